Background: an optimization exercise with open tools, aiming at small area and a short achievable clock period. Do not read the settings as production practice. Where RTL was checked, it was by simulation tests only, not by an equivalence proof against the original. Runs are listed by start time; runs that overlapped did not see each other's results, and the first one shown may already differ from the original design. Not every run is shown, and edits may drop behaviour that the tests do not exercise. Only the layout flow was run in runs 3 to 10, 12, 26, 29, 31 to 34, 36, 40 and 43; the RTL was not checked for function there. No activity file was given, so power comes from the tool's default toggle rates.

File: flow/config.mk
export PLATFORM = sky130hd
export DESIGN_NAME = arm_exe
export DESIGN_NICKNAME = arm_exe
export VERILOG_FILES = /design/flow/design.v
export SDC_FILE = /design/flow/constraint.sdc
export NUM_CORES = 4
export LEC_CHECK = 0
export CAP_MARGIN = 20
export CORE_MARGIN = 2
export CORE_UTILIZATION = 40
export PLACE_DENSITY = 0.6
export SLEW_MARGIN = 20
File: flow/constraint.sdc
create_clock -name core_clock -period 10.0 [get_ports {clk}]
set_input_delay 2.0000 -clock core_clock [delete_from_list [all_inputs] [get_ports {clk}]]
set_output_delay 2.0000 -clock core_clock [all_outputs]
set_load 0.01 [all_outputs]
File: flow/design.v
module Val2gen (
    input         m,
    input         I,
    input  [31:0] Val_RM,
    input  [11:0] imm,
    input  [11:0] shift_operand,
    output reg [31:0] Val2
);
wire [4:0]  rot_amt  = {imm[11:8], 1'b0};
wire [63:0] rot_imm  = {24'b0, imm[7:0], 24'b0, imm[7:0]} >> rot_amt;
wire [4:0]  sh_amt   = shift_operand[11:7];
wire [63:0] rot_rm   = {Val_RM, Val_RM} >> sh_amt;
always @(*) begin
    if (m)
        Val2 = {20'b0, imm};
    else if (I)
        Val2 = rot_imm[31:0];
    else begin
        case (shift_operand[6:5])
            2'b00: Val2 = Val_RM << sh_amt;
            2'b01: Val2 = Val_RM >> sh_amt;
            2'b10: Val2 = $signed(Val_RM) >>> sh_amt;
            default: Val2 = rot_rm[31:0];
        endcase
    end
end
endmodule
module ALU (input [3:0] ALU_Comnd,
            input [31:0] Val1,Val2,
            input C,
            output reg [31:0] ALU_out,
            output [3:0] SR);
reg V1, C1;
wire N1, Z1;
assign SR = {Z1, C1, N1, V1};
assign N1 = ALU_out[31];
assign Z1 = |ALU_out ? 1'b0:1'b1;
parameter [3:0] MOV=4'b0001,MVN=4'b1001,ADD=4'b0010,ADC=4'b0011,         SUB=4'b0100,AND=4'b0110,SBC=4'b0101,
                ORR=4'b0111,EOR=4'b1000,CMP=4'b0100,TST=4'b0110,LDR=4'b0010,STR=4'b0010;
always @(ALU_Comnd,Val1,Val2,C) begin
    C1 = 1'b0; V1 = 1'b0;
    case (ALU_Comnd)
    MOV:  ALU_out = Val2;
    MVN:  ALU_out = ~Val2;
    ADD:  begin {C1, ALU_out} = Val1+Val2;
                    V1 = (Val1[31] ~^ Val2[31]) & (ALU_out[31] ^ Val1[31]);
    end
    ADC:  begin {C1, ALU_out} = Val1+Val2+C; V1 = (Val1[31] ~^ Val2[31]) & (ALU_out[31] ^ Val1[31]);end
    SUB:  begin {C1, ALU_out} = Val1-Val2; V1 = (Val1[31] ^ Val2[31]) & (ALU_out[31] ^ Val1[31]);end
    SBC:  begin {C1, ALU_out} = Val1-Val2-(!C); V1 = (Val1[31] ^ Val2[31]) & (ALU_out[31] ^ Val1[31]);end
    AND:  ALU_out = Val1&Val2;
    ORR:  ALU_out = Val1|Val2;
    EOR:  ALU_out = Val1^Val2;
    CMP:  begin {C1, ALU_out} = Val1-Val2; V1 = (Val1[31] ^ Val2[31]) &     (ALU_out[31] ^ Val1[31]);end
    TST:  ALU_out = Val1&Val2;
    LDR:  ALU_out = Val1+Val2;
    STR:  ALU_out = Val1+Val2;
        default: ALU_out=32'b0;
    endcase 
end
endmodule
module EXE_stage(
                input [31:0] PC,
                input MEM_R_EN,
                input MEM_W_EN,
                input [3:0] EXE_CMD,
                input S, 
                input I,
                input [31:0] Val_RN,
                input [31:0] Val_RM,
                input [11:0] imm,
                input [11:0] shift_operand,
                input signed [23:0] signed_immed_24,
                input [3:0] status,
                output wire [31:0] BranchAddr,
                output [3:0] status_out,
                output wire [31:0] ALU_out
                );
wire [31:0] Val2;
            Val2gen val2gen_instance (
                                      .m(MEM_R_EN|MEM_W_EN),
                                      .I(I),
                                      .Val_RM(Val_RM),
                                      .imm(imm),
                                      .shift_operand(shift_operand),
                                      .Val2(Val2)
                                     );
assign BranchAddr = PC + {signed_immed_24[23], signed_immed_24[23],
                          signed_immed_24[23], signed_immed_24[23],
                          signed_immed_24[23], signed_immed_24[23],
                          signed_immed_24, 2'b00};
            ALU alu_instance(
                             .ALU_Comnd(EXE_CMD),
                             .Val1(Val_RN), 
                             .Val2(Val2),
                             .C(status[2]),
                             .ALU_out(ALU_out),
                             .SR(status_out)
                            );
endmodule
module arm_exe (
    input             clk,
    input             rst,
    input      [31:0] PC,
    input             MEM_R_EN,
    input             MEM_W_EN,
    input      [3:0]  EXE_CMD,
    input             I,
    input      [31:0] Val_RN,
    input      [31:0] Val_RM,
    input      [11:0] imm,
    input      [11:0] shift_operand,
    input      [23:0] signed_immed_24,
    input      [3:0]  status,
    output reg [31:0] BranchAddr,
    output reg [3:0]  status_out,
    output reg [31:0] ALU_out
);
wire [31:0] branch_w, alu_w;
wire [3:0]  status_w;
EXE_stage exe (
    .PC(PC), .MEM_R_EN(MEM_R_EN), .MEM_W_EN(MEM_W_EN), .EXE_CMD(EXE_CMD),
    .S(1'b0), .I(I), .Val_RN(Val_RN), .Val_RM(Val_RM), .imm(imm),
    .shift_operand(shift_operand), .signed_immed_24(signed_immed_24),
    .status(status), .BranchAddr(branch_w), .status_out(status_w),
    .ALU_out(alu_w)
);
always @(posedge clk or posedge rst) begin
    if (rst) begin
        BranchAddr <= 32'b0;
        status_out <= 4'b0;
        ALU_out    <= 32'b0;
    end else begin
        BranchAddr <= branch_w;
        status_out <= status_w;
        ALU_out    <= alu_w;
    end
end
endmodule
File: flow/run.sh
#!/bin/bash
# synth_recipe.tcl (not shown) runs the flow's synth.tcl, then flattens the netlist and writes it again
# the make line also repeats each setting of config.mk as NAME=value (left out here)
make -C /OpenROAD-flow-scripts/flow DESIGN_CONFIG=/design/flow/config.mk WORK_HOME=/design/flow/orfs CLKGATE_MAP_FILE= SYNTH_SCRIPT=/design/flow/synth_recipe.tcl finish
==> results of run 1 <==
routing by layer:
metal	track usage, %	vias to the layer above	part of all wire [%]
met2	60.0	1338	45
met4	18.0	6	5.5
li1	-	9863	-
met5	0	-	0.045
met3	4.93	251	8.9
met1	49.5	10800	41
layout make-up:
| type | instances | area share [%] |
|---|---|---|
| sequential | 67 | 7.47 |
| clock buffer | 9 | 1.00 |
| clock inverter | 5 | 0.357 |
| multi-input combinational | 2086 | 68.9 |
| inverter | 125 | 2.09 |
| timing repair buffer | 425 | 16.8 |
| tap | 600 | 3.34 |
cells in the mapped netlist, types with 10 or more instances:
master / instances / share of area (%)
nand2b_1: 42 / 1.4
nor3_1: 75 / 2.0
a31oi_1: 34 / 1.1
xnor2_1: 84 / 4.0
a211o_1: 11 / 0.52
inv_1: 121 / 2.4
o311ai_0: 11 / 0.52
mux2i_1: 96 / 5.2
or3_1: 21 / 0.71
o221ai_1: 25 / 1.2
nand2_1: 208 / 4.2
buf_1: 18 / 0.36
nor4_1: 23 / 0.77
a32oi_1: 10 / 0.47
or4_1: 12 / 0.49
or2_2: 19 / 0.64
o21a_1: 20 / 0.81
ha_1: 131 / 8.8
nand4_1: 29 / 0.98
mux2_2: 39 / 2.4
o21ai_0: 135 / 3.6
nor4b_1: 10 / 0.47
a221o_1: 10 / 0.54
a21oi_1: 142 / 3.8
nor2b_1: 31 / 1.0
a221oi_1: 23 / 1.1
nor2_1: 203 / 4.1
o211ai_1: 52 / 2.1
o31ai_1: 25 / 1.0
mux4_2: 53 / 6.4
buf_2: 46 / 1.2
o21bai_1: 11 / 0.44
clkbuf_1: 114 / 2.3
a211oi_1: 47 / 1.9
and2_1: 28 / 0.94
and3_1: 32 / 1.1
xor2_1: 29 / 1.4
o22ai_1: 27 / 0.91
nand3_1: 77 / 2.1
dfrtp_1: 67 / 9.0
a311oi_1: 12 / 0.57
a22oi_1: 31 / 1.3
buf_4: 10 / 0.40
a21o_1: 33 / 1.3
cells in the final DEF, fill, tap and decap left out, types with 27 or more instances in the layout:
master | synthesis | final
xnor2_1 | 84 | 84
ha_1 | 131 | 131
o211ai_1 | 52 | 52
nand2_1 | 208 | 208
a22oi_1 | 31 | 31
mux2_2 | 39 | 39
nand4_1 | 29 | 29
clkdlybuf4s50_1 | 0 | 211
dfrtp_1 | 67 | 67
a211oi_1 | 47 | 47
a21oi_1 | 142 | 142
nor2b_1 | 31 | 31
nand3_1 | 77 | 77
mux4_2 | 53 | 53
and3_1 | 32 | 32
a21o_1 | 33 | 33
and2_1 | 28 | 28
nand2b_1 | 42 | 42
a31oi_1 | 34 | 34
nor2_1 | 203 | 203
xor2_1 | 29 | 29
o22ai_1 | 27 | 27
mux2i_1 | 96 | 96
inv_1 | 121 | 120
o21ai_0 | 135 | 135
buf_4 | 10 | 206
nor3_1 | 75 | 75
worst min-delay path by stage:
stage | startpoint | endpoint | slack (ns) | cells after the start
finish | PC[0] | BranchAddr[0] | 2.09 | 1
floorplan | PC[0] | BranchAddr[0] | 2.03 | 0
global placement | PC[0] | BranchAddr[0] | 2.45 | 1
global route | PC[1] | BranchAddr[1] | 2.09 | 1
detailed placement | PC[0] | BranchAddr[0] | 2.45 | 1
CTS | PC[0] | BranchAddr[0] | 2.08 | 1
through the flow:
step | total power, W | instance area [µm²] | instances | setup WS (ns) | hold slack (ns)
after global placement | 0.00175 | 22100 | 3303 | 0.363 | 2.45
after floorplan | 0.00119 | 18600 | 2480 | 1.78 | 2.03
after CTS | 0.00213 | 22400 | 3317 | 0.644 | 2.08
after global routing | 0.00227 | 22400 | 3317 | 0.194 | 2.09
after detailed placement | 0.00177 | 22100 | 3303 | 0.348 | 2.45
final | 0.00216 | 22400 | 3317 | 0.385 | 2.09
sequential cells by signal (all words and copies together), names as in the netlist:
register    flops
BranchAddr     32
ALU_out        31
status_out      4
power by group through the flow:
stage                     Sequential [W]  Clock (W)  Combinational [W]
final                           0.000330   0.000354            0.00148
after global routing            0.000334   0.000367            0.00157
after CTS                       0.000330   0.000360            0.00144
after detailed placement        0.000335          0            0.00143
after global placement          0.000335          0            0.00142
after floorplan                 0.000359          0           0.000833
logic make-up after synthesis:
logic type | Yosys count
AO/OA/AOI/OAI | 769
XOR/XNOR | 114
adder cells (fa/ha/maj) | 134
buffers and inverters | 327
flip-flops | 67
multiplexers | 197
AND/OR/NAND/NOR | 872
==> impl_metrics.csv, run 1 <==
group,metric,value,unit
finish,area_delta_synth_final,20.9,%
drt,vias,22300,
clocking,cts_htree_levels,3,
logic_synthesis,synth-simple-area-share,24.4,%
worst_setup_path,startpoint,"Val_RM[13]",
job,max_cap_viol_count,0,
logic_synthesis,synth_area,18600,µm²
finish,multiInputGateArea,15500,µm²
place,hpwl,73500,µm
global_routing,grt_usage,37.4,%
floorplanning,dieArea,48200,µm²
worst_setup_path,critical_path_class,"in -> reg",
place,gp_congestion,1.08,
clocking,clockBufferDepth,2,
logic_synthesis,synth_top_family_by_area,"compound AO/OA/AOI/OAI gates",
worst_setup_path,cp.depth,25,
logic_synthesis,syn_avg_cell_area,7.49,µm²
global_routing,grt_overflow,0,
clocking,cts_hold_buf,0,
global_routing,grt_pass1_vias,21100,
clocking,clockRootBuffer,"clkbuf_16",
finish,finalNetCount,3005,
worst_setup_path,cpMaxStageDelayCell,"clkdlybuf4s50_1",
drt,drt-total-wl,91900,µm
logic_synthesis,synth_xor_xnor_area_share,5.42,%
logic_synthesis,synth_mux_area_share,15.1,%
logic_synthesis,syn-instance-count,2480,
logic_synthesis,synth_warnings,3,
sta,timing.fmax,104,MHz
drt,ant_nets,0,
finish,final_util,49.3,%
finish,ff_latch_area,1680,µm²
logic_synthesis,ys_ff_latch,67,
power_and_ir_drop,p_per_area,96.3,nW/µm²
drt,vias_per_cell,6.71,
clocking,cts.sinks,67,
drt,drtIter0Drc,2585,
floorplanning,core_area,45600,µm²
sta,finalHoldViolCount,0,
floorplanning,rows,78,
power_and_ir_drop,ir_drop,0.0000751,V
sta,period_share,96.1,%
logic_synthesis,synth_edf_count,0,
logic_synthesis,synth_fa_ha_area_share,9.15,%
worst_setup_path,critPathBufInv,5,
worst_setup_path,max_stage_delay,0.82,ns
clocking,cts_resized,0,
worst_setup_path,crit_path_start_kind,"input port",
sta,rsz0062_at_grt,"no",
run_status,status,"timing/DRC/antenna clean",
power_and_ir_drop,power_frac_clock,16.4,%
sta,post-route-min-period,9.61,ns
sta,worstMarginPinSlew,1.17,ns
place,port_buffers,216,
floorplanning,start_util,40.8,%
clocking,cts_made_buffers,9,
sta,setup_viol,0,
power_and_ir_drop,p_sw_share,47.3,%
worst_setup_path,critPathCapture,"status_out[3]",
floorplanning,die_w,219,µm
logic_synthesis,synthDistinctLibCells,119,
drt,drc,0,
global_routing,grt_antenna_before_repair,3,
worst_setup_path,cp-end-kind,"flip-flop",
logic_synthesis,synth_ff_type,"dfrtp_1",
power_and_ir_drop,p_switching,0.00102,W
clocking,cts_tree,"built",
sta,setup_tns,0,ns
worst_setup_path,crit_path_frequent_cell,"mux2i_1",
finish,layout-drive-gt1-share,14.5,%
worst_setup_path,worstPathArrival,9.87,ns
clocking,path_clk_slew,0.06,ns
global_routing,grt_pass1_wl,135000,µm
floorplanning,die_h,219,µm
sta,timing.slew.headroom,21.5,%
floorplanning,io_pins,225,
power_and_ir_drop,total_leakage_power,9.19,nW
sta,slew_violations,0,
power_and_ir_drop,sequentialPowerShare,15.2,%
logic_synthesis,synth_async_sr_flop_share,100,%
worst_setup_path,required,10.26,ns
power_and_ir_drop,combPwrFrac,68.4,%
clocking,post-cts-setup-buffers,0,
logic_synthesis,synth-seq-area-share,9.03,%
power_and_ir_drop,power.internal,0.00114,W
finish,fillCellCount,4543,
drt,dr.pass1.iters,6,
finish,antenna_cells,0,
logic_synthesis,synth_compound_area_share,29.0,%
global_routing,grt_max_degree,68,
worst_setup_path,crit_family,"compound AO/OA/AOI/OAI gates",
hold_path,min_path_type,"in -> reg",
logic_synthesis,synth_fp_nets,2771,
drt,avgRoutedWirePerCell,27.7,µm
worst_setup_path,path_max_fanout,13,
==> run 2: changes to the inputs <==
==> flow/design.v (replaced) <==
module Val2gen (
    input         m,
    input         I,
    input  [31:0] Val_RM,
    input  [11:0] imm,
    input  [11:0] shift_operand,
    output [31:0] Val2
);
wire [4:0] n   = shift_operand[11:7];
wire [1:0] st  = shift_operand[6:5];
wire       sh  = ~(m | I);
wire       lsl = sh & (st == 2'b00);
wire       rsh = sh & (st[1] ^ st[0]);       
wire       asr = sh & (st == 2'b10);
wire [4:0] nn  = {n[4] ^ (|n[3:0]), n[3] ^ (|n[2:0]), n[2] ^ (|n[1:0]),
                  n[1] ^ n[0], n[0]};
wire [4:0] amt = m ? 5'd0 : I ? {imm[11:8], 1'b0} : lsl ? nn : n;
wire [31:0] d  = m ? {20'b0, imm} : I ? {24'b0, imm[7:0]} : Val_RM;
wire [31:0] r1 = amt[0] ? {d[0],      d[31:1]}   : d;
wire [31:0] r2 = amt[1] ? {r1[1:0],   r1[31:2]}  : r1;
wire [31:0] r3 = amt[2] ? {r2[3:0],   r2[31:4]}  : r2;
wire [31:0] r4 = amt[3] ? {r3[7:0],   r3[31:8]}  : r3;
wire [31:0] r5 = amt[4] ? {r4[15:0],  r4[31:16]} : r4;
wire [31:0] lo;
wire        fill = asr & Val_RM[31];
genvar i;
generate
    for (i = 0; i < 32; i = i + 1) begin : g_mask
        assign lo[i] = n > i;
        wire drop = (lsl & lo[i]) | (rsh & lo[31-i]);
        assign Val2[i] = drop ? fill : r5[i];
    end
endgenerate
endmodule
module ALU (input [3:0] ALU_Comnd,
            input [31:0] Val1, Val2,
            input C,
            output [31:0] ALU_out,
            output [3:0] SR);
wire [3:0] cmd = ALU_Comnd;
wire add   = cmd == 4'b0010;
wire adc   = cmd == 4'b0011;
wire sub   = cmd == 4'b0100;
wire sbc   = cmd == 4'b0101;
wire arith = add | adc | sub | sbc;
wire neg   = sub | sbc;
wire pos   = add | adc;
wire cin   = ((adc | sbc) & C) | sub;
reg [3:0] t;
always @(*) begin
    case (cmd)
    4'b0001: t = 4'b1010;            
    4'b1001: t = 4'b0101;            
    4'b0010, 4'b0011,
    4'b1000: t = 4'b0110;            
    4'b0100, 4'b0101: t = 4'b1001;   
    4'b0110: t = 4'b1000;            
    4'b0111: t = 4'b1110;            
    default: t = 4'b0000;
    endcase
end
wire [31:0] A = Val1, B = Val2;
wire [31:0] X, g, k;
genvar i;
generate
    for (i = 0; i < 32; i = i + 1) begin : g_bit
        assign X[i] = t[{A[i], B[i]}];
        assign g[i] = A[i] & ((B[i] & pos) | (~B[i] & neg));
        assign k[i] = (A[i] & arith) | (B[i] & pos) | (~B[i] & neg);
    end
endgenerate
wire [32:0] c;       
prefix_carry #(.N(32)) pc (.g(g), .k(k), .cin(cin), .c(c));
assign ALU_out = X ^ c[31:0];
wire [31:0] zb = ~(X ^ {k[30:0], cin});
wire Z1 = &zb;
wire N1 = ALU_out[31];
wire C1 = c[32] ^ neg;
wire V1 = arith & ~(A[31] ^ B[31] ^ neg) & (A[31] ^ c[31]);
assign SR = {Z1, C1, N1, V1};
endmodule
module prefix_carry #(parameter N = 32) (
    input  [N-1:0] g, k,
    input          cin,
    output [N:0]   c
);
localparam L = 5;   
wire [N*(L+1)-1:0] G, K;
genvar l, i;
generate
    for (i = 0; i < N; i = i + 1) begin : g_l0
        if (i == 0) begin : g_c
            assign G[0] = g[0] | (k[0] & cin);
            assign K[0] = 1'b0;
        end else begin : g_n
            assign G[i] = g[i];
            assign K[i] = k[i];
        end
    end
    for (l = 1; l <= L; l = l + 1) begin : g_lv
        for (i = 0; i < N; i = i + 1) begin : g_b
            if (i >= (1 << (l-1))) begin : g_op
                assign G[l*N+i] = G[(l-1)*N+i] | (K[(l-1)*N+i] & G[(l-1)*N+i-(1<<(l-1))]);
                assign K[l*N+i] = K[(l-1)*N+i] & K[(l-1)*N+i-(1<<(l-1))];
            end else begin : g_pass
                assign G[l*N+i] = G[(l-1)*N+i];
                assign K[l*N+i] = K[(l-1)*N+i];
            end
        end
    end
endgenerate
assign c = {G[L*N +: N], cin};
endmodule
module EXE_stage(
                input [31:0] PC,
                input MEM_R_EN,
                input MEM_W_EN,
                input [3:0] EXE_CMD,
                input S,
                input I,
                input [31:0] Val_RN,
                input [31:0] Val_RM,
                input [11:0] imm,
                input [11:0] shift_operand,
                input signed [23:0] signed_immed_24,
                input [3:0] status,
                output wire [31:0] BranchAddr,
                output [3:0] status_out,
                output wire [31:0] ALU_out
                );
wire [31:0] Val2;
            Val2gen val2gen_instance (
                                      .m(MEM_R_EN|MEM_W_EN),
                                      .I(I),
                                      .Val_RM(Val_RM),
                                      .imm(imm),
                                      .shift_operand(shift_operand),
                                      .Val2(Val2)
                                     );
assign BranchAddr[1:0]  = PC[1:0];
assign BranchAddr[31:2] = PC[31:2] + {{6{signed_immed_24[23]}}, signed_immed_24};
            ALU alu_instance(
                             .ALU_Comnd(EXE_CMD),
                             .Val1(Val_RN),
                             .Val2(Val2),
                             .C(status[2]),
                             .ALU_out(ALU_out),
                             .SR(status_out)
                            );
endmodule
module arm_exe (
    input             clk,
    input             rst,
    input      [31:0] PC,
    input             MEM_R_EN,
    input             MEM_W_EN,
    input      [3:0]  EXE_CMD,
    input             I,
    input      [31:0] Val_RN,
    input      [31:0] Val_RM,
    input      [11:0] imm,
    input      [11:0] shift_operand,
    input      [23:0] signed_immed_24,
    input      [3:0]  status,
    output reg [31:0] BranchAddr,
    output reg [3:0]  status_out,
    output reg [31:0] ALU_out
);
wire [31:0] branch_w, alu_w;
wire [3:0]  status_w;
EXE_stage exe (
    .PC(PC), .MEM_R_EN(MEM_R_EN), .MEM_W_EN(MEM_W_EN), .EXE_CMD(EXE_CMD),
    .S(1'b0), .I(I), .Val_RN(Val_RN), .Val_RM(Val_RM), .imm(imm),
    .shift_operand(shift_operand), .signed_immed_24(signed_immed_24),
    .status(status), .BranchAddr(branch_w), .status_out(status_w),
    .ALU_out(alu_w)
);
always @(posedge clk or posedge rst) begin
    if (rst) begin
        BranchAddr <= 32'b0;
        status_out <= 4'b0;
        ALU_out    <= 32'b0;
    end else begin
        BranchAddr <= branch_w;
        status_out <= status_w;
        ALU_out    <= alu_w;
    end
end
endmodule
==> run 2 against run 1 <==
  * Core utilization decreased by 1.0 points
  * Cell area decreased by 30%
  * Synthesized area decreased by 30%
  * Sequential power increased by 1%
  * Setup slack improved by 1.5 ns
  * Non-clock buffer count decreased by 178
  * Via count decreased by 34%
  * Clock power decreased by 8.5%
  * First-iteration DRC count decreased by 36%
  * Critical path depth decreased by 4
==> impl_metrics.csv, run 2 <==
group,metric,value,unit
worst_setup_path,worstPathArrival,8.31,ns
drt,dr.pass1.iters,6,
floorplanning,dieArea,34100,µm²
worst_setup_path,crit_family,"compound AO/OA/AOI/OAI gates",
drt,avgRoutedWirePerCell,21.4,µm
place,pre_cts_ws,1.73,ns
sta,worstMarginPinSlew,1.25,ns
global_routing,grt_pass1_vias,13400,
worst_setup_path,required,10.24,ns
floorplanning,die_w,185,µm
finish,multiInputGateArea,10500,µm²
sta,period_share,80.7,%
drt,drtIter0Drc,1661,
floorplanning,io_pins,225,
logic_synthesis,yosys.area.top_type,"dfrtp_1",
logic_synthesis,ys_ff_latch,67,
floorplanning,start_util,40.4,%
finish,fillCellCount,3269,
sta,setup_viol,0,
worst_setup_path,path_max_fanout,21,
worst_setup_path,critPathBufInv,4,
global_routing,grt_usage,28.9,%
logic_synthesis,synth_area,13100,µm²
logic_synthesis,synth_async_sr_flop_share,100,%
worst_setup_path,critical_path_class,"in -> reg",
power_and_ir_drop,p_per_area,102,nW/µm²
sta,slew_violations,0,
sta,finalHoldViolCount,0,
logic_synthesis,syn-instance-count,1789,
clocking,cts_resized,0,
finish,regMostFlops,"BranchAddr",
logic_synthesis,synth_edf_count,0,
finish,largest_reg_flops,32,
logic_synthesis,synth_warnings,2,
finish,layout-drive-gt1-share,8.03,%
clocking,cts.sinks,67,
clocking,post-cts-setup-buffers,0,
drt,drt-total-wl,50400,µm
place,port_buffers,216,
drt,vias_per_cell,6.22,
logic_synthesis,synth_common_cells,"nor2_1 (185), nand2_1 (141), o21ai_0 (122)",
run_status,status,"timing/DRC/antenna clean",
power_and_ir_drop,ir_drop,0.0000866,V
hold_path,min_path_type,"in -> reg",
clocking,cts_htree_levels,3,
clocking,path_clk_slew,0.06,ns
finish,top_regs,"BranchAddr (32), ALU_out (31), status_out (4)",
drt,drc,0,
sta,rsz0062_at_grt,"no",
global_routing,grt_antenna_before_repair,1,
sta,timing.slew.headroom,16.6,%
clocking,clockRootBuffer,"clkbuf_16",
floorplanning,core_area,32400,µm²
finish,area_delta_synth_final,19.4,%
clocking,cts_tree,"built",
place,hpwl,38300,µm
job,max_cap_viol_count,0,
worst_setup_path,cp_cell_sequence,"clkdlybuf4s50_1, buf_4, inv_1, ha_1, ha_1, mux2i_4, a211o_1, buf_4, a21oi_1, a22oi_1, nand3_1, a31oi_2, nor2_1, o31a_1, o22a_1, o21ai_0, nand3_1, o22a_1, nor4_1, nand4_1, nor4_1",
finish,most-common-layout-cells,"clkdlybuf4s50_1 (214), nor2_1 (181), nand2_1 (141), o21ai_0 (122), a21oi_1 (113)",
drt,vias,14700,
worst_setup_path,cpMaxStageDelayCell,"a211o_1",
sta,timing.final.ws_setup,1.93,ns
finish,final_common_cell,"clkdlybuf4s50_1",
logic_synthesis,synthTopCellsByArea,"dfrtp_1 (13%), mux2i_1 (6.4%), nor2_1 (5.3%), xnor2_1 (5.0%), o21ai_0 (4.7%)",
logic_synthesis,synth.most_common_cell,"nor2_1",
global_routing,grt_pass1_wl,77100,µm
power_and_ir_drop,total_leakage_power,5.93,nW
logic_synthesis,yosysTopAreaCellShare,12.8,%
global_routing,grt_overflow,0,
logic_synthesis,syn_avg_cell_area,7.31,µm²
logic_synthesis,synth_ff_type,"dfrtp_1",
logic_synthesis,synth_fp_nets,1983,
floorplanning,rows,66,
clocking,cts_hold_buf,0,
drt,ant_nets,0,
sta,post-route-min-period,8.07,ns
worst_setup_path,crit_path_start_kind,"input port",
logic_synthesis,synth-seq-area-share,12.8,%
sta,timing.fmax,124,MHz
worst_setup_path,max_stage_delay,0.64,ns
clocking,clockBufferDepth,2,
global_routing,grt_max_degree,68,
sta,setup_tns,0,ns
worst_setup_path,cp-end-kind,"flip-flop",
floorplanning,die_h,185,µm
clocking,cts_made_buffers,9,
place,gp_congestion,0.994,
finish,ff_latch_area,1680,µm²
finish,finalNetCount,2107,
logic_synthesis,synthDistinctLibCells,113,
[run 2: changes by cell type in the layout (fill, tap and decap cells not counted), moves of 19 or more]
cell | previous run | this run
buf_4 | 206 | 31
ha_1 | 131 | 36
nand2_1 | 208 | 141
inv_1 | 120 | 55
mux4_2 | 53 | 1
maj3_1 | 0 | 39
a21oi_1 | 142 | 113
nand2b_1 | 42 | 15
mux2_2 | 39 | 13
o211ai_1 | 52 | 26
nor2_1 | 203 | 181
nand4_1 | 29 | 10
o221ai_1 | 25 | 6
[run 2: cells by family after synthesis]
family	Yosys count	synth area share [%]
muxes	108	9.08
and+or+nand+nor	615	22.9
DFF	67	12.8
AOI/OAI and AO/OA	617	33.7
buffers and inverters	191	7.27
xor gates and xnor gates	115	7.71
adders and majority gates	76	6.59
[run 2: per-layer routing]
metal	up-vias	global-route usage [%]	part of all wire (%)
met5	-	0	0
met4	0	9.84	3.4
met3	101	4.78	10
met2	809	46.0	44
met1	6834	39.3	43
li1	6945	-	-
[run 2: path summary, 6_finish.rpt]
kind	end	start	depth (start not counted)	slack (ns)
min in group asynchronous	BranchAddr[9]	rst	3	2.25
min	BranchAddr[1]	PC[1]	1	2.10
max	status_out[3]	shift_operand[8]	21	1.93
max in group asynchronous	ALU_out[23]	rst	3	7.21
[run 2: layout make-up]
class	instances	area share [%]
Tap cell	442	3.54
Antenna cell	1	0.0160
Sequential cell	67	10.7
Timing Repair Buffer	247	15.3
Clock inverter	6	0.465
Multi-Input combinational cell	1531	67.1
Clock buffer	10	1.53
Inverter	57	1.37
[run 2: report_power, final]
group / internal [W] / total (W) / switching [W]
logic: 0.000406 / 0.000939 / 0.000533
clock network: 0.000202 / 0.000324 / 0.000122
registers: 0.000322 / 0.000334 / 0.0000128
[run 2: per-stage QoR]
step	power [W]	std cells	area, µm²	util [%]	hold slack, ns
floorplan	0.000929	1789	13100	-	2.03
global placement	0.00125	2344	15300	47.2	2.45
detailed placement	0.00126	2344	15300	47.2	2.45
CTS	0.00159	2360	15600	48.2	2.08
global route	0.00170	2361	15600	48.2	2.08
finish	0.00160	2361	15600	48.2	2.10
==> run 3: changes to the inputs <==
--- a/flow/design.v
+++ b/flow/design.v
@@ -10,27 +10,35 @@
 wire [1:0] st  = shift_operand[6:5];
 wire       sh  = ~(m | I);
 wire       lsl = sh & (st == 2'b00);
-wire       rsh = sh & (st[1] ^ st[0]);       
+wire       ror = sh & (st == 2'b11);
 wire       asr = sh & (st == 2'b10);
-wire [4:0] nn  = {n[4] ^ (|n[3:0]), n[3] ^ (|n[2:0]), n[2] ^ (|n[1:0]),
-                  n[1] ^ n[0], n[0]};
-wire [4:0] amt = m ? 5'd0 : I ? {imm[11:8], 1'b0} : lsl ? nn : n;
-wire [31:0] d  = m ? {20'b0, imm} : I ? {24'b0, imm[7:0]} : Val_RM;
-wire [31:0] r1 = amt[0] ? {d[0],      d[31:1]}   : d;
-wire [31:0] r2 = amt[1] ? {r1[1:0],   r1[31:2]}  : r1;
-wire [31:0] r3 = amt[2] ? {r2[3:0],   r2[31:4]}  : r2;
-wire [31:0] r4 = amt[3] ? {r3[7:0],   r3[31:8]}  : r3;
-wire [31:0] r5 = amt[4] ? {r4[15:0],  r4[31:16]} : r4;
+wire       rm_lo = sh & ~lsl;           
+wire [31:0] imx = {24'b0, imm[7:0]};
+wire [30:0] hi;
 wire [31:0] lo;
-wire        fill = asr & Val_RM[31];
 genvar i;
 generate
-    for (i = 0; i < 32; i = i + 1) begin : g_mask
-        assign lo[i] = n > i;
-        wire drop = (lsl & lo[i]) | (rsh & lo[31-i]);
-        assign Val2[i] = drop ? fill : r5[i];
+    for (i = 0; i < 31; i = i + 1) begin : g_hi
+        assign hi[i] = (ror & Val_RM[i]) | (asr & Val_RM[31]) | (lsl & Val_RM[i+1]) | (I & imx[i]);
+    end
+    for (i = 0; i < 32; i = i + 1) begin : g_lo
+        if (i < 8)
+            assign lo[i] = (rm_lo & Val_RM[i]) | (~sh & imm[i]);
+        else if (i < 12)
+            assign lo[i] = (rm_lo & Val_RM[i]) | (m & imm[i]);
+        else if (i < 31)
+            assign lo[i] = rm_lo & Val_RM[i];
+        else
+            assign lo[i] = (rm_lo & Val_RM[31]) | (lsl & Val_RM[0]);
     end
 endgenerate
+wire [4:0] k = m ? 5'd0 : I ? {imm[11:8], 1'b0} : lsl ? ~n : n;
+wire [62:0] s0 = {hi, lo};
+wire [46:0] s4 = k[4] ? s0[62:16] : s0[46:0];
+wire [38:0] s3 = k[3] ? s4[46:8]  : s4[38:0];
+wire [34:0] s2 = k[2] ? s3[38:4]  : s3[34:0];
+wire [32:0] s1 = k[1] ? s2[34:2]  : s2[32:0];
+assign Val2    = k[0] ? s1[32:1]  : s1[31:0];
 endmodule
 module ALU (input [3:0] ALU_Comnd,
             input [31:0] Val1, Val2,
@@ -70,7 +78,7 @@
     end
 endgenerate
 wire [32:0] c;       
-prefix_carry #(.N(32)) pc (.g(g), .k(k), .cin(cin), .c(c));
+prefix_carry #(.N(32), .TYPE(1)) pc (.g(g), .k(k), .cin(cin), .c(c));
 assign ALU_out = X ^ c[31:0];
 wire [31:0] zb = ~(X ^ {k[30:0], cin});
 wire Z1 = &zb;
@@ -79,14 +87,15 @@
 wire V1 = arith & ~(A[31] ^ B[31] ^ neg) & (A[31] ^ c[31]);
 assign SR = {Z1, C1, N1, V1};
 endmodule
-module prefix_carry #(parameter N = 32) (
+module prefix_carry #(parameter N = 32, parameter TYPE = 1) (
     input  [N-1:0] g, k,
     input          cin,
     output [N:0]   c
 );
-localparam L = 5;   
-wire [N*(L+1)-1:0] G, K;
-genvar l, i;
+localparam L = 5;    
+localparam S = 2*L;
+wire [N*(S+1)-1:0] G, K;
+genvar s, i;
 generate
     for (i = 0; i < N; i = i + 1) begin : g_l0
         if (i == 0) begin : g_c
@@ -97,19 +106,27 @@
             assign K[i] = k[i];
         end
     end
-    for (l = 1; l <= L; l = l + 1) begin : g_lv
+    for (s = 1; s <= S; s = s + 1) begin : g_st
         for (i = 0; i < N; i = i + 1) begin : g_b
-            if (i >= (1 << (l-1))) begin : g_op
-                assign G[l*N+i] = G[(l-1)*N+i] | (K[(l-1)*N+i] & G[(l-1)*N+i-(1<<(l-1))]);
-                assign K[l*N+i] = K[(l-1)*N+i] & K[(l-1)*N+i-(1<<(l-1))];
+            localparam integer J =
+                (TYPE == 0) ? ((s <= L && i >= (1 << (s-1))) ? i - (1 << (s-1)) : -1) :
+                (TYPE == 1) ? ((s <= L && ((i >> (s-1)) & 1)) ? ((i >> (s-1)) << (s-1)) - 1 : -1) :
+                (TYPE == 2) ? ((s <= L) ? ((((i + 1) % (1 << s)) == 0) ? i - (1 << (s-1)) : -1)
+                                        : ((s < S && ((i + 1) % (1 << (S-s))) == (1 << (S-s-1)) && i >= (1 << (S-s)))
+                                              ? i - (1 << (S-s-1)) : -1)) :
+                      ((s <= L) ? (((i % 2) == 1 && i >= (1 << (s-1))) ? i - (1 << (s-1)) : -1)
+                            : ((s == L+1 && (i % 2) == 0 && i > 0) ? i - 1 : -1));
+            if (J >= 0) begin : g_op
+                assign G[s*N+i] = G[(s-1)*N+i] | (K[(s-1)*N+i] & G[(s-1)*N+J]);
+                assign K[s*N+i] = K[(s-1)*N+i] & K[(s-1)*N+J];
             end else begin : g_pass
-                assign G[l*N+i] = G[(l-1)*N+i];
-                assign K[l*N+i] = K[(l-1)*N+i];
+                assign G[s*N+i] = G[(s-1)*N+i];
+                assign K[s*N+i] = K[(s-1)*N+i];
             end
         end
     end
 endgenerate
-assign c = {G[L*N +: N], cin};
+assign c = {G[S*N +: N], cin};
 endmodule
 module EXE_stage(
                 input [31:0] PC,
==> flow/flow/run.sh (new file) <==
#!/bin/bash
# Own layout flow: the standard ORFS flow (standard.sh) with two changes:
#  - synthesis maps with the ABC script in flow/abc.script (an area-oriented
#    mapping; OpenROAD's repair steps buffer and size the netlist later),
#  - the port buffers that global placement inserts are buf_1 cells.
# Everything else (synthesis script, floorplan, power grid, tap cells,
# placement, CTS, routing) is the standard flow. Each tool's output goes
# to the ORFS logs under orfs/logs; make's own output to flow_make.log.
set -euo pipefail
W=$(pwd)
rm -rf "$W/own_scripts"
cp -r "$FLOW_HOME/scripts" "$W/own_scripts"
cp "$W/flow/abc.script" "$W/own_scripts/abc_area.script"
export SCRIPTS_DIR="$W/own_scripts"
export BUFFER_PORTS_ARGS="-buffer_cell sky130_fd_sc_hd__buf_1"
bash "$W/standard.sh" > "$W/flow_make.log" 2>&1
==> flow/flow/abc.script (new file) <==
strash
&get -n
&fraig -x
&put
scorr
dc2
dretime
strash
&get -n
&dch -f
&nf
&put
==> flow/standard.sh (new file) <==
#!/bin/bash
# synth_recipe.tcl (not shown) runs the flow's synth.tcl, then flattens the netlist and writes it again
# the make line also repeats each setting of config.mk as NAME=value (left out here)
make -C /OpenROAD-flow-scripts/flow DESIGN_CONFIG=/design/flow/config.mk WORK_HOME=/design/flow/orfs CLKGATE_MAP_FILE= SYNTH_SCRIPT=/design/flow/synth_recipe.tcl "${@:-finish}"
--- a/flow/config.mk
+++ b/flow/config.mk
@@ -5,6 +5,7 @@
 export SDC_FILE = /design/flow/constraint.sdc
 export NUM_CORES = 4
 export LEC_CHECK = 0
+export ABC_AREA = 1
 export CAP_MARGIN = 20
 export CORE_MARGIN = 2
 export CORE_UTILIZATION = 40
removed: flow/run.sh
==> run 3 against run 2 <==
  * Still clean on timing, DRC and antenna
  * Total power is 24% lower
  * First-iteration DRC count shrank 65%
  * Sequential power is essentially flat
  * Sequential share of layout area increased by 5.5 points
  * Clock-buffer cell count grew 1
  * Critical path type unchanged
  * Largest cell class unchanged
  * Largest power group unchanged
  * Highest routed layer unchanged
==> impl_metrics.csv, run 3 <==
group,metric,value,unit
hold_path,min_path_type,"in -> reg",
drt,drt-met1-wl,11000,µm
finish,layout-drive-gt1-share,15.0,%
worst_setup_path,max_stage_delay,0.56,ns
finish,most-common-layout-cells,"buf_1 (216), buf_4 (121), mux2i_1 (92), o21ai_0 (88), nand2_1 (87)",
place,post_dp_cell_area,9870,µm²
logic_synthesis,synth_fp_nets,1091,
worst_setup_path,startpoint,"shift_operand[5]",
finish,regMostFlops,"BranchAddr",
drt,wl_met2,13200,µm
worst_setup_path,critical_path_class,"in -> reg",
global_routing,grt_max_degree,68,
logic_synthesis,syn-instance-count,904,
logic_synthesis,yosysTopAreaCellShare,21.5,%
clocking,cts_tree,"built",
drt,vias_per_cell,5.73,
worst_setup_path,crit_path_frequent_cell,"a22o_1",
finish,finalNetCount,1441,
run_status,status,"timing/DRC/antenna clean",
sta,worstMarginPinSlew,0.984,ns
sta,rsz0062_at_grt,"no",
sta,setup_viol,0,
place,gp_congestion,0.949,
logic_synthesis,synth_warnings,2,
clocking,cts_htree_levels,3,
finish,antenna_cells,0,
finish,ff_latch_area,1680,µm²
sta,slew_violations,0,
global_routing,grt_pass1_vias,8271,
place,hpwl,21900,µm
floorplanning,die_w,144,µm
sta,timing.fmax,104,MHz
floorplanning,rows,51,
finish,stdcell_area,10300,µm²
clocking,cts_made_buffers,9,
global_routing,grt_antenna_before_repair,0,
place,port_buffers,216,
sta,post-route-min-period,9.61,ns
logic_synthesis,synth-seq-area-share,21.5,%
sta,finalHoldViolCount,0,
clocking,cts.sinks,67,
power_and_ir_drop,total_leakage_power,4.37,nW
drt,avgRoutedWirePerCell,18.0,µm
logic_synthesis,synth_area,7790,µm²
worst_setup_path,critPathBufInv,8,
power_and_ir_drop,ir_drop,0.0000973,V
floorplanning,dieArea,20600,µm²
floorplanning,start_util,40.4,%
global_routing,grt_overflow,0,
drt,vias,8730,
worst_setup_path,required,10.26,ns
logic_synthesis,synth_ff_type,"dfrtp_1",
logic_synthesis,synth_async_sr_flop_share,100,%
clocking,path_clk_slew,0.05,ns
worst_setup_path,worstPathArrival,9.87,ns
power_and_ir_drop,p_per_area,118,nW/µm²
finish,largest_reg_flops,32,
clocking,clockBufferDepth,2,
logic_synthesis,synth.most_common_cell,"o21ai_0",
logic_synthesis,synthTopCellsByArea,"dfrtp_1 (22%), mux2i_1 (12%), mux4_2 (9.3%), o21ai_0 (6.0%), xor2_1 (5.7%)",
drt,drtIter0Drc,584,
floorplanning,core_area,19300,µm²
drt,drc,0,
global_routing,grt_pass1_wl,42500,µm
drt,dr.pass1.iters,8,
finish,multiInputGateArea,6140,µm²
logic_synthesis,ys_ff_latch,67,
worst_setup_path,critPathCapture,"status_out[0]",
logic_synthesis,yosys.area.top_type,"dfrtp_1",
worst_setup_path,cp-end-kind,"flip-flop",
floorplanning,io_pins,225,
floorplanning,die_h,144,µm
finish,top_regs,"BranchAddr (32), ALU_out (31), status_out (4)",
drt,ant_nets,0,
logic_synthesis,synth_common_cells,"o21ai_0 (94), mux2i_1 (92), nand2_1 (88)",
logic_synthesis,synthDistinctLibCells,54,
global_routing,grt_usage,26.0,%
worst_setup_path,crit_path_start_kind,"input port",
worst_setup_path,path_max_fanout,8,
drt,dr.max_layer_used,"met4",
clocking,clockRootBuffer,"clkbuf_16",
worst_setup_path,cp.depth,38,
finish,fillCellCount,1869,
logic_synthesis,synth_edf_count,0,
drt,drt-total-wl,27400,µm
finish,area_delta_synth_final,32.2,%
finish,final_common_cell,"buf_1",
worst_setup_path,cpMaxStageDelayCell,"o311ai_0",
power_and_ir_drop,p_total,0.00121,W
sta,period_share,96.1,%
worst_setup_path,crit_family,"compound AO/OA/AOI/OAI gates",
logic_synthesis,syn_avg_cell_area,8.61,µm²
sta,timing.slew.headroom,34.2,%
drt,route.met3.wl,2000,µm
job,max_cap_viol_count,0,
run 3: through the flow:
stage	worst slack (ns)	TNS [ns]	utilization (%)	instances	hold WS, ns
4_1_cts	0.0913	0	52.8	1517	1.77
5_1_grt	0.00556	0	53.4	1524	1.78
3_5_place_dp	-0.142	-0.142	51.2	1501	2.10
3_3_place_gp	-0.0329	-0.0329	51.2	1501	2.11
6_report	0.390	0	53.4	1524	1.78
2_1_floorplan	0.0392	0	-	904	2.03
run 3: how the worst min path moves through the flow:
| stage | from | endpoint | cells after the start |
|---|---|---|---|
| 4_1_cts | PC[1] | BranchAddr[1] | 1 |
| 3_5_place_dp | PC[1] | BranchAddr[1] | 1 |
| 6_report | PC[1] | BranchAddr[1] | 1 |
| 3_3_place_gp | PC[1] | BranchAddr[1] | 1 |
| 2_1_floorplan | PC[0] | BranchAddr[0] | 0 |
| 5_1_grt | PC[0] | BranchAddr[0] | 1 |
run 3: power breakdown:
part	leakage, nW	total [W]	internal [W]	switching, W
clock network	0.150	0.000325	0.000217	0.000108
registers	0.821	0.000335	0.000322	0.0000130
logic	3.40	0.000550	0.000232	0.000318
run 3: cell type report:
class | count | share of cell area (%)
clock buffer | 11 | 2.26
clock inverter | 5 | 0.753
inverter | 24 | 0.875
multi-input combinational | 813 | 59.6
sequential | 67 | 16.3
tap | 265 | 3.22
timing repair buffer | 339 | 17.0
run 3: cells by family (layout without fill, tap and decap cells):
group                      count (synthesis)  after routing  synth area share (%)
adders and majority gates                 30             30                  4.92
DFF                                       67             67                  21.5
AOI/OAI and AO/OA                        301            301                  25.2
xor gates and xnor gates                  94             94                  10.6
muxes                                    130            130                  21.9
buffers and inverters                     25            379                  1.25
and+or+nand+nor                          257            258                  14.6
run 3: metal layers:
metal	vias up	global-route usage, %
li1	4218	-
met1	4006	31.3
met2	433	45.9
met3	73	3.63
met4	0	11.8
met5	-	0
run 3: what timing repair did:
item	4_1_cts	5_1_grt
setup endpoints to repair	0	3
hold buffers	0	0
resized for setup	0	18
setup buffers	0	6
==> run 4: changes to the inputs <==
==> flow/flow/abc.script (replaced) <==
strash
&get -n
&dch
&nf
&put
==> run 4 against run 3 <==
  * Critical path depth decreased by 19
  * Critical path type unchanged
  * Highest routed layer unchanged
  * Sequential cell count stayed put
  * Clock power about the same
  * Die area grew 7.0%
  * Clock-buffer cell count is 1 lower
  * Total power fell by 6.0%
  * Critical endpoint unchanged
  * Largest power group unchanged
  * Sequential power is essentially flat
==> impl_metrics.csv, run 4 <==
group,metric,value,unit
logic_synthesis,synth_ff_type,"dfrtp_1",
global_routing,grt_max_degree,68,
clocking,cts_htree_levels,3,
floorplanning,dieArea,22000,µm²
logic_synthesis,synth_async_sr_flop_share,100,%
sta,worstMarginPinSlew,1.30,ns
logic_synthesis,synth-seq-area-share,20.1,%
power_and_ir_drop,ir_drop,0.0000689,V
clocking,cts_resized,0,
worst_setup_path,cp-end-kind,"flip-flop",
worst_setup_path,cp.depth,19,
worst_setup_path,critPathBufInv,3,
hold_path,min_path_type,"in -> reg",
power_and_ir_drop,total_leakage_power,3.82,nW
sta,timing.slew.headroom,11.0,%
clocking,cts_made_buffers,9,
sta,setup_viol,0,
drt,drtIter0Drc,658,
drt,drt-total-wl,27600,µm
place,gp_congestion,0.958,
worst_setup_path,worstPathArrival,8.65,ns
floorplanning,core_area,20400,µm²
worst_setup_path,max_stage_delay,0.65,ns
worst_setup_path,cp_cell_sequence,"buf_1, or3_1, o31ai_1, o21a_1, buf_4, mux2i_1, o22ai_1, a211oi_1, a21oi_1, o21ai_0, a221oi_1, o32ai_1, a31oi_1, o211ai_1, a221oi_1, buf_4, or3_1, nand3_1, nor4bb_1",
logic_synthesis,synth_warnings,2,
drt,avgRoutedWirePerCell,19.0,µm
finish,finalNetCount,1362,
worst_setup_path,crit_family,"compound AO/OA/AOI/OAI gates",
global_routing,grt_pass1_wl,43300,µm
hold_path,min_path_cells,1,
floorplanning,die_w,148,µm
finish,antenna_cells,0,
worst_setup_path,crit_path_start_kind,"input port",
clocking,clockBufferDepth,2,
clocking,path_clk_slew,0.06,ns
drt,dr.pass1.iters,5,
finish,stdcell_area,10000,µm²
floorplanning,start_util,41.0,%
drt,vias,8659,
finish,area_delta_synth_final,20.0,%
finish,regMostFlops,"BranchAddr",
floorplanning,rows,52,
logic_synthesis,synthTopCellsByArea,"dfrtp_1 (20%), mux2i_1 (16%), mux4_2 (8.6%), xor2_1 (5.8%), o21ai_0 (4.5%)",
drt,drc,0,
logic_synthesis,syn_avg_cell_area,9.03,µm²
logic_synthesis,synth.most_common_cell,"mux2i_1",
logic_synthesis,ys_ff_latch,67,
worst_setup_path,cpMaxStageDelayCell,"or3_1",
global_routing,grt_antenna_before_repair,0,
clocking,cts.sinks,67,
clocking,post-cts-setup-buffers,0,
finish,layout-drive-gt1-share,6.78,%
sta,setup_tns,0,ns
logic_synthesis,synth_fp_nets,1111,
clocking,cts_tree,"built",
logic_synthesis,synth_common_cells,"mux2i_1 (136), nand2_1 (80), o21ai_0 (75)",
floorplanning,die_h,148,µm
finish,final_common_cell,"buf_1",
job,max_cap_viol_count,0,
clocking,clockRootBuffer,"clkbuf_16",
global_routing,grt_overflow,0,
drt,vias_per_cell,5.97,
place,port_buffers,216,
drt,ant_nets,0,
finish,top_regs,"BranchAddr (32), ALU_out (31), status_out (4)",
place,post_dp_cell_area,9700,µm²
power_and_ir_drop,p_per_area,114,nW/µm²
logic_synthesis,synth_edf_count,0,
sta,finalHoldViolCount,0,
worst_setup_path,required,10.24,ns
sta,post-route-min-period,8.41,ns
logic_synthesis,synthDistinctLibCells,60,
logic_synthesis,syn-instance-count,924,
logic_synthesis,synth_area,8350,µm²
sta,timing.fmax,119,MHz
finish,most-common-layout-cells,"buf_1 (216), mux2i_1 (136), nand2_1 (80), o21ai_0 (72), dfrtp_1 (67)",
logic_synthesis,yosysTopAreaCellShare,20.1,%
worst_setup_path,startpoint,"I",
global_routing,grt_pass1_vias,8183,
sta,period_share,84.1,%
global_routing,grt_usage,24.6,%
sta,slew_violations,0,
worst_setup_path,critPathCapture,"status_out[0]",
logic_synthesis,yosys.area.top_type,"dfrtp_1",
floorplanning,io_pins,225,
worst_setup_path,path_max_fanout,21,
place,hpwl,21400,µm
finish,largest_reg_flops,32,
run_status,status,"timing/DRC/antenna clean",
worst_setup_path,critical_path_class,"in -> reg",
sta,rsz0062_at_grt,"no",
sta,hold_ws,1.78,ns
clocking,cts_hold_buf,0,
==> run 4: area by class of cell <==
type / instances / area [µm²]
clock inverters: 6 / 63.8
well taps: 270 / 338
clock buffers: 10 / 239
multi-input cells: 837 / 6630
flip-flops and latches: 67 / 1680
inverters: 19 / 71.3
fillers: 2071 / 10300
repair buffers: 241 / 998
==> run 4: power breakdown <==
part | total (W) | internal (W) | leakage, nW | switching, W
sequential | 0.000335 | 0.000320 | 0.822 | 0.0000146
combinational | 0.000481 | 0.000190 | 2.85 | 0.000292
clock | 0.000322 | 0.000200 | 0.145 | 0.000122
total | 0.00114 | 0.000709 | 3.82 | 0.000429
==> run 4: cell families (layout without fill, tap and decap cells) <==
| family | after synthesis | in the layout | synth area share [%] |
|---|---|---|---|
| AOI/OAI and AO/OA | 310 | 310 | 25.2 |
| and+or+nand+nor | 221 | 221 | 12.5 |
| muxes | 181 | 181 | 26.7 |
| xor gates and xnor gates | 95 | 95 | 9.97 |
| DFF | 67 | 67 | 20.1 |
| adders and majority gates | 30 | 30 | 4.59 |
| buffers and inverters | 20 | 276 | 0.944 |
==> run 4: worst min-delay path by stage <==
stage                     startpoint            end
after global placement         PC[0]  BranchAddr[0]
after global routing           PC[0]  BranchAddr[0]
after floorplan                PC[0]  BranchAddr[0]
final                          PC[1]  BranchAddr[1]
after CTS                      PC[0]  BranchAddr[0]
after detailed placement       PC[0]  BranchAddr[0]
==> run 4: through the flow <==
| stage | utilization [%] | worst slack, ns | cells | total power [W] |
|---|---|---|---|---|
| 2_1_floorplan | - | 0.332 | 924 | 0.000658 |
| 5_1_grt | 49.2 | 1.02 | 1450 | 0.00121 |
| 3_5_place_dp | 47.6 | 1.37 | 1434 | 0.000818 |
| 6_report | 49.2 | 1.59 | 1450 | 0.00114 |
| 4_1_cts | 49.1 | 1.73 | 1450 | 0.00115 |
| 3_3_place_gp | 47.6 | 1.41 | 1434 | 0.000816 |
==> run 4: routing by layer <==
| layer | routed length, µm | GRT usage [%] |
|---|---|---|
| met1 | 12500 | 33.6 |
| met2 | 12600 | 39.7 |
| met3 | 1760 | 3.47 |
| met4 | 816 | 8.76 |
| met5 | 0 | 0 |
==> run 5: changes to the inputs <==
==> flow/flow/abc.script (replaced) <==
strash
&get -n
&dch -f
&nf
&put
buffer -c
upsize -c
dnsize -c
==> run 5 against run 4 <==
  * Via count shrank 1.2%
  * Die area grew 7.2%
  * Routed wire length shrank 4.0%
  * Cell area grew 1.8%
  * Synthesized cell count grew 7.5%
  * Largest cell class unchanged
  * Largest power group unchanged
==> impl_metrics.csv, run 5 <==
group,metric,value,unit
run_status,status,"timing/DRC/antenna clean",
worst_setup_path,path_max_fanout,41,
logic_synthesis,synth_async_sr_flop_share,100,%
clocking,path_clk_slew,0.05,ns
drt,ant_nets,0,
place,gp_congestion,0.889,
finish,antenna_cells,0,
global_routing,grt_overflow,0,
global_routing,grt_antenna_before_repair,0,
power_and_ir_drop,p_total,0.00118,W
clocking,cts_hold_buf,0,
finish,final_common_cell,"buf_1",
logic_synthesis,yosysTopAreaCellShare,18.7,%
logic_synthesis,synth_xor_xnor_area_share,9.17,%
logic_synthesis,synth_fp_nets,1180,
global_routing,grt_util_met1,30.6,%
hold_path,min_path_type,"in -> reg",
finish,largest_reg_flops,32,
clocking,clockBufferDepth,2,
worst_setup_path,required,10.24,ns
finish,stdcell_area,10200,µm²
power_and_ir_drop,p_per_area,115,nW/µm²
logic_synthesis,syn_avg_cell_area,9.03,µm²
place,dp.cells,1435,
logic_synthesis,synth_common_cells,"mux2i_1 (143), nand2_1 (93), a21oi_1 (68)",
global_routing,use_met3,2.65,%
floorplanning,die_h,154,µm
sta,hold_ws,1.77,ns
finish,regMostFlops,"BranchAddr",
sta,setup_tns,0,ns
drt,drc,0,
finish,most-common-layout-cells,"buf_1 (216), mux2i_1 (143), nand2_1 (93), a21oi_1 (68), dfrtp_1 (67)",
floorplanning,dieArea,23600,µm²
floorplanning,rows,54,
worst_setup_path,critical_path_class,"in -> reg",
global_routing,grt_pass1_vias,8163,
logic_synthesis,synth-simple-area-share,13.5,%
drt,dr.pass1.iters,5,
logic_synthesis,synthDistinctLibCells,86,
floorplanning,start_util,40.9,%
clocking,cts_made_buffers,9,
logic_synthesis,synth_fa_ha_area_share,4.27,%
sta,timing.fmax,136,MHz
place,port_buffers,216,
drt,drt-total-wl,26500,µm
sta,timing.slew.headroom,28.6,%
logic_synthesis,ys_ff_latch,67,
sta,slew_violations,0,
place,hpwl,20700,µm
logic_synthesis,synth-seq-area-share,18.7,%
clocking,cts.sinks,67,
drt,avgRoutedWirePerCell,18.3,µm
job,max_cap_viol_count,0,
finish,area_delta_synth_final,13.8,%
clocking,cts_tree,"built",
logic_synthesis,synth_mux_area_share,27.5,%
logic_synthesis,synth_edf_count,0,
logic_synthesis,syn-instance-count,993,
finish,fin_cells,1452,
finish,layout-drive-gt1-share,10.2,%
global_routing,grt_pass1_wl,42400,µm
power_and_ir_drop,ir_drop,0.0000711,V
sta,rsz0062_at_grt,"no",
sta,post-route-min-period,7.36,ns
drt,drtIter0Drc,594,
clocking,cts_resized,0,
logic_synthesis,synth.most_common_cell,"mux2i_1",
worst_setup_path,crit_path_start_kind,"input port",
sta,period_share,73.6,%
drt,vias,8552,
global_routing,grt_usage,21.8,%
floorplanning,core_area,21900,µm²
logic_synthesis,synth_top_family_by_area,"multiplexers",
sta,worstMarginPinSlew,1.07,ns
logic_synthesis,synth_area,8960,µm²
logic_synthesis,synthTopCellsByArea,"dfrtp_1 (19%), mux2i_1 (16%), mux4_2 (8.0%), xnor2_1 (5.7%), ha_1 (4.0%)",
sta,setup_viol,0,
logic_synthesis,synth_warnings,2,
finish,fillCellCount,2178,
clocking,post-cts-setup-buffers,0,
logic_synthesis,synth_ff_type,"dfrtp_1",
clocking,clockRootBuffer,"clkbuf_16",
finish,top_regs,"BranchAddr (32), ALU_out (31), status_out (4)",
global_routing,use_met2,36.1,%
drt,vias_per_cell,5.89,
global_routing,grt_busiest_layer,"met2",
worst_setup_path,worstPathArrival,7.59,ns
finish,finalNetCount,1354,
logic_synthesis,yosys.area.top_type,"dfrtp_1",
global_routing,grt_max_degree,68,
floorplanning,io_pins,225,
power_and_ir_drop,total_leakage_power,3.96,nW
sta,finalHoldViolCount,0,
floorplanning,die_w,154,µm
logic_synthesis,synth_compound_area_share,21.8,%
place,post_dp_cell_area,9850,µm²
worst_setup_path,cp-end-kind,"flip-flop",
clocking,cts_htree_levels,3,
-- run 5: worst max-delay path, stage by stage --
cell and delay, ns:
buf_1 0.16, nor3_4 0.67, a21o_1 0.18, o31a_2 0.85, mux2i_1 0.53, a221oi_1 0.17, a21oi_1 0.21, mux2i_1 0.13
mux2i_1 0.40, mux2i_1 0.33, o21ai_0 0.22, or4_1 0.48, o211a_4 0.28, o221ai_4 0.37, nand2_2 0.19, a22oi_1 0.25
xnor2_1 0.16
-- run 5: per-layer routing --
metal,wire length [µm],vias up,part of all wire [%]
met5,0,-,0
met4,444,0,1.7
met3,1850,30,7.0
met2,12300,364,46
met1,11900,4002,45
li1,-,4156,-
-- run 5: kinds of logic after synthesis --
family	Yosys count
AOI/OAI and AO/OA	281
xor gates and xnor gates	93
adders and majority gates	30
buffers and inverters	84
DFF	67
muxes	200
and+or+nand+nor	238
-- run 5: worst paths after layout --
check                         start        endpoint  depth (start not counted)
min in group asynchronous       rst  BranchAddr[15]                          3
worst min-delay path          PC[1]   BranchAddr[1]                          1
max in group asynchronous       rst     ALU_out[30]                          3
worst max-delay path       MEM_W_EN     ALU_out[26]                         17
-- run 5: metrics by stage --
stage	utilization (%)	setup slack, ns
6_report	46.6	2.64
5_1_grt	46.6	2.30
4_1_cts	46.5	2.42
3_5_place_dp	45.0	2.07
3_3_place_gp	45.0	2.09
2_1_floorplan	-	3.99
-- run 5: cell type report --
class	count	area [µm²]	share of cell area, %
multi-input cells	842	6840	67.1
clock inverters	6	87.6	0.859
repair buffers	233	946	9.28
well taps	280	350	3.44
inverters	14	52.6	0.515
clock buffers	10	239	2.34
flip-flops and latches	67	1680	16.4
-- run 5: power breakdown --
group	switching (W)	internal, W
clock	0.000118	0.000225
combinational	0.000294	0.000204
sequential	0.0000142	0.000321
==> run 6: changes to the inputs <==
--- a/flow/config.mk
+++ b/flow/config.mk
@@ -10,4 +10,5 @@
 export CORE_MARGIN = 2
 export CORE_UTILIZATION = 40
 export PLACE_DENSITY = 0.6
+export SETUP_SLACK_MARGIN = 4.5
 export SLEW_MARGIN = 20
==> run 6 against run 5 <==
  * Synthesized cell count is the same
  * Setup slack gained 1.3 ns
  * Via count grew 14%
  * Total power grew 14%
  * Routed wire length grew 22%
  * Fmax grew 21%
  * Sequential cell count is the same
  * Critical path depth grew 3
  * Largest cell class unchanged
  * Largest power group unchanged
==> impl_metrics.csv, run 6 <==
group,metric,value,unit
run_status,status,"timing/DRC/antenna clean",
power_and_ir_drop,ir_drop,0.0000936,V
worst_setup_path,crit_path_start_kind,"input port",
logic_synthesis,synth_edf_count,0,
place,hpwl,21000,µm
finish,area_delta_synth_final,42.4,%
clocking,clockBufferDepth,2,
logic_synthesis,synth_async_sr_flop_share,100,%
finish,final_util,58.3,%
floorplanning,io_pins,225,
clocking,cts_made_buffers,9,
global_routing,grt_usage,24.5,%
finish,regMostFlops,"BranchAddr",
logic_synthesis,synthDistinctLibCells,86,
sta,period_share,61.0,%
logic_synthesis,ys_ff_latch,67,
finish,finalNetCount,1488,
worst_setup_path,required,10.26,ns
finish,stdcell_area,12800,µm²
floorplanning,dieArea,23600,µm²
logic_synthesis,synth.most_common_cell,"mux2i_1",
worst_setup_path,max_stage_delay,0.50,ns
global_routing,grt_max_degree,68,
logic_synthesis,synth_warnings,2,
sta,finalHoldViolCount,0,
logic_synthesis,syn-instance-count,993,
sta,setup_tns,0,ns
worst_setup_path,worstPathArrival,6.36,ns
finish,fillCellCount,1891,
finish,antenna_cells,0,
job,max_cap_viol_count,0,
finish,most-common-layout-cells,"buf_1 (211), buf_4 (111), nand2_1 (85), mux2i_1 (73), dfrtp_1 (67)",
worst_setup_path,cp-end-kind,"flip-flop",
hold_path,min_path_type,"in -> reg",
worst_setup_path,critPathBufInv,5,
worst_setup_path,path_max_fanout,7,
place,port_buffers,216,
floorplanning,start_util,40.9,%
sta,timing.fmax,164,MHz
clocking,path_clk_slew,0.06,ns
drt,dr.pass1.iters,5,
worst_setup_path,cp_cell_sequence,"buf_12, or3_4, buf_4, nor3_4, o311ai_2, buf_6, buf_4, o22a_1, mux2i_2, mux2i_4, mux2i_4, mux2i_2, nor2_1, or4_1, o211a_4, o221ai_4, buf_12, nand3_4, a31oi_4, xnor2_2",
sta,timing.slew.headroom,42.0,%
finish,layout-drive-gt1-share,32.2,%
global_routing,grt_overflow,0,
sta,post-route-min-period,6.10,ns
place,gp_congestion,0.918,
sta,slew_violations,0,
clocking,cts_tree,"built",
logic_synthesis,synth-seq-area-share,18.7,%
drt,vias,9726,
power_and_ir_drop,p_total,0.00134,W
power_and_ir_drop,p_per_area,105,nW/µm²
drt,avgRoutedWirePerCell,20.4,µm
worst_setup_path,cpMaxStageDelayCell,"or4_1",
logic_synthesis,synth_area,8960,µm²
logic_synthesis,synth_ff_type,"dfrtp_1",
floorplanning,rows,54,
global_routing,grt_pass1_wl,47700,µm
logic_synthesis,yosysTopAreaCellShare,18.7,%
place,post_dp_cell_area,9910,µm²
drt,vias_per_cell,6.13,
sta,rsz0062_at_grt,"yes",
finish,final_common_cell,"buf_1",
clocking,cts_htree_levels,3,
logic_synthesis,synth_common_cells,"mux2i_1 (143), nand2_1 (93), a21oi_1 (68)",
drt,drtIter0Drc,676,
sta,worstMarginPinSlew,0.870,ns
sta,setup_viol,0,
drt,drt-total-wl,32300,µm
floorplanning,die_h,154,µm
sta,hold_ws,1.78,ns
clocking,cts.sinks,67,
finish,largest_reg_flops,32,
clocking,cts_hold_buf,0,
floorplanning,core_area,21900,µm²
floorplanning,die_w,154,µm
logic_synthesis,yosys.area.top_type,"dfrtp_1",
logic_synthesis,syn_avg_cell_area,9.03,µm²
worst_setup_path,critical_path_class,"in -> reg",
finish,top_regs,"BranchAddr (32), ALU_out (31), status_out (4)",
power_and_ir_drop,total_leakage_power,4.89,nW
drt,ant_nets,0,
logic_synthesis,synthTopCellsByArea,"dfrtp_1 (19%), mux2i_1 (16%), mux4_2 (8.0%), xnor2_1 (5.7%), ha_1 (4.0%)",
drt,drc,0,
logic_synthesis,synth_fp_nets,1180,
worst_setup_path,crit_family,"simple AND/OR/NAND/NOR gates",
global_routing,grt_antenna_before_repair,0,
global_routing,grt_pass1_vias,9252,
clocking,clockRootBuffer,"clkbuf_16",
[run 6: cell counts after synthesis]
Identical to the previous run, type by type.
[run 6: path summary, 6_finish.rpt]
kind / slack (ns) / from / cells after the start / endpoint
worst max-delay path: 3.90 / MEM_R_EN / 20 / ALU_out[22]
worst min-delay path: 1.78 / PC[0] / 1 / BranchAddr[0]
max in group asynchronous: 7.51 / rst / 3 / BranchAddr[2]
min in group asynchronous: 1.87 / rst / 3 / BranchAddr[14]
[run 6: power breakdown]
part / switching [W] / total, W / internal [W]
logic: 0.000363 / 0.000655 / 0.000292
clock network: 0.000127 / 0.000348 / 0.000221
registers: 0.0000136 / 0.000335 / 0.000321
[run 6: kinds of logic (layout without fill, tap and decap cells)]
logic type | count (synthesis) | count (layout) | share of synthesized area (%)
flip-flops | 67 | 67 | 18.7
adder cells (fa/ha/maj) | 30 | 30 | 4.27
XOR/XNOR | 93 | 93 | 9.17
buffers and inverters | 84 | 389 | 5.10
AND/OR/NAND/NOR | 238 | 242 | 13.5
AO/OA/AOI/OAI | 281 | 285 | 21.8
multiplexers | 200 | 200 | 27.5
[run 6: cell type report]
cell class	instances	area (µm²)	share of cell area [%]
flip-flops and latches	67	1680	13.1
clock buffers	9	225	1.76
repair buffers	359	2210	17.3
inverters	14	55.1	0.431
multi-input cells	850	8150	63.8
clock inverters	7	98.8	0.774
well taps	280	350	2.74
[run 6: through the flow]
stage                     instances  setup WS [ns]
after floorplan                 993           4.15
after global placement         1436           2.07
after detailed placement       1436           2.02
after CTS                      1537           3.96
after global routing           1586           3.76
final                          1586           3.90
[run 6: repair_timing]
action                     CTS  global route
hold endpoints to repair     0             0
setup buffers               75            44
gates cloned                10             5
gates resized for setup    129           163
setup endpoints to repair   35            32
pin swaps                   38            38
[run 6: metal layers]
layer / global-route usage [%] / vias to the layer above / wire (µm)
met5: 0 / - / 0
met4: 9.96 / 0 / 1600
met3: 3.78 / 143 / 2600
met2: 42.1 / 573 / 15200
met1: 30.9 / 4567 / 12900
li1: - / 4443 / -
==> run 7: changes to the inputs <==
--- a/flow/config.mk
+++ b/flow/config.mk
@@ -10,5 +10,5 @@
 export CORE_MARGIN = 2
 export CORE_UTILIZATION = 40
 export PLACE_DENSITY = 0.6
-export SETUP_SLACK_MARGIN = 4.5
+export SETUP_SLACK_MARGIN = 3
 export SLEW_MARGIN = 20
==> run 7 against run 6 <==
  * Sequential share of layout area rose by 3.0 points
  * Worst hold slack lost 0.0057 ns
  * Non-clock buffer count is 121 lower
  * Clock-buffer cell count rose by 1
  * First-iteration DRC count shrank 2.4%
  * Via count fell by 9.8%
  * Sequential power barely moved
  * Total power is 11% lower
  * Combinational power shrank 22%
  * Fmax fell by 9.3%
  * Global-route usage down 2.3 points
  * Critical path depth shrank 3
  * Critical path type unchanged
  * Largest power group unchanged
  * Highest routed layer unchanged
==> impl_metrics.csv, run 7 <==
group,metric,value,unit
finish,antenna_cells,0,
place,port_buffers,216,
logic_synthesis,synth_async_sr_flop_share,100,%
sta,setup_tns,0,ns
sta,setup_viol,0,
global_routing,grt_pass1_vias,8228,
logic_synthesis,syn_avg_cell_area,9.03,µm²
drt,vias_per_cell,6.00,
logic_synthesis,syn-instance-count,993,
clocking,path_clk_slew,0.05,ns
clocking,cts_made_buffers,9,
floorplanning,io_pins,225,
clocking,clockBufferDepth,2,
floorplanning,dieArea,23600,µm²
sta,post-route-min-period,6.73,ns
run_status,status,"timing/DRC/antenna clean",
floorplanning,rows,54,
floorplanning,die_w,154,µm
worst_setup_path,startpoint,"I",
drt,drc,0,
power_and_ir_drop,ir_drop,0.0000711,V
finish,stdcell_area,10400,µm²
global_routing,grt_max_degree,68,
logic_synthesis,synth_fp_nets,1180,
finish,fillCellCount,2164,
sta,finalHoldViolCount,0,
logic_synthesis,synth.most_common_cell,"mux2i_1",
hold_path,worstHoldStart,"PC[1]",
clocking,cts_htree_levels,3,
drt,avgRoutedWirePerCell,19.0,µm
drt,ant_nets,0,
logic_synthesis,synth_warnings,2,
place,hpwl,20700,µm
sta,rsz0062_at_grt,"no",
logic_synthesis,synth_common_cells,"mux2i_1 (143), nand2_1 (93), a21oi_1 (68)",
floorplanning,start_util,40.9,%
finish,layout-drive-gt1-share,12.4,%
finish,final_common_cell,"buf_1",
finish,area_delta_synth_final,15.7,%
sta,worstMarginPinSlew,1.06,ns
job,max_cap_viol_count,0,
finish,regMostFlops,"BranchAddr",
logic_synthesis,yosysTopAreaCellShare,18.7,%
worst_setup_path,crit_path_start_kind,"input port",
clocking,cts_tree,"built",
global_routing,grt_pass1_wl,43000,µm
clocking,cts.sinks,67,
worst_setup_path,critical_path_class,"in -> reg",
logic_synthesis,synthTopCellsByArea,"dfrtp_1 (19%), mux2i_1 (16%), mux4_2 (8.0%), xnor2_1 (5.7%), ha_1 (4.0%)",
clocking,clockRootBuffer,"clkbuf_16",
drt,drtIter0Drc,660,
hold_path,min_path_type,"in -> reg",
logic_synthesis,synth_area,8960,µm²
finish,top_regs,"BranchAddr (32), ALU_out (31), status_out (4)",
sta,period_share,67.3,%
finish,most-common-layout-cells,"buf_1 (214), mux2i_1 (137), nand2_1 (93), a21oi_1 (68), dfrtp_1 (67)",
floorplanning,die_h,154,µm
global_routing,grt_antenna_before_repair,0,
place,gp_congestion,0.889,
logic_synthesis,synth-seq-area-share,18.7,%
drt,dr.pass1.iters,6,
logic_synthesis,synth_ff_type,"dfrtp_1",
worst_setup_path,path_max_fanout,25,
logic_synthesis,ys_ff_latch,67,
logic_synthesis,synthDistinctLibCells,86,
power_and_ir_drop,total_leakage_power,4.02,nW
worst_setup_path,cp-end-kind,"flip-flop",
sta,slew_violations,0,
global_routing,grt_usage,22.2,%
sta,timing.slew.headroom,29.1,%
drt,vias,8771,
drt,drt-total-wl,27800,µm
logic_synthesis,synth_edf_count,0,
global_routing,grt_overflow,0,
place,post_dp_cell_area,9850,µm²
sta,timing.fmax,149,MHz
finish,largest_reg_flops,32,
worst_setup_path,required,10.24,ns
floorplanning,core_area,21900,µm²
worst_setup_path,worstPathArrival,6.97,ns
finish,finalNetCount,1364,
power_and_ir_drop,p_per_area,115,nW/µm²
logic_synthesis,yosys.area.top_type,"dfrtp_1",
[run 7: cell counts after synthesis]
Identical to the previous run, type by type.
[run 7: worst paths after layout]
path,to,slack [ns],depth (start not counted)
worst max-delay path,ALU_out[26],3.27,17
worst min-delay path,BranchAddr[1],1.77,1
max in group asynchronous,ALU_out[30],7.57,3
min in group asynchronous,BranchAddr[15],1.91,3
[run 7: worst max-delay path, cell delays in order]
cell      delay, ns
clkbuf_4       0.28
or3_4          0.52
nor3_4         0.31
o31a_2         0.41
mux2_2         0.41
mux2i_1        0.32
mux2i_1        0.19
mux2_2         0.30
mux2i_1        0.28
mux2i_1        0.28
a21o_1         0.22
nand3b_1       0.16
or2_2          0.34
o221ai_4       0.35
nand2_2        0.19
a22oi_1        0.24
xnor2_1        0.16
[run 7: area by class of cell]
cell class | count | area, µm² | area share [%]
multi-input combinational | 847 | 6980 | 67.3
timing repair buffer | 238 | 987 | 9.52
inverter | 14 | 52.6 | 0.507
sequential | 67 | 1680 | 16.2
clock inverter | 6 | 87.6 | 0.844
tap | 280 | 350 | 3.38
clock buffer | 10 | 239 | 2.30
[run 7: cells by family after synthesis]
family	share of synthesized area (%)
flip-flops	18.7
XOR/XNOR	9.17
adder cells (fa/ha/maj)	4.27
AO/OA/AOI/OAI	21.8
multiplexers	27.5
buffers and inverters	5.10
AND/OR/NAND/NOR	13.5
[run 7: layer usage]
metal,GRT usage [%],vias up,part of all wire [%]
met5,0,-,0
met4,5.64,0,2.1
met3,2.71,51,7.3
met2,36.6,429,47
met1,31.0,4093,44
li1,-,4198,-
[run 7: metrics by stage]
step                hold slack, ns  utilization, %  setup slack (ns)  total power, W  instances
floorplan                     2.03               -              3.99        0.000694        993
global route                  1.76            47.4              3.01         0.00126       1462
global placement              2.11            45.0              2.09        0.000833       1435
detailed placement            2.10            45.0              2.07        0.000836       1435
CTS                           1.76            46.8              3.01         0.00119       1454
finish                        1.77            47.4              3.27         0.00119       1462
[run 7: what timing repair did]
action	CTS	global route
setup buffers	2	4
setup endpoints to repair	27	24
pin swaps	2	4
cloned	1	4
gates resized for setup	10	17
hold buffers	0	0
[run 7: power by group]
group / internal (W) / switching, W / leakage [nW]
combinational: 0.000208 / 0.000302 / 3.04
sequential: 0.000321 / 0.0000143 / 0.821
clock: 0.000225 / 0.000118 / 0.163
total: 0.000754 / 0.000434 / 4.02
==> run 8: changes to the inputs <==
--- a/flow/config.mk
+++ b/flow/config.mk
@@ -9,6 +9,7 @@
 export CAP_MARGIN = 20
 export CORE_MARGIN = 2
 export CORE_UTILIZATION = 40
+export CTS_BUF_LIST = sky130_fd_sc_hd__clkbuf_4 sky130_fd_sc_hd__clkbuf_8
 export PLACE_DENSITY = 0.6
 export SETUP_SLACK_MARGIN = 3
 export SLEW_MARGIN = 20
==> run 8 against run 7 <==
  * Critical path type unchanged
  * Combinational power is 0.8% lower
  * Cell area down 1.4%
  * Via count shrank 0.93%
  * Setup slack better by 0.053 ns
  * Global-route usage shrank 0.066 points
  * Fmax increased by 0.80%
  * Die area stayed put
  * Synthesized cell count unchanged
  * Sequential cell count stayed put
  * Clock power is 25% lower
==> impl_metrics.csv, run 8 <==
group,metric,value,unit
clocking,cts_made_buffers,9,
logic_synthesis,yosysTopAreaCellShare,18.7,%
worst_setup_path,cp-end-kind,"flip-flop",
power_and_ir_drop,ir_drop,0.0000566,V
worst_setup_path,crit_path_start_kind,"input port",
power_and_ir_drop,p_per_area,107,nW/µm²
floorplanning,die_h,154,µm
clocking,clockRootBuffer,"clkbuf_8",
power_and_ir_drop,combPwrFrac,46.1,%
place,gp_congestion,0.889,
clocking,cts_tree,"built",
place,hpwl,20700,µm
sta,timing.fmax,150,MHz
finish,regMostFlops,"BranchAddr",
drt,vias,8689,
floorplanning,dieArea,23600,µm²
sta,finalHoldViolCount,0,
finish,finalNetCount,1362,
job,max_cap_viol_count,0,
clocking,cts.sinks,67,
power_and_ir_drop,sequentialPowerShare,30.5,%
logic_synthesis,synth_area,8960,µm²
drt,ant_nets,0,
logic_synthesis,synth_common_cells,"mux2i_1 (143), nand2_1 (93), a21oi_1 (68)",
logic_synthesis,synth.most_common_cell,"mux2i_1",
drt,avgRoutedWirePerCell,18.6,µm
finish,top_regs,"BranchAddr (32), ALU_out (31), status_out (4)",
finish,area_delta_synth_final,14.2,%
power_and_ir_drop,p_total,0.00110,W
logic_synthesis,synth_edf_count,0,
logic_synthesis,synth_warnings,2,
logic_synthesis,yosys.area.top_type,"dfrtp_1",
floorplanning,die_w,154,µm
global_routing,grt_pass1_vias,8204,
global_routing,grt_max_degree,68,
sta,worstMarginPinSlew,1.06,ns
logic_synthesis,synth_async_sr_flop_share,100,%
floorplanning,core_area,21900,µm²
power_and_ir_drop,total_leakage_power,3.96,nW
place,post_dp_cell_area,9850,µm²
logic_synthesis,synth_fp_nets,1180,
clocking,clockBufferDepth,2,
finish,antenna_cells,0,
sta,setup_tns,0,ns
sta,slew_violations,0,
logic_synthesis,synthDistinctLibCells,86,
finish,fillCellCount,2184,
drt,drtIter0Drc,576,
global_routing,grt_antenna_before_repair,0,
logic_synthesis,syn-instance-count,993,
drt,drc,0,
sta,post-route-min-period,6.68,ns
run_status,status,"timing/DRC/antenna clean",
finish,stdcell_area,10200,µm²
logic_synthesis,syn_avg_cell_area,9.03,µm²
power_and_ir_drop,power_frac_clock,23.4,%
logic_synthesis,synth-seq-area-share,18.7,%
worst_setup_path,required,10.25,ns
global_routing,grt_pass1_wl,42900,µm
worst_setup_path,worstPathArrival,6.93,ns
power_and_ir_drop,p_sw_share,38.5,%
global_routing,grt_overflow,0,
sta,rsz0062_at_grt,"no",
power_and_ir_drop,power.internal,0.000675,W
finish,largest_reg_flops,32,
worst_setup_path,critical_path_class,"in -> reg",
finish,final_common_cell,"buf_1",
floorplanning,io_pins,225,
sta,period_share,66.8,%
floorplanning,rows,54,
finish,final_util,46.7,%
logic_synthesis,synth_ff_type,"dfrtp_1",
drt,drt-total-wl,27100,µm
floorplanning,start_util,40.9,%
sta,setup_viol,0,
drt,vias_per_cell,5.95,
global_routing,grt_usage,22.1,%
clocking,path_clk_slew,0.07,ns
finish,most-common-layout-cells,"buf_1 (214), mux2i_1 (138), nand2_1 (93), a21oi_1 (68), dfrtp_1 (67)",
clocking,cts_hold_buf,0,
place,port_buffers,216,
power_and_ir_drop,p_switching,0.000422,W
finish,layout-drive-gt1-share,12.0,%
logic_synthesis,synthTopCellsByArea,"dfrtp_1 (19%), mux2i_1 (16%), mux4_2 (8.0%), xnor2_1 (5.7%), ha_1 (4.0%)",
drt,dr.pass1.iters,6,
worst_setup_path,path_max_fanout,23,
sta,timing.slew.headroom,29.3,%
hold_path,min_path_type,"in -> reg",
clocking,cts_htree_levels,3,
logic_synthesis,ys_ff_latch,67,
[run 8: cell counts after synthesis]
No cell type changed its count.
[run 8: cells by family (layout without fill, tap and decap cells)]
family | count (synthesis) | after routing | share of synthesized area [%]
xor+xnor | 93 | 93 | 9.17
mux | 200 | 200 | 27.5
simple gates | 238 | 239 | 13.5
flops | 67 | 67 | 18.7
compound gates | 281 | 283 | 21.8
buf+inv | 84 | 268 | 5.10
fa+ha+maj | 30 | 30 | 4.27
[run 8: final timing paths]
path | start | endpoint | cells past startpoint
min in group asynchronous | rst | ALU_out[29] | 3
max in group asynchronous | rst | ALU_out[7] | 3
worst min-delay path | PC[1] | BranchAddr[1] | 1
worst max-delay path | I | ALU_out[26] | 17
[run 8: cell type report]
cell class	instances	area, µm²	area share (%)
multi-input cells	845	6950	67.9
flip-flops and latches	67	1680	16.4
repair buffers	238	981	9.59
well taps	280	350	3.42
clock buffers	10	138	1.35
clock inverters	6	87.6	0.856
inverters	14	52.6	0.514
[run 8: timing repair]
action                     in CTS  in global routing
gates cloned                    1                  2
resized for setup               9                 13
setup buffers                   2                  4
pin swaps                       2                  3
setup endpoints to repair      25                 24
[run 8: per-layer routing]
metal	up-vias	global-route usage, %	wire length [µm]
met5	-	0	0
met4	0	5.90	543
met3	45	2.79	2020
met2	402	36.2	12500
met1	4058	31.0	12000
li1	4184	-	-
[run 8: critical path, stage by stage]
cell      delay [ns]
clkbuf_4        0.26
or3_4           0.51
nor3_1          0.33
o311a_4         0.41
buf_4           0.28
mux2i_1         0.12
mux2i_1         0.26
mux2i_1         0.17
mux2i_2         0.31
mux2i_1         0.32
o21ai_0         0.22
or4_1           0.48
o211a_4         0.28
o221ai_4        0.37
nand2_2         0.19
a22oi_1         0.24
xnor2_1         0.16
[run 8: power by group through the flow]
stage,Sequential (W),Clock [W],Combinational [W]
after floorplan,0.000367,0,0.000326
after global placement,0.000340,0,0.000492
after detailed placement,0.000341,0,0.000495
after CTS,0.000336,0.000266,0.000500
after global routing,0.000339,0.000276,0.000555
final,0.000335,0.000257,0.000506
[run 8: metrics by stage]
stage | hold WS (ns) | instances | setup WS [ns]
after floorplan | 2.03 | 993 | 3.99
after global routing | 1.74 | 1460 | 3.00
after CTS | 1.73 | 1454 | 3.03
after detailed placement | 2.10 | 1435 | 2.07
final | 1.76 | 1460 | 3.32
after global placement | 2.11 | 1435 | 2.09
==> run 9: changes to the inputs <==
--- a/flow/config.mk
+++ b/flow/config.mk
@@ -9,7 +9,7 @@
 export CAP_MARGIN = 20
 export CORE_MARGIN = 2
 export CORE_UTILIZATION = 40
-export CTS_BUF_LIST = sky130_fd_sc_hd__clkbuf_4 sky130_fd_sc_hd__clkbuf_8
+export GPL_TIMING_DRIVEN = 0
 export PLACE_DENSITY = 0.6
-export SETUP_SLACK_MARGIN = 3
+export SETUP_SLACK_MARGIN = 2
 export SLEW_MARGIN = 20
==> run 9 against run 8 <==
  * Setup slack got worse by 0.056 ns
  * Synthesized area unchanged
  * Fmax decreased by 0.82%
  * First-iteration DRC count is 15% higher
  * Still clean
  * Routed wire length rose by 5.1%
==> impl_metrics.csv, run 9 <==
group,metric,value,unit
run_status,status,"timing/DRC/antenna clean",
finish,ff_latch_area,1680,µm²
sta,worstMarginPinSlew,0.866,ns
global_routing,grt_overflow,0,
logic_synthesis,yosys.area.top_type,"dfrtp_1",
logic_synthesis,synth_area,8960,µm²
logic_synthesis,synthTopCellsByArea,"dfrtp_1 (19%), mux2i_1 (16%), mux4_2 (8.0%), xnor2_1 (5.7%), ha_1 (4.0%)",
logic_synthesis,synth_edf_count,0,
logic_synthesis,synth_xor_xnor_area_share,9.17,%
global_routing,grt_util_met1,31.0,%
finish,largest_reg_flops,32,
clocking,clockBufferDepth,2,
place,pre_cts_ws,3.02,ns
drt,drc,0,
logic_synthesis,synth.most_common_cell,"mux2i_1",
drt,avgRoutedWirePerCell,18.9,µm
drt,drt-total-wl,28500,µm
sta,setup_viol,0,
global_routing,grt_antenna_before_repair,0,
finish,multiInputGateArea,6830,µm²
logic_synthesis,synth_async_sr_flop_share,100,%
logic_synthesis,synth_warnings,2,
clocking,clockRootBuffer,"clkbuf_16",
global_routing,grt_usage,23.2,%
drt,drtIter0Drc,664,
logic_synthesis,synth-seq-area-share,18.7,%
sta,timing.fmax,148,MHz
global_routing,grt_pass1_vias,8475,
worst_setup_path,max_stage_delay,0.45,ns
clocking,path_clk_slew,0.06,ns
floorplanning,die_h,154,µm
clocking,cts_htree_levels,3,
worst_setup_path,critical_path_class,"in -> reg",
worst_setup_path,path_max_fanout,10,
drt,ant_nets,0,
power_and_ir_drop,p_per_area,109,nW/µm²
place,gp_congestion,0.914,
clocking,cts_resized,0,
sta,timing.slew.headroom,42.0,%
logic_synthesis,synth_ff_type,"dfrtp_1",
global_routing,use_met2,39.6,%
logic_synthesis,ys_ff_latch,67,
floorplanning,rows,54,
place,port_buffers,215,
power_and_ir_drop,total_leakage_power,4.09,nW
logic_synthesis,syn_avg_cell_area,9.03,µm²
worst_setup_path,crit_path_start_kind,"input port",
finish,finalNetCount,1407,
worst_setup_path,cp_cell_sequence,"buf_1, or3_4, buf_6, nor2_8, xor2_2, o211ai_1, buf_2, buf_2, mux2i_1, mux2i_1, mux2i_1, mux2i_1, o21ai_0, o2bb2a_1, o31a_1, o21ai_2, a21oi_1, nand3_1, nor4bb_1",
finish,top_regs,"BranchAddr (32), ALU_out (31), status_out (4)",
hold_path,min_path_type,"in -> async",
logic_synthesis,synthDistinctLibCells,86,
clocking,cts_made_buffers,9,
sta,post-route-min-period,6.74,ns
clocking,cts.sinks,67,
finish,layout-drive-gt1-share,11.4,%
sta,period_share,67.4,%
global_routing,grt_pass1_wl,44800,µm
logic_synthesis,synth_common_cells,"mux2i_1 (143), nand2_1 (93), a21oi_1 (68)",
logic_synthesis,synth_fa_ha_area_share,4.27,%
logic_synthesis,synth-simple-area-share,13.5,%
floorplanning,core_area,21900,µm²
sta,setup_tns,0,ns
finish,area_delta_synth_final,16.3,%
clocking,post-cts-setup-buffers,0,
worst_setup_path,required,10.23,ns
floorplanning,die_w,154,µm
drt,dr.pass1.iters,5,
drt,vias_per_cell,5.89,
place,hpwl,23500,µm
logic_synthesis,yosysTopAreaCellShare,18.7,%
worst_setup_path,crit_path_frequent_cell,"mux2i_1",
clocking,cts_hold_buf,0,
sta,timing.final.ws_setup,3.26,ns
global_routing,use_met3,2.93,%
worst_setup_path,cp-end-kind,"flip-flop",
finish,fillCellCount,2239,
finish,regMostFlops,"BranchAddr",
global_routing,grt_busiest_layer,"met2",
finish,final_common_cell,"buf_1",
logic_synthesis,synth_fp_nets,1180,
logic_synthesis,synth_top_family_by_area,"multiplexers",
logic_synthesis,syn-instance-count,993,
global_routing,grt_max_degree,40,
finish,most-common-layout-cells,"buf_1 (220), mux2i_1 (143), nand2_1 (93), a21oi_1 (68), dfrtp_1 (67)",
sta,slew_violations,0,
job,max_cap_viol_count,0,
sta,finalHoldViolCount,0,
drt,vias,8869,
logic_synthesis,synth_compound_area_share,21.8,%
clocking,cts_tree,"built",
logic_synthesis,synth_mux_area_share,27.5,%
floorplanning,start_util,40.9,%
worst_setup_path,cpMaxStageDelayCell,"or3_4",
power_and_ir_drop,ir_drop,0.0000620,V
worst_setup_path,worstPathArrival,6.96,ns
sta,rsz0062_at_grt,"no",
floorplanning,io_pins,225,
floorplanning,dieArea,23600,µm²
finish,antenna_cells,0,
==> run 9: final timing paths <==
path / from / endpoint / slack [ns] / depth (start not counted)
max: MEM_W_EN / status_out[0] / 3.26 / 19
min in group core_clock: PC[1] / BranchAddr[1] / 1.78 / 1
max in group asynchronous: rst / status_out[1] / 7.82 / 3
min: rst / BranchAddr[16] / 1.66 / 2
==> run 9: critical path, delay by kind of cell <==
kind / cells / cell delay, ns
AO/OA/AOI/OAI: 6 / 1.68
multiplexers: 4 / 1.16
buffers and inverters: 4 / 1.00
AND/OR/NAND/NOR: 4 / 0.99
XOR/XNOR: 1 / 0.10
==> run 9: cell type report <==
type                            count  area share, %
Tap cell                          280           3.36
Clock inverter                      4          0.252
Inverter                           14          0.528
Multi-Input combinational cell    842           65.6
Sequential cell                    67           16.1
Timing Repair Buffer              216           7.94
Clock buffer                       12           2.37
Buffer                             70           3.88
==> run 9: kinds of logic (layout without fill, tap and decap cells) <==
kind of cell / Yosys count / in the layout
and+or+nand+nor: 238 / 238
adders and majority gates: 30 / 30
muxes: 200 / 200
AOI/OAI and AO/OA: 281 / 281
xor gates and xnor gates: 93 / 93
DFF: 67 / 67
buffers and inverters: 84 / 316
==> run 9: per-layer routing <==
| metal | wire, µm | vias up |
|---|---|---|
| met2 | 13500 | 415 |
| met3 | 1910 | 45 |
| met4 | 631 | 0 |
| met1 | 12400 | 4153 |
| li1 | - | 4256 |
| met5 | 0 | - |
==> run 9: metrics by stage <==
stage                     utilization [%]  instances  instance area, µm²  hold WS, ns  total power [W]
after global placement               46.2       1488               10100         2.11         0.000845
final                                47.6       1505               10400         1.66          0.00113
after global routing                 47.6       1505               10400         1.67          0.00121
after detailed placement             46.3       1489               10100         2.01         0.000849
after floorplan                         -        993                8960         2.03         0.000694
after CTS                            47.6       1505               10400         1.66          0.00114
==> run 9: power breakdown <==
group	leakage [nW]	switching, W	internal, W
Clock	0.133	0.000112	0.000174
Sequential	0.821	0.0000130	0.000321
Combinational	3.13	0.000303	0.000210
Total	4.09	0.000428	0.000706
==> run 10: changes to the inputs <==
==> flow/flow/abc.script (replaced) <==
strash
&get -n
&dch
&nf
&put
--- a/flow/config.mk
+++ b/flow/config.mk
@@ -9,7 +9,7 @@
 export CAP_MARGIN = 20
 export CORE_MARGIN = 2
 export CORE_UTILIZATION = 40
-export GPL_TIMING_DRIVEN = 0
+export CTS_BUF_LIST = sky130_fd_sc_hd__clkbuf_4 sky130_fd_sc_hd__clkbuf_8
 export PLACE_DENSITY = 0.6
-export SETUP_SLACK_MARGIN = 2
+export SETUP_SLACK_MARGIN = 3
 export SLEW_MARGIN = 20
==> run 10 against run 9 <==
  * Global-route usage increased by 1.4 points
  * Non-clock buffer count decreased by 31
  * Core utilization increased by 2.6 points
  * Clock-buffer cell count decreased by 3
  * Combinational power decreased by 3.9%
  * Synthesized cell count decreased by 6.9%
  * Critical endpoint is now ALU_out[29]
  * Critical path depth decreased by 1
  * Sequential power about the same
  * Setup slack got worse by 0.064 ns
  * Total power decreased by 4.5%
  * Final cell count decreased by 2.7%
==> impl_metrics.csv, run 10 <==
group,metric,value,unit
finish,top_regs,"BranchAddr (32), ALU_out (31), status_out (4)",
place,port_buffers,216,
sta,timing.slew.headroom,44.5,%
finish,ff_latch_area,1680,µm²
place,gp_congestion,0.966,
drt,drc,0,
logic_synthesis,syn_avg_cell_area,9.03,µm²
logic_synthesis,synth_fa_ha_area_share,4.59,%
clocking,path_clk_slew,0.08,ns
finish,layout-drive-gt1-share,10.1,%
logic_synthesis,synth.most_common_cell,"mux2i_1",
clocking,clockRootBuffer,"clkbuf_8",
logic_synthesis,synthDistinctLibCells,60,
logic_synthesis,syn-instance-count,924,
clocking,cts_htree_levels,3,
finish,most-common-layout-cells,"buf_1 (216), mux2i_1 (132), nand2_1 (79), dfrtp_1 (67), o21ai_0 (62)",
sta,setup_viol,0,
logic_synthesis,synth_ff_type,"dfrtp_1",
power_and_ir_drop,p_total,0.00108,W
drt,drtIter0Drc,606,
worst_setup_path,path_max_fanout,20,
sta,period_share,68.0,%
logic_synthesis,synth_top_family_by_area,"multiplexers",
clocking,cts.sinks,67,
clocking,clockBufferDepth,2,
drt,ant_nets,0,
job,max_cap_viol_count,0,
worst_setup_path,crit_path_start_kind,"input port",
power_and_ir_drop,ir_drop,0.0000563,V
worst_setup_path,cpMaxStageDelayCell,"or3_4",
logic_synthesis,synth-simple-area-share,12.5,%
place,post_dp_cell_area,9790,µm²
worst_setup_path,critical_path_class,"in -> reg",
finish,regMostFlops,"BranchAddr",
global_routing,grt_max_degree,68,
finish,finalNetCount,1377,
clocking,cts_tree,"built",
drt,drt-total-wl,27900,µm
drt,vias,8841,
power_and_ir_drop,total_leakage_power,3.88,nW
logic_synthesis,synth_edf_count,0,
finish,area_delta_synth_final,22.5,%
finish,stdcell_area,10200,µm²
logic_synthesis,synth_xor_xnor_area_share,9.97,%
logic_synthesis,ys_ff_latch,67,
sta,worstMarginPinSlew,0.833,ns
logic_synthesis,synth-seq-area-share,20.1,%
sta,timing.fmax,147,MHz
power_and_ir_drop,p_per_area,106,nW/µm²
finish,final_util,50.2,%
logic_synthesis,synth_common_cells,"mux2i_1 (136), nand2_1 (80), o21ai_0 (75)",
floorplanning,start_util,41.0,%
worst_setup_path,crit_path_frequent_cell,"a211oi_1",
logic_synthesis,yosys.area.top_type,"dfrtp_1",
logic_synthesis,synth_mux_area_share,26.7,%
sta,setup_tns,0,ns
global_routing,grt_overflow,0,
global_routing,grt_pass1_vias,8406,
worst_setup_path,cp_cell_sequence,"buf_2, or3_4, o31ai_2, o21a_4, mux2i_1, o22ai_1, a211oi_1, a211oi_1, or3_1, a31oi_2, o32ai_2, a31oi_2, o211ai_1, buf_4, a221oi_4, nor2_1, a211oi_1, xor2_1",
finish,antenna_cells,0,
floorplanning,rows,52,
logic_synthesis,synthTopCellsByArea,"dfrtp_1 (20%), mux2i_1 (16%), mux4_2 (8.6%), xor2_1 (5.8%), o21ai_0 (4.5%)",
logic_synthesis,synth_fp_nets,1111,
hold_path,min_path_type,"in -> reg",
run_status,status,"timing/DRC/antenna clean",
global_routing,grt_antenna_before_repair,0,
logic_synthesis,yosysTopAreaCellShare,20.1,%
clocking,cts_hold_buf,0,
floorplanning,dieArea,22000,µm²
logic_synthesis,synth_area,8350,µm²
drt,vias_per_cell,6.03,
sta,rsz0062_at_grt,"yes",
floorplanning,die_h,148,µm
finish,final_common_cell,"buf_1",
logic_synthesis,synth_warnings,2,
place,hpwl,21600,µm
drt,dr.pass1.iters,5,
drt,avgRoutedWirePerCell,19.1,µm
worst_setup_path,worstPathArrival,7.08,ns
worst_setup_path,required,10.28,ns
finish,fillCellCount,2053,
worst_setup_path,max_stage_delay,0.48,ns
sta,post-route-min-period,6.80,ns
clocking,cts_made_buffers,9,
place,dp.cells,1434,
global_routing,grt_usage,24.7,%
floorplanning,io_pins,225,
finish,largest_reg_flops,32,
global_routing,grt_pass1_wl,43500,µm
sta,finalHoldViolCount,0,
sta,slew_violations,0,
logic_synthesis,synth_compound_area_share,25.2,%
floorplanning,core_area,20400,µm²
floorplanning,die_w,148,µm
finish,multiInputGateArea,6810,µm²
finish,fin_cells,1465,
logic_synthesis,synth_async_sr_flop_share,100,%
worst_setup_path,cp-end-kind,"flip-flop",
[run 10: cell count changes after synthesis, moves of 11 or more]
| cell | before | now |
|---|---|---|
| xor2_1 | 34 | 55 |
| mux2_2 | 18 | 0 |
| o221ai_1 | 0 | 12 |
| inv_1 | 14 | 0 |
| nand2_1 | 93 | 80 |
| buf_2 | 17 | 0 |
| clkbuf_1 | 26 | 0 |
| xnor2_1 | 58 | 40 |
| clkinv_1 | 0 | 19 |
| o21ai_0 | 50 | 75 |
| buf_4 | 12 | 1 |
| and2_0 | 0 | 12 |
[run 10: cells by family after synthesis]
group	Yosys count
AO/OA/AOI/OAI	310
XOR/XNOR	95
adder cells (fa/ha/maj)	30
buffers and inverters	20
flip-flops	67
multiplexers	181
AND/OR/NAND/NOR	221
[run 10: cell type report]
cell class,count,share of cell area [%]
multi-input combinational,838,66.6
sequential,67,16.4
timing repair buffer,255,10.8
tap,270,3.30
clock buffer,9,1.21
clock inverter,7,0.979
inverter,19,0.697
[run 10: power breakdown]
group,leakage [nW],internal [W],switching (W)
Sequential,0.822,0.000320,0.0000144
Clock,0.114,0.000142,0.000114
Combinational,2.95,0.000197,0.000297
Total,3.88,0.000658,0.000425
[run 10: path summary, 6_finish.rpt]
kind / slack [ns] / endpoint / cells past startpoint / startpoint
worst min-delay path: 1.73 / BranchAddr[1] / 1 / PC[1]
max in group asynchronous: 7.60 / ALU_out[30] / 3 / rst
min in group asynchronous: 1.87 / BranchAddr[10] / 3 / rst
worst max-delay path: 3.20 / ALU_out[29] / 18 / I
[run 10: repair_timing]
item,CTS,global route
pin swaps,5,4
endpoints found under the hold margin,0,0
setup buffers,7,7
setup endpoints to repair,27,22
gates resized for setup,20,16
cloned,1,0
[run 10: per-layer routing]
| metal | GRT usage, % | share of wire, % | up-vias | wire length, µm |
|---|---|---|---|---|
| met2 | 41.6 | 47 | 366 | 13100 |
| met4 | 6.62 | 2.2 | 0 | 624 |
| met3 | 3.50 | 6.4 | 46 | 1800 |
| li1 | - | - | 4212 | - |
| met5 | 0 | 0 | - | 0 |
| met1 | 33.3 | 44 | 4217 | 12400 |
[run 10: stage by stage]
stage          hold slack, ns  worst slack, ns
2_1_floorplan            2.03             2.69
3_3_place_gp             2.11             1.83
3_5_place_dp             2.10             1.73
4_1_cts                  1.72             3.00
5_1_grt                  1.72             2.92
6_report                 1.73             3.20
[run 10: critical path, delay by kind of cell]
| kind | cells | cell delay [ns] |
|---|---|---|
| buffers and inverters | 2 | 0.42 |
| AND/OR/NAND/NOR | 3 | 1.07 |
| AO/OA/AOI/OAI | 11 | 2.95 |
| XOR/XNOR | 1 | 0.21 |
| multiplexers | 1 | 0.43 |
==> run 11: changes to the inputs <==
--- a/flow/design.v
+++ b/flow/design.v
@@ -8,31 +8,34 @@
 );
 wire [4:0] n   = shift_operand[11:7];
 wire [1:0] st  = shift_operand[6:5];
-wire       sh  = ~(m | I);
-wire       lsl = sh & (st == 2'b00);
-wire       ror = sh & (st == 2'b11);
-wire       asr = sh & (st == 2'b10);
-wire       rm_lo = sh & ~lsl;           
-wire [31:0] imx = {24'b0, imm[7:0]};
+wire       t_lsl = (st == 2'b00);
+wire       t_ror = (st == 2'b11);
+wire       t_asr = (st == 2'b10);
+wire       nm    = ~m;
+wire       sh    = nm & ~I;
 wire [30:0] hi;
 wire [31:0] lo;
 genvar i;
 generate
     for (i = 0; i < 31; i = i + 1) begin : g_hi
-        assign hi[i] = (ror & Val_RM[i]) | (asr & Val_RM[31]) | (lsl & Val_RM[i+1]) | (I & imx[i]);
+        wire rs = (t_ror & Val_RM[i]) | (t_asr & Val_RM[31]) | (t_lsl & Val_RM[i+1]);
+        if (i < 8)
+            assign hi[i] = I ? imm[i] : rs;
+        else
+            assign hi[i] = ~I & rs;
     end
     for (i = 0; i < 32; i = i + 1) begin : g_lo
         if (i < 8)
-            assign lo[i] = (rm_lo & Val_RM[i]) | (~sh & imm[i]);
+            assign lo[i] = sh ? (~t_lsl & Val_RM[i]) : imm[i];
         else if (i < 12)
-            assign lo[i] = (rm_lo & Val_RM[i]) | (m & imm[i]);
+            assign lo[i] = sh ? (~t_lsl & Val_RM[i]) : (m & imm[i]);
         else if (i < 31)
-            assign lo[i] = rm_lo & Val_RM[i];
+            assign lo[i] = sh & ~t_lsl & Val_RM[i];
         else
-            assign lo[i] = (rm_lo & Val_RM[31]) | (lsl & Val_RM[0]);
+            assign lo[i] = sh & (t_lsl ? Val_RM[0] : Val_RM[31]);
     end
 endgenerate
-wire [4:0] k = m ? 5'd0 : I ? {imm[11:8], 1'b0} : lsl ? ~n : n;
+wire [4:0] k = {5{nm}} & (I ? {imm[11:8], 1'b0} : (n ^ {5{t_lsl}}));
 wire [62:0] s0 = {hi, lo};
 wire [46:0] s4 = k[4] ? s0[62:16] : s0[46:0];
 wire [38:0] s3 = k[3] ? s4[46:8]  : s4[38:0];
==> flow/flow/abc.script (replaced) <==
strash
&get -n
&dch -f
&nf
&put
buffer -c
upsize -c
dnsize -c
==> run 11 against run 10 <==
  * Critical endpoint is now status_out[2]
  * Clock-buffer cell count rose by 3
  * Clock power fell by 8.2%
  * Routed wire length rose by 2.5%
  * Final cell count rose by 5.9%
  * Total power rose by 3.8%
  * Combinational power rose by 11%
  * Sequential share of layout area fell by 0.61 points
  * Largest cell class unchanged
  * Still clean on timing, DRC and antenna
==> impl_metrics.csv, run 11 <==
group,metric,value,unit
run_status,status,"timing/DRC/antenna clean",
finish,final_common_cell,"buf_1",
power_and_ir_drop,p_total,0.00112,W
power_and_ir_drop,power_frac_clock,20.9,%
global_routing,grt_usage,22.4,%
finish,largest_reg_flops,32,
floorplanning,core_area,22800,µm²
worst_setup_path,path_max_fanout,41,
drt,vias_per_cell,5.87,
logic_synthesis,synth_compound_area_share,20.9,%
logic_synthesis,synth_common_cells,"mux2i_1 (142), nand2_1 (83), dfrtp_1 (67)",
drt,drtIter0Drc,665,
power_and_ir_drop,p_per_area,106,nW/µm²
logic_synthesis,synth_xor_xnor_area_share,8.83,%
logic_synthesis,synth_area,9320,µm²
finish,area_delta_synth_final,13.9,%
sta,finalHoldViolCount,0,
drt,drc,0,
power_and_ir_drop,sequentialPowerShare,30.2,%
logic_synthesis,synthDistinctLibCells,81,
worst_setup_path,critical_path_class,"in -> reg",
floorplanning,start_util,40.9,%
floorplanning,die_w,157,µm
finish,most-common-layout-cells,"buf_1 (213), mux2i_1 (137), nand2_1 (82), dfrtp_1 (67), a21oi_1 (65)",
drt,ant_nets,0,
clocking,cts_htree_levels,3,
sta,setup_viol,0,
floorplanning,dieArea,24500,µm²
logic_synthesis,syn-instance-count,1070,
global_routing,grt_pass1_wl,44200,µm
power_and_ir_drop,combPwrFrac,48.9,%
sta,period_share,68.2,%
sta,worstMarginPinSlew,0.938,ns
logic_synthesis,synth_async_sr_flop_share,100,%
clocking,clockBufferDepth,2,
logic_synthesis,synth-seq-area-share,18.0,%
sta,post-route-min-period,6.82,ns
floorplanning,io_pins,225,
power_and_ir_drop,ir_drop,0.0000501,V
logic_synthesis,yosysTopAreaCellShare,18.0,%
finish,regMostFlops,"BranchAddr",
worst_setup_path,cp-end-kind,"flip-flop",
sta,timing.fmax,147,MHz
finish,fin_cells,1551,
global_routing,grt_overflow,0,
finish,fillCellCount,2279,
power_and_ir_drop,p_switching,0.000448,W
logic_synthesis,synth_warnings,2,
job,max_cap_viol_count,0,
place,dp.cells,1530,
drt,dr.pass1.iters,5,
global_routing,grt_antenna_before_repair,1,
clocking,cts_tree,"built",
worst_setup_path,cp_cell_sequence,"clkbuf_2, buf_6, o21a_1, o311a_4, buf_4, a31oi_1, a221oi_1, a21oi_1, mux2i_1, mux2i_2, mux2i_1, o21ai_0, or4_1, o211a_2, o221a_4, or4_1, a21oi_1, xnor2_1",
logic_synthesis,synth_top_family_by_area,"multiplexers",
logic_synthesis,synth_ff_type,"dfrtp_1",
floorplanning,rows,55,
worst_setup_path,crit_path_start_kind,"input port",
worst_setup_path,max_stage_delay,0.58,ns
drt,avgRoutedWirePerCell,18.4,µm
sta,timing.slew.headroom,37.3,%
finish,top_regs,"BranchAddr (32), ALU_out (31), status_out (4)",
sta,setup_tns,0,ns
place,gp_congestion,0.907,
worst_setup_path,required,10.27,ns
clocking,cts_made_buffers,9,
worst_setup_path,cpMaxStageDelayCell,"or4_1",
logic_synthesis,synth_fa_ha_area_share,4.11,%
global_routing,grt_pass1_vias,8364,
global_routing,grt_max_degree,68,
logic_synthesis,synthTopCellsByArea,"dfrtp_1 (18%), mux2i_1 (15%), mux4_2 (7.2%), xnor2_1 (5.5%), ha_1 (3.9%)",
logic_synthesis,synth_edf_count,0,
logic_synthesis,yosys.area.top_type,"dfrtp_1",
sta,rsz0062_at_grt,"no",
drt,vias,9099,
logic_synthesis,synth_fp_nets,1257,
sta,slew_violations,0,
hold_path,min_path_type,"in -> reg",
power_and_ir_drop,total_leakage_power,4.21,nW
drt,drt-total-wl,28600,µm
logic_synthesis,ys_ff_latch,67,
clocking,cts.sinks,67,
floorplanning,die_h,157,µm
logic_synthesis,syn_avg_cell_area,8.71,µm²
place,hpwl,22100,µm
power_and_ir_drop,p_sw_share,39.9,%
logic_synthesis,synth_mux_area_share,26.8,%
finish,layout-drive-gt1-share,12.1,%
power_and_ir_drop,power.internal,0.000676,W
finish,finalNetCount,1420,
logic_synthesis,synth-simple-area-share,16.5,%
clocking,path_clk_slew,0.08,ns
worst_setup_path,worstPathArrival,7.10,ns
place,port_buffers,216,
logic_synthesis,synth.most_common_cell,"mux2i_1",
finish,antenna_cells,0,
clocking,clockRootBuffer,"clkbuf_8",
run 11: power groups by stage:
stage	Clock [W]	Sequential [W]	Combinational, W
3_3_place_gp	0	0.000345	0.000533
3_5_place_dp	0	0.000345	0.000538
2_1_floorplan	0	0.000372	0.000355
4_1_cts	0.000242	0.000340	0.000543
6_report	0.000235	0.000339	0.000550
5_1_grt	0.000250	0.000344	0.000603
run 11: worst max-delay path, delay by kind of cell:
family / cells / cell delay (ns)
buffers and inverters: 3 / 0.77
XOR/XNOR: 1 / 0.15
multiplexers: 3 / 0.70
AND/OR/NAND/NOR: 2 / 1.09
AO/OA/AOI/OAI: 9 / 2.36
run 11: worst paths after layout:
check	start	endpoint	slack, ns	depth (start not counted)
max	shift_operand[5]	status_out[2]	3.18	18
min	PC[1]	BranchAddr[1]	1.75	1
min in group asynchronous	rst	BranchAddr[3]	1.86	3
max in group asynchronous	rst	BranchAddr[27]	7.54	3
run 11: what timing repair did:
item                       4_1_cts  5_1_grt
setup endpoints to repair       23       16
gates cloned                     2        0
pin swaps                        2        0
buffers inserted                 0        3
hold buffers                     0        0
gates resized for setup         10       13
hold endpoints to repair         0        0
run 11: logic make-up after synthesis:
kind of cell / after synthesis
xor gates and xnor gates: 94
and+or+nand+nor: 294
DFF: 67
muxes: 202
AOI/OAI and AO/OA: 283
adders and majority gates: 30
buffers and inverters: 100
run 11: stage by stage:
step	cell area, µm²	util (%)	setup slack (ns)	hold WS (ns)
floorplan	9320	-	3.75	2.03
global placement	10300	45.1	2.05	2.11
global route	10600	46.6	2.99	1.75
detailed placement	10300	45.1	1.94	2.12
finish	10600	46.6	3.18	1.75
CTS	10500	46.3	3.00	1.75
run 11: layer usage:
metal  wire, µm  track usage [%]  up-vias
li1           -                -     4386
met1      12700             30.6     4261
met2      13200             37.2      410
met3       2110             2.94       40
met4        560             6.42        2
met5         13                0        -
run 11: cell type report:
class | instances | area, µm² | area share (%)
Clock buffer | 12 | 153 | 1.44
Timing Repair Buffer | 236 | 977 | 9.20
Inverter | 14 | 52.6 | 0.495
Tap cell | 313 | 392 | 3.69
Clock inverter | 4 | 50.0 | 0.471
Multi-Input combinational cell | 905 | 7320 | 68.9
Sequential cell | 67 | 1680 | 15.8
==> run 12: changes to the inputs <==
--- a/flow/design.v
+++ b/flow/design.v
@@ -8,34 +8,31 @@
 );
 wire [4:0] n   = shift_operand[11:7];
 wire [1:0] st  = shift_operand[6:5];
-wire       t_lsl = (st == 2'b00);
-wire       t_ror = (st == 2'b11);
-wire       t_asr = (st == 2'b10);
-wire       nm    = ~m;
-wire       sh    = nm & ~I;
+wire       sh  = ~(m | I);
+wire       lsl = sh & (st == 2'b00);
+wire       ror = sh & (st == 2'b11);
+wire       asr = sh & (st == 2'b10);
+wire       rm_lo = sh & ~lsl;           
+wire [31:0] imx = {24'b0, imm[7:0]};
 wire [30:0] hi;
 wire [31:0] lo;
 genvar i;
 generate
     for (i = 0; i < 31; i = i + 1) begin : g_hi
-        wire rs = (t_ror & Val_RM[i]) | (t_asr & Val_RM[31]) | (t_lsl & Val_RM[i+1]);
-        if (i < 8)
-            assign hi[i] = I ? imm[i] : rs;
-        else
-            assign hi[i] = ~I & rs;
+        assign hi[i] = (ror & Val_RM[i]) | (asr & Val_RM[31]) | (lsl & Val_RM[i+1]) | (I & imx[i]);
     end
     for (i = 0; i < 32; i = i + 1) begin : g_lo
         if (i < 8)
-            assign lo[i] = sh ? (~t_lsl & Val_RM[i]) : imm[i];
+            assign lo[i] = (rm_lo & Val_RM[i]) | (~sh & imm[i]);
         else if (i < 12)
-            assign lo[i] = sh ? (~t_lsl & Val_RM[i]) : (m & imm[i]);
+            assign lo[i] = (rm_lo & Val_RM[i]) | (m & imm[i]);
         else if (i < 31)
-            assign lo[i] = sh & ~t_lsl & Val_RM[i];
+            assign lo[i] = rm_lo & Val_RM[i];
         else
-            assign lo[i] = sh & (t_lsl ? Val_RM[0] : Val_RM[31]);
+            assign lo[i] = (rm_lo & Val_RM[31]) | (lsl & Val_RM[0]);
     end
 endgenerate
-wire [4:0] k = {5{nm}} & (I ? {imm[11:8], 1'b0} : (n ^ {5{t_lsl}}));
+wire [4:0] k = m ? 5'd0 : I ? {imm[11:8], 1'b0} : lsl ? ~n : n;
 wire [62:0] s0 = {hi, lo};
 wire [46:0] s4 = k[4] ? s0[62:16] : s0[46:0];
 wire [38:0] s3 = k[3] ? s4[46:8]  : s4[38:0];
==> flow/flow/abc.script (replaced) <==
strash
dch
map -D 3000
buffer -c
upsize -c
dnsize -c
==> run 12 against run 11 <==
  * Sequential power about the same
  * Sequential cell count unchanged
  * Clock power increased by 12%
  * Clock-buffer cell count decreased by 3
  * First-iteration DRC count increased by 34%
  * Combinational power decreased by 3%
  * Fmax increased by 3.2%
  * Critical path depth increased by 8
  * Synthesized cell count increased by 27%
  * Routed wire length increased by 6.9%
  * Setup slack improved by 0.21 ns
  * Cell area decreased by 5.3%
  * Largest power group unchanged
  * Highest routed layer is now met4
==> impl_metrics.csv, run 12 <==
group,metric,value,unit
floorplanning,die_w,153,µm
sta,worstMarginPinSlew,1.05,ns
drt,drc,0,
worst_setup_path,max_stage_delay,0.40,ns
logic_synthesis,synth_fp_nets,1551,
clocking,clockRootBuffer,"clkbuf_8",
worst_setup_path,crit_path_frequent_cell,"o21ai_1",
drt,avgRoutedWirePerCell,16.7,µm
sta,rsz0062_at_grt,"no",
place,gp_congestion,0.936,
worst_setup_path,path_max_fanout,40,
sta,post-route-min-period,6.61,ns
global_routing,grt_pass1_vias,9145,
finish,final_common_cell,"nand2_1",
global_routing,grt_usage,25.1,%
global_routing,grt_max_degree,68,
finish,layout-drive-gt1-share,8.21,%
drt,drtIter0Drc,893,
finish,regMostFlops,"BranchAddr",
clocking,cts_tree,"built",
logic_synthesis,syn-instance-count,1364,
place,port_buffers,216,
logic_synthesis,syn_avg_cell_area,6.51,µm²
worst_setup_path,worstPathArrival,6.85,ns
sta,period_share,66.1,%
sta,timing.final.ws_setup,3.39,ns
worst_setup_path,cp-end-kind,"flip-flop",
logic_synthesis,synthTopCellsByArea,"dfrtp_1 (19%), nand2_1 (13%), a21oi_1 (7.0%), o21ai_0 (6.2%), xor2_1 (5.8%)",
finish,fillCellCount,2415,
finish,most-common-layout-cells,"nand2_1 (315), buf_1 (216), a21oi_1 (125), o21ai_0 (109), inv_1 (105)",
floorplanning,io_pins,225,
sta,finalHoldViolCount,0,
floorplanning,die_h,153,µm
floorplanning,rows,54,
sta,timing.fmax,151,MHz
floorplanning,dieArea,23400,µm²
clocking,clockBufferDepth,2,
worst_setup_path,crit_path_start_kind,"input port",
floorplanning,start_util,40.7,%
worst_setup_path,required,10.24,ns
worst_setup_path,cpMaxStageDelayCell,"nor2_4",
place,pre_cts_ws,2.79,ns
power_and_ir_drop,total_leakage_power,4.23,nW
sta,slew_violations,0,
power_and_ir_drop,p_per_area,113,nW/µm²
floorplanning,core_area,21800,µm²
worst_setup_path,critical_path_class,"in -> reg",
clocking,cts_htree_levels,3,
drt,vias_per_cell,5.55,
drt,dr.pass1.iters,7,
logic_synthesis,synth_warnings,2,
drt,vias,10100,
logic_synthesis,yosys.area.top_type,"dfrtp_1",
clocking,post-cts-setup-buffers,0,
logic_synthesis,synth_edf_count,0,
sta,setup_viol,0,
logic_synthesis,synthDistinctLibCells,69,
logic_synthesis,synth_ff_type,"dfrtp_1",
logic_synthesis,synth.most_common_cell,"nand2_1",
job,max_cap_viol_count,0,
logic_synthesis,yosysTopAreaCellShare,18.9,%
logic_synthesis,ys_ff_latch,67,
sta,setup_tns,0,ns
clocking,cts_hold_buf,0,
clocking,cts_made_buffers,9,
global_routing,grt_overflow,0,
power_and_ir_drop,ir_drop,0.0000708,V
drt,drt-total-wl,30600,µm
drt,ant_nets,0,
logic_synthesis,synth-seq-area-share,18.9,%
finish,area_delta_synth_final,13.3,%
logic_synthesis,synth_common_cells,"nand2_1 (315), a21oi_1 (125), o21ai_0 (110)",
global_routing,grt_antenna_before_repair,1,
place,hpwl,23200,µm
hold_path,min_path_type,"in -> reg",
logic_synthesis,synth_area,8880,µm²
clocking,cts.sinks,67,
sta,timing.slew.headroom,29.9,%
finish,finalNetCount,1728,
finish,largest_reg_flops,32,
logic_synthesis,synth_async_sr_flop_share,100,%
global_routing,grt_pass1_wl,47700,µm
run_status,status,"timing/DRC/antenna clean",
finish,top_regs,"BranchAddr (32), ALU_out (31), status_out (4)",
clocking,path_clk_slew,0.09,ns
## run 12: routing by layer
| metal | part of all wire [%] | vias up | GRT usage (%) |
|---|---|---|---|
| met2 | 45 | 407 | 41.5 |
| met1 | 45 | 4617 | 34.4 |
| met4 | 2.2 | 0 | 6.35 |
| met3 | 7.3 | 44 | 3.83 |
| met5 | 0 | - | 0 |
| li1 | - | 5080 | - |
## run 12: per-stage QoR
step	cell area, µm²	total power (W)	util (%)	instances	hold WS, ns
2_1_floorplan	8880	0.000703	-	1364	2.03
3_3_place_gp	9790	0.000863	44.9	1808	2.11
3_5_place_dp	9790	0.000868	44.9	1808	2.12
4_1_cts	10000	0.00114	45.8	1824	1.72
5_1_grt	10100	0.00122	46.1	1826	1.72
6_report	10100	0.00113	46.1	1828	1.73
## run 12: cell families after synthesis
| kind of cell | share of synthesized area, % |
|---|---|
| xor+xnor | 7.98 |
| compound gates | 33.9 |
| flops | 18.9 |
| buf+inv | 9.58 |
| simple gates | 22.7 |
| mux | 2.59 |
| fa+ha+maj | 4.44 |
## run 12: repair_timing
action / CTS / global route
gates resized for setup: 0 / 9
hold endpoints to repair: 0 / 0
setup endpoints to repair: 0 / 25
## run 12: area by class of cell
cell class | instances | area, µm² | area share, %
Antenna cell | 2 | 5.00 | 0.0497
Clock buffer | 9 | 124 | 1.23
Clock inverter | 7 | 82.6 | 0.821
Inverter | 128 | 487 | 4.84
Multi-Input combinational cell | 1105 | 6420 | 63.8
Sequential cell | 67 | 1680 | 16.7
Tap cell | 280 | 350 | 3.48
Timing Repair Buffer | 229 | 908 | 9.03
Timing Repair inverter | 1 | 5.00 | 0.0497
## run 12: path summary, 6_finish.rpt
check,from,to,slack [ns],cells after the start
worst min-delay path,PC[1],BranchAddr[1],1.73,1
min in group asynchronous,rst,BranchAddr[2],1.82,3
worst max-delay path,I,ALU_out[22],3.39,26
max in group asynchronous,rst,BranchAddr[20],7.57,3
## run 12: critical path: cells and delay by family
| kind | cells | cell delay [ns] |
|---|---|---|
| AO/OA/AOI/OAI | 11 | 2.25 |
| AND/OR/NAND/NOR | 9 | 1.47 |
| buffers and inverters | 4 | 0.77 |
| XOR/XNOR | 2 | 0.29 |
## run 12: where the power goes
group	total, W	switching, W	internal, W	leakage (nW)
sequential	0.000336	0.0000133	0.000323	0.807
clock	0.000263	0.000143	0.000120	0.0988
combinational	0.000534	0.000358	0.000176	3.32
==> run 13: changes to the inputs <==
--- a/flow/design.v
+++ b/flow/design.v
@@ -8,31 +8,34 @@
 );
 wire [4:0] n   = shift_operand[11:7];
 wire [1:0] st  = shift_operand[6:5];
-wire       sh  = ~(m | I);
-wire       lsl = sh & (st == 2'b00);
-wire       ror = sh & (st == 2'b11);
-wire       asr = sh & (st == 2'b10);
-wire       rm_lo = sh & ~lsl;           
-wire [31:0] imx = {24'b0, imm[7:0]};
+wire       t_lsl = (st == 2'b00);
+wire       t_ror = (st == 2'b11);
+wire       t_asr = (st == 2'b10);
+wire       nm    = ~m;
+wire       sh    = nm & ~I;
 wire [30:0] hi;
 wire [31:0] lo;
 genvar i;
 generate
     for (i = 0; i < 31; i = i + 1) begin : g_hi
-        assign hi[i] = (ror & Val_RM[i]) | (asr & Val_RM[31]) | (lsl & Val_RM[i+1]) | (I & imx[i]);
+        wire rs = (t_ror & Val_RM[i]) | (t_asr & Val_RM[31]) | (t_lsl & Val_RM[i+1]);
+        if (i < 8)
+            assign hi[i] = I ? imm[i] : rs;
+        else
+            assign hi[i] = ~I & rs;
     end
     for (i = 0; i < 32; i = i + 1) begin : g_lo
         if (i < 8)
-            assign lo[i] = (rm_lo & Val_RM[i]) | (~sh & imm[i]);
+            assign lo[i] = sh ? (~t_lsl & Val_RM[i]) : imm[i];
         else if (i < 12)
-            assign lo[i] = (rm_lo & Val_RM[i]) | (m & imm[i]);
+            assign lo[i] = sh ? (~t_lsl & Val_RM[i]) : (m & imm[i]);
         else if (i < 31)
-            assign lo[i] = rm_lo & Val_RM[i];
+            assign lo[i] = sh & ~t_lsl & Val_RM[i];
         else
-            assign lo[i] = (rm_lo & Val_RM[31]) | (lsl & Val_RM[0]);
+            assign lo[i] = sh & (t_lsl ? Val_RM[0] : Val_RM[31]);
     end
 endgenerate
-wire [4:0] k = m ? 5'd0 : I ? {imm[11:8], 1'b0} : lsl ? ~n : n;
+wire [4:0] k = {5{nm}} & (I ? {imm[11:8], 1'b0} : (n ^ {5{t_lsl}}));
 wire [62:0] s0 = {hi, lo};
 wire [46:0] s4 = k[4] ? s0[62:16] : s0[46:0];
 wire [38:0] s3 = k[3] ? s4[46:8]  : s4[38:0];
==> flow/flow/abc.script (replaced) <==
strash
dch
map -D 4000
buffer -c
upsize -c
dnsize -c
==> run 13 against run 12 <==
  * Via count rose by 1.3%
  * Synthesized cell count increased by 7.2%
  * Highest routed layer unchanged
  * Synthesized area about the same
  * Largest cell class unchanged
  * Sequential cell count unchanged
  * Largest power group unchanged
  * Critical path type unchanged
  * Clock power decreased by 3%
  * Die area about the same
==> impl_metrics.csv, run 13 <==
group,metric,value,unit
run_status,status,"timing/DRC/antenna clean",
drt,vias_per_cell,5.35,
sta,worstMarginPinSlew,1.04,ns
drt,drt-total-wl,29600,µm
power_and_ir_drop,sequentialPowerShare,28.8,%
place,pre_cts_ws,2.77,ns
floorplanning,core_area,21800,µm²
worst_setup_path,crit_path_start_kind,"input port",
worst_setup_path,required,10.27,ns
sta,setup_viol,0,
sta,period_share,64.5,%
logic_synthesis,synth_common_cells,"nand2_1 (350), nor2_1 (142), a21oi_1 (140), o21ai_0 (140), inv_1 (108)",
logic_synthesis,synth_async_sr_flop_share,100,%
clocking,post-cts-setup-buffers,0,
sta,timing.fmax,155,MHz
floorplanning,rows,54,
finish,regMostFlops,"BranchAddr",
worst_setup_path,critPathBufInv,4,
worst_setup_path,cp.depth,19,
clocking,cts_hold_buf,0,
power_and_ir_drop,power_frac_clock,21.4,%
power_and_ir_drop,power.internal,0.000663,W
power_and_ir_drop,p_sw_share,44.1,%
sta,post-route-min-period,6.45,ns
power_and_ir_drop,combPwrFrac,49.8,%
finish,area_delta_synth_final,12.9,%
hold_path,min_path_type,"in -> reg",
global_routing,grt_pass1_vias,9423,
logic_synthesis,synth_edf_count,0,
floorplanning,io_pins,225,
logic_synthesis,synth_compound_area_share,31.1,%
sta,finalHoldViolCount,0,
sta,rsz0062_at_grt,"no",
drt,avgRoutedWirePerCell,15.4,µm
worst_setup_path,cp_cell_sequence,"buf_1, inv_1, nor2_2, inv_1, o21ai_0, o21ai_1, nor2_1, a21oi_1, o21ai_1, inv_1, o211ai_1, o21ai_0, o21ai_0, o21ai_0, a21oi_1, xnor2_1, nor4_1, nand3_1, nor3_1",
logic_synthesis,synth_top_family_by_area,"compound AO/OA/AOI/OAI gates",
logic_synthesis,synth-seq-area-share,18.9,%
sta,setup_tns,0,ns
clocking,cts_made_buffers,9,
finish,finalNetCount,1821,
worst_setup_path,max_stage_delay,0.81,ns
place,port_buffers,216,
logic_synthesis,synth_fp_nets,1649,
finish,most-common-layout-cells,"nand2_1 (350), buf_1 (216), o21ai_0 (140), nor2_1 (140), a21oi_1 (139)",
place,hpwl,23000,µm
floorplanning,die_w,153,µm
logic_synthesis,ys_ff_latch,67,
logic_synthesis,synth_mux_area_share,0.113,%
worst_setup_path,worstPathArrival,6.72,ns
logic_synthesis,yosysTopAreaCellShare,18.9,%
clocking,cts_resized,0,
logic_synthesis,synth_area,8890,µm²
sta,timing.final.ws_setup,3.55,ns
floorplanning,die_h,153,µm
clocking,cts.sinks,67,
place,gp_congestion,0.930,
logic_synthesis,synth_warnings,2,
power_and_ir_drop,p_total,0.00119,W
logic_synthesis,synth_xor_xnor_area_share,9.26,%
drt,dr.pass1.iters,5,
finish,largest_reg_flops,32,
hold_path,min_path_cells,1,
clocking,cts_tree,"built",
power_and_ir_drop,p_switching,0.000523,W
finish,top_regs,"BranchAddr (32), ALU_out (31), status_out (4)",
global_routing,grt_max_degree,68,
clocking,clockRootBuffer,"clkbuf_8",
worst_setup_path,crit_path_frequent_cell,"o21ai_0",
logic_synthesis,synth_ff_type,"dfrtp_1",
drt,vias,10300,
worst_setup_path,path_max_fanout,18,
global_routing,grt_pass1_wl,47500,µm
logic_synthesis,syn_avg_cell_area,6.08,µm²
power_and_ir_drop,total_leakage_power,4.45,nW
worst_setup_path,cpMaxStageDelayCell,"o21ai_0",
worst_setup_path,critical_path_class,"in -> reg",
floorplanning,dieArea,23400,µm²
logic_synthesis,synth.most_common_cell,"nand2_1",
clocking,cts_htree_levels,3,
job,max_cap_viol_count,0,
logic_synthesis,synth_fa_ha_area_share,4.42,%
logic_synthesis,synthDistinctLibCells,58,
drt,drtIter0Drc,776,
logic_synthesis,synthTopCellsByArea,"dfrtp_1 (19%), nand2_1 (15%), a21oi_1 (7.9%), o21ai_0 (7.9%), nor2_1 (6.0%)",
finish,final_common_cell,"nand2_1",
floorplanning,start_util,40.8,%
logic_synthesis,yosys.area.top_type,"dfrtp_1",
logic_synthesis,synth-simple-area-share,26.0,%
clocking,path_clk_slew,0.09,ns
logic_synthesis,syn-instance-count,1462,
sta,slew_violations,0,
worst_setup_path,crit_family,"compound AO/OA/AOI/OAI gates",
global_routing,grt_antenna_before_repair,2,
sta,timing.slew.headroom,29.7,%
drt,ant_nets,0,
global_routing,grt_usage,24.7,%
worst_setup_path,cp-end-kind,"flip-flop",
global_routing,grt_overflow,0,
drt,drc,0,
finish,layout-drive-gt1-share,6.65,%
power_and_ir_drop,ir_drop,0.0000743,V
clocking,clockBufferDepth,2,
power_and_ir_drop,p_per_area,118,nW/µm²
-- run 13: metal layers --
metal	wire, µm	up-vias	GRT usage (%)
met5	0	-	0
met4	902	0	8.07
met3	1580	49	2.75
met2	14100	330	43.0
met1	13000	4642	31.9
li1	-	5256	-
-- run 13: stage by stage --
step	utilization, %	hold WS (ns)	instance area (µm²)	instances
2_1_floorplan	-	2.03	8890	1462
3_3_place_gp	44.9	2.10	9790	1902
3_5_place_dp	44.9	2.10	9790	1902
4_1_cts	45.8	1.73	10000	1917
5_1_grt	46.0	1.74	10000	1919
6_report	46.0	1.74	10000	1920
-- run 13: worst paths after layout --
| path | startpoint | endpoint | slack, ns |
|---|---|---|---|
| worst min-delay path | PC[0] | BranchAddr[0] | 1.74 |
| min in group asynchronous | rst | BranchAddr[14] | 1.88 |
| max in group asynchronous | rst | ALU_out[5] | 7.55 |
| worst max-delay path | shift_operand[5] | status_out[3] | 3.55 |
-- run 13: logic make-up (layout without fill, tap and decap cells) --
group | Yosys count | in the layout
other cells | 0 | 2
mux | 1 | 1
fa+ha+maj | 31 | 31
compound gates | 488 | 488
buf+inv | 210 | 385
xor+xnor | 94 | 94
simple gates | 571 | 572
flops | 67 | 67
-- run 13: power by group through the flow --
stage	clock network [W]	logic [W]	registers [W]
after floorplan	0	0.000380	0.000379
after global placement	0	0.000578	0.000347
after detailed placement	0	0.000584	0.000348
after CTS	0.000261	0.000587	0.000342
after global routing	0.000273	0.000661	0.000347
final	0.000254	0.000590	0.000342
-- run 13: final cells by class --
cell class                      count  area (µm²)
Inverter                          140         538
Clock buffer                        9         124
Multi-Input combinational cell   1186        6340
Tap cell                          280         350
Fill cell                        2408       11800
Sequential cell                    67        1680
Clock inverter                      6        90.1
Antenna cell                        2        5.00
Timing Repair Buffer              230         916
==> run 14: changes to the inputs <==
==> flow/flow/abc.script (replaced) <==
strash
dch
map -D 3000
buffer -c
upsize -c
dnsize -c
==> run 14 against run 13 <==
  * Sequential power hardly changed
  * Sequential share of layout area is 0.11 points lower
  * Clock-buffer cell count stayed put
  * Final cell count is 0.63% lower
  * Fmax is 0.91% lower
  * Critical endpoint is now ALU_out[25]
  * Core utilization hardly changed
  * Non-clock buffer count is 1 higher
  * Still clean
  * Critical path type unchanged
==> impl_metrics.csv, run 14 <==
group,metric,value,unit
floorplanning,core_area,22000,µm²
floorplanning,start_util,41.0,%
global_routing,grt_pass1_wl,46200,µm
clocking,clockBufferDepth,2,
sta,worstMarginPinSlew,0.987,ns
clocking,cts_htree_levels,3,
finish,stdcell_area,10100,µm²
place,hpwl,22400,µm
finish,final_common_cell,"nand2_1",
logic_synthesis,synth_ff_type,"dfrtp_1",
floorplanning,die_h,154,µm
logic_synthesis,synth.most_common_cell,"nand2_1",
global_routing,grt_max_degree,68,
finish,antenna_cells,0,
global_routing,grt_overflow,0,
finish,layout-drive-gt1-share,6.27,%
drt,vias_per_cell,5.39,
hold_path,min_path_type,"in -> reg",
power_and_ir_drop,p_sw_share,44.9,%
logic_synthesis,synth_warnings,2,
drt,drt-total-wl,29200,µm
logic_synthesis,syn-instance-count,1447,
logic_synthesis,synth_edf_count,0,
hold_path,worstHoldStart,"PC[0]",
logic_synthesis,synthDistinctLibCells,60,
worst_setup_path,crit_path_frequent_cell,"nand2_1",
worst_setup_path,path_max_fanout,56,
logic_synthesis,synth_common_cells,"nand2_1 (331), o21ai_0 (143), a21oi_1 (130)",
logic_synthesis,synth_compound_area_share,31.7,%
floorplanning,rows,54,
place,pre_cts_ws,2.61,ns
power_and_ir_drop,combPwrFrac,49.9,%
sta,finalHoldViolCount,0,
finish,finalNetCount,1810,
drt,ant_nets,0,
finish,top_regs,"BranchAddr (32), ALU_out (31), status_out (4)",
logic_synthesis,synth-seq-area-share,18.6,%
logic_synthesis,yosys.area.top_type,"dfrtp_1",
worst_setup_path,crit_path_start_kind,"input port",
place,gp_congestion,0.944,
hold_path,min_to,"BranchAddr[0]",
finish,largest_reg_flops,32,
clocking,post-cts-setup-buffers,0,
logic_synthesis,ys_ff_latch,67,
clocking,clockRootBuffer,"clkbuf_8",
floorplanning,die_w,154,µm
worst_setup_path,max_stage_delay,0.45,ns
sta,timing.fmax,154,MHz
logic_synthesis,synth_async_sr_flop_share,100,%
run_status,status,"timing/DRC/antenna clean",
power_and_ir_drop,ir_drop,0.0000454,V
power_and_ir_drop,power_frac_clock,21.0,%
logic_synthesis,synth_top_family_by_area,"compound AO/OA/AOI/OAI gates",
sta,post-route-min-period,6.51,ns
logic_synthesis,synth_area,9000,µm²
place,post_dp_cell_area,9890,µm²
sta,slew_violations,0,
global_routing,grt_usage,23.9,%
drt,avgRoutedWirePerCell,15.3,µm
logic_synthesis,synthTopCellsByArea,"dfrtp_1 (19%), nand2_1 (14%), o21ai_0 (7.9%), a21oi_1 (7.2%), o21ai_1 (6.1%)",
logic_synthesis,syn_avg_cell_area,6.22,µm²
clocking,cts_tree,"built",
power_and_ir_drop,p_switching,0.000525,W
hold_path,min_path_cells,1,
logic_synthesis,synth_fa_ha_area_share,4.36,%
power_and_ir_drop,sequentialPowerShare,29.1,%
global_routing,grt_pass1_vias,9382,
drt,drtIter0Drc,736,
worst_setup_path,worstPathArrival,6.80,ns
floorplanning,io_pins,225,
worst_setup_path,required,10.29,ns
worst_setup_path,cpMaxStageDelayCell,"inv_2",
logic_synthesis,synth_mux_area_share,0.959,%
job,max_cap_viol_count,0,
place,port_buffers,216,
clocking,cts_made_buffers,9,
sta,timing.slew.headroom,34.1,%
logic_synthesis,synth_fp_nets,1634,
sta,rsz0062_at_grt,"no",
sta,setup_tns,0,ns
sta,timing.final.ws_setup,3.49,ns
power_and_ir_drop,total_leakage_power,4.50,nW
power_and_ir_drop,p_per_area,116,nW/µm²
drt,vias,10300,
worst_setup_path,critical_path_class,"in -> reg",
drt,dr.pass1.iters,6,
finish,area_delta_synth_final,12.2,%
sta,period_share,65.1,%
logic_synthesis,yosysTopAreaCellShare,18.6,%
finish,fillCellCount,2407,
logic_synthesis,synth-simple-area-share,25.0,%
clocking,path_clk_slew,0.09,ns
sta,setup_viol,0,
power_and_ir_drop,p_total,0.00117,W
logic_synthesis,synth_xor_xnor_area_share,9.05,%
finish,regMostFlops,"BranchAddr",
finish,final_util,46.0,%
finish,most-common-layout-cells,"nand2_1 (331), buf_1 (215), o21ai_0 (143), a21oi_1 (129), nor2_1 (124)",
drt,drc,0,
worst_setup_path,cp-end-kind,"flip-flop",
clocking,cts.sinks,67,
power_and_ir_drop,power.internal,0.000643,W
global_routing,grt_antenna_before_repair,0,
floorplanning,dieArea,23700,µm²
-- run 14: timing repair --
action                                  in CTS  in global routing
resized for setup                            0                  3
hold buffers                                 0                  0
endpoints found under the setup margin       0                 25
-- run 14: area by class of cell --
| cell class | count | area, µm² | share of cell area [%] |
|---|---|---|---|
| clock inverter | 7 | 82.6 | 0.817 |
| sequential | 67 | 1680 | 16.6 |
| timing repair buffer | 231 | 925 | 9.15 |
| clock buffer | 9 | 124 | 1.23 |
| tap | 280 | 350 | 3.47 |
| multi-input combinational | 1175 | 6420 | 63.6 |
| inverter | 139 | 524 | 5.19 |
-- run 14: cells by family after synthesis --
family	Yosys count
AND/OR/NAND/NOR	544
AO/OA/AOI/OAI	499
buffers and inverters	206
XOR/XNOR	93
flip-flops	67
adder cells (fa/ha/maj)	31
multiplexers	7
-- run 14: metrics by stage --
| step | std cells | hold WS, ns |
|---|---|---|
| floorplan | 1447 | 2.03 |
| global placement | 1891 | 2.10 |
| detailed placement | 1891 | 2.11 |
| CTS | 1907 | 1.71 |
| global route | 1908 | 1.70 |
| finish | 1908 | 1.73 |
-- run 14: worst max-delay path: cells and delay by family --
kind                   cells  cell delay, ns
AO/OA/AOI/OAI              8            1.41
XOR/XNOR                   1            0.20
buffers and inverters      5            1.42
AND/OR/NAND/NOR           15            1.72
-- run 14: layer usage --
layer	global-route usage [%]	vias to the layer above	routed length [µm]
met3	3.52	55	1720
met2	40.8	366	13500
met1	30.8	4629	13300
met4	8.10	0	712
li1	-	5235	-
met5	0	-	0
-- run 14: worst max path at each step --
stage | start | endpoint | slack (ns) | depth (start not counted)
after global routing | I | ALU_out[25] | 3.03 | 28
after floorplan | MEM_W_EN | status_out[0] | 4.69 | 27
after global placement | I | ALU_out[25] | 2.67 | 27
after detailed placement | I | ALU_out[25] | 2.61 | 28
after CTS | I | ALU_out[25] | 3.03 | 27
final | I | ALU_out[25] | 3.49 | 29
-- run 14: power groups by stage --
stage	Combinational, W	Sequential (W)	Clock [W]
2_1_floorplan	0.000382	0.000378	0
3_3_place_gp	0.000573	0.000346	0
3_5_place_dp	0.000578	0.000346	0
4_1_cts	0.000581	0.000341	0.000255
5_1_grt	0.000653	0.000347	0.000270
6_report	0.000583	0.000340	0.000246
==> run 15: changes to the inputs <==
==> flow/flow/abc.script (replaced) <==
strash
dch
map -D 4000
buffer -c
upsize -c
dnsize -c
--- a/flow/config.mk
+++ b/flow/config.mk
@@ -11,5 +11,5 @@
 export CORE_UTILIZATION = 40
 export CTS_BUF_LIST = sky130_fd_sc_hd__clkbuf_4 sky130_fd_sc_hd__clkbuf_8
 export PLACE_DENSITY = 0.6
-export SETUP_SLACK_MARGIN = 3
+export SETUP_SLACK_MARGIN = 3.6
 export SLEW_MARGIN = 20
==> run 15 against run 14 <==
  * Largest power group unchanged
  * Clock power grew 3%
  * Setup slack better by 0.45 ns
  * Critical path depth up 4
  * Cell area rose by 2.4%
  * Combinational power increased by 4.5%
  * Core utilization is 1.4 points higher
  * Sequential share of layout area shrank 0.40 points
  * Worst hold slack improved by 0.011 ns
  * Die area down 1.2%
  * Still clean
==> impl_metrics.csv, run 15 <==
group,metric,value,unit
logic_synthesis,synth-seq-area-share,18.9,%
clocking,cts_made_buffers,9,
sta,rsz0062_at_grt,"no",
finish,finalNetCount,1838,
sta,timing.fmax,165,MHz
logic_synthesis,synth_ff_type,"dfrtp_1",
sta,worstMarginPinSlew,0.942,ns
drt,vias,10500,
power_and_ir_drop,p_total,0.00120,W
drt,dr.pass1.iters,7,
floorplanning,rows,54,
clocking,cts_tree,"built",
hold_path,min_path_cells,1,
logic_synthesis,synth_warnings,2,
floorplanning,dieArea,23400,µm²
drt,route.met3.wl,2050,µm
place,post_dp_cell_area,9790,µm²
finish,most-common-layout-cells,"nand2_1 (349), buf_1 (214), a21oi_1 (138), o21ai_0 (137), nor2_1 (137)",
sta,hold_ws,1.74,ns
clocking,clockRootBuffer,"clkbuf_8",
worst_setup_path,cpMaxStageDelayCell,"nor2_4",
logic_synthesis,synth_fp_nets,1649,
drt,ant_nets,0,
sta,slew_violations,0,
finish,largest_reg_flops,32,
logic_synthesis,synth_async_sr_flop_share,100,%
sta,period_share,60.6,%
logic_synthesis,synthDistinctLibCells,58,
clocking,cts.sinks,67,
finish,stdcell_area,10400,µm²
global_routing,grt_max_degree,68,
clocking,path_clk_slew,0.09,ns
finish,final_util,47.4,%
logic_synthesis,syn-instance-count,1462,
sta,setup_viol,0,
logic_synthesis,synth_area,8890,µm²
clocking,clockBufferDepth,2,
power_and_ir_drop,ir_drop,0.0000739,V
worst_setup_path,required,10.29,ns
global_routing,grt_pass1_wl,47800,µm
floorplanning,die_w,153,µm
finish,regMostFlops,"BranchAddr",
hold_path,min_to,"BranchAddr[0]",
hold_path,min_path_type,"in -> reg",
floorplanning,die_h,153,µm
logic_synthesis,synth.most_common_cell,"nand2_1",
finish,layout-drive-gt1-share,8.58,%
place,gp_congestion,0.930,
sta,finalHoldViolCount,0,
drt,avgRoutedWirePerCell,15.8,µm
logic_synthesis,yosys.area.top_type,"dfrtp_1",
logic_synthesis,synthTopCellsByArea,"dfrtp_1 (19%), nand2_1 (15%), a21oi_1 (7.9%), o21ai_0 (7.9%), nor2_1 (6.0%)",
power_and_ir_drop,total_leakage_power,4.60,nW
run_status,status,"timing/DRC/antenna clean",
drt,drc,0,
floorplanning,core_area,21800,µm²
place,hpwl,23000,µm
worst_setup_path,worstPathArrival,6.35,ns
drt,wl_met2,14200,µm
sta,post-route-min-period,6.06,ns
drt,vias_per_cell,5.41,
clocking,cts_htree_levels,3,
floorplanning,start_util,40.8,%
floorplanning,io_pins,225,
worst_setup_path,crit_path_start_kind,"input port",
logic_synthesis,yosysTopAreaCellShare,18.9,%
finish,top_regs,"BranchAddr (32), ALU_out (31), status_out (4)",
logic_synthesis,synth_edf_count,0,
finish,final_common_cell,"nand2_1",
global_routing,grt_overflow,0,
drt,dr.max_layer_used,"met4",
sta,setup_tns,0,ns
global_routing,grt_usage,24.9,%
finish,fillCellCount,2384,
drt,drtIter0Drc,898,
logic_synthesis,synth_common_cells,"nand2_1 (350), nor2_1 (142), a21oi_1 (140), o21ai_0 (140), inv_1 (108)",
hold_path,worstHoldStart,"PC[0]",
worst_setup_path,cp-end-kind,"flip-flop",
power_and_ir_drop,p_per_area,116,nW/µm²
logic_synthesis,syn_avg_cell_area,6.08,µm²
job,max_cap_viol_count,0,
drt,drt-met1-wl,13100,µm
worst_setup_path,critical_path_class,"in -> reg",
global_routing,grt_pass1_vias,9458,
global_routing,grt_antenna_before_repair,2,
worst_setup_path,max_stage_delay,0.24,ns
drt,drt-total-wl,30500,µm
logic_synthesis,ys_ff_latch,67,
sta,timing.slew.headroom,36.5,%
place,port_buffers,216,
finish,area_delta_synth_final,16.4,%
worst_setup_path,path_max_fanout,47,
==> run 15: cell types whose count changed in the layout (fill, tap and decap cells not counted), sizes merged, moves of 5 or more <==
cell / change
o21ai: -26
nand2: +20
nor2: +19
a21oi: +16
a31oi: +12
buf: +11
mux2i: -6
a211oi: -5
or2: -5
==> run 15: metrics by stage <==
stage,setup slack (ns),std cells
4_1_cts,3.62,1920
3_5_place_dp,2.77,1902
2_1_floorplan,4.63,1462
5_1_grt,3.56,1936
3_3_place_gp,2.78,1902
6_report,3.94,1937
==> run 15: worst max path at each step <==
| stage | depth (start not counted) | start | to | slack, ns |
|---|---|---|---|---|
| after CTS | 31 | shift_operand[5] | status_out[2] | 3.62 |
| final | 33 | shift_operand[6] | status_out[2] | 3.94 |
| after global routing | 33 | shift_operand[6] | status_out[2] | 3.56 |
| after global placement | 33 | shift_operand[6] | ALU_out[25] | 2.78 |
| after floorplan | 23 | shift_operand[6] | status_out[2] | 4.63 |
| after detailed placement | 34 | shift_operand[6] | status_out[2] | 2.77 |
==> run 15: logic make-up after synthesis <==
family,Yosys count,synth area share (%)
buf+inv,210,10.3
fa+ha+maj,31,4.42
flops,67,18.9
simple gates,571,26.0
mux,1,0.113
xor+xnor,94,9.26
compound gates,488,31.1
==> run 15: layout make-up <==
cell class	count	area, µm²	area share (%)
diodes	2	5.00	0.0483
clock buffers	9	124	1.20
clock inverters	6	90.1	0.870
inverters	140	572	5.52
multi-input cells	1189	6450	62.3
flip-flops and latches	67	1680	16.2
well taps	280	350	3.38
repair buffers	244	1090	10.5
==> run 15: repair_timing <==
action,CTS,global route
hold buffers,0,0
gates resized for setup,6,44
pin swaps,1,9
setup endpoints to repair,23,24
gates cloned,1,4
buffers inserted,2,11
==> run 15: metal layers <==
layer	global-route usage (%)	up-vias
met2	42.8	408
met5	0	-
met4	8.60	0
met3	2.95	66
met1	32.2	4693
li1	-	5303
==> run 15: power breakdown <==
| part | internal [W] | switching [W] | leakage [nW] |
|---|---|---|---|
| sequential | 0.000327 | 0.0000153 | 0.803 |
| clock | 0.000140 | 0.000114 | 0.106 |
| combinational | 0.000205 | 0.000403 | 3.69 |
| total | 0.000672 | 0.000533 | 4.60 |
==> run 15: worst max-delay path: cells and delay by family <==
family | cells | cell delay, ns
AOI/OAI and AO/OA | 15 | 2.14
and+or+nand+nor | 9 | 1.05
buffers and inverters | 7 | 0.87
xor gates and xnor gates | 2 | 0.26
==> run 16: changes to the inputs <==
--- a/flow/config.mk
+++ b/flow/config.mk
@@ -11,5 +11,5 @@
 export CORE_UTILIZATION = 40
 export CTS_BUF_LIST = sky130_fd_sc_hd__clkbuf_4 sky130_fd_sc_hd__clkbuf_8
 export PLACE_DENSITY = 0.6
-export SETUP_SLACK_MARGIN = 3.6
+export SETUP_SLACK_MARGIN = 4.2
 export SLEW_MARGIN = 20
==> run 16 against run 15 <==
  * Still clean on timing, DRC and antenna
  * First-iteration DRC count up 17%
  * Sequential cell count unchanged
  * Critical path depth down 4
  * Clock power about the same
  * Clock-buffer cell count unchanged
  * Sequential power about the same
  * Critical path type unchanged
  * Largest power group unchanged
==> impl_metrics.csv, run 16 <==
group,metric,value,unit
power_and_ir_drop,p_switching,0.000569,W
sta,setup_tns,0,ns
power_and_ir_drop,p_total,0.00128,W
global_routing,grt_usage,26.0,%
logic_synthesis,synthTopCellsByArea,"dfrtp_1 (19%), nand2_1 (15%), a21oi_1 (7.9%), o21ai_0 (7.9%), nor2_1 (6.0%)",
drt,dr.max_layer_used,"met4",
finish,stdcell_area,11600,µm²
finish,most-common-layout-cells,"nand2_1 (335), buf_1 (214), o21ai_0 (124), nor2_1 (123), a21oi_1 (121)",
power_and_ir_drop,total_leakage_power,5.08,nW
global_routing,grt_max_degree,68,
clocking,path_clk_slew,0.09,ns
clocking,cts_made_buffers,9,
finish,regMostFlops,"BranchAddr",
clocking,clockRootBuffer,"clkbuf_8",
logic_synthesis,synth_ff_type,"dfrtp_1",
floorplanning,core_area,21800,µm²
power_and_ir_drop,p_sw_share,44.5,%
place,gp_congestion,0.930,
clocking,cts_htree_levels,3,
place,post_dp_cell_area,9790,µm²
floorplanning,start_util,40.8,%
sta,finalHoldViolCount,0,
finish,ff_latch_area,1680,µm²
sta,rsz0062_at_grt,"yes",
hold_path,worstHoldStart,"PC[0]",
power_and_ir_drop,power_frac_clock,20.1,%
finish,largest_reg_flops,32,
sta,setup_viol,0,
finish,multiInputGateArea,7000,µm²
clocking,cts.sinks,67,
drt,drc,0,
drt,wl_met2,15600,µm
power_and_ir_drop,sequentialPowerShare,26.8,%
drt,dr.pass1.iters,6,
drt,vias_per_cell,5.51,
power_and_ir_drop,combPwrFrac,53.2,%
place,port_buffers,216,
finish,final_common_cell,"nand2_1",
sta,slew_violations,0,
logic_synthesis,synth.most_common_cell,"nand2_1",
worst_setup_path,crit_path_frequent_cell,"nand2_1",
logic_synthesis,synthDistinctLibCells,58,
logic_synthesis,synth_compound_area_share,31.1,%
logic_synthesis,synth_top_family_by_area,"compound AO/OA/AOI/OAI gates",
logic_synthesis,synth_common_cells,"nand2_1 (350), nor2_1 (142), a21oi_1 (140), o21ai_0 (140), inv_1 (108)",
logic_synthesis,synth-simple-area-share,26.0,%
drt,drtIter0Drc,1048,
global_routing,grt_pass1_wl,49800,µm
logic_synthesis,synth_edf_count,0,
logic_synthesis,synth_fa_ha_area_share,4.42,%
finish,finalNetCount,1919,
logic_synthesis,syn_avg_cell_area,6.08,µm²
logic_synthesis,synth_warnings,2,
sta,worstMarginPinSlew,0.940,ns
drt,drt-total-wl,33100,µm
hold_path,min_path_cells,1,
logic_synthesis,yosysTopAreaCellShare,18.9,%
hold_path,min_path_type,"in -> reg",
logic_synthesis,synth_async_sr_flop_share,100,%
sta,timing.fmax,173,MHz
global_routing,grt_overflow,0,
drt,avgRoutedWirePerCell,16.4,µm
power_and_ir_drop,p_per_area,110,nW/µm²
power_and_ir_drop,ir_drop,0.0000752,V
worst_setup_path,required,10.29,ns
finish,top_regs,"BranchAddr (32), ALU_out (31), status_out (4)",
clocking,cts_hold_buf,0,
sta,post-route-min-period,5.80,ns
floorplanning,die_w,153,µm
drt,ant_nets,0,
logic_synthesis,synth_mux_area_share,0.113,%
global_routing,grt_pass1_vias,9804,
logic_synthesis,syn-instance-count,1462,
logic_synthesis,synth_area,8890,µm²
clocking,cts_tree,"built",
worst_setup_path,cpMaxStageDelayCell,"o22ai_1",
logic_synthesis,yosys.area.top_type,"dfrtp_1",
drt,vias,11100,
sta,timing.slew.headroom,36.9,%
worst_setup_path,crit_path_start_kind,"input port",
power_and_ir_drop,power.internal,0.000709,W
hold_path,min_to,"BranchAddr[0]",
global_routing,grt_antenna_before_repair,2,
worst_setup_path,max_stage_delay,0.29,ns
finish,area_delta_synth_final,30.3,%
place,hpwl,23000,µm
floorplanning,io_pins,225,
job,max_cap_viol_count,0,
logic_synthesis,ys_ff_latch,67,
logic_synthesis,synth_xor_xnor_area_share,9.26,%
worst_setup_path,cp-end-kind,"flip-flop",
finish,fillCellCount,2244,
sta,period_share,58.0,%
run_status,status,"timing/DRC/antenna clean",
floorplanning,rows,54,
finish,layout-drive-gt1-share,18.4,%
drt,route.met3.wl,2780,µm
clocking,clockBufferDepth,2,
worst_setup_path,worstPathArrival,6.08,ns
worst_setup_path,path_max_fanout,16,
logic_synthesis,synth_fp_nets,1649,
worst_setup_path,critical_path_class,"in -> reg",
floorplanning,die_h,153,µm
drt,drt-met1-wl,13400,µm
floorplanning,dieArea,23400,µm²
logic_synthesis,synth-seq-area-share,18.9,%
[run 16: cell counts after synthesis]
Identical to the previous run, type by type.
[run 16: per-layer routing]
metal  track usage (%)  up-vias
li1                  -     5475
met1              33.4     4988
met2              44.3      542
met3              3.49      105
met4              10.4        0
met5                 0        -
[run 16: logic make-up after synthesis]
| family | Yosys count |
|---|---|
| adders and majority gates | 31 |
| AOI/OAI and AO/OA | 488 |
| and+or+nand+nor | 571 |
| buffers and inverters | 210 |
| DFF | 67 |
| xor gates and xnor gates | 94 |
| muxes | 1 |
[run 16: area by class of cell]
cell class              count  area share, %
multi-input cells        1194           60.4
inverters                 140           5.34
flip-flops and latches     67           14.5
diodes                      2         0.0432
clock buffers               9           1.07
repair buffers            317           14.7
well taps                 280           3.02
repair inverters            3          0.216
clock inverters             6          0.777
[run 16: stage by stage]
stage	worst slack [ns]	instances	util, %	hold WS (ns)
2_1_floorplan	4.63	1462	-	2.03
3_3_place_gp	2.78	1902	44.9	2.10
3_5_place_dp	2.77	1902	44.9	2.10
4_1_cts	4.20	1947	48.2	1.73
5_1_grt	3.96	2017	53.1	1.74
6_report	4.20	2018	53.1	1.74
[run 16: what timing repair did]
action / CTS / global route
pin swaps: 14 / 35
endpoints found under the hold margin: 0 / 0
setup buffers: 23 / 63
cloned: 7 / 6
setup endpoints to repair: 31 / 26
resized for setup: 54 / 147
[run 16: worst max path at each step]
| stage | from | to | slack, ns | depth (start not counted) |
|---|---|---|---|---|
| 2_1_floorplan | shift_operand[6] | status_out[2] | 4.63 | 23 |
| 3_3_place_gp | shift_operand[6] | ALU_out[25] | 2.78 | 33 |
| 3_5_place_dp | shift_operand[6] | status_out[2] | 2.77 | 34 |
| 4_1_cts | shift_operand[5] | status_out[2] | 4.20 | 34 |
| 5_1_grt | MEM_W_EN | status_out[2] | 3.96 | 36 |
| 6_report | shift_operand[6] | status_out[2] | 4.20 | 29 |
[run 16: power by group through the flow]
stage / clock (W) / sequential, W / combinational (W)
3_5_place_dp: 0 / 0.000348 / 0.000584
6_report: 0.000256 / 0.000342 / 0.000680
3_3_place_gp: 0 / 0.000347 / 0.000578
5_1_grt: 0.000273 / 0.000347 / 0.000747
2_1_floorplan: 0 / 0.000379 / 0.000380
4_1_cts: 0.000261 / 0.000342 / 0.000616
[run 16: worst max-delay path: cells and delay by family]
kind                      cells  cell delay (ns)
xor gates and xnor gates      1             0.16
and+or+nand+nor              12             1.35
buffers and inverters         6             0.71
AOI/OAI and AO/OA            10             1.84
==> run 17: changes to the inputs <==
--- a/flow/design.v
+++ b/flow/design.v
@@ -157,8 +157,20 @@
                                       .shift_operand(shift_operand),
                                       .Val2(Val2)
                                      );
-assign BranchAddr[1:0]  = PC[1:0];
-assign BranchAddr[31:2] = PC[31:2] + {{6{signed_immed_24[23]}}, signed_immed_24};
+wire [24:0] ba_lo = {1'b0, PC[25:2]} + {1'b0, signed_immed_24};
+wire        ba_c  = ba_lo[24];
+wire        ba_s  = signed_immed_24[23];
+wire [5:0]  ba_h  = PC[31:26];
+wire [5:0]  ba_hi;
+genvar j;
+generate
+    for (j = 0; j < 6; j = j + 1) begin : g_hi
+        wire ones  = (j == 0) ? 1'b1 : &ba_h[(j == 0 ? 0 : j-1):0];
+        wire zeros = (j == 0) ? 1'b1 : ~|ba_h[(j == 0 ? 0 : j-1):0];
+        assign ba_hi[j] = ba_h[j] ^ ((ba_c & ~ba_s & ones) | (~ba_c & ba_s & zeros));
+    end
+endgenerate
+assign BranchAddr = {ba_hi, ba_lo[23:0], PC[1:0]};
             ALU alu_instance(
                              .ALU_Comnd(EXE_CMD),
                              .Val1(Val_RN),
--- a/flow/config.mk
+++ b/flow/config.mk
@@ -11,5 +11,5 @@
 export CORE_UTILIZATION = 40
 export CTS_BUF_LIST = sky130_fd_sc_hd__clkbuf_4 sky130_fd_sc_hd__clkbuf_8
 export PLACE_DENSITY = 0.6
-export SETUP_SLACK_MARGIN = 4.2
+export SETUP_SLACK_MARGIN = 3.6
 export SLEW_MARGIN = 20
==> run 17 against run 16 <==
  * Non-clock buffer count is 86 lower
  * Largest power group unchanged
  * Highest routed layer unchanged
  * Clock-buffer cell count is 1 higher
  * Synthesized cell count is 2.5% lower
  * Still clean on timing, DRC and antenna
==> impl_metrics.csv, run 17 <==
group,metric,value,unit
place,dp.cells,1867,
finish,regMostFlops,"BranchAddr",
sta,period_share,61.6,%
floorplanning,rows,54,
floorplanning,die_h,153,µm
logic_synthesis,ys_ff_latch,67,
worst_setup_path,cpMaxStageDelayCell,"o21ai_2",
sta,rsz0062_at_grt,"yes",
floorplanning,core_area,21800,µm²
drt,drt-total-wl,30400,µm
logic_synthesis,synth_async_sr_flop_share,100,%
floorplanning,dieArea,23400,µm²
global_routing,grt_max_degree,56,
run_status,status,"timing/DRC/antenna clean",
floorplanning,io_pins,225,
finish,top_regs,"BranchAddr (32), ALU_out (31), status_out (4)",
global_routing,grt_usage,24.8,%
drt,vias_per_cell,5.48,
worst_setup_path,path_max_fanout,16,
place,hpwl,23000,µm
power_and_ir_drop,ir_drop,0.0000559,V
clocking,cts.sinks,67,
sta,timing.slew.headroom,27.8,%
job,max_cap_viol_count,0,
worst_setup_path,required,10.23,ns
clocking,cts_tree,"built",
global_routing,grt_pass1_vias,9256,
drt,avgRoutedWirePerCell,16.0,µm
logic_synthesis,yosysTopAreaCellShare,18.8,%
global_routing,grt_antenna_before_repair,0,
global_routing,grt_pass1_wl,47600,µm
sta,timing.fmax,162,MHz
worst_setup_path,max_stage_delay,0.27,ns
place,port_buffers,216,
power_and_ir_drop,p_per_area,121,nW/µm²
drt,vias,10400,
finish,stdcell_area,10300,µm²
logic_synthesis,synth_warnings,2,
logic_synthesis,syn_avg_cell_area,6.24,µm²
logic_synthesis,synth-seq-area-share,18.8,%
clocking,cts_hold_buf,0,
clocking,cts_htree_levels,3,
clocking,clockRootBuffer,"clkbuf_8",
finish,final_common_cell,"nand2_1",
finish,fillCellCount,2362,
sta,post-route-min-period,6.16,ns
floorplanning,die_w,153,µm
finish,antenna_cells,0,
logic_synthesis,synth_ff_type,"dfrtp_1",
worst_setup_path,critical_path_class,"in -> reg",
logic_synthesis,synthTopCellsByArea,"dfrtp_1 (19%), nand2_1 (14%), o21ai_0 (7.5%), a21oi_1 (7.1%), xor2_1 (5.9%)",
sta,setup_viol,0,
sta,slew_violations,0,
place,gp_congestion,0.946,
finish,area_delta_synth_final,15.4,%
logic_synthesis,syn-instance-count,1426,
logic_synthesis,synth_common_cells,"nand2_1 (332), o21ai_0 (133), a21oi_1 (126)",
logic_synthesis,synth.most_common_cell,"nand2_1",
worst_setup_path,startpoint,"shift_operand[5]",
worst_setup_path,crit_path_frequent_cell,"o21ai_1",
drt,dr.pass1.iters,6,
drt,drtIter0Drc,1016,
finish,layout-drive-gt1-share,9.37,%
logic_synthesis,synth_edf_count,0,
drt,drc,0,
sta,finalHoldViolCount,0,
clocking,path_clk_slew,0.08,ns
finish,finalNetCount,1791,
power_and_ir_drop,total_leakage_power,4.58,nW
logic_synthesis,synth_area,8890,µm²
clocking,cts_made_buffers,9,
global_routing,grt_overflow,0,
worst_setup_path,critPathCapture,"ALU_out[28]",
worst_setup_path,cp-end-kind,"flip-flop",
finish,most-common-layout-cells,"nand2_1 (330), buf_1 (214), o21ai_0 (130), a21oi_1 (124), nor2_1 (120)",
clocking,clockBufferDepth,2,
drt,ant_nets,0,
hold_path,min_path_type,"in -> async",
logic_synthesis,yosys.area.top_type,"dfrtp_1",
worst_setup_path,crit_path_start_kind,"input port",
sta,worstMarginPinSlew,1.07,ns
finish,fin_cells,1892,
sta,setup_tns,0,ns
logic_synthesis,synthDistinctLibCells,66,
floorplanning,start_util,40.8,%
logic_synthesis,synth_fp_nets,1610,
finish,largest_reg_flops,32,
worst_setup_path,worstPathArrival,6.39,ns
place,post_dp_cell_area,9760,µm²
run 17: power by group:
group          internal, W  switching, W  total [W]  leakage [nW]
sequential        0.000324     0.0000148   0.000339         0.801
combinational     0.000200      0.000411   0.000611          3.65
clock             0.000173      0.000115   0.000288         0.126
run 17: final cells by class:
class,instances,area (µm²),share of cell area (%)
Clock buffer,10,138,1.34
Tap cell,280,350,3.41
Timing Repair Buffer,231,983,9.58
Multi-Input combinational cell,1145,6390,62.3
Clock inverter,6,113,1.10
Timing Repair inverter,2,12.5,0.122
Inverter,151,599,5.84
Sequential cell,67,1680,16.3
run 17: worst min path at each step:
stage	from	to	slack, ns	cells after the start
after floorplan	PC[0]	BranchAddr[0]	2.03	0
after global placement	rst	BranchAddr[1]	1.94	2
after detailed placement	rst	BranchAddr[1]	1.94	2
after CTS	rst	BranchAddr[1]	1.54	2
after global routing	rst	BranchAddr[1]	1.55	2
final	rst	BranchAddr[1]	1.55	2
run 17: timing repair:
action                                 CTS  global route
gates resized for setup                 16            32
pin swaps                                1             7
cloned                                   2             5
setup buffers                            0             2
setup endpoints to repair               31            23
endpoints found under the hold margin    0             0
run 17: cell families after synthesis:
kind of cell	Yosys count	share of synthesized area, %
AND/OR/NAND/NOR	522	24.0
AO/OA/AOI/OAI	501	33.3
buffers and inverters	218	10.8
XOR/XNOR	88	8.83
flip-flops	67	18.8
adder cells (fa/ha/maj)	28	4.01
multiplexers	2	0.239
run 17: critical path, delay by kind of cell:
family / cells / cell delay (ns)
xor gates and xnor gates: 2 / 0.26
buffers and inverters: 6 / 0.74
AOI/OAI and AO/OA: 11 / 1.92
and+or+nand+nor: 12 / 1.42
run 17: layer usage:
metal	routed length [µm]	global-route usage, %	share of wire [%]
met5	0	0	0
met4	852	7.50	2.8
met3	2180	3.37	7.2
met2	13800	40.8	46
met1	13500	34.0	44
run 17: per-stage QoR:
stage / hold slack (ns) / setup WS (ns) / total power [W] / util (%)
after floorplan: 2.03 / 4.61 / 0.000757 / -
after global placement: 1.94 / 2.05 / 0.000927 / 44.7
after detailed placement: 1.94 / 2.07 / 0.000933 / 44.7
after CTS: 1.54 / 3.61 / 0.00123 / 46.2
after global routing: 1.55 / 3.59 / 0.00133 / 47.0
final: 1.55 / 3.84 / 0.00124 / 47.0
==> run 18: changes to the inputs <==
--- a/flow/flow/run.sh
+++ b/flow/flow/run.sh
@@ -2,6 +2,7 @@
 # Own layout flow: the standard ORFS flow (standard.sh) with two changes:
 #  - synthesis maps with the ABC script in flow/abc.script (an area-oriented
 #    mapping; OpenROAD's repair steps buffer and size the netlist later),
+#  - no full/half-adder cell extraction before ABC,
 #  - the port buffers that global placement inserts are buf_1 cells.
 # Everything else (synthesis script, floorplan, power grid, tap cells,
 # placement, CTS, routing) is the standard flow. Each tool's output goes
@@ -13,4 +14,6 @@
 cp "$W/flow/abc.script" "$W/own_scripts/abc_area.script"
 export SCRIPTS_DIR="$W/own_scripts"
 export BUFFER_PORTS_ARGS="-buffer_cell sky130_fd_sc_hd__buf_1"
+# no full/half-adder cell extraction: ABC maps the adders itself
+export ADDER_MAP_FILE=
 bash "$W/standard.sh" > "$W/flow_make.log" 2>&1
==> run 18 against run 17 <==
  * Still clean
  * Sequential share of layout area decreased by 0.22 points
  * Core utilization increased by 0.80 points
  * Worst hold slack improved by 0.19 ns
  * Die area decreased by 0.56%
  * Final cell count increased by 4.3%
  * Combinational power decreased by 1%
  * Clock power decreased by 7%
  * Global-route usage decreased by 0.080 points
  * Critical path type unchanged
  * Critical endpoint is now ALU_out[23]
  * Highest routed layer unchanged
==> impl_metrics.csv, run 18 <==
group,metric,value,unit
run_status,status,"timing/DRC/antenna clean",
floorplanning,start_util,40.6,%
drt,vias_per_cell,5.44,
clocking,cts_htree_levels,3,
logic_synthesis,synth_edf_count,0,
logic_synthesis,synth_fa_ha_area_share,0,%
clocking,cts_hold_buf,0,
sta,post-route-min-period,6.09,ns
worst_setup_path,required,10.28,ns
finish,finalNetCount,1844,
hold_path,min_path_type,"in -> reg",
sta,slew_violations,0,
global_routing,grt_overflow,0,
clocking,cts_tree,"built",
finish,fillCellCount,2420,
worst_setup_path,startpoint,"shift_operand[6]",
global_routing,grt_pass1_wl,47600,µm
finish,most-common-layout-cells,"nand2_1 (339), buf_1 (214), inv_1 (160), nor2_1 (157), o21ai_0 (126)",
worst_setup_path,max_stage_delay,0.43,ns
drt,dr.pass1.iters,5,
finish,largest_reg_flops,32,
drt,ant_nets,0,
clocking,clockBufferDepth,2,
logic_synthesis,syn-instance-count,1484,
finish,layout-drive-gt1-share,9.63,%
worst_setup_path,worstPathArrival,6.37,ns
clocking,clockRootBuffer,"clkbuf_8",
logic_synthesis,synth_compound_area_share,33.6,%
logic_synthesis,ys_ff_latch,67,
worst_setup_path,critical_path_class,"in -> reg",
power_and_ir_drop,sequentialPowerShare,27.7,%
finish,final_common_cell,"nand2_1",
sta,timing.final.ws_setup,3.91,ns
finish,area_delta_synth_final,17.7,%
global_routing,grt_pass1_vias,9497,
logic_synthesis,yosys.area.top_type,"dfrtp_1",
place,gp_congestion,0.936,
sta,setup_viol,0,
logic_synthesis,synth-seq-area-share,19.0,%
clocking,path_clk_slew,0.08,ns
clocking,cts.sinks,67,
power_and_ir_drop,p_sw_share,45.2,%
finish,stdcell_area,10400,µm²
power_and_ir_drop,combPwrFrac,50.0,%
sta,timing.slew.headroom,31.6,%
sta,period_share,60.9,%
power_and_ir_drop,p_switching,0.000544,W
global_routing,grt_antenna_before_repair,2,
finish,regMostFlops,"BranchAddr",
logic_synthesis,synth_top_family_by_area,"compound AO/OA/AOI/OAI gates",
place,post_dp_cell_area,9760,µm²
logic_synthesis,synthDistinctLibCells,59,
sta,rsz0062_at_grt,"no",
logic_synthesis,yosysTopAreaCellShare,19.0,%
clocking,cts_made_buffers,9,
sta,worstMarginPinSlew,1.02,ns
power_and_ir_drop,power_frac_clock,22.3,%
drt,drt-total-wl,31000,µm
drt,drc,0,
place,pre_cts_ws,2.70,ns
logic_synthesis,synth_async_sr_flop_share,100,%
power_and_ir_drop,total_leakage_power,4.73,nW
sta,setup_tns,0,ns
power_and_ir_drop,p_per_area,116,nW/µm²
drt,vias,10700,
power_and_ir_drop,power.internal,0.000660,W
floorplanning,core_area,21800,µm²
place,port_buffers,216,
floorplanning,die_w,153,µm
logic_synthesis,synth_ff_type,"dfrtp_1",
floorplanning,die_h,153,µm
logic_synthesis,synth_area,8840,µm²
place,hpwl,23300,µm
worst_setup_path,path_max_fanout,8,
logic_synthesis,synth_xor_xnor_area_share,8.70,%
sta,timing.fmax,164,MHz
job,max_cap_viol_count,0,
worst_setup_path,cp-end-kind,"flip-flop",
finish,final_util,47.8,%
global_routing,grt_max_degree,68,
hold_path,worstHoldStart,"PC[1]",
logic_synthesis,synth.most_common_cell,"nand2_1",
drt,drtIter0Drc,977,
logic_synthesis,synth-simple-area-share,26.5,%
logic_synthesis,synth_mux_area_share,0.368,%
power_and_ir_drop,ir_drop,0.0000494,V
logic_synthesis,synth_common_cells,"nand2_1 (339), inv_1 (165), nor2_1 (162)",
worst_setup_path,crit_family,"compound AO/OA/AOI/OAI gates",
worst_setup_path,critPathBufInv,6,
worst_setup_path,cpMaxStageDelayCell,"o21ai_1",
sta,finalHoldViolCount,0,
floorplanning,dieArea,23300,µm²
finish,top_regs,"BranchAddr (32), ALU_out (31), status_out (4)",
logic_synthesis,synth_fp_nets,1641,
logic_synthesis,synthTopCellsByArea,"dfrtp_1 (19%), nand2_1 (14%), o21ai_0 (7.6%), inv_1 (7.0%), nor2_1 (6.9%)",
logic_synthesis,synth_warnings,2,
drt,avgRoutedWirePerCell,15.7,µm
global_routing,grt_usage,24.7,%
worst_setup_path,crit_path_start_kind,"input port",
floorplanning,rows,54,
logic_synthesis,syn_avg_cell_area,5.96,µm²
worst_setup_path,crit_path_frequent_cell,"o21ai_1",
floorplanning,io_pins,225,
run 18: changes by cell type after synthesis, sizes merged, moves of 6 or more:
cell / before / now
a22oi: 22 / 29
and2: 0 / 7
buf: 53 / 40
clkbuf: 14 / 28
ha: 26 / 0
inv: 147 / 181
nand2: 337 / 343
nor2: 129 / 170
o21ai: 268 / 261
o221ai: 3 / 13
o22ai: 7 / 13
xor2: 61 / 55
run 18: power groups by stage:
stage               logic [W]  clock network, W  registers [W]
floorplan            0.000371                 0       0.000368
global route         0.000668          0.000286       0.000340
detailed placement   0.000573                 0       0.000340
global placement     0.000567                 0       0.000339
finish               0.000602          0.000269       0.000334
CTS                  0.000578          0.000276       0.000335
run 18: metrics by stage:
stage | total power (W) | std cells | hold WS (ns)
global placement | 0.000906 | 1923 | 2.11
global route | 0.00129 | 1973 | 1.74
detailed placement | 0.000913 | 1923 | 2.11
finish | 0.00120 | 1974 | 1.74
CTS | 0.00119 | 1944 | 1.74
floorplan | 0.000739 | 1484 | 2.03
run 18: path summary, 6_finish.rpt:
path	cells after the start	slack (ns)	endpoint
setup / recovery	26	3.91	ALU_out[23]
hold / removal	1	1.74	BranchAddr[1]
max in group asynchronous	3	7.60	ALU_out[29]
min in group asynchronous	3	1.86	BranchAddr[11]
run 18: kinds of logic (layout without fill, tap and decap cells):
kind of cell / after synthesis / in the layout
buffers and inverters: 252 / 455
flip-flops: 67 / 67
XOR/XNOR: 87 / 87
other: 0 / 2
multiplexers: 2 / 2
AO/OA/AOI/OAI: 503 / 503
AND/OR/NAND/NOR: 573 / 578
run 18: layer usage:
layer / wire, µm / track usage, % / up-vias
li1: - / - / 5370
met1: 13800 / 32.9 / 4843
met2: 14300 / 42.4 / 469
met3: 2130 / 3.41 / 56
met4: 760 / 6.13 / 0
met5: 0 / 0 / -
run 18: timing repair:
action,4_1_cts,5_1_grt
buffers inserted,3,22
pin swaps,1,8
resized for setup,10,41
gates cloned,2,6
hold endpoints to repair,0,0
endpoints found under the setup margin,23,24
run 18: area by class of cell:
cell class,count,area [µm²],area share (%)
multi-input combinational,1170,6310,60.6
sequential,67,1680,16.1
timing repair buffer,252,1110,10.6
inverter,184,719,6.91
tap,280,350,3.37
clock buffer,9,124,1.19
clock inverter,7,98.8,0.950
timing repair inverter,3,20.0,0.192
antenna,2,5.00,0.0481
==> run 19: changes to the inputs <==
==> flow/flow/run.sh (replaced) <==
#!/bin/bash
# Own layout flow: the standard ORFS flow (standard.sh) with two changes:
#  - synthesis maps with the ABC script in flow/abc.script (an area-oriented
#    mapping; OpenROAD's repair steps buffer and size the netlist later),
#  - the port buffers that global placement inserts are buf_1 cells.
# Everything else (synthesis script, floorplan, power grid, tap cells,
# placement, CTS, routing) is the standard flow. Each tool's output goes
# to the ORFS logs under orfs/logs; make's own output to flow_make.log.
set -euo pipefail
W=$(pwd)
rm -rf "$W/own_scripts"
cp -r "$FLOW_HOME/scripts" "$W/own_scripts"
cp "$W/flow/abc.script" "$W/own_scripts/abc_area.script"
export SCRIPTS_DIR="$W/own_scripts"
export BUFFER_PORTS_ARGS="-buffer_cell sky130_fd_sc_hd__buf_1"
bash "$W/standard.sh" > "$W/flow_make.log" 2>&1
--- a/flow/config.mk
+++ b/flow/config.mk
@@ -8,8 +8,8 @@
 export ABC_AREA = 1
 export CAP_MARGIN = 20
 export CORE_MARGIN = 2
-export CORE_UTILIZATION = 40
+export CORE_UTILIZATION = 60
 export CTS_BUF_LIST = sky130_fd_sc_hd__clkbuf_4 sky130_fd_sc_hd__clkbuf_8
-export PLACE_DENSITY = 0.6
+export PLACE_DENSITY = 0.8
 export SETUP_SLACK_MARGIN = 3.6
 export SLEW_MARGIN = 20
==> run 19 against run 18 <==
  * Synthesized area up 0.58%
  * Total power down 4.5%
  * Worst hold slack worse by 0.0025 ns
  * Sequential power is 1% higher
  * Sequential share of layout area up 0.43 points
  * Sequential cell count is the same
  * Global-route usage is 10 points higher
  * Die area decreased by 32%
  * First-iteration DRC count increased by 38%
  * Largest cell class unchanged
  * Largest power group unchanged
  * Highest routed layer unchanged
==> impl_metrics.csv, run 19 <==
group,metric,value,unit
floorplanning,die_w,126,µm
sta,timing.slew.headroom,24.0,%
finish,area_delta_synth_final,14.0,%
floorplanning,dieArea,15800,µm²
floorplanning,die_h,126,µm
clocking,cts_tree,"built",
clocking,cts.sinks,67,
clocking,clockRootBuffer,"clkbuf_8",
power_and_ir_drop,ir_drop,0.0000553,V
finish,top_regs,"BranchAddr (32), ALU_out (31), status_out (4)",
logic_synthesis,synthDistinctLibCells,66,
sta,rsz0062_at_grt,"yes",
drt,drtIter0Drc,1350,
run_status,status,"timing/DRC/antenna clean",
logic_synthesis,synthTopCellsByArea,"dfrtp_1 (19%), nand2_1 (14%), o21ai_0 (7.5%), a21oi_1 (7.1%), xor2_1 (5.9%)",
place,gp_congestion,0.972,
logic_synthesis,synth_common_cells,"nand2_1 (332), o21ai_0 (133), a21oi_1 (126)",
finish,finalNetCount,1802,
hold_path,worstHoldStart,"PC[1]",
finish,regMostFlops,"BranchAddr",
logic_synthesis,yosys.area.top_type,"dfrtp_1",
logic_synthesis,synth_ff_type,"dfrtp_1",
drt,ant_nets,0,
place,port_buffers,216,
worst_setup_path,critical_path_class,"in -> reg",
hold_path,min_path_type,"in -> reg",
floorplanning,rows,44,
logic_synthesis,syn_avg_cell_area,6.24,µm²
drt,drc,0,
worst_setup_path,required,10.30,ns
power_and_ir_drop,total_leakage_power,4.59,nW
finish,antenna_cells,0,
clocking,cts_hold_buf,0,
sta,setup_tns,0,ns
global_routing,grt_usage,34.7,%
worst_setup_path,critPathBufInv,4,
logic_synthesis,synth_edf_count,0,
logic_synthesis,synth-seq-area-share,18.8,%
worst_setup_path,worstPathArrival,6.45,ns
finish,layout-drive-gt1-share,9.86,%
clocking,cts_made_buffers,9,
clocking,clockBufferDepth,2,
drt,avgRoutedWirePerCell,15.9,µm
floorplanning,start_util,61.2,%
floorplanning,core_area,14500,µm²
finish,final_common_cell,"nand2_1",
logic_synthesis,synth.most_common_cell,"nand2_1",
global_routing,grt_overflow,0,
sta,timing.fmax,163,MHz
logic_synthesis,yosysTopAreaCellShare,18.8,%
sta,period_share,61.5,%
worst_setup_path,path_max_fanout,39,
clocking,path_clk_slew,0.08,ns
drt,dr.pass1.iters,7,
logic_synthesis,synth_fp_nets,1610,
worst_setup_path,max_stage_delay,0.37,ns
sta,finalHoldViolCount,0,
drt,vias,10700,
hold_path,min_to,"BranchAddr[1]",
job,max_cap_viol_count,0,
global_routing,grt_pass1_wl,44900,µm
worst_setup_path,crit_path_frequent_cell,"o21ai_2",
sta,worstMarginPinSlew,1.13,ns
drt,vias_per_cell,5.92,
sta,hold_ws,1.73,ns
finish,most-common-layout-cells,"nand2_1 (331), buf_1 (215), o21ai_0 (131), a21oi_1 (125), nor2_1 (120)",
logic_synthesis,synth_area,8890,µm²
worst_setup_path,crit_family,"compound AO/OA/AOI/OAI gates",
logic_synthesis,synth_warnings,2,
clocking,cts_htree_levels,3,
power_and_ir_drop,p_per_area,114,nW/µm²
global_routing,grt_antenna_before_repair,0,
global_routing,grt_max_degree,68,
worst_setup_path,cpMaxStageDelayCell,"a221oi_1",
power_and_ir_drop,p_total,0.00115,W
floorplanning,io_pins,225,
global_routing,grt_pass1_vias,9446,
logic_synthesis,ys_ff_latch,67,
sta,slew_violations,0,
worst_setup_path,cp-end-kind,"flip-flop",
hold_path,min_path_cells,1,
place,hpwl,21000,µm
drt,drt-total-wl,28700,µm
sta,setup_viol,0,
finish,largest_reg_flops,32,
worst_setup_path,crit_path_start_kind,"input port",
logic_synthesis,syn-instance-count,1426,
sta,post-route-min-period,6.15,ns
logic_synthesis,synth_async_sr_flop_share,100,%
-- run 19: cell families (layout without fill, tap and decap cells) --
logic type	after synthesis	in the layout	share of synthesized area, %
AO/OA/AOI/OAI	501	501	33.3
XOR/XNOR	88	88	8.83
adder cells (fa/ha/maj)	28	28	4.01
buffers and inverters	218	410	10.8
flip-flops	67	67	18.8
multiplexers	2	2	0.239
AND/OR/NAND/NOR	522	527	24.0
-- run 19: final cells by class --
type / instances / area, µm²
clock buffer: 9 / 124
clock inverter: 7 / 45.0
sequential: 67 / 1680
timing repair inverter: 1 / 7.51
multi-input combinational: 1146 / 6400
inverter: 151 / 599
fill: 1359 / 4400
tap: 184 / 230
timing repair buffer: 242 / 1050
-- run 19: what timing repair did --
| action | 4_1_cts | 5_1_grt |
|---|---|---|
| cloned | 1 | 5 |
| buffers inserted | 4 | 11 |
| endpoints found under the setup margin | 29 | 28 |
| gates resized for setup | 5 | 33 |
| pin swaps | 1 | 7 |
-- run 19: how the worst max path moves through the flow --
stage	from	end	slack (ns)	depth (start not counted)
final	shift_operand[5]	status_out[2]	3.85	27
after global routing	shift_operand[5]	status_out[2]	3.55	28
after CTS	shift_operand[5]	status_out[2]	3.60	30
after detailed placement	shift_operand[5]	status_out[2]	2.38	30
after global placement	shift_operand[5]	status_out[0]	2.49	31
after floorplan	PC[2]	BranchAddr[30]	4.61	31
-- run 19: metrics by stage --
step | utilization, % | instances | cell area (µm²) | setup WS, ns
after global routing | 69.7 | 1807 | 10100 | 3.55
after global placement | 66.3 | 1770 | 9640 | 2.49
after CTS | 67.9 | 1791 | 9870 | 3.60
after detailed placement | 66.3 | 1770 | 9640 | 2.38
final | 69.7 | 1807 | 10100 | 3.85
after floorplan | - | 1426 | 8890 | 4.61
-- run 19: metal layers --
layer | vias up | share of wire (%) | GRT usage (%) | wire (µm)
li1 | 5200 | - | - | -
met1 | 4721 | 41 | 47.4 | 11800
met2 | 656 | 44 | 56.7 | 12700
met3 | 115 | 10 | 3.99 | 2990
met4 | 0 | 4.1 | 13.3 | 1190
met5 | - | 0 | 0 | 0
-- run 19: report_power, final --
| part | switching (W) | internal (W) | total [W] |
|---|---|---|---|
| Clock | 0.000116 | 0.0000888 | 0.000204 |
| Sequential | 0.0000151 | 0.000324 | 0.000339 |
| Combinational | 0.000405 | 0.000202 | 0.000607 |
| Total | 0.000536 | 0.000615 | 0.00115 |
==> run 20: changes to the inputs <==
==> flow/flow/abc.script (replaced) <==
strash
dch
map -D 3000
buffer -c
upsize -c
dnsize -c
--- a/flow/config.mk
+++ b/flow/config.mk
@@ -8,8 +8,8 @@
 export ABC_AREA = 1
 export CAP_MARGIN = 20
 export CORE_MARGIN = 2
-export CORE_UTILIZATION = 60
+export CORE_UTILIZATION = 40
 export CTS_BUF_LIST = sky130_fd_sc_hd__clkbuf_4 sky130_fd_sc_hd__clkbuf_8
-export PLACE_DENSITY = 0.8
+export PLACE_DENSITY = 0.6
 export SETUP_SLACK_MARGIN = 3.6
 export SLEW_MARGIN = 20
==> run 20 against run 19 <==
  * Clock-buffer cell count is the same
  * Sequential cell count is the same
  * First-iteration DRC count shrank 30%
  * Setup slack gained 0.075 ns
  * Synthesized cell count grew 0.56%
  * Critical path depth shrank 6
  * Sequential share of layout area shrank 0.32 points
  * Cell area grew 2.0%
  * Sequential power is essentially flat
  * Total power grew 4.2%
  * Critical path type unchanged
  * Critical endpoint is now status_out[3]
  * Largest cell class unchanged
==> impl_metrics.csv, run 20 <==
group,metric,value,unit
run_status,status,"timing/DRC/antenna clean",
sta,setup_tns,0,ns
global_routing,grt_max_degree,68,
drt,drc,0,
logic_synthesis,syn-instance-count,1434,
floorplanning,core_area,22400,µm²
global_routing,grt_pass1_wl,49100,µm
worst_setup_path,required,10.28,ns
worst_setup_path,worstPathArrival,6.35,ns
sta,timing.final.ws_setup,3.92,ns
floorplanning,io_pins,225,
worst_setup_path,crit_path_start_kind,"input port",
worst_setup_path,cpMaxStageDelayCell,"a2111oi_0",
logic_synthesis,syn_avg_cell_area,6.33,µm²
drt,vias,10500,
drt,ant_nets,0,
worst_setup_path,path_max_fanout,27,
logic_synthesis,ys_ff_latch,67,
floorplanning,start_util,40.5,%
clocking,clockRootBuffer,"clkbuf_8",
finish,layout-drive-gt1-share,9.17,%
power_and_ir_drop,power.internal,0.000647,W
logic_synthesis,synthDistinctLibCells,65,
worst_setup_path,cp-end-kind,"flip-flop",
floorplanning,rows,55,
place,gp_congestion,0.968,
drt,drtIter0Drc,949,
power_and_ir_drop,combPwrFrac,51.3,%
logic_synthesis,yosys.area.top_type,"dfrtp_1",
place,pre_cts_ws,2.28,ns
drt,dr.pass1.iters,6,
sta,setup_viol,0,
finish,area_delta_synth_final,13.8,%
power_and_ir_drop,p_sw_share,46.1,%
sta,rsz0062_at_grt,"no",
worst_setup_path,max_stage_delay,0.70,ns
worst_setup_path,critical_path_class,"in -> reg",
clocking,cts_hold_buf,0,
worst_setup_path,cp_cell_sequence,"clkbuf_4, inv_6, nor2_1, nor2_4, a21boi_4, nand2_1, o21ai_1, nand2_1, nand2_1, nand2_1, o21ai_1, nand2_1, o21ai_1, inv_2, o21ai_2, nor2_1, o31ai_1, o21ai_0, a2111oi_0, nand4_1, nor2_1",
sta,period_share,60.8,%
job,max_cap_viol_count,0,
logic_synthesis,yosysTopAreaCellShare,18.5,%
global_routing,grt_antenna_before_repair,0,
global_routing,grt_overflow,0,
finish,finalNetCount,1804,
finish,largest_reg_flops,32,
logic_synthesis,synthTopCellsByArea,"dfrtp_1 (18%), nand2_1 (14%), o21ai_1 (7.1%), a21oi_1 (6.6%), o21ai_0 (6.1%)",
sta,slew_violations,0,
clocking,cts_made_buffers,9,
finish,antenna_cells,0,
sta,timing.slew.headroom,33.6,%
sta,timing.fmax,165,MHz
clocking,cts_tree,"built",
power_and_ir_drop,sequentialPowerShare,28.4,%
logic_synthesis,synth_area,9080,µm²
floorplanning,dieArea,23900,µm²
sta,worstMarginPinSlew,0.996,ns
logic_synthesis,synth_edf_count,0,
clocking,clockBufferDepth,2,
floorplanning,die_w,155,µm
drt,vias_per_cell,5.50,
hold_path,min_path_type,"in -> reg",
power_and_ir_drop,ir_drop,0.0000583,V
finish,most-common-layout-cells,"nand2_1 (344), buf_1 (213), o21ai_1 (130), a21oi_1 (119), inv_1 (110)",
floorplanning,die_h,155,µm
place,hpwl,23900,µm
drt,avgRoutedWirePerCell,16.5,µm
global_routing,grt_usage,25.4,%
finish,regMostFlops,"BranchAddr",
sta,finalHoldViolCount,0,
finish,top_regs,"BranchAddr (32), ALU_out (31), status_out (4)",
clocking,cts_htree_levels,3,
clocking,cts.sinks,67,
clocking,path_clk_slew,0.08,ns
global_routing,grt_pass1_vias,9585,
logic_synthesis,synth_ff_type,"dfrtp_1",
worst_setup_path,crit_path_frequent_cell,"nand2_1",
power_and_ir_drop,power_frac_clock,20.3,%
logic_synthesis,synth-seq-area-share,18.5,%
drt,drt-total-wl,31500,µm
logic_synthesis,synth_fp_nets,1618,
sta,post-route-min-period,6.08,ns
power_and_ir_drop,total_leakage_power,4.59,nW
logic_synthesis,synth_async_sr_flop_share,100,%
power_and_ir_drop,p_per_area,116,nW/µm²
logic_synthesis,synth_warnings,2,
logic_synthesis,synth.most_common_cell,"nand2_1",
finish,final_common_cell,"nand2_1",
place,port_buffers,216,
power_and_ir_drop,p_switching,0.000553,W
logic_synthesis,synth_common_cells,"nand2_1 (346), o21ai_1 (128), a21oi_1 (119)",
==> run 20: worst paths after layout <==
kind | startpoint | cells after the start | endpoint
max in group asynchronous | rst | 3 | BranchAddr[20]
worst max-delay path | I | 21 | status_out[3]
worst min-delay path | PC[1] | 1 | BranchAddr[1]
min in group asynchronous | rst | 3 | BranchAddr[1]
==> run 20: power by group through the flow <==
stage	registers, W	logic, W	clock network (W)
after floorplan	0.000373	0.000390	0
after global placement	0.000345	0.000593	0
after detailed placement	0.000347	0.000600	0
after CTS	0.000341	0.000604	0.000252
after global routing	0.000346	0.000684	0.000262
final	0.000341	0.000615	0.000244
==> run 20: timing repair <==
action / CTS / global route
gates resized for setup: 5 / 20
endpoints found under the setup margin: 27 / 24
pin swaps: 1 / 3
cloned: 2 / 2
buffers inserted: 0 / 8
==> run 20: logic make-up after synthesis <==
group | share of synthesized area (%)
buf+inv | 10.3
xor+xnor | 7.54
compound gates | 33.5
fa+ha+maj | 3.93
mux | 1.01
simple gates | 25.3
flops | 18.5
==> run 20: final cells by class <==
cell class / count / area, µm²
multi-input cells: 1167 / 6570
repair buffers: 240 / 1000
well taps: 285 / 357
flip-flops and latches: 67 / 1680
inverters: 135 / 519
clock inverters: 7 / 82.6
fillers: 2446 / 12100
clock buffers: 9 / 124
==> run 20: metal layers <==
metal | share of wire (%) | global-route usage, % | vias to the layer above
li1 | - | - | 5234
met1 | 43 | 32.5 | 4699
met2 | 46 | 43.1 | 486
met3 | 7.2 | 3.78 | 80
met4 | 3.5 | 9.88 | 0
met5 | 0 | 0 | -
==> run 20: metrics by stage <==
step           utilization, %  total power, W  cells  hold WS, ns  cell area (µm²)
6_report                 46.1         0.00120   1910         1.74            10300
5_1_grt                  46.1         0.00129   1910         1.73            10300
4_1_cts                  45.4         0.00120   1900         1.72            10200
3_5_place_dp             44.4        0.000947   1882         2.10             9950
3_3_place_gp             44.4        0.000939   1882         2.10             9950
2_1_floorplan               -        0.000763   1434         2.03             9080
==> run 20: critical path: cells and delay by family <==
kind / cells / cell delay [ns]
AO/OA/AOI/OAI: 8 / 2.60
AND/OR/NAND/NOR: 10 / 1.18
buffers and inverters: 3 / 0.55
==> run 21: changes to the inputs <==
==> flow/flow/abc.script (replaced) <==
strash
dch
map -D 4000
buffer -c
upsize -c
dnsize -c
--- a/flow/config.mk
+++ b/flow/config.mk
@@ -9,7 +9,8 @@
 export CAP_MARGIN = 20
 export CORE_MARGIN = 2
 export CORE_UTILIZATION = 40
-export CTS_BUF_LIST = sky130_fd_sc_hd__clkbuf_4 sky130_fd_sc_hd__clkbuf_8
+export CTS_BUF_LIST = sky130_fd_sc_hd__clkbuf_4
+export CTS_CLUSTER_SIZE = 25
 export PLACE_DENSITY = 0.6
 export SETUP_SLACK_MARGIN = 3.6
 export SLEW_MARGIN = 20
==> run 21 against run 20 <==
  * Sequential power about the same
  * Synthesized area down 2.0%
  * Combinational power down 1%
  * Global-route usage down 0.71 points
  * Synthesized cell count down 0.56%
  * Core utilization up 0.34 points
  * Largest power group unchanged
==> impl_metrics.csv, run 21 <==
group,metric,value,unit
logic_synthesis,syn-instance-count,1426,
clocking,path_clk_slew,0.12,ns
job,max_cap_viol_count,0,
global_routing,grt_max_degree,56,
drt,drtIter0Drc,1067,
logic_synthesis,synth_area,8890,µm²
floorplanning,io_pins,225,
finish,final_common_cell,"nand2_1",
finish,regMostFlops,"BranchAddr",
finish,most-common-layout-cells,"nand2_1 (331), buf_1 (214), o21ai_0 (130), a21oi_1 (124), nor2_1 (120)",
clocking,cts_htree_levels,3,
floorplanning,die_w,153,µm
worst_setup_path,startpoint,"shift_operand[5]",
finish,final_util,46.4,%
sta,timing.slew.headroom,31.8,%
run_status,status,"timing/DRC/antenna clean",
hold_path,min_path_type,"in -> async",
floorplanning,core_area,21800,µm²
drt,dr.pass1.iters,5,
logic_synthesis,synth_warnings,2,
drt,vias,10300,
drt,drc,0,
logic_synthesis,synthDistinctLibCells,66,
sta,post-route-min-period,6.14,ns
logic_synthesis,synth-seq-area-share,18.8,%
sta,finalHoldViolCount,0,
drt,avgRoutedWirePerCell,15.9,µm
logic_synthesis,yosys.area.top_type,"dfrtp_1",
drt,ant_nets,0,
logic_synthesis,synth.most_common_cell,"nand2_1",
global_routing,grt_pass1_vias,9223,
logic_synthesis,synth_ff_type,"dfrtp_1",
sta,setup_viol,0,
worst_setup_path,max_stage_delay,0.28,ns
clocking,cts_hold_buf,0,
logic_synthesis,synth_common_cells,"nand2_1 (332), o21ai_0 (133), a21oi_1 (126)",
global_routing,grt_usage,24.7,%
global_routing,grt_antenna_before_repair,1,
global_routing,grt_overflow,0,
worst_setup_path,crit_path_frequent_cell,"o21ai_1",
worst_setup_path,cp-end-kind,"flip-flop",
floorplanning,dieArea,23400,µm²
place,gp_congestion,0.946,
sta,period_share,61.4,%
worst_setup_path,path_max_fanout,30,
logic_synthesis,synth_async_sr_flop_share,100,%
worst_setup_path,required,10.32,ns
finish,largest_reg_flops,32,
place,pre_cts_ws,2.07,ns
clocking,cts_made_buffers,9,
worst_setup_path,cpMaxStageDelayCell,"o21ai_2",
place,port_buffers,216,
logic_synthesis,synthTopCellsByArea,"dfrtp_1 (19%), nand2_1 (14%), o21ai_0 (7.5%), a21oi_1 (7.1%), xor2_1 (5.9%)",
clocking,clockBufferDepth,2,
worst_setup_path,cp.depth,31,
finish,fin_cells,1892,
power_and_ir_drop,total_leakage_power,4.52,nW
logic_synthesis,synth_fp_nets,1610,
finish,area_delta_synth_final,13.8,%
place,dp.cells,1867,
worst_setup_path,crit_family,"compound AO/OA/AOI/OAI gates",
finish,layout-drive-gt1-share,9.13,%
clocking,clockRootBuffer,"clkbuf_4",
sta,slew_violations,0,
sta,setup_tns,0,ns
sta,rsz0062_at_grt,"no",
floorplanning,die_h,153,µm
logic_synthesis,yosysTopAreaCellShare,18.8,%
power_and_ir_drop,ir_drop,0.0000499,V
floorplanning,start_util,40.8,%
finish,finalNetCount,1789,
power_and_ir_drop,p_per_area,117,nW/µm²
sta,timing.fmax,163,MHz
logic_synthesis,syn_avg_cell_area,6.24,µm²
worst_setup_path,critical_path_class,"in -> reg",
global_routing,grt_pass1_wl,47300,µm
logic_synthesis,synth_edf_count,0,
worst_setup_path,critPathBufInv,6,
clocking,cts.sinks,67,
worst_setup_path,critPathCapture,"ALU_out[28]",
finish,top_regs,"BranchAddr (32), ALU_out (31), status_out (4)",
place,hpwl,23000,µm
worst_setup_path,worstPathArrival,6.46,ns
logic_synthesis,ys_ff_latch,67,
drt,vias_per_cell,5.44,
drt,drt-total-wl,30100,µm
sta,worstMarginPinSlew,1.02,ns
clocking,cts_tree,"built",
sta,timing.final.ws_setup,3.86,ns
worst_setup_path,crit_path_start_kind,"input port",
floorplanning,rows,54,
[run 21: final cells by class]
| class | instances | area, µm² |
|---|---|---|
| antenna | 2 | 5.00 |
| clock buffer | 9 | 67.6 |
| clock inverter | 7 | 116 |
| fill | 2401 | 11700 |
| inverter | 151 | 589 |
| multi-input combinational | 1143 | 6350 |
| sequential | 67 | 1680 |
| tap | 280 | 350 |
| timing repair buffer | 231 | 961 |
| timing repair inverter | 2 | 12.5 |
[run 21: worst min-delay path by stage]
| stage | slack, ns | endpoint |
|---|---|---|
| 2_1_floorplan | 2.03 | BranchAddr[0] |
| 3_3_place_gp | 1.94 | BranchAddr[1] |
| 3_5_place_dp | 1.94 | BranchAddr[1] |
| 4_1_cts | 1.44 | BranchAddr[1] |
| 5_1_grt | 1.45 | BranchAddr[3] |
| 6_report | 1.45 | BranchAddr[1] |
[run 21: cell families (layout without fill, tap and decap cells)]
| family | Yosys count | in the layout | synth area share, % |
|---|---|---|---|
| flops | 67 | 67 | 18.8 |
| buf+inv | 218 | 400 | 10.8 |
| other cells | 0 | 2 | 0 |
| xor+xnor | 88 | 88 | 8.83 |
| fa+ha+maj | 28 | 28 | 4.01 |
| compound gates | 501 | 501 | 33.3 |
| simple gates | 522 | 524 | 24.0 |
| mux | 2 | 2 | 0.239 |
[run 21: routing by layer]
layer	global-route usage (%)	vias to the layer above	routed length, µm
met4	7.94	0	830
li1	-	5170	-
met3	3.01	56	2010
met1	33.6	4656	13500
met5	0	-	0
met2	40.8	409	13800
[run 21: power breakdown]
group          total (W)  switching, W  leakage, nW  internal (W)
logic           0.000606      0.000408         3.63      0.000198
registers       0.000338     0.0000149        0.801      0.000323
clock network   0.000236      0.000110       0.0975      0.000126
total            0.00118      0.000533         4.52      0.000648
[run 21: timing repair]
action,4_1_cts,5_1_grt
setup endpoints to repair,31,24
gates resized for setup,12,25
gates cloned,1,3
pin swaps,0,3
endpoints found under the hold margin,0,0
setup buffers,0,3
[run 21: per-stage QoR]
step / cell area (µm²) / power [W] / hold WS, ns
6_report: 10100 / 0.00118 / 1.45
5_1_grt: 10100 / 0.00127 / 1.45
4_1_cts: 9990 / 0.00118 / 1.44
3_5_place_dp: 9760 / 0.000933 / 1.94
3_3_place_gp: 9760 / 0.000927 / 1.94
2_1_floorplan: 8890 / 0.000757 / 2.03
==> run 22: changes to the inputs <==
--- a/flow/config.mk
+++ b/flow/config.mk
@@ -9,8 +9,7 @@
 export CAP_MARGIN = 20
 export CORE_MARGIN = 2
 export CORE_UTILIZATION = 40
-export CTS_BUF_LIST = sky130_fd_sc_hd__clkbuf_4
-export CTS_CLUSTER_SIZE = 25
+export CTS_BUF_LIST = sky130_fd_sc_hd__clkbuf_4 sky130_fd_sc_hd__clkbuf_8
 export PLACE_DENSITY = 0.6
-export SETUP_SLACK_MARGIN = 3.6
+export SETUP_SLACK_MARGIN = 3.9
 export SLEW_MARGIN = 20
==> run 22 against run 21 <==
  * Still clean on timing, DRC and antenna
  * Cell area up 6.0%
  * Global-route usage up 0.41 points
  * Sequential share of layout area down 0.93 points
  * Setup slack better by 0.23 ns
  * Sequential cell count unchanged
  * Combinational power up 5.8%
  * Critical endpoint is now ALU_out[30]
  * Largest power group unchanged
==> impl_metrics.csv, run 22 <==
group,metric,value,unit
logic_synthesis,synth_warnings,2,
clocking,cts.sinks,67,
finish,finalNetCount,1816,
drt,dr.pass1.iters,6,
clocking,clockBufferDepth,2,
worst_setup_path,crit_path_frequent_cell,"o21ai_1",
clocking,cts_tree,"built",
floorplanning,die_w,153,µm
run_status,status,"timing/DRC/antenna clean",
floorplanning,core_area,21800,µm²
logic_synthesis,synth_async_sr_flop_share,100,%
logic_synthesis,synth_ff_type,"dfrtp_1",
sta,timing.fmax,169,MHz
clocking,clockRootBuffer,"clkbuf_8",
logic_synthesis,syn-instance-count,1426,
logic_synthesis,synth_area,8890,µm²
place,port_buffers,216,
clocking,cts_htree_levels,3,
global_routing,grt_usage,25.1,%
logic_synthesis,synth-seq-area-share,18.8,%
logic_synthesis,synthTopCellsByArea,"dfrtp_1 (19%), nand2_1 (14%), o21ai_0 (7.5%), a21oi_1 (7.1%), xor2_1 (5.9%)",
sta,period_share,59.1,%
finish,top_regs,"BranchAddr (32), ALU_out (31), status_out (4)",
power_and_ir_drop,total_leakage_power,4.77,nW
logic_synthesis,ys_ff_latch,67,
logic_synthesis,synth_fp_nets,1610,
finish,regMostFlops,"BranchAddr",
drt,vias_per_cell,5.48,
floorplanning,dieArea,23400,µm²
finish,antenna_cells,0,
drt,avgRoutedWirePerCell,16.3,µm
sta,worstMarginPinSlew,1.05,ns
logic_synthesis,yosys.area.top_type,"dfrtp_1",
clocking,cts_made_buffers,9,
floorplanning,start_util,40.8,%
finish,largest_reg_flops,32,
sta,post-route-min-period,5.91,ns
floorplanning,rows,54,
floorplanning,die_h,153,µm
job,max_cap_viol_count,0,
power_and_ir_drop,p_total,0.00127,W
drt,drt-total-wl,31300,µm
sta,timing.final.ws_setup,4.09,ns
finish,area_delta_synth_final,20.6,%
worst_setup_path,cpMaxStageDelayCell,"o21ai_4",
power_and_ir_drop,p_per_area,118,nW/µm²
sta,rsz0062_at_grt,"no",
worst_setup_path,crit_path_start_kind,"input port",
drt,ant_nets,0,
logic_synthesis,synth.most_common_cell,"nand2_1",
global_routing,grt_max_degree,56,
drt,drc,0,
worst_setup_path,critical_path_class,"in -> reg",
power_and_ir_drop,ir_drop,0.0000558,V
sta,finalHoldViolCount,0,
global_routing,grt_pass1_vias,9315,
place,pre_cts_ws,2.07,ns
logic_synthesis,yosysTopAreaCellShare,18.8,%
floorplanning,io_pins,225,
sta,setup_tns,0,ns
place,hpwl,23000,µm
worst_setup_path,cp-end-kind,"flip-flop",
worst_setup_path,worstPathArrival,6.16,ns
worst_setup_path,max_stage_delay,0.26,ns
place,gp_congestion,0.946,
worst_setup_path,path_max_fanout,15,
finish,final_common_cell,"nand2_1",
worst_setup_path,required,10.24,ns
drt,drtIter0Drc,1000,
finish,final_util,49.2,%
finish,layout-drive-gt1-share,12.5,%
logic_synthesis,synthDistinctLibCells,66,
hold_path,min_path_type,"in -> async",
sta,timing.slew.headroom,29.6,%
clocking,path_clk_slew,0.08,ns
logic_synthesis,syn_avg_cell_area,6.24,µm²
finish,most-common-layout-cells,"nand2_1 (330), buf_1 (214), o21ai_0 (122), a21oi_1 (120), nor2_1 (118)",
global_routing,grt_overflow,0,
global_routing,grt_antenna_before_repair,0,
logic_synthesis,synth_common_cells,"nand2_1 (332), o21ai_0 (133), a21oi_1 (126)",
drt,vias,10500,
sta,slew_violations,0,
logic_synthesis,synth_edf_count,0,
global_routing,grt_pass1_wl,48000,µm
sta,setup_viol,0,
[run 22: cell counts after synthesis]
No cell type changed its count.
[run 22: worst paths after layout]
kind                                   from       endpoint
setup / recovery           shift_operand[5]    ALU_out[30]
hold / removal                          rst  BranchAddr[1]
max in group asynchronous               rst     ALU_out[3]
min in group core_clock               PC[1]  BranchAddr[1]
[run 22: through the flow]
| step | instance area [µm²] | instances | hold slack (ns) |
|---|---|---|---|
| after floorplan | 8890 | 1426 | 2.03 |
| after global placement | 9760 | 1867 | 1.94 |
| after detailed placement | 9760 | 1867 | 1.94 |
| after CTS | 10200 | 1891 | 1.54 |
| after global routing | 10700 | 1917 | 1.55 |
| final | 10700 | 1917 | 1.55 |
[run 22: cell type report]
| type | count | area (µm²) |
|---|---|---|
| fillers | 2306 | 11100 |
| multi-input cells | 1146 | 6620 |
| flip-flops and latches | 67 | 1680 |
| repair buffers | 254 | 1200 |
| inverters | 151 | 613 |
| well taps | 280 | 350 |
| clock buffers | 10 | 138 |
| clock inverters | 6 | 113 |
| repair inverters | 3 | 20.0 |
[run 22: cell families (layout without fill, tap and decap cells)]
kind of cell,after synthesis,count (layout),synth area share (%)
buffers and inverters,218,424,10.8
and+or+nand+nor,522,527,24.0
muxes,2,2,0.239
xor gates and xnor gates,88,88,8.83
AOI/OAI and AO/OA,501,501,33.3
DFF,67,67,18.8
adders and majority gates,28,28,4.01
[run 22: timing repair]
| item | 4_1_cts | 5_1_grt |
|---|---|---|
| pin swaps | 2 | 20 |
| hold endpoints to repair | 0 | 0 |
| cloned | 4 | 6 |
| gates resized for setup | 30 | 73 |
| setup buffers | 4 | 20 |
| endpoints found under the setup margin | 35 | 24 |
| hold buffers | 0 | 0 |
[run 22: routing by layer]
metal,track usage [%],wire [µm],vias to the layer above
met3,3.35,2280,58
met1,34.1,13800,4771
li1,-,-,5236
met5,0,0,-
met4,7.28,841,0
met2,41.6,14400,438
[run 22: critical path: cells and delay by family]
| family | cells | cell delay [ns] |
|---|---|---|
| buf+inv | 7 | 0.90 |
| xor+xnor | 2 | 0.32 |
| compound gates | 11 | 1.76 |
| simple gates | 11 | 1.15 |
[run 22: where the power goes]
part | switching (W) | internal, W | leakage [nW]
Sequential | 0.0000148 | 0.000324 | 0.801
Clock | 0.000116 | 0.000173 | 0.126
Combinational | 0.000425 | 0.000216 | 3.85
Total | 0.000556 | 0.000712 | 4.77
==> run 23: changes to the inputs <==
==> flow/flow/run.sh (replaced) <==
#!/bin/bash
# Own layout flow: the standard ORFS flow (standard.sh) with these changes:
#  - synthesis maps with the ABC script in flow/abc.script (an area-oriented
#    mapping; OpenROAD's repair steps buffer and size the netlist later),
#  - the port buffers that global placement inserts are buf_1 cells,
#  - clock tree synthesis uses small buffers and no dummy loads.
# Everything else (synthesis script, floorplan, power grid, tap cells,
# placement, CTS, routing) is the standard flow. Each tool's output goes
# to the ORFS logs under orfs/logs; make's own output to flow_make.log.
set -euo pipefail
W=$(pwd)
rm -rf "$W/own_scripts"
cp -r "$FLOW_HOME/scripts" "$W/own_scripts"
cp "$W/flow/abc.script" "$W/own_scripts/abc_area.script"
export SCRIPTS_DIR="$W/own_scripts"
export BUFFER_PORTS_ARGS="-buffer_cell sky130_fd_sc_hd__buf_1"
# clock tree of clkbuf_4 cells, at most 10 flip-flops per leaf buffer, and
# no dummy loads
export CTS_ARGS="-sink_clustering_enable -repair_clock_nets -sink_clustering_size 10 -buf_list sky130_fd_sc_hd__clkbuf_4 -dont_use_dummy_load"
bash "$W/standard.sh" > "$W/flow_make.log" 2>&1
--- a/flow/config.mk
+++ b/flow/config.mk
@@ -9,7 +9,6 @@
 export CAP_MARGIN = 20
 export CORE_MARGIN = 2
 export CORE_UTILIZATION = 40
-export CTS_BUF_LIST = sky130_fd_sc_hd__clkbuf_4 sky130_fd_sc_hd__clkbuf_8
 export PLACE_DENSITY = 0.6
-export SETUP_SLACK_MARGIN = 3.9
+export SETUP_SLACK_MARGIN = 3.6
 export SLEW_MARGIN = 20
==> run 23 against run 22 <==
  * Global-route usage shrank 0.32 points
  * Critical path depth fell by 1
  * Setup slack worse by 0.19 ns
  * Non-clock buffer count decreased by 24
  * Fmax down 3.1%
  * Combinational power down 5.5%
  * Synthesized area did not move
  * Critical endpoint is now ALU_out[25]
==> impl_metrics.csv, run 23 <==
group,metric,value,unit
run_status,status,"timing/DRC/antenna clean",
logic_synthesis,synth_async_sr_flop_share,100,%
clocking,clockRootBuffer,"clkbuf_4",
logic_synthesis,synth-seq-area-share,18.8,%
drt,ant_nets,0,
job,max_cap_viol_count,0,
drt,drt-total-wl,30000,µm
logic_synthesis,yosysTopAreaCellShare,18.8,%
global_routing,grt_antenna_before_repair,1,
logic_synthesis,synth_area,8890,µm²
logic_synthesis,synth_common_cells,"nand2_1 (332), o21ai_0 (133), a21oi_1 (126)",
global_routing,grt_usage,24.8,%
sta,hold_ws,1.46,ns
worst_setup_path,crit_path_start_kind,"input port",
logic_synthesis,synth.most_common_cell,"nand2_1",
clocking,path_clk_slew,0.11,ns
worst_setup_path,critical_path_class,"in -> reg",
power_and_ir_drop,total_leakage_power,4.46,nW
power_and_ir_drop,p_per_area,108,nW/µm²
drt,drc,0,
logic_synthesis,synthDistinctLibCells,66,
logic_synthesis,syn-instance-count,1426,
floorplanning,die_w,153,µm
sta,finalHoldViolCount,0,
drt,drtIter0Drc,1026,
floorplanning,core_area,21800,µm²
sta,rsz0062_at_grt,"yes",
worst_setup_path,cp-end-kind,"flip-flop",
finish,final_common_cell,"nand2_1",
finish,largest_reg_flops,32,
drt,vias_per_cell,5.46,
worst_setup_path,required,10.30,ns
sta,timing.final.ws_setup,3.90,ns
clocking,cts_tree,"built",
drt,avgRoutedWirePerCell,15.9,µm
hold_path,min_path_type,"in -> async",
sta,timing.slew.headroom,29.8,%
global_routing,grt_pass1_wl,47400,µm
sta,timing.fmax,164,MHz
global_routing,grt_max_degree,56,
place,gp_congestion,0.946,
drt,dr.pass1.iters,5,
finish,layout-drive-gt1-share,8.61,%
floorplanning,rows,54,
worst_setup_path,path_max_fanout,30,
global_routing,grt_pass1_vias,9214,
floorplanning,io_pins,225,
finish,finalNetCount,1788,
worst_setup_path,startpoint,"shift_operand[5]",
global_routing,grt_overflow,0,
logic_synthesis,synth_ff_type,"dfrtp_1",
sta,slew_violations,0,
worst_setup_path,cpMaxStageDelayCell,"o21ai_2",
drt,vias,10300,
sta,period_share,61.0,%
sta,worstMarginPinSlew,1.04,ns
finish,final_util,45.8,%
clocking,cts_htree_levels,3,
finish,area_delta_synth_final,12.4,%
power_and_ir_drop,ir_drop,0.0000371,V
finish,top_regs,"BranchAddr (32), ALU_out (31), status_out (4)",
logic_synthesis,yosys.area.top_type,"dfrtp_1",
worst_setup_path,critPathCapture,"ALU_out[25]",
logic_synthesis,ys_ff_latch,67,
logic_synthesis,synth_fp_nets,1610,
floorplanning,start_util,40.8,%
place,pre_cts_ws,2.07,ns
sta,setup_tns,0,ns
clocking,cts_made_buffers,9,
clocking,clockBufferDepth,2,
logic_synthesis,synth_edf_count,0,
place,port_buffers,216,
logic_synthesis,syn_avg_cell_area,6.24,µm²
floorplanning,die_h,153,µm
worst_setup_path,max_stage_delay,0.27,ns
sta,post-route-min-period,6.10,ns
logic_synthesis,synth_warnings,2,
clocking,cts.sinks,67,
logic_synthesis,synthTopCellsByArea,"dfrtp_1 (19%), nand2_1 (14%), o21ai_0 (7.5%), a21oi_1 (7.1%), xor2_1 (5.9%)",
finish,regMostFlops,"BranchAddr",
floorplanning,dieArea,23400,µm²
finish,most-common-layout-cells,"nand2_1 (331), buf_1 (214), o21ai_0 (130), a21oi_1 (124), nor2_1 (120)",
worst_setup_path,worstPathArrival,6.41,ns
place,hpwl,23000,µm
sta,setup_viol,0,
worst_setup_path,crit_path_frequent_cell,"o21ai_1",
[run 23: cell count changes in the layout (fill, tap and decap cells not counted), sizes merged]
cell / before / now
buf: 252 / 228
bufinv: 3 / 0
clkbuf: 12 / 11
clkinv: 6 / 3
clkinvlp: 5 / 4
diode: 0 / 2
nand2: 340 / 338
nor2: 131 / 130
[run 23: how the worst min path moves through the flow]
stage	from	endpoint	slack (ns)	cells after the start
4_1_cts	rst	BranchAddr[1]	1.45	2
5_1_grt	rst	BranchAddr[1]	1.46	2
3_3_place_gp	rst	BranchAddr[1]	1.94	2
6_report	rst	BranchAddr[1]	1.46	2
2_1_floorplan	PC[0]	BranchAddr[0]	2.03	0
3_5_place_dp	rst	BranchAddr[1]	1.94	2
[run 23: cell type report]
| cell class | count | area (µm²) |
|---|---|---|
| repair buffers | 230 | 953 |
| repair inverters | 2 | 12.5 |
| multi-input cells | 1143 | 6350 |
| diodes | 2 | 5.00 |
| inverters | 151 | 589 |
| flip-flops and latches | 67 | 1680 |
| clock buffers | 9 | 67.6 |
| well taps | 280 | 350 |
| fillers | 2409 | 11800 |
[run 23: per-layer routing]
metal	up-vias	wire, µm	global-route usage, %
met5	-	0	0
met4	0	827	8.25
met3	52	2010	3.15
met2	405	13700	40.6
met1	4668	13400	33.7
li1	5169	-	-
[run 23: kinds of logic (layout without fill, tap and decap cells)]
logic type	count (synthesis)	after routing	synth area share (%)
AOI/OAI and AO/OA	501	501	33.3
xor gates and xnor gates	88	88	8.83
adders and majority gates	28	28	4.01
buffers and inverters	218	392	10.8
DFF	67	67	18.8
muxes	2	2	0.239
other	0	2	0
and+or+nand+nor	522	524	24.0
[run 23: timing repair]
action,in CTS,in global routing
resized for setup,13,24
hold buffers,0,0
buffers inserted,0,2
endpoints found under the setup margin,31,24
pin swaps,1,2
gates cloned,2,2
[run 23: power by group]
group	switching, W	total (W)	internal, W
Combinational	0.000408	0.000606	0.000198
Clock	0.0000923	0.000134	0.0000418
Sequential	0.0000148	0.000338	0.000324
Total	0.000515	0.00108	0.000563
[run 23: metrics by stage]
| stage | cells | cell area [µm²] | total power [W] |
|---|---|---|---|
| after floorplan | 1426 | 8890 | 0.000757 |
| after global placement | 1867 | 9760 | 0.000927 |
| after detailed placement | 1867 | 9760 | 0.000933 |
| after CTS | 1878 | 9880 | 0.00107 |
| after global routing | 1884 | 10000 | 0.00117 |
| final | 1884 | 10000 | 0.00108 |
[run 23: critical path: cells and delay by family]
kind,cells,cell delay [ns]
AND/OR/NAND/NOR,12,1.43
XOR/XNOR,2,0.34
AO/OA/AOI/OAI,11,1.85
buffers and inverters,5,0.77
==> run 24: changes to the inputs <==
==> flow/flow/run.sh (replaced) <==
#!/bin/bash
# Own layout flow: the standard ORFS flow (standard.sh) with two changes:
#  - synthesis maps with the ABC script in flow/abc.script (an area-oriented
#    mapping; OpenROAD's repair steps buffer and size the netlist later),
#  - the port buffers that global placement inserts are buf_1 cells.
# Everything else (synthesis script, floorplan, power grid, tap cells,
# placement, CTS, routing) is the standard flow. Each tool's output goes
# to the ORFS logs under orfs/logs; make's own output to flow_make.log.
set -euo pipefail
W=$(pwd)
rm -rf "$W/own_scripts"
cp -r "$FLOW_HOME/scripts" "$W/own_scripts"
cp "$W/flow/abc.script" "$W/own_scripts/abc_area.script"
export SCRIPTS_DIR="$W/own_scripts"
export BUFFER_PORTS_ARGS="-buffer_cell sky130_fd_sc_hd__buf_1"
bash "$W/standard.sh" > "$W/flow_make.log" 2>&1
==> flow/flow/abc.script (replaced) <==
strash
dch
map -D 4000
--- a/flow/config.mk
+++ b/flow/config.mk
@@ -9,6 +9,7 @@
 export CAP_MARGIN = 20
 export CORE_MARGIN = 2
 export CORE_UTILIZATION = 40
+export CTS_BUF_LIST = sky130_fd_sc_hd__clkbuf_4 sky130_fd_sc_hd__clkbuf_8
 export PLACE_DENSITY = 0.6
 export SETUP_SLACK_MARGIN = 3.6
 export SLEW_MARGIN = 20
==> run 24 against run 23 <==
  * Core utilization up 6.4 points
  * Non-clock buffer count up 25
  * Largest cell class unchanged
  * Critical path type unchanged
  * Via count up 1.6%
  * First-iteration DRC count down 12%
  * Final cell count up 1.2%
  * Routed wire length up 1.5%
  * Clock power up 78%
  * Highest routed layer unchanged
==> impl_metrics.csv, run 24 <==
group,metric,value,unit
logic_synthesis,yosysTopAreaCellShare,20.4,%
power_and_ir_drop,sequentialPowerShare,28.1,%
worst_setup_path,critical_path_class,"in -> reg",
power_and_ir_drop,ir_drop,0.0000523,V
global_routing,grt_antenna_before_repair,0,
finish,largest_reg_flops,32,
hold_path,min_path_type,"in -> reg",
global_routing,grt_pass1_wl,47200,µm
worst_setup_path,crit_path_frequent_cell,"nand2_1",
sta,timing.final.ws_setup,3.90,ns
worst_setup_path,max_stage_delay,0.51,ns
job,max_cap_viol_count,0,
drt,drc,0,
place,port_buffers,216,
finish,regMostFlops,"BranchAddr",
sta,timing.slew.headroom,27.3,%
finish,fillCellCount,2191,
drt,dr.pass1.iters,6,
power_and_ir_drop,p_sw_share,45.8,%
run_status,status,"timing/DRC/antenna clean",
logic_synthesis,synth_ff_type,"dfrtp_1",
place,pre_cts_ws,2.31,ns
global_routing,grt_pass1_vias,9418,
worst_setup_path,cp-end-kind,"flip-flop",
clocking,clockBufferDepth,2,
clocking,cts.sinks,67,
power_and_ir_drop,p_total,0.00120,W
drt,avgRoutedWirePerCell,16.0,µm
worst_setup_path,worstPathArrival,6.39,ns
floorplanning,core_area,20200,µm²
logic_synthesis,synth_edf_count,0,
clocking,cts_made_buffers,9,
power_and_ir_drop,p_switching,0.000549,W
finish,multiInputGateArea,6500,µm²
logic_synthesis,synth.most_common_cell,"nand2_1",
floorplanning,die_h,147,µm
finish,stdcell_area,10500,µm²
power_and_ir_drop,power.internal,0.000651,W
sta,rsz0062_at_grt,"yes",
logic_synthesis,synth_warnings,2,
drt,vias,10500,
floorplanning,start_util,40.7,%
clocking,cts_htree_levels,3,
global_routing,grt_overflow,0,
sta,timing.fmax,164,MHz
worst_setup_path,critPathBufInv,5,
global_routing,grt_usage,27.0,%
power_and_ir_drop,combPwrFrac,52.1,%
floorplanning,dieArea,21700,µm²
worst_setup_path,crit_path_start_kind,"input port",
finish,layout-drive-gt1-share,10.7,%
clocking,clockRootBuffer,"clkbuf_8",
finish,finalNetCount,1815,
place,hpwl,22100,µm
finish,final_common_cell,"nand2_1",
logic_synthesis,synthTopCellsByArea,"dfrtp_1 (20%), o21ai_0 (16%), nand2_1 (15%), a21oi_1 (7.8%), clkinv_1 (6.9%)",
logic_synthesis,yosys.area.top_type,"dfrtp_1",
drt,drt-met1-wl,13200,µm
logic_synthesis,ys_ff_latch,67,
finish,ff_latch_area,1680,µm²
sta,period_share,61.0,%
power_and_ir_drop,p_per_area,114,nW/µm²
drt,dr.max_layer_used,"met4",
logic_synthesis,synthDistinctLibCells,37,
sta,worstMarginPinSlew,1.08,ns
drt,drt-total-wl,30400,µm
drt,vias_per_cell,5.48,
place,post_dp_cell_area,9610,µm²
logic_synthesis,synth_fp_nets,1544,
floorplanning,io_pins,225,
sta,setup_viol,0,
drt,wl_met2,14100,µm
worst_setup_path,cpMaxStageDelayCell,"o21ai_4",
worst_setup_path,startpoint,"shift_operand[6]",
logic_synthesis,synth-seq-area-share,20.4,%
finish,most-common-layout-cells,"nand2_1 (333), buf_1 (214), o21ai_0 (177), clkinv_1 (133), a21oi_1 (120)",
place,gp_congestion,0.928,
logic_synthesis,synth_area,8200,µm²
logic_synthesis,syn_avg_cell_area,6.03,µm²
worst_setup_path,crit_family,"compound AO/OA/AOI/OAI gates",
finish,top_regs,"BranchAddr (32), ALU_out (31), status_out (4)",
finish,area_delta_synth_final,28.4,%
power_and_ir_drop,power_frac_clock,19.8,%
logic_synthesis,syn-instance-count,1360,
drt,ant_nets,0,
drt,route.met3.wl,2400,µm
hold_path,worstHoldStart,"PC[0]",
floorplanning,die_w,147,µm
sta,setup_tns,0,ns
worst_setup_path,required,10.29,ns
sta,finalHoldViolCount,0,
floorplanning,rows,52,
clocking,path_clk_slew,0.09,ns
worst_setup_path,path_max_fanout,34,
logic_synthesis,synth_common_cells,"nand2_1 (337), o21ai_0 (268), clkinv_1 (151)",
global_routing,grt_max_degree,68,
power_and_ir_drop,total_leakage_power,4.25,nW
clocking,cts_tree,"built",
logic_synthesis,synth_async_sr_flop_share,100,%
sta,post-route-min-period,6.10,ns
sta,slew_violations,0,
drt,drtIter0Drc,908,
run 24: changes by cell type in the layout (fill, tap and decap cells not counted), sizes merged, moves of 2 or more:
cell,change
buf,+26
clkinvlp,-2
o21ai,+2
clkinv,+142
inv,-136
run 24: what timing repair did:
| item | in CTS | in global routing |
|---|---|---|
| setup buffers | 13 | 16 |
| gates resized for setup | 58 | 100 |
| cloned | 4 | 2 |
| endpoints found under the hold margin | 0 | 0 |
| hold buffers | 0 | 0 |
| setup endpoints to repair | 25 | 24 |
| pin swaps | 8 | 11 |
run 24: kinds of logic (layout without fill, tap and decap cells):
family	after synthesis	count (layout)	synth area share, %
AOI/OAI and AO/OA	501	503	33.5
DFF	67	67	20.4
xor gates and xnor gates	88	88	9.40
buffers and inverters	152	422	7.00
and+or+nand+nor	522	526	25.0
adders and majority gates	28	28	4.33
other	0	1	0
muxes	2	2	0.259
run 24: final timing paths:
kind | endpoint | slack (ns) | depth (start not counted)
worst max-delay path | status_out[0] | 3.90 | 27
worst min-delay path | BranchAddr[0] | 1.73 | 1
max in group asynchronous | ALU_out[7] | 7.58 | 3
min in group asynchronous | ALU_out[28] | 1.85 | 3
run 24: final cells by class:
class,instances,share of cell area [%]
multi-input cells,1147,61.8
flip-flops and latches,67,15.9
repair buffers,255,11.3
inverters,151,5.93
well taps,270,3.21
clock buffers,9,1.18
clock inverters,7,0.713
diodes,1,0.0238
run 24: power by group through the flow:
stage | Clock [W] | Sequential (W) | Combinational, W
2_1_floorplan | 0 | 0.000374 | 0.000353
6_report | 0.000238 | 0.000337 | 0.000625
4_1_cts | 0.000246 | 0.000338 | 0.000589
3_3_place_gp | 0 | 0.000342 | 0.000564
3_5_place_dp | 0 | 0.000343 | 0.000568
5_1_grt | 0.000256 | 0.000343 | 0.000694
run 24: per-stage QoR:
stage               cells  util [%]  hold slack, ns
floorplan            1360         -            2.03
global placement     1855      47.6            2.11
detailed placement   1855      47.6            2.10
CTS                  1888      50.1            1.71
global route         1906      52.2            1.71
finish               1907      52.2            1.73
run 24: layer usage:
layer / vias up / track usage, %
met5: - / 0
met4: 0 / 7.88
met2: 452 / 44.8
met1: 4720 / 36.1
li1: 5233 / -
met3: 53 / 4.75
==> run 25: changes to the inputs <==
==> flow/flow/run.sh (replaced) <==
#!/bin/bash
# Own layout flow: the standard ORFS flow (standard.sh) with these changes:
#  - synthesis maps with the ABC script in flow/abc.script (an area-oriented
#    mapping; OpenROAD's repair steps buffer and size the netlist later),
#  - the port buffers that global placement inserts are buf_1 cells,
#  - clock tree synthesis uses small buffers and no dummy loads.
# Everything else (synthesis script, floorplan, power grid, tap cells,
# placement, CTS, routing) is the standard flow. Each tool's output goes
# to the ORFS logs under orfs/logs; make's own output to flow_make.log.
set -euo pipefail
W=$(pwd)
rm -rf "$W/own_scripts"
cp -r "$FLOW_HOME/scripts" "$W/own_scripts"
cp "$W/flow/abc.script" "$W/own_scripts/abc_area.script"
export SCRIPTS_DIR="$W/own_scripts"
export BUFFER_PORTS_ARGS="-buffer_cell sky130_fd_sc_hd__buf_1"
# clock tree of clkbuf_4 and clkbuf_8 cells, and
# no dummy loads
export CTS_ARGS="-sink_clustering_enable -repair_clock_nets -buf_list \"sky130_fd_sc_hd__clkbuf_4 sky130_fd_sc_hd__clkbuf_8\" -dont_use_dummy_load"
bash "$W/standard.sh" > "$W/flow_make.log" 2>&1
==> flow/flow/abc.script (replaced) <==
strash
dch
map -D 4000
buffer -c
upsize -c
dnsize -c
--- a/flow/config.mk
+++ b/flow/config.mk
@@ -9,7 +9,6 @@
 export CAP_MARGIN = 20
 export CORE_MARGIN = 2
 export CORE_UTILIZATION = 40
-export CTS_BUF_LIST = sky130_fd_sc_hd__clkbuf_4 sky130_fd_sc_hd__clkbuf_8
 export PLACE_DENSITY = 0.6
 export SETUP_SLACK_MARGIN = 3.6
 export SLEW_MARGIN = 20
==> run 25 against run 24 <==
  * Sequential share of layout area grew 0.58 points
  * Total power shrank 5.8%
  * Non-clock buffer count shrank 24
  * Worst hold slack lost 0.18 ns
  * Global-route usage shrank 2.3 points
  * First-iteration DRC count grew 3.9%
  * Die area grew 8.2%
  * Sequential cell count is the same
  * Largest power group unchanged
==> impl_metrics.csv, run 25 <==
group,metric,value,unit
finish,antenna_cells,0,
power_and_ir_drop,ir_drop,0.0000486,V
logic_synthesis,synth_area,8890,µm²
logic_synthesis,synth_fp_nets,1610,
global_routing,grt_overflow,0,
worst_setup_path,crit_path_start_kind,"input port",
power_and_ir_drop,p_total,0.00113,W
logic_synthesis,synth_compound_area_share,33.3,%
sta,slew_violations,0,
sta,timing.slew.headroom,30.1,%
logic_synthesis,synth_xor_xnor_area_share,8.83,%
worst_setup_path,cp.depth,28,
worst_setup_path,critPathBufInv,5,
clocking,clockBufferDepth,2,
global_routing,use_met2,40.4,%
logic_synthesis,synth-seq-area-share,18.8,%
sta,finalHoldViolCount,0,
floorplanning,core_area,21800,µm²
sta,rsz0062_at_grt,"no",
finish,largest_reg_flops,32,
logic_synthesis,synthDistinctLibCells,66,
place,gp_congestion,0.946,
finish,final_util,46.6,%
power_and_ir_drop,p_per_area,111,nW/µm²
logic_synthesis,synth_ff_type,"dfrtp_1",
drt,vias,10300,
global_routing,grt_usage,24.8,%
logic_synthesis,synthTopCellsByArea,"dfrtp_1 (19%), nand2_1 (14%), o21ai_0 (7.5%), a21oi_1 (7.1%), xor2_1 (5.9%)",
logic_synthesis,synth_edf_count,0,
worst_setup_path,path_max_fanout,39,
clocking,cts_made_buffers,9,
logic_synthesis,syn_avg_cell_area,6.24,µm²
sta,worstMarginPinSlew,1.04,ns
worst_setup_path,worstPathArrival,6.46,ns
clocking,cts_tree,"built",
sta,setup_viol,0,
finish,final_common_cell,"nand2_1",
sta,setup_tns,0,ns
logic_synthesis,yosysTopAreaCellShare,18.8,%
worst_setup_path,startpoint,"shift_operand[5]",
logic_synthesis,synth_async_sr_flop_share,100,%
finish,regMostFlops,"BranchAddr",
worst_setup_path,required,10.29,ns
worst_setup_path,cp-end-kind,"flip-flop",
worst_setup_path,critical_path_class,"in -> reg",
floorplanning,start_util,40.8,%
place,port_buffers,216,
floorplanning,die_h,153,µm
floorplanning,dieArea,23400,µm²
clocking,cts_htree_levels,3,
finish,layout-drive-gt1-share,9.28,%
finish,top_regs,"BranchAddr (32), ALU_out (31), status_out (4)",
place,hpwl,23000,µm
global_routing,grt_util_met1,33.9,%
worst_setup_path,max_stage_delay,0.31,ns
sta,hold_ws,1.55,ns
finish,finalNetCount,1791,
place,pre_cts_ws,2.07,ns
floorplanning,io_pins,225,
logic_synthesis,synth_fa_ha_area_share,4.01,%
global_routing,grt_max_degree,56,
logic_synthesis,synth_top_family_by_area,"compound AO/OA/AOI/OAI gates",
sta,timing.fmax,162,MHz
logic_synthesis,ys_ff_latch,67,
drt,drt-total-wl,30300,µm
clocking,clockRootBuffer,"clkbuf_8",
global_routing,grt_busiest_layer,"met2",
drt,drc,0,
clocking,cts.sinks,67,
logic_synthesis,syn-instance-count,1426,
floorplanning,rows,54,
global_routing,use_met3,3.52,%
sta,timing.final.ws_setup,3.82,ns
finish,area_delta_synth_final,14.3,%
hold_path,min_path_type,"in -> async",
global_routing,grt_antenna_before_repair,0,
floorplanning,die_w,153,µm
logic_synthesis,synth-simple-area-share,24.0,%
drt,ant_nets,0,
logic_synthesis,synth.most_common_cell,"nand2_1",
sta,period_share,61.8,%
drt,vias_per_cell,5.47,
global_routing,grt_pass1_vias,9234,
worst_setup_path,cpMaxStageDelayCell,"a221oi_2",
logic_synthesis,synth_mux_area_share,0.239,%
drt,dr.pass1.iters,5,
drt,avgRoutedWirePerCell,16.1,µm
global_routing,grt_pass1_wl,47500,µm
sta,post-route-min-period,6.18,ns
clocking,path_clk_slew,0.08,ns
finish,most-common-layout-cells,"nand2_1 (330), buf_1 (214), o21ai_0 (129), a21oi_1 (124), nor2_1 (120)",
logic_synthesis,synth_common_cells,"nand2_1 (332), o21ai_0 (133), a21oi_1 (126)",
logic_synthesis,yosys.area.top_type,"dfrtp_1",
run_status,status,"timing/DRC/antenna clean",
job,max_cap_viol_count,0,
worst_setup_path,crit_family,"compound AO/OA/AOI/OAI gates",
power_and_ir_drop,total_leakage_power,4.52,nW
drt,drtIter0Drc,943,
logic_synthesis,synth_warnings,2,
==> run 25: changes by cell type in the layout (fill, tap and decap cells not counted), moves of 4 or more <==
cell / delta
inv_1: +116
clkinv_4: -4
o21ai_1: +51
or2_1: +5
or2_2: -6
clkinv_2: -7
clkinv_1: -130
buf_4: -19
inv_2: +22
o21ai_0: -48
a21oi_1: +4
nand2_2: +4
==> run 25: power breakdown <==
group | internal (W) | switching (W) | leakage, nW
Sequential | 0.000324 | 0.0000148 | 0.801
Combinational | 0.000201 | 0.000412 | 3.66
Clock | 0.0000802 | 0.0000977 | 0.0647
Total | 0.000605 | 0.000525 | 4.52
==> run 25: worst max-delay path by stage <==
stage                      to  slack (ns)
2_1_floorplan  BranchAddr[30]        4.61
3_3_place_gp    status_out[0]        2.05
3_5_place_dp    status_out[2]        2.07
4_1_cts         status_out[2]        3.61
5_1_grt           ALU_out[25]        3.57
6_report          ALU_out[26]        3.82
==> run 25: per-layer routing <==
layer,up-vias,share of wire (%)
li1,5161,-
met1,4665,45
met2,431,46
met3,56,6.7
met4,0,2.7
met5,-,0
==> run 25: through the flow <==
step,instance area (µm²),cells
5_1_grt,10200,1885
3_3_place_gp,9760,1867
2_1_floorplan,8890,1426
4_1_cts,9950,1878
3_5_place_dp,9760,1867
6_report,10200,1885
==> run 25: cell type report <==
class | count | area [µm²]
clock buffers | 9 | 124
fillers | 2384 | 11700
inverters | 151 | 599
multi-input cells | 1145 | 6430
flip-flops and latches | 67 | 1680
well taps | 280 | 350
repair buffers | 231 | 966
repair inverters | 2 | 12.5
==> run 25: cells by family after synthesis <==
kind of cell,Yosys count
XOR/XNOR,88
AND/OR/NAND/NOR,522
adder cells (fa/ha/maj),28
AO/OA/AOI/OAI,501
multiplexers,2
flip-flops,67
buffers and inverters,218
==> run 25: timing repair <==
action | in CTS | in global routing
pin swaps | 1 | 9
gates resized for setup | 16 | 39
endpoints found under the setup margin | 31 | 23
endpoints found under the hold margin | 0 | 0
hold buffers | 0 | 0
gates cloned | 2 | 4
setup buffers | 0 | 3
==> run 26: changes to the inputs <==
--- a/flow/design.v
+++ b/flow/design.v
@@ -81,7 +81,7 @@
     end
 endgenerate
 wire [32:0] c;       
-prefix_carry #(.N(32), .TYPE(1)) pc (.g(g), .k(k), .cin(cin), .c(c));
+prefix_carry #(.N(32), .TYPE(2)) pc (.g(g), .k(k), .cin(cin), .c(c));
 assign ALU_out = X ^ c[31:0];
 wire [31:0] zb = ~(X ^ {k[30:0], cin});
 wire Z1 = &zb;
==> flow/flow/run.sh (replaced) <==
#!/bin/bash
# Own layout flow: the standard ORFS flow (standard.sh) with two changes:
#  - synthesis maps with the ABC script in flow/abc.script (an area-oriented
#    mapping; OpenROAD's repair steps buffer and size the netlist later),
#  - the port buffers that global placement inserts are buf_1 cells.
# Everything else (synthesis script, floorplan, power grid, tap cells,
# placement, CTS, routing) is the standard flow. Each tool's output goes
# to the ORFS logs under orfs/logs; make's own output to flow_make.log.
set -euo pipefail
W=$(pwd)
rm -rf "$W/own_scripts"
cp -r "$FLOW_HOME/scripts" "$W/own_scripts"
cp "$W/flow/abc.script" "$W/own_scripts/abc_area.script"
export SCRIPTS_DIR="$W/own_scripts"
export BUFFER_PORTS_ARGS="-buffer_cell sky130_fd_sc_hd__buf_1"
bash "$W/standard.sh" > "$W/flow_make.log" 2>&1
--- a/flow/config.mk
+++ b/flow/config.mk
@@ -9,6 +9,7 @@
 export CAP_MARGIN = 20
 export CORE_MARGIN = 2
 export CORE_UTILIZATION = 40
+export CTS_BUF_LIST = sky130_fd_sc_hd__clkbuf_4 sky130_fd_sc_hd__clkbuf_8
 export PLACE_DENSITY = 0.6
 export SETUP_SLACK_MARGIN = 3.6
 export SLEW_MARGIN = 20
==> run 26 against run 25 <==
  * First-iteration DRC count shrank 17%
  * Sequential cell count is the same
  * Worst hold slack gained 0.11 ns
  * Setup slack got worse by 0.28 ns
  * Routed wire length decreased by 3.5%
  * Synthesized cell count decreased by 1.2%
  * Global-route usage about the same
  * Sequential power is essentially flat
  * Fmax decreased by 4.3%
  * Sequential share of layout area decreased by 1.2 points
  * Combinational power increased by 3%
  * Largest power group unchanged
==> impl_metrics.csv, run 26 <==
group,metric,value,unit
place,pre_cts_ws,1.70,ns
worst_setup_path,crit_path_start_kind,"input port",
clocking,cts_tree,"built",
sta,slew_violations,0,
logic_synthesis,synth_fp_nets,1593,
power_and_ir_drop,power_frac_clock,21.9,%
logic_synthesis,synth-seq-area-share,19.4,%
global_routing,grt_pass1_vias,9171,
clocking,path_clk_slew,0.11,ns
logic_synthesis,synth_area,8650,µm²
sta,rsz0062_at_grt,"yes",
logic_synthesis,yosys.area.top_type,"dfrtp_1",
power_and_ir_drop,ir_drop,0.0000657,V
sta,setup_viol,0,
drt,vias,10200,
sta,timing.final.ws_setup,3.54,ns
job,max_cap_viol_count,0,
power_and_ir_drop,p_switching,0.000540,W
finish,fillCellCount,2219,
sta,period_share,64.6,%
floorplanning,start_util,40.9,%
global_routing,grt_max_degree,43,
sta,timing.slew.headroom,31.0,%
finish,layout-drive-gt1-share,13.9,%
global_routing,grt_usage,24.8,%
floorplanning,dieArea,22800,µm²
floorplanning,core_area,21200,µm²
clocking,cts.sinks,67,
hold_path,min_path_type,"in -> async",
place,post_dp_cell_area,9650,µm²
sta,hold_ws,1.67,ns
place,hpwl,21300,µm
logic_synthesis,synth_async_sr_flop_share,100,%
floorplanning,io_pins,225,
global_routing,grt_antenna_before_repair,0,
clocking,cts_made_buffers,9,
clocking,clockRootBuffer,"clkbuf_8",
power_and_ir_drop,power.internal,0.000708,W
sta,post-route-min-period,6.46,ns
drt,drt-total-wl,29300,µm
global_routing,use_met3,3.67,%
finish,most-common-layout-cells,"nand2_1 (349), buf_1 (213), inv_1 (139), o21ai_0 (139), a21oi_1 (130)",
worst_setup_path,cpMaxStageDelayCell,"a221oi_4",
worst_setup_path,path_max_fanout,7,
drt,wl_met2,13500,µm
finish,regMostFlops,"BranchAddr",
drt,dr.max_layer_used,"met4",
drt,drt-met1-wl,12900,µm
worst_setup_path,crit_path_frequent_cell,"o21ai_2",
logic_synthesis,syn_avg_cell_area,6.14,µm²
finish,finalNetCount,1832,
power_and_ir_drop,sequentialPowerShare,27.5,%
finish,largest_reg_flops,32,
logic_synthesis,synth.most_common_cell,"nand2_1",
power_and_ir_drop,p_per_area,114,nW/µm²
drt,route.met3.wl,1960,µm
logic_synthesis,syn-instance-count,1409,
place,port_buffers,216,
floorplanning,rows,53,
clocking,clockBufferDepth,2,
logic_synthesis,synth_warnings,2,
logic_synthesis,synth_edf_count,0,
finish,fin_cells,1928,
power_and_ir_drop,total_leakage_power,4.77,nW
finish,final_common_cell,"nand2_1",
finish,top_regs,"BranchAddr (32), ALU_out (31), status_out (4)",
sta,setup_tns,0,ns
finish,stdcell_area,11000,µm²
run_status,status,"timing/DRC/antenna clean",
drt,drc,0,
global_routing,grt_util_met1,32.4,%
worst_setup_path,cp-end-kind,"flip-flop",
worst_setup_path,critical_path_class,"in -> reg",
place,gp_congestion,0.951,
power_and_ir_drop,combPwrFrac,50.6,%
floorplanning,die_h,151,µm
sta,timing.fmax,155,MHz
logic_synthesis,synthDistinctLibCells,55,
clocking,cts_htree_levels,3,
logic_synthesis,synthTopCellsByArea,"dfrtp_1 (19%), nand2_1 (15%), o21ai_0 (9.5%), a21oi_1 (7.6%), inv_1 (6.4%)",
drt,dr.pass1.iters,7,
power_and_ir_drop,p_sw_share,43.3,%
finish,antenna_cells,0,
logic_synthesis,ys_ff_latch,67,
worst_setup_path,required,10.25,ns
clocking,cts_hold_buf,0,
worst_setup_path,worstPathArrival,6.71,ns
global_routing,grt_busiest_layer,"met2",
logic_synthesis,synth_common_cells,"nand2_1 (355), o21ai_0 (164), inv_1 (147)",
global_routing,grt_overflow,0,
drt,avgRoutedWirePerCell,15.2,µm
drt,drtIter0Drc,782,
drt,vias_per_cell,5.30,
sta,finalHoldViolCount,0,
drt,ant_nets,0,
logic_synthesis,yosysTopAreaCellShare,19.4,%
logic_synthesis,synth_ff_type,"dfrtp_1",
global_routing,use_met2,42.2,%
floorplanning,die_w,151,µm
worst_setup_path,max_stage_delay,0.31,ns
place,dp.cells,1847,
sta,worstMarginPinSlew,1.03,ns
global_routing,grt_pass1_wl,45400,µm
finish,area_delta_synth_final,26.8,%
## run 26: cell count changes in the layout (fill, tap and decap cells not counted), moves of 7 or more
cell      before  now
o21ai_2       32   50
o211ai_1      14    7
buf_4         12   58
a31oi_1       19    5
nand2_1      330  349
o21ai_1      103   72
buf_6          0   10
a211oi_1       8    0
inv_1        116  139
nor2_1       120   79
inv_2         27   10
o21ai_0      129  139
## run 26: worst max-delay path by stage
stage	slack, ns	from	depth (start not counted)	endpoint
final	3.54	MEM_W_EN	38	status_out[0]
after global routing	3.22	MEM_W_EN	38	status_out[0]
after CTS	3.49	MEM_R_EN	36	status_out[0]
after detailed placement	1.70	I	31	status_out[2]
after global placement	1.76	I	31	status_out[2]
after floorplan	3.81	MEM_W_EN	33	status_out[2]
## run 26: kinds of logic after synthesis
logic type / after synthesis / synth area share [%]
buf+inv: 226 / 10.7
flops: 67 / 19.4
fa+ha+maj: 27 / 3.99
simple gates: 509 / 23.9
compound gates: 480 / 31.8
xor+xnor: 97 / 9.91
mux: 3 / 0.347
## run 26: critical path: cells and delay by family
| family | cells | cell delay (ns) |
|---|---|---|
| AOI/OAI and AO/OA | 14 | 1.80 |
| buffers and inverters | 8 | 1.13 |
| and+or+nand+nor | 16 | 1.78 |
## run 26: stage by stage
step	total power [W]	utilization [%]
after global routing	0.00135	51.8
final	0.00125	51.8
after global placement	0.000908	45.6
after floorplan	0.000750	-
after CTS	0.00123	49.7
after detailed placement	0.000915	45.6
## run 26: layout make-up
| cell class | instances | area [µm²] | area share, % |
|---|---|---|---|
| Multi-Input combinational cell | 1118 | 6490 | 59.2 |
| Sequential cell | 67 | 1680 | 15.3 |
| Timing Repair Buffer | 291 | 1580 | 14.4 |
| Inverter | 158 | 631 | 5.75 |
| Tap cell | 275 | 344 | 3.14 |
| Clock buffer | 10 | 138 | 1.26 |
| Clock inverter | 6 | 95.1 | 0.867 |
| Timing Repair inverter | 3 | 17.5 | 0.160 |
## run 26: what timing repair did
action / CTS / global route
endpoints found under the setup margin: 27 / 13
gates resized for setup: 80 / 74
setup buffers: 37 / 19
pin swaps: 26 / 33
hold endpoints to repair: 0 / 0
gates cloned: 6 / 3
## run 26: power groups by stage
| stage | logic [W] | clock network, W | registers [W] |
|---|---|---|---|
| floorplan | 0.000373 | 0 | 0.000377 |
| global placement | 0.000561 | 0 | 0.000346 |
| detailed placement | 0.000567 | 0 | 0.000349 |
| CTS | 0.000602 | 0.000284 | 0.000343 |
| global route | 0.000709 | 0.000294 | 0.000349 |
| finish | 0.000632 | 0.000273 | 0.000342 |
==> run 27: changes to the inputs <==
--- a/flow/design.v
+++ b/flow/design.v
@@ -81,7 +81,7 @@
     end
 endgenerate
 wire [32:0] c;       
-prefix_carry #(.N(32), .TYPE(2)) pc (.g(g), .k(k), .cin(cin), .c(c));
+prefix_carry #(.N(32), .TYPE(1)) pc (.g(g), .k(k), .cin(cin), .c(c));
 assign ALU_out = X ^ c[31:0];
 wire [31:0] zb = ~(X ^ {k[30:0], cin});
 wire Z1 = &zb;
==> flow/flow/run.sh (replaced) <==
#!/bin/bash
# Own layout flow: the standard ORFS flow (standard.sh) with these changes:
#  - synthesis maps with the ABC script in flow/abc.script (an area-oriented
#    mapping; OpenROAD's repair steps buffer and size the netlist later),
#  - the port buffers that global placement inserts are buf_1 cells,
#  - clock tree synthesis uses small buffers and no dummy loads.
# Everything else (synthesis script, floorplan, power grid, tap cells,
# placement, CTS, routing) is the standard flow. Each tool's output goes
# to the ORFS logs under orfs/logs; make's own output to flow_make.log.
set -euo pipefail
W=$(pwd)
rm -rf "$W/own_scripts"
cp -r "$FLOW_HOME/scripts" "$W/own_scripts"
cp "$W/flow/abc.script" "$W/own_scripts/abc_area.script"
export SCRIPTS_DIR="$W/own_scripts"
export BUFFER_PORTS_ARGS="-buffer_cell sky130_fd_sc_hd__buf_1"
# clock tree of clkbuf_4 and clkbuf_8 cells, and
# no dummy loads
export CTS_ARGS="-sink_clustering_enable -repair_clock_nets -buf_list \"sky130_fd_sc_hd__clkbuf_4 sky130_fd_sc_hd__clkbuf_8\" -dont_use_dummy_load"
bash "$W/standard.sh" > "$W/flow_make.log" 2>&1
==> flow/flow/abc.script (replaced) <==
strash
dch
map -D 3500
buffer -c
upsize -c
dnsize -c
--- a/flow/config.mk
+++ b/flow/config.mk
@@ -9,7 +9,6 @@
 export CAP_MARGIN = 20
 export CORE_MARGIN = 2
 export CORE_UTILIZATION = 40
-export CTS_BUF_LIST = sky130_fd_sc_hd__clkbuf_4 sky130_fd_sc_hd__clkbuf_8
 export PLACE_DENSITY = 0.6
 export SETUP_SLACK_MARGIN = 3.6
 export SLEW_MARGIN = 20
==> run 27 against run 26 <==
  * Total power is 9.5% lower
  * Via count is 0.60% higher
  * First-iteration DRC count is 26% higher
  * Highest routed layer unchanged
  * Critical path depth is 11 lower
  * Largest cell class unchanged
  * Cell area is 7.9% lower
  * Clock-buffer cell count is 1 lower
  * Synthesized cell count is 1.3% higher
  * Global-route usage is 0.79 points higher
  * Die area is 2.7% higher
  * Non-clock buffer count is 53 lower
  * Final cell count is 1.8% lower
  * Critical endpoint unchanged
==> impl_metrics.csv, run 27 <==
group,metric,value,unit
power_and_ir_drop,sequentialPowerShare,29.9,%
power_and_ir_drop,total_leakage_power,4.52,nW
global_routing,grt_pass1_wl,49000,µm
worst_setup_path,path_max_fanout,36,
floorplanning,io_pins,225,
global_routing,use_met3,4.68,%
worst_setup_path,crit_path_start_kind,"input port",
sta,period_share,60.5,%
global_routing,grt_busiest_layer,"met2",
finish,multiInputGateArea,6320,µm²
clocking,clockBufferDepth,2,
logic_synthesis,synth_async_sr_flop_share,100,%
finish,ff_latch_area,1680,µm²
floorplanning,die_w,153,µm
finish,largest_reg_flops,32,
sta,setup_viol,0,
worst_setup_path,cp.depth,27,
clocking,cts_htree_levels,3,
floorplanning,die_h,153,µm
sta,slew_violations,0,
drt,ant_nets,0,
sta,post-route-min-period,6.05,ns
logic_synthesis,synth-seq-area-share,18.9,%
place,post_dp_cell_area,9780,µm²
clocking,cts.sinks,67,
finish,fillCellCount,2431,
drt,vias,10300,
sta,hold_ws,1.76,ns
global_routing,use_met2,41.5,%
floorplanning,dieArea,23400,µm²
worst_setup_path,crit_family,"simple AND/OR/NAND/NOR gates",
global_routing,grt_util_met1,34.1,%
power_and_ir_drop,ir_drop,0.0000609,V
global_routing,grt_pass1_vias,9682,
drt,dr.pass1.iters,6,
worst_setup_path,max_stage_delay,0.28,ns
clocking,cts_hold_buf,0,
power_and_ir_drop,p_switching,0.000523,W
logic_synthesis,yosys.area.top_type,"dfrtp_1",
worst_setup_path,critPathBufInv,5,
worst_setup_path,required,10.24,ns
global_routing,grt_max_degree,68,
worst_setup_path,cp-end-kind,"flip-flop",
global_routing,grt_usage,25.6,%
clocking,cts_tree,"built",
sta,finalHoldViolCount,0,
logic_synthesis,synth.most_common_cell,"nand2_1",
logic_synthesis,synthDistinctLibCells,61,
global_routing,grt_overflow,0,
sta,setup_tns,0,ns
floorplanning,rows,54,
clocking,clockRootBuffer,"clkbuf_8",
drt,drtIter0Drc,987,
logic_synthesis,synth_fp_nets,1612,
floorplanning,core_area,21800,µm²
floorplanning,start_util,40.7,%
sta,worstMarginPinSlew,0.923,ns
drt,vias_per_cell,5.43,
hold_path,min_path_type,"in -> reg",
clocking,cts_made_buffers,9,
finish,layout-drive-gt1-share,9.12,%
logic_synthesis,synthTopCellsByArea,"dfrtp_1 (19%), nand2_1 (14%), a21oi_1 (7.0%), o21ai_0 (6.9%), o21ai_1 (6.7%)",
sta,timing.slew.headroom,38.1,%
finish,stdcell_area,10100,µm²
drt,avgRoutedWirePerCell,16.2,µm
place,hpwl,23500,µm
sta,timing.fmax,165,MHz
worst_setup_path,critical_path_class,"in -> reg",
place,pre_cts_ws,2.18,ns
sta,timing.final.ws_setup,3.95,ns
power_and_ir_drop,p_sw_share,46.4,%
run_status,status,"timing/DRC/antenna clean",
clocking,path_clk_slew,0.07,ns
drt,drt-total-wl,30700,µm
global_routing,grt_antenna_before_repair,0,
finish,area_delta_synth_final,13.5,%
worst_setup_path,cpMaxStageDelayCell,"nor2_8",
sta,rsz0062_at_grt,"no",
logic_synthesis,synth_edf_count,0,
logic_synthesis,ys_ff_latch,67,
finish,most-common-layout-cells,"nand2_1 (336), buf_1 (213), a21oi_1 (123), o21ai_0 (122), o21ai_1 (119)",
place,gp_congestion,0.971,
logic_synthesis,synth_area,8890,µm²
power_and_ir_drop,p_per_area,112,nW/µm²
finish,finalNetCount,1798,
hold_path,min_path_cells,1,
power_and_ir_drop,power_frac_clock,16.0,%
logic_synthesis,yosysTopAreaCellShare,18.9,%
power_and_ir_drop,power.internal,0.000605,W
logic_synthesis,synth_ff_type,"dfrtp_1",
logic_synthesis,syn-instance-count,1428,
logic_synthesis,synth_warnings,2,
finish,regMostFlops,"BranchAddr",
finish,top_regs,"BranchAddr (32), ALU_out (31), status_out (4)",
logic_synthesis,syn_avg_cell_area,6.23,µm²
drt,drc,0,
finish,final_common_cell,"nand2_1",
place,port_buffers,216,
job,max_cap_viol_count,0,
power_and_ir_drop,combPwrFrac,54.1,%
worst_setup_path,worstPathArrival,6.29,ns
logic_synthesis,synth_common_cells,"nand2_1 (336), a21oi_1 (125), o21ai_0 (123)",
[run 27: cell type report]
cell class / instances / area share [%]
timing repair inverter: 2 / 0.124
clock buffer: 9 / 1.23
inverter: 151 / 5.94
sequential: 67 / 16.6
tap: 280 / 3.47
timing repair buffer: 238 / 9.96
antenna: 1 / 0.0248
multi-input combinational: 1145 / 62.6
[run 27: power by group through the flow]
stage / clock network (W) / registers [W] / logic (W)
after CTS: 0.000188 / 0.000338 / 0.000601
after global placement: 0 / 0.000342 / 0.000590
final: 0.000181 / 0.000337 / 0.000610
after global routing: 0.000199 / 0.000343 / 0.000682
after floorplan: 0 / 0.000373 / 0.000386
after detailed placement: 0 / 0.000343 / 0.000594
[run 27: what timing repair did]
action / 4_1_cts / 5_1_grt
resized for setup: 12 / 19
gates cloned: 3 / 2
buffers inserted: 4 / 4
endpoints found under the setup margin: 30 / 24
pin swaps: 1 / 2
[run 27: metal layers]
| metal | part of all wire (%) | wire length, µm | vias to the layer above |
|---|---|---|---|
| met1 | 44 | 13500 | 4622 |
| met2 | 45 | 14000 | 440 |
| met5 | 0 | 0 | - |
| met4 | 3.0 | 917 | 0 |
| met3 | 7.8 | 2390 | 67 |
| li1 | - | - | 5159 |
[run 27: worst paths after layout]
kind                       slack, ns             end             start
min in group asynchronous       1.85  BranchAddr[25]               rst
setup / recovery                3.95   status_out[0]  shift_operand[5]
hold / removal                  1.76   BranchAddr[1]             PC[1]
max in group asynchronous       7.58      ALU_out[8]               rst
[run 27: logic make-up (layout without fill, tap and decap cells)]
kind of cell	Yosys count	after routing	synth area share (%)
xor gates and xnor gates	88	88	8.88
other	0	1	0
buffers and inverters	219	400	10.8
muxes	1	1	0.127
DFF	67	67	18.9
and+or+nand+nor	522	524	24.2
adders and majority gates	28	28	4.01
AOI/OAI and AO/OA	503	504	33.1
[run 27: per-stage QoR]
stage	power, W	std cells	utilization (%)
detailed placement	0.000937	1870	44.8
global route	0.00122	1892	46.3
global placement	0.000932	1870	44.8
finish	0.00113	1893	46.3
CTS	0.00113	1886	45.7
floorplan	0.000759	1428	-
==> run 28: changes to the inputs <==
==> flow/flow/abc.script (replaced) <==
strash
dch
map -D 4000
buffer -c
upsize -c
dnsize -c
--- a/flow/config.mk
+++ b/flow/config.mk
@@ -9,6 +9,7 @@
 export CAP_MARGIN = 20
 export CORE_MARGIN = 2
 export CORE_UTILIZATION = 40
+export GPL_TIMING_DRIVEN = 0
 export PLACE_DENSITY = 0.6
 export SETUP_SLACK_MARGIN = 3.6
 export SLEW_MARGIN = 20
==> run 28 against run 27 <==
  * Core utilization grew 0.69 points
  * Clock-buffer cell count is the same
  * Final cell count grew 2.0%
  * First-iteration DRC count grew 1.4%
  * Synthesized area is essentially flat
  * Critical path type unchanged
  * Critical endpoint is now ALU_out[25]
  * Largest cell class unchanged
==> impl_metrics.csv, run 28 <==
group,metric,value,unit
run_status,status,"timing/DRC/antenna clean",
global_routing,grt_overflow,0,
worst_setup_path,worstPathArrival,6.31,ns
worst_setup_path,max_stage_delay,0.29,ns
floorplanning,core_area,21800,µm²
worst_setup_path,critical_path_class,"in -> reg",
global_routing,grt_pass1_wl,52400,µm
hold_path,min_path_type,"in -> async",
logic_synthesis,yosysTopAreaCellShare,18.8,%
sta,setup_viol,0,
logic_synthesis,ys_ff_latch,67,
logic_synthesis,synth_warnings,2,
finish,area_delta_synth_final,15.2,%
clocking,clockBufferDepth,2,
logic_synthesis,synth_common_cells,"nand2_1 (332), o21ai_0 (133), a21oi_1 (126)",
sta,period_share,60.4,%
drt,drtIter0Drc,1001,
sta,finalHoldViolCount,0,
global_routing,grt_pass1_vias,9828,
drt,vias,10600,
finish,final_common_cell,"nand2_1",
logic_synthesis,syn-instance-count,1426,
floorplanning,die_w,153,µm
sta,setup_tns,0,ns
drt,ant_nets,0,
logic_synthesis,synth_edf_count,0,
global_routing,grt_usage,28.0,%
sta,slew_violations,0,
finish,regMostFlops,"BranchAddr",
power_and_ir_drop,ir_drop,0.0000470,V
finish,layout-drive-gt1-share,9.99,%
sta,rsz0062_at_grt,"yes",
finish,top_regs,"BranchAddr (32), ALU_out (31), status_out (4)",
drt,avgRoutedWirePerCell,17.4,µm
floorplanning,rows,54,
floorplanning,start_util,40.8,%
drt,dr.pass1.iters,5,
logic_synthesis,syn_avg_cell_area,6.24,µm²
sta,timing.fmax,165,MHz
finish,final_util,46.9,%
clocking,cts_tree,"built",
finish,antenna_cells,0,
clocking,clockRootBuffer,"clkbuf_8",
floorplanning,die_h,153,µm
logic_synthesis,synthTopCellsByArea,"dfrtp_1 (19%), nand2_1 (14%), o21ai_0 (7.5%), a21oi_1 (7.1%), xor2_1 (5.9%)",
clocking,cts.sinks,67,
clocking,cts_htree_levels,3,
power_and_ir_drop,p_per_area,113,nW/µm²
floorplanning,dieArea,23400,µm²
worst_setup_path,path_max_fanout,10,
logic_synthesis,yosys.area.top_type,"dfrtp_1",
place,gp_congestion,0.977,
finish,finalNetCount,1837,
logic_synthesis,synth_fp_nets,1610,
worst_setup_path,required,10.27,ns
global_routing,grt_max_degree,42,
logic_synthesis,synth-seq-area-share,18.8,%
floorplanning,io_pins,225,
power_and_ir_drop,total_leakage_power,4.66,nW
clocking,cts_made_buffers,9,
finish,largest_reg_flops,32,
worst_setup_path,cp-end-kind,"flip-flop",
sta,worstMarginPinSlew,0.976,ns
drt,drt-total-wl,33700,µm
logic_synthesis,synth.most_common_cell,"nand2_1",
logic_synthesis,synth_area,8890,µm²
drt,drc,0,
sta,post-route-min-period,6.04,ns
logic_synthesis,synthDistinctLibCells,66,
clocking,path_clk_slew,0.08,ns
global_routing,grt_antenna_before_repair,0,
place,hpwl,27600,µm
job,max_cap_viol_count,0,
place,port_buffers,215,
sta,timing.slew.headroom,34.4,%
logic_synthesis,synth_async_sr_flop_share,100,%
worst_setup_path,cpMaxStageDelayCell,"buf_2",
finish,most-common-layout-cells,"nand2_1 (332), buf_1 (219), o21ai_0 (131), a21oi_1 (126), nor2_1 (122)",
drt,vias_per_cell,5.47,
worst_setup_path,crit_path_start_kind,"input port",
logic_synthesis,synth_ff_type,"dfrtp_1",
## run 28: through the flow
| stage | hold WS [ns] | cells | instance area, µm² | power, W | setup slack [ns] |
|---|---|---|---|---|---|
| after global placement | 2.11 | 1921 | 10100 | 0.000953 | 3.52 |
| after global routing | 1.63 | 1931 | 10200 | 0.00124 | 3.59 |
| after detailed placement | 2.01 | 1922 | 10100 | 0.000959 | 3.52 |
| after CTS | 1.60 | 1931 | 10200 | 0.00115 | 3.90 |
| final | 1.60 | 1931 | 10200 | 0.00115 | 3.96 |
| after floorplan | 2.03 | 1426 | 8890 | 0.000757 | 4.61 |
## run 28: cell type report
class | count | area, µm²
multi-input cells | 1141 | 6310
well taps | 280 | 350
inverters | 151 | 569
fillers | 2391 | 11600
plain buffers | 67 | 392
repair buffers | 216 | 828
flip-flops and latches | 67 | 1680
clock buffers | 9 | 124
## run 28: kinds of logic after synthesis
group	synth area share (%)
AND/OR/NAND/NOR	24.0
AO/OA/AOI/OAI	33.3
buffers and inverters	10.8
XOR/XNOR	8.83
flip-flops	18.8
adder cells (fa/ha/maj)	4.01
multiplexers	0.239
## run 28: timing repair
| item | CTS | global route |
|---|---|---|
| setup endpoints to repair | 0 | 20 |
| hold buffers | 0 | 0 |
| gates resized for setup | 0 | 11 |
| setup buffers | 0 | 0 |
## run 28: power by group
part	internal, W	total [W]	switching [W]	leakage, nW
clock	0.0000804	0.000184	0.000104	0.0647
sequential	0.000324	0.000339	0.0000148	0.801
combinational	0.000206	0.000630	0.000424	3.79
total	0.000610	0.00115	0.000543	4.66
## run 28: final timing paths
path / slack, ns / end / cells after the start / start
min in group core_clock: 1.74 / BranchAddr[1] / 1 / PC[1]
worst max-delay path: 3.96 / ALU_out[25] / 29 / MEM_W_EN
worst min-delay path: 1.60 / BranchAddr[1] / 2 / rst
max in group asynchronous: 7.85 / ALU_out[13] / 3 / rst
## run 28: critical path: cells and delay by family
family          cells  cell delay [ns]
compound gates     11             1.98
simple gates       11             1.38
buf+inv             6             0.78
xor+xnor            1             0.18
## run 28: per-layer routing
layer  global-route usage [%]  vias up  part of all wire (%)
li1                         -     5238                     -
met1                     37.4     4805                    44
met2                     45.5      449                    45
met3                     5.27       70                   8.1
met4                     9.30        0                   3.0
met5                        0        -                     0
==> run 29: changes to the inputs <==
--- a/flow/design.v
+++ b/flow/design.v
@@ -9,8 +9,6 @@
 wire [4:0] n   = shift_operand[11:7];
 wire [1:0] st  = shift_operand[6:5];
 wire       t_lsl = (st == 2'b00);
-wire       t_ror = (st == 2'b11);
-wire       t_asr = (st == 2'b10);
 wire       nm    = ~m;
 wire       sh    = nm & ~I;
 wire [30:0] hi;
@@ -18,11 +16,20 @@
 genvar i;
 generate
     for (i = 0; i < 31; i = i + 1) begin : g_hi
-        wire rs = (t_ror & Val_RM[i]) | (t_asr & Val_RM[31]) | (t_lsl & Val_RM[i+1]);
-        if (i < 8)
+        reg rs;
+        always @(*) begin
+            case (st)
+            2'b00:   rs = Val_RM[i+1];
+            2'b01:   rs = 1'b0;
+            2'b10:   rs = Val_RM[31];
+            default: rs = Val_RM[i];
+            endcase
+        end
+        if (i < 8) begin : g_i
             assign hi[i] = I ? imm[i] : rs;
-        else
+        end else begin : g_z
             assign hi[i] = ~I & rs;
+        end
     end
     for (i = 0; i < 32; i = i + 1) begin : g_lo
         if (i < 8)
==> flow/flow/abc.script (replaced) <==
strash
dch
map -D 3500
buffer -c
upsize -c
dnsize -c
--- a/flow/config.mk
+++ b/flow/config.mk
@@ -9,7 +9,6 @@
 export CAP_MARGIN = 20
 export CORE_MARGIN = 2
 export CORE_UTILIZATION = 40
-export GPL_TIMING_DRIVEN = 0
 export PLACE_DENSITY = 0.6
 export SETUP_SLACK_MARGIN = 3.6
 export SLEW_MARGIN = 20
==> run 29 against run 28 <==
  * Still clean
  * Routed wire length decreased by 16%
  * Worst hold slack improved by 0.12 ns
  * Cell area decreased by 1.2%
  * Sequential power is essentially flat
  * Clock-buffer cell count is the same
  * Combinational power fell by 5.4%
  * Clock power fell by 4%
  * Global-route usage fell by 5.1 points
  * Synthesized cell count rose by 2.2%
  * Via count fell by 4.4%
  * Critical endpoint is now ALU_out[26]
==> impl_metrics.csv, run 29 <==
group,metric,value,unit
run_status,status,"timing/DRC/antenna clean",
drt,drtIter0Drc,723,
clocking,cts_htree_levels,3,
place,hpwl,21000,µm
finish,regMostFlops,"BranchAddr",
logic_synthesis,ys_ff_latch,67,
hold_path,worstHoldStart,"PC[0]",
logic_synthesis,synthTopCellsByArea,"dfrtp_1 (19%), nand2_1 (17%), a21oi_1 (7.9%), o21ai_0 (7.1%), o21ai_1 (5.9%)",
sta,worstMarginPinSlew,1.01,ns
sta,timing.final.ws_setup,3.94,ns
place,port_buffers,216,
worst_setup_path,crit_path_start_kind,"input port",
logic_synthesis,synth_warnings,3,
clocking,cts_tree,"built",
finish,top_regs,"BranchAddr (32), ALU_out (31), status_out (4)",
hold_path,min_path_cells,1,
sta,rsz0062_at_grt,"no",
sta,setup_tns,0,ns
power_and_ir_drop,p_per_area,110,nW/µm²
floorplanning,rows,54,
clocking,clockRootBuffer,"clkbuf_8",
power_and_ir_drop,total_leakage_power,4.74,nW
place,pre_cts_ws,2.60,ns
global_routing,grt_max_degree,68,
logic_synthesis,synth_fp_nets,1641,
drt,vias_per_cell,5.26,
power_and_ir_drop,sequentialPowerShare,30.4,%
global_routing,grt_pass1_wl,44700,µm
finish,finalNetCount,1826,
worst_setup_path,critPathCapture,"ALU_out[26]",
power_and_ir_drop,ir_drop,0.0000611,V
worst_setup_path,startpoint,"shift_operand[5]",
finish,layout-drive-gt1-share,8.17,%
global_routing,grt_antenna_before_repair,0,
logic_synthesis,synth_common_cells,"nand2_1 (398), a21oi_1 (141), inv_1 (136)",
global_routing,grt_overflow,0,
power_and_ir_drop,p_sw_share,45.2,%
place,gp_congestion,0.923,
sta,finalHoldViolCount,0,
worst_setup_path,cp-end-kind,"flip-flop",
logic_synthesis,synth_edf_count,0,
power_and_ir_drop,power_frac_clock,15.9,%
place,post_dp_cell_area,9820,µm²
drt,dr.pass1.iters,7,
floorplanning,dieArea,23500,µm²
logic_synthesis,yosys.area.top_type,"dfrtp_1",
logic_synthesis,syn_avg_cell_area,6.11,µm²
sta,period_share,60.6,%
finish,fillCellCount,2379,
worst_setup_path,required,10.23,ns
finish,largest_reg_flops,32,
sta,post-route-min-period,6.06,ns
worst_setup_path,max_stage_delay,0.30,ns
power_and_ir_drop,combPwrFrac,53.6,%
hold_path,min_path_type,"in -> reg",
clocking,path_clk_slew,0.09,ns
drt,avgRoutedWirePerCell,14.6,µm
logic_synthesis,syn-instance-count,1457,
drt,vias,10100,
logic_synthesis,synth_ff_type,"dfrtp_1",
finish,area_delta_synth_final,13.8,%
logic_synthesis,synth_async_sr_flop_share,100,%
drt,drc,0,
sta,timing.fmax,165,MHz
clocking,clockBufferDepth,2,
finish,most-common-layout-cells,"nand2_1 (397), buf_1 (214), a21oi_1 (139), inv_1 (134), o21ai_0 (121)",
logic_synthesis,synth-seq-area-share,18.8,%
floorplanning,die_h,153,µm
floorplanning,die_w,153,µm
clocking,cts_made_buffers,9,
sta,slew_violations,0,
sta,timing.slew.headroom,32.4,%
logic_synthesis,yosysTopAreaCellShare,18.8,%
logic_synthesis,synthDistinctLibCells,62,
logic_synthesis,synth.most_common_cell,"nand2_1",
sta,setup_viol,0,
global_routing,grt_pass1_vias,9149,
floorplanning,core_area,21800,µm²
finish,antenna_cells,0,
power_and_ir_drop,power.internal,0.000609,W
floorplanning,start_util,40.8,%
worst_setup_path,path_max_fanout,25,
worst_setup_path,worstPathArrival,6.29,ns
drt,drt-total-wl,28100,µm
finish,stdcell_area,10100,µm²
finish,final_common_cell,"nand2_1",
floorplanning,io_pins,225,
power_and_ir_drop,p_switching,0.000503,W
drt,ant_nets,0,
clocking,cts.sinks,67,
global_routing,grt_usage,22.9,%
logic_synthesis,synth_area,8900,µm²
worst_setup_path,cpMaxStageDelayCell,"or2_4",
worst_setup_path,critical_path_class,"in -> reg",
job,max_cap_viol_count,0,
## run 29: kinds of logic after synthesis
logic type	synth area share [%]
flops	18.8
compound gates	30.5
simple gates	25.8
xor+xnor	9.43
fa+ha+maj	3.88
buf+inv	11.3
mux	0.351
## run 29: metrics by stage
stage	power (W)	std cells	util (%)	hold slack [ns]
after floorplan	0.000762	1457	-	2.03
after global placement	0.000917	1897	45.0	2.10
after detailed placement	0.000924	1897	45.0	2.10
after CTS	0.00111	1911	45.8	1.70
after global routing	0.00121	1920	46.4	1.71
final	0.00111	1920	46.4	1.72
## run 29: critical path, delay by kind of cell
| family | cells | cell delay, ns |
|---|---|---|
| AOI/OAI and AO/OA | 10 | 1.57 |
| xor gates and xnor gates | 1 | 0.15 |
| buffers and inverters | 8 | 0.98 |
| and+or+nand+nor | 11 | 1.57 |
## run 29: layer usage
layer | GRT usage (%) | routed length, µm
met5 | 0 | 0
met4 | 6.44 | 667
met3 | 3.94 | 1810
met2 | 39.4 | 12900
met1 | 29.6 | 12700
## run 29: how the worst min path moves through the flow
stage | endpoint | slack (ns)
4_1_cts | BranchAddr[0] | 1.70
2_1_floorplan | BranchAddr[0] | 2.03
3_5_place_dp | BranchAddr[0] | 2.10
5_1_grt | BranchAddr[0] | 1.71
6_report | BranchAddr[0] | 1.72
3_3_place_gp | BranchAddr[1] | 2.10
## run 29: area by class of cell
class	count	area (µm²)	share of cell area, %
timing repair buffer	240	993	9.81
tap	280	350	3.46
inverter	161	626	6.18
clock buffer	9	124	1.22
multi-input combinational	1162	6350	62.7
sequential	67	1680	16.6
timing repair inverter	1	5.00	0.0494
## run 29: power groups by stage
stage	sequential, W	combinational [W]	clock, W
3_3_place_gp	0.000343	0.000575	0
2_1_floorplan	0.000374	0.000388	0
6_report	0.000338	0.000596	0.000177
3_5_place_dp	0.000344	0.000580	0
4_1_cts	0.000339	0.000587	0.000186
5_1_grt	0.000344	0.000673	0.000196
## run 29: timing repair
item                                   4_1_cts  5_1_grt
buffers inserted                             3        7
setup endpoints to repair                   24       27
hold buffers                                 0        0
gates cloned                                 2        2
pin swaps                                    1        4
gates resized for setup                      5       23
endpoints found under the hold margin        0        0
==> run 30: changes to the inputs <==
--- a/flow/design.v
+++ b/flow/design.v
@@ -9,6 +9,8 @@
 wire [4:0] n   = shift_operand[11:7];
 wire [1:0] st  = shift_operand[6:5];
 wire       t_lsl = (st == 2'b00);
+wire       t_ror = (st == 2'b11);
+wire       t_asr = (st == 2'b10);
 wire       nm    = ~m;
 wire       sh    = nm & ~I;
 wire [30:0] hi;
@@ -16,20 +18,11 @@
 genvar i;
 generate
     for (i = 0; i < 31; i = i + 1) begin : g_hi
-        reg rs;
-        always @(*) begin
-            case (st)
-            2'b00:   rs = Val_RM[i+1];
-            2'b01:   rs = 1'b0;
-            2'b10:   rs = Val_RM[31];
-            default: rs = Val_RM[i];
-            endcase
-        end
-        if (i < 8) begin : g_i
+        wire rs = (t_ror & Val_RM[i]) | (t_asr & Val_RM[31]) | (t_lsl & Val_RM[i+1]);
+        if (i < 8)
             assign hi[i] = I ? imm[i] : rs;
-        end else begin : g_z
+        else
             assign hi[i] = ~I & rs;
-        end
     end
     for (i = 0; i < 32; i = i + 1) begin : g_lo
         if (i < 8)
--- a/flow/flow/run.sh
+++ b/flow/flow/run.sh
@@ -1,7 +1,7 @@
 #!/bin/bash
 # Own layout flow: the standard ORFS flow (standard.sh) with these changes:
-#  - synthesis maps with the ABC script in flow/abc.script (an area-oriented
-#    mapping; OpenROAD's repair steps buffer and size the netlist later),
+#  - synthesis maps with the ABC script in flow/abc.script (map with a
+#    3.5 ns delay target and area recovery, in place of ORFS's own scripts),
 #  - the port buffers that global placement inserts are buf_1 cells,
 #  - clock tree synthesis uses small buffers and no dummy loads.
 # Everything else (synthesis script, floorplan, power grid, tap cells,
==> run 30 against run 29 <==
  * Still clean
  * Global-route usage grew 2.7 points
  * Critical path depth fell by 3
  * Via count is 1.9% higher
  * Sequential cell count unchanged
  * Synthesized area is essentially flat
  * Critical path type unchanged
  * Critical endpoint is now status_out[0]
  * Largest cell class unchanged
  * Largest power group unchanged
  * Highest routed layer unchanged
==> impl_metrics.csv, run 30 <==
group,metric,value,unit
finish,top_regs,"BranchAddr (32), ALU_out (31), status_out (4)",
run_status,status,"timing/DRC/antenna clean",
global_routing,grt_pass1_vias,9682,
clocking,cts_tree,"built",
global_routing,grt_pass1_wl,49000,µm
sta,timing.slew.headroom,38.1,%
logic_synthesis,synth_warnings,2,
worst_setup_path,cp-end-kind,"flip-flop",
floorplanning,io_pins,225,
global_routing,grt_antenna_before_repair,0,
sta,rsz0062_at_grt,"no",
drt,drc,0,
clocking,clockRootBuffer,"clkbuf_8",
logic_synthesis,yosys.area.top_type,"dfrtp_1",
floorplanning,die_h,153,µm
logic_synthesis,synth_ff_type,"dfrtp_1",
power_and_ir_drop,ir_drop,0.0000609,V
global_routing,grt_usage,25.6,%
place,pre_cts_ws,2.18,ns
clocking,path_clk_slew,0.07,ns
power_and_ir_drop,p_total,0.00113,W
worst_setup_path,critical_path_class,"in -> reg",
global_routing,grt_max_degree,68,
logic_synthesis,synth_async_sr_flop_share,100,%
logic_synthesis,synthTopCellsByArea,"dfrtp_1 (19%), nand2_1 (14%), a21oi_1 (7.0%), o21ai_0 (6.9%), o21ai_1 (6.7%)",
finish,regMostFlops,"BranchAddr",
logic_synthesis,synth_fp_nets,1612,
hold_path,min_path_type,"in -> reg",
worst_setup_path,path_max_fanout,36,
worst_setup_path,worstPathArrival,6.29,ns
floorplanning,die_w,153,µm
place,dp.cells,1870,
floorplanning,start_util,40.7,%
finish,largest_reg_flops,32,
worst_setup_path,required,10.24,ns
sta,post-route-min-period,6.05,ns
drt,vias_per_cell,5.43,
logic_synthesis,yosysTopAreaCellShare,18.9,%
sta,timing.final.ws_setup,3.95,ns
job,max_cap_viol_count,0,
logic_synthesis,synth.most_common_cell,"nand2_1",
logic_synthesis,synth-seq-area-share,18.9,%
logic_synthesis,synth_edf_count,0,
finish,most-common-layout-cells,"nand2_1 (336), buf_1 (213), a21oi_1 (123), o21ai_0 (122), o21ai_1 (119)",
finish,stdcell_area,10100,µm²
sta,slew_violations,0,
drt,drtIter0Drc,987,
sta,setup_tns,0,ns
drt,dr.pass1.iters,6,
finish,fin_cells,1893,
place,gp_congestion,0.971,
floorplanning,dieArea,23400,µm²
power_and_ir_drop,total_leakage_power,4.52,nW
drt,vias,10300,
hold_path,min_path_cells,1,
drt,ant_nets,0,
sta,period_share,60.5,%
logic_synthesis,ys_ff_latch,67,
place,post_dp_cell_area,9780,µm²
drt,avgRoutedWirePerCell,16.2,µm
logic_synthesis,synth_area,8890,µm²
floorplanning,rows,54,
sta,setup_viol,0,
logic_synthesis,synth_common_cells,"nand2_1 (336), a21oi_1 (125), o21ai_0 (123)",
clocking,cts_made_buffers,9,
sta,timing.fmax,165,MHz
drt,drt-total-wl,30700,µm
place,hpwl,23500,µm
global_routing,grt_overflow,0,
logic_synthesis,syn_avg_cell_area,6.23,µm²
worst_setup_path,crit_path_start_kind,"input port",
clocking,cts_htree_levels,3,
finish,area_delta_synth_final,13.5,%
logic_synthesis,synthDistinctLibCells,61,
finish,finalNetCount,1798,
clocking,clockBufferDepth,2,
sta,finalHoldViolCount,0,
finish,final_common_cell,"nand2_1",
clocking,cts.sinks,67,
floorplanning,core_area,21800,µm²
sta,worstMarginPinSlew,0.923,ns
finish,layout-drive-gt1-share,9.12,%
place,port_buffers,216,
logic_synthesis,syn-instance-count,1428,
power_and_ir_drop,p_per_area,112,nW/µm²
run 30: path summary, 6_finish.rpt:
kind,slack [ns],endpoint,from
setup / recovery,3.95,status_out[0],shift_operand[5]
hold / removal,1.76,BranchAddr[1],PC[1]
max in group asynchronous,7.58,ALU_out[8],rst
min in group asynchronous,1.85,BranchAddr[25],rst
run 30: power breakdown:
part | total (W) | switching, W | internal, W | leakage, nW
registers | 0.000337 | 0.0000137 | 0.000324 | 0.801
clock network | 0.000181 | 0.000100 | 0.0000801 | 0.0647
logic | 0.000610 | 0.000409 | 0.000201 | 3.66
run 30: logic make-up (layout without fill, tap and decap cells):
kind of cell,Yosys count,in the layout,share of synthesized area (%)
AOI/OAI and AO/OA,503,504,33.1
xor gates and xnor gates,88,88,8.88
buffers and inverters,219,400,10.8
and+or+nand+nor,522,524,24.2
muxes,1,1,0.127
DFF,67,67,18.9
adders and majority gates,28,28,4.01
other,0,1,0
run 30: routing by layer:
layer	vias to the layer above	part of all wire [%]	track usage (%)
met3	67	7.8	4.68
met5	-	0	0
met4	0	3.0	9.22
met1	4622	44	34.1
li1	5159	-	-
met2	440	45	41.5
run 30: final cells by class:
type / instances / area [µm²]
inverter: 151 / 599
multi-input combinational: 1145 / 6320
sequential: 67 / 1680
clock buffer: 9 / 124
tap: 280 / 350
timing repair inverter: 2 / 12.5
antenna: 1 / 2.50
timing repair buffer: 238 / 1010
fill: 2431 / 11700
run 30: worst max-delay path, stage by stage:
cell,delay (ns)
clkbuf_2,0.18
nor2_8,0.28
xnor2_4,0.17
nand2_2,0.16
nand2_8,0.22
clkinv_8,0.18
nand2_1,0.09
o21ai_1,0.10
o21ai_1,0.25
a21boi_1,0.14
or2_1,0.23
o21ai_1,0.09
inv_2,0.06
o21ai_2,0.22
nand2_1,0.12
a31oi_1,0.25
inv_1,0.10
nor3_2,0.18
o2111ai_1,0.13
nand2_1,0.19
inv_2,0.08
nor3_2,0.11
or2_4,0.21
nand4_1,0.17
nand2_2,0.13
xor2_1,0.18
nor3_2,0.05
run 30: per-stage QoR:
step / hold WS, ns / utilization [%]
final: 1.76 / 46.3
after global routing: 1.75 / 46.3
after CTS: 1.74 / 45.7
after detailed placement: 2.10 / 44.8
after global placement: 2.11 / 44.8
after floorplan: 2.03 / -
run 30: timing repair:
action                                 4_1_cts  5_1_grt
cloned                                       3        2
setup buffers                                4        4
setup endpoints to repair                   30       24
gates resized for setup                     12       19
pin swaps                                    1        2
hold buffers                                 0        0
endpoints found under the hold margin        0        0
==> run 31: changes to the inputs <==
--- a/flow/design.v
+++ b/flow/design.v
@@ -81,7 +81,7 @@
     end
 endgenerate
 wire [32:0] c;       
-prefix_carry #(.N(32), .TYPE(1)) pc (.g(g), .k(k), .cin(cin), .c(c));
+prefix_carry #(.N(32), .TYPE(0)) pc (.g(g), .k(k), .cin(cin), .c(c));
 assign ALU_out = X ^ c[31:0];
 wire [31:0] zb = ~(X ^ {k[30:0], cin});
 wire Z1 = &zb;
--- a/flow/flow/run.sh
+++ b/flow/flow/run.sh
@@ -1,7 +1,7 @@
 #!/bin/bash
 # Own layout flow: the standard ORFS flow (standard.sh) with these changes:
-#  - synthesis maps with the ABC script in flow/abc.script (map with a
-#    3.5 ns delay target and area recovery, in place of ORFS's own scripts),
+#  - synthesis maps with the ABC script in flow/abc.script (an area-oriented
+#    mapping; OpenROAD's repair steps buffer and size the netlist later),
 #  - the port buffers that global placement inserts are buf_1 cells,
 #  - clock tree synthesis uses small buffers and no dummy loads.
 # Everything else (synthesis script, floorplan, power grid, tap cells,
==> run 31 against run 30 <==
  * Still clean
  * Synthesized area increased by 6.1%
  * Routed wire length increased by 1.9%
  * Fmax decreased by 0.74%
  * Cell area increased by 7.3%
  * Final cell count increased by 11%
  * Sequential share of layout area decreased by 1.1 points
  * Non-clock buffer count increased by 2
  * Critical path depth decreased by 1
  * Setup slack got worse by 0.045 ns
  * Total power decreased by 0.25%
  * Sequential cell count unchanged
==> impl_metrics.csv, run 31 <==
group,metric,value,unit
floorplanning,rows,56,
logic_synthesis,syn-instance-count,1584,
global_routing,grt_max_degree,68,
logic_synthesis,ys_ff_latch,67,
floorplanning,die_w,158,µm
global_routing,grt_usage,24.3,%
clocking,cts_tree,"built",
sta,slew_violations,0,
logic_synthesis,synth_ff_type,"dfrtp_1",
clocking,clockRootBuffer,"clkbuf_8",
logic_synthesis,synth_warnings,2,
sta,period_share,60.9,%
sta,timing.fmax,164,MHz
finish,top_regs,"BranchAddr (32), ALU_out (31), status_out (4)",
place,gp_congestion,0.962,
logic_synthesis,yosysTopAreaCellShare,17.8,%
logic_synthesis,synthDistinctLibCells,54,
worst_setup_path,crit_path_frequent_cell,"nand2_1",
drt,drtIter0Drc,891,
worst_setup_path,required,10.29,ns
floorplanning,start_util,40.4,%
clocking,cts_made_buffers,9,
worst_setup_path,critPathBufInv,4,
finish,final_util,46.4,%
place,port_buffers,216,
sta,post-route-min-period,6.09,ns
drt,dr.pass1.iters,5,
worst_setup_path,cpMaxStageDelayCell,"o21ai_4",
finish,antenna_cells,0,
power_and_ir_drop,ir_drop,0.0000556,V
sta,hold_ws,1.72,ns
logic_synthesis,synth-seq-area-share,17.8,%
global_routing,grt_pass1_wl,48300,µm
logic_synthesis,yosys.area.top_type,"dfrtp_1",
floorplanning,core_area,23300,µm²
finish,final_common_cell,"nand2_1",
clocking,clockBufferDepth,2,
floorplanning,io_pins,225,
global_routing,grt_pass1_vias,9888,
finish,fin_cells,2092,
logic_synthesis,synth_common_cells,"nand2_1 (408), nor2_1 (177), inv_1 (159)",
power_and_ir_drop,total_leakage_power,4.84,nW
logic_synthesis,synthTopCellsByArea,"dfrtp_1 (18%), nand2_1 (16%), o21ai_0 (8.1%), nor2_1 (7.0%), inv_1 (6.3%)",
global_routing,grt_overflow,0,
global_routing,grt_antenna_before_repair,0,
logic_synthesis,synth.most_common_cell,"nand2_1",
sta,timing.slew.headroom,36.9,%
finish,most-common-layout-cells,"nand2_1 (408), buf_1 (215), nor2_1 (172), inv_1 (156), o21ai_0 (150)",
floorplanning,dieArea,24800,µm²
worst_setup_path,critical_path_class,"in -> reg",
finish,fillCellCount,2601,
finish,layout-drive-gt1-share,6.94,%
sta,setup_viol,0,
sta,finalHoldViolCount,0,
clocking,cts.sinks,67,
worst_setup_path,worstPathArrival,6.38,ns
finish,regMostFlops,"BranchAddr",
finish,finalNetCount,1959,
power_and_ir_drop,p_total,0.00113,W
hold_path,min_path_type,"in -> reg",
worst_setup_path,path_max_fanout,35,
sta,setup_tns,0,ns
clocking,cts_htree_levels,3,
clocking,path_clk_slew,0.09,ns
place,hpwl,24300,µm
drt,drc,0,
drt,vias,11000,
logic_synthesis,syn_avg_cell_area,5.96,µm²
sta,worstMarginPinSlew,0.946,ns
clocking,cts_hold_buf,0,
logic_synthesis,synth_async_sr_flop_share,100,%
job,max_cap_viol_count,0,
place,dp.cells,2061,
finish,area_delta_synth_final,14.8,%
drt,avgRoutedWirePerCell,15.0,µm
drt,drt-total-wl,31300,µm
floorplanning,die_h,158,µm
logic_synthesis,synth_fp_nets,1768,
worst_setup_path,crit_path_start_kind,"input port",
worst_setup_path,crit_family,"compound AO/OA/AOI/OAI gates",
worst_setup_path,cp-end-kind,"flip-flop",
finish,largest_reg_flops,32,
drt,vias_per_cell,5.25,
sta,rsz0062_at_grt,"yes",
power_and_ir_drop,p_per_area,104,nW/µm²
worst_setup_path,max_stage_delay,0.46,ns
drt,ant_nets,0,
run_status,status,"timing/DRC/antenna clean",
logic_synthesis,synth_area,9440,µm²
logic_synthesis,synth_edf_count,0,
[run 31: cell count changes after synthesis, sizes merged, moves of 10 or more]
| cell | before | now |
|---|---|---|
| nor2 | 125 | 184 |
| clkbuf | 21 | 31 |
| o21ai | 273 | 257 |
| buf | 47 | 36 |
| inv | 148 | 171 |
| nand2 | 343 | 412 |
| nand3 | 22 | 34 |
| xnor2 | 28 | 38 |
| o211ai | 15 | 41 |
[run 31: kinds of logic (layout without fill, tap and decap cells)]
kind of cell	after synthesis	after routing	synth area share (%)
buf+inv	239	422	10.7
flops	67	67	17.8
fa+ha+maj	27	27	3.66
xor+xnor	93	93	8.63
simple gates	667	671	28.8
compound gates	489	491	30.3
mux	2	2	0.212
[run 31: area by class of cell]
| cell class | instances | area (µm²) | area share (%) |
|---|---|---|---|
| inverter | 172 | 676 | 6.24 |
| clock buffer | 9 | 124 | 1.14 |
| timing repair buffer | 240 | 1030 | 9.48 |
| tap | 319 | 399 | 3.68 |
| sequential | 67 | 1680 | 15.5 |
| multi-input combinational | 1284 | 6930 | 63.9 |
| timing repair inverter | 1 | 5.00 | 0.0462 |
[run 31: worst paths after layout]
check | slack [ns] | cells past startpoint | start | end
hold / removal | 1.72 | 1 | PC[0] | BranchAddr[0]
max in group asynchronous | 7.58 | 3 | rst | BranchAddr[15]
setup / recovery | 3.91 | 26 | shift_operand[5] | ALU_out[26]
min in group asynchronous | 1.82 | 3 | rst | BranchAddr[0]
[run 31: repair_timing]
action | in CTS | in global routing
gates cloned | 2 | 5
buffers inserted | 0 | 15
resized for setup | 13 | 23
endpoints found under the setup margin | 28 | 22
endpoints found under the hold margin | 0 | 0
pin swaps | 2 | 11
[run 31: per-layer routing]
| layer | global-route usage [%] | vias up | wire length (µm) |
|---|---|---|---|
| li1 | - | 5650 | - |
| met5 | 0 | - | 0 |
| met4 | 7.32 | 0 | 728 |
| met1 | 31.7 | 4902 | 14100 |
| met3 | 4.11 | 44 | 2230 |
| met2 | 41.1 | 381 | 14300 |
[run 31: through the flow]
step,cell area (µm²),setup WS (ns)
after floorplan,9440,4.47
after global placement,10400,2.34
after detailed placement,10400,2.26
after CTS,10600,3.61
after global routing,10800,3.58
final,10800,3.91
[run 31: report_power, final]
group | switching [W] | leakage, nW | internal [W]
Combinational | 0.000403 | 3.97 | 0.000205
Sequential | 0.0000131 | 0.804 | 0.000326
Clock | 0.0000993 | 0.0647 | 0.0000802
Total | 0.000515 | 4.84 | 0.000611
==> run 32: changes to the inputs <==
--- a/flow/design.v
+++ b/flow/design.v
@@ -9,8 +9,6 @@
 wire [4:0] n   = shift_operand[11:7];
 wire [1:0] st  = shift_operand[6:5];
 wire       t_lsl = (st == 2'b00);
-wire       t_ror = (st == 2'b11);
-wire       t_asr = (st == 2'b10);
 wire       nm    = ~m;
 wire       sh    = nm & ~I;
 wire [30:0] hi;
@@ -18,11 +16,20 @@
 genvar i;
 generate
     for (i = 0; i < 31; i = i + 1) begin : g_hi
-        wire rs = (t_ror & Val_RM[i]) | (t_asr & Val_RM[31]) | (t_lsl & Val_RM[i+1]);
-        if (i < 8)
+        reg rs;
+        always @(*) begin
+            case (st)
+            2'b00:   rs = Val_RM[i+1];
+            2'b01:   rs = 1'b0;
+            2'b10:   rs = Val_RM[31];
+            default: rs = Val_RM[i];
+            endcase
+        end
+        if (i < 8) begin : g_i
             assign hi[i] = I ? imm[i] : rs;
-        else
+        end else begin : g_z
             assign hi[i] = ~I & rs;
+        end
     end
     for (i = 0; i < 32; i = i + 1) begin : g_lo
         if (i < 8)
@@ -81,7 +88,7 @@
     end
 endgenerate
 wire [32:0] c;       
-prefix_carry #(.N(32), .TYPE(0)) pc (.g(g), .k(k), .cin(cin), .c(c));
+prefix_carry #(.N(32), .TYPE(1)) pc (.g(g), .k(k), .cin(cin), .c(c));
 assign ALU_out = X ^ c[31:0];
 wire [31:0] zb = ~(X ^ {k[30:0], cin});
 wire Z1 = &zb;
@@ -157,20 +164,7 @@
                                       .shift_operand(shift_operand),
                                       .Val2(Val2)
                                      );
-wire [24:0] ba_lo = {1'b0, PC[25:2]} + {1'b0, signed_immed_24};
-wire        ba_c  = ba_lo[24];
-wire        ba_s  = signed_immed_24[23];
-wire [5:0]  ba_h  = PC[31:26];
-wire [5:0]  ba_hi;
-genvar j;
-generate
-    for (j = 0; j < 6; j = j + 1) begin : g_hi
-        wire ones  = (j == 0) ? 1'b1 : &ba_h[(j == 0 ? 0 : j-1):0];
-        wire zeros = (j == 0) ? 1'b1 : ~|ba_h[(j == 0 ? 0 : j-1):0];
-        assign ba_hi[j] = ba_h[j] ^ ((ba_c & ~ba_s & ones) | (~ba_c & ba_s & zeros));
-    end
-endgenerate
-assign BranchAddr = {ba_hi, ba_lo[23:0], PC[1:0]};
+branch_adder badd_instance (.PC(PC), .off(signed_immed_24), .BA(BranchAddr));
             ALU alu_instance(
                              .ALU_Comnd(EXE_CMD),
                              .Val1(Val_RN),
@@ -179,6 +173,153 @@
                              .ALU_out(ALU_out),
                              .SR(status_out)
                             );
+endmodule
+module branch_adder (
+    input  [31:0] PC,
+    input  [23:0] off,
+    output [31:0] BA
+);
+wire [23:0] a = PC[25:2];
+wire [23:0] b = off;
+wire [23:0] s;
+wire [4:0] c0_0;
+wire [3:0] s0_0;
+assign c0_0[0] = 1'b0;
+assign s0_0[0] = a[0] ^ b[0] ^ c0_0[0];
+assign c0_0[1] = (a[0] & b[0]) | (c0_0[0] & (a[0] ^ b[0]));
+assign s0_0[1] = a[1] ^ b[1] ^ c0_0[1];
+assign c0_0[2] = (a[1] & b[1]) | (c0_0[1] & (a[1] ^ b[1]));
+assign s0_0[2] = a[2] ^ b[2] ^ c0_0[2];
+assign c0_0[3] = (a[2] & b[2]) | (c0_0[2] & (a[2] ^ b[2]));
+assign s0_0[3] = a[3] ^ b[3] ^ c0_0[3];
+assign c0_0[4] = (a[3] & b[3]) | (c0_0[3] & (a[3] ^ b[3]));
+assign s[3:0] = s0_0;
+wire bc1 = c0_0[4];
+wire [4:0] c1_0;
+wire [3:0] s1_0;
+assign c1_0[0] = 1'b0;
+assign s1_0[0] = a[4] ^ b[4] ^ c1_0[0];
+assign c1_0[1] = (a[4] & b[4]) | (c1_0[0] & (a[4] ^ b[4]));
+assign s1_0[1] = a[5] ^ b[5] ^ c1_0[1];
+assign c1_0[2] = (a[5] & b[5]) | (c1_0[1] & (a[5] ^ b[5]));
+assign s1_0[2] = a[6] ^ b[6] ^ c1_0[2];
+assign c1_0[3] = (a[6] & b[6]) | (c1_0[2] & (a[6] ^ b[6]));
+assign s1_0[3] = a[7] ^ b[7] ^ c1_0[3];
+assign c1_0[4] = (a[7] & b[7]) | (c1_0[3] & (a[7] ^ b[7]));
+wire [4:0] c1_1;
+wire [3:0] s1_1;
+assign c1_1[0] = 1'b1;
+assign s1_1[0] = a[4] ^ b[4] ^ c1_1[0];
+assign c1_1[1] = (a[4] & b[4]) | (c1_1[0] & (a[4] ^ b[4]));
+assign s1_1[1] = a[5] ^ b[5] ^ c1_1[1];
+assign c1_1[2] = (a[5] & b[5]) | (c1_1[1] & (a[5] ^ b[5]));
+assign s1_1[2] = a[6] ^ b[6] ^ c1_1[2];
+assign c1_1[3] = (a[6] & b[6]) | (c1_1[2] & (a[6] ^ b[6]));
+assign s1_1[3] = a[7] ^ b[7] ^ c1_1[3];
+assign c1_1[4] = (a[7] & b[7]) | (c1_1[3] & (a[7] ^ b[7]));
+assign s[7:4] = bc1 ? s1_1 : s1_0;
+wire bc2 = bc1 ? c1_1[4] : c1_0[4];
+wire [5:0] c2_0;
+wire [4:0] s2_0;
+assign c2_0[0] = 1'b0;
+assign s2_0[0] = a[8] ^ b[8] ^ c2_0[0];
+assign c2_0[1] = (a[8] & b[8]) | (c2_0[0] & (a[8] ^ b[8]));
+assign s2_0[1] = a[9] ^ b[9] ^ c2_0[1];
+assign c2_0[2] = (a[9] & b[9]) | (c2_0[1] & (a[9] ^ b[9]));
+assign s2_0[2] = a[10] ^ b[10] ^ c2_0[2];
+assign c2_0[3] = (a[10] & b[10]) | (c2_0[2] & (a[10] ^ b[10]));
+assign s2_0[3] = a[11] ^ b[11] ^ c2_0[3];
+assign c2_0[4] = (a[11] & b[11]) | (c2_0[3] & (a[11] ^ b[11]));
+assign s2_0[4] = a[12] ^ b[12] ^ c2_0[4];
+assign c2_0[5] = (a[12] & b[12]) | (c2_0[4] & (a[12] ^ b[12]));
+wire [5:0] c2_1;
+wire [4:0] s2_1;
+assign c2_1[0] = 1'b1;
+assign s2_1[0] = a[8] ^ b[8] ^ c2_1[0];
+assign c2_1[1] = (a[8] & b[8]) | (c2_1[0] & (a[8] ^ b[8]));
+assign s2_1[1] = a[9] ^ b[9] ^ c2_1[1];
+assign c2_1[2] = (a[9] & b[9]) | (c2_1[1] & (a[9] ^ b[9]));
+assign s2_1[2] = a[10] ^ b[10] ^ c2_1[2];
+assign c2_1[3] = (a[10] & b[10]) | (c2_1[2] & (a[10] ^ b[10]));
+assign s2_1[3] = a[11] ^ b[11] ^ c2_1[3];
+assign c2_1[4] = (a[11] & b[11]) | (c2_1[3] & (a[11] ^ b[11]));
+assign s2_1[4] = a[12] ^ b[12] ^ c2_1[4];
+assign c2_1[5] = (a[12] & b[12]) | (c2_1[4] & (a[12] ^ b[12]));
+assign s[12:8] = bc2 ? s2_1 : s2_0;
+wire bc3 = bc2 ? c2_1[5] : c2_0[5];
+wire [5:0] c3_0;
+wire [4:0] s3_0;
+assign c3_0[0] = 1'b0;
+assign s3_0[0] = a[13] ^ b[13] ^ c3_0[0];
+assign c3_0[1] = (a[13] & b[13]) | (c3_0[0] & (a[13] ^ b[13]));
+assign s3_0[1] = a[14] ^ b[14] ^ c3_0[1];
+assign c3_0[2] = (a[14] & b[14]) | (c3_0[1] & (a[14] ^ b[14]));
+assign s3_0[2] = a[15] ^ b[15] ^ c3_0[2];
+assign c3_0[3] = (a[15] & b[15]) | (c3_0[2] & (a[15] ^ b[15]));
+assign s3_0[3] = a[16] ^ b[16] ^ c3_0[3];
+assign c3_0[4] = (a[16] & b[16]) | (c3_0[3] & (a[16] ^ b[16]));
+assign s3_0[4] = a[17] ^ b[17] ^ c3_0[4];
+assign c3_0[5] = (a[17] & b[17]) | (c3_0[4] & (a[17] ^ b[17]));
+wire [5:0] c3_1;
+wire [4:0] s3_1;
+assign c3_1[0] = 1'b1;
+assign s3_1[0] = a[13] ^ b[13] ^ c3_1[0];
+assign c3_1[1] = (a[13] & b[13]) | (c3_1[0] & (a[13] ^ b[13]));
+assign s3_1[1] = a[14] ^ b[14] ^ c3_1[1];
+assign c3_1[2] = (a[14] & b[14]) | (c3_1[1] & (a[14] ^ b[14]));
+assign s3_1[2] = a[15] ^ b[15] ^ c3_1[2];
+assign c3_1[3] = (a[15] & b[15]) | (c3_1[2] & (a[15] ^ b[15]));
+assign s3_1[3] = a[16] ^ b[16] ^ c3_1[3];
+assign c3_1[4] = (a[16] & b[16]) | (c3_1[3] & (a[16] ^ b[16]));
+assign s3_1[4] = a[17] ^ b[17] ^ c3_1[4];
+assign c3_1[5] = (a[17] & b[17]) | (c3_1[4] & (a[17] ^ b[17]));
+assign s[17:13] = bc3 ? s3_1 : s3_0;
+wire bc4 = bc3 ? c3_1[5] : c3_0[5];
+wire [6:0] c4_0;
+wire [5:0] s4_0;
+assign c4_0[0] = 1'b0;
+assign s4_0[0] = a[18] ^ b[18] ^ c4_0[0];
+assign c4_0[1] = (a[18] & b[18]) | (c4_0[0] & (a[18] ^ b[18]));
+assign s4_0[1] = a[19] ^ b[19] ^ c4_0[1];
+assign c4_0[2] = (a[19] & b[19]) | (c4_0[1] & (a[19] ^ b[19]));
+assign s4_0[2] = a[20] ^ b[20] ^ c4_0[2];
+assign c4_0[3] = (a[20] & b[20]) | (c4_0[2] & (a[20] ^ b[20]));
+assign s4_0[3] = a[21] ^ b[21] ^ c4_0[3];
+assign c4_0[4] = (a[21] & b[21]) | (c4_0[3] & (a[21] ^ b[21]));
+assign s4_0[4] = a[22] ^ b[22] ^ c4_0[4];
+assign c4_0[5] = (a[22] & b[22]) | (c4_0[4] & (a[22] ^ b[22]));
+assign s4_0[5] = a[23] ^ b[23] ^ c4_0[5];
+assign c4_0[6] = (a[23] & b[23]) | (c4_0[5] & (a[23] ^ b[23]));
+wire [6:0] c4_1;
+wire [5:0] s4_1;
+assign c4_1[0] = 1'b1;
+assign s4_1[0] = a[18] ^ b[18] ^ c4_1[0];
+assign c4_1[1] = (a[18] & b[18]) | (c4_1[0] & (a[18] ^ b[18]));
+assign s4_1[1] = a[19] ^ b[19] ^ c4_1[1];
+assign c4_1[2] = (a[19] & b[19]) | (c4_1[1] & (a[19] ^ b[19]));
+assign s4_1[2] = a[20] ^ b[20] ^ c4_1[2];
+assign c4_1[3] = (a[20] & b[20]) | (c4_1[2] & (a[20] ^ b[20]));
+assign s4_1[3] = a[21] ^ b[21] ^ c4_1[3];
+assign c4_1[4] = (a[21] & b[21]) | (c4_1[3] & (a[21] ^ b[21]));
+assign s4_1[4] = a[22] ^ b[22] ^ c4_1[4];
+assign c4_1[5] = (a[22] & b[22]) | (c4_1[4] & (a[22] ^ b[22]));
+assign s4_1[5] = a[23] ^ b[23] ^ c4_1[5];
+assign c4_1[6] = (a[23] & b[23]) | (c4_1[5] & (a[23] ^ b[23]));
+assign s[23:18] = bc4 ? s4_1 : s4_0;
+wire bc5 = bc4 ? c4_1[6] : c4_0[6];
+wire       ba_c = bc5;
+wire       ba_s = off[23];
+wire [5:0] h    = PC[31:26];
+wire [5:0] hi;
+genvar i;
+generate
+    for (i = 0; i < 6; i = i + 1) begin : g_hi
+        wire ones  = (i == 0) ? 1'b1 : &h[(i == 0 ? 0 : i-1):0];
+        wire zeros = (i == 0) ? 1'b1 : ~|h[(i == 0 ? 0 : i-1):0];
+        assign hi[i] = h[i] ^ ((ba_c & ~ba_s & ones) | (~ba_c & ba_s & zeros));
+    end
+endgenerate
+assign BA = {hi, s, PC[1:0]};
 endmodule
 module arm_exe (
     input             clk,
--- a/flow/flow/run.sh
+++ b/flow/flow/run.sh
@@ -1,7 +1,8 @@
 #!/bin/bash
 # Own layout flow: the standard ORFS flow (standard.sh) with these changes:
-#  - synthesis maps with the ABC script in flow/abc.script (an area-oriented
-#    mapping; OpenROAD's repair steps buffer and size the netlist later),
+#  - synthesis maps with the ABC script in flow/abc.script (map with a
+#    3.5 ns delay target and area recovery, in place of ORFS's own scripts),
+#  - no full/half-adder cell extraction before ABC (ABC maps the adders),
 #  - the port buffers that global placement inserts are buf_1 cells,
 #  - clock tree synthesis uses small buffers and no dummy loads.
 # Everything else (synthesis script, floorplan, power grid, tap cells,
@@ -13,6 +14,7 @@
 cp -r "$FLOW_HOME/scripts" "$W/own_scripts"
 cp "$W/flow/abc.script" "$W/own_scripts/abc_area.script"
 export SCRIPTS_DIR="$W/own_scripts"
+export ADDER_MAP_FILE=
 export BUFFER_PORTS_ARGS="-buffer_cell sky130_fd_sc_hd__buf_1"
 # clock tree of clkbuf_4 and clkbuf_8 cells, and
 # no dummy loads
==> run 32 against run 31 <==
  * First-iteration DRC count is 18% lower
  * Clock power hardly changed
  * Sequential cell count stayed put
  * Still clean on timing, DRC and antenna
  * Sequential share of layout area is 1.0 points higher
  * Critical endpoint is now status_out[2]
  * Fmax is 1.6% lower
  * Final cell count is 8.9% lower
  * Largest cell class unchanged
  * Combinational power is 1% higher
  * Cell area is 6.4% lower
==> impl_metrics.csv, run 32 <==
group,metric,value,unit
run_status,status,"timing/DRC/antenna clean",
worst_setup_path,path_max_fanout,61,
clocking,path_clk_slew,0.07,ns
hold_path,min_path_cells,1,
finish,most-common-layout-cells,"nand2_1 (384), buf_1 (213), o21ai_0 (144), inv_1 (139), nor2_1 (123)",
place,gp_congestion,0.931,
power_and_ir_drop,p_total,0.00113,W
sta,finalHoldViolCount,0,
sta,timing.slew.headroom,40.9,%
drt,vias_per_cell,5.48,
logic_synthesis,yosysTopAreaCellShare,19.5,%
place,hpwl,22700,µm
finish,stdcell_area,10100,µm²
worst_setup_path,max_stage_delay,0.41,ns
sta,rsz0062_at_grt,"no",
sta,setup_viol,0,
worst_setup_path,critPathBufInv,3,
finish,layout-drive-gt1-share,8.85,%
logic_synthesis,synth_ff_type,"dfrtp_1",
finish,area_delta_synth_final,18.2,%
place,port_buffers,216,
drt,dr.pass1.iters,5,
worst_setup_path,cpMaxStageDelayCell,"o21ai_0",
worst_setup_path,required,10.27,ns
floorplanning,start_util,40.8,%
worst_setup_path,critical_path_class,"in -> reg",
logic_synthesis,synth_async_sr_flop_share,100,%
logic_synthesis,ys_ff_latch,67,
sta,period_share,61.9,%
worst_setup_path,cp.depth,26,
worst_setup_path,crit_family,"compound AO/OA/AOI/OAI gates",
finish,finalNetCount,1787,
finish,final_common_cell,"nand2_1",
clocking,cts_tree,"built",
global_routing,grt_overflow,0,
global_routing,grt_max_degree,68,
worst_setup_path,cp-end-kind,"flip-flop",
logic_synthesis,synth_area,8590,µm²
clocking,clockRootBuffer,"clkbuf_8",
logic_synthesis,synth_fp_nets,1589,
drt,drt-total-wl,30400,µm
floorplanning,core_area,21000,µm²
power_and_ir_drop,ir_drop,0.0000593,V
drt,vias,10400,
place,dp.cells,1863,
floorplanning,io_pins,225,
sta,setup_tns,0,ns
worst_setup_path,crit_path_start_kind,"input port",
drt,drc,0,
sta,slew_violations,0,
logic_synthesis,syn-instance-count,1432,
hold_path,worstHoldStart,"PC[1]",
sta,timing.fmax,162,MHz
logic_synthesis,synth_common_cells,"nand2_1 (386), o21ai_0 (165), inv_1 (144)",
clocking,cts_made_buffers,9,
floorplanning,die_w,151,µm
place,post_dp_cell_area,9510,µm²
logic_synthesis,synthDistinctLibCells,60,
finish,top_regs,"BranchAddr (32), ALU_out (31), status_out (4)",
finish,fillCellCount,2286,
finish,fin_cells,1905,
logic_synthesis,syn_avg_cell_area,6.00,µm²
clocking,cts_htree_levels,3,
global_routing,grt_pass1_vias,9232,
logic_synthesis,synth_edf_count,0,
finish,largest_reg_flops,32,
clocking,cts.sinks,67,
logic_synthesis,synthTopCellsByArea,"dfrtp_1 (20%), nand2_1 (17%), o21ai_0 (9.6%), xor2_1 (6.5%), inv_1 (6.3%)",
global_routing,grt_pass1_wl,46100,µm
drt,avgRoutedWirePerCell,16.0,µm
floorplanning,die_h,151,µm
drt,drtIter0Drc,728,
logic_synthesis,synth_warnings,3,
clocking,clockBufferDepth,2,
sta,hold_ws,1.75,ns
hold_path,min_path_type,"in -> reg",
clocking,cts_hold_buf,0,
worst_setup_path,worstPathArrival,6.47,ns
logic_synthesis,synth.most_common_cell,"nand2_1",
worst_setup_path,startpoint,"shift_operand[6]",
drt,ant_nets,0,
global_routing,grt_antenna_before_repair,1,
finish,regMostFlops,"BranchAddr",
power_and_ir_drop,p_per_area,112,nW/µm²
power_and_ir_drop,total_leakage_power,4.54,nW
logic_synthesis,synth-seq-area-share,19.5,%
global_routing,grt_usage,25.4,%
sta,post-route-min-period,6.19,ns
logic_synthesis,yosys.area.top_type,"dfrtp_1",
floorplanning,dieArea,22700,µm²
job,max_cap_viol_count,0,
sta,worstMarginPinSlew,0.885,ns
floorplanning,rows,53,
## run 32: final timing paths
kind,endpoint,slack [ns]
setup / recovery,status_out[2],3.81
hold / removal,BranchAddr[1],1.75
max in group asynchronous,BranchAddr[18],7.54
min in group asynchronous,ALU_out[2],1.84
## run 32: what timing repair did
action	CTS	global route
gates cloned	3	5
hold endpoints to repair	0	0
pin swaps	2	11
buffers inserted	6	17
setup endpoints to repair	25	24
gates resized for setup	11	68
## run 32: cell type report
cell class	instances	area (µm²)	area share (%)
multi-input combinational	1143	6160	60.7
sequential	67	1680	16.5
timing repair buffer	254	1210	11.9
inverter	152	607	5.98
tap	275	344	3.39
clock buffer	9	124	1.22
timing repair inverter	3	20.0	0.197
antenna	2	5.00	0.0493
## run 32: kinds of logic (layout without fill, tap and decap cells)
| family | after synthesis | after routing | synth area share, % |
|---|---|---|---|
| XOR/XNOR | 85 | 85 | 8.67 |
| AND/OR/NAND/NOR | 589 | 592 | 28.3 |
| AO/OA/AOI/OAI | 462 | 462 | 32.2 |
| buffers and inverters | 225 | 418 | 10.8 |
| flip-flops | 67 | 67 | 19.5 |
| other | 0 | 2 | 0 |
| multiplexers | 4 | 4 | 0.466 |
## run 32: power breakdown
| part | internal [W] | total, W | switching [W] |
|---|---|---|---|
| Combinational | 0.000207 | 0.000613 | 0.000406 |
| Clock | 0.0000803 | 0.000180 | 0.0000999 |
| Sequential | 0.000325 | 0.000341 | 0.0000158 |
## run 32: metrics by stage
stage / utilization, % / worst slack (ns)
after floorplan: - / 4.49
after global placement: 45.2 / 2.68
after detailed placement: 45.2 / 2.60
after CTS: 46.3 / 3.58
after global routing: 48.3 / 3.56
final: 48.3 / 3.81
## run 32: metal layers
metal	GRT usage, %	routed length [µm]
met1	32.7	12800
met5	0	0
met4	11.0	1350
met3	2.24	2110
met2	43.4	14200
==> run 33: changes to the inputs <==
==> flow/flow/abc.script (replaced) <==
strash
dch
map -D 4000
buffer -c
upsize -c
dnsize -c
==> run 33 against run 32 <==
  * Final cell count down 0.42%
  * Clock power about the same
  * Global-route usage up 0.34 points
  * Die area down 0.46%
  * Sequential cell count unchanged
  * Highest routed layer unchanged
  * Worst hold slack worse by 0.013 ns
  * Critical path type unchanged
  * First-iteration DRC count up 41%
  * Critical path depth up 6
  * Fmax about the same
  * Sequential power about the same
  * Non-clock buffer count up 13
==> impl_metrics.csv, run 33 <==
group,metric,value,unit
finish,antenna_cells,0,
job,max_cap_viol_count,0,
logic_synthesis,synthTopCellsByArea,"dfrtp_1 (20%), nand2_1 (16%), o21ai_0 (11%), xor2_1 (7.6%), inv_1 (6.2%)",
logic_synthesis,synth_edf_count,0,
sta,rsz0062_at_grt,"yes",
sta,post-route-min-period,6.19,ns
clocking,path_clk_slew,0.07,ns
power_and_ir_drop,p_switching,0.000532,W
global_routing,grt_pass1_vias,9237,
power_and_ir_drop,ir_drop,0.0000598,V
worst_setup_path,crit_family,"compound AO/OA/AOI/OAI gates",
worst_setup_path,cp-end-kind,"flip-flop",
finish,largest_reg_flops,32,
clocking,cts.sinks,67,
sta,worstMarginPinSlew,0.901,ns
floorplanning,start_util,40.6,%
sta,timing.final.ws_setup,3.81,ns
logic_synthesis,synth_mux_area_share,0.234,%
logic_synthesis,synth_common_cells,"nand2_1 (363), o21ai_0 (190), inv_1 (140)",
logic_synthesis,synth-seq-area-share,19.6,%
clocking,cts_tree,"built",
finish,fillCellCount,2287,
worst_setup_path,crit_path_start_kind,"input port",
worst_setup_path,cpMaxStageDelayCell,"a31oi_4",
worst_setup_path,required,10.29,ns
drt,dr.max_layer_used,"met4",
clocking,cts_htree_levels,3,
global_routing,grt_usage,25.8,%
logic_synthesis,synthDistinctLibCells,61,
logic_synthesis,synth-simple-area-share,27.7,%
place,hpwl,22600,µm
finish,most-common-layout-cells,"nand2_1 (360), buf_1 (213), o21ai_0 (155), inv_1 (136), nor2_1 (112)",
finish,multiInputGateArea,6230,µm²
place,pre_cts_ws,2.26,ns
finish,final_common_cell,"nand2_1",
power_and_ir_drop,p_sw_share,46.2,%
finish,top_regs,"BranchAddr (32), ALU_out (31), status_out (4)",
hold_path,worstHoldStart,"PC[0]",
logic_synthesis,ys_ff_latch,67,
logic_synthesis,syn-instance-count,1416,
drt,vias,10500,
drt,route.met3.wl,2710,µm
worst_setup_path,path_max_fanout,6,
worst_setup_path,worstPathArrival,6.48,ns
global_routing,grt_antenna_before_repair,0,
logic_synthesis,synth_ff_type,"dfrtp_1",
logic_synthesis,synth_area,8540,µm²
clocking,clockBufferDepth,2,
logic_synthesis,synth_async_sr_flop_share,100,%
floorplanning,io_pins,225,
power_and_ir_drop,p_per_area,112,nW/µm²
clocking,cts_made_buffers,9,
finish,ff_latch_area,1680,µm²
logic_synthesis,syn_avg_cell_area,6.03,µm²
logic_synthesis,synth_xor_xnor_area_share,9.43,%
logic_synthesis,synth_top_family_by_area,"compound AO/OA/AOI/OAI gates",
logic_synthesis,synth.most_common_cell,"nand2_1",
floorplanning,rows,53,
logic_synthesis,synth_fp_nets,1573,
global_routing,grt_max_degree,68,
logic_synthesis,yosys.area.top_type,"dfrtp_1",
sta,setup_viol,0,
finish,layout-drive-gt1-share,11.4,%
logic_synthesis,synth_compound_area_share,32.2,%
power_and_ir_drop,power.internal,0.000621,W
hold_path,min_path_type,"in -> reg",
worst_setup_path,startpoint,"shift_operand[5]",
power_and_ir_drop,combPwrFrac,54.7,%
worst_setup_path,critPathBufInv,8,
place,port_buffers,216,
power_and_ir_drop,total_leakage_power,4.57,nW
power_and_ir_drop,sequentialPowerShare,29.7,%
drt,drt-met1-wl,13600,µm
sta,setup_tns,0,ns
floorplanning,die_w,150,µm
sta,finalHoldViolCount,0,
drt,ant_nets,0,
sta,hold_ws,1.74,ns
worst_setup_path,crit_path_frequent_cell,"nand2_1",
clocking,cts_hold_buf,0,
worst_setup_path,critical_path_class,"in -> reg",
floorplanning,core_area,21000,µm²
drt,dr.pass1.iters,7,
sta,period_share,61.9,%
logic_synthesis,synth_warnings,3,
drt,avgRoutedWirePerCell,16.4,µm
drt,wl_met2,14200,µm
place,gp_congestion,0.974,
logic_synthesis,yosysTopAreaCellShare,19.6,%
sta,slew_violations,0,
drt,drtIter0Drc,1027,
finish,finalNetCount,1781,
sta,timing.slew.headroom,39.9,%
floorplanning,die_h,150,µm
drt,drc,0,
finish,area_delta_synth_final,20.9,%
clocking,clockRootBuffer,"clkbuf_8",
sta,timing.fmax,162,MHz
finish,regMostFlops,"BranchAddr",
power_and_ir_drop,power_frac_clock,15.6,%
logic_synthesis,synth_fa_ha_area_share,0,%
worst_setup_path,max_stage_delay,0.24,ns
finish,final_util,49.2,%
floorplanning,dieArea,22500,µm²
global_routing,grt_overflow,0,
drt,drt-total-wl,31000,µm
drt,vias_per_cell,5.53,
run_status,status,"timing/DRC/antenna clean",
global_routing,grt_pass1_wl,46300,µm
[run 33: final timing paths]
| path | endpoint | cells after the start |
|---|---|---|
| max | status_out[0] | 32 |
| min | BranchAddr[0] | 1 |
| max in group asynchronous | ALU_out[20] | 3 |
| min in group asynchronous | BranchAddr[6] | 3 |
[run 33: area by class of cell]
cell class / count / area share (%)
clock buffers: 9 / 1.20
inverters: 152 / 5.86
multi-input cells: 1125 / 60.3
flip-flops and latches: 67 / 16.2
well taps: 275 / 3.33
repair buffers: 267 / 13.0
repair inverters: 2 / 0.0969
[run 33: stage by stage]
| stage | std cells | instance area [µm²] | power, W |
|---|---|---|---|
| after detailed placement | 1849 | 9480 | 0.000928 |
| after global placement | 1849 | 9480 | 0.000920 |
| final | 1897 | 10300 | 0.00115 |
| after floorplan | 1416 | 8540 | 0.000747 |
| after global routing | 1897 | 10300 | 0.00124 |
| after CTS | 1865 | 9730 | 0.00112 |
[run 33: metal layers]
| metal | track usage (%) | up-vias |
|---|---|---|
| met2 | 43.1 | 493 |
| met1 | 34.6 | 4779 |
| li1 | - | 5169 |
| met4 | 6.65 | 0 |
| met5 | 0 | - |
| met3 | 4.18 | 46 |
[run 33: what timing repair did]
action	4_1_cts	5_1_grt
endpoints found under the setup margin	28	23
setup buffers	6	23
gates resized for setup	23	95
pin swaps	4	14
hold endpoints to repair	0	0
cloned	1	9
[run 33: power by group through the flow]
stage               clock (W)  sequential (W)  combinational (W)
floorplan                   0        0.000378           0.000370
global placement            0        0.000347           0.000573
detailed placement          0        0.000348           0.000580
CTS                  0.000187        0.000343           0.000589
global route         0.000194        0.000348           0.000700
finish               0.000180        0.000342           0.000630
[run 33: kinds of logic (layout without fill, tap and decap cells)]
| kind of cell | Yosys count | in the layout |
|---|---|---|
| buffers and inverters | 225 | 430 |
| flip-flops | 67 | 67 |
| AND/OR/NAND/NOR | 566 | 567 |
| XOR/XNOR | 92 | 92 |
| AO/OA/AOI/OAI | 464 | 464 |
| multiplexers | 2 | 2 |
==> run 34: changes to the inputs <==
==> flow/flow/abc.script (replaced) <==
strash
dch
map -D 3500
buffer -c
upsize -c
dnsize -c
--- a/flow/config.mk
+++ b/flow/config.mk
@@ -10,5 +10,5 @@
 export CORE_MARGIN = 2
 export CORE_UTILIZATION = 40
 export PLACE_DENSITY = 0.6
-export SETUP_SLACK_MARGIN = 3.6
+export SETUP_SLACK_MARGIN = 3.3
 export SLEW_MARGIN = 20
==> run 34 against run 33 <==
  * Still clean on timing, DRC and antenna
  * Sequential cell count stayed put
  * Cell area down 5.2%
  * Global-route usage is 0.45 points lower
  * Non-clock buffer count is 27 lower
  * Worst hold slack improved by 0.020 ns
  * Critical path depth down 7
  * Fmax down 3.3%
  * Sequential power hardly changed
  * Routed wire length fell by 4.5%
  * Die area grew 0.47%
  * Critical path type unchanged
  * Largest cell class unchanged
  * Largest power group unchanged
  * Highest routed layer unchanged
==> impl_metrics.csv, run 34 <==
group,metric,value,unit
global_routing,grt_pass1_wl,46000,µm
drt,drc,0,
floorplanning,die_h,151,µm
logic_synthesis,synth_warnings,3,
sta,period_share,64.0,%
place,hpwl,22700,µm
power_and_ir_drop,p_sw_share,45.9,%
floorplanning,start_util,40.8,%
power_and_ir_drop,power.internal,0.000602,W
sta,slew_violations,0,
clocking,clockRootBuffer,"clkbuf_8",
worst_setup_path,path_max_fanout,61,
floorplanning,io_pins,225,
clocking,path_clk_slew,0.08,ns
global_routing,grt_overflow,0,
clocking,cts_htree_levels,3,
power_and_ir_drop,p_switching,0.000511,W
drt,ant_nets,0,
drt,vias,10300,
worst_setup_path,critPathCapture,"ALU_out[27]",
power_and_ir_drop,ir_drop,0.0000580,V
finish,final_util,46.6,%
sta,timing.fmax,156,MHz
power_and_ir_drop,combPwrFrac,53.3,%
sta,hold_ws,1.76,ns
sta,setup_tns,0,ns
power_and_ir_drop,p_total,0.00111,W
worst_setup_path,required,10.28,ns
drt,drtIter0Drc,690,
sta,worstMarginPinSlew,0.885,ns
logic_synthesis,synth-seq-area-share,19.5,%
floorplanning,dieArea,22700,µm²
place,post_dp_cell_area,9510,µm²
power_and_ir_drop,p_per_area,114,nW/µm²
worst_setup_path,startpoint,"shift_operand[5]",
clocking,cts.sinks,67,
place,port_buffers,216,
logic_synthesis,synth_fp_nets,1589,
global_routing,grt_usage,25.3,%
drt,avgRoutedWirePerCell,15.7,µm
clocking,cts_tree,"built",
place,dp.cells,1863,
logic_synthesis,synth_ff_type,"dfrtp_1",
sta,setup_viol,0,
power_and_ir_drop,total_leakage_power,4.40,nW
sta,finalHoldViolCount,0,
logic_synthesis,synthDistinctLibCells,60,
clocking,clockBufferDepth,2,
finish,stdcell_area,9790,µm²
power_and_ir_drop,power_frac_clock,16.0,%
finish,top_regs,"BranchAddr (32), ALU_out (31), status_out (4)",
finish,regMostFlops,"BranchAddr",
worst_setup_path,crit_path_start_kind,"input port",
place,gp_congestion,0.931,
run_status,status,"timing/DRC/antenna clean",
logic_synthesis,yosysTopAreaCellShare,19.5,%
global_routing,grt_max_degree,68,
logic_synthesis,synth_common_cells,"nand2_1 (386), o21ai_0 (165), inv_1 (144)",
job,max_cap_viol_count,0,
logic_synthesis,ys_ff_latch,67,
sta,timing.slew.headroom,40.9,%
logic_synthesis,synth_async_sr_flop_share,100,%
logic_synthesis,synth.most_common_cell,"nand2_1",
drt,vias_per_cell,5.43,
clocking,cts_hold_buf,0,
logic_synthesis,synthTopCellsByArea,"dfrtp_1 (20%), nand2_1 (17%), o21ai_0 (9.6%), xor2_1 (6.5%), inv_1 (6.3%)",
logic_synthesis,synth_area,8590,µm²
sta,rsz0062_at_grt,"no",
hold_path,min_path_cells,1,
hold_path,min_path_type,"in -> reg",
logic_synthesis,yosys.area.top_type,"dfrtp_1",
finish,layout-drive-gt1-share,6.64,%
floorplanning,rows,53,
drt,dr.pass1.iters,5,
global_routing,grt_pass1_vias,9188,
sta,post-route-min-period,6.40,ns
finish,largest_reg_flops,32,
logic_synthesis,synth_edf_count,0,
finish,final_common_cell,"nand2_1",
floorplanning,die_w,151,µm
global_routing,grt_antenna_before_repair,1,
drt,drt-total-wl,29600,µm
sta,timing.final.ws_setup,3.60,ns
place,pre_cts_ws,2.60,ns
floorplanning,core_area,21000,µm²
worst_setup_path,worstPathArrival,6.68,ns
finish,finalNetCount,1771,
worst_setup_path,critical_path_class,"in -> reg",
logic_synthesis,syn_avg_cell_area,6.00,µm²
worst_setup_path,cp-end-kind,"flip-flop",
logic_synthesis,syn-instance-count,1432,
finish,most-common-layout-cells,"nand2_1 (385), buf_1 (215), o21ai_0 (156), inv_1 (140), nor2_1 (125)",
clocking,cts_made_buffers,9,
finish,fin_cells,1889,
finish,area_delta_synth_final,14.0,%
power_and_ir_drop,sequentialPowerShare,30.6,%
-- run 34: cell families (layout without fill, tap and decap cells) --
logic type      Yosys count  count (layout)  synth area share, %
buf+inv                 225             404                 10.8
mux                       4               4                0.466
flops                    67              67                 19.5
xor+xnor                 85              85                 8.67
compound gates          462             462                 32.2
other cells               0               2                    0
simple gates            589             590                 28.3
-- run 34: worst min-delay path by stage --
| stage | start | to |
|---|---|---|
| floorplan | PC[0] | BranchAddr[0] |
| global route | PC[0] | BranchAddr[0] |
| detailed placement | PC[1] | BranchAddr[1] |
| global placement | PC[0] | BranchAddr[0] |
| finish | PC[1] | BranchAddr[1] |
| CTS | PC[1] | BranchAddr[1] |
-- run 34: critical path, cell delays in order --
cell and delay (ns):
buf_1 0.30, nor2_4 0.12, xnor2_1 0.14, nand2_1 0.10, nand2_4 0.23, inv_8 0.33
o21ai_0 0.20, nand2_1 0.08, o21ai_0 0.20, o21ai_0 0.28, nand2_1 0.07, o21ai_0 0.11
nand2_1 0.07, o21ai_1 0.25, o21ai_0 0.18, o21ai_1 0.36, nor2_1 0.12, a221oi_1 0.29
and2_4 0.23, nor3_2 0.06, o211ai_1 0.27, o21ai_2 0.15, buf_4 0.17, a31oi_1 0.16
xor2_1 0.17
-- run 34: area by class of cell --
cell class | instances | area, µm²
fillers | 2314 | 11200
multi-input cells | 1141 | 6020
flip-flops and latches | 67 | 1680
repair buffers | 240 | 1010
inverters | 152 | 592
well taps | 275 | 344
clock buffers | 9 | 124
repair inverters | 3 | 17.5
diodes | 2 | 5.00
-- run 34: timing repair --
item / 4_1_cts / 5_1_grt
endpoints found under the hold margin: 0 / 0
cloned: 3 / 1
setup buffers: 1 / 10
endpoints found under the setup margin: 15 / 23
pin swaps: 2 / 3
resized for setup: 4 / 19
-- run 34: metal layers --
metal	global-route usage, %	wire length, µm	vias up	part of all wire [%]
li1	-	-	5145	-
met1	32.6	12800	4667	43
met2	43.3	13700	390	46
met3	2.24	1890	64	6.4
met4	10.8	1170	0	3.9
met5	0	0	-	0
-- run 34: power by group through the flow --
stage | Combinational (W) | Sequential, W | Clock, W
after floorplan | 0.000371 | 0.000376 | 0
final | 0.000594 | 0.000341 | 0.000179
after detailed placement | 0.000578 | 0.000347 | 0
after global placement | 0.000571 | 0.000344 | 0
after CTS | 0.000583 | 0.000342 | 0.000186
after global routing | 0.000665 | 0.000347 | 0.000196
==> run 35: changes to the inputs <==
==> flow/design.v: back to that of run 17 <==
--- a/flow/flow/run.sh
+++ b/flow/flow/run.sh
@@ -2,7 +2,6 @@
 # Own layout flow: the standard ORFS flow (standard.sh) with these changes:
 #  - synthesis maps with the ABC script in flow/abc.script (map with a
 #    3.5 ns delay target and area recovery, in place of ORFS's own scripts),
-#  - no full/half-adder cell extraction before ABC (ABC maps the adders),
 #  - the port buffers that global placement inserts are buf_1 cells,
 #  - clock tree synthesis uses small buffers and no dummy loads.
 # Everything else (synthesis script, floorplan, power grid, tap cells,
@@ -14,7 +13,6 @@
 cp -r "$FLOW_HOME/scripts" "$W/own_scripts"
 cp "$W/flow/abc.script" "$W/own_scripts/abc_area.script"
 export SCRIPTS_DIR="$W/own_scripts"
-export ADDER_MAP_FILE=
 export BUFFER_PORTS_ARGS="-buffer_cell sky130_fd_sc_hd__buf_1"
 # clock tree of clkbuf_4 and clkbuf_8 cells, and
 # no dummy loads
==> flow/flow/abc.script (replaced) <==
strash
dch
map -D 3000
buffer -c
upsize -c
dnsize -c
--- a/flow/config.mk
+++ b/flow/config.mk
@@ -10,5 +10,5 @@
 export CORE_MARGIN = 2
 export CORE_UTILIZATION = 40
 export PLACE_DENSITY = 0.6
-export SETUP_SLACK_MARGIN = 3.3
+export SETUP_SLACK_MARGIN = 3.6
 export SLEW_MARGIN = 20
==> run 35 against run 34 <==
  * Final cell count is 0.53% higher
  * Synthesized cell count increased by 0.14%
  * Global-route usage about the same
  * Via count is 2.3% higher
  * Core utilization fell by 1.0 points
  * Worst hold slack improved by 0.0011 ns
  * Die area rose by 5.6%
  * Combinational power grew 3%
  * Critical path type unchanged
  * Largest power group unchanged
==> impl_metrics.csv, run 35 <==
group,metric,value,unit
finish,finalNetCount,1800,
hold_path,min_path_type,"in -> reg",
clocking,cts_htree_levels,3,
power_and_ir_drop,power_frac_clock,15.6,%
logic_synthesis,synth_area,9080,µm²
finish,final_util,45.6,%
worst_setup_path,crit_path_start_kind,"input port",
floorplanning,die_w,155,µm
worst_setup_path,crit_path_frequent_cell,"o21ai_1",
drt,drtIter0Drc,841,
clocking,clockRootBuffer,"clkbuf_8",
worst_setup_path,cp_cell_sequence,"clkbuf_2, nor2_8, xnor2_4, nand2_2, nand2_8, o21ai_0, o21ai_1, mux2i_1, or2_0, o21ai_1, inv_1, o21ai_1, o21ai_0, a21oi_1, nor2_1, a22oi_1, o22ai_1, nor2_4, nor2_1, o2111ai_1, nand2_1",
power_and_ir_drop,combPwrFrac,54.3,%
finish,final_common_cell,"nand2_1",
worst_setup_path,max_stage_delay,0.41,ns
global_routing,grt_max_degree,68,
clocking,cts.sinks,67,
global_routing,grt_antenna_before_repair,0,
drt,dr.pass1.iters,6,
drt,drt-total-wl,31400,µm
logic_synthesis,synth_ff_type,"dfrtp_1",
sta,timing.fmax,165,MHz
sta,post-route-min-period,6.07,ns
worst_setup_path,cp-end-kind,"flip-flop",
finish,antenna_cells,0,
run_status,status,"timing/DRC/antenna clean",
sta,setup_tns,0,ns
power_and_ir_drop,total_leakage_power,4.54,nW
worst_setup_path,cpMaxStageDelayCell,"o21ai_1",
global_routing,grt_pass1_wl,48900,µm
logic_synthesis,synth_edf_count,0,
drt,ant_nets,0,
worst_setup_path,path_max_fanout,46,
drt,drc,0,
logic_synthesis,synth_async_sr_flop_share,100,%
worst_setup_path,required,10.23,ns
power_and_ir_drop,p_per_area,111,nW/µm²
logic_synthesis,synth_fp_nets,1618,
power_and_ir_drop,p_switching,0.000524,W
floorplanning,dieArea,23900,µm²
finish,most-common-layout-cells,"nand2_1 (344), buf_1 (213), o21ai_1 (129), a21oi_1 (119), inv_1 (110)",
global_routing,grt_pass1_vias,9546,
floorplanning,io_pins,225,
logic_synthesis,synth_common_cells,"nand2_1 (346), o21ai_1 (128), a21oi_1 (119)",
logic_synthesis,yosys.area.top_type,"dfrtp_1",
logic_synthesis,synthTopCellsByArea,"dfrtp_1 (18%), nand2_1 (14%), o21ai_1 (7.1%), a21oi_1 (6.6%), o21ai_0 (6.1%)",
floorplanning,start_util,40.5,%
logic_synthesis,synth.most_common_cell,"nand2_1",
worst_setup_path,critical_path_class,"in -> reg",
logic_synthesis,syn-instance-count,1434,
floorplanning,rows,55,
power_and_ir_drop,ir_drop,0.0000486,V
place,gp_congestion,0.968,
sta,timing.slew.headroom,33.3,%
drt,vias_per_cell,5.53,
clocking,cts_hold_buf,0,
power_and_ir_drop,p_sw_share,46.3,%
logic_synthesis,syn_avg_cell_area,6.33,µm²
floorplanning,core_area,22400,µm²
finish,largest_reg_flops,32,
floorplanning,die_h,155,µm
clocking,clockBufferDepth,2,
job,max_cap_viol_count,0,
place,port_buffers,216,
sta,slew_violations,0,
sta,period_share,60.7,%
sta,rsz0062_at_grt,"no",
drt,vias,10500,
logic_synthesis,synth_warnings,2,
clocking,path_clk_slew,0.07,ns
clocking,cts_resized,5,
sta,worstMarginPinSlew,0.999,ns
power_and_ir_drop,power.internal,0.000607,W
finish,layout-drive-gt1-share,8.61,%
power_and_ir_drop,sequentialPowerShare,30.1,%
global_routing,grt_usage,25.4,%
drt,avgRoutedWirePerCell,16.5,µm
clocking,cts_tree,"built",
logic_synthesis,yosysTopAreaCellShare,18.5,%
sta,setup_viol,0,
global_routing,grt_overflow,0,
clocking,post-cts-setup-buffers,0,
logic_synthesis,synth-seq-area-share,18.5,%
finish,regMostFlops,"BranchAddr",
clocking,cts_made_buffers,9,
logic_synthesis,ys_ff_latch,67,
worst_setup_path,worstPathArrival,6.31,ns
place,hpwl,23900,µm
logic_synthesis,synthDistinctLibCells,65,
finish,top_regs,"BranchAddr (32), ALU_out (31), status_out (4)",
finish,area_delta_synth_final,12.7,%
sta,finalHoldViolCount,0,
[run 35: changes by cell type after synthesis, moves of 16 or more]
cell	before	now
nand2_1	386	346
inv_1	144	111
a22oi_1	9	25
nor2_1	127	99
a21oi_1	98	119
a32o_1	19	0
ha_1	0	26
o21ai_2	10	29
o21ai_1	58	128
o21ai_0	165	110
[run 35: power by group through the flow]
stage / Sequential, W / Clock, W / Combinational [W]
global route: 0.000346 / 0.000194 / 0.000683
global placement: 0.000345 / 0 / 0.000593
floorplan: 0.000373 / 0 / 0.000390
CTS: 0.000341 / 0.000184 / 0.000604
detailed placement: 0.000347 / 0 / 0.000600
finish: 0.000341 / 0.000177 / 0.000614
[run 35: cell type report]
| cell class | count | area, µm² |
|---|---|---|
| Inverter | 135 | 519 |
| Sequential cell | 67 | 1680 |
| Tap cell | 285 | 357 |
| Multi-Input combinational cell | 1167 | 6580 |
| Timing Repair Buffer | 236 | 971 |
| Fill cell | 2449 | 12200 |
| Clock buffer | 9 | 124 |
[run 35: cell families (layout without fill, tap and decap cells)]
group | Yosys count | count (layout) | synth area share [%]
adder cells (fa/ha/maj) | 28 | 28 | 3.93
AND/OR/NAND/NOR | 543 | 545 | 25.3
XOR/XNOR | 76 | 76 | 7.54
flip-flops | 67 | 67 | 18.5
multiplexers | 9 | 9 | 1.01
buffers and inverters | 204 | 380 | 10.3
AO/OA/AOI/OAI | 507 | 509 | 33.5
[run 35: metal layers]
| metal | share of wire (%) | GRT usage (%) |
|---|---|---|
| met1 | 44 | 32.6 |
| met2 | 46 | 43.2 |
| met3 | 7.1 | 3.61 |
| met4 | 3.3 | 9.44 |
| met5 | 0 | 0 |
[run 35: final timing paths]
path | from | to | cells past startpoint
max in group asynchronous | rst | ALU_out[18] | 3
min in group asynchronous | rst | BranchAddr[3] | 3
setup / recovery | shift_operand[5] | ALU_out[25] | 21
hold / removal | PC[1] | BranchAddr[1] | 1
[run 35: per-stage QoR]
step	hold WS [ns]	instances	power, W	setup WS [ns]	instance area (µm²)
3_3_place_gp	2.10	1882	0.000939	2.28	9950
2_1_floorplan	2.03	1434	0.000763	4.61	9080
5_1_grt	1.75	1899	0.00122	3.61	10200
3_5_place_dp	2.10	1882	0.000947	2.28	9950
4_1_cts	1.74	1893	0.00113	3.62	10100
6_report	1.76	1899	0.00113	3.93	10200
[run 35: worst max-delay path: cells and delay by family]
kind            cells  cell delay [ns]
mux                 1             0.14
simple gates        8             1.54
xor+xnor            1             0.23
compound gates      9             2.10
buf+inv             2             0.26
==> run 36: changes to the inputs <==
--- a/flow/design.v
+++ b/flow/design.v
@@ -81,7 +81,7 @@
     end
 endgenerate
 wire [32:0] c;       
-prefix_carry #(.N(32), .TYPE(1)) pc (.g(g), .k(k), .cin(cin), .c(c));
+prefix_carry #(.N(32), .TYPE(3)) pc (.g(g), .k(k), .cin(cin), .c(c));
 assign ALU_out = X ^ c[31:0];
 wire [31:0] zb = ~(X ^ {k[30:0], cin});
 wire Z1 = &zb;
==> flow/flow/abc.script (replaced) <==
strash
dch
map -D 3500
buffer -c
upsize -c
dnsize -c
==> run 36 against run 35 <==
  * Still clean
  * Clock-buffer cell count unchanged
  * Routed wire length decreased by 4.8%
  * First-iteration DRC count decreased by 20%
  * Via count decreased by 1.7%
  * Fmax decreased by 0.86%
  * Sequential power decreased by 1%
  * Sequential cell count unchanged
  * Worst hold slack got worse by 0.17 ns
  * Total power decreased by 3.1%
  * Non-clock buffer count increased by 11
  * Combinational power decreased by 4.4%
  * Critical path type unchanged
  * Highest routed layer unchanged
==> impl_metrics.csv, run 36 <==
group,metric,value,unit
worst_setup_path,cp-end-kind,"flip-flop",
logic_synthesis,yosysTopAreaCellShare,18.6,%
floorplanning,die_h,154,µm
drt,drt-total-wl,29900,µm
global_routing,grt_usage,24.1,%
clocking,clockRootBuffer,"clkbuf_8",
finish,layout-drive-gt1-share,10.2,%
finish,fin_cells,1912,
power_and_ir_drop,total_leakage_power,4.46,nW
logic_synthesis,syn-instance-count,1435,
clocking,clockBufferDepth,2,
worst_setup_path,max_stage_delay,0.28,ns
logic_synthesis,synth-seq-area-share,18.6,%
clocking,cts_made_buffers,9,
finish,finalNetCount,1818,
place,dp.cells,1882,
clocking,cts.sinks,67,
finish,antenna_cells,0,
power_and_ir_drop,power_frac_clock,15.7,%
logic_synthesis,synth_async_sr_flop_share,100,%
finish,fillCellCount,2447,
finish,ff_latch_area,1680,µm²
global_routing,grt_max_degree,53,
floorplanning,io_pins,225,
worst_setup_path,worstPathArrival,6.33,ns
finish,final_util,47.0,%
power_and_ir_drop,p_per_area,106,nW/µm²
drt,vias,10300,
floorplanning,core_area,22000,µm²
logic_synthesis,ys_ff_latch,67,
drt,avgRoutedWirePerCell,15.6,µm
worst_setup_path,required,10.20,ns
finish,stdcell_area,10300,µm²
worst_setup_path,critical_path_class,"in -> reg",
finish,largest_reg_flops,32,
floorplanning,dieArea,23700,µm²
sta,timing.slew.headroom,30.3,%
finish,multiInputGateArea,6510,µm²
place,hpwl,22900,µm
global_routing,grt_overflow,0,
drt,drc,0,
logic_synthesis,synth_common_cells,"nand2_1 (337), a21oi_1 (149), o21ai_0 (118)",
place,gp_congestion,0.968,
hold_path,min_path_type,"in -> async",
drt,ant_nets,0,
logic_synthesis,synth_edf_count,0,
worst_setup_path,critPathBufInv,5,
floorplanning,die_w,154,µm
job,max_cap_viol_count,0,
clocking,path_clk_slew,0.08,ns
place,port_buffers,216,
logic_synthesis,synth_ff_type,"dfrtp_1",
power_and_ir_drop,sequentialPowerShare,30.7,%
drt,vias_per_cell,5.40,
finish,most-common-layout-cells,"nand2_1 (336), buf_1 (214), a21oi_1 (148), o21ai_0 (115), inv_1 (114)",
clocking,cts_htree_levels,3,
finish,area_delta_synth_final,14.7,%
sta,setup_tns,0,ns
sta,setup_viol,0,
place,post_dp_cell_area,9900,µm²
sta,slew_violations,0,
floorplanning,start_util,41.0,%
worst_setup_path,path_max_fanout,13,
global_routing,grt_pass1_vias,9176,
power_and_ir_drop,combPwrFrac,53.6,%
sta,worstMarginPinSlew,1.05,ns
worst_setup_path,crit_family,"simple AND/OR/NAND/NOR gates",
power_and_ir_drop,power.internal,0.000603,W
global_routing,grt_pass1_wl,46600,µm
logic_synthesis,syn_avg_cell_area,6.27,µm²
logic_synthesis,yosys.area.top_type,"dfrtp_1",
worst_setup_path,crit_path_frequent_cell,"nand2_1",
global_routing,grt_antenna_before_repair,0,
finish,top_regs,"BranchAddr (32), ALU_out (31), status_out (4)",
power_and_ir_drop,p_sw_share,45.0,%
logic_synthesis,synth_area,8990,µm²
logic_synthesis,synthDistinctLibCells,65,
worst_setup_path,crit_path_start_kind,"input port",
sta,timing.fmax,163,MHz
logic_synthesis,synth_fp_nets,1619,
worst_setup_path,cpMaxStageDelayCell,"a31oi_1",
logic_synthesis,synth_warnings,2,
finish,regMostFlops,"BranchAddr",
sta,finalHoldViolCount,0,
drt,drtIter0Drc,673,
power_and_ir_drop,p_total,0.00110,W
power_and_ir_drop,ir_drop,0.0000587,V
floorplanning,rows,54,
run_status,status,"timing/DRC/antenna clean",
clocking,cts_tree,"built",
sta,rsz0062_at_grt,"yes",
sta,post-route-min-period,6.13,ns
sta,period_share,61.3,%
finish,final_common_cell,"nand2_1",
logic_synthesis,synth.most_common_cell,"nand2_1",
power_and_ir_drop,p_switching,0.000493,W
logic_synthesis,synthTopCellsByArea,"dfrtp_1 (19%), nand2_1 (14%), a21oi_1 (8.3%), o21ai_0 (6.6%), xor2_1 (5.7%)",
drt,dr.pass1.iters,6,
==> run 36: per-layer routing <==
layer	wire [µm]	part of all wire [%]	up-vias	track usage [%]
met3	1810	6.1	35	2.59
met1	13400	45	4643	32.1
met5	0	0	-	0
li1	-	-	5252	-
met4	629	2.1	0	7.12
met2	14000	47	393	41.2
==> run 36: path summary, 6_finish.rpt <==
| check | depth (start not counted) | slack (ns) | to | start |
|---|---|---|---|---|
| setup / recovery | 28 | 3.87 | status_out[2] | shift_operand[5] |
| hold / removal | 2 | 1.59 | status_out[3] | rst |
| max in group asynchronous | 3 | 7.41 | BranchAddr[2] | rst |
| min in group core_clock | 1 | 1.76 | BranchAddr[1] | PC[1] |
==> run 36: per-stage QoR <==
stage          hold WS, ns  setup slack [ns]
5_1_grt               1.61              3.55
2_1_floorplan         2.03              4.49
3_5_place_dp          1.97              2.80
3_3_place_gp          1.95              2.77
6_report              1.59              3.87
4_1_cts               1.57              3.60
==> run 36: cell families after synthesis <==
group           Yosys count  share of synthesized area, %
xor+xnor                 92                          9.04
buf+inv                 214                          10.5
flops                    67                          18.6
fa+ha+maj                27                          3.84
compound gates          505                          33.3
mux                       3                         0.334
simple gates            527                          24.4
==> run 36: power by group through the flow <==
| stage | clock network (W) | registers [W] | logic (W) |
|---|---|---|---|
| 2_1_floorplan | 0 | 0.000371 | 0.000373 |
| 4_1_cts | 0.000181 | 0.000338 | 0.000569 |
| 3_5_place_dp | 0 | 0.000343 | 0.000565 |
| 3_3_place_gp | 0 | 0.000342 | 0.000559 |
| 6_report | 0.000172 | 0.000337 | 0.000587 |
| 5_1_grt | 0.000192 | 0.000342 | 0.000653 |
==> run 36: final cells by class <==
class / count / area share, %
sequential: 67 / 16.2
tap: 280 / 3.40
clock buffer: 9 / 1.20
timing repair buffer: 247 / 10.3
inverter: 151 / 5.76
multi-input combinational: 1158 / 63.1
==> run 36: timing repair <==
item                                    in CTS  in global routing
buffers inserted                             1                 16
resized for setup                            8                 36
hold buffers                                 0                  0
cloned                                       2                  2
endpoints found under the setup margin      14                 17
pin swaps                                    2                  8
==> run 37: changes to the inputs <==
--- a/flow/design.v
+++ b/flow/design.v
@@ -81,7 +81,7 @@
     end
 endgenerate
 wire [32:0] c;       
-prefix_carry #(.N(32), .TYPE(3)) pc (.g(g), .k(k), .cin(cin), .c(c));
+prefix_carry #(.N(32), .TYPE(1)) pc (.g(g), .k(k), .cin(cin), .c(c));
 assign ALU_out = X ^ c[31:0];
 wire [31:0] zb = ~(X ^ {k[30:0], cin});
 wire Z1 = &zb;
--- a/flow/config.mk
+++ b/flow/config.mk
@@ -10,5 +10,5 @@
 export CORE_MARGIN = 2
 export CORE_UTILIZATION = 40
 export PLACE_DENSITY = 0.6
-export SETUP_SLACK_MARGIN = 3.6
+export SETUP_SLACK_MARGIN = 3.8
 export SLEW_MARGIN = 20
==> run 37 against run 36 <==
  * Clock power grew 5%
  * Clock-buffer cell count is the same
  * Synthesized cell count shrank 0.49%
  * Critical path depth shrank 1
  * Sequential power is essentially flat
  * Non-clock buffer count shrank 5
  * Synthesized area shrank 1.1%
  * Critical endpoint is now ALU_out[28]
  * Largest power group unchanged
==> impl_metrics.csv, run 37 <==
group,metric,value,unit
finish,final_common_cell,"nand2_1",
clocking,cts.sinks,67,
sta,setup_tns,0,ns
finish,fin_cells,1899,
worst_setup_path,crit_path_start_kind,"input port",
floorplanning,io_pins,225,
floorplanning,rows,54,
logic_synthesis,synth.most_common_cell,"nand2_1",
sta,rsz0062_at_grt,"yes",
finish,area_delta_synth_final,15.2,%
drt,vias_per_cell,5.46,
finish,regMostFlops,"BranchAddr",
place,pre_cts_ws,2.18,ns
logic_synthesis,synth_area,8890,µm²
job,max_cap_viol_count,0,
power_and_ir_drop,total_leakage_power,4.58,nW
clocking,clockRootBuffer,"clkbuf_8",
logic_synthesis,synth_fp_nets,1612,
logic_synthesis,synth_async_sr_flop_share,100,%
worst_setup_path,path_max_fanout,36,
sta,timing.fmax,171,MHz
drt,ant_nets,0,
logic_synthesis,synthDistinctLibCells,61,
clocking,cts_made_buffers,9,
floorplanning,core_area,21800,µm²
drt,drc,0,
logic_synthesis,synth_common_cells,"nand2_1 (336), a21oi_1 (125), o21ai_0 (123)",
finish,most-common-layout-cells,"nand2_1 (336), buf_1 (213), a21oi_1 (123), o21ai_0 (122), nor2_1 (117)",
sta,finalHoldViolCount,0,
worst_setup_path,cp-end-kind,"flip-flop",
finish,top_regs,"BranchAddr (32), ALU_out (31), status_out (4)",
logic_synthesis,yosys.area.top_type,"dfrtp_1",
global_routing,grt_max_degree,68,
logic_synthesis,synthTopCellsByArea,"dfrtp_1 (19%), nand2_1 (14%), a21oi_1 (7.0%), o21ai_0 (6.9%), o21ai_1 (6.7%)",
finish,layout-drive-gt1-share,9.95,%
power_and_ir_drop,ir_drop,0.0000609,V
logic_synthesis,synth-seq-area-share,18.9,%
logic_synthesis,synth_ff_type,"dfrtp_1",
sta,setup_viol,0,
logic_synthesis,yosysTopAreaCellShare,18.9,%
floorplanning,die_w,153,µm
global_routing,grt_overflow,0,
global_routing,grt_pass1_wl,49100,µm
worst_setup_path,critical_path_class,"in -> reg",
floorplanning,dieArea,23400,µm²
logic_synthesis,syn-instance-count,1428,
power_and_ir_drop,p_total,0.00114,W
logic_synthesis,synth_edf_count,0,
clocking,clockBufferDepth,2,
finish,stdcell_area,10200,µm²
place,hpwl,23500,µm
hold_path,min_path_type,"in -> reg",
clocking,cts_htree_levels,3,
drt,avgRoutedWirePerCell,16.3,µm
drt,drtIter0Drc,991,
sta,timing.final.ws_setup,4.15,ns
clocking,cts_tree,"built",
drt,drt-total-wl,30900,µm
place,gp_congestion,0.971,
finish,finalNetCount,1804,
worst_setup_path,worstPathArrival,6.12,ns
logic_synthesis,ys_ff_latch,67,
finish,fillCellCount,2432,
drt,dr.pass1.iters,7,
sta,hold_ws,1.76,ns
worst_setup_path,required,10.27,ns
power_and_ir_drop,p_per_area,111,nW/µm²
place,post_dp_cell_area,9780,µm²
global_routing,grt_antenna_before_repair,0,
finish,final_util,47.0,%
floorplanning,start_util,40.7,%
place,port_buffers,216,
logic_synthesis,synth_warnings,2,
sta,slew_violations,0,
sta,post-route-min-period,5.85,ns
run_status,status,"timing/DRC/antenna clean",
sta,period_share,58.5,%
sta,timing.slew.headroom,36.4,%
floorplanning,die_h,153,µm
global_routing,grt_usage,25.7,%
drt,vias,10400,
sta,worstMarginPinSlew,0.948,ns
clocking,path_clk_slew,0.07,ns
global_routing,grt_pass1_vias,9681,
finish,largest_reg_flops,32,
logic_synthesis,syn_avg_cell_area,6.23,µm²
place,dp.cells,1870,
run 37: changes by cell type after synthesis, moves of 6 or more:
cell     previous run  this run
nor2_1            112       120
a21oi_1           149       125
o21ai_2            24        30
nor3_1             11         5
o21ai_1            99       119
run 37: worst max-delay path, cell delays in order:
cell	delay, ns
clkbuf_2	0.19
nor2_8	0.23
xnor2_4	0.16
nand2_4	0.14
nand2_8	0.16
clkinv_8	0.16
o21ai_1	0.30
o21ai_2	0.11
a21boi_1	0.22
nand2_1	0.09
nand2_1	0.11
o21ai_2	0.09
nand2_1	0.08
o21ai_1	0.09
o21ai_2	0.19
o21ai_2	0.09
a22oi_2	0.28
nor3_2	0.10
o2111ai_1	0.19
nand2_1	0.17
inv_2	0.12
nor3_2	0.04
or2_4	0.29
nand2_4	0.12
inv_2	0.04
a21oi_1	0.15
xnor2_1	0.17
run 37: power breakdown:
| part | internal, W | switching, W | leakage (nW) |
|---|---|---|---|
| Clock | 0.0000801 | 0.0000996 | 0.0647 |
| Combinational | 0.000205 | 0.000414 | 3.71 |
| Sequential | 0.000324 | 0.0000137 | 0.801 |
run 37: worst paths after layout:
check	start	endpoint	slack, ns	cells past startpoint
worst max-delay path	shift_operand[6]	ALU_out[28]	4.15	27
worst min-delay path	PC[1]	BranchAddr[1]	1.76	1
max in group asynchronous	rst	ALU_out[8]	7.58	3
min in group asynchronous	rst	BranchAddr[25]	1.85	3
run 37: kinds of logic after synthesis:
| kind of cell | Yosys count | share of synthesized area (%) |
|---|---|---|
| buf+inv | 219 | 10.8 |
| mux | 1 | 0.127 |
| fa+ha+maj | 28 | 4.01 |
| flops | 67 | 18.9 |
| simple gates | 522 | 24.2 |
| xor+xnor | 88 | 8.88 |
| compound gates | 503 | 33.1 |
run 37: area by class of cell:
| class | count | area [µm²] | area share (%) |
|---|---|---|---|
| clock buffers | 9 | 124 | 1.21 |
| repair buffers | 242 | 1040 | 10.2 |
| diodes | 1 | 2.50 | 0.0244 |
| flip-flops and latches | 67 | 1680 | 16.4 |
| repair inverters | 2 | 12.5 | 0.122 |
| well taps | 280 | 350 | 3.42 |
| inverters | 151 | 609 | 5.95 |
| multi-input cells | 1147 | 6430 | 62.8 |
run 37: repair_timing:
| action | 4_1_cts | 5_1_grt |
|---|---|---|
| buffers inserted | 4 | 8 |
| hold buffers | 0 | 0 |
| pin swaps | 2 | 4 |
| resized for setup | 15 | 36 |
| gates cloned | 4 | 3 |
| setup endpoints to repair | 32 | 24 |
run 37: metal layers:
metal,wire length [µm],global-route usage [%]
met5,0,0
met4,872,9.22
met3,2390,4.82
met2,14000,41.5
met1,13700,34.3
==> run 38: changes to the inputs <==
--- a/flow/config.mk
+++ b/flow/config.mk
@@ -8,7 +8,7 @@
 export ABC_AREA = 1
 export CAP_MARGIN = 20
 export CORE_MARGIN = 2
-export CORE_UTILIZATION = 40
-export PLACE_DENSITY = 0.6
-export SETUP_SLACK_MARGIN = 3.8
+export CORE_UTILIZATION = 50
+export PLACE_DENSITY = 0.7
+export SETUP_SLACK_MARGIN = 3.6
 export SLEW_MARGIN = 20
==> run 38 against run 37 <==
  * Cell area shrank 2.4%
  * Setup slack got worse by 0.20 ns
  * Die area is 20% lower
  * Sequential power about the same
  * Critical path depth is 1 lower
  * Synthesized area is the same
  * First-iteration DRC count is 6.0% lower
  * Fmax fell by 3.2%
  * Final cell count fell by 3.4%
  * Highest routed layer unchanged
  * Non-clock buffer count is 6 lower
==> impl_metrics.csv, run 38 <==
group,metric,value,unit
run_status,status,"timing/DRC/antenna clean",
power_and_ir_drop,ir_drop,0.0000631,V
power_and_ir_drop,total_leakage_power,4.51,nW
finish,n_all_inverters,153,
finish,largest_class,"multi-input gates",
drt,drtIter0Drc,932,
floorplanning,die_h,137,µm
finish,regMostFlops,"BranchAddr",
place,gp_congestion,0.962,
finish,sh_seq_area,16.8,%
floorplanning,taps,225,
finish,multi_input_area_share,63.3,%
finish,top_regs,"BranchAddr (32), ALU_out (31), status_out (4)",
sta,setup_viol,0,
sta,worstMarginPinSlew,0.911,ns
finish,clockNetworkAreaShare,1.24,%
drt,dr.pass1.iters,8,
finish,buffer_area_share,9.83,%
clocking,cts_tree,"built",
logic_synthesis,synth_fp_nets,1612,
place,port_buffers,216,
global_routing,grt_pass1_wl,45500,µm
logic_synthesis,synth_area,8890,µm²
floorplanning,io_pins,225,
worst_setup_path,critical_path_class,"in -> reg",
floorplanning,dieArea,18900,µm²
sta,period_share,60.5,%
drt,drt-total-wl,29200,µm
logic_synthesis,ys_ff_latch,67,
logic_synthesis,synth-seq-area-share,18.9,%
clocking,clockBufferDepth,2,
sta,setup_tns,0,ns
finish,antenna_cells,0,
worst_setup_path,path_max_fanout,27,
sta,finalHoldViolCount,0,
drt,avgRoutedWirePerCell,15.9,µm
finish,area_delta_synth_final,12.5,%
clocking,cts_hold_buf,0,
worst_setup_path,cp-end-kind,"flip-flop",
finish,layout-drive-gt1-share,9.01,%
logic_synthesis,syn_avg_cell_area,6.23,µm²
power_and_ir_drop,p_per_area,113,nW/µm²
worst_setup_path,worstPathArrival,6.29,ns
logic_synthesis,yosysTopAreaCellShare,18.9,%
finish,finalNetCount,1796,
drt,drc,0,
logic_synthesis,synthDistinctLibCells,61,
job,max_cap_viol_count,0,
logic_synthesis,synth.most_common_cell,"nand2_1",
finish,multi_input_cells,1145,
sta,post-route-min-period,6.05,ns
logic_synthesis,synth_edf_count,0,
logic_synthesis,synth_common_cells,"nand2_1 (336), a21oi_1 (125), o21ai_0 (123)",
floorplanning,rows,48,
hold_path,min_path_type,"in -> reg",
drt,vias_per_cell,5.66,
finish,most-common-layout-cells,"nand2_1 (336), buf_1 (213), a21oi_1 (124), o21ai_0 (123)",
finish,largest_reg_flops,32,
finish,final_common_cell,"nand2_1",
drt,vias,10400,
worst_setup_path,cpMaxStageDelayCell,"nand2_2",
logic_synthesis,syn-instance-count,1428,
finish,nClkBuffers,9,
clocking,path_clk_slew,0.07,ns
logic_synthesis,synth_async_sr_flop_share,100,%
sta,timing.fmax,165,MHz
worst_setup_path,required,10.24,ns
floorplanning,die_w,137,µm
global_routing,grt_pass1_vias,9419,
global_routing,grt_usage,30.3,%
finish,buffers,236,
logic_synthesis,yosys.area.top_type,"dfrtp_1",
clocking,cts_made_buffers,9,
global_routing,grt_overflow,0,
worst_setup_path,crit_path_start_kind,"input port",
sta,timing.slew.headroom,37.7,%
clocking,cts.sinks,67,
drt,ant_nets,0,
clocking,clockRootBuffer,"clkbuf_8",
clocking,cts_htree_levels,3,
global_routing,grt_max_degree,68,
sta,rsz0062_at_grt,"no",
worst_setup_path,max_stage_delay,0.34,ns
logic_synthesis,synth_warnings,2,
finish,final_util,57.6,%
floorplanning,core_area,17400,µm²
finish,fillCellCount,1772,
logic_synthesis,synthTopCellsByArea,"dfrtp_1 (19%), nand2_1 (14%), a21oi_1 (7.0%), o21ai_0 (6.9%), o21ai_1 (6.7%)",
floorplanning,start_util,51.2,%
finish,ff_latch_area,1680,µm²
place,hpwl,22500,µm
logic_synthesis,synth_ff_type,"dfrtp_1",
finish,seq_cells,67,
finish,multiInputGateArea,6330,µm²
global_routing,grt_antenna_before_repair,0,
sta,slew_violations,0,
## run 38: cell count changes in the layout (fill, tap and decap cells not counted), moves of 2 or more
| cell | before | now |
|---|---|---|
| buf_4 | 24 | 19 |
| o21ai_4 | 4 | 2 |
| nor3_2 | 6 | 4 |
| nand2_2 | 3 | 5 |
| nor2_4 | 5 | 3 |
| nand2_4 | 4 | 2 |
| o21ai_1 | 116 | 118 |
| clkinv_8 | 2 | 0 |
## run 38: logic make-up after synthesis
logic type                 after synthesis  share of synthesized area (%)
muxes                                    1                          0.127
DFF                                     67                           18.9
buffers and inverters                  219                           10.8
adders and majority gates               28                           4.01
AOI/OAI and AO/OA                      503                           33.1
and+or+nand+nor                        522                           24.2
xor gates and xnor gates                88                           8.88
## run 38: per-layer routing
| layer | GRT usage, % | vias to the layer above | routed length [µm] |
|---|---|---|---|
| met5 | 0 | - | 0 |
| met4 | 8.59 | 0 | 587 |
| met3 | 5.59 | 57 | 2770 |
| met2 | 51.1 | 536 | 13300 |
| met1 | 39.6 | 4630 | 12600 |
| li1 | - | 5165 | - |
## run 38: per-stage QoR
step / instances / instance area [µm²] / hold slack (ns) / worst slack (ns) / power [W]
finish: 1835 / 10000 / 1.73 / 3.95 / 0.00113
global route: 1835 / 10000 / 1.72 / 3.62 / 0.00122
CTS: 1829 / 9890 / 1.72 / 3.60 / 0.00112
detailed placement: 1813 / 9690 / 2.10 / 2.19 / 0.000929
global placement: 1813 / 9690 / 2.10 / 2.27 / 0.000919
floorplan: 1428 / 8890 / 2.03 / 4.61 / 0.000759
## run 38: worst max-delay path: cells and delay by family
kind,cells,cell delay [ns]
simple gates,13,2.29
compound gates,8,1.40
xor+xnor,2,0.30
buf+inv,3,0.29
## run 38: power by group
group          switching (W)  internal (W)  total, W  leakage, nW
clock               0.000102     0.0000803  0.000182       0.0647
combinational       0.000405      0.000200  0.000605         3.65
sequential         0.0000149      0.000324  0.000339        0.801
total               0.000522      0.000604   0.00113         4.51
## run 38: what timing repair did
item,4_1_cts,5_1_grt
pin swaps,2,3
setup endpoints to repair,30,22
hold endpoints to repair,0,0
setup buffers,3,5
resized for setup,11,22
gates cloned,4,1
## run 38: final timing paths
| kind | from | end | slack, ns | depth (start not counted) |
|---|---|---|---|---|
| hold / removal | PC[1] | BranchAddr[1] | 1.73 | 1 |
| max in group asynchronous | rst | ALU_out[3] | 7.57 | 3 |
| setup / recovery | shift_operand[6] | status_out[0] | 3.95 | 26 |
| min in group asynchronous | rst | BranchAddr[1] | 1.84 | 3 |
==> run 39: changes to the inputs <==
--- a/flow/config.mk
+++ b/flow/config.mk
@@ -8,7 +8,7 @@
 export ABC_AREA = 1
 export CAP_MARGIN = 20
 export CORE_MARGIN = 2
-export CORE_UTILIZATION = 50
-export PLACE_DENSITY = 0.7
-export SETUP_SLACK_MARGIN = 3.6
+export CORE_UTILIZATION = 40
+export PLACE_DENSITY = 0.6
+export SETUP_SLACK_MARGIN = 4.0
 export SLEW_MARGIN = 20
==> run 39 against run 38 <==
  * Core utilization is 9.4 points lower
  * Worst hold slack gained 0.024 ns
  * Synthesized area is the same
  * Largest power group unchanged
  * Total power up 2.5%
  * Synthesized cell count is the same
  * Non-clock buffer count rose by 24
  * Clock power is essentially flat
  * Fmax is 5.2% higher
  * First-iteration DRC count increased by 7.4%
  * Combinational power up 5.1%
  * Clock-buffer cell count stayed put
  * Sequential cell count stayed put
==> impl_metrics.csv, run 39 <==
group,metric,value,unit
sta,timing.fmax,174,MHz
drt,vias,10500,
logic_synthesis,synth_fp_nets,1612,
logic_synthesis,synth_warnings,2,
finish,stdcell_area,10500,µm²
finish,final_common_cell,"nand2_1",
floorplanning,die_h,153,µm
finish,top_regs,"BranchAddr (32), ALU_out (31), status_out (4)",
floorplanning,core_area,21800,µm²
logic_synthesis,synth-seq-area-share,18.9,%
logic_synthesis,syn_avg_cell_area,6.23,µm²
finish,final_util,48.2,%
hold_path,worstHoldStart,"PC[1]",
sta,timing.slew.headroom,37.2,%
logic_synthesis,synth_async_sr_flop_share,100,%
clocking,clockRootBuffer,"clkbuf_8",
global_routing,grt_overflow,0,
drt,dr.pass1.iters,5,
worst_setup_path,required,10.24,ns
finish,fin_cells,1917,
clocking,clockBufferDepth,2,
clocking,cts_htree_levels,3,
place,dp.cells,1870,
global_routing,grt_usage,25.8,%
clocking,cts_made_buffers,9,
sta,period_share,57.5,%
finish,largest_reg_flops,32,
job,max_cap_viol_count,0,
sta,setup_tns,0,ns
finish,regMostFlops,"BranchAddr",
drt,vias_per_cell,5.49,
power_and_ir_drop,total_leakage_power,4.69,nW
logic_synthesis,synthDistinctLibCells,61,
place,hpwl,23500,µm
logic_synthesis,synth_edf_count,0,
logic_synthesis,synthTopCellsByArea,"dfrtp_1 (19%), nand2_1 (14%), a21oi_1 (7.0%), o21ai_0 (6.9%), o21ai_1 (6.7%)",
hold_path,min_path_type,"in -> reg",
logic_synthesis,synth_ff_type,"dfrtp_1",
logic_synthesis,synth_common_cells,"nand2_1 (336), a21oi_1 (125), o21ai_0 (123)",
sta,worstMarginPinSlew,0.936,ns
drt,ant_nets,0,
power_and_ir_drop,ir_drop,0.0000630,V
sta,finalHoldViolCount,0,
floorplanning,rows,54,
logic_synthesis,synth_area,8890,µm²
drt,avgRoutedWirePerCell,16.4,µm
hold_path,min_to,"BranchAddr[1]",
place,port_buffers,216,
global_routing,grt_max_degree,68,
logic_synthesis,syn-instance-count,1428,
floorplanning,start_util,40.7,%
clocking,cts.sinks,67,
finish,most-common-layout-cells,"nand2_1 (335), buf_1 (213), a21oi_1 (119), o21ai_0 (119), nor2_1 (114)",
drt,drtIter0Drc,1001,
place,gp_congestion,0.971,
global_routing,grt_pass1_vias,9722,
finish,area_delta_synth_final,18.3,%
drt,drc,0,
clocking,cts_tree,"built",
run_status,status,"timing/DRC/antenna clean",
global_routing,grt_pass1_wl,49300,µm
logic_synthesis,yosysTopAreaCellShare,18.9,%
drt,drt-total-wl,31400,µm
logic_synthesis,ys_ff_latch,67,
worst_setup_path,critical_path_class,"in -> reg",
clocking,path_clk_slew,0.07,ns
finish,layout-drive-gt1-share,11.9,%
floorplanning,dieArea,23400,µm²
sta,slew_violations,0,
sta,post-route-min-period,5.75,ns
floorplanning,die_w,153,µm
place,post_dp_cell_area,9780,µm²
worst_setup_path,crit_path_start_kind,"input port",
logic_synthesis,synth.most_common_cell,"nand2_1",
sta,hold_ws,1.76,ns
global_routing,grt_antenna_before_repair,0,
power_and_ir_drop,p_per_area,110,nW/µm²
worst_setup_path,worstPathArrival,6.00,ns
sta,setup_viol,0,
logic_synthesis,yosys.area.top_type,"dfrtp_1",
sta,rsz0062_at_grt,"yes",
floorplanning,io_pins,225,
hold_path,min_path_cells,1,
finish,finalNetCount,1822,
worst_setup_path,path_max_fanout,9,
worst_setup_path,cp-end-kind,"flip-flop",
[run 39: cell counts after synthesis]
Identical to the previous run, type by type.
[run 39: how the worst max path moves through the flow]
| stage | from | to | slack [ns] | depth (start not counted) |
|---|---|---|---|---|
| 6_report | shift_operand[6] | status_out[0] | 4.25 | 27 |
| 3_5_place_dp | I | status_out[0] | 2.18 | 24 |
| 5_1_grt | shift_operand[6] | status_out[0] | 3.96 | 28 |
| 3_3_place_gp | I | status_out[0] | 2.21 | 24 |
| 2_1_floorplan | PC[2] | BranchAddr[30] | 4.61 | 31 |
| 4_1_cts | I | status_out[0] | 4.01 | 27 |
[run 39: worst max-delay path, cell delays in order]
cell and delay [ns]:
buf_2 0.18, nor2_8 0.24, xnor2_4 0.17, nand2_4 0.15, nand2_8 0.14, buf_4 0.13
o21ai_0 0.07, o21ai_1 0.15, nand2_1 0.07, o21ai_1 0.12, inv_2 0.06, o21ai_1 0.20
nand2_1 0.08, nand2_1 0.08, inv_1 0.06, o21ai_1 0.37, nand2_1 0.13, a31oi_1 0.33
o2111ai_1 0.19, nand2_2 0.14, inv_2 0.07, nor3_2 0.10, or2_4 0.21, nand4_1 0.17
nand2_2 0.13, xor2_1 0.18, nor3_2 0.05
[run 39: stage by stage]
step                      total power, W  worst slack, ns
final                            0.00115             4.25
after global routing             0.00125             3.96
after CTS                        0.00113             4.01
after detailed placement        0.000937             2.18
after global placement          0.000932             2.21
after floorplan                 0.000759             4.61
[run 39: timing repair]
item                                    CTS  global route
resized for setup                        18            62
buffers inserted                          5            23
pin swaps                                 2            13
cloned                                    5             4
endpoints found under the setup margin   32            27
hold buffers                              0             0
[run 39: cells by family after synthesis]
family	Yosys count	share of synthesized area, %
adder cells (fa/ha/maj)	28	4.01
multiplexers	1	0.127
flip-flops	67	18.9
XOR/XNOR	88	8.88
buffers and inverters	219	10.8
AND/OR/NAND/NOR	522	24.2
AO/OA/AOI/OAI	503	33.1
[run 39: area by class of cell]
cell class	count	area, µm²
tap	280	350
antenna	1	2.50
timing repair inverter	2	12.5
timing repair buffer	260	1240
sequential	67	1680
clock buffer	9	124
inverter	151	613
fill	2401	11300
multi-input combinational	1147	6500
[run 39: power breakdown]
part	total [W]	switching, W	internal (W)	leakage, nW
Clock	0.000180	0.000100	0.0000801	0.0647
Combinational	0.000636	0.000421	0.000215	3.83
Sequential	0.000337	0.0000138	0.000324	0.801
[run 39: routing by layer]
layer  GRT usage (%)  vias up  routed length (µm)
met5               0        -                   0
met4            8.99        0                 877
met3            4.65       62                2470
met2            41.8      490               14200
met1            34.7     4734               13800
li1                -     5230                   -
==> run 40: changes to the inputs <==
--- a/flow/design.v
+++ b/flow/design.v
@@ -9,8 +9,6 @@
 wire [4:0] n   = shift_operand[11:7];
 wire [1:0] st  = shift_operand[6:5];
 wire       t_lsl = (st == 2'b00);
-wire       t_ror = (st == 2'b11);
-wire       t_asr = (st == 2'b10);
 wire       nm    = ~m;
 wire       sh    = nm & ~I;
 wire [30:0] hi;
@@ -18,11 +16,20 @@
 genvar i;
 generate
     for (i = 0; i < 31; i = i + 1) begin : g_hi
-        wire rs = (t_ror & Val_RM[i]) | (t_asr & Val_RM[31]) | (t_lsl & Val_RM[i+1]);
-        if (i < 8)
+        reg rs;
+        always @(*) begin
+            case (st)
+            2'b00:   rs = Val_RM[i+1];
+            2'b01:   rs = 1'b0;
+            2'b10:   rs = Val_RM[31];
+            default: rs = Val_RM[i];
+            endcase
+        end
+        if (i < 8) begin : g_i
             assign hi[i] = I ? imm[i] : rs;
-        else
+        end else begin : g_z
             assign hi[i] = ~I & rs;
+        end
     end
     for (i = 0; i < 32; i = i + 1) begin : g_lo
         if (i < 8)
--- a/flow/config.mk
+++ b/flow/config.mk
@@ -10,5 +10,5 @@
 export CORE_MARGIN = 2
 export CORE_UTILIZATION = 40
 export PLACE_DENSITY = 0.6
-export SETUP_SLACK_MARGIN = 4.0
+export SETUP_SLACK_MARGIN = 3.8
 export SLEW_MARGIN = 20
==> run 40 against run 39 <==
  * Still clean
  * Clock-buffer cell count stayed put
  * Sequential power hardly changed
  * Fmax is 4.0% lower
  * Final cell count is 0.94% higher
  * Sequential cell count stayed put
  * Global-route usage is 2.9 points lower
  * Via count is 2.7% lower
  * Worst hold slack worse by 0.037 ns
  * Critical path depth is 2 higher
  * Clock power hardly changed
  * Synthesized area hardly changed
  * Non-clock buffer count is 8 lower
  * Largest cell class unchanged
==> impl_metrics.csv, run 40 <==
group,metric,value,unit
floorplanning,start_util,40.8,%
power_and_ir_drop,p_sw_share,45.3,%
finish,largest_reg_flops,32,
sta,period_share,60.0,%
worst_setup_path,cp-end-kind,"flip-flop",
place,port_buffers,216,
floorplanning,rows,54,
finish,antenna_cells,0,
logic_synthesis,synth_ff_type,"dfrtp_1",
place,hpwl,21000,µm
drt,drt-total-wl,28600,µm
sta,rsz0062_at_grt,"yes",
sta,timing.fmax,167,MHz
logic_synthesis,synthTopCellsByArea,"dfrtp_1 (19%), nand2_1 (17%), a21oi_1 (7.9%), o21ai_0 (7.1%), o21ai_1 (5.9%)",
worst_setup_path,path_max_fanout,12,
clocking,cts_hold_buf,0,
clocking,cts_made_buffers,9,
worst_setup_path,crit_family,"simple AND/OR/NAND/NOR gates",
global_routing,grt_pass1_wl,44700,µm
drt,vias,10200,
clocking,cts.sinks,67,
finish,fillCellCount,2351,
logic_synthesis,ys_ff_latch,67,
hold_path,min_to,"BranchAddr[0]",
global_routing,grt_overflow,0,
drt,drc,0,
logic_synthesis,yosys.area.top_type,"dfrtp_1",
clocking,path_clk_slew,0.09,ns
finish,ff_latch_area,1680,µm²
finish,regMostFlops,"BranchAddr",
floorplanning,die_h,153,µm
logic_synthesis,synth_async_sr_flop_share,100,%
hold_path,min_path_cells,1,
logic_synthesis,synthDistinctLibCells,62,
worst_setup_path,required,10.23,ns
global_routing,grt_pass1_vias,9178,
drt,ant_nets,0,
power_and_ir_drop,power.internal,0.000616,W
floorplanning,dieArea,23500,µm²
finish,most-common-layout-cells,"nand2_1 (397), buf_1 (214), a21oi_1 (138), inv_1 (133), o21ai_0 (115)",
sta,slew_violations,0,
sta,post-route-min-period,6.00,ns
logic_synthesis,synth_warnings,3,
worst_setup_path,cpMaxStageDelayCell,"or2_4",
logic_synthesis,synth_fp_nets,1641,
clocking,cts_htree_levels,3,
drt,drtIter0Drc,838,
place,gp_congestion,0.923,
global_routing,grt_antenna_before_repair,0,
clocking,cts_tree,"built",
finish,area_delta_synth_final,17.0,%
worst_setup_path,worstPathArrival,6.22,ns
hold_path,min_path_type,"in -> reg",
worst_setup_path,critical_path_class,"in -> reg",
logic_synthesis,syn-instance-count,1457,
drt,vias_per_cell,5.29,
finish,multiInputGateArea,6500,µm²
worst_setup_path,startpoint,"shift_operand[6]",
sta,timing.slew.headroom,32.0,%
logic_synthesis,synth_area,8900,µm²
finish,layout-drive-gt1-share,10.2,%
logic_synthesis,synth_edf_count,0,
global_routing,grt_max_degree,68,
power_and_ir_drop,ir_drop,0.0000611,V
worst_setup_path,crit_path_frequent_cell,"o21ai_2",
clocking,clockRootBuffer,"clkbuf_8",
job,max_cap_viol_count,0,
power_and_ir_drop,power_frac_clock,15.7,%
clocking,clockBufferDepth,2,
worst_setup_path,critPathBufInv,6,
logic_synthesis,synth_common_cells,"nand2_1 (398), a21oi_1 (141), inv_1 (136)",
power_and_ir_drop,sequentialPowerShare,30.0,%
finish,top_regs,"BranchAddr (32), ALU_out (31), status_out (4)",
finish,finalNetCount,1841,
run_status,status,"timing/DRC/antenna clean",
logic_synthesis,syn_avg_cell_area,6.11,µm²
power_and_ir_drop,p_per_area,108,nW/µm²
power_and_ir_drop,combPwrFrac,54.3,%
logic_synthesis,yosysTopAreaCellShare,18.8,%
logic_synthesis,synth-seq-area-share,18.8,%
sta,setup_tns,0,ns
logic_synthesis,synth.most_common_cell,"nand2_1",
drt,dr.pass1.iters,8,
sta,worstMarginPinSlew,1.02,ns
drt,avgRoutedWirePerCell,14.8,µm
floorplanning,io_pins,225,
global_routing,grt_usage,23.0,%
power_and_ir_drop,p_total,0.00113,W
sta,setup_viol,0,
floorplanning,core_area,21800,µm²
power_and_ir_drop,total_leakage_power,4.83,nW
hold_path,worstHoldStart,"PC[0]",
worst_setup_path,crit_path_start_kind,"input port",
sta,finalHoldViolCount,0,
finish,final_common_cell,"nand2_1",
power_and_ir_drop,p_switching,0.000511,W
floorplanning,die_w,153,µm
worst_setup_path,max_stage_delay,0.32,ns
==> run 40: changes by cell type in the layout (fill, tap and decap cells not counted), moves of 5 or more <==
cell,previous run,this run
o21ai_1,113,107
xnor2_1,27,34
inv_2,28,21
a21oi_1,119,138
nand3_1,21,13
o211ai_1,15,7
nand2_1,335,397
a211oi_1,8,0
buf_4,37,32
inv_1,111,133
a221oi_1,1,6
o21ai_2,35,23
nor2_1,114,89
a22oi_1,22,17
==> run 40: cell type report <==
class,instances,share of cell area [%]
repair buffers,252,10.7
flip-flops and latches,67,16.1
repair inverters,2,0.0961
well taps,280,3.36
clock buffers,9,1.19
inverters,161,6.14
multi-input cells,1164,62.5
==> run 40: kinds of logic after synthesis <==
logic type,Yosys count,share of synthesized area [%]
and+or+nand+nor,556,25.8
AOI/OAI and AO/OA,478,30.5
buffers and inverters,231,11.3
xor gates and xnor gates,95,9.43
DFF,67,18.8
adders and majority gates,27,3.88
muxes,3,0.351
==> run 40: what timing repair did <==
item,4_1_cts,5_1_grt
setup endpoints to repair,26,29
gates cloned,2,5
resized for setup,7,62
pin swaps,2,11
setup buffers,6,16
==> run 40: layer usage <==
layer  vias up  wire length (µm)  global-route usage, %  part of all wire [%]
met5         -                 0                      0                     0
met4         0               684                   6.44                   2.4
met3        54              2050                   3.94                   7.2
met2       402             13200                   39.5                    46
met1      4548             12700                   29.6                    44
li1       5227                 -                      -                     -
==> run 40: power groups by stage <==
stage / logic [W] / clock network, W / registers [W]
floorplan: 0.000388 / 0 / 0.000374
global placement: 0.000575 / 0 / 0.000343
detailed placement: 0.000580 / 0 / 0.000344
CTS: 0.000588 / 0.000186 / 0.000339
global route: 0.000689 / 0.000196 / 0.000344
finish: 0.000612 / 0.000177 / 0.000338
==> run 40: worst max-delay path by stage <==
stage / end / slack [ns] / cells past startpoint
detailed placement: ALU_out[26] / 2.60 / 30
global placement: ALU_out[26] / 2.69 / 29
finish: ALU_out[26] / 4.00 / 29
global route: ALU_out[26] / 3.75 / 29
CTS: ALU_out[26] / 3.78 / 29
floorplan: BranchAddr[31] / 4.19 / 28
==> run 40: stage by stage <==
stage	worst slack (ns)	hold slack, ns	area [µm²]	util (%)	std cells
floorplan	4.19	2.03	8900	-	1457
global placement	2.69	2.10	9820	45.0	1897
detailed placement	2.60	2.10	9820	45.0	1897
CTS	3.78	1.70	10000	45.9	1914
global route	3.75	1.71	10400	47.7	1935
finish	4.00	1.72	10400	47.7	1935
==> run 41: changes to the inputs <==
--- a/flow/design.v
+++ b/flow/design.v
@@ -9,6 +9,8 @@
 wire [4:0] n   = shift_operand[11:7];
 wire [1:0] st  = shift_operand[6:5];
 wire       t_lsl = (st == 2'b00);
+wire       t_ror = (st == 2'b11);
+wire       t_asr = (st == 2'b10);
 wire       nm    = ~m;
 wire       sh    = nm & ~I;
 wire [30:0] hi;
@@ -16,20 +18,11 @@
 genvar i;
 generate
     for (i = 0; i < 31; i = i + 1) begin : g_hi
-        reg rs;
-        always @(*) begin
-            case (st)
-            2'b00:   rs = Val_RM[i+1];
-            2'b01:   rs = 1'b0;
-            2'b10:   rs = Val_RM[31];
-            default: rs = Val_RM[i];
-            endcase
-        end
-        if (i < 8) begin : g_i
+        wire rs = (t_ror & Val_RM[i]) | (t_asr & Val_RM[31]) | (t_lsl & Val_RM[i+1]);
+        if (i < 8)
             assign hi[i] = I ? imm[i] : rs;
-        end else begin : g_z
+        else
             assign hi[i] = ~I & rs;
-        end
     end
     for (i = 0; i < 32; i = i + 1) begin : g_lo
         if (i < 8)
--- a/flow/config.mk
+++ b/flow/config.mk
@@ -8,7 +8,7 @@
 export ABC_AREA = 1
 export CAP_MARGIN = 20
 export CORE_MARGIN = 2
-export CORE_UTILIZATION = 40
-export PLACE_DENSITY = 0.6
+export CORE_UTILIZATION = 50
+export PLACE_DENSITY = 0.7
 export SETUP_SLACK_MARGIN = 3.8
 export SLEW_MARGIN = 20
==> run 41 against run 40 <==
  * Critical endpoint is now status_out[0]
  * Die area shrank 20%
  * Still clean on timing, DRC and antenna
  * Synthesized area is essentially flat
  * Sequential share of layout area grew 0.50 points
  * Sequential power is essentially flat
  * Largest cell class unchanged
  * Routed wire length grew 3.1%
  * Fmax grew 1.5%
  * Clock power is essentially flat
==> impl_metrics.csv, run 41 <==
group,metric,value,unit
run_status,status,"timing/DRC/antenna clean",
sta,timing.slew.headroom,36.1,%
worst_setup_path,critPathCapture,"status_out[0]",
logic_synthesis,ys_ff_latch,67,
power_and_ir_drop,sequentialPowerShare,30.0,%
worst_setup_path,critical_path_class,"in -> reg",
finish,top_regs,"BranchAddr (32), ALU_out (31), status_out (4)",
drt,dr.pass1.iters,6,
floorplanning,start_util,51.2,%
floorplanning,rows,48,
logic_synthesis,synth_area,8890,µm²
global_routing,grt_pass1_vias,9431,
power_and_ir_drop,ir_drop,0.0000631,V
logic_synthesis,synthTopCellsByArea,"dfrtp_1 (19%), nand2_1 (14%), a21oi_1 (7.0%), o21ai_0 (6.9%), o21ai_1 (6.7%)",
power_and_ir_drop,total_leakage_power,4.55,nW
power_and_ir_drop,p_sw_share,46.4,%
floorplanning,die_w,137,µm
logic_synthesis,synthDistinctLibCells,61,
place,port_buffers,216,
job,max_cap_viol_count,0,
worst_setup_path,worstPathArrival,6.15,ns
sta,timing.final.ws_setup,4.09,ns
place,gp_congestion,0.962,
sta,rsz0062_at_grt,"no",
finish,regMostFlops,"BranchAddr",
global_routing,grt_antenna_before_repair,0,
sta,setup_viol,0,
drt,drt-total-wl,29500,µm
logic_synthesis,synth_common_cells,"nand2_1 (336), a21oi_1 (125), o21ai_0 (123)",
sta,slew_violations,0,
worst_setup_path,cp-end-kind,"flip-flop",
hold_path,min_path_type,"in -> reg",
clocking,clockRootBuffer,"clkbuf_8",
finish,finalNetCount,1800,
finish,layout-drive-gt1-share,9.60,%
finish,largest_reg_flops,32,
sta,setup_tns,0,ns
finish,final_common_cell,"nand2_1",
clocking,post-cts-setup-buffers,3,
clocking,cts_htree_levels,3,
drt,drc,0,
power_and_ir_drop,power_frac_clock,16.0,%
clocking,path_clk_slew,0.07,ns
clocking,cts.sinks,67,
sta,post-route-min-period,5.91,ns
logic_synthesis,synth_edf_count,0,
sta,finalHoldViolCount,0,
clocking,clockBufferDepth,2,
drt,vias,10500,
floorplanning,die_h,137,µm
logic_synthesis,synth.most_common_cell,"nand2_1",
drt,ant_nets,0,
floorplanning,core_area,17400,µm²
logic_synthesis,synth-seq-area-share,18.9,%
logic_synthesis,synth_ff_type,"dfrtp_1",
worst_setup_path,crit_path_start_kind,"input port",
sta,period_share,59.1,%
floorplanning,dieArea,18900,µm²
logic_synthesis,synth_fp_nets,1612,
finish,final_util,58.2,%
worst_setup_path,path_max_fanout,17,
global_routing,grt_overflow,0,
power_and_ir_drop,combPwrFrac,54.1,%
logic_synthesis,yosys.area.top_type,"dfrtp_1",
finish,area_delta_synth_final,13.6,%
sta,timing.fmax,169,MHz
place,hpwl,22500,µm
power_and_ir_drop,power.internal,0.000606,W
drt,drtIter0Drc,1123,
sta,worstMarginPinSlew,0.953,ns
clocking,cts_tree,"built",
logic_synthesis,yosysTopAreaCellShare,18.9,%
floorplanning,io_pins,225,
clocking,cts_resized,16,
drt,avgRoutedWirePerCell,16.0,µm
clocking,cts_hold_buf,0,
global_routing,grt_usage,30.4,%
finish,fillCellCount,1759,
power_and_ir_drop,p_per_area,112,nW/µm²
power_and_ir_drop,p_total,0.00113,W
clocking,cts_made_buffers,9,
drt,vias_per_cell,5.68,
worst_setup_path,required,10.24,ns
power_and_ir_drop,p_switching,0.000524,W
logic_synthesis,synth_async_sr_flop_share,100,%
worst_setup_path,startpoint,"shift_operand[6]",
logic_synthesis,synth_warnings,2,
logic_synthesis,syn_avg_cell_area,6.23,µm²
global_routing,grt_max_degree,68,
finish,most-common-layout-cells,"nand2_1 (336), buf_1 (213), a21oi_1 (124), o21ai_0 (122), nor2_1 (118)",
logic_synthesis,syn-instance-count,1428,
place,pre_cts_ws,2.19,ns
global_routing,grt_pass1_wl,45600,µm
finish,antenna_cells,0,
-- run 41: area by class of cell --
class,count,area [µm²],share of cell area [%]
repair inverters,2,12.5,0.124
multi-input cells,1147,6400,63.4
inverters,151,604,5.98
clock buffers,9,124,1.23
flip-flops and latches,67,1680,16.6
well taps,225,282,2.79
repair buffers,238,998,9.88
-- run 41: per-stage QoR --
| stage | hold WS, ns | std cells | area, µm² |
|---|---|---|---|
| 5_1_grt | 1.72 | 1839 | 10100 |
| 3_5_place_dp | 2.10 | 1813 | 9690 |
| 6_report | 1.73 | 1839 | 10100 |
| 2_1_floorplan | 2.03 | 1428 | 8890 |
| 4_1_cts | 1.72 | 1829 | 9900 |
| 3_3_place_gp | 2.10 | 1813 | 9690 |
-- run 41: worst min path at each step --
stage,from,endpoint,slack [ns],depth (start not counted)
CTS,PC[1],BranchAddr[1],1.72,1
global route,PC[1],BranchAddr[1],1.72,1
floorplan,PC[0],BranchAddr[0],2.03,0
detailed placement,PC[1],BranchAddr[1],2.10,1
finish,PC[1],BranchAddr[1],1.73,1
global placement,PC[1],BranchAddr[1],2.10,1
-- run 41: cells by family after synthesis --
logic type,share of synthesized area [%]
adder cells (fa/ha/maj),4.01
AND/OR/NAND/NOR,24.2
AO/OA/AOI/OAI,33.1
buffers and inverters,10.8
XOR/XNOR,8.88
multiplexers,0.127
flip-flops,18.9
-- run 41: worst max-delay path, cell delays in order --
cell and delay, ns:
clkbuf_2 0.21, nor2_8 0.29, xor2_1 0.57, o21ai_4 0.29, clkinvlp_4 0.13, buf_4 0.14, buf_4 0.12, nor2_1 0.04
a31oi_1 0.22, nand2_1 0.10, o21ai_2 0.11, nand2_1 0.07, o21ai_1 0.11, o21ai_1 0.13, o21ai_0 0.31, o2111ai_1 0.17
nand2_1 0.17, inv_2 0.08, nor3_2 0.11, or2_4 0.22, nand4_1 0.18, nand2_2 0.14, xor2_1 0.18, nor3_2 0.05
-- run 41: layer usage --
layer	wire [µm]	track usage [%]	up-vias	share of wire (%)
li1	-	-	5182	-
met2	13300	51.0	503	45
met4	668	8.88	0	2.3
met3	2730	5.41	60	9.2
met5	0	0	-	0
met1	12800	39.9	4706	43
-- run 41: power by group through the flow --
stage	sequential (W)	clock, W	combinational, W
6_report	0.000339	0.000180	0.000611
5_1_grt	0.000345	0.000197	0.000681
4_1_cts	0.000339	0.000187	0.000593
3_5_place_dp	0.000344	0	0.000585
3_3_place_gp	0.000343	0	0.000577
2_1_floorplan	0.000373	0	0.000386
==> run 42: changes to the inputs <==
--- a/flow/config.mk
+++ b/flow/config.mk
@@ -9,6 +9,7 @@
 export CAP_MARGIN = 20
 export CORE_MARGIN = 2
 export CORE_UTILIZATION = 50
+export GPL_TIMING_DRIVEN = 0
 export PLACE_DENSITY = 0.7
 export SETUP_SLACK_MARGIN = 3.8
 export SLEW_MARGIN = 20
==> run 42 against run 41 <==
  * Critical path depth down 8
  * Critical endpoint is now status_out[3]
  * Clock-buffer cell count unchanged
  * Highest routed layer unchanged
  * Critical path type unchanged
  * First-iteration DRC count down 10%
  * Cell area up 1.3%
  * Final cell count up 2.2%
  * Synthesized cell count unchanged
  * Total power up 1.4%
  * Clock power up 3%
  * Via count up 1.8%
  * Sequential power about the same
  * Synthesized area unchanged
==> impl_metrics.csv, run 42 <==
group,metric,value,unit
run_status,status,"timing/DRC/antenna clean",
finish,final_util,58.9,%
sta,timing.final.ws_setup,3.96,ns
floorplanning,die_h,137,µm
place,dp.cells,1869,
clocking,cts_made_buffers,9,
floorplanning,die_w,137,µm
finish,largest_reg_flops,32,
worst_setup_path,worstPathArrival,6.34,ns
logic_synthesis,synth_mux_area_share,0.127,%
floorplanning,start_util,51.2,%
drt,vias,10600,
clocking,cts_tree,"built",
logic_synthesis,ys_ff_latch,67,
worst_setup_path,cpMaxStageDelayCell,"clkinv_1",
global_routing,grt_pass1_vias,9560,
drt,drc,0,
sta,post-route-min-period,6.04,ns
finish,regMostFlops,"BranchAddr",
logic_synthesis,synth.most_common_cell,"nand2_1",
sta,rsz0062_at_grt,"yes",
logic_synthesis,synth-seq-area-share,18.9,%
power_and_ir_drop,power_frac_clock,16.1,%
finish,fillCellCount,1832,
logic_synthesis,synth_fp_nets,1612,
clocking,cts.sinks,67,
power_and_ir_drop,combPwrFrac,54.3,%
global_routing,grt_pass1_wl,48300,µm
drt,drtIter0Drc,1007,
job,max_cap_viol_count,0,
place,pre_cts_ws,3.62,ns
logic_synthesis,synth-simple-area-share,24.2,%
floorplanning,io_pins,225,
worst_setup_path,critical_path_class,"in -> reg",
finish,ff_latch_area,1680,µm²
logic_synthesis,syn-instance-count,1428,
finish,fin_cells,1879,
finish,most-common-layout-cells,"nand2_1 (336), buf_1 (216), a21oi_1 (124), o21ai_0 (121)",
logic_synthesis,synth_area,8890,µm²
clocking,cts_htree_levels,3,
logic_synthesis,synthDistinctLibCells,61,
finish,final_common_cell,"nand2_1",
worst_setup_path,cp_cell_sequence,"buf_1, nor2_1, inv_1, nor2_1, clkbuf_1, clkbuf_1, buf_2, a31oi_1, clkinv_1, clkbuf_2, o21ai_0, o21ai_0, xnor2_1, nor4_1, nand4_1, nor2_1",
global_routing,grt_usage,32.8,%
global_routing,grt_overflow,0,
worst_setup_path,path_max_fanout,10,
logic_synthesis,syn_avg_cell_area,6.23,µm²
logic_synthesis,synthTopCellsByArea,"dfrtp_1 (19%), nand2_1 (14%), a21oi_1 (7.0%), o21ai_0 (6.9%), o21ai_1 (6.7%)",
worst_setup_path,crit_path_start_kind,"input port",
drt,vias_per_cell,5.66,
hold_path,min_path_type,"in -> async",
finish,top_regs,"BranchAddr (32), ALU_out (31), status_out (4)",
worst_setup_path,max_stage_delay,0.61,ns
logic_synthesis,synth_ff_type,"dfrtp_1",
power_and_ir_drop,sequentialPowerShare,29.6,%
power_and_ir_drop,p_switching,0.000534,W
clocking,clockBufferDepth,2,
sta,timing.fmax,166,MHz
logic_synthesis,synth_async_sr_flop_share,100,%
finish,layout-drive-gt1-share,10.3,%
sta,setup_viol,0,
floorplanning,core_area,17400,µm²
global_routing,grt_max_degree,56,
logic_synthesis,synth_top_family_by_area,"compound AO/OA/AOI/OAI gates",
sta,setup_tns,0,ns
place,port_buffers,215,
worst_setup_path,cp-end-kind,"flip-flop",
power_and_ir_drop,p_sw_share,46.6,%
worst_setup_path,required,10.30,ns
clocking,cts_hold_buf,0,
power_and_ir_drop,power.internal,0.000612,W
floorplanning,rows,48,
finish,area_delta_synth_final,15.0,%
logic_synthesis,yosys.area.top_type,"dfrtp_1",
logic_synthesis,synth_xor_xnor_area_share,8.88,%
sta,hold_ws,1.55,ns
power_and_ir_drop,total_leakage_power,4.69,nW
power_and_ir_drop,ir_drop,0.0000784,V
sta,timing.slew.headroom,29.2,%
finish,multiInputGateArea,6320,µm²
finish,antenna_cells,0,
sta,period_share,60.4,%
logic_synthesis,synth_warnings,2,
drt,avgRoutedWirePerCell,16.6,µm
drt,dr.pass1.iters,6,
logic_synthesis,synth_edf_count,0,
clocking,clockRootBuffer,"clkbuf_8",
sta,worstMarginPinSlew,1.05,ns
finish,finalNetCount,1840,
global_routing,grt_antenna_before_repair,1,
floorplanning,dieArea,18900,µm²
drt,ant_nets,0,
place,hpwl,25400,µm
clocking,path_clk_slew,0.09,ns
logic_synthesis,yosysTopAreaCellShare,18.9,%
worst_setup_path,crit_path_frequent_cell,"nor2_1",
drt,drt-total-wl,31200,µm
logic_synthesis,synth_compound_area_share,33.1,%
sta,finalHoldViolCount,0,
place,gp_congestion,0.998,
logic_synthesis,synth_fa_ha_area_share,4.01,%
logic_synthesis,synth_common_cells,"nand2_1 (336), a21oi_1 (125), o21ai_0 (123)",
sta,slew_violations,0,
power_and_ir_drop,p_per_area,112,nW/µm²
[run 42: what timing repair did]
action,in CTS,in global routing
gates resized for setup,0,28
setup endpoints to repair,0,12
buffers inserted,0,1
[run 42: logic make-up after synthesis]
group           after synthesis
compound gates              503
xor+xnor                     88
fa+ha+maj                    28
buf+inv                     219
flops                        67
mux                           1
simple gates                522
[run 42: layout make-up]
type / count / area share [%]
plain buffers: 68 / 3.98
well taps: 225 / 2.75
flip-flops and latches: 67 / 16.4
inverters: 151 / 5.59
clock buffers: 9 / 1.21
repair buffers: 217 / 8.24
multi-input cells: 1142 / 61.8
[run 42: power by group through the flow]
stage	clock (W)	combinational, W	sequential (W)
4_1_cts	0.000191	0.000608	0.000339
2_1_floorplan	0	0.000386	0.000373
3_3_place_gp	0	0.000597	0.000343
5_1_grt	0.000199	0.000692	0.000345
3_5_place_dp	0	0.000605	0.000344
6_report	0.000185	0.000623	0.000339
[run 42: worst max path at each step]
stage | slack (ns) | depth (start not counted) | end | from
after floorplan | 4.61 | 31 | BranchAddr[30] | PC[2]
after global placement | 3.66 | 28 | status_out[0] | shift_operand[5]
after detailed placement | 3.62 | 28 | status_out[0] | shift_operand[5]
after CTS | 3.99 | 28 | status_out[0] | shift_operand[5]
after global routing | 3.76 | 31 | status_out[2] | shift_operand[6]
final | 3.96 | 16 | status_out[3] | EXE_CMD[3]
[run 42: critical path, delay by kind of cell]
kind / cells / cell delay, ns
simple gates: 5 / 0.95
buf+inv: 7 / 2.23
xor+xnor: 1 / 0.23
compound gates: 3 / 0.92
[run 42: metrics by stage]
step                area, µm²  power, W
floorplan                8890  0.000759
global placement         9980  0.000941
global route            10200   0.00124
CTS                     10100   0.00114
finish                  10200   0.00115
detailed placement      10000  0.000950
[run 42: layer usage]
layer	GRT usage (%)	share of wire (%)
met4	8.36	2.0
met2	53.3	45
met3	6.29	9.9
met1	44.7	43
met5	0	0
==> run 43: changes to the inputs <==
==> flow/design.v: back to that of run 32 <==
--- a/flow/flow/run.sh
+++ b/flow/flow/run.sh
@@ -2,6 +2,7 @@
 # Own layout flow: the standard ORFS flow (standard.sh) with these changes:
 #  - synthesis maps with the ABC script in flow/abc.script (map with a
 #    3.5 ns delay target and area recovery, in place of ORFS's own scripts),
+#  - no full/half-adder cell extraction before ABC (ABC maps the adders),
 #  - the port buffers that global placement inserts are buf_1 cells,
 #  - clock tree synthesis uses small buffers and no dummy loads.
 # Everything else (synthesis script, floorplan, power grid, tap cells,
@@ -13,6 +14,7 @@
 cp -r "$FLOW_HOME/scripts" "$W/own_scripts"
 cp "$W/flow/abc.script" "$W/own_scripts/abc_area.script"
 export SCRIPTS_DIR="$W/own_scripts"
+export ADDER_MAP_FILE=
 export BUFFER_PORTS_ARGS="-buffer_cell sky130_fd_sc_hd__buf_1"
 # clock tree of clkbuf_4 and clkbuf_8 cells, and
 # no dummy loads
--- a/flow/config.mk
+++ b/flow/config.mk
@@ -9,7 +9,6 @@
 export CAP_MARGIN = 20
 export CORE_MARGIN = 2
 export CORE_UTILIZATION = 50
-export GPL_TIMING_DRIVEN = 0
 export PLACE_DENSITY = 0.7
 export SETUP_SLACK_MARGIN = 3.8
 export SLEW_MARGIN = 20
==> run 43 against run 42 <==
  * Critical endpoint is now status_out[0]
  * Combinational power grew 6.1%
  * Synthesized cell count grew 0.28%
  * Worst hold slack gained 0.20 ns
  * Setup slack lost 0.020 ns
  * Critical path type unchanged
==> impl_metrics.csv, run 43 <==
group,metric,value,unit
clocking,clockBufferDepth,2,
global_routing,grt_antenna_before_repair,0,
logic_synthesis,synth_common_cells,"nand2_1 (386), o21ai_0 (165), inv_1 (144)",
run_status,status,"timing/DRC/antenna clean",
sta,post-route-min-period,6.06,ns
finish,antenna_cells,0,
worst_setup_path,crit_path_start_kind,"input port",
sta,timing.final.ws_setup,3.94,ns
floorplanning,core_area,16700,µm²
drt,avgRoutedWirePerCell,17.0,µm
clocking,cts_htree_levels,3,
drt,drtIter0Drc,1359,
floorplanning,io_pins,225,
power_and_ir_drop,p_per_area,110,nW/µm²
global_routing,grt_pass1_vias,9372,
drt,vias,11000,
clocking,clockRootBuffer,"clkbuf_8",
logic_synthesis,synth_area,8590,µm²
sta,rsz0062_at_grt,"no",
drt,dr.pass1.iters,6,
logic_synthesis,syn-instance-count,1432,
logic_synthesis,yosys.area.top_type,"dfrtp_1",
global_routing,use_met3,6.16,%
finish,regMostFlops,"BranchAddr",
finish,multiInputGateArea,6430,µm²
clocking,cts_made_buffers,9,
finish,final_common_cell,"nand2_1",
logic_synthesis,ys_ff_latch,67,
logic_synthesis,synth_fp_nets,1589,
global_routing,grt_busiest_layer,"met2",
place,gp_congestion,0.993,
logic_synthesis,synth.most_common_cell,"nand2_1",
floorplanning,dieArea,18200,µm²
global_routing,grt_overflow,0,
logic_synthesis,synth_async_sr_flop_share,100,%
global_routing,use_met2,54.2,%
clocking,path_clk_slew,0.06,ns
power_and_ir_drop,p_total,0.00118,W
logic_synthesis,yosysTopAreaCellShare,19.5,%
worst_setup_path,cp-end-kind,"flip-flop",
drt,ant_nets,0,
drt,drt-total-wl,32000,µm
worst_setup_path,critical_path_class,"in -> reg",
finish,layout-drive-gt1-share,13.6,%
logic_synthesis,synth_ff_type,"dfrtp_1",
worst_setup_path,required,10.29,ns
sta,period_share,60.6,%
finish,fillCellCount,1630,
job,max_cap_viol_count,0,
sta,setup_viol,0,
global_routing,grt_util_met1,41.5,%
sta,setup_tns,0,ns
worst_setup_path,path_max_fanout,12,
power_and_ir_drop,ir_drop,0.0000667,V
clocking,cts_tree,"built",
sta,timing.fmax,165,MHz
floorplanning,die_w,135,µm
logic_synthesis,syn_avg_cell_area,6.00,µm²
place,port_buffers,216,
hold_path,min_path_type,"in -> reg",
drt,drc,0,
clocking,cts_hold_buf,0,
global_routing,grt_max_degree,68,
floorplanning,die_h,135,µm
logic_synthesis,synth_warnings,3,
global_routing,grt_pass1_wl,47000,µm
logic_synthesis,synthDistinctLibCells,60,
finish,most-common-layout-cells,"nand2_1 (379), buf_1 (211), inv_1 (138), nor2_1 (122), o21ai_0 (113)",
sta,timing.slew.headroom,28.4,%
finish,finalNetCount,1823,
sta,worstMarginPinSlew,1.07,ns
logic_synthesis,synth_edf_count,0,
clocking,cts.sinks,67,
finish,ff_latch_area,1680,µm²
place,hpwl,22000,µm
global_routing,grt_usage,32.3,%
finish,area_delta_synth_final,24.7,%
logic_synthesis,synthTopCellsByArea,"dfrtp_1 (20%), nand2_1 (17%), o21ai_0 (9.6%), xor2_1 (6.5%), inv_1 (6.3%)",
floorplanning,rows,47,
finish,largest_reg_flops,32,
floorplanning,start_util,51.4,%
finish,top_regs,"BranchAddr (32), ALU_out (31), status_out (4)",
power_and_ir_drop,total_leakage_power,4.84,nW
sta,slew_violations,0,
worst_setup_path,worstPathArrival,6.35,ns
logic_synthesis,synth-seq-area-share,19.5,%
drt,vias_per_cell,5.83,
sta,finalHoldViolCount,0,
place,pre_cts_ws,2.53,ns
run 43: area by class of cell:
cell class,count,area share (%)
clock buffer,9,1.16
inverter,152,5.89
multi-input combinational,1144,60.1
sequential,67,15.7
tap,220,2.57
timing repair buffer,287,14.3
timing repair inverter,5,0.362
run 43: critical path, stage by stage:
cell	delay [ns]
buf_4	0.15
nor2_4	0.21
buf_4	0.16
buf_8	0.15
inv_2	0.12
o21ai_0	0.25
nor2_1	0.11
nand2_1	0.08
nand2_1	0.07
o21ai_2	0.20
o21ai_2	0.09
o21ai_2	0.27
o21ai_4	0.10
o21ai_2	0.15
o21ai_2	0.10
o21ai_2	0.22
a22o_4	0.16
a21oi_4	0.07
o21ai_4	0.20
nand3_2	0.10
and2_4	0.17
nor3_4	0.18
o211ai_1	0.16
o21ai_2	0.30
nand4_2	0.19
nand2_2	0.12
nand4_1	0.09
a21oi_2	0.14
run 43: final timing paths:
path | startpoint | cells after the start | to
min in group asynchronous | rst | 3 | status_out[0]
min | PC[1] | 1 | BranchAddr[1]
max in group asynchronous | rst | 3 | ALU_out[6]
max | shift_operand[6] | 28 | status_out[0]
run 43: logic make-up after synthesis:
group,share of synthesized area [%]
xor+xnor,8.67
mux,0.466
flops,19.5
simple gates,28.3
buf+inv,10.8
compound gates,32.2
run 43: what timing repair did:
item / 4_1_cts / 5_1_grt
setup buffers: 12 / 45
pin swaps: 8 / 42
cloned: 6 / 6
setup endpoints to repair: 27 / 26
gates resized for setup: 25 / 157
endpoints found under the hold margin: 0 / 0
run 43: layer usage:
| layer | up-vias | share of wire, % |
|---|---|---|
| li1 | 5262 | - |
| met1 | 4968 | 39 |
| met2 | 620 | 46 |
| met3 | 134 | 10 |
| met4 | 0 | 4.5 |
| met5 | - | 0 |
run 43: through the flow:
stage,util [%],cell area [µm²],hold WS (ns),instances
2_1_floorplan,-,8590,2.03,1432
3_3_place_gp,56.4,9430,2.10,1806
3_5_place_dp,56.4,9430,2.11,1806
4_1_cts,58.7,9800,1.73,1833
5_1_grt,64.1,10700,1.74,1884
6_report,64.1,10700,1.74,1884
run 43: report_power, final:
group / internal [W] / switching [W]
Clock: 0.0000801 / 0.0000967
Combinational: 0.000227 / 0.000434
Sequential: 0.000325 / 0.0000151
Total: 0.000632 / 0.000546
==> run 44: changes to the inputs <==
==> flow/design.v: back to that of run 17 <==
--- a/flow/flow/run.sh
+++ b/flow/flow/run.sh
@@ -2,7 +2,6 @@
 # Own layout flow: the standard ORFS flow (standard.sh) with these changes:
 #  - synthesis maps with the ABC script in flow/abc.script (map with a
 #    3.5 ns delay target and area recovery, in place of ORFS's own scripts),
-#  - no full/half-adder cell extraction before ABC (ABC maps the adders),
 #  - the port buffers that global placement inserts are buf_1 cells,
 #  - clock tree synthesis uses small buffers and no dummy loads.
 # Everything else (synthesis script, floorplan, power grid, tap cells,
@@ -14,7 +13,6 @@
 cp -r "$FLOW_HOME/scripts" "$W/own_scripts"
 cp "$W/flow/abc.script" "$W/own_scripts/abc_area.script"
 export SCRIPTS_DIR="$W/own_scripts"
-export ADDER_MAP_FILE=
 export BUFFER_PORTS_ARGS="-buffer_cell sky130_fd_sc_hd__buf_1"
 # clock tree of clkbuf_4 and clkbuf_8 cells, and
 # no dummy loads
==> flow/flow/abc.script (replaced) <==
strash
dch -f
map -D 3500
buffer -c
upsize -c
dnsize -c
==> run 44 against run 43 <==
  * Critical path depth is 5 higher
  * Global-route usage down 4.2 points
  * Synthesized area rose by 5.5%
  * Largest power group unchanged
  * Critical path type unchanged
  * Clock power rose by 8%
  * Still clean
  * Synthesized cell count up 0.70%
  * Setup slack improved by 0.15 ns
  * Core utilization is 5.8 points lower
  * Sequential share of layout area grew 0.45 points
  * Total power fell by 3.6%
  * Largest cell class unchanged
==> impl_metrics.csv, run 44 <==
group,metric,value,unit
run_status,status,"timing/DRC/antenna clean",
sta,setup_viol,0,
clocking,clockBufferDepth,2,
drt,dr.max_layer_used,"met4",
finish,finalNetCount,1824,
global_routing,grt_pass1_wl,44800,µm
logic_synthesis,synth_async_sr_flop_share,100,%
sta,setup_tns,0,ns
logic_synthesis,syn-instance-count,1442,
worst_setup_path,crit_path_frequent_cell,"nand2_1",
floorplanning,dieArea,19200,µm²
place,port_buffers,216,
logic_synthesis,yosysTopAreaCellShare,18.5,%
finish,ff_latch_area,1680,µm²
sta,period_share,59.2,%
global_routing,grt_pass1_vias,9263,
worst_setup_path,path_max_fanout,12,
logic_synthesis,synth_edf_count,0,
clocking,clockRootBuffer,"clkbuf_8",
global_routing,grt_max_degree,68,
power_and_ir_drop,ir_drop,0.0000632,V
worst_setup_path,crit_path_start_kind,"input port",
finish,antenna_cells,0,
logic_synthesis,synthDistinctLibCells,68,
logic_synthesis,synth_ff_type,"dfrtp_1",
finish,layout-drive-gt1-share,11.0,%
drt,ant_nets,0,
finish,final_util,58.3,%
worst_setup_path,worstPathArrival,6.19,ns
floorplanning,die_h,139,µm
global_routing,grt_usage,28.1,%
drt,drtIter0Drc,896,
worst_setup_path,cp-end-kind,"flip-flop",
drt,drt-met1-wl,11800,µm
global_routing,grt_overflow,0,
floorplanning,start_util,50.8,%
drt,route.met3.wl,2360,µm
logic_synthesis,synth_warnings,2,
sta,finalHoldViolCount,0,
finish,area_delta_synth_final,14.9,%
floorplanning,die_w,139,µm
finish,most-common-layout-cells,"nand2_1 (333), buf_1 (213), o21ai_0 (137), inv_1 (133), a21oi_1 (128)",
global_routing,grt_antenna_before_repair,1,
logic_synthesis,synth_fp_nets,1626,
drt,vias,10400,
drt,dr.pass1.iters,10,
finish,final_common_cell,"nand2_1",
drt,drc,0,
sta,rsz0062_at_grt,"no",
finish,largest_reg_flops,32,
logic_synthesis,synth-seq-area-share,18.5,%
hold_path,min_path_type,"in -> reg",
logic_synthesis,synthTopCellsByArea,"dfrtp_1 (19%), nand2_1 (14%), o21ai_0 (7.8%), a21oi_1 (7.3%), xor2_1 (6.2%)",
power_and_ir_drop,p_per_area,109,nW/µm²
worst_setup_path,cpMaxStageDelayCell,"o21ai_1",
job,max_cap_viol_count,0,
logic_synthesis,syn_avg_cell_area,6.28,µm²
logic_synthesis,synth_common_cells,"nand2_1 (334), o21ai_0 (141), inv_1 (136)",
logic_synthesis,yosys.area.top_type,"dfrtp_1",
place,hpwl,20900,µm
sta,worstMarginPinSlew,0.842,ns
logic_synthesis,synth.most_common_cell,"nand2_1",
sta,post-route-min-period,5.92,ns
power_and_ir_drop,total_leakage_power,4.48,nW
sta,timing.fmax,169,MHz
floorplanning,rows,49,
place,gp_congestion,0.914,
worst_setup_path,max_stage_delay,0.30,ns
power_and_ir_drop,p_total,0.00114,W
drt,vias_per_cell,5.55,
finish,multiInputGateArea,6480,µm²
clocking,cts_made_buffers,9,
floorplanning,core_area,17800,µm²
worst_setup_path,critical_path_class,"in -> reg",
clocking,path_clk_slew,0.09,ns
drt,avgRoutedWirePerCell,15.2,µm
logic_synthesis,synth_area,9060,µm²
drt,drt-total-wl,28300,µm
clocking,cts_htree_levels,3,
sta,slew_violations,0,
drt,wl_met2,13500,µm
finish,top_regs,"BranchAddr (32), ALU_out (31), status_out (4)",
sta,timing.slew.headroom,43.8,%
clocking,cts_tree,"built",
worst_setup_path,required,10.27,ns
logic_synthesis,ys_ff_latch,67,
finish,fillCellCount,1813,
finish,regMostFlops,"BranchAddr",
floorplanning,io_pins,225,
clocking,cts.sinks,67,
-- run 44: cell count changes in the layout (fill, tap and decap cells not counted), moves of 15 or more --
cell / delta
a21oi_1: +33
a31oi_1: -15
a32o_1: -19
buf_4: -33
ha_1: +26
inv_2: +24
nand2_1: -46
o21ai_0: +24
o21ai_1: +15
o21ai_2: -18
-- run 44: routing by layer --
metal  vias to the layer above  GRT usage, %
met4                         0          7.57
met2                       468          49.8
met1                      4603          35.8
met3                        63          4.04
met5                         -             0
li1                       5226             -
-- run 44: path summary, 6_finish.rpt --
kind | start | to | cells past startpoint
setup / recovery | shift_operand[6] | ALU_out[21] | 33
min in group asynchronous | rst | BranchAddr[31] | 3
hold / removal | PC[0] | BranchAddr[0] | 1
max in group asynchronous | rst | BranchAddr[16] | 3
-- run 44: area by class of cell --
class,count,share of cell area [%]
timing repair buffer,247,10.8
multi-input combinational,1136,62.3
inverter,177,6.69
timing repair inverter,2,0.120
clock buffer,9,1.19
tap,229,2.75
sequential,67,16.1
-- run 44: logic make-up (layout without fill, tap and decap cells) --
group	Yosys count	count (layout)	share of synthesized area [%]
xor gates and xnor gates	93	93	9.16
DFF	67	67	18.5
and+or+nand+nor	512	515	23.5
AOI/OAI and AO/OA	494	495	33.0
adders and majority gates	29	29	4.03
muxes	4	4	0.525
buffers and inverters	243	435	11.3
-- run 44: where the power goes --
part	total [W]	switching [W]	internal, W
clock	0.000192	0.000112	0.0000806
combinational	0.000598	0.000390	0.000208
sequential	0.000345	0.0000178	0.000328
total	0.00114	0.000520	0.000616
-- run 44: worst max-delay path, delay by kind of cell --
family | cells | cell delay [ns]
XOR/XNOR | 1 | 0.26
buffers and inverters | 7 | 0.92
AND/OR/NAND/NOR | 15 | 1.47
AO/OA/AOI/OAI | 10 | 1.52
-- run 44: per-stage QoR --
| stage | hold WS, ns | setup slack, ns | cell area [µm²] | std cells |
|---|---|---|---|---|
| 2_1_floorplan | 2.03 | 4.58 | 9060 | 1442 |
| 3_3_place_gp | 2.10 | 2.43 | 9910 | 1834 |
| 3_5_place_dp | 2.10 | 2.34 | 9910 | 1834 |
| 4_1_cts | 1.70 | 3.81 | 10100 | 1850 |
| 5_1_grt | 1.72 | 3.81 | 10400 | 1867 |
| 6_report | 1.71 | 4.08 | 10400 | 1867 |
-- run 44: what timing repair did --
action / 4_1_cts / 5_1_grt
cloned: 4 / 4
hold buffers: 0 / 0
hold endpoints to repair: 0 / 0
setup buffers: 3 / 13
setup endpoints to repair: 31 / 23
resized for setup: 15 / 35
pin swaps: 3 / 7
==> run 45: changes to the inputs <==
==> flow/flow/abc.script (replaced) <==
strash
dch
map -D 3500
buffer -c
upsize -c
dnsize -c
--- a/flow/config.mk
+++ b/flow/config.mk
@@ -8,7 +8,7 @@
 export ABC_AREA = 1
 export CAP_MARGIN = 20
 export CORE_MARGIN = 2
-export CORE_UTILIZATION = 50
-export PLACE_DENSITY = 0.7
+export CORE_UTILIZATION = 45
+export PLACE_DENSITY = 0.65
 export SETUP_SLACK_MARGIN = 3.8
 export SLEW_MARGIN = 20
==> run 45 against run 44 <==
  * Final cell count increased by 0.64%
  * Largest cell class unchanged
  * Clock power decreased by 2%
  * Sequential power decreased by 3%
  * Global-route usage decreased by 1.2 points
  * Via count decreased by 0.30%
  * Combinational power increased by 2%
  * Highest routed layer unchanged
  * Sequential share of layout area increased by 0.40 points
  * Routed wire length increased by 3.6%
  * Non-clock buffer count decreased by 9
  * Still clean on timing, DRC and antenna
  * Worst hold slack improved by 0.025 ns
  * Fmax increased by 0.16%
==> impl_metrics.csv, run 45 <==
group,metric,value,unit
run_status,status,"timing/DRC/antenna clean",
worst_setup_path,path_max_fanout,21,
finish,top_regs,"BranchAddr (32), ALU_out (31), status_out (4)",
power_and_ir_drop,total_leakage_power,4.55,nW
finish,most-common-layout-cells,"nand2_1 (336), buf_1 (213), a21oi_1 (122), o21ai_0 (121), o21ai_1 (118)",
global_routing,grt_usage,26.9,%
logic_synthesis,synth_area,8890,µm²
power_and_ir_drop,ir_drop,0.0000601,V
sta,timing.fmax,169,MHz
finish,fillCellCount,2069,
worst_setup_path,crit_path_frequent_cell,"o21ai_1",
clocking,clockBufferDepth,2,
job,max_cap_viol_count,0,
power_and_ir_drop,p_total,0.00114,W
finish,antenna_cells,0,
floorplanning,rows,51,
finish,multiInputGateArea,6390,µm²
logic_synthesis,syn_avg_cell_area,6.23,µm²
sta,rsz0062_at_grt,"yes",
drt,vias_per_cell,5.50,
worst_setup_path,worstPathArrival,6.16,ns
sta,finalHoldViolCount,0,
power_and_ir_drop,p_per_area,112,nW/µm²
drt,vias,10300,
sta,slew_violations,0,
drt,drc,0,
global_routing,grt_antenna_before_repair,0,
worst_setup_path,cp-end-kind,"flip-flop",
logic_synthesis,synth_common_cells,"nand2_1 (336), a21oi_1 (125), o21ai_0 (123)",
worst_setup_path,crit_family,"simple AND/OR/NAND/NOR gates",
logic_synthesis,synth_edf_count,0,
worst_setup_path,critPathBufInv,4,
worst_setup_path,max_stage_delay,0.30,ns
logic_synthesis,ys_ff_latch,67,
drt,avgRoutedWirePerCell,15.6,µm
worst_setup_path,required,10.26,ns
finish,layout-drive-gt1-share,9.48,%
place,port_buffers,216,
sta,setup_tns,0,ns
place,gp_congestion,0.955,
worst_setup_path,cpMaxStageDelayCell,"o21ai_1",
place,hpwl,22200,µm
finish,regMostFlops,"BranchAddr",
floorplanning,die_h,145,µm
logic_synthesis,synth_fp_nets,1612,
sta,period_share,59.1,%
logic_synthesis,synthDistinctLibCells,61,
drt,drtIter0Drc,866,
worst_setup_path,crit_path_start_kind,"input port",
finish,final_common_cell,"nand2_1",
place,post_dp_cell_area,9740,µm²
global_routing,grt_pass1_vias,9088,
hold_path,min_path_type,"in -> reg",
clocking,cts_htree_levels,3,
sta,worstMarginPinSlew,0.957,ns
finish,stdcell_area,10200,µm²
finish,finalNetCount,1800,
clocking,cts.sinks,67,
logic_synthesis,syn-instance-count,1428,
clocking,cts_made_buffers,9,
clocking,path_clk_slew,0.08,ns
logic_synthesis,synth.most_common_cell,"nand2_1",
clocking,cts_tree,"built",
finish,ff_latch_area,1680,µm²
sta,hold_ws,1.74,ns
floorplanning,dieArea,20900,µm²
global_routing,grt_max_degree,68,
clocking,clockRootBuffer,"clkbuf_8",
drt,drt-total-wl,29300,µm
logic_synthesis,synthTopCellsByArea,"dfrtp_1 (19%), nand2_1 (14%), a21oi_1 (7.0%), o21ai_0 (6.9%), o21ai_1 (6.7%)",
floorplanning,io_pins,225,
logic_synthesis,synth_async_sr_flop_share,100,%
global_routing,grt_pass1_wl,44600,µm
finish,area_delta_synth_final,14.2,%
drt,dr.pass1.iters,5,
finish,largest_reg_flops,32,
floorplanning,start_util,45.8,%
sta,timing.slew.headroom,35.8,%
logic_synthesis,synth-seq-area-share,18.9,%
sta,post-route-min-period,5.91,ns
logic_synthesis,yosys.area.top_type,"dfrtp_1",
logic_synthesis,synth_warnings,2,
drt,ant_nets,0,
global_routing,grt_overflow,0,
floorplanning,die_w,145,µm
floorplanning,core_area,19400,µm²
worst_setup_path,critical_path_class,"in -> reg",
sta,setup_viol,0,
logic_synthesis,yosysTopAreaCellShare,18.9,%
logic_synthesis,synth_ff_type,"dfrtp_1",
[run 45: changes by cell type in the layout (fill, tap and decap cells not counted), moves of 6 or more]
| cell | previous run | this run |
|---|---|---|
| a22oi_1 | 11 | 22 |
| a21oi_1 | 128 | 122 |
| a31oi_1 | 5 | 19 |
| o211ai_1 | 23 | 15 |
| o21ai_1 | 90 | 118 |
| nor2_1 | 108 | 117 |
| inv_1 | 133 | 113 |
| o21ai_0 | 137 | 121 |
| o221ai_1 | 10 | 4 |
[run 45: layer usage]
metal | part of all wire (%) | up-vias | track usage, %
met5 | 0 | - | 0
met3 | 8.6 | 69 | 4.90
met2 | 46 | 459 | 44.8
met1 | 43 | 4620 | 35.1
li1 | - | 5181 | -
met4 | 2.9 | 0 | 9.04
[run 45: power by group]
group | total [W] | switching [W] | leakage (nW) | internal, W
registers | 0.000336 | 0.0000127 | 0.801 | 0.000324
clock network | 0.000188 | 0.000108 | 0.0647 | 0.0000805
logic | 0.000612 | 0.000409 | 3.69 | 0.000203
total | 0.00114 | 0.000529 | 4.55 | 0.000607
[run 45: path summary, 6_finish.rpt]
kind	startpoint	to	slack, ns	cells after the start
setup / recovery	shift_operand[6]	status_out[0]	4.09	26
hold / removal	PC[1]	BranchAddr[1]	1.74	1
max in group asynchronous	rst	status_out[1]	7.59	3
min in group asynchronous	rst	BranchAddr[2]	1.85	3
[run 45: stage by stage]
stage,utilization (%),instances,setup slack (ns)
after floorplan,-,1428,4.61
after global placement,50.2,1853,2.24
after detailed placement,50.2,1853,2.21
after CTS,51.0,1864,3.82
after global routing,52.4,1879,3.77
final,52.4,1879,4.09
[run 45: logic make-up (layout without fill, tap and decap cells)]
kind of cell / count (synthesis) / count (layout) / synth area share, %
and+or+nand+nor: 522 / 526 / 24.2
AOI/OAI and AO/OA: 503 / 503 / 33.1
buffers and inverters: 219 / 401 / 10.8
xor gates and xnor gates: 88 / 88 / 8.88
DFF: 67 / 67 / 18.9
adders and majority gates: 28 / 28 / 4.01
muxes: 1 / 1 / 0.127
[run 45: final cells by class]
class | instances | area share [%]
tap | 265 | 3.26
multi-input combinational | 1146 | 63.0
sequential | 67 | 16.5
clock buffer | 9 | 1.22
inverter | 151 | 5.93
timing repair buffer | 238 | 9.95
timing repair inverter | 3 | 0.172
[run 45: what timing repair did]
action                     CTS  global route
buffers inserted             0            10
resized for setup           10            37
setup endpoints to repair   31            26
hold buffers                 0             0
gates cloned                 2             5
pin swaps                    1             2
==> run 46: changes to the inputs <==
--- a/flow/config.mk
+++ b/flow/config.mk
@@ -8,7 +8,7 @@
 export ABC_AREA = 1
 export CAP_MARGIN = 20
 export CORE_MARGIN = 2
-export CORE_UTILIZATION = 45
-export PLACE_DENSITY = 0.65
-export SETUP_SLACK_MARGIN = 3.8
+export CORE_UTILIZATION = 50
+export PLACE_DENSITY = 0.7
+export SETUP_SLACK_MARGIN = 3.9
 export SLEW_MARGIN = 20
==> run 46 against run 45 <==
  * Global-route usage grew 3.5 points
  * Largest cell class unchanged
  * Critical path type unchanged
  * Still clean
  * Sequential share of layout area shrank 0.091 points
  * Combinational power grew 1%
  * Synthesized cell count is the same
==> impl_metrics.csv, run 46 <==
group,metric,value,unit
logic_synthesis,syn-instance-count,1428,
global_routing,grt_max_degree,68,
global_routing,grt_usage,30.4,%
floorplanning,die_h,137,µm
logic_synthesis,synth_async_sr_flop_share,100,%
global_routing,grt_overflow,0,
sta,setup_viol,0,
logic_synthesis,syn_avg_cell_area,6.23,µm²
finish,area_delta_synth_final,14.8,%
global_routing,grt_pass1_vias,9431,
power_and_ir_drop,ir_drop,0.0000629,V
drt,dr.pass1.iters,8,
logic_synthesis,synth-seq-area-share,18.9,%
worst_setup_path,required,10.30,ns
clocking,clockBufferDepth,2,
clocking,cts_tree,"built",
finish,top_regs,"BranchAddr (32), ALU_out (31), status_out (4)",
finish,largest_reg_flops,32,
logic_synthesis,synth.most_common_cell,"nand2_1",
logic_synthesis,synthTopCellsByArea,"dfrtp_1 (19%), nand2_1 (14%), a21oi_1 (7.0%), o21ai_0 (6.9%), o21ai_1 (6.7%)",
sta,post-route-min-period,5.93,ns
sta,worstMarginPinSlew,0.971,ns
clocking,cts_made_buffers,9,
drt,vias_per_cell,5.66,
worst_setup_path,path_max_fanout,22,
hold_path,min_path_type,"in -> reg",
drt,drc,0,
clocking,cts_htree_levels,3,
clocking,path_clk_slew,0.09,ns
place,port_buffers,216,
finish,finalNetCount,1807,
worst_setup_path,cp-end-kind,"flip-flop",
global_routing,grt_pass1_wl,45600,µm
logic_synthesis,synth_area,8890,µm²
drt,ant_nets,0,
drt,drtIter0Drc,1031,
floorplanning,die_w,137,µm
logic_synthesis,synth_common_cells,"nand2_1 (336), a21oi_1 (125), o21ai_0 (123)",
run_status,status,"timing/DRC/antenna clean",
hold_path,min_path_cells,1,
hold_path,worstHoldStart,"PC[1]",
sta,slew_violations,0,
logic_synthesis,synth_fp_nets,1612,
sta,period_share,59.3,%
worst_setup_path,critical_path_class,"in -> reg",
logic_synthesis,ys_ff_latch,67,
floorplanning,io_pins,225,
finish,most-common-layout-cells,"nand2_1 (336), buf_1 (213), a21oi_1 (123), o21ai_0 (120), nor2_1 (117)",
floorplanning,rows,48,
logic_synthesis,synth_edf_count,0,
finish,fillCellCount,1734,
sta,setup_tns,0,ns
place,dp.cells,1813,
clocking,cts_hold_buf,0,
logic_synthesis,synth_warnings,2,
worst_setup_path,max_stage_delay,0.72,ns
finish,fin_cells,1846,
finish,layout-drive-gt1-share,10.4,%
floorplanning,start_util,51.2,%
worst_setup_path,critPathBufInv,5,
global_routing,grt_antenna_before_repair,0,
sta,timing.slew.headroom,34.9,%
drt,avgRoutedWirePerCell,16.1,µm
logic_synthesis,synthDistinctLibCells,61,
power_and_ir_drop,total_leakage_power,4.59,nW
logic_synthesis,yosysTopAreaCellShare,18.9,%
job,max_cap_viol_count,0,
clocking,cts.sinks,67,
drt,vias,10500,
place,hpwl,22500,µm
drt,drt-total-wl,29600,µm
floorplanning,dieArea,18900,µm²
logic_synthesis,yosys.area.top_type,"dfrtp_1",
power_and_ir_drop,p_per_area,111,nW/µm²
worst_setup_path,cpMaxStageDelayCell,"a2111oi_0",
logic_synthesis,synth_ff_type,"dfrtp_1",
sta,rsz0062_at_grt,"yes",
hold_path,min_to,"BranchAddr[1]",
floorplanning,core_area,17400,µm²
worst_setup_path,cp_cell_sequence,"buf_1, nor2_1, inv_1, nor2_2, buf_4, a31oi_1, buf_4, clkinv_1, a211oi_1, a21oi_1, a22oi_1, o211ai_1, a2111oi_0, nand4_1, nor2_1",
worst_setup_path,worstPathArrival,6.23,ns
sta,timing.fmax,169,MHz
worst_setup_path,crit_family,"compound AO/OA/AOI/OAI gates",
finish,antenna_cells,0,
finish,regMostFlops,"BranchAddr",
sta,finalHoldViolCount,0,
place,gp_congestion,0.962,
finish,final_common_cell,"nand2_1",
worst_setup_path,crit_path_start_kind,"input port",
clocking,clockRootBuffer,"clkbuf_8",
==> run 46: cells by family after synthesis <==
| family | after synthesis | share of synthesized area (%) |
|---|---|---|
| simple gates | 522 | 24.2 |
| compound gates | 503 | 33.1 |
| buf+inv | 219 | 10.8 |
| xor+xnor | 88 | 8.88 |
| flops | 67 | 18.9 |
| fa+ha+maj | 28 | 4.01 |
| mux | 1 | 0.127 |
==> run 46: worst max path at each step <==
stage / from / endpoint / slack, ns / cells past startpoint
3_3_place_gp: I / status_out[0] / 2.27 / 24
2_1_floorplan: PC[2] / BranchAddr[30] / 4.61 / 31
6_report: EXE_CMD[3] / status_out[3] / 4.07 / 15
4_1_cts: I / status_out[0] / 3.88 / 26
3_5_place_dp: I / status_out[0] / 2.19 / 24
5_1_grt: shift_operand[6] / status_out[0] / 3.80 / 27
==> run 46: repair_timing <==
action | 4_1_cts | 5_1_grt
gates cloned | 4 | 3
pin swaps | 2 | 6
gates resized for setup | 16 | 47
buffers inserted | 3 | 14
setup endpoints to repair | 32 | 26
==> run 46: per-stage QoR <==
| step | hold slack [ns] | power (W) | util [%] | instance area (µm²) | setup slack (ns) |
|---|---|---|---|---|---|
| finish | 1.73 | 0.00114 | 58.8 | 10200 | 4.07 |
| CTS | 1.72 | 0.00112 | 57.1 | 9900 | 3.88 |
| global placement | 2.10 | 0.000919 | 55.8 | 9690 | 2.27 |
| floorplan | 2.03 | 0.000759 | - | 8890 | 4.61 |
| detailed placement | 2.10 | 0.000929 | 55.8 | 9690 | 2.19 |
| global route | 1.72 | 0.00123 | 58.8 | 10200 | 3.80 |
==> run 46: final cells by class <==
| cell class | instances | area (µm²) | share of cell area [%] |
|---|---|---|---|
| Tap cell | 225 | 282 | 2.76 |
| Clock buffer | 9 | 124 | 1.21 |
| Inverter | 151 | 604 | 5.92 |
| Sequential cell | 67 | 1680 | 16.4 |
| Timing Repair inverter | 2 | 12.5 | 0.123 |
| Timing Repair Buffer | 245 | 1050 | 10.3 |
| Multi-Input combinational cell | 1147 | 6460 | 63.3 |
==> run 46: layer usage <==
layer | vias to the layer above | track usage, % | wire, µm
li1 | 5197 | - | -
met1 | 4668 | 39.9 | 12600
met2 | 530 | 51.0 | 13500
met3 | 62 | 5.41 | 2980
met4 | 0 | 8.88 | 638
met5 | - | 0 | 0
==> run 46: where the power goes <==
part	leakage, nW	internal, W	switching, W
combinational	3.73	0.000206	0.000413
sequential	0.801	0.000324	0.0000149
clock	0.0647	0.0000802	0.000100
total	4.59	0.000610	0.000528
==> run 47: changes to the inputs <==
==> flow/flow/abc.script (replaced) <==
strash
dch
map -D 3500
upsize -c
dnsize -c
--- a/flow/config.mk
+++ b/flow/config.mk
@@ -10,5 +10,5 @@
 export CORE_MARGIN = 2
 export CORE_UTILIZATION = 50
 export PLACE_DENSITY = 0.7
-export SETUP_SLACK_MARGIN = 3.9
+export SETUP_SLACK_MARGIN = 3.8
 export SLEW_MARGIN = 20
==> run 47 against run 46 <==
  * Still clean
  * Cell area decreased by 0.27%
  * Global-route usage up 0.37 points
  * Critical path depth increased by 14
  * Routed wire length fell by 2.9%
  * Clock-buffer cell count unchanged
  * Fmax shrank 1.4%
  * Sequential share of layout area about the same
  * Combinational power decreased by 0.8%
  * Worst hold slack improved by 0.025 ns
  * Critical path type unchanged
==> impl_metrics.csv, run 47 <==
group,metric,value,unit
run_status,status,"timing/DRC/antenna clean",
power_and_ir_drop,power_frac_clock,15.6,%
logic_synthesis,synthDistinctLibCells,54,
drt,vias_per_cell,5.64,
place,dp.cells,1805,
floorplanning,die_h,134,µm
power_and_ir_drop,p_sw_share,46.2,%
sta,rsz0062_at_grt,"yes",
floorplanning,rows,47,
finish,final_util,61.6,%
sta,setup_viol,0,
worst_setup_path,path_max_fanout,36,
global_routing,grt_usage,30.8,%
finish,final_common_cell,"nand2_1",
sta,period_share,60.2,%
logic_synthesis,synth_async_sr_flop_share,100,%
floorplanning,start_util,51.1,%
drt,dr.pass1.iters,5,
logic_synthesis,synth_edf_count,0,
worst_setup_path,crit_path_frequent_cell,"nand2_1",
clocking,cts_htree_levels,3,
power_and_ir_drop,sequentialPowerShare,30.1,%
logic_synthesis,synth-seq-area-share,19.8,%
worst_setup_path,required,10.24,ns
clocking,path_clk_slew,0.07,ns
power_and_ir_drop,total_leakage_power,4.21,nW
drt,drtIter0Drc,858,
logic_synthesis,synth_ff_type,"dfrtp_1",
job,max_cap_viol_count,0,
global_routing,grt_max_degree,68,
place,gp_congestion,0.970,
finish,finalNetCount,1800,
worst_setup_path,cp-end-kind,"flip-flop",
worst_setup_path,cpMaxStageDelayCell,"a221oi_1",
sta,hold_ws,1.76,ns
logic_synthesis,ys_ff_latch,67,
sta,slew_violations,0,
power_and_ir_drop,p_per_area,111,nW/µm²
global_routing,grt_pass1_wl,44600,µm
sta,timing.fmax,166,MHz
worst_setup_path,startpoint,"I",
logic_synthesis,synth_area,8450,µm²
finish,regMostFlops,"BranchAddr",
place,port_buffers,216,
finish,fin_cells,1834,
worst_setup_path,critical_path_class,"in -> reg",
global_routing,grt_antenna_before_repair,0,
floorplanning,die_w,134,µm
floorplanning,io_pins,225,
finish,area_delta_synth_final,20.5,%
sta,timing.slew.headroom,27.2,%
power_and_ir_drop,power.internal,0.000608,W
finish,most-common-layout-cells,"nand2_1 (338), buf_1 (214), o21ai_0 (171), a21oi_1 (123), nor2_1 (117)",
logic_synthesis,yosys.area.top_type,"dfrtp_1",
finish,layout-drive-gt1-share,10.3,%
clocking,clockRootBuffer,"clkbuf_8",
finish,multiInputGateArea,6450,µm²
hold_path,min_path_cells,1,
drt,drc,0,
power_and_ir_drop,ir_drop,0.0000670,V
logic_synthesis,synth.most_common_cell,"nand2_1",
clocking,cts.sinks,67,
logic_synthesis,syn-instance-count,1361,
logic_synthesis,syn_avg_cell_area,6.21,µm²
place,hpwl,21300,µm
worst_setup_path,crit_path_start_kind,"input port",
sta,post-route-min-period,6.02,ns
finish,antenna_cells,0,
drt,vias,10300,
finish,ff_latch_area,1680,µm²
drt,drt-total-wl,28800,µm
global_routing,grt_overflow,0,
logic_synthesis,synth_fp_nets,1545,
clocking,clockBufferDepth,2,
finish,largest_reg_flops,32,
sta,setup_tns,0,ns
hold_path,worstHoldStart,"PC[0]",
logic_synthesis,synth_warnings,2,
power_and_ir_drop,p_switching,0.000522,W
hold_path,min_to,"BranchAddr[0]",
logic_synthesis,yosysTopAreaCellShare,19.8,%
finish,top_regs,"BranchAddr (32), ALU_out (31), status_out (4)",
worst_setup_path,worstPathArrival,6.25,ns
logic_synthesis,synth_common_cells,"nand2_1 (340), o21ai_0 (189), a21oi_1 (130)",
logic_synthesis,synthTopCellsByArea,"dfrtp_1 (20%), nand2_1 (15%), o21ai_0 (11%), a21oi_1 (7.7%), xor2_1 (6.2%)",
power_and_ir_drop,combPwrFrac,54.3,%
sta,finalHoldViolCount,0,
floorplanning,dieArea,18000,µm²
drt,ant_nets,0,
clocking,cts_tree,"built",
hold_path,min_path_type,"in -> reg",
finish,fillCellCount,1644,
worst_setup_path,max_stage_delay,0.32,ns
sta,worstMarginPinSlew,1.08,ns
clocking,cts_made_buffers,9,
drt,avgRoutedWirePerCell,15.7,µm
global_routing,grt_pass1_vias,9048,
floorplanning,core_area,16500,µm²
==> run 47: worst max-delay path by stage <==
| stage | endpoint | slack, ns |
|---|---|---|
| after floorplan | status_out[0] | 4.17 |
| after CTS | status_out[0] | 3.81 |
| after global placement | status_out[2] | 2.97 |
| after global routing | status_out[0] | 3.66 |
| after detailed placement | status_out[0] | 2.87 |
| final | status_out[0] | 3.98 |
==> run 47: per-stage QoR <==
step / total power, W / worst slack [ns] / instance area, µm²
2_1_floorplan: 0.000737 / 4.17 / 8450
3_3_place_gp: 0.000913 / 2.97 / 9610
3_5_place_dp: 0.000920 / 2.87 / 9610
4_1_cts: 0.00110 / 3.81 / 9780
5_1_grt: 0.00122 / 3.66 / 10200
6_report: 0.00113 / 3.98 / 10200
==> run 47: metal layers <==
metal  vias up  share of wire [%]  track usage, %
li1       5192                  -               -
met1      4580                 42            40.3
met2       504                 47            53.1
met3        60                9.2            5.03
met4         0                2.2            7.33
met5         -                  0               0
==> run 47: worst max-delay path, delay by kind of cell <==
| kind | cells | cell delay (ns) |
|---|---|---|
| AO/OA/AOI/OAI | 10 | 2.01 |
| AND/OR/NAND/NOR | 11 | 1.19 |
| buffers and inverters | 7 | 0.82 |
| XOR/XNOR | 1 | 0.19 |
==> run 47: repair_timing <==
action | 4_1_cts | 5_1_grt
endpoints found under the setup margin | 24 | 30
hold buffers | 0 | 0
cloned | 2 | 3
setup buffers | 2 | 13
pin swaps | 3 | 12
gates resized for setup | 8 | 79
==> run 47: logic make-up after synthesis <==
kind of cell             synth area share, %
adder cells (fa/ha/maj)                 4.22
AO/OA/AOI/OAI                           34.1
buffers and inverters                   7.20
flip-flops                              19.8
AND/OR/NAND/NOR                         25.4
multiplexers                           0.133
XOR/XNOR                                9.12
==> run 47: power groups by stage <==
stage          Combinational [W]  Clock [W]  Sequential (W)
3_5_place_dp            0.000574          0        0.000346
2_1_floorplan           0.000364          0        0.000373
3_3_place_gp            0.000568          0        0.000345
4_1_cts                 0.000579   0.000183        0.000341
5_1_grt                 0.000683   0.000192        0.000344
6_report                0.000614   0.000177        0.000340
==> run 47: area by class of cell <==
| type | count | area share (%) |
|---|---|---|
| multi-input combinational | 1147 | 63.3 |
| timing repair buffer | 240 | 10.1 |
| sequential | 67 | 16.5 |
| clock buffer | 9 | 1.22 |
| inverter | 151 | 6.13 |
| tap | 220 | 2.70 |
==> run 48: changes to the inputs <==
==> flow/flow/abc.script (replaced) <==
strash
dch
map -D 3750
buffer -c
upsize -c
dnsize -c
==> run 48 against run 47 <==
  * Cell area hardly changed
  * Sequential share of layout area about the same
  * Synthesized area increased by 4.4%
  * Critical endpoint is now ALU_out[28]
  * Global-route usage down 0.36 points
  * Routed wire length rose by 2.7%
  * Fmax up 0.96%
  * Die area is 4.3% higher
  * Core utilization shrank 2.8 points
  * Still clean on timing, DRC and antenna
==> impl_metrics.csv, run 48 <==
group,metric,value,unit
run_status,status,"timing/DRC/antenna clean",
worst_setup_path,max_stage_delay,0.25,ns
finish,regMostFlops,"BranchAddr",
finish,most-common-layout-cells,"nand2_1 (331), buf_1 (214), o21ai_0 (129), a21oi_1 (125), nor2_1 (118)",
clocking,cts.sinks,67,
finish,antenna_cells,0,
global_routing,grt_max_degree,68,
drt,dr.pass1.iters,6,
finish,largest_reg_flops,32,
logic_synthesis,synth-seq-area-share,19.0,%
logic_synthesis,yosys.area.top_type,"dfrtp_1",
place,hpwl,22200,µm
logic_synthesis,synth_async_sr_flop_share,100,%
sta,rsz0062_at_grt,"yes",
place,port_buffers,216,
sta,setup_tns,0,ns
drt,avgRoutedWirePerCell,16.0,µm
worst_setup_path,cp-end-kind,"flip-flop",
sta,timing.fmax,168,MHz
worst_setup_path,critical_path_class,"in -> reg",
sta,period_share,59.6,%
global_routing,use_met3,5.93,%
global_routing,grt_pass1_wl,45300,µm
logic_synthesis,synth_ff_type,"dfrtp_1",
global_routing,grt_overflow,0,
logic_synthesis,synth_edf_count,0,
worst_setup_path,crit_path_start_kind,"input port",
sta,post-route-min-period,5.96,ns
floorplanning,start_util,51.0,%
logic_synthesis,syn_avg_cell_area,6.20,µm²
logic_synthesis,syn-instance-count,1423,
logic_synthesis,synthTopCellsByArea,"dfrtp_1 (19%), nand2_1 (14%), o21ai_0 (7.5%), a21oi_1 (7.1%), o21ai_1 (6.2%)",
logic_synthesis,synth_fp_nets,1607,
finish,finalNetCount,1803,
logic_synthesis,synth_warnings,2,
global_routing,grt_usage,30.4,%
finish,area_delta_synth_final,15.4,%
finish,top_regs,"BranchAddr (32), ALU_out (31), status_out (4)",
clocking,cts_htree_levels,3,
worst_setup_path,path_max_fanout,25,
worst_setup_path,critPathCapture,"ALU_out[28]",
worst_setup_path,worstPathArrival,6.16,ns
worst_setup_path,cpMaxStageDelayCell,"o21ai_2",
job,max_cap_viol_count,0,
logic_synthesis,synth_area,8820,µm²
worst_setup_path,required,10.20,ns
global_routing,grt_busiest_layer,"met2",
logic_synthesis,synth_common_cells,"nand2_1 (333), o21ai_0 (133), a21oi_1 (126)",
floorplanning,io_pins,225,
clocking,clockBufferDepth,2,
global_routing,grt_util_met1,40.7,%
floorplanning,rows,48,
clocking,clockRootBuffer,"clkbuf_8",
floorplanning,core_area,17300,µm²
power_and_ir_drop,total_leakage_power,4.61,nW
logic_synthesis,synth.most_common_cell,"nand2_1",
power_and_ir_drop,ir_drop,0.0000629,V
floorplanning,dieArea,18700,µm²
hold_path,min_path_type,"in -> reg",
finish,final_common_cell,"nand2_1",
drt,vias,10500,
logic_synthesis,synthDistinctLibCells,63,
power_and_ir_drop,p_per_area,111,nW/µm²
sta,timing.slew.headroom,34.3,%
floorplanning,die_h,137,µm
finish,layout-drive-gt1-share,9.34,%
clocking,path_clk_slew,0.06,ns
drt,ant_nets,0,
global_routing,use_met2,49.6,%
global_routing,grt_pass1_vias,9185,
place,gp_congestion,0.953,
worst_setup_path,startpoint,"I",
drt,drc,0,
drt,drt-total-wl,29500,µm
drt,vias_per_cell,5.68,
logic_synthesis,ys_ff_latch,67,
global_routing,grt_antenna_before_repair,0,
drt,drtIter0Drc,1127,
sta,setup_viol,0,
sta,worstMarginPinSlew,0.985,ns
logic_synthesis,yosysTopAreaCellShare,19.0,%
clocking,cts_hold_buf,0,
floorplanning,die_w,137,µm
sta,slew_violations,0,
sta,finalHoldViolCount,0,
clocking,cts_made_buffers,9,
clocking,cts_tree,"built",
finish,final_util,58.9,%
run 48: cell count changes after synthesis, sizes merged, moves of 6 or more:
cell    change
a31oi       +6
buf        +46
clkbuf     +20
clkinv    -104
inv       +104
nand2       -8
run 48: metal layers:
layer / share of wire (%) / wire length, µm
met4: 3.0 / 881
met1: 43 / 12600
met3: 9.5 / 2790
met2: 45 / 13300
met5: 0 / 0
run 48: worst min-delay path by stage:
stage | startpoint | end | slack [ns] | depth (start not counted)
global route | PC[0] | BranchAddr[0] | 1.73 | 1
floorplan | PC[0] | BranchAddr[0] | 2.03 | 0
global placement | PC[0] | BranchAddr[0] | 2.10 | 1
detailed placement | PC[0] | BranchAddr[0] | 2.10 | 1
CTS | PC[0] | BranchAddr[0] | 1.73 | 1
finish | PC[0] | BranchAddr[0] | 1.75 | 1
run 48: worst max-delay path: cells and delay by family:
kind | cells | cell delay, ns
simple gates | 12 | 1.28
buf+inv | 8 | 0.93
compound gates | 11 | 1.83
xor+xnor | 1 | 0.09
run 48: logic make-up after synthesis:
group | share of synthesized area, %
simple gates | 23.8
compound gates | 33.4
buf+inv | 10.6
xor+xnor | 8.91
flops | 19.0
fa+ha+maj | 4.03
mux | 0.241
run 48: repair_timing:
item                                    CTS  global route
hold endpoints to repair                  0             0
pin swaps                                 1             8
setup buffers                             3            13
endpoints found under the setup margin   30            30
cloned                                    1             5
gates resized for setup                   6            47
run 48: layout make-up:
| cell class | count | area, µm² |
|---|---|---|
| multi-input cells | 1143 | 6380 |
| repair buffers | 248 | 1120 |
| inverters | 150 | 607 |
| fillers | 1759 | 7110 |
| well taps | 225 | 282 |
| flip-flops and latches | 67 | 1680 |
| clock buffers | 9 | 124 |
run 48: power by group:
group          internal [W]  switching [W]  total, W
logic              0.000205       0.000408  0.000613
clock network     0.0000802      0.0000941  0.000174
registers          0.000324      0.0000142  0.000338
run 48: metrics by stage:
step	total power [W]	hold slack, ns	setup slack (ns)	std cells	instance area, µm²
3_3_place_gp	0.000917	2.10	2.55	1811	9660
5_1_grt	0.00122	1.73	3.73	1842	10200
2_1_floorplan	0.000753	2.03	4.61	1423	8820
6_report	0.00113	1.75	4.04	1842	10200
4_1_cts	0.00111	1.73	3.77	1824	9830
3_5_place_dp	0.000926	2.10	2.49	1811	9660
==> run 49: changes to the inputs <==
==> flow/flow/abc.script (replaced) <==
strash
dch
map -D 3500
buffer -c
upsize -c
dnsize -c
--- a/flow/config.mk
+++ b/flow/config.mk
@@ -12,3 +12,4 @@
 export PLACE_DENSITY = 0.7
 export SETUP_SLACK_MARGIN = 3.8
 export SLEW_MARGIN = 20
+export TNS_END_PERCENT = 10
==> run 49 against run 48 <==
  * Global-route usage about the same
  * Core utilization decreased by 0.67 points
  * Non-clock buffer count decreased by 10
  * Via count about the same
  * Clock power increased by 3%
  * Die area increased by 0.79%
  * Sequential share of layout area increased by 0.13 points
==> impl_metrics.csv, run 49 <==
group,metric,value,unit
sta,slew_violations,0,
global_routing,grt_max_degree,68,
sta,worstMarginPinSlew,0.953,ns
logic_synthesis,synth.most_common_cell,"nand2_1",
worst_setup_path,cpMaxStageDelayCell,"xor2_1",
logic_synthesis,synth_ff_type,"dfrtp_1",
logic_synthesis,syn-instance-count,1428,
logic_synthesis,synth_async_sr_flop_share,100,%
worst_setup_path,cp-end-kind,"flip-flop",
worst_setup_path,required,10.24,ns
place,port_buffers,216,
power_and_ir_drop,p_per_area,112,nW/µm²
place,gp_congestion,0.962,
drt,drc,0,
power_and_ir_drop,total_leakage_power,4.55,nW
floorplanning,start_util,51.2,%
sta,rsz0062_at_grt,"no",
finish,antenna_cells,0,
logic_synthesis,synth_fp_nets,1612,
drt,dr.pass1.iters,6,
floorplanning,rows,48,
logic_synthesis,synth-seq-area-share,18.9,%
worst_setup_path,path_max_fanout,17,
worst_setup_path,critical_path_class,"in -> reg",
sta,period_share,59.1,%
global_routing,grt_antenna_before_repair,0,
worst_setup_path,worstPathArrival,6.15,ns
global_routing,grt_pass1_vias,9431,
logic_synthesis,synthDistinctLibCells,61,
worst_setup_path,cp_cell_sequence,"clkbuf_2, nor2_8, xor2_1, o21ai_4, clkinvlp_4, buf_4, buf_4, nor2_1, a31oi_1, nand2_1, o21ai_2, nand2_1, o21ai_1, o21ai_1, o21ai_0, o2111ai_1, nand2_1, inv_2, nor3_2, or2_4, nand4_1, nand2_2, xor2_1, nor3_2",
finish,layout-drive-gt1-share,9.60,%
clocking,path_clk_slew,0.07,ns
run_status,status,"timing/DRC/antenna clean",
logic_synthesis,synth_warnings,2,
logic_synthesis,yosysTopAreaCellShare,18.9,%
sta,timing.final.ws_setup,4.09,ns
finish,regMostFlops,"BranchAddr",
global_routing,grt_pass1_wl,45600,µm
drt,drtIter0Drc,1123,
drt,avgRoutedWirePerCell,16.0,µm
clocking,cts_htree_levels,3,
drt,drt-total-wl,29500,µm
worst_setup_path,crit_path_start_kind,"input port",
sta,setup_tns,0,ns
clocking,clockRootBuffer,"clkbuf_8",
worst_setup_path,critPathBufInv,5,
sta,hold_ws,1.73,ns
sta,post-route-min-period,5.91,ns
floorplanning,die_h,137,µm
global_routing,grt_usage,30.4,%
clocking,cts_made_buffers,9,
worst_setup_path,crit_family,"simple AND/OR/NAND/NOR gates",
logic_synthesis,ys_ff_latch,67,
floorplanning,io_pins,225,
finish,top_regs,"BranchAddr (32), ALU_out (31), status_out (4)",
clocking,clockBufferDepth,2,
sta,finalHoldViolCount,0,
sta,timing.slew.headroom,36.1,%
logic_synthesis,synth_common_cells,"nand2_1 (336), a21oi_1 (125), o21ai_0 (123)",
logic_synthesis,syn_avg_cell_area,6.23,µm²
job,max_cap_viol_count,0,
sta,timing.fmax,169,MHz
clocking,cts_tree,"built",
place,post_dp_cell_area,9690,µm²
sta,setup_viol,0,
finish,stdcell_area,10100,µm²
place,hpwl,22500,µm
finish,area_delta_synth_final,13.6,%
finish,fillCellCount,1759,
finish,final_common_cell,"nand2_1",
drt,vias,10500,
global_routing,grt_overflow,0,
logic_synthesis,synth_edf_count,0,
logic_synthesis,synthTopCellsByArea,"dfrtp_1 (19%), nand2_1 (14%), a21oi_1 (7.0%), o21ai_0 (6.9%), o21ai_1 (6.7%)",
finish,finalNetCount,1800,
power_and_ir_drop,ir_drop,0.0000631,V
floorplanning,die_w,137,µm
worst_setup_path,max_stage_delay,0.57,ns
floorplanning,core_area,17400,µm²
logic_synthesis,yosys.area.top_type,"dfrtp_1",
logic_synthesis,synth_area,8890,µm²
place,pre_cts_ws,2.19,ns
drt,ant_nets,0,
floorplanning,dieArea,18900,µm²
finish,most-common-layout-cells,"nand2_1 (336), buf_1 (213), a21oi_1 (124), o21ai_0 (122), nor2_1 (118)",
finish,largest_reg_flops,32,
worst_setup_path,crit_path_frequent_cell,"nand2_1",
hold_path,min_path_type,"in -> reg",
clocking,cts.sinks,67,
finish,final_util,58.2,%
drt,vias_per_cell,5.68,
clocking,cts_hold_buf,0,
-- run 49: changes by cell type after synthesis, sizes merged, moves of 3 or more --
| cell | delta |
|---|---|
| nand2 | +8 |
| a31oi | -6 |
| nor2 | -4 |
| o21ai | +4 |
| nand3 | -3 |
| or2 | +3 |
-- run 49: cell families (layout without fill, tap and decap cells) --
group / count (synthesis) / in the layout / share of synthesized area (%)
flops: 67 / 67 / 18.9
buf+inv: 219 / 400 / 10.8
mux: 1 / 1 / 0.127
simple gates: 522 / 526 / 24.2
xor+xnor: 88 / 88 / 8.88
compound gates: 503 / 504 / 33.1
fa+ha+maj: 28 / 28 / 4.01
-- run 49: metal layers --
layer | up-vias | share of wire, % | global-route usage, %
met5 | - | 0 | 0
met1 | 4706 | 43 | 39.9
li1 | 5182 | - | -
met3 | 60 | 9.2 | 5.41
met4 | 0 | 2.3 | 8.88
met2 | 503 | 45 | 51.0
-- run 49: layout make-up --
cell class / instances / area (µm²) / share of cell area (%)
Timing Repair inverter: 2 / 12.5 / 0.124
Clock buffer: 9 / 124 / 1.23
Tap cell: 225 / 282 / 2.79
Multi-Input combinational cell: 1147 / 6400 / 63.4
Sequential cell: 67 / 1680 / 16.6
Inverter: 151 / 604 / 5.98
Timing Repair Buffer: 238 / 998 / 9.88
-- run 49: path summary, 6_finish.rpt --
kind	depth (start not counted)	slack, ns	endpoint	start
max	24	4.09	status_out[0]	shift_operand[6]
min	1	1.73	BranchAddr[1]	PC[1]
max in group asynchronous	3	7.57	status_out[0]	rst
min in group asynchronous	3	1.84	BranchAddr[1]	rst
-- run 49: power by group --
part	switching, W	internal [W]	total [W]
Sequential	0.0000148	0.000324	0.000339
Combinational	0.000409	0.000202	0.000611
Clock	0.000100	0.0000802	0.000180
-- run 49: metrics by stage --
stage / power, W / std cells
6_report: 0.00113 / 1839
2_1_floorplan: 0.000759 / 1428
5_1_grt: 0.00122 / 1839
3_3_place_gp: 0.000919 / 1813
4_1_cts: 0.00112 / 1829
3_5_place_dp: 0.000929 / 1813
-- run 49: timing repair --
| action | in CTS | in global routing |
|---|---|---|
| hold endpoints to repair | 0 | 0 |
| setup buffers | 3 | 7 |
| pin swaps | 2 | 5 |
| setup endpoints to repair | 31 | 24 |
| cloned | 4 | 3 |
| gates resized for setup | 16 | 34 |
==> run 50: changes to the inputs <==
--- a/flow/config.mk
+++ b/flow/config.mk
@@ -12,4 +12,4 @@
 export PLACE_DENSITY = 0.7
 export SETUP_SLACK_MARGIN = 3.8
 export SLEW_MARGIN = 20
-export TNS_END_PERCENT = 10
+export TNS_END_PERCENT = 40
==> run 50 against run 49 <==
  * Sequential cell count unchanged
  * Worst hold slack unchanged
  * Setup slack stayed put
  * Global-route usage unchanged
  * Core utilization unchanged
  * Critical path depth unchanged
  * Routed wire length is the same
  * Non-clock buffer count unchanged
  * First-iteration DRC count is the same
==> impl_metrics.csv, run 50 <==
group,metric,value,unit
sta,slew_violations,0,
worst_setup_path,crit_family,"simple AND/OR/NAND/NOR gates",
sta,post-route-min-period,5.91,ns
floorplanning,start_util,51.2,%
floorplanning,dieArea,18900,µm²
floorplanning,core_area,17400,µm²
drt,drtIter0Drc,1123,
finish,largest_reg_flops,32,
global_routing,grt_pass1_wl,45600,µm
sta,timing.slew.headroom,36.1,%
logic_synthesis,synthTopCellsByArea,"dfrtp_1 (19%), nand2_1 (14%), a21oi_1 (7.0%), o21ai_0 (6.9%), o21ai_1 (6.7%)",
place,gp_congestion,0.962,
floorplanning,rows,48,
logic_synthesis,synth_ff_type,"dfrtp_1",
worst_setup_path,critPathBufInv,5,
finish,layout-drive-gt1-share,9.60,%
power_and_ir_drop,total_leakage_power,4.55,nW
global_routing,grt_usage,30.4,%
drt,avgRoutedWirePerCell,16.0,µm
global_routing,grt_antenna_before_repair,0,
worst_setup_path,required,10.24,ns
place,port_buffers,216,
drt,vias_per_cell,5.68,
clocking,cts_tree,"built",
power_and_ir_drop,power_frac_clock,16.0,%
power_and_ir_drop,p_switching,0.000524,W
floorplanning,die_w,137,µm
power_and_ir_drop,sequentialPowerShare,30.0,%
logic_synthesis,ys_ff_latch,67,
finish,regMostFlops,"BranchAddr",
floorplanning,die_h,137,µm
drt,drt-total-wl,29500,µm
worst_setup_path,crit_path_frequent_cell,"nand2_1",
drt,ant_nets,0,
sta,finalHoldViolCount,0,
logic_synthesis,yosysTopAreaCellShare,18.9,%
logic_synthesis,synth_common_cells,"nand2_1 (336), a21oi_1 (125), o21ai_0 (123)",
finish,top_regs,"BranchAddr (32), ALU_out (31), status_out (4)",
power_and_ir_drop,combPwrFrac,54.1,%
logic_synthesis,synth.most_common_cell,"nand2_1",
sta,timing.fmax,169,MHz
clocking,cts_hold_buf,0,
logic_synthesis,syn-instance-count,1428,
power_and_ir_drop,ir_drop,0.0000631,V
logic_synthesis,synth_area,8890,µm²
logic_synthesis,syn_avg_cell_area,6.23,µm²
clocking,cts.sinks,67,
logic_synthesis,yosys.area.top_type,"dfrtp_1",
worst_setup_path,cpMaxStageDelayCell,"xor2_1",
finish,final_util,58.2,%
clocking,path_clk_slew,0.07,ns
global_routing,grt_overflow,0,
power_and_ir_drop,p_per_area,112,nW/µm²
logic_synthesis,synth_warnings,2,
finish,finalNetCount,1800,
floorplanning,io_pins,225,
sta,worstMarginPinSlew,0.953,ns
logic_synthesis,synth_edf_count,0,
drt,drc,0,
sta,setup_viol,0,
logic_synthesis,synth-seq-area-share,18.9,%
clocking,clockBufferDepth,2,
hold_path,min_path_type,"in -> reg",
finish,antenna_cells,0,
worst_setup_path,max_stage_delay,0.57,ns
global_routing,grt_max_degree,68,
run_status,status,"timing/DRC/antenna clean",
worst_setup_path,crit_path_start_kind,"input port",
logic_synthesis,synthDistinctLibCells,61,
worst_setup_path,cp-end-kind,"flip-flop",
finish,most-common-layout-cells,"nand2_1 (336), buf_1 (213), a21oi_1 (124), o21ai_0 (122), nor2_1 (118)",
worst_setup_path,critical_path_class,"in -> reg",
sta,rsz0062_at_grt,"no",
clocking,clockRootBuffer,"clkbuf_8",
place,hpwl,22500,µm
worst_setup_path,cp_cell_sequence,"clkbuf_2, nor2_8, xor2_1, o21ai_4, clkinvlp_4, buf_4, buf_4, nor2_1, a31oi_1, nand2_1, o21ai_2, nand2_1, o21ai_1, o21ai_1, o21ai_0, o2111ai_1, nand2_1, inv_2, nor3_2, or2_4, nand4_1, nand2_2, xor2_1, nor3_2",
power_and_ir_drop,p_sw_share,46.4,%
drt,dr.pass1.iters,6,
logic_synthesis,synth_fp_nets,1612,
power_and_ir_drop,power.internal,0.000606,W
worst_setup_path,worstPathArrival,6.15,ns
worst_setup_path,path_max_fanout,17,
job,max_cap_viol_count,0,
clocking,cts_made_buffers,9,
logic_synthesis,synth_async_sr_flop_share,100,%
global_routing,grt_pass1_vias,9431,
finish,area_delta_synth_final,13.6,%
sta,period_share,59.1,%
finish,final_common_cell,"nand2_1",
finish,fillCellCount,1759,
sta,setup_tns,0,ns
drt,vias,10500,
power_and_ir_drop,p_total,0.00113,W
clocking,cts_htree_levels,3,
-- run 50: logic make-up (layout without fill, tap and decap cells) --
logic type / count (synthesis) / after routing / synth area share (%)
compound gates: 503 / 504 / 33.1
xor+xnor: 88 / 88 / 8.88
mux: 1 / 1 / 0.127
flops: 67 / 67 / 18.9
buf+inv: 219 / 400 / 10.8
simple gates: 522 / 526 / 24.2
fa+ha+maj: 28 / 28 / 4.01
-- run 50: metal layers --
layer	share of wire, %	global-route usage, %	up-vias
met5	0	0	-
met4	2.3	8.88	0
met3	9.2	5.41	60
met2	45	51.0	503
met1	43	39.9	4706
li1	-	-	5182
-- run 50: layout make-up --
cell class	count	area (µm²)	area share (%)
multi-input combinational	1147	6400	63.4
sequential	67	1680	16.6
timing repair buffer	238	998	9.88
inverter	151	604	5.98
tap	225	282	2.79
clock buffer	9	124	1.23
timing repair inverter	2	12.5	0.124
-- run 50: repair_timing --
item,4_1_cts,5_1_grt
resized for setup,16,34
buffers inserted,3,7
pin swaps,2,5
gates cloned,4,3
endpoints found under the setup margin,31,24
-- run 50: power by group through the flow --
| stage | Sequential, W | Clock [W] | Combinational, W |
|---|---|---|---|
| after detailed placement | 0.000344 | 0 | 0.000585 |
| after global placement | 0.000343 | 0 | 0.000577 |
| after CTS | 0.000339 | 0.000187 | 0.000593 |
| after floorplan | 0.000373 | 0 | 0.000386 |
| after global routing | 0.000345 | 0.000197 | 0.000681 |
| final | 0.000339 | 0.000180 | 0.000611 |
-- run 50: worst paths after layout --
kind,cells after the start,startpoint,endpoint
setup / recovery,24,shift_operand[6],status_out[0]
max in group asynchronous,3,rst,status_out[0]
hold / removal,1,PC[1],BranchAddr[1]
min in group asynchronous,3,rst,BranchAddr[1]
-- run 50: through the flow --
| step | setup slack [ns] | cell area (µm²) | hold WS, ns | cells |
|---|---|---|---|---|
| 6_report | 4.09 | 10100 | 1.73 | 1839 |
| 5_1_grt | 3.78 | 10100 | 1.72 | 1839 |
| 4_1_cts | 3.88 | 9900 | 1.72 | 1829 |
| 3_5_place_dp | 2.19 | 9690 | 2.10 | 1813 |
| 3_3_place_gp | 2.27 | 9690 | 2.10 | 1813 |
| 2_1_floorplan | 4.61 | 8890 | 2.03 | 1428 |

==> port drivers added, routing unchanged <==
How much do the figures lean on ideal ports? The routed layouts below were timed once more, with nothing changed but the port constraints. Step 1: set_driving_cell puts a clkbuf_16 on clk and a buf_2 on each other input, an assumption about the parent block. Step 2, shift: input delay + t, output delay - t, t = (earliest + latest rising clock arrival at the registers) / 2. This alone moves slack from input paths to output paths. Slacks: no drivers / after step 1 / after step 2; pairs: no drivers / after step 1.
run	shift t [ns]	setup slack, ns	hold WS [ns]	worst setup path at the end	worst slew at a driven data input, ns
run 1	0.407	0.385 / 0.419 / 0.012	2.088 / 2.061 / 2.468	input to register	0.09
run 2	0.379	1.931 / 1.952 / 1.573	2.099 / 2.085 / 2.464	input to register	0.09
run 3	0.358	0.390 / 0.413 / 0.054	1.779 / 1.765 / 2.123	input to register	0.07
run 4	0.378	1.588 / 1.612 / 1.234	1.775 / 1.755 / 2.133	input to register	0.08
run 5	0.364	2.643 / 2.664 / 2.300	1.773 / 1.761 / 2.126	input to register	0.07
run 6	0.364	3.895 / 3.856 / 3.492	1.779 / 1.761 / 2.125	input to register	0.13
run 7	0.363	3.267 / 3.286 / 2.923	1.774 / 1.762 / 2.125	input to register	0.08
run 8	0.370	3.320 / 3.332 / 2.962	1.756 / 1.752 / 2.122	input to register	0.08
run 9	0.360	3.265 / 3.285 / 2.925	1.657 / 1.637 / 1.997	input to register	0.08
run 10	0.393	3.201 / 3.221 / 2.829	1.733 / 1.722 / 2.114	input to register	0.07
run 11	0.393	3.176 / 3.195 / 2.803	1.755 / 1.739 / 2.131	input to register	0.09
run 12	0.413	3.389 / 3.410 / 2.997	1.729 / 1.708 / 2.121	input to register	0.07
run 13	0.386	3.547 / 3.563 / 3.178	1.741 / 1.727 / 2.112	input to register	0.09
run 14	0.415	3.487 / 3.511 / 3.096	1.729 / 1.707 / 2.122	input to register	0.09
run 15	0.386	3.935 / 3.953 / 3.567	1.740 / 1.726 / 2.112	input to register	0.10
run 16	0.389	4.204 / 4.224 / 3.835	1.738 / 1.723 / 2.112	input to register	0.08
run 17	0.399	3.837 / 3.856 / 3.457	1.548 / 1.528 / 1.927	input to register	0.07
run 18	0.409	3.908 / 3.927 / 3.518	1.737 / 1.720 / 2.129	input to register	0.08
run 19	0.406	3.850 / 3.871 / 3.464	1.735 / 1.734 / 2.140	input to register	0.08
run 20	0.393	3.925 / 3.941 / 3.548	1.737 / 1.723 / 2.116	input to register	0.08
run 21	0.485	3.858 / 3.878 / 3.393	1.452 / 1.431 / 1.916	input to register	0.07
run 22	0.401	4.085 / 4.106 / 3.705	1.545 / 1.525 / 1.927	input to register	0.07
run 23	0.473	3.895 / 3.916 / 3.443	1.462 / 1.442 / 1.915	input to register	0.07
run 24	0.399	3.899 / 3.918 / 3.519	1.732 / 1.722 / 2.121	input to register	0.08
run 25	0.394	3.821 / 3.838 / 3.444	1.554 / 1.533 / 1.927	input to register	0.07
run 26	0.408	3.542 / 3.565 / 3.157	1.669 / 1.646 / 2.055	input to register	0.07
run 27	0.397	3.951 / 3.974 / 3.576	1.760 / 1.744 / 2.142	input to register	0.08
run 28	0.400	3.956 / 3.974 / 3.574	1.599 / 1.578 / 1.978	input to register	0.06
run 29	0.391	3.936 / 3.956 / 3.565	1.724 / 1.707 / 2.098	input to register	0.08
run 30	0.397	3.951 / 3.974 / 3.576	1.760 / 1.744 / 2.142	input to register	0.08
run 31	0.393	3.905 / 3.926 / 3.532	1.724 / 1.706 / 2.099	input to register	0.07
run 32	0.392	3.808 / 3.827 / 3.435	1.751 / 1.735 / 2.127	input to register	0.09
run 33	0.406	3.812 / 3.835 / 3.429	1.738 / 1.722 / 2.128	input to register	0.08
run 34	0.387	3.604 / 3.616 / 3.230	1.758 / 1.743 / 2.129	input to register	0.09
run 35	0.391	3.926 / 3.944 / 3.553	1.760 / 1.743 / 2.134	input to register	0.08
run 36	0.374	3.874 / 3.893 / 3.519	1.587 / 1.569 / 1.943	input to register	0.06
run 37	0.396	4.146 / 4.163 / 3.766	1.761 / 1.745 / 2.142	input to register	0.08
run 38	0.403	3.949 / 3.962 / 3.559	1.735 / 1.716 / 2.119	input to register	0.07
run 39	0.399	4.246 / 4.241 / 3.842	1.759 / 1.742 / 2.141	input to register	0.08
run 40	0.392	4.004 / 4.024 / 3.631	1.721 / 1.705 / 2.097	input to register	0.08
run 41	0.404	4.092 / 4.104 / 3.700	1.733 / 1.714 / 2.118	input to register	0.07
run 42	0.398	3.959 / 3.950 / 3.552	1.549 / 1.527 / 1.926	input to register	0.06
run 43	0.394	3.939 / 3.949 / 3.554	1.745 / 1.731 / 2.126	input to register	0.06
run 44	0.401	4.084 / 4.102 / 3.701	1.714 / 1.700 / 2.101	input to register	0.05
run 45	0.401	4.093 / 4.100 / 3.698	1.739 / 1.724 / 2.126	input to register	0.07
run 46	0.404	4.067 / 4.078 / 3.674	1.731 / 1.714 / 2.118	input to register	0.07
run 47	0.396	3.983 / 3.994 / 3.598	1.756 / 1.740 / 2.137	input to register	0.07
run 48	0.385	4.040 / 4.051 / 3.667	1.752 / 1.741 / 2.126	input to register	0.07
run 49	0.404	4.092 / 4.104 / 3.700	1.733 / 1.714 / 2.118	input to register	0.07
run 50	0.404	4.092 / 4.104 / 3.700	1.733 / 1.714 / 2.118	input to register	0.07
After both steps setup and hold are still met in every run listed. For run 21, which loses most, drivers alone change the setup slack by +0.020 ns; drivers and shift together by -0.465 ns.
